What follows belongs to an exercise in optimizing a design on an open flow for small area, a short achievable clock period and few clock cycles per item; a production flow would make more cautious choices.
Where RTL was checked, it was by simulation tests only, not by an equivalence proof against the original.
Runs are listed by start time; runs that overlapped did not see each other's results, and the first one shown may already differ from the original design.
Some runs may be left out. An edit can pass the tests and still lose a function that they never use.
No functional check of the RTL was part of runs 2 to 4, 6 to 9, 11, 14 and 20.
Power figures rest on the tool's default switching activity, not on a simulated workload.

**design/flow/constraint.sdc**
```tcl
create_clock -name core_clock -period 5.0 [get_ports {clk}]
set_input_delay 1.0000 -clock core_clock [delete_from_list [all_inputs] [get_ports {clk}]]
set_output_delay 1.0000 -clock core_clock [all_outputs]
set_load 0.01 [all_outputs]
```
**design/flow/run.sh**
```bash
#!/bin/bash
# synth_recipe.tcl (not shown) runs the flow's synth.tcl, then flattens the netlist and writes it again
# the make line also repeats each setting of config.mk as NAME=value (left out here)
make -C /OpenROAD-flow-scripts/flow DESIGN_CONFIG=/design/flow/config.mk WORK_HOME=/design/flow/orfs CLKGATE_MAP_FILE= SYNTH_SCRIPT=/design/flow/synth_recipe.tcl finish
```
**design/flow/config.mk**
```make
export PLATFORM = sky130hd
export DESIGN_NAME = qoi_compressor
export DESIGN_NICKNAME = qoi_compressor
export VERILOG_FILES = /design/flow/design.v
export SDC_FILE = /design/flow/constraint.sdc
export NUM_CORES = 4
export LEC_CHECK = 0
export CAP_MARGIN = 20
export CORE_MARGIN = 2
export CORE_UTILIZATION = 40
export SLEW_MARGIN = 20
```
**design/flow/design.v**
```verilog
module qoi_compressor (
    input  wire        rstn,
    input  wire        clk,
    output wire        ctrl_ready,
    input  wire        ctrl_start,
    input  wire [15:0] ctrl_width,
    input  wire [15:0] ctrl_height,
    output wire        i_tready,
    input  wire        i_tvalid,
    input  wire        i_tlast,
    input  wire [ 7:0] i_R, i_G, i_B,
    input  wire        o_tready,
    output reg         o_tvalid,
    output reg         o_tlast,
    output reg  [ 3:0] o_tkeep,
    output reg  [31:0] o_tdata       
);
localparam [2:0] S_INIT  = 3'd0,
                 S_HDR   = 3'd1,
                 S_WAIT  = 3'd2,
                 S_WORK  = 3'd3,
                 S_FLUSH = 3'd4;
reg  [ 2:0] state;
reg  [ 6:0] cnt;
reg  [ 8:0] pipe_shift;
reg  [15:0] width, xpos, ypos;
reg         width_e1, xpos_e1;
wire   pipe_ready =  ~o_tvalid | o_tready;
wire   pipe_flow  = ((state == S_WORK && i_tvalid) || state==S_FLUSH) & pipe_ready;
reg    pipe_flow_r1, pipe_flow_r2;
always @ (posedge clk) {pipe_flow_r1, pipe_flow_r2} <= {pipe_flow, pipe_flow_r1};
assign ctrl_ready =  (state == S_WAIT);
assign i_tready   =  (state == S_WORK) & pipe_ready;
always @ (posedge clk or negedge rstn)
    if (~rstn) begin
        state <= S_INIT;
        cnt   <= 7'd0;
        pipe_shift <= 9'h0;
    end else begin
        case (state)
            S_INIT :     
                if (cnt < 7'd72) begin
                    cnt <= cnt + 7'd1;
                end else begin
                    cnt <= 7'd0;
                    state <= S_WAIT;
                end
            S_WAIT :
                state  <= ctrl_start ? S_HDR : S_WAIT;
            S_HDR  :
                if (pipe_ready) begin
                    if (cnt < 7'd2) begin
                        cnt <= cnt + 7'd1;
                    end else begin
                        cnt <= 7'd0;
                        state <= S_WORK;
                    end
                end
            S_WORK :
                if (pipe_ready & i_tvalid) begin
                    state <= ((xpos==16'd1 && ypos==16'd1) || i_tlast) ? S_FLUSH : S_WORK;
                    pipe_shift <= {1'b1, pipe_shift[8:1]};
                end
            default   : begin
                state <= (pipe_shift == 9'h0) ? S_INIT : S_FLUSH;
                if (pipe_ready)
                    pipe_shift <= {1'b0, pipe_shift[8:1]};
            end
        endcase
    end
always @ (posedge clk)
    case (state)
        S_WAIT : begin
            width   <= (ctrl_width == 16'd0) ? 16'd1 : ctrl_width;
            xpos    <= (ctrl_width == 16'd0) ? 16'd1 : ctrl_width;
            width_e1<= (ctrl_width <= 16'd1);
            xpos_e1 <= (ctrl_width <= 16'd1);
            ypos    <= (ctrl_height== 16'd0) ? 16'd1 : ctrl_height;
        end
        S_WORK :
            if (pipe_ready & i_tvalid) begin
                if (xpos_e1) begin
                    xpos    <= width;
                    xpos_e1 <= width_e1;
                    ypos    <= ypos - 16'd1;
                end else begin
                    xpos    <= xpos - 16'd1;
                    xpos_e1 <=(xpos ==16'd2);
                end
            end
    endcase
wire    a_e, b_e, c_e, d_e, e_e, f_e, g_e, h_e, j_e;                  
assign {a_e, b_e, c_e, d_e, e_e, f_e, g_e, h_e, j_e} = pipe_shift;    
reg  [23:0] a_BGR, b_BGR, c_BGR, d_BGR, e_BGR, f_BGR;
reg         d_same_as_previous;
reg  [ 5:0] e_run   , f_run_m1;
reg         e_run_nz, f_run_nz;
reg  [ 7:0] d_dB, d_dG, d_dR;
reg  [ 7:0] e_xB, e_xG, e_xR;
reg         e_diff;
reg  [ 5:0] e_diff_d;
reg         f_diff;
reg  [ 5:0] f_diff_d;
reg         f_luma;
reg  [13:0] f_luma_d;
reg  [ 5:0] a_hash_5G, a_hash_7B, b_hash_5G7B, b_hash_3R;
reg  [ 5:0] c_hash, d_hash, e_hash, f_hash;
reg  [24:0] HASH_TAB [63:0];     
reg  [24:0] rd1, rd2, rd4;
wire [24:0] rd3, rd5;
always @ (posedge clk)  HASH_TAB[c_hash] <= {c_e, c_BGR};  
always @ (posedge clk)  rd1 <= HASH_TAB[c_hash];           
always @ (posedge clk)  if (pipe_flow_r2) rd2 <= rd1;
assign                                    rd3  = pipe_flow_r2 ? rd1 : rd2;
always @ (posedge clk)  if (pipe_flow_r1) rd4 <= rd3;
assign                                    rd5  = pipe_flow_r1 ? rd3 : rd4;
reg         e_hash_BGR_e;
reg  [23:0] e_hash_BGR;
reg         f_hash_match;
reg  [ 1:0] g_type;       
reg  [31:0] g_bytes;
reg  [ 1:0] g_rem_cnt;    
reg  [23:0] g_rem_bytes;
wire [ 2:0] g_merge_cnt   = (g_type<2'd3) ?  ({1'b0,g_type}+{1'b0,g_rem_cnt}) : {1'b1,g_rem_cnt} ;
wire [55:0] g_merge_bytes = (g_rem_cnt==2'd0) ? {24'h0, g_bytes                   } :
                            (g_rem_cnt==2'd1) ? {16'h0, g_bytes, g_rem_bytes[ 7:0]} :
                            (g_rem_cnt==2'd2) ? { 8'h0, g_bytes, g_rem_bytes[15:0]} :
                                                {       g_bytes, g_rem_bytes      } ;
reg         h_tvalid;
reg         h_tlast;
reg  [ 3:0] h_tkeep;
reg  [31:0] h_tdata;
always @ (posedge clk)
    if (pipe_flow) begin
        {a_BGR, b_BGR, c_BGR, d_BGR, e_BGR, f_BGR} <= {i_B,i_G,i_R, a_BGR, b_BGR, c_BGR, d_BGR, e_BGR};
        d_same_as_previous <= c_e && d_e && (c_BGR == d_BGR);
        e_run    <= (d_same_as_previous && (e_run < 6'd62)) ? (e_run + 6'd1) : 6'd0;
        e_run_nz <= (d_same_as_previous && (e_run < 6'd62));
        f_run_m1 <= e_run - 6'd1;
        f_run_nz <= e_run_nz;
        d_dB <= c_BGR[23:16] - d_BGR[23:16] + 8'd2;
        d_dG <= c_BGR[15: 8] - d_BGR[15: 8] + 8'd2;
        d_dR <= c_BGR[ 7: 0] - d_BGR[ 7: 0] + 8'd2;
        e_xB <= d_dB - d_dG + 8'd8;
        e_xG <= d_dG        + 8'd30;
        e_xR <= d_dR - d_dG + 8'd8;
        e_diff   <= (d_dR<8'd4  && d_dG<8'd4  && d_dB<8'd4 ) && e_e;
        e_diff_d <= {d_dR[1:0],    d_dG[1:0],    d_dB[1:0]};
        f_diff   <= e_diff;
        f_diff_d <= e_diff_d;
        f_luma   <= (e_xR<8'd16 && e_xB<8'd16 && e_xG<8'd64) && f_e;
        f_luma_d <= {e_xR[3:0],    e_xB[3:0],    e_xG[5:0]};
        a_hash_5G  <= i_G[5:0] + {i_G[3:0],2'b0};
        a_hash_7B  <= i_B[5:0] + {i_B[4:0],1'b0} + {i_B[3:0],2'b0};
        b_hash_5G7B <= a_hash_5G + a_hash_7B;
        b_hash_3R   <= a_BGR[5:0] + {a_BGR[4:0],1'b0} + 6'd53;
        c_hash <= b_hash_3R + b_hash_5G7B;
        d_hash <= c_hash;
        e_hash <= d_hash;
        f_hash <= e_hash;
        {e_hash_BGR_e, e_hash_BGR} <= rd5;
        f_hash_match <= (e_hash_BGR_e && (e_hash_BGR == e_BGR));
        if (~f_e) begin
            g_type  <= 2'd0;
            g_bytes <= 0;
        end else if (f_run_nz) begin
            g_type  <= e_run_nz ? 2'd0 : 2'd1;             
            g_bytes <= {24'h0, 2'b11, f_run_m1};
        end else if (f_hash_match) begin                   
            g_type  <= 2'd1;
            g_bytes <= {24'h0, 2'b00, f_hash};
        end else if (f_diff) begin                         
            g_type  <= 2'd1;
            g_bytes <= {24'h0, 2'b01, f_diff_d};
        end else if (f_luma) begin                         
            g_type  <= 2'd2;
            g_bytes <= {16'h0, f_luma_d[13:6], 2'b10, f_luma_d[5:0]};
        end else begin                                     
            g_type  <= 2'd3;
            g_bytes <= {f_BGR, 8'hFE};
        end
        if (g_e) begin
            if (g_merge_cnt[2]) begin
                g_rem_cnt   <= g_merge_cnt[1:0];
                g_rem_bytes <= g_merge_bytes[55:32];
                h_tvalid <= 1'b1;
                h_tlast  <= (~f_e) && (g_merge_cnt[1:0]==2'd0);
                h_tkeep  <= 4'b1111;
                h_tdata  <= g_merge_bytes[31:0];
            end else begin
                g_rem_cnt   <= g_merge_cnt[1:0];
                g_rem_bytes <= g_merge_bytes[23:0];
                h_tvalid <= 1'b0;
            end
        end else if (h_e) begin        
            h_tvalid <= (g_rem_cnt > 2'd0) ? 1'b1 : 1'b0;
            h_tlast  <= (g_rem_cnt > 2'd0) ? 1'b1 : 1'b0;
            h_tkeep  <= (g_rem_cnt== 2'd3) ? 4'b0111 : (g_rem_cnt==2'd2) ? 4'b0011 : 4'b0001 ;
            h_tdata  <= {8'h0, g_rem_bytes};
        end else begin
            h_tvalid <= 1'b0;
            h_tlast  <= 1'b0;
        end
    end else if (state == S_INIT) begin
        c_hash <= c_hash + 6'd1;
        g_rem_cnt   <= 2'd2;        
        g_rem_bytes <= 24'h00_03;   
        h_tvalid <= 1'b0;
    end
always @ (posedge clk or negedge rstn)
    if (~rstn) begin
        {o_tvalid, o_tlast, o_tkeep, o_tdata} <= 38'h0;
    end else begin
        if (state==S_HDR && pipe_ready) begin
            o_tvalid <= 1'b1;
            o_tlast  <= 1'b0;
            o_tkeep  <= 4'b1111;
            o_tdata  <= (cnt==7'd0) ? 32'h66_69_6f_71                :   
                        (cnt==7'd1) ? {xpos[7:0], xpos[15:8], 16'd0} :   
                                      {ypos[7:0], ypos[15:8], 16'd0} ;   
        end else if (pipe_flow) begin
            o_tvalid <= h_tvalid;
            o_tlast  <= h_tlast;
            o_tkeep  <= h_tkeep;
            o_tdata  <= h_tdata;
        end else if (o_tready) begin
            o_tvalid <= 1'b0;
            o_tlast  <= 1'b0;
        end
    end
endmodule
```
==> results of run 1 <==
power by group:
group          leakage (uW)  switching, uW  internal, uW
registers            0.0199           1280         23300
logic               0.00948          13100          6220
clock network       0.00351           7090          9340
total                0.0329          21400         38800
routing by layer:
layer	track usage [%]	share of wire, %	vias up
met5	0	0.032	-
met4	10.8	5.4	12
met3	5.02	9.8	603
met2	36.8	46	2743
met1	30.9	38	25300
li1	-	-	20600
logic make-up after synthesis:
kind of cell | Yosys count | share of synthesized area [%]
adders and majority gates | 117 | 1.82
and+or+nand+nor | 672 | 3.61
DFF | 2186 | 74.9
xor gates and xnor gates | 122 | 1.24
AOI/OAI and AO/OA | 970 | 7.69
muxes | 559 | 8.63
buffers and inverters | 408 | 2.15
area by class of cell:
| class | instances | share of cell area [%] |
|---|---|---|
| multi-input cells | 2440 | 20.4 |
| flip-flops and latches | 2186 | 65.4 |
| clock buffers | 272 | 5.92 |
| inverters | 110 | 0.429 |
| repair buffers | 330 | 2.96 |
| clock inverters | 132 | 1.35 |
| well taps | 2838 | 3.59 |
| diodes | 9 | 0.0228 |
stage by stage:
step                      util, %  total power (uW)
after detailed placement     42.7             43800
after CTS                    46.1             60100
after global placement       42.7             43600
after global routing         46.1             62000
final                        46.1             60200
after floorplan                 -             35200
registers in the layout, summed over array words and instances (netlist names), 9 cells and up:
signal,count
rd1,25
d_BGR,24
ypos,16
f_BGR,24
rd4,25
g_rem_bytes,24
c_BGR,24
pipe_shift,9
xpos,16
h_tdata,32
e_BGR,24
rd2,25
f_luma_d,13
HASH_TAB,1600
b_BGR,24
a_BGR,21
width,16
o_tdata,32
g_bytes,32
e_hash_BGR,24
cell usage in the layout, fill, tap and decap left out, types with 30 or more instances in the layout:
master	synthesis	layout
mux4_2	129	129
xor2_1	46	46
clkbuf_16	0	219
a22oi_1	131	131
inv_1	108	106
dfrtp_1	57	56
o22ai_1	73	73
nand2_1	216	215
nand3_1	47	46
a21oi_1	193	192
clkinv_1	1	51
xnor2_1	76	76
ha_1	103	103
clkdlybuf4s50_1	0	100
mux2_2	190	190
buf_4	38	213
a221oi_1	172	172
clkbuf_1	143	36
dfxtp_1	77	77
nor2_2	1	64
clkinv_2	0	35
edfxtp_1	2052	2052
mux2i_1	240	240
o21ai_0	190	189
nor2_1	212	146
nor3_1	31	30
path summary, 6_finish.rpt:
path | startpoint | to | slack (ns) | depth (start not counted)
hold reg to reg | b_BGR[4] | c_BGR[4] | 0.40 | 0
max in group asynchronous | rstn | pipe_shift[6] | 4.16 | 2
min in group core_clock | b_BGR[4] | c_BGR[4] | 0.40 | 0
hold / removal | rstn | o_tdata[12] | 0.31 | 2
setup reg to reg | c_hash[0] | rd1[6] | 0.56 | 8
setup / recovery | c_hash[0] | rd1[6] | 0.56 | 8
worst max-delay path, cell delays in order (launching register included):
cell	delay (ns)
edfxtp_1	0.86
buf_4	0.30
nand2b_1	0.58
buf_4	0.26
o22ai_1	0.08
a221oi_1	0.24
a21oi_1	0.28
a2111oi_0	0.92
nand4_1	0.56
==> results_dict.tcl, run 1 <==
set metrics [dict create \
    cap_violations 0 \
    clkLatencyLatePin_ns 0.88 \
    fin_hold_ws_ns 0.315 \
    drive_gt1_share_pct 17.7 \
    ys_seq_area_share_pct 74.9 \
    hold_class "input port to asynchronous set/reset pin" \
    rsz0062_at_grt "false" \
    synth_top_area_share_pct 71.4 \
    drc 0 \
    peakVddDrop_mv 0.386 \
    cts_tree "built" \
    fin_area_mm2 0.0988 \
    numCtsBuffers 215 \
    post-route-min-period_ns 4.44 \
    slew_headroom_pct 17.9 \
    postLayoutSetupSlackWorst_ns 0.557 \
    yosys.area.top_type "edfxtp_1" \
    die_x_um 468 \
    async_reset_ff_share_pct 2.61 \
    cts_buffer_depth 3 \
    detail-route-antenna-nets 0 \
    ys_top_cells_by_count "edfxtp_1 (2,052), mux2i_1 (240), nand2_1 (216)" \
    grt_max_degree 125 \
    cts_resized 0 \
    cts-root-buf "clkbuf_16" \
    end_kind "flop" \
    path_max_fanout 11 \
    antenna_found_initial 24 \
    status "finished clean" \
    finalSetupViolCount 0 \
    grt_pass1_wl_mm 363 \
    drt_iter0_drc 7016 \
    synth_flop_cell "edfxtp_1" \
    yosysWarnings 1 \
    fillers 18400 \
    cp-start-kind "flop" \
    io-pin-count 102 \
    synthTopCellsByArea "edfxtp_1 (71%), mux4_2 (3.4%), mux2i_1 (2.8%)" \
    post_drt_wl_per_cell_um 31.3 \
    synth.most_common_cell "edfxtp_1" \
    cts_sinks 2186 \
    syn_area_per_cell_um2 17.1 \
    multi_input_area_mm2 0.0201 \
    clkTransAtPathRegs_ns 0.07 \
    fin_skew_ns 0.0844 \
    fin_cells 8317 \
    synth_edf_count 2052 \
    rows 170 \
    dp.cells 7903 \
    clock.fmax_mhz 225 \
    coreArea_mm2 0.214 \
    hold_viol_final 0 \
    ys_types 77 \
    place_ws_ns 1.02 \
    track_usage_pct 23.3 \
    cp.required_ns 5.54 \
    dp_hpwl_mm 160 \
    cts_setup_buffers 0 \
    routabilityCongestion 0.929 \
    power.density_mw_per_mm2 610 \
    vias 49200 \
    area_delta_synth_final_pct 14.5 \
    io_buffers 101 \
    p_leak_uw 0.0329 \
    initial_core_util_pct 40.2 \
    synth_area_mm2 0.0863 \
    totalWireLength_mm 260 \
    fin_setup_tns_ns 0 \
    worstMarginPinSlew_ns 1.22 \
    overflow 0 \
    firstDrtPassIters 6 \
    synth_cells 5034 \
    dieArea_mm2 0.219 \
    first_global_vias 47400 \
    path_class "flop to flop" \
    maxSlewViolCount 0 \
    fin_nets 5462 \
    viasPerCell 5.92 \
    htree_levels 4 \
    crit_arrival_ns 4.98 \
    dpl-instance-area_mm2 0.0916 \
    synth_nets 5213 \
    min_period_over_period_pct 88.9 \
    cts_hold_buf 0 \
    synth.ff_latch_count 2186 \
    regArea_mm2 0.0646 \
    die_h_um 468 \
]
Testbench counts, summed over its fixed seeds: cycles 56,851, pixels 48,510.
==> run 2, diff against run 1 <==
==> design/flow/design.v (replaced) <==
module qoi_compressor (
    input  wire        rstn,
    input  wire        clk,
    output reg         ctrl_ready,
    input  wire        ctrl_start,
    input  wire [15:0] ctrl_width,
    input  wire [15:0] ctrl_height,
    output reg         i_tready,
    input  wire        i_tvalid,
    input  wire        i_tlast,
    input  wire [ 7:0] i_R, i_G, i_B,
    input  wire        o_tready,
    output reg         o_tvalid,
    output reg         o_tlast,
    output reg  [ 3:0] o_tkeep,
    output reg  [31:0] o_tdata
);
localparam [1:0] K_PIX = 2'd0, K_H0 = 2'd1, K_H1 = 2'd2, K_H2 = 2'd3;
localparam [2:0] S_IDLE = 3'd0, S_H0 = 3'd1, S_H1 = 3'd2, S_H2 = 3'd3, S_PIX = 3'd4;
reg  [ 2:0] state;
reg  [15:0] img_w, img_h;
reg         first_pend;           
reg         I_v, I_first, I_last;
reg  [ 1:0] I_k;
reg  [23:0] I_px;                 
reg         A_v, A_first, A_last, A_same;
reg  [ 1:0] A_k;
reg  [23:0] A_px;
reg  [ 5:0] A_h;
reg  [ 7:0] A_dR, A_dG, A_dB;
reg         S_v;                  
wire        out_ok = ~S_v;
wire A_hold = A_v & (A_k == K_PIX) & ~A_last;
wire A_lpix = A_v & (A_k == K_PIX) & A_last;    
wire adv    = out_ok & (I_v | ~A_hold);
wire I_cons = adv & ~A_lpix;
wire I_free = ~I_v | (out_ok & ~A_lpix);         
wire take = i_tvalid & i_tready;
wire inj  = (state == S_H0 || state == S_H1 || state == S_H2) & I_free;
reg  [2:0] state_n;
always @* begin
    state_n = state;
    case (state)
        S_IDLE: if (ctrl_start & ctrl_ready) state_n = S_H0;
        S_H0:   if (I_free) state_n = S_H1;
        S_H1:   if (I_free) state_n = S_H2;
        S_H2:   if (I_free) state_n = S_PIX;
        default: if (take & i_tlast) state_n = S_IDLE;
    endcase
end
wire I_v_n = take | inj | (I_v & ~I_cons);
wire        W_v;
wire        W_last;
wire [ 3:0] W_keep;
wire [31:0] W_data;
wire push  = adv & W_v;
wire o_cons = o_tvalid & o_tready;
wire S_v_n = S_v ? ~o_tready : (o_tvalid & ~o_tready & push);
always @(posedge clk or negedge rstn)
    if (~rstn) begin
        state      <= S_IDLE;
        ctrl_ready <= 1'b0;
        i_tready   <= 1'b0;
        I_v        <= 1'b0;
        S_v        <= 1'b0;
    end else begin
        state      <= state_n;
        ctrl_ready <= (state_n == S_IDLE);
        i_tready   <= (state_n == S_PIX) & (~I_v_n | ~S_v_n);
        I_v        <= I_v_n;
        S_v        <= S_v_n;
    end
always @(posedge clk) begin
    if (ctrl_start && ctrl_ready) begin
        img_w <= ctrl_width;
        img_w[0] <= ctrl_width[0] | (ctrl_width == 16'd0);
        img_h <= ctrl_height;
        img_h[0] <= ctrl_height[0] | (ctrl_height == 16'd0);
    end
    if (inj) first_pend <= 1'b1;
    else if (take) first_pend <= 1'b0;
end
always @(posedge clk)
    if (take) begin
        I_k     <= K_PIX;
        I_first <= first_pend;
        I_last  <= i_tlast;
        I_px    <= {i_R, i_G, i_B};
    end else if (inj) begin
        I_first <= 1'b0;
        I_last  <= 1'b0;
        case (state)
            S_H0:    begin I_k <= K_H0; I_px <= 24'h6F_69_66; end         
            S_H1:    begin I_k <= K_H1; I_px <= {8'h00, img_w[15:8], img_w[7:0]}; end
            default: begin I_k <= K_H2; I_px <= {8'h00, img_h[15:8], img_h[7:0]}; end
        endcase
    end
wire [7:0] iR = I_px[23:16], iG = I_px[15:8], iB = I_px[7:0];
wire [5:0] hash = {iR[5:0], 1'b0} + iR[5:0]
                + {iG[3:0], 2'b0} + iG[5:0]
                + {iB[2:0], 3'b0} - iB[5:0] + 6'd53;
always @(posedge clk or negedge rstn)
    if (~rstn) A_v <= 1'b0;
    else if (adv) A_v <= I_v & ~A_lpix;
always @(posedge clk)
    if (adv) begin
        A_k     <= I_k;
        A_first <= I_first;
        A_last  <= I_last;
        A_px    <= I_px;
        A_h     <= hash;
        A_same  <= (I_px == A_px);
        A_dR    <= iR - A_px[23:16];
        A_dG    <= iG - A_px[15: 8];
        A_dB    <= iB - A_px[ 7: 0];
    end
reg  [17:0] tab_d [0:63];
reg  [63:0] tab_v;
wire        A_pix = A_v & (A_k == K_PIX);
wire        A_clr = A_v & (A_k == K_H0);
wire [17:0] A_key = {A_px[23:22], A_px[15:0]};
genvar gi;
generate
    for (gi = 0; gi < 64; gi = gi + 1) begin : g_tab
        always @(posedge clk) begin
            if (adv & A_pix & (A_h == gi)) tab_d[gi] <= A_key;
            if (adv & A_clr) tab_v[gi] <= 1'b0;
            else if (adv & A_pix & (A_h == gi)) tab_v[gi] <= 1'b1;
        end
    end
endgenerate
wire [18:0] l1 [0:15];
wire [18:0] l2 [0:3];
generate
    for (gi = 0; gi < 16; gi = gi + 1) begin : g_l1
        wire [18:0] e0 = {tab_v[4*gi+0], tab_d[4*gi+0]};
        wire [18:0] e1 = {tab_v[4*gi+1], tab_d[4*gi+1]};
        wire [18:0] e2 = {tab_v[4*gi+2], tab_d[4*gi+2]};
        wire [18:0] e3 = {tab_v[4*gi+3], tab_d[4*gi+3]};
        assign l1[gi] = A_h[1] ? (A_h[0] ? e3 : e2) : (A_h[0] ? e1 : e0);
    end
    for (gi = 0; gi < 4; gi = gi + 1) begin : g_l2
        assign l2[gi] = A_h[3] ? (A_h[2] ? l1[4*gi+3] : l1[4*gi+2]) : (A_h[2] ? l1[4*gi+1] : l1[4*gi+0]);
    end
endgenerate
wire [18:0] rd = A_h[5] ? (A_h[4] ? l2[3] : l2[2]) : (A_h[4] ? l2[1] : l2[0]);
reg         B_v, B_first, B_last, B_run;
reg  [ 1:0] B_k;
reg  [23:0] B_px;
reg  [ 5:0] B_h, B_q;             
reg  [18:0] B_rd;
reg         B_diff, B_luma;
reg  [ 5:0] B_dcode;
reg  [13:0] B_lcode;
wire A_run = A_pix & A_same & ~A_first & ~(B_run & (B_q == 6'd61));
wire [7:0] dR2 = A_dR + 8'd2, dG2 = A_dG + 8'd2, dB2 = A_dB + 8'd2;
wire [7:0] lG  = A_dG + 8'd32;
wire [7:0] lR  = A_dR - A_dG + 8'd8;
wire [7:0] lB  = A_dB - A_dG + 8'd8;
always @(posedge clk or negedge rstn)
    if (~rstn) B_v <= 1'b0;
    else if (adv) B_v <= A_v;
always @(posedge clk)
    if (adv) begin
        B_k     <= A_k;
        B_first <= A_first;
        B_last  <= A_last;
        B_px    <= A_px;
        B_h     <= A_h;
        B_rd    <= rd;
        B_run   <= A_run;
        B_q     <= B_run ? B_q + 6'd1 : 6'd0;
        B_diff  <= (dR2[7:2] == 6'd0) & (dG2[7:2] == 6'd0) & (dB2[7:2] == 6'd0);
        B_dcode <= {dR2[1:0], dG2[1:0], dB2[1:0]};
        B_luma  <= (lG[7:6] == 2'd0) & (lR[7:4] == 4'd0) & (lB[7:4] == 4'd0);
        B_lcode <= {lR[3:0], lB[3:0], lG[5:0]};
    end
reg         C_v, C_last, C_h2;
reg  [ 2:0] C_n;
reg  [31:0] C_bytes;
wire B_pix   = B_v & (B_k == K_PIX);
wire B_match = B_rd[18] & (B_rd[17:0] == {B_px[23:22], B_px[15:0]});
always @(posedge clk or negedge rstn)
    if (~rstn) C_v <= 1'b0;
    else if (adv) C_v <= B_v;
always @(posedge clk)
    if (adv) begin
        C_last <= B_pix & B_last;
        C_h2   <= B_v & (B_k == K_H2);
        if (~B_v) begin
            C_n     <= 3'd0;
            C_bytes <= 32'hx;
        end else if (B_pix & B_run) begin
            C_n     <= (A_run & ~B_last) ? 3'd0 : 3'd1;
            C_bytes <= {24'hx, 2'b11, B_q};
        end else if (B_pix & ~B_first & B_match) begin
            C_n     <= 3'd1;
            C_bytes <= {24'hx, 2'b00, B_h};
        end else if (B_pix & ~B_first & B_diff) begin
            C_n     <= 3'd1;
            C_bytes <= {24'hx, 2'b01, B_dcode};
        end else if (B_pix & ~B_first & B_luma) begin
            C_n     <= 3'd2;
            C_bytes <= {16'hx, B_lcode[13:6], 2'b10, B_lcode[5:0]};
        end else begin
            C_n     <= 3'd4;
            C_bytes <= {B_px[7:0], B_px[15:8], B_px[23:16],
                        (B_k == K_PIX) ? 8'hFE : (B_k == K_H0) ? 8'h71 : 8'h00};
        end
    end
reg  [ 1:0] P_cnt;
reg  [23:0] P_rem;
reg         P_flush;
wire [ 3:0] tot = {2'b0, P_cnt} + {1'b0, C_n};
reg  [55:0] merged;
always @*
    case (P_cnt)
        2'd0: merged = {24'hx, C_bytes};
        2'd1: merged = {16'hx, C_bytes, P_rem[7:0]};
        2'd2: merged = { 8'hx, C_bytes, P_rem[15:0]};
        default: merged = {C_bytes, P_rem};
    endcase
wire cv = C_v;
assign W_v    = P_flush | (cv & (tot[2] | C_last));
assign W_last = P_flush | (C_last & ~tot[3] & ~(tot[2] & |tot[1:0]));
wire [2:0] kcnt = P_flush ? {1'b0, P_cnt} : (C_last & ~tot[2]) ? tot[2:0] : 3'd4;
assign W_keep = (kcnt == 3'd1) ? 4'b0001 : (kcnt == 3'd2) ? 4'b0011 : (kcnt == 3'd3) ? 4'b0111 : 4'b1111;
assign W_data = P_flush ? {8'hx, P_rem} : merged[31:0];
always @(posedge clk or negedge rstn)
    if (~rstn) begin
        P_cnt   <= 2'd0;
        P_flush <= 1'b0;
    end else if (adv) begin
        if (P_flush) begin
            P_cnt   <= 2'd0;
            P_flush <= 1'b0;
        end else if (cv & C_h2) begin
            P_cnt   <= 2'd2;
        end else if (cv & C_last) begin
            P_cnt   <= (tot > 4'd4) ? tot[1:0] : 2'd0;
            P_flush <= (tot > 4'd4);
        end else if (cv) begin
            P_cnt   <= tot[1:0];
        end
    end
always @(posedge clk)
    if (adv & ~P_flush & cv) begin
        if (C_h2)        P_rem <= 24'h00_03;         
        else if (tot[2]) P_rem <= merged[55:32];
        else             P_rem <= merged[23:0];
    end
reg        S_last;
reg [ 3:0] S_keep;
reg [31:0] S_data;
always @(posedge clk or negedge rstn)
    if (~rstn) o_tvalid <= 1'b0;
    else if (~o_tvalid | o_tready) o_tvalid <= S_v | push;
always @(posedge clk) begin
    if (~o_tvalid | o_tready) begin
        if (S_v) begin
            o_tlast <= S_last; o_tkeep <= S_keep; o_tdata <= S_data;
        end else begin
            o_tlast <= W_last; o_tkeep <= W_keep; o_tdata <= W_data;
        end
    end
    if (~S_v) begin
        S_last <= W_last; S_keep <= W_keep; S_data <= W_data;
    end
end
endmodule
==> results_dict.tcl, run 2 <==
set metrics [dict create \
    peakVddDrop_mv 0.578 \
    cts_hold_buf 0 \
    fin_cells 5698 \
    regArea_mm2 0.0459 \
    firstDrtPassIters 5 \
    clock.fmax_mhz 272 \
    drc 0 \
    cts_buffer_depth 3 \
    path_class "flop to flop" \
    cp_slowest_cell "fa_1" \
    post_drt_wl_per_cell_um 26.8 \
    cp-start-kind "flop" \
    io_buffers 101 \
    vias 31800 \
    worstMarginPinSlew_ns 1.09 \
    status "finished clean" \
    synth.ff_latch_count 1566 \
    cp.required_ns 5.53 \
    first_global_vias 32000 \
    cap_violations 0 \
    synth.most_common_cell "edfxtp_1" \
    fillers 13000 \
    dp.cells 5397 \
    dp_hpwl_mm 90.9 \
    fin_setup_tns_ns 0 \
    slew_headroom_pct 27.1 \
    die_x_um 397 \
    cp_num_buf_inv 2 \
    fin_nets 3658 \
    syn_area_per_cell_um2 18.8 \
    post-route-min-period_ns 3.67 \
    cts_setup_buffers 0 \
    overflow 0 \
    synth_cells 3295 \
    grt_max_degree 75 \
    antenna_found_initial 1 \
    ys_seq_area_share_pct 74.2 \
    crit_chain "fa_1 -> inv_1 -> fa_1 -> fa_1 -> fa_1 -> inv_1 -> ha_1 -> xnor2_1 -> xnor2_1 -> xnor2_1 -> xnor2_1" \
    drive_gt1_share_pct 21.4 \
    top_register "tab_d" \
    hold_class "flop to flop" \
    multi_input_area_mm2 0.0151 \
    dieArea_mm2 0.158 \
    yosysWarnings 2 \
    synth_area_mm2 0.0618 \
    synth_edf_count 1448 \
    yosys.area.top_type "edfxtp_1" \
    clkTransAtPathRegs_ns 0.06 \
    hold_viol_final 0 \
    detail-route-antenna-nets 0 \
    coreArea_mm2 0.154 \
    cts_resized 0 \
    totalWireLength_mm 153 \
    numCtsBuffers 161 \
    cts_tree "built" \
    routabilityCongestion 0.833 \
    ys_types 66 \
    power.density_mw_per_mm2 667 \
    htree_levels 4 \
    crit_family "adder cells" \
    fin_skew_ns 0.0217 \
    synth_flop_cell "edfxtp_1" \
    grt_pass1_wl_mm 222 \
    viasPerCell 5.58 \
    crit_arrival_ns 4.20 \
    synthTopCellsByArea "edfxtp_1 (70%), mux4_2 (11%), dfxtp_1 (3.4%)" \
    path_max_fanout 4 \
    max_stage_delay_ns 0.59 \
    synth_nets 3437 \
    cts_sinks 1566 \
    io-pin-count 102 \
    die_h_um 397 \
    track_usage_pct 19.3 \
    p_leak_uw 0.0234 \
    initial_core_util_pct 40.2 \
    ys_top_cells_by_count "edfxtp_1 (1,448), mux4_2 (304), nor2_1 (190)" \
    area_delta_synth_final_pct 15.2 \
    async_reset_ff_share_pct 0.894 \
    finalSetupViolCount 0 \
    maxSlewViolCount 0 \
    end_kind "flop" \
    layout_common_cells "edfxtp_1 (1,448), mux4_2 (304), clkbuf_16 (164), nor2_1 (124), buf_4 (117)" \
    min_period_over_period_pct 73.5 \
    largest_register_ffs 1152 \
    cts-root-buf "clkbuf_16" \
    fin_hold_ws_ns 0.435 \
    clkLatencyLatePin_ns 0.78 \
    worstSetupStartpoint "I_px[10]" \
    hold_start "I_k[1]" \
    drt_iter0_drc 3245 \
    rsz0062_at_grt "false" \
    fin_total_pwr_uw 47600 \
    reg.largest.list "tab_d (1152), tab_v (64)" \
    synth_top_area_share_pct 70.3 \
    rows 144 \
    mostFrequentLayoutCell "edfxtp_1" \
    r2r_start "I_px[10]" \
]
## run 2: area by class of cell
class                      count  area share (%)
sequential                  1566            64.4
multi-input combinational   1465            21.2
clock buffer                 211            6.13
tap                         2044            3.59
timing repair buffer         230            2.98
clock inverter                88            1.15
inverter                      92           0.486
antenna                        2         0.00702
## run 2: report_power, final
part / switching [uW] / total [uW] / internal, uW
clock: 4970 / 11800 / 6840
combinational: 10000 / 16200 / 6180
sequential: 1190 / 19500 / 18300
## run 2: logic make-up (layout without fill, tap and decap cells)
| group | Yosys count | after routing | synth area share (%) |
|---|---|---|---|
| XOR/XNOR | 62 | 62 | 0.878 |
| multiplexers | 371 | 371 | 12.2 |
| adder cells (fa/ha/maj) | 80 | 80 | 1.85 |
| other | 0 | 2 | 0 |
| flip-flops | 1566 | 1566 | 74.2 |
| AND/OR/NAND/NOR | 448 | 448 | 3.30 |
| buffers and inverters | 264 | 621 | 1.73 |
| AO/OA/AOI/OAI | 504 | 504 | 5.79 |
## run 2: worst register-to-register path, cell delays in order, from the launching register on
cell and delay [ns]:
edfxtp_1 0.49, fa_1 0.59, inv_1 0.06, fa_1 0.55
fa_1 0.44, fa_1 0.49, inv_1 0.04, ha_1 0.18
xnor2_1 0.19, xnor2_1 0.16, xnor2_1 0.15, xnor2_1 0.09
## run 2: path summary, 6_finish.rpt
path | end | slack [ns] | cells after the start
min reg2reg | A_k[1] | 0.43 | 0
min | A_k[1] | 0.43 | 0
min in group asynchronous | i_tready | 0.75 | 1
max in group asynchronous | S_v | 3.60 | 1
max | A_h[5] | 1.33 | 11
max reg2reg | A_h[5] | 1.33 | 11
## run 2: per-layer routing
metal  up-vias  GRT usage (%)  routed length (um)
met1     16800           26.5               64200
met5         -              0                   0
met4         0           5.30                3200
met3       178           3.01                9780
met2      1088           31.9               75400
li1      13800              -                   -
## run 2: through the flow
step,setup WS (ns),instance area (um2),utilization [%]
2_1_floorplan,-0.108,61900,-
3_3_place_gp,1.31,66000,42.9
3_5_place_dp,1.33,66000,42.9
4_1_cts,1.32,71200,46.3
5_1_grt,1.12,71300,46.3
6_report,1.33,71300,46.3
==> run 3, diff against run 2 <==
--- a/design/flow/config.mk
+++ b/design/flow/config.mk
@@ -7,5 +7,7 @@
 export LEC_CHECK = 0
+export ABC_CLOCK_PERIOD_IN_PS = 2000
 export CAP_MARGIN = 20
 export CORE_MARGIN = 2
-export CORE_UTILIZATION = 40
+export CORE_UTILIZATION = 55
+export SETUP_SLACK_MARGIN = 3.0
 export SLEW_MARGIN = 20
==> results_dict.tcl, run 3 <==
set metrics [dict create \
    status "finished clean" \
    synth.ff_latch_count 1566 \
    top_register "tab_d" \
    drive_gt1_share_pct 43.1 \
    cap_violations 0 \
    maxSlewViolCount 0 \
    max_stage_delay_ns 0.58 \
    mostFrequentLayoutCell "edfxtp_1" \
    clkTransAtPathRegs_ns 0.06 \
    drt_iter0_drc 5339 \
    ys_types 66 \
    vias 38700 \
    cp_num_buf_inv 2 \
    rows 123 \
    post_drt_wl_per_cell_um 37.0 \
    ys_top_cells_by_count "edfxtp_1 (1,448), mux4_2 (304), nor2_1 (190)" \
    dieArea_mm2 0.115 \
    numCtsBuffers 162 \
    path_max_fanout 2 \
    synthTopCellsByArea "edfxtp_1 (70%), mux4_2 (11%), dfxtp_1 (3.4%)" \
    drc 0 \
    firstDrtPassIters 5 \
    cts_sinks 1566 \
    path_class "flop to flop" \
    grt_max_degree 75 \
    crit_arrival_ns 4.05 \
    clkLatencyLatePin_ns 0.79 \
    cp-start-kind "flop" \
    io-pin-count 102 \
    routabilityCongestion 0.840 \
    synth_edf_count 1448 \
    fin_hold_ws_ns 0.437 \
    reg.largest.list "tab_d (1152), tab_v (64)" \
    cts_tree "built" \
    post-route-min-period_ns 3.52 \
    ys_seq_area_share_pct 74.2 \
    track_usage_pct 34.5 \
    totalWireLength_mm 215 \
    multi_input_area_mm2 0.0184 \
    clock.fmax_mhz 284 \
    min_period_over_period_pct 70.3 \
    cp.required_ns 5.54 \
    hold_viol_final 0 \
    cpMostUsedCell "fa_1" \
    power.density_mw_per_mm2 674 \
    crit_chain "fa_1 -> inv_2 -> fa_1 -> fa_1 -> fa_1 -> inv_2 -> ha_4 -> xnor2_2 -> xnor2_1 -> xnor2_1 -> xnor2_1" \
    detail-route-antenna-nets 0 \
    initial_core_util_pct 55.2 \
    async_reset_ff_share_pct 0.894 \
    die_x_um 339 \
    synth_top_area_share_pct 70.3 \
    yosys.area.top_type "edfxtp_1" \
    overflow 0 \
    synth_cells 3295 \
    fin_setup_tns_ns 0 \
    dp_hpwl_mm 93.2 \
    cts-root-buf "clkbuf_16" \
    fillers 6070 \
    antenna_found_initial 7 \
    dp.cells 4817 \
    hold_class "flop to flop" \
    fin_skew_ns 0.0379 \
    peakVddDrop_mv 0.605 \
    synth_nets 3437 \
    finalSetupViolCount 0 \
    layout_common_cells "edfxtp_1 (1,448), mux4_2 (304), buf_4 (208), clkbuf_16 (204), buf_12 (201)" \
    cp_slowest_cell "fa_1" \
    coreArea_mm2 0.112 \
    largest_register_ffs 1152 \
    regArea_mm2 0.0459 \
    postLayoutSetupSlackWorst_ns 1.48 \
    synth_flop_cell "edfxtp_1" \
    fin_nets 4306 \
    synth.most_common_cell "edfxtp_1" \
    crit_family "adder cells" \
    rsz0062_at_grt "true" \
    syn_area_per_cell_um2 18.8 \
    worstMarginPinSlew_ns 1.21 \
    fin_total_pwr_uw 57500 \
    end_kind "flop" \
    htree_levels 4 \
    place_ws_ns 1.39 \
    synth_area_mm2 0.0618 \
    area_delta_synth_final_pct 37.8 \
    viasPerCell 6.67 \
    yosysWarnings 2 \
    fin_cells 5806 \
    cts_buffer_depth 3 \
    cts_hold_buf 0 \
    slew_headroom_pct 19.5 \
    io_buffers 101 \
    first_global_vias 37100 \
    die_h_um 339 \
    p_leak_uw 0.0294 \
    grt_pass1_wl_mm 279 \
]
run 3: cell types whose count changed in the layout (fill, tap and decap cells not counted), moves of 61 or more:
cell     before  now
buf_12       11  201
buf_4       117  208
nor2_4        8  100
buf_16        0  122
a22oi_1      85   24
a22oi_2       0   61
buf_6         1  158
run 3: cells by family after synthesis:
logic type | count (synthesis) | synth area share, %
multiplexers | 371 | 12.2
buffers and inverters | 264 | 1.73
adder cells (fa/ha/maj) | 80 | 1.85
AO/OA/AOI/OAI | 504 | 5.79
flip-flops | 1566 | 74.2
XOR/XNOR | 62 | 0.878
AND/OR/NAND/NOR | 448 | 3.30
run 3: area by class of cell:
type                       instances  share of cell area [%]
clock buffer                     202                    5.21
antenna                            3                 0.00881
clock inverter                   101                   0.963
inverter                          92                   0.430
sequential                      1566                    53.9
tap                             1500                    2.20
multi-input combinational       1479                    21.6
timing repair buffer             863                    15.7
run 3: worst register-to-register path, delay by kind of cell (launching register included):
family                   cells  cell delay, ns
buffers and inverters        2            0.10
XOR/XNOR                     4            0.55
flip-flops                   1            0.43
adder cells (fa/ha/maj)      5            2.21
run 3: metrics by stage:
stage               instance area, um2  util (%)
floorplan                        62400         -
global placement                 65500      58.4
detailed placement               65500      58.4
CTS                              81800      73.0
global route                     85200      76.1
finish                           85200      76.1
run 3: layer usage:
layer | global-route usage, % | wire length [um] | vias to the layer above
met5 | 0 | 22 | -
met4 | 16.9 | 13700 | 4
met3 | 5.90 | 23800 | 625
met2 | 56.1 | 104000 | 2864
met1 | 45.7 | 73100 | 20000
li1 | - | - | 15300
run 3: what timing repair did:
action                                  in CTS  in global routing
endpoints found under the setup margin    1650               1536
pin swaps                                  188                177
buffers inserted                           367                131
resized for setup                          905                289
gates cloned                               142                 43
run 3: final timing paths:
kind | start | endpoint | slack (ns) | cells after the start
hold / removal | S_keep[0] | S_keep[0] | 0.44 | 1
setup reg to reg | I_px[12] | A_h[5] | 1.48 | 11
setup / recovery | I_px[12] | A_h[5] | 1.48 | 11
hold reg to reg | S_keep[0] | S_keep[0] | 0.44 | 1
max in group asynchronous | rstn | B_v | 3.65 | 1
min in group asynchronous | rstn | P_flush | 0.73 | 1
run 3: power breakdown:
part	internal, uW	leakage [uW]	switching, uW
registers	18300	0.0144	1260
logic	11200	0.0124	14700
clock network	6880	0.00260	5220
==> run 4, diff against run 3 <==
--- a/design/flow/config.mk
+++ b/design/flow/config.mk
@@ -7,7 +7,7 @@
 export LEC_CHECK = 0
-export ABC_CLOCK_PERIOD_IN_PS = 2000
+export ABC_CLOCK_PERIOD_IN_PS = 2500
 export CAP_MARGIN = 20
 export CORE_MARGIN = 2
-export CORE_UTILIZATION = 55
-export SETUP_SLACK_MARGIN = 3.0
+export CORE_UTILIZATION = 40
+export SETUP_SLACK_MARGIN = 2.5
 export SLEW_MARGIN = 20
==> results_dict.tcl, run 4 <==
set metrics [dict create \
    mostFrequentLayoutCell "edfxtp_1" \
    cts_hold_buf 0 \
    regArea_mm2 0.0459 \
    netSwitchingFraction_pct 34.8 \
    first_global_vias 32400 \
    synth_flop_cell "edfxtp_1" \
    drt_iter0_drc 3562 \
    peakVddDrop_mv 0.522 \
    synth_cells 3295 \
    clkLatencyLatePin_ns 0.79 \
    synth.most_common_cell "edfxtp_1" \
    power.density_mw_per_mm2 687 \
    hold_start "S_keep[0]" \
    cts_sinks 1566 \
    internal-power_uw 33500 \
    cts_tree "built" \
    r2r_cells 11 \
    grt_pass1_wl_mm 226 \
    crit_arrival_ns 4.09 \
    track_usage_pct 19.7 \
    fin_setup_tns_ns 0 \
    cts-root-buf "clkbuf_16" \
    pwr-share-seq_pct 37.8 \
    cap_violations 0 \
    synthTopCellsByArea "edfxtp_1 (70%), mux4_2 (11%), dfxtp_1 (3.4%)" \
    vias 32500 \
    path_max_fanout 2 \
    die_x_um 397 \
    reg.largest.list "tab_d (1152), tab_v (64)" \
    viasPerCell 5.58 \
    antenna_found_initial 4 \
    clkTransAtPathRegs_ns 0.06 \
    switchingPower_uw 17900 \
    dp_hpwl_mm 88.5 \
    multi_input_area_mm2 0.0166 \
    hold_viol_final 0 \
    slew_headroom_pct 19.5 \
    clock.fmax_mhz 282 \
    fin_area_mm2 0.0749 \
    top_register "tab_d" \
    async_reset_ff_share_pct 0.894 \
    worstMarginPinSlew_ns 1.21 \
    fillers 12600 \
    die_h_um 397 \
    initial_core_util_pct 40.2 \
    area_delta_synth_final_pct 21.2 \
    synth_top_area_share_pct 70.3 \
    synth_edf_count 1448 \
    end_kind "flop" \
    synth_area_mm2 0.0618 \
    routabilityCongestion 0.825 \
    yosys.area.top_type "edfxtp_1" \
    reg2reg_slack_ns 1.45 \
    ys_top_cells_by_count "edfxtp_1 (1,448), mux4_2 (304), nor2_1 (190)" \
    io_buffers 101 \
    totalWireLength_mm 157 \
    firstDrtPassIters 5 \
    post-route-min-period_ns 3.55 \
    ys_types 66 \
    coreArea_mm2 0.154 \
    finalSetupViolCount 0 \
    timing.rr.end "A_h[5]" \
    min_period_over_period_pct 71.0 \
    status "finished clean" \
    drc 0 \
    comb_power_share_pct 39.3 \
    syn_area_per_cell_um2 18.8 \
    htree_levels 4 \
    ys_seq_area_share_pct 74.2 \
    rsz0062_at_grt "true" \
    fin_nets 3795 \
    largest_register_ffs 1152 \
    hold_depth 1 \
    numCtsBuffers 158 \
    p_leak_uw 0.0248 \
    drive_gt1_share_pct 30.4 \
    maxSlewViolCount 0 \
    post_drt_wl_per_cell_um 26.9 \
    detail-route-antenna-nets 0 \
    cts_buffer_depth 3 \
    cp-start-kind "flop" \
    hold_end "S_keep[0]" \
    dieArea_mm2 0.158 \
    grt_max_degree 86 \
    final_util_pct 48.7 \
    path_class "flop to flop" \
    cp.required_ns 5.54 \
    yosysWarnings 2 \
    rows 144 \
    synth_nets 3437 \
    overflow 0 \
    dpl-instance-area_mm2 0.0660 \
    clkPwrFrac_pct 22.9 \
    fin_skew_ns 0.0290 \
    hold_class "flop to flop" \
    io-pin-count 102 \
    r2r_start "I_px[12]" \
    synth.ff_latch_count 1566 \
    layout_common_cells "edfxtp_1 (1,448), mux4_2 (304), clkbuf_16 (167), buf_4 (121), dfxtp_1 (104)" \
]
[run 4: cell counts after synthesis]
Identical to the previous run, type by type.
[run 4: layout make-up]
cell class / instances / area share, %
tap: 2044 / 3.41
antenna: 2 / 0.00668
clock inverter: 84 / 1.15
timing repair buffer: 365 / 5.82
clock buffer: 204 / 5.71
multi-input combinational: 1470 / 22.1
sequential: 1566 / 61.3
inverter: 92 / 0.478
[run 4: worst max path at each step]
stage | start | end | cells after the start
finish | I_px[12] | A_h[5] | 11
global route | I_px[19] | A_h[5] | 13
CTS | I_px[12] | A_h[5] | 11
detailed placement | I_px[19] | A_h[5] | 13
global placement | I_px[10] | A_h[5] | 11
floorplan | S_v | P_rem[0] | 4
[run 4: logic make-up (layout without fill, tap and decap cells)]
| kind of cell | after synthesis | count (layout) | synth area share [%] |
|---|---|---|---|
| compound gates | 504 | 504 | 5.79 |
| xor+xnor | 62 | 62 | 0.878 |
| fa+ha+maj | 80 | 80 | 1.85 |
| buf+inv | 264 | 745 | 1.73 |
| flops | 1566 | 1566 | 74.2 |
| mux | 371 | 371 | 12.2 |
| other cells | 0 | 2 | 0 |
| simple gates | 448 | 453 | 3.30 |
[run 4: worst max-delay path, cell delays in order, from the launching register on]
cell      delay, ns
edfxtp_1       0.42
fa_1           0.57
inv_1          0.06
fa_1           0.46
fa_1           0.49
fa_1           0.51
inv_2          0.05
ha_4           0.16
xnor2_1        0.18
xnor2_1        0.16
xnor2_1        0.16
xnor2_1        0.09
[run 4: power by group through the flow]
stage	logic [uW]	registers, uW	clock network, uW
global route	21600	19600	12500
CTS	19200	19500	12000
global placement	16100	19800	0
finish	20200	19500	11800
detailed placement	16300	19800	0
floorplan	9830	20100	0
[run 4: layer usage]
metal | GRT usage (%) | share of wire [%]
met5 | 0 | 0.0083
met4 | 5.66 | 2.4
met3 | 3.27 | 6.2
met2 | 31.9 | 49
met1 | 27.6 | 42
[run 4: what timing repair did]
item                       in CTS  in global routing
cloned                         25                  5
pin swaps                      78                 58
setup endpoints to repair    1470               1013
gates resized for setup       395                108
setup buffers                  75                 39
[run 4: through the flow]
stage / setup WS, ns / hold slack, ns / instances / power (uW)
3_5_place_dp: 1.43 / 0.421 / 5393 / 36000
2_1_floorplan: -0.108 / 0.400 / 3295 / 29900
6_report: 1.45 / 0.431 / 5827 / 51400
5_1_grt: 1.38 / 0.474 / 5827 / 53700
4_1_cts: 1.47 / 0.435 / 5781 / 50700
3_3_place_gp: 1.41 / 0.417 / 5392 / 35900
==> run 5, diff against run 4 <==
--- a/design/flow/design.v
+++ b/design/flow/design.v
@@ -25,3 +25,3 @@
 reg  [23:0] I_px;                 
-reg         A_v, A_first, A_last, A_same;
+reg         A_v, A_first, A_last;
 reg  [ 1:0] A_k;
@@ -82,2 +82,14 @@
 end
+reg  [5:0] I_hs, I_hc;
+wire [5:0] o1 = i_R[5:0], o2 = {i_R[4:0], 1'b0}, o3 = i_G[5:0];
+wire [5:0] o4 = {i_G[3:0], 2'b0}, o5 = {i_B[2:0], 3'b0}, o6 = ~i_B[5:0];
+wire [5:0] s1 = o1 ^ o2 ^ o3, c1 = {(o1[4:0] & o2[4:0]) | (o1[4:0] & o3[4:0]) | (o2[4:0] & o3[4:0]), 1'b0};
+wire [5:0] s2 = o4 ^ o5 ^ o6, c2 = {(o4[4:0] & o5[4:0]) | (o4[4:0] & o6[4:0]) | (o5[4:0] & o6[4:0]), 1'b0};
+wire [5:0] s3 = s1 ^ c1 ^ s2, c3 = {(s1[4:0] & c1[4:0]) | (s1[4:0] & s2[4:0]) | (c1[4:0] & s2[4:0]), 1'b0};
+wire [5:0] s4 = s3 ^ c3 ^ c2, c4 = {(s3[4:0] & c3[4:0]) | (s3[4:0] & c2[4:0]) | (c3[4:0] & c2[4:0]), 1'b0};
+always @(posedge clk)
+    if (take) begin
+        I_hs <= s4;
+        I_hc <= c4;
+    end
 always @(posedge clk)
@@ -98,5 +110,3 @@
 wire [7:0] iR = I_px[23:16], iG = I_px[15:8], iB = I_px[7:0];
-wire [5:0] hash = {iR[5:0], 1'b0} + iR[5:0]
-                + {iG[3:0], 2'b0} + iG[5:0]
-                + {iB[2:0], 3'b0} - iB[5:0] + 6'd53;
+wire [5:0] hash = I_hs + I_hc + 6'd54;
 always @(posedge clk or negedge rstn)
@@ -111,3 +121,2 @@
         A_h     <= hash;
-        A_same  <= (I_px == A_px);
         A_dR    <= iR - A_px[23:16];
@@ -116,2 +125,3 @@
     end
+wire A_same = ~|{A_dR, A_dG, A_dB};
 reg  [17:0] tab_d [0:63];
--- a/design/flow/config.mk
+++ b/design/flow/config.mk
@@ -7,3 +7,2 @@
 export LEC_CHECK = 0
-export ABC_CLOCK_PERIOD_IN_PS = 2500
 export CAP_MARGIN = 20
@@ -11,3 +10,2 @@
 export CORE_UTILIZATION = 40
-export SETUP_SLACK_MARGIN = 2.5
 export SLEW_MARGIN = 20
==> results_dict.tcl, run 5 <==
set metrics [dict create \
    status "finished clean" \
    synth_cells 3320 \
    first_global_vias 32200 \
    top_register "tab_d" \
    synth.ff_latch_count 1575 \
    cts_resized 0 \
    end_kind "flop" \
    hold_viol_final 0 \
    maxSlewViolCount 0 \
    overflow 0 \
    cts_buffer_depth 3 \
    grt_max_degree 184 \
    power.density_mw_per_mm2 622 \
    yosysWarnings 2 \
    synth_top_family_by_area "multiplexers" \
    clkTransAtPathRegs_ns 0.06 \
    fin_nets 3679 \
    cts_tree "built" \
    numCtsBuffers 162 \
    synth_area_mm2 0.0622 \
    reg.largest.list "tab_d (1152), tab_v (64)" \
    drive_gt1_share_pct 20.8 \
    detail-route-antenna-nets 0 \
    mostFrequentLayoutCell "edfxtp_1" \
    viasPerCell 5.54 \
    clkLatencyLatePin_ns 0.77 \
    synth.most_common_cell "edfxtp_1" \
    rows 144 \
    slew_headroom_pct 28.0 \
    cts_setup_buffers 0 \
    synth_nets 3467 \
    fin_area_mm2 0.0714 \
    peakVddDrop_mv 0.465 \
    dp_hpwl_mm 88.7 \
    hold_class "flop to flop" \
    finalSetupViolCount 0 \
    dpl-instance-area_mm2 0.0664 \
    synth-compound-area-share_pct 5.75 \
    antenna_found_initial 3 \
    initial_core_util_pct 40.3 \
    cp.required_ns 5.46 \
    yosys.area.top_type "edfxtp_1" \
    ys_types 67 \
    area_delta_synth_final_pct 14.8 \
    drt_iter0_drc 3338 \
    crit_arrival_ns 4.09 \
    met1Wirelength_mm 64.9 \
    htree_levels 4 \
    largest_register_ffs 1152 \
    io_buffers 101 \
    vias 31600 \
    routed.top_layer "met4" \
    rsz0062_at_grt "false" \
    post_drt_wl_per_cell_um 26.4 \
    path_class "flop to flop" \
    cts-root-buf "clkbuf_16" \
    fin_total_pwr_uw 44400 \
    ys_top_cells_by_count "edfxtp_1 (1,457), mux4_2 (304), nor2_1 (180)" \
    synth-adder-area-share_pct 1.94 \
    track_usage_pct 19.2 \
    grt_pass1_wl_mm 222 \
    clock.fmax_mhz 275 \
    cts_sinks 1575 \
    cap_violations 0 \
    p_leak_uw 0.0235 \
    dieArea_mm2 0.159 \
    die_h_um 398 \
    fin_skew_ns 0.0238 \
    worstMarginPinSlew_ns 1.08 \
    syn_area_per_cell_um2 18.7 \
    drc 0 \
    io-pin-count 102 \
    synth_edf_count 1457 \
    fillers 13100 \
    post-route-min-period_ns 3.63 \
    totalWireLength_mm 151 \
    synthTopCellsByArea "edfxtp_1 (70%), mux4_2 (11%), dfxtp_1 (3.3%)" \
    layout_common_cells "edfxtp_1 (1,457), mux4_2 (304), clkbuf_16 (166), nor2_1 (114), buf_4 (112)" \
    die_x_um 398 \
    synth_flop_cell "edfxtp_1" \
    cts_hold_buf 0 \
    wl_met3_mm 8.21 \
    cp-start-kind "flop" \
    coreArea_mm2 0.154 \
    synthSimpleGateAreaFrac_pct 3.31 \
    wl_met2_mm 73.9 \
    synth_xor_xnor_area_share_pct 0.958 \
    ys_seq_area_share_pct 74.3 \
    routabilityCongestion 0.828 \
    firstDrtPassIters 5 \
    path_max_fanout 72 \
    synth_top_area_share_pct 70.3 \
    async_reset_ff_share_pct 0.889 \
    muxShareOfSynthArea_pct 12.1 \
    min_period_over_period_pct 72.6 \
]
## run 5: cell count changes in the layout (fill, tap and decap cells not counted), sizes merged, moves of 11 or more
cell,delta
buf,-136
a21oi,+13
clkbuf,+21
clkdlybuf4s50,+40
nor2,-14
clkinv,-12
dlygate4sd2,-23
inv,+11
nand3,+14
## run 5: metal layers
metal / up-vias / GRT usage [%]
met5: - / 0
met4: 0 / 5.41
met3: 211 / 2.93
met2: 977 / 31.4
met1: 16600 / 26.6
li1: 13800 / -
## run 5: critical path: stages, from the launching register on
cell	delay, ns
edfxtp_1	0.90
buf_12	0.53
mux4_2	0.62
a22oi_1	0.42
a21oi_1	0.18
nor2_1	0.32
o221ai_1	0.20
## run 5: final cells by class
type,count,area [um2],area share (%)
clock inverters,61,574,0.804
diodes,2,5.00,0.00701
clock buffers,234,4470,6.26
flip-flops and latches,1575,46200,64.7
repair buffers,221,2010,2.82
multi-input cells,1468,15200,21.3
well taps,2044,2560,3.58
inverters,104,390,0.547
## run 5: path summary, 6_finish.rpt
check	start	to	slack (ns)	depth (start not counted)
hold / removal	I_first	A_first	0.43	0
hold reg to reg	I_first	A_first	0.43	0
max in group asynchronous	rstn	S_v	3.72	1
setup / recovery	A_h[0]	B_rd[2]	1.37	6
setup reg to reg	A_h[0]	B_rd[2]	1.37	6
min in group asynchronous	rstn	P_cnt[1]	0.71	1
## run 5: where the power goes
| part | switching (uW) | internal (uW) | total (uW) |
|---|---|---|---|
| registers | 1260 | 18300 | 19600 |
| logic | 8430 | 4820 | 13200 |
| clock network | 4930 | 6630 | 11600 |
| total | 14600 | 29800 | 44400 |
## run 5: cells by family (layout without fill, tap and decap cells)
kind of cell,after synthesis,count (layout)
AOI/OAI and AO/OA,509,509
DFF,1575,1575
xor gates and xnor gates,68,68
other,0,2
adders and majority gates,85,85
muxes,366,366
and+or+nand+nor,440,440
buffers and inverters,277,620
## run 5: metrics by stage
stage	setup TNS (ns)	util, %	instances	hold WS [ns]	worst slack (ns)
2_1_floorplan	-0.283	-	3320	0.400	-0.283
3_3_place_gp	0	43.0	5412	0.408	1.34
3_5_place_dp	0	43.0	5412	0.419	1.30
4_1_cts	0	46.3	5707	0.433	1.26
5_1_grt	0	46.3	5707	0.450	1.16
6_report	0	46.3	5709	0.429	1.37
Testbench counts for the RTL of run 5, summed over its fixed seeds: cycles 48,935, pixels 48,510.
==> run 6, diff against run 5 <==
--- a/design/flow/design.v
+++ b/design/flow/design.v
@@ -28,3 +28,3 @@
 reg  [23:0] A_px;
-reg  [ 5:0] A_h;
+reg  [ 3:0] A_h0, A_h1, A_h2;        
 reg  [ 7:0] A_dR, A_dG, A_dB;
@@ -90,3 +90,3 @@
 always @(posedge clk)
-    if (take) begin
+    if (i_tready) begin
         I_hs <= s4;
@@ -95,3 +95,3 @@
 always @(posedge clk)
-    if (take) begin
+    if (i_tready) begin
         I_k     <= K_PIX;
@@ -120,3 +120,5 @@
         A_px    <= I_px;
-        A_h     <= hash;
+        A_h0    <= 4'b1 << hash[1:0];
+        A_h1    <= 4'b1 << hash[3:2];
+        A_h2    <= 4'b1 << hash[5:4];
         A_dR    <= iR - A_px[23:16];
@@ -135,5 +137,5 @@
         always @(posedge clk) begin
-            if (adv & A_pix & (A_h == gi)) tab_d[gi] <= A_key;
+            if (adv & A_pix & A_sel[gi]) tab_d[gi] <= A_key;
             if (adv & A_clr) tab_v[gi] <= 1'b0;
-            else if (adv & A_pix & (A_h == gi)) tab_v[gi] <= 1'b1;
+            else if (adv & A_pix & A_sel[gi]) tab_v[gi] <= 1'b1;
         end
@@ -141,17 +143,15 @@
 endgenerate
-wire [18:0] l1 [0:15];
-wire [18:0] l2 [0:3];
+wire [63:0] A_sel;
+reg  [18:0] rd;
+integer ri;
 generate
-    for (gi = 0; gi < 16; gi = gi + 1) begin : g_l1
-        wire [18:0] e0 = {tab_v[4*gi+0], tab_d[4*gi+0]};
-        wire [18:0] e1 = {tab_v[4*gi+1], tab_d[4*gi+1]};
-        wire [18:0] e2 = {tab_v[4*gi+2], tab_d[4*gi+2]};
-        wire [18:0] e3 = {tab_v[4*gi+3], tab_d[4*gi+3]};
-        assign l1[gi] = A_h[1] ? (A_h[0] ? e3 : e2) : (A_h[0] ? e1 : e0);
-    end
-    for (gi = 0; gi < 4; gi = gi + 1) begin : g_l2
-        assign l2[gi] = A_h[3] ? (A_h[2] ? l1[4*gi+3] : l1[4*gi+2]) : (A_h[2] ? l1[4*gi+1] : l1[4*gi+0]);
+    for (gi = 0; gi < 64; gi = gi + 1) begin : g_sel
+        assign A_sel[gi] = A_h2[gi / 16] & A_h1[(gi / 4) % 4] & A_h0[gi % 4];
     end
 endgenerate
-wire [18:0] rd = A_h[5] ? (A_h[4] ? l2[3] : l2[2]) : (A_h[4] ? l2[1] : l2[0]);
+always @* begin
+    rd = 19'd0;
+    for (ri = 0; ri < 64; ri = ri + 1)
+        rd = rd | ({19{A_sel[ri]}} & {tab_v[ri], tab_d[ri]});
+end
 reg         B_v, B_first, B_last, B_run;
@@ -178,3 +178,5 @@
         B_px    <= A_px;
-        B_h     <= A_h;
+        B_h     <= {A_h2[3] | A_h2[2], A_h2[3] | A_h2[1],
+                    A_h1[3] | A_h1[2], A_h1[3] | A_h1[1],
+                    A_h0[3] | A_h0[2], A_h0[3] | A_h0[1]};
         B_rd    <= rd;
--- a/design/flow/config.mk
+++ b/design/flow/config.mk
@@ -10,2 +10,3 @@
 export CORE_UTILIZATION = 40
+export SETUP_SLACK_MARGIN = 2.5
 export SLEW_MARGIN = 20
==> results_dict.tcl, run 6 <==
set metrics [dict create \
    status "finished clean" \
    synth-compound-area-share_pct 12.2 \
    regArea_mm2 0.0464 \
    post_drt_wl_per_cell_um 41.3 \
    antenna_found_initial 23 \
    cts_buffer_depth 3 \
    synthSimpleGateAreaFrac_pct 6.04 \
    viasPerCell 6.81 \
    mostFrequentLayoutCell "edfxtp_1" \
    fin_setup_tns_ns 0 \
    first_global_vias 40400 \
    synth-adder-area-share_pct 1.96 \
    peakVddDrop_mv 0.481 \
    io-pin-count 102 \
    die_x_um 396 \
    hold_start "I_first" \
    worstSetupStartpoint "A_h1[2]" \
    switchingPower_uw 19100 \
    internal-power_uw 31400 \
    clkTransAtPathRegs_ns 0.07 \
    dpl-instance-area_mm2 0.0655 \
    ys_types 69 \
    cts-root-buf "clkbuf_16" \
    pwr-share-seq_pct 39.9 \
    fillers 12400 \
    drive_gt1_share_pct 25.1 \
    layout_common_cells "edfxtp_1 (1,463), buf_4 (275), a22oi_1 (263), nand2_1 (184), clkbuf_16 (161)" \
    muxShareOfSynthArea_pct 0.996 \
    synth_top_area_share_pct 71.5 \
    synth_edf_count 1463 \
    io_buffers 101 \
    htree_levels 4 \
    cts_tree "built" \
    dp_hpwl_mm 154 \
    crit_chain "buf_4 -> buf_4 -> buf_4 -> and3_2 -> a22oi_1 -> o21ai_0 -> nor4_2 -> nand4_1 -> or3_1" \
    fin_area_mm2 0.0764 \
    slew_headroom_pct 5.74 \
    die_h_um 396 \
    synth.most_common_cell "edfxtp_1" \
    netSwitchingFraction_pct 37.8 \
    synth.ff_latch_count 1581 \
    vias 44400 \
    fin_nets 4504 \
    busiest_layer "met2" \
    async_reset_ff_share_pct 0.886 \
    grtUsageMet2_pct 45.7 \
    cp.required_ns 5.57 \
    path_max_fanout 12 \
    min_period_over_period_pct 63.8 \
    routabilityCongestion 1.01 \
    numCtsBuffers 155 \
    yosysWarnings 2 \
    synth_top_family_by_area "compound AO/OA/AOI/OAI gates" \
    cp_slowest_cell "nor4_2" \
    top_register "tab_d" \
    synth_cells 3896 \
    largest_register_ffs 1152 \
    maxSlewViolCount 0 \
    path_class "flop to flop" \
    reg.largest.list "tab_d (1152), tab_v (64)" \
    synth_nets 4043 \
    dieArea_mm2 0.157 \
    max_stage_delay_ns 0.47 \
    firstDrtPassIters 10 \
    end_kind "flop" \
    use_met1_pct 40.3 \
    cpMostUsedCell "buf_4" \
    hold_class "flop to flop" \
    synth_xor_xnor_area_share_pct 1.01 \
    fin_total_pwr_uw 50400 \
    totalWireLength_mm 269 \
    yosys.area.top_type "edfxtp_1" \
    use_met3_pct 17.6 \
    finalSetupViolCount 0 \
    synthTopCellsByArea "edfxtp_1 (72%), a22oi_1 (4.2%), dfxtp_1 (3.4%)" \
    rows 143 \
    fin_skew_ns 0.0471 \
    clkPwrFrac_pct 23.2 \
    grt_pass1_wl_mm 353 \
    synth_area_mm2 0.0614 \
    comb_power_share_pct 36.8 \
    clkLatencyLatePin_ns 0.84 \
    synth_flop_cell "edfxtp_1" \
    fin_hold_ws_ns 0.417 \
    ys_top_cells_by_count "edfxtp_1 (1,463), a22oi_1 (344), nand2_1 (224)" \
    clock.fmax_mhz 314 \
    drt_iter0_drc 10000 \
    ys_seq_area_share_pct 75.5 \
    syn_area_per_cell_um2 15.8 \
    coreArea_mm2 0.152 \
    grt_max_degree 109 \
    multi_input_area_mm2 0.0163 \
    cts_sinks 1581 \
    rsz0062_at_grt "true" \
    track_usage_pct 33.4 \
    power.density_mw_per_mm2 660 \
    overflow 0 \
    post-route-min-period_ns 3.19 \
    r2r_start "A_h1[2]" \
    cap_violations 0 \
    initial_core_util_pct 40.3 \
    cp-start-kind "flop" \
    crit_arrival_ns 3.76 \
    detail-route-antenna-nets 0 \
    drc 0 \
    hold_viol_final 0 \
    p_leak_uw 0.0261 \
    worstMarginPinSlew_ns 1.41 \
    area_delta_synth_final_pct 24.5 \
]
run 6: final timing paths:
| check | end | slack [ns] | cells after the start |
|---|---|---|---|
| setup reg to reg | B_rd[10] | 1.81 | 9 |
| max in group asynchronous | A_v | 3.78 | 1 |
| hold reg to reg | A_first | 0.42 | 0 |
| min in group asynchronous | o_tvalid | 0.65 | 1 |
| hold / removal | A_first | 0.42 | 0 |
| setup / recovery | B_rd[10] | 1.81 | 9 |
run 6: final cells by class:
| cell class | instances | share of cell area (%) |
|---|---|---|
| sequential | 1581 | 60.7 |
| tap | 2030 | 3.32 |
| timing repair inverter | 1 | 0.0262 |
| clock buffer | 208 | 5.54 |
| antenna | 10 | 0.0327 |
| multi-input combinational | 1991 | 21.3 |
| timing repair buffer | 532 | 7.59 |
| inverter | 95 | 0.509 |
| clock inverter | 76 | 0.980 |
run 6: logic make-up (layout without fill, tap and decap cells):
family	after synthesis	count (layout)
xor+xnor	71	71
mux	58	58
fa+ha+maj	85	85
flops	1581	1581
simple gates	734	742
buf+inv	332	912
other cells	0	10
compound gates	1035	1035
run 6: power groups by stage:
stage	clock network, uW	registers, uW	logic [uW]
floorplan	0	20500	7010
global placement	0	20500	13800
detailed placement	0	20500	13900
CTS	11700	20100	16700
global route	12200	20300	18800
finish	11700	20100	18600
run 6: stage by stage:
stage / std cells / util (%) / worst slack [ns]
2_1_floorplan: 3896 / - / 2.27
3_3_place_gp: 5955 / 43.0 / 0.976
3_5_place_dp: 5957 / 43.0 / 1.14
4_1_cts: 6412 / 49.0 / 2.04
5_1_grt: 6518 / 50.2 / 1.89
6_report: 6524 / 50.2 / 1.81
run 6: repair_timing:
item                                    4_1_cts  5_1_grt
setup buffers                               146       97
cloned                                       25        5
hold buffers                                  0        0
gates resized for setup                     633      172
pin swaps                                   128      108
endpoints found under the setup margin     1380      959
run 6: critical path: cells and delay by family, from the launching register on:
family	cells	cell delay [ns]
buffers and inverters	3	0.51
flip-flops	1	0.40
AO/OA/AOI/OAI	2	0.42
AND/OR/NAND/NOR	4	1.61
run 6: per-layer routing:
metal  part of all wire (%)  wire length [um]
met5                   0.21               570
met2                     40            108000
met4                    9.2             24800
met1                     33             88600
met3                     18             47600
==> run 7, diff against run 6 <==
--- a/design/flow/design.v
+++ b/design/flow/design.v
@@ -28,3 +28,4 @@
 reg  [23:0] A_px;
-reg  [ 3:0] A_h0, A_h1, A_h2;        
+reg  [ 5:0] A_h;
+reg  [63:0] A_sel;                  
 reg  [ 7:0] A_dR, A_dG, A_dB;
@@ -120,5 +121,4 @@
         A_px    <= I_px;
-        A_h0    <= 4'b1 << hash[1:0];
-        A_h1    <= 4'b1 << hash[3:2];
-        A_h2    <= 4'b1 << hash[5:4];
+        A_h     <= hash;
+        A_sel   <= 64'd1 << hash;
         A_dR    <= iR - A_px[23:16];
@@ -143,10 +143,4 @@
 endgenerate
-wire [63:0] A_sel;
 reg  [18:0] rd;
 integer ri;
-generate
-    for (gi = 0; gi < 64; gi = gi + 1) begin : g_sel
-        assign A_sel[gi] = A_h2[gi / 16] & A_h1[(gi / 4) % 4] & A_h0[gi % 4];
-    end
-endgenerate
 always @* begin
@@ -165,6 +159,5 @@
 wire A_run = A_pix & A_same & ~A_first & ~(B_run & (B_q == 6'd61));
-wire [7:0] dR2 = A_dR + 8'd2, dG2 = A_dG + 8'd2, dB2 = A_dB + 8'd2;
-wire [7:0] lG  = A_dG + 8'd32;
-wire [7:0] lR  = A_dR - A_dG + 8'd8;
-wire [7:0] lB  = A_dB - A_dG + 8'd8;
+wire [7:0] xR = A_dR - A_dG, xB = A_dB - A_dG;
+wire diff_ok = (&A_dR[7:1] | ~|A_dR[7:1]) & (&A_dG[7:1] | ~|A_dG[7:1]) & (&A_dB[7:1] | ~|A_dB[7:1]);
+wire luma_ok = (&A_dG[7:5] | ~|A_dG[7:5]) & (&xR[7:3] | ~|xR[7:3]) & (&xB[7:3] | ~|xB[7:3]);
 always @(posedge clk or negedge rstn)
@@ -178,5 +171,3 @@
         B_px    <= A_px;
-        B_h     <= {A_h2[3] | A_h2[2], A_h2[3] | A_h2[1],
-                    A_h1[3] | A_h1[2], A_h1[3] | A_h1[1],
-                    A_h0[3] | A_h0[2], A_h0[3] | A_h0[1]};
+        B_h     <= A_h;
         B_rd    <= rd;
@@ -184,6 +175,6 @@
         B_q     <= B_run ? B_q + 6'd1 : 6'd0;
-        B_diff  <= (dR2[7:2] == 6'd0) & (dG2[7:2] == 6'd0) & (dB2[7:2] == 6'd0);
-        B_dcode <= {dR2[1:0], dG2[1:0], dB2[1:0]};
-        B_luma  <= (lG[7:6] == 2'd0) & (lR[7:4] == 4'd0) & (lB[7:4] == 4'd0);
-        B_lcode <= {lR[3:0], lB[3:0], lG[5:0]};
+        B_diff  <= diff_ok;
+        B_dcode <= {~A_dR[1], A_dR[0], ~A_dG[1], A_dG[0], ~A_dB[1], A_dB[0]};    
+        B_luma  <= luma_ok;
+        B_lcode <= {~xR[3], xR[2:0], ~xB[3], xB[2:0], ~A_dG[5], A_dG[4:0]};       
     end
==> results_dict.tcl, run 7 <==
set metrics [dict create \
    synth_top_area_share_pct 73.8 \
    fin_hold_ws_ns 0.417 \
    p_leak_uw 0.0263 \
    hold_class "flop to flop" \
    io_buffers 101 \
    top_register "tab_d" \
    dieArea_mm2 0.158 \
    rows 144 \
    cp_num_buf_inv 0 \
    antenna_found_initial 18 \
    peakVddDrop_mv 0.479 \
    cts_tree "built" \
    end_kind "flop" \
    cp-start-kind "flop" \
    max_stage_delay_ns 0.49 \
    coreArea_mm2 0.154 \
    drc 0 \
    reg.largest.list "tab_d (1152), A_sel (64), tab_v (64)" \
    initial_core_util_pct 40.2 \
    cts_sinks 1639 \
    rsz0062_at_grt "true" \
    fin_skew_ns 0.0377 \
    slew_headroom_pct 22.7 \
    cp_slowest_cell "a222oi_1" \
    crit_cells 7 \
    synth_nets 3827 \
    synth_edf_count 1521 \
    first_global_vias 38200 \
    routabilityCongestion 0.986 \
    ys_types 67 \
    post-route-min-period_ns 2.81 \
    cts-root-buf "clkbuf_16" \
    finalSetupViolCount 0 \
    clkLatencyLatePin_ns 0.83 \
    synth.most_common_cell "edfxtp_1" \
    final_util_pct 49.5 \
    area_delta_synth_final_pct 23.1 \
    crit_arrival_ns 3.35 \
    layout_common_cells "edfxtp_1 (1,521), a22o_1 (296), buf_4 (276), nor2_1 (266), clkbuf_16 (167)" \
    synth_area_mm2 0.0619 \
    status "finished clean" \
    io-pin-count 102 \
    track_usage_pct 30.3 \
    die_h_um 397 \
    crit_family "compound AO/OA/AOI/OAI gates" \
    maxSlewViolCount 0 \
    cts_buffer_depth 3 \
    crit_chain "ha_2 -> fa_2 -> nand2b_4 -> a211oi_4 -> a311oi_2 -> or4_1 -> a222oi_1" \
    fin_nets 4306 \
    drive_gt1_share_pct 23.4 \
    htree_levels 4 \
    mostFrequentLayoutCell "edfxtp_1" \
    firstDrtPassIters 10 \
    grt_max_degree 91 \
    path_class "flop to flop" \
    synth_cells 3696 \
    path_max_fanout 3 \
    vias 41500 \
    hold_depth 0 \
    totalWireLength_mm 245 \
    yosysWarnings 2 \
    synthTopCellsByArea "edfxtp_1 (74%), a221oi_1 (4.5%), a22o_1 (4.4%)" \
    fin_setup_tns_ns 0 \
    place_ws_ns 1.32 \
    synth_flop_cell "edfxtp_1" \
    clkTransAtPathRegs_ns 0.06 \
    r2r_cells 7 \
    overflow 0 \
    numCtsBuffers 162 \
    viasPerCell 6.53 \
    ys_seq_area_share_pct 77.7 \
    hold_viol_final 0 \
    synth.ff_latch_count 1639 \
    grt_pass1_wl_mm 324 \
    worstMarginPinSlew_ns 1.16 \
    detail-route-antenna-nets 0 \
    clock.fmax_mhz 355 \
    syn_area_per_cell_um2 16.7 \
    ys_top_cells_by_count "edfxtp_1 (1,521), a221oi_1 (316), a22o_1 (314)" \
    yosys.area.top_type "edfxtp_1" \
    power.density_mw_per_mm2 677 \
    cap_violations 0 \
    drt_iter0_drc 8283 \
    post_drt_wl_per_cell_um 38.6 \
    dp_hpwl_mm 148 \
    async_reset_ff_share_pct 0.854 \
    largest_register_ffs 1152 \
    die_x_um 397 \
    cp.required_ns 5.54 \
    min_period_over_period_pct 56.3 \
    reg2reg_slack_ns 2.19 \
    postLayoutSetupSlackWorst_ns 2.19 \
    cts_hold_buf 0 \
]
## run 7: cell count changes after synthesis, moves of 31 or more
cell and change:
and2_1 +76, buf_2 -43, o21ai_0 -69, clkbuf_1 +31, nand2_1 -124, o22ai_1 -79, and3_1 -139, a22o_1 +248
nor2_1 +161, o21a_1 -63, a22oi_1 -330, a221oi_1 +185, edfxtp_1 +58
## run 7: power by group
group / leakage (uW) / switching, uW / internal [uW]
Clock: 0.00253 / 5320 / 6780
Combinational: 0.00853 / 12200 / 5630
Sequential: 0.0153 / 1630 / 20000
Total: 0.0263 / 19200 / 32400
## run 7: worst register-to-register path, delay by kind of cell (launching register included)
family / cells / cell delay [ns]
AO/OA/AOI/OAI: 3 / 0.89
adder cells (fa/ha/maj): 2 / 0.59
flip-flops: 1 / 0.44
AND/OR/NAND/NOR: 2 / 0.64
## run 7: what timing repair did
action | CTS | global route
gates resized for setup | 437 | 219
pin swaps | 67 | 72
setup buffers | 156 | 74
endpoints found under the setup margin | 1513 | 655
cloned | 8 | 3
## run 7: metal layers
metal / vias up / routed length [um] / track usage [%]
li1: 15900 / - / -
met1: 20500 / 82500 / 38.2
met2: 4086 / 101000 / 42.7
met3: 1021 / 38900 / 11.7
met4: 18 / 22100 / 21.6
met5: - / 204 / 0.121
## run 7: metrics by stage
step                cell area, um2  cells  total power [uW]
finish                       76200   6357             51600
global route                 76200   6351             52500
CTS                          74400   6273             49700
detailed placement           66200   5814             36200
global placement             66100   5809             36000
floorplan                    62000   3696             28700
## run 7: layout make-up
cell class	count	area (um2)
diodes	7	17.5
clock buffers	211	4390
clock inverters	84	767
fillers	12600	77700
inverters	92	364
multi-input cells	1769	14900
flip-flops and latches	1639	48100
well taps	2044	2560
repair buffers	510	5070
repair inverters	1	8.76
## run 7: logic make-up (layout without fill, tap and decap cells)
group,count (synthesis),in the layout,share of synthesized area (%)
AND/OR/NAND/NOR,694,699,5.55
adder cells (fa/ha/maj),69,69,1.63
other,0,7,0
multiplexers,74,74,1.23
XOR/XNOR,67,67,0.948
flip-flops,1639,1639,77.7
AO/OA/AOI/OAI,860,860,11.1
buffers and inverters,293,898,1.79
## run 7: final timing paths
check | start | to
min reg2reg | A_h[1] | B_h[1]
min in group asynchronous | rstn | state[0]
max | A_dG[0] | B_luma
max reg2reg | A_dG[0] | B_luma
min | A_h[1] | B_h[1]
max in group asynchronous | rstn | P_cnt[1]
==> run 8, diff against run 7 <==
--- a/design/flow/config.mk
+++ b/design/flow/config.mk
@@ -7,2 +7,3 @@
 export LEC_CHECK = 0
+export ABC_CLOCK_PERIOD_IN_PS = 2500
 export CAP_MARGIN = 20
==> results_dict.tcl, run 8 <==
set metrics [dict create \
    htree_levels 4 \
    clock.fmax_mhz 355 \
    reg.largest.list "tab_d (1152), A_sel (64), tab_v (64)" \
    track_usage_pct 30.3 \
    crit_arrival_ns 3.35 \
    dieArea_mm2 0.158 \
    largest_register_ffs 1152 \
    fin_nets 4306 \
    r2r_start "A_dG[0]" \
    fin_hold_ws_ns 0.417 \
    yosysWarnings 2 \
    fin_setup_tns_ns 0 \
    synthTopCellsByArea "edfxtp_1 (74%), a221oi_1 (4.5%), a22o_1 (4.4%)" \
    layout_common_cells "edfxtp_1 (1,521), a22o_1 (296), buf_4 (276), nor2_1 (266), clkbuf_16 (167)" \
    synth_area_mm2 0.0619 \
    io-pin-count 102 \
    finalSetupViolCount 0 \
    path_max_fanout 3 \
    cts_tree "built" \
    crit_end "B_luma" \
    use_met3_pct 11.7 \
    grt_max_degree 91 \
    rsz0062_at_grt "true" \
    first_global_vias 38200 \
    grtUsageMet2_pct 42.7 \
    end_kind "flop" \
    viasPerCell 6.53 \
    mostFrequentLayoutCell "edfxtp_1" \
    min_period_over_period_pct 56.3 \
    vias 41500 \
    die_h_um 397 \
    overflow 0 \
    worstMarginPinSlew_ns 1.16 \
    top_register "tab_d" \
    max_stage_delay_ns 0.49 \
    p_leak_uw 0.0263 \
    cts_sinks 1639 \
    rows 144 \
    crit_chain "ha_2 -> fa_2 -> nand2b_4 -> a211oi_4 -> a311oi_2 -> or4_1 -> a222oi_1" \
    drive_gt1_share_pct 23.4 \
    slew_headroom_pct 22.7 \
    busiest_layer "met2" \
    use_met1_pct 38.2 \
    async_reset_ff_share_pct 0.854 \
    post_drt_wl_per_cell_um 38.6 \
    area_delta_synth_final_pct 23.1 \
    coreArea_mm2 0.154 \
    antenna_found_initial 18 \
    synth_nets 3827 \
    synth.most_common_cell "edfxtp_1" \
    r2r_cells 7 \
    post-route-min-period_ns 2.81 \
    syn_area_per_cell_um2 16.7 \
    dp_hpwl_mm 148 \
    detail-route-antenna-nets 0 \
    drc 0 \
    ys_top_cells_by_count "edfxtp_1 (1,521), a221oi_1 (316), a22o_1 (314)" \
    ys_types 67 \
    worstSetupStartpoint "A_dG[0]" \
    ys_seq_area_share_pct 77.7 \
    synth.ff_latch_count 1639 \
    postLayoutSetupSlackWorst_ns 2.19 \
    initial_core_util_pct 40.2 \
    place_ws_ns 1.32 \
    drt_iter0_drc 8283 \
    timing.rr.end "B_luma" \
    final_util_pct 49.5 \
    fin_skew_ns 0.0377 \
    routabilityCongestion 0.986 \
    hold_viol_final 0 \
    io_buffers 101 \
    cap_violations 0 \
    grt_pass1_wl_mm 324 \
    numCtsBuffers 162 \
    clkLatencyLatePin_ns 0.83 \
    yosys.area.top_type "edfxtp_1" \
    clkTransAtPathRegs_ns 0.06 \
    peakVddDrop_mv 0.479 \
    cp.required_ns 5.54 \
    synth_edf_count 1521 \
    power.density_mw_per_mm2 677 \
    cp_slowest_cell "a222oi_1" \
    totalWireLength_mm 245 \
    synth_cells 3696 \
    firstDrtPassIters 10 \
    synth_top_area_share_pct 73.8 \
    synth_flop_cell "edfxtp_1" \
    cts_buffer_depth 3 \
    hold_class "flop to flop" \
    cts-root-buf "clkbuf_16" \
    maxSlewViolCount 0 \
    cp-start-kind "flop" \
    die_x_um 397 \
    path_class "flop to flop" \
    status "finished clean" \
    reg2reg_slack_ns 2.19 \
]
==> run 8: kinds of logic after synthesis <==
group | count (synthesis) | share of synthesized area, %
fa+ha+maj | 69 | 1.63
simple gates | 694 | 5.55
xor+xnor | 67 | 0.948
buf+inv | 293 | 1.79
compound gates | 860 | 11.1
flops | 1639 | 77.7
mux | 74 | 1.23
==> run 8: per-layer routing <==
metal,routed length [um],vias up
li1,-,15900
met1,82500,20500
met2,101000,4086
met3,38900,1021
met4,22100,18
met5,204,-
==> run 8: critical path: cells and delay by family (launching register included) <==
family,cells,cell delay (ns)
AO/OA/AOI/OAI,3,0.89
AND/OR/NAND/NOR,2,0.64
adder cells (fa/ha/maj),2,0.59
flip-flops,1,0.44
==> run 8: how the worst min path moves through the flow <==
stage,startpoint,endpoint,slack [ns],depth (start not counted)
final,A_h[1],B_h[1],0.42,0
after global routing,A_h[1],B_h[1],0.42,0
after CTS,A_h[3],B_h[3],0.42,0
after detailed placement,A_h[5],B_h[5],0.41,0
after global placement,A_h[0],B_h[0],0.41,0
after floorplan,I_first,A_first,0.40,0
==> run 8: metrics by stage <==
step | cell area, um2 | instances | total power (uW)
after floorplan | 62000 | 3696 | 28700
after global placement | 66100 | 5809 | 36000
after detailed placement | 66200 | 5814 | 36200
after CTS | 74400 | 6273 | 49700
after global routing | 76200 | 6351 | 52500
final | 76200 | 6357 | 51600
==> run 8: area by class of cell <==
class	instances	area [um2]
diodes	7	17.5
clock buffers	211	4390
clock inverters	84	767
fillers	12600	77700
inverters	92	364
multi-input cells	1769	14900
flip-flops and latches	1639	48100
well taps	2044	2560
repair buffers	510	5070
repair inverters	1	8.76
==> run 8: repair_timing <==
item	in CTS	in global routing
pin swaps	67	72
gates cloned	8	3
hold buffers	0	0
endpoints found under the setup margin	1513	655
resized for setup	437	219
buffers inserted	156	74
==> run 8: power breakdown <==
part           leakage, uW  total, uW  internal (uW)  switching (uW)
Sequential          0.0153      21600          20000            1630
Clock              0.00253      12100           6780            5320
Combinational      0.00853      17900           5630           12200
Total               0.0263      51600          32400           19200
==> run 9, diff against run 8 <==
--- a/design/flow/design.v
+++ b/design/flow/design.v
@@ -143,8 +143,11 @@
 endgenerate
-reg  [18:0] rd;
+reg  [18:0] rd0, rd1;
 integer ri;
 always @* begin
-    rd = 19'd0;
-    for (ri = 0; ri < 64; ri = ri + 1)
-        rd = rd | ({19{A_sel[ri]}} & {tab_v[ri], tab_d[ri]});
+    rd0 = 19'd0;
+    rd1 = 19'd0;
+    for (ri = 0; ri < 32; ri = ri + 1) begin
+        rd0 = rd0 | ({19{A_sel[ri]}}      & {tab_v[ri],      tab_d[ri]});
+        rd1 = rd1 | ({19{A_sel[ri + 32]}} & {tab_v[ri + 32], tab_d[ri + 32]});
+    end
 end
@@ -154,3 +157,3 @@
 reg  [ 5:0] B_h, B_q;             
-reg  [18:0] B_rd;
+reg  [18:0] B_rd0, B_rd1;
 reg         B_diff, B_luma;
@@ -172,3 +175,4 @@
         B_h     <= A_h;
-        B_rd    <= rd;
+        B_rd0   <= rd0;
+        B_rd1   <= rd1;
         B_run   <= A_run;
@@ -184,2 +188,3 @@
 wire B_pix   = B_v & (B_k == K_PIX);
+wire [18:0] B_rd = B_h[5] ? B_rd1 : B_rd0;
 wire B_match = B_rd[18] & (B_rd[17:0] == {B_px[23:22], B_px[15:0]});
--- a/design/flow/config.mk
+++ b/design/flow/config.mk
@@ -7,3 +7,2 @@
 export LEC_CHECK = 0
-export ABC_CLOCK_PERIOD_IN_PS = 2500
 export CAP_MARGIN = 20
==> results_dict.tcl, run 9 <==
set metrics [dict create \
    post_drt_wl_per_cell_um 31.0 \
    fin_area_mm2 0.0741 \
    async_reset_ff_share_pct 0.844 \
    rsz0062_at_grt "true" \
    hold_start "A_h[4]" \
    synth_top_area_share_pct 73.7 \
    crit_family "simple AND/OR/NAND/NOR gates" \
    fillers 13200 \
    hold_depth 0 \
    firstDrtPassIters 6 \
    drt_iter0_drc 5694 \
    reg.largest.list "tab_d (1152), A_sel (64), tab_v (64)" \
    cp_num_buf_inv 0 \
    synth_cells 3855 \
    fin_nets 4299 \
    area_delta_synth_final_pct 18.2 \
    min_period_over_period_pct 52.5 \
    dp.cells 5950 \
    max_stage_delay_ns 0.54 \
    worstMarginPinSlew_ns 1.15 \
    path_class "flop to flop" \
    post-route-min-period_ns 2.63 \
    p_leak_uw 0.0251 \
    vias 38100 \
    r2r_cells 8 \
    finalSetupViolCount 0 \
    hold_class "flop to flop" \
    grt_pass1_wl_mm 271 \
    numCtsBuffers 166 \
    mostFrequentLayoutCell "edfxtp_1" \
    peakVddDrop_mv 0.448 \
    layout_common_cells "edfxtp_1 (1,540), a22oi_1 (469), nor2_1 (283), clkbuf_16 (181), buf_4 (176)" \
    clock.fmax_mhz 381 \
    synth_area_mm2 0.0627 \
    drive_gt1_share_pct 15.8 \
    r2r_start "A_dG[0]" \
    path_max_fanout 3 \
    dp_hpwl_mm 114 \
    syn_area_per_cell_um2 16.3 \
    yosys.area.top_type "edfxtp_1" \
    fin_skew_ns 0.0495 \
    first_global_vias 36300 \
    synth_nets 3986 \
    cts_buffer_depth 3 \
    crit_cells 8 \
    end_kind "flop" \
    top_register "tab_d" \
    cp-start-kind "flop" \
    cap_violations 0 \
    ys_types 73 \
    yosysWarnings 2 \
    io-pin-count 102 \
    cts_hold_buf 0 \
    clkLatencyLatePin_ns 0.80 \
    grt_max_degree 93 \
    dpl-instance-area_mm2 0.0667 \
    cts_sinks 1658 \
    routabilityCongestion 0.867 \
    rows 145 \
    crit_chain "ha_4 -> fa_2 -> nand2b_4 -> a21oi_4 -> nand3_2 -> o311a_1 -> or4_4 -> a222oi_1" \
    coreArea_mm2 0.156 \
    cts_tree "built" \
    final_util_pct 47.5 \
    cp.required_ns 5.60 \
    synth_edf_count 1540 \
    viasPerCell 5.98 \
    status "finished clean" \
    power.density_mw_per_mm2 662 \
    largest_register_ffs 1152 \
    initial_core_util_pct 40.2 \
    worstSetupStartpoint "A_dG[0]" \
    die_h_um 400 \
    cp_slowest_cell "or4_4" \
    antenna_found_initial 6 \
    detail-route-antenna-nets 0 \
    crit_arrival_ns 3.23 \
    fin_cells 6367 \
    cts-root-buf "clkbuf_16" \
    maxSlewViolCount 0 \
    synth.most_common_cell "edfxtp_1" \
    synthTopCellsByArea "edfxtp_1 (74%), a22oi_1 (5.6%), dfxtp_1 (3.3%)" \
    ys_top_cells_by_count "edfxtp_1 (1,540), a22oi_1 (470), nor2_1 (290)" \
    ys_seq_area_share_pct 77.6 \
    totalWireLength_mm 197 \
    io_buffers 101 \
    overflow 0 \
    hold_viol_final 0 \
    drc 0 \
    dieArea_mm2 0.160 \
    clkTransAtPathRegs_ns 0.06 \
    slew_headroom_pct 23.5 \
    htree_levels 4 \
    track_usage_pct 23.9 \
    die_x_um 400 \
    synth.ff_latch_count 1658 \
    synth_flop_cell "edfxtp_1" \
]
[run 9: cells by family after synthesis]
group	Yosys count	share of synthesized area [%]
AO/OA/AOI/OAI	860	10.1
AND/OR/NAND/NOR	829	6.61
buffers and inverters	293	1.82
adder cells (fa/ha/maj)	69	1.60
multiplexers	81	1.34
flip-flops	1658	77.6
XOR/XNOR	65	0.907
[run 9: stage by stage]
step	power, uW	setup TNS, ns	setup WS (ns)	hold slack [ns]
3_3_place_gp	34900	0	1.28	0.404
5_1_grt	50900	0	2.30	0.419
4_1_cts	48300	0	2.42	0.419
2_1_floorplan	29200	-156.61	-0.761	0.400
6_report	49100	0	2.37	0.414
3_5_place_dp	35300	0	1.29	0.409
[run 9: power by group]
group | internal, uW | switching, uW
clock | 6920 | 5390
combinational | 4830 | 10300
sequential | 20200 | 1410
total | 32000 | 17100
[run 9: path summary, 6_finish.rpt]
| path | endpoint | slack [ns] |
|---|---|---|
| setup / recovery | B_luma | 2.37 |
| min in group asynchronous | B_v | 0.70 |
| hold reg to reg | B_h[4] | 0.41 |
| setup reg to reg | B_luma | 2.37 |
| hold / removal | B_h[4] | 0.41 |
| max in group asynchronous | P_cnt[0] | 3.66 |
[run 9: worst register-to-register path, cell delays in order (launching register included)]
cell and delay [ns]:
edfxtp_1 0.51, ha_4 0.22, fa_2 0.37, nand2b_4 0.16, a21oi_4 0.15, nand3_2 0.09
o311a_1 0.15, or4_4 0.54, a222oi_1 0.24
[run 9: timing repair]
action,in CTS,in global routing
setup buffers,64,18
resized for setup,234,113
endpoints found under the hold margin,0,0
pin swaps,14,17
setup endpoints to repair,1515,513
gates cloned,5,20
[run 9: area by class of cell]
cell class              instances  area (um2)  area share (%)
clock buffers                 247        4680            6.32
repair buffers                344        3560            4.81
inverters                      87         333           0.449
flip-flops and latches       1658       48700            65.7
well taps                    2058        2570            3.47
diodes                          2        5.00         0.00675
multi-input cells            1911       13600            18.3
clock inverters                60         698           0.942
[run 9: routing by layer]
metal	part of all wire, %	vias to the layer above	global-route usage (%)
li1	-	16000	-
met1	40	19400	33.2
met2	46	2322	37.2
met3	11	316	5.64
met4	3.0	4	7.37
met5	0.014	-	0
==> run 10, diff against run 9 <==
==> design/flow/design.v: back to that of run 5 <==
--- a/design/flow/config.mk
+++ b/design/flow/config.mk
@@ -10,3 +10,5 @@
 export CORE_UTILIZATION = 40
-export SETUP_SLACK_MARGIN = 2.5
+export CTS_BUF_LIST = sky130_fd_sc_hd__clkbuf_4 sky130_fd_sc_hd__clkbuf_8
+export CTS_CLUSTER_SIZE = 25
+export SETUP_SLACK_MARGIN = 2.3
 export SLEW_MARGIN = 20
==> results_dict.tcl, run 10 <==
set metrics [dict create \
    area_delta_synth_final_pct 19.5 \
    totalWireLength_mm 163 \
    initial_core_util_pct 40.3 \
    post-route-min-period_ns 2.76 \
    cap_violations 0 \
    fin_hold_ws_ns 0.419 \
    ys_seq_area_share_pct 74.3 \
    rsz0062_at_grt "true" \
    hold_class "flop to flop" \
    antenna_found_initial 4 \
    layout_common_cells "edfxtp_1 (1,457), mux4_2 (304), clkbuf_8 (303), buf_4 (105), dfxtp_1 (104)" \
    min_period_over_period_pct 55.1 \
    power.density_mw_per_mm2 616 \
    fin_skew_ns 0.0649 \
    reg.largest.list "tab_d (1152), tab_v (64)" \
    synth_xor_xnor_area_share_pct 0.958 \
    first_global_vias 34300 \
    drive_gt1_share_pct 30.0 \
    path_max_fanout 17 \
    synth_top_family_by_area "multiplexers" \
    wl_met2_mm 78.3 \
    fin_total_pwr_uw 45800 \
    muxShareOfSynthArea_pct 12.1 \
    dieArea_mm2 0.159 \
    io-pin-count 102 \
    met1Wirelength_mm 67.7 \
    track_usage_pct 20.6 \
    rows 144 \
    synth.ff_latch_count 1575 \
    synth_area_mm2 0.0622 \
    ys_types 67 \
    fin_nets 3907 \
    synth_top_area_share_pct 70.3 \
    detail-route-antenna-nets 0 \
    drt_iter0_drc 3885 \
    clock.fmax_mhz 363 \
    syn_area_per_cell_um2 18.7 \
    async_reset_ff_share_pct 0.889 \
    postLayoutSetupSlackWorst_ns 2.24 \
    clkTransAtPathRegs_ns 0.06 \
    worstMarginPinSlew_ns 1.11 \
    end_kind "flop" \
    largest_register_ffs 1152 \
    overflow 0 \
    final_util_pct 48.2 \
    die_h_um 398 \
    io_buffers 101 \
    dp.cells 5409 \
    synth_edf_count 1457 \
    peakVddDrop_mv 0.473 \
    post_drt_wl_per_cell_um 27.3 \
    slew_headroom_pct 26.1 \
    firstDrtPassIters 7 \
    r2r_start "A_k[1]" \
    cp-start-kind "flop" \
    cts_sinks 1575 \
    maxSlewViolCount 0 \
    synth_flop_cell "edfxtp_1" \
    vias 33800 \
    coreArea_mm2 0.154 \
    routabilityCongestion 0.816 \
    cts-root-buf "clkbuf_8" \
    synth_nets 3467 \
    viasPerCell 5.63 \
    grt_pass1_wl_mm 237 \
    mostFrequentLayoutCell "edfxtp_1" \
    wl_met3_mm 12.9 \
    place_ws_ns 1.38 \
    die_x_um 398 \
    cts_hold_buf 0 \
    hold_viol_final 0 \
    clkLatencyLatePin_ns 1.00 \
    crit_arrival_ns 3.41 \
    p_leak_uw 0.0249 \
    synthTopCellsByArea "edfxtp_1 (70%), mux4_2 (11%), dfxtp_1 (3.3%)" \
    hold_start "I_first" \
    fin_cells 5994 \
    worstSetupStartpoint "A_k[1]" \
    dp_hpwl_mm 89.7 \
    path_class "flop to flop" \
    synth.most_common_cell "edfxtp_1" \
    status "finished clean" \
    top_register "tab_d" \
    cp.required_ns 5.65 \
    cts_buffer_depth 4 \
    yosysWarnings 2 \
    routed.top_layer "met5" \
    numCtsBuffers 278 \
    synthSimpleGateAreaFrac_pct 3.31 \
    cts_tree "built" \
    yosys.area.top_type "edfxtp_1" \
    htree_levels 5 \
    synth-compound-area-share_pct 5.75 \
    synth-adder-area-share_pct 1.94 \
    synth_cells 3320 \
    ys_top_cells_by_count "edfxtp_1 (1,457), mux4_2 (304), nor2_1 (180)" \
    drc 0 \
    finalSetupViolCount 0 \
    grt_max_degree 93 \
]
-- run 10: repair_timing --
item	4_1_cts	5_1_grt
setup endpoints to repair	1301	541
setup buffers	83	12
gates cloned	11	8
gates resized for setup	214	92
pin swaps	42	26
-- run 10: metal layers --
metal,vias up,global-route usage (%)
met5,-,0
li1,14400,-
met3,256,4.68
met4,4,6.76
met2,1474,32.6
met1,17700,28.2
-- run 10: logic make-up after synthesis --
kind of cell	after synthesis
AO/OA/AOI/OAI	509
XOR/XNOR	68
adder cells (fa/ha/maj)	85
buffers and inverters	277
flip-flops	1575
multiplexers	366
AND/OR/NAND/NOR	440
-- run 10: worst paths after layout --
kind                                     end  slack (ns)  depth (start not counted)
worst max-delay path            tab_d[50][6]        2.24                          7
worst min-delay path                 A_first        0.42                          0
worst max register to register  tab_d[50][6]        2.24                          7
worst min register to register       A_first        0.42                          0
max in group asynchronous                S_v        3.88                          1
min in group asynchronous           i_tready        0.51                          1
-- run 10: worst max-delay path: stages, from the launching register on --
cell      delay [ns]
edfxtp_1        0.40
or3b_4          0.45
or3_4           0.48
nor3b_4         0.35
buf_6           0.17
nand2_8         0.08
nor2_4          0.22
buf_12          0.21
-- run 10: power by group --
| group | switching, uW | internal (uW) |
|---|---|---|
| registers | 1250 | 18300 |
| logic | 9080 | 5690 |
| clock network | 5100 | 6330 |
| total | 15400 | 30400 |
-- run 10: cell type report --
type | count | area [um2]
Inverter | 104 | 390
Timing Repair Buffer | 331 | 4120
Tap cell | 2044 | 2560
Fill cell | 12800 | 79900
Clock inverter | 84 | 494
Multi-Input combinational cell | 1470 | 15800
Clock buffer | 382 | 4760
Sequential cell | 1575 | 46200
Antenna cell | 4 | 10.0
-- run 10: metrics by stage --
stage / instance area (um2) / TNS (ns)
finish: 74300 / 0
global route: 74300 / 0
CTS: 73600 / 0
detailed placement: 66500 / 0
global placement: 66500 / 0
floorplan: 62400 / -0.282
Testbench counts for the RTL of run 10, summed over its fixed seeds: cycles 48,935, pixels 48,510.
==> run 11, diff against run 10 <==
--- a/design/flow/design.v
+++ b/design/flow/design.v
@@ -18,5 +18,4 @@
 localparam [1:0] K_PIX = 2'd0, K_H0 = 2'd1, K_H1 = 2'd2, K_H2 = 2'd3;
-localparam [2:0] S_IDLE = 3'd0, S_H0 = 3'd1, S_H1 = 3'd2, S_H2 = 3'd3, S_PIX = 3'd4;
-reg  [ 2:0] state;
-reg  [15:0] img_w, img_h;
+localparam [1:0] S_IDLE = 2'd0, S_H1 = 2'd1, S_H2 = 2'd2, S_PIX = 2'd3;
+reg  [ 1:0] state;
 reg         first_pend;           
@@ -29,2 +28,3 @@
 reg  [ 5:0] A_h;
+reg  [63:0] A_sel;                  
 reg  [ 7:0] A_dR, A_dG, A_dB;
@@ -32,4 +32,5 @@
 wire        out_ok = ~S_v;
-wire A_hold = A_v & (A_k == K_PIX) & ~A_last;
-wire A_lpix = A_v & (A_k == K_PIX) & A_last;    
+reg  A_pix;                      
+wire A_hold = A_pix & ~A_last;
+wire A_lpix = A_pix & A_last;    
 wire adv    = out_ok & (I_v | ~A_hold);
@@ -38,4 +39,7 @@
 wire take = i_tvalid & i_tready;
-wire inj  = (state == S_H0 || state == S_H1 || state == S_H2) & I_free;
-reg  [2:0] state_n;
+wire inj  = (state == S_H1 || state == S_H2) & I_free;
+wire hs   = ctrl_start & ctrl_ready;   
+wire [15:0] ww = {ctrl_width[15:1],  ctrl_width[0]  | (ctrl_width  == 16'd0)};
+wire [15:0] hh = {ctrl_height[15:1], ctrl_height[0] | (ctrl_height == 16'd0)};
+reg  [1:0] state_n;
 always @* begin
@@ -43,4 +47,3 @@
     case (state)
-        S_IDLE: if (ctrl_start & ctrl_ready) state_n = S_H0;
-        S_H0:   if (I_free) state_n = S_H1;
+        S_IDLE: if (hs) state_n = S_H1;
         S_H1:   if (I_free) state_n = S_H2;
@@ -50,3 +53,4 @@
 end
-wire I_v_n = take | inj | (I_v & ~I_cons);
+wire I_v_n = take | inj | hs | (I_v & ~I_cons);
+wire A_lpix_n = adv ? (I_v & ~A_lpix & (I_k == K_PIX) & I_last) : A_lpix;
 wire        W_v;
@@ -67,3 +71,3 @@
         state      <= state_n;
-        ctrl_ready <= (state_n == S_IDLE);
+        ctrl_ready <= (state_n == S_IDLE) & (~I_v_n | (~S_v_n & ~A_lpix_n));
         i_tready   <= (state_n == S_PIX) & (~I_v_n | ~S_v_n);
@@ -73,8 +77,2 @@
 always @(posedge clk) begin
-    if (ctrl_start && ctrl_ready) begin
-        img_w <= ctrl_width;
-        img_w[0] <= ctrl_width[0] | (ctrl_width == 16'd0);
-        img_h <= ctrl_height;
-        img_h[0] <= ctrl_height[0] | (ctrl_height == 16'd0);
-    end
     if (inj) first_pend <= 1'b1;
@@ -90,8 +88,9 @@
 always @(posedge clk)
-    if (take) begin
+    if (i_tready) begin
         I_hs <= s4;
         I_hc <= c4;
-    end
-always @(posedge clk)
-    if (take) begin
+    end else if (hs)
+        I_hs <= hh[13:8];
+always @(posedge clk)
+    if (i_tready) begin
         I_k     <= K_PIX;
@@ -100,10 +99,13 @@
         I_px    <= {i_R, i_G, i_B};
+    end else if (hs) begin
+        I_k     <= K_H0;
+        I_px    <= {hh[7:0], ww};
+        I_first <= hh[14];
+        I_last  <= hh[15];
     end else if (inj) begin
-        I_first <= 1'b0;
-        I_last  <= 1'b0;
-        case (state)
-            S_H0:    begin I_k <= K_H0; I_px <= 24'h6F_69_66; end         
-            S_H1:    begin I_k <= K_H1; I_px <= {8'h00, img_w[15:8], img_w[7:0]}; end
-            default: begin I_k <= K_H2; I_px <= {8'h00, img_h[15:8], img_h[7:0]}; end
-        endcase
+        if (state == S_H1) I_k <= K_H1;
+        else begin
+            I_k  <= K_H2;
+            I_px <= {8'hxx, I_last, I_first, I_hs, I_px[23:16]};
+        end
     end
@@ -112,4 +114,9 @@
 always @(posedge clk or negedge rstn)
-    if (~rstn) A_v <= 1'b0;
-    else if (adv) A_v <= I_v & ~A_lpix;
+    if (~rstn) begin
+        A_v   <= 1'b0;
+        A_pix <= 1'b0;
+    end else if (adv) begin
+        A_v   <= I_v & ~A_lpix;
+        A_pix <= I_v & ~A_lpix & (I_k == K_PIX);
+    end
 always @(posedge clk)
@@ -121,2 +128,3 @@
         A_h     <= hash;
+        A_sel   <= 64'd1 << hash;
         A_dR    <= iR - A_px[23:16];
@@ -128,3 +136,2 @@
 reg  [63:0] tab_v;
-wire        A_pix = A_v & (A_k == K_PIX);
 wire        A_clr = A_v & (A_k == K_H0);
@@ -135,5 +142,5 @@
         always @(posedge clk) begin
-            if (adv & A_pix & (A_h == gi)) tab_d[gi] <= A_key;
+            if (adv & A_pix & A_sel[gi]) tab_d[gi] <= A_key;
             if (adv & A_clr) tab_v[gi] <= 1'b0;
-            else if (adv & A_pix & (A_h == gi)) tab_v[gi] <= 1'b1;
+            else if (adv & A_pix & A_sel[gi]) tab_v[gi] <= 1'b1;
         end
@@ -141,17 +148,9 @@
 endgenerate
-wire [18:0] l1 [0:15];
-wire [18:0] l2 [0:3];
-generate
-    for (gi = 0; gi < 16; gi = gi + 1) begin : g_l1
-        wire [18:0] e0 = {tab_v[4*gi+0], tab_d[4*gi+0]};
-        wire [18:0] e1 = {tab_v[4*gi+1], tab_d[4*gi+1]};
-        wire [18:0] e2 = {tab_v[4*gi+2], tab_d[4*gi+2]};
-        wire [18:0] e3 = {tab_v[4*gi+3], tab_d[4*gi+3]};
-        assign l1[gi] = A_h[1] ? (A_h[0] ? e3 : e2) : (A_h[0] ? e1 : e0);
-    end
-    for (gi = 0; gi < 4; gi = gi + 1) begin : g_l2
-        assign l2[gi] = A_h[3] ? (A_h[2] ? l1[4*gi+3] : l1[4*gi+2]) : (A_h[2] ? l1[4*gi+1] : l1[4*gi+0]);
-    end
-endgenerate
-wire [18:0] rd = A_h[5] ? (A_h[4] ? l2[3] : l2[2]) : (A_h[4] ? l2[1] : l2[0]);
+reg  [18:0] rd;
+integer ri;
+always @* begin
+    rd = 19'd0;
+    for (ri = 0; ri < 64; ri = ri + 1)
+        rd = rd | ({19{A_sel[ri]}} & {tab_v[ri], tab_d[ri]});
+end
 reg         B_v, B_first, B_last, B_run;
@@ -165,6 +164,22 @@
 wire A_run = A_pix & A_same & ~A_first & ~(B_run & (B_q == 6'd61));
-wire [7:0] dR2 = A_dR + 8'd2, dG2 = A_dG + 8'd2, dB2 = A_dB + 8'd2;
-wire [7:0] lG  = A_dG + 8'd32;
-wire [7:0] lR  = A_dR - A_dG + 8'd8;
-wire [7:0] lB  = A_dB - A_dG + 8'd8;
+function eq5;    
+    input [4:0] a, b, k;
+    reg   [4:0] c;
+    begin
+        c = {(a[3:0] & b[3:0]) | ((a[3:0] | b[3:0]) & ~k[3:0]), 1'b0};
+        eq5 = ((a ^ b ^ k) == c);
+    end
+endfunction
+function small8;    
+    input [7:0] a, g;
+    reg   [3:0] lo;
+    begin
+        lo = {1'b0, a[2:0]} + {1'b0, ~g[2:0]} + 4'd1;
+        small8 = lo[3] ? (eq5(a[7:3], ~g[7:3], 5'd31) | eq5(a[7:3], ~g[7:3], 5'd30))
+                       : (eq5(a[7:3], ~g[7:3], 5'd0)  | eq5(a[7:3], ~g[7:3], 5'd31));
+    end
+endfunction
+wire [3:0] xR = A_dR[3:0] - A_dG[3:0], xB = A_dB[3:0] - A_dG[3:0];
+wire diff_ok = (&A_dR[7:1] | ~|A_dR[7:1]) & (&A_dG[7:1] | ~|A_dG[7:1]) & (&A_dB[7:1] | ~|A_dB[7:1]);
+wire luma_ok = (&A_dG[7:5] | ~|A_dG[7:5]) & small8(A_dR, A_dG) & small8(A_dB, A_dG);
 always @(posedge clk or negedge rstn)
@@ -182,6 +197,6 @@
         B_q     <= B_run ? B_q + 6'd1 : 6'd0;
-        B_diff  <= (dR2[7:2] == 6'd0) & (dG2[7:2] == 6'd0) & (dB2[7:2] == 6'd0);
-        B_dcode <= {dR2[1:0], dG2[1:0], dB2[1:0]};
-        B_luma  <= (lG[7:6] == 2'd0) & (lR[7:4] == 4'd0) & (lB[7:4] == 4'd0);
-        B_lcode <= {lR[3:0], lB[3:0], lG[5:0]};
+        B_diff  <= diff_ok;
+        B_dcode <= {~A_dR[1], A_dR[0], ~A_dG[1], A_dG[0], ~A_dB[1], A_dB[0]};    
+        B_luma  <= luma_ok;
+        B_lcode <= {~xR[3], xR[2:0], ~xB[3], xB[2:0], ~A_dG[5], A_dG[4:0]};       
     end
@@ -216,4 +231,5 @@
             C_n     <= 3'd4;
-            C_bytes <= {B_px[7:0], B_px[15:8], B_px[23:16],
-                        (B_k == K_PIX) ? 8'hFE : (B_k == K_H0) ? 8'h71 : 8'h00};
+            C_bytes <= (B_k == K_H0)  ? 32'h66_69_6F_71 :                           
+                       (B_k == K_PIX) ? {B_px[7:0], B_px[15:8], B_px[23:16], 8'hFE} :
+                                        {B_px[7:0], B_px[15:8], 16'h0};              
         end
--- a/design/flow/config.mk
+++ b/design/flow/config.mk
@@ -7,2 +7,3 @@
 export LEC_CHECK = 0
+export ABC_CLOCK_PERIOD_IN_PS = 2500
 export CAP_MARGIN = 20
@@ -10,5 +11,3 @@
 export CORE_UTILIZATION = 40
-export CTS_BUF_LIST = sky130_fd_sc_hd__clkbuf_4 sky130_fd_sc_hd__clkbuf_8
-export CTS_CLUSTER_SIZE = 25
-export SETUP_SLACK_MARGIN = 2.3
+export SETUP_SLACK_MARGIN = 2.5
 export SLEW_MARGIN = 20
==> results_dict.tcl, run 11 <==
set metrics [dict create \
    cts_tree "built" \
    grt_pass1_wl_mm 308 \
    yosys.area.top_type "edfxtp_1" \
    routabilityCongestion 0.935 \
    drt_iter0_drc 7210 \
    peakVddDrop_mv 0.489 \
    htree_levels 4 \
    cp.required_ns 5.50 \
    synth-adder-area-share_pct 1.88 \
    dp.cells 5741 \
    synthTopCellsByArea "edfxtp_1 (73%), a221oi_1 (4.4%), a22o_1 (4.3%)" \
    r2r_cells 4 \
    syn_area_per_cell_um2 16.8 \
    synth_cells 3656 \
    end_kind "flop" \
    clkPwrFrac_pct 23.1 \
    p_leak_uw 0.0255 \
    cts_sinks 1607 \
    crit_family "simple AND/OR/NAND/NOR gates" \
    cts_buffer_depth 3 \
    synth_edf_count 1489 \
    hold_class "flop to flop" \
    track_usage_pct 28.7 \
    dieArea_mm2 0.157 \
    synth_top_family_by_area "compound AO/OA/AOI/OAI gates" \
    synth_xor_xnor_area_share_pct 1.05 \
    clkLatencyLatePin_ns 0.83 \
    internal-power_uw 32500 \
    post-route-min-period_ns 2.79 \
    hold_viol_final 0 \
    die_h_um 396 \
    fin_skew_ns 0.0578 \
    fin_nets 4200 \
    drive_gt1_share_pct 22.2 \
    worstMarginPinSlew_ns 1.13 \
    coreArea_mm2 0.152 \
    grt_max_degree 81 \
    cap_violations 0 \
    power.density_mw_per_mm2 696 \
    path_max_fanout 20 \
    crit_chain "buf_4 -> a221oi_2 -> nand4_1 -> or4_4" \
    rsz0062_at_grt "true" \
    pwr-share-seq_pct 42.2 \
    firstDrtPassIters 6 \
    synth_area_mm2 0.0615 \
    hold_start "A_h[3]" \
    io-pin-count 102 \
    worstSetupStartpoint "A_sel[14]" \
    fin_setup_tns_ns 0 \
    clock.fmax_mhz 359 \
    overflow 0 \
    synth.most_common_cell "edfxtp_1" \
    synth-compound-area-share_pct 12.0 \
    synth_nets 3799 \
    ys_top_cells_by_count "edfxtp_1 (1,489), a221oi_1 (312), a22o_1 (304)" \
    rows 143 \
    comb_power_share_pct 34.7 \
    clkTransAtPathRegs_ns 0.06 \
    viasPerCell 6.43 \
    totalWireLength_mm 230 \
    cp_slowest_cell "or4_4" \
    netSwitchingFraction_pct 37.3 \
    fillers 12700 \
    layout_common_cells "edfxtp_1 (1,489), a22o_1 (297), buf_4 (236), a221oi_1 (181), clkbuf_16 (161)" \
    numCtsBuffers 159 \
    mostFrequentLayoutCell "edfxtp_1" \
    switchingPower_uw 19300 \
    crit_cells 4 \
    reg.largest.list "tab_d (1152), A_sel (64), tab_v (64)" \
    largest_register_ffs 1152 \
    hold_depth 0 \
    min_period_over_period_pct 55.7 \
    first_global_vias 37000 \
    r2r_start "A_sel[14]" \
    synth_flop_cell "edfxtp_1" \
    io_buffers 101 \
    cts-root-buf "clkbuf_16" \
    async_reset_ff_share_pct 0.871 \
    crit_arrival_ns 3.29 \
    cp_num_buf_inv 1 \
    reg2reg_slack_ns 2.21 \
    die_x_um 396 \
    drc 0 \
    antenna_found_initial 9 \
    max_stage_delay_ns 0.78 \
    timing.rr.end "B_rd[14]" \
    finalSetupViolCount 0 \
    path_class "flop to flop" \
    ys_types 76 \
    post_drt_wl_per_cell_um 37.0 \
    top_register "tab_d" \
    area_delta_synth_final_pct 21.0 \
    slew_headroom_pct 24.6 \
    dp_hpwl_mm 137 \
    crit_end "B_rd[14]" \
    yosysWarnings 2 \
    status "finished clean" \
    detail-route-antenna-nets 0 \
    cp-start-kind "flop" \
    maxSlewViolCount 0 \
    synth_top_area_share_pct 72.7 \
    synth.ff_latch_count 1607 \
    muxShareOfSynthArea_pct 1.38 \
    fin_cells 6226 \
    synthSimpleGateAreaFrac_pct 5.00 \
    vias 40000 \
    initial_core_util_pct 40.4 \
    ys_seq_area_share_pct 76.7 \
]
-- run 11: area by class of cell --
class	count	area, um2	share of cell area, %
flip-flops and latches	1607	47200	63.3
multi-input cells	1737	14700	19.7
repair buffers	449	4470	6.00
clock buffers	213	4300	5.78
well taps	2030	2540	3.41
clock inverters	84	872	1.17
inverters	101	412	0.553
repair inverters	2	23.8	0.0319
diodes	3	7.51	0.0101
-- run 11: repair_timing --
action                                 in CTS  in global routing
resized for setup                         356                122
setup endpoints to repair                1626                364
pin swaps                                  58                 55
cloned                                      4                  4
setup buffers                             142                 35
endpoints found under the hold margin       0                  0
hold buffers                                0                  0
-- run 11: power groups by stage --
stage	clock [uW]	combinational (uW)	sequential (uW)
after detailed placement	0	14700	22600
final	12000	18000	21900
after global routing	12500	18500	22100
after global placement	0	14500	22500
after CTS	12000	16700	21800
after floorplan	0	7640	22100
-- run 11: how the worst min path moves through the flow --
stage                     endpoint  slack [ns]
final                       B_h[3]        0.42
after global routing        B_h[2]        0.43
after CTS                   B_h[3]        0.42
after detailed placement    B_h[3]        0.41
after global placement      B_h[2]        0.41
after floorplan             B_h[0]        0.40
-- run 11: metrics by stage --
step	power, uW	utilization (%)	area (um2)	hold slack [ns]	worst slack, ns
detailed placement	37300	43.1	65600	0.410	1.29
CTS	50500	48.2	73400	0.424	2.36
finish	51800	48.9	74400	0.420	2.21
floorplan	29700	-	61600	0.400	2.02
global placement	37000	43.0	65500	0.407	1.30
global route	53100	48.9	74400	0.434	2.28
-- run 11: worst reg2reg max path, cell delays in order, from the launching register on --
cell and delay, ns:
edfxtp_1 0.37, buf_4 0.31, a221oi_2 0.36, nand4_1 0.65, or4_4 0.79
-- run 11: logic make-up after synthesis --
family / Yosys count
adder cells (fa/ha/maj): 81
AO/OA/AOI/OAI: 894
buffers and inverters: 314
AND/OR/NAND/NOR: 605
flip-flops: 1607
XOR/XNOR: 74
multiplexers: 81
-- run 11: routing by layer --
| metal | track usage, % | part of all wire (%) | vias up |
|---|---|---|---|
| li1 | - | - | 15700 |
| met1 | 37.5 | 36 | 20300 |
| met2 | 42.4 | 43 | 3389 |
| met3 | 9.80 | 15 | 631 |
| met4 | 14.6 | 5.6 | 16 |
| met5 | 0.647 | 0.18 | - |
==> run 12, diff against run 11 <==
--- a/design/flow/design.v
+++ b/design/flow/design.v
@@ -148,8 +148,11 @@
 endgenerate
-reg  [18:0] rd;
+reg  [18:0] rd0, rd1;
 integer ri;
 always @* begin
-    rd = 19'd0;
-    for (ri = 0; ri < 64; ri = ri + 1)
-        rd = rd | ({19{A_sel[ri]}} & {tab_v[ri], tab_d[ri]});
+    rd0 = 19'd0;
+    rd1 = 19'd0;
+    for (ri = 0; ri < 32; ri = ri + 1) begin
+        rd0 = rd0 | ({19{A_sel[ri]}}      & {tab_v[ri],      tab_d[ri]});
+        rd1 = rd1 | ({19{A_sel[ri + 32]}} & {tab_v[ri + 32], tab_d[ri + 32]});
+    end
 end
@@ -159,3 +162,3 @@
 reg  [ 5:0] B_h, B_q;             
-reg  [18:0] B_rd;
+reg  [18:0] B_rd0, B_rd1;
 reg         B_diff, B_luma;
@@ -194,3 +197,4 @@
         B_h     <= A_h;
-        B_rd    <= rd;
+        B_rd0   <= rd0;
+        B_rd1   <= rd1;
         B_run   <= A_run;
@@ -206,2 +210,3 @@
 wire B_pix   = B_v & (B_k == K_PIX);
+wire [18:0] B_rd = B_h[5] ? B_rd1 : B_rd0;
 wire B_match = B_rd[18] & (B_rd[17:0] == {B_px[23:22], B_px[15:0]});
--- a/design/flow/config.mk
+++ b/design/flow/config.mk
@@ -7,3 +7,2 @@
 export LEC_CHECK = 0
-export ABC_CLOCK_PERIOD_IN_PS = 2500
 export CAP_MARGIN = 20
@@ -11,2 +10,4 @@
 export CORE_UTILIZATION = 40
+export CTS_CLUSTER_DIAMETER = 60
+export CTS_CLUSTER_SIZE = 24
 export SETUP_SLACK_MARGIN = 2.5
==> results_dict.tcl, run 12 <==
set metrics [dict create \
    area_delta_synth_final_pct 15.3 \
    initial_core_util_pct 40.2 \
    die_h_um 398 \
    multi_input_area_mm2 0.0137 \
    totalWireLength_mm 192 \
    min_period_over_period_pct 50.3 \
    io-pin-count 102 \
    clkTransAtPathRegs_ns 0.09 \
    place_ws_ns 1.31 \
    drive_gt1_share_pct 14.4 \
    cap_violations 0 \
    routabilityCongestion 0.855 \
    cts_sinks 1626 \
    status "finished clean" \
    grt_pass1_wl_mm 268 \
    rows 144 \
    synth_flop_cell "edfxtp_1" \
    regArea_mm2 0.0477 \
    synth_top_area_share_pct 73.0 \
    crit_arrival_ns 2.92 \
    worstSetupStartpoint "I_v" \
    detail-route-antenna-nets 0 \
    hold_class "flop to flop" \
    cp.required_ns 5.41 \
    cts_buffer_depth 3 \
    fin_nets 4234 \
    dieArea_mm2 0.158 \
    hold_viol_final 0 \
    fin_cells 6231 \
    numCtsBuffers 108 \
    grt_max_degree 100 \
    drc 0 \
    postLayoutSetupSlackWorst_ns 2.48 \
    clock.fmax_mhz 398 \
    path_max_fanout 55 \
    synth.ff_latch_count 1626 \
    cts-root-buf "clkbuf_16" \
    fillers 13300 \
    synth.most_common_cell "edfxtp_1" \
    peakVddDrop_mv 0.452 \
    die_x_um 398 \
    synth_edf_count 1508 \
    drt_iter0_drc 5540 \
    p_leak_uw 0.0240 \
    end_kind "flop" \
    overflow 0 \
    hold_end "B_h[3]" \
    ys_top_cells_by_count "edfxtp_1 (1,508), a22oi_1 (457), nor2_1 (307)" \
    rsz0062_at_grt "true" \
    worstMarginPinSlew_ns 1.05 \
    syn_area_per_cell_um2 16.0 \
    viasPerCell 6.03 \
    ys_types 68 \
    track_usage_pct 23.8 \
    synthTopCellsByArea "edfxtp_1 (73%), a22oi_1 (5.5%), dfxtp_1 (3.4%)" \
    finalSetupViolCount 0 \
    synth_cells 3863 \
    post_drt_wl_per_cell_um 30.9 \
    maxSlewViolCount 0 \
    reg.largest.list "tab_d (1152), A_sel (64), tab_v (64)" \
    mostFrequentLayoutCell "edfxtp_1" \
    cts_tree "built" \
    synth_area_mm2 0.0620 \
    dp.cells 5928 \
    dpl-instance-area_mm2 0.0659 \
    hold_depth 0 \
    vias 37600 \
    timing.rr.end "tab_d[60][15]" \
    post-route-min-period_ns 2.52 \
    async_reset_ff_share_pct 0.861 \
    synth_nets 4006 \
    yosys.area.top_type "edfxtp_1" \
    largest_register_ffs 1152 \
    cp-start-kind "flop" \
    firstDrtPassIters 11 \
    coreArea_mm2 0.154 \
    top_register "tab_d" \
    first_global_vias 35400 \
    io_buffers 101 \
    fin_total_pwr_uw 47500 \
    yosysWarnings 2 \
    slew_headroom_pct 30.1 \
    antenna_found_initial 8 \
    fin_area_mm2 0.0715 \
    ys_seq_area_share_pct 77.0 \
    fin_setup_tns_ns 0 \
    fin_skew_ns 0.0695 \
    layout_common_cells "edfxtp_1 (1,508), a22oi_1 (457), nor2_1 (303), buf_4 (175), nand2_1 (118)" \
    reg2reg_slack_ns 2.48 \
    path_class "flop to flop" \
    power.density_mw_per_mm2 664 \
    r2r_cells 5 \
    clkLatencyLatePin_ns 0.78 \
    hold_start "A_h[3]" \
    r2r_start "I_v" \
    dp_hpwl_mm 111 \
    htree_levels 3 \
]
-- run 12: report_power, final --
group          switching [uW]  internal (uW)  total [uW]
Sequential               1500          20500       22000
Combinational           10900           4640       15500
Clock                    5220           4800       10000
Total                   17600          29900       47500
-- run 12: layer usage --
metal	wire [um]	global-route usage (%)	vias up
met2	89100	37.6	2252
met1	77400	33.9	19300
li1	-	-	15700
met5	80	0	-
met4	5060	6.30	6
met3	20800	4.43	297
-- run 12: final cells by class --
type                       count  share of cell area (%)
sequential                  1626                    66.7
timing repair inverter         1                  0.0157
clock buffer                 116                    3.94
clock inverter                89                    1.59
tap                         2044                    3.58
timing repair buffer         327                    4.39
inverter                     102                   0.576
antenna                        1                 0.00350
multi-input combinational   1925                    19.2
-- run 12: worst max path at each step --
stage	end	slack, ns	cells past startpoint
6_report	tab_d[60][15]	2.48	5
5_1_grt	tab_d[60][15]	2.40	5
4_1_cts	i_tready	2.28	2
3_5_place_dp	I_hs[4]	1.31	7
3_3_place_gp	I_hs[4]	1.34	7
2_1_floorplan	I_hs[4]	2.02	4
-- run 12: critical path, cell delays in order, from the launching register on --
cell,delay (ns)
dfrtp_1,0.45
nor3b_1,0.08
or2_2,0.44
bufinv_16,0.38
and3_4,0.36
buf_4,0.34
-- run 12: timing repair --
item,CTS,global route
hold buffers,0,0
pin swaps,10,15
cloned,4,3
buffers inserted,37,53
setup endpoints to repair,1356,450
gates resized for setup,178,87
-- run 12: kinds of logic (layout without fill, tap and decap cells) --
| group | count (synthesis) | in the layout | share of synthesized area [%] |
|---|---|---|---|
| AOI/OAI and AO/OA | 833 | 833 | 9.92 |
| xor gates and xnor gates | 74 | 74 | 1.05 |
| adders and majority gates | 81 | 81 | 1.86 |
| buffers and inverters | 313 | 635 | 1.93 |
| DFF | 1626 | 1626 | 77.0 |
| muxes | 100 | 100 | 1.68 |
| other | 0 | 1 | 0 |
| and+or+nand+nor | 836 | 837 | 6.60 |
-- run 12: through the flow --
| stage | hold slack [ns] | utilization [%] |
|---|---|---|
| final | 0.426 | 46.4 |
| after global routing | 0.437 | 46.4 |
| after CTS | 0.426 | 45.8 |
| after detailed placement | 0.405 | 42.8 |
| after global placement | 0.405 | 42.8 |
| after floorplan | 0.400 | - |
Testbench counts for the RTL of run 12, summed over its fixed seeds: cycles 48,927, pixels 48,510.
==> run 13, diff against run 12 <==
--- a/design/flow/config.mk
+++ b/design/flow/config.mk
@@ -10,4 +10,4 @@
 export CORE_UTILIZATION = 40
-export CTS_CLUSTER_DIAMETER = 60
-export CTS_CLUSTER_SIZE = 24
+export CTS_CLUSTER_DIAMETER = 50
+export CTS_CLUSTER_SIZE = 30
 export SETUP_SLACK_MARGIN = 2.5
==> results_dict.tcl, run 13 <==
set metrics [dict create \
    status "finished clean" \
    grtUsageMet2_pct 37.9 \
    dieArea_mm2 0.158 \
    firstDrtPassIters 6 \
    layout_common_cells "edfxtp_1 (1,508), a22oi_1 (457), nor2_1 (304), buf_4 (165), clkbuf_16 (141)" \
    final_util_pct 46.9 \
    busiest_layer "met2" \
    peakVddDrop_mv 0.476 \
    fin_area_mm2 0.0722 \
    cp.required_ns 4.00 \
    synth_edf_count 1508 \
    drive_gt1_share_pct 14.9 \
    top_register "tab_d" \
    cap_violations 0 \
    internal-power_uw 31100 \
    hold_start "A_h[5]" \
    reg2reg_slack_ns 2.48 \
    mostFrequentLayoutCell "edfxtp_1" \
    clock.fmax_mhz 396 \
    maxSlewViolCount 0 \
    cp_slowest_cell "dfrtp_2" \
    synth.most_common_cell "edfxtp_1" \
    r2r_cells 5 \
    drt_iter0_drc 5551 \
    switchingPower_uw 17900 \
    netSwitchingFraction_pct 36.5 \
    cts-root-buf "clkbuf_16" \
    path_class "flop to output pin" \
    cp-start-kind "flop" \
    coreArea_mm2 0.154 \
    io-pin-count 102 \
    r2r_start "A_pix" \
    rows 144 \
    ys_types 68 \
    reg.largest.list "tab_d (1152), A_sel (64), tab_v (64)" \
    crit_chain "buf_12 -> clkbuf_2" \
    vias 37700 \
    htree_levels 4 \
    clkPwrFrac_pct 24.1 \
    crit_family "flip-flops" \
    slew_headroom_pct 27.8 \
    grt_pass1_wl_mm 270 \
    async_reset_ff_share_pct 0.861 \
    routabilityCongestion 0.855 \
    synthTopCellsByArea "edfxtp_1 (73%), a22oi_1 (5.5%), dfxtp_1 (3.4%)" \
    hold_viol_final 0 \
    clkLatencyLatePin_ns 0.83 \
    worstMarginPinSlew_ns 1.08 \
    timing.rr.end "tab_d[18][2]" \
    dpl-instance-area_mm2 0.0659 \
    use_met3_pct 5.17 \
    io_buffers 101 \
    overflow 0 \
    cts_buffer_depth 3 \
    synth_top_area_share_pct 73.0 \
    finalSetupViolCount 0 \
    first_global_vias 35800 \
    hold_end "B_h[5]" \
    post_drt_wl_per_cell_um 30.8 \
    totalWireLength_mm 193 \
    detail-route-antenna-nets 0 \
    drc 0 \
    hold_class "flop to flop" \
    cp_num_buf_inv 2 \
    cts_sinks 1626 \
    syn_area_per_cell_um2 16.0 \
    end_kind "output pin" \
    synth_flop_cell "edfxtp_1" \
    grt_max_degree 100 \
    cts_tree "built" \
    antenna_found_initial 9 \
    p_leak_uw 0.0243 \
    yosys.area.top_type "edfxtp_1" \
    ys_top_cells_by_count "edfxtp_1 (1,508), a22oi_1 (457), nor2_1 (307)" \
    path_max_fanout 9 \
    fin_setup_tns_ns 0 \
    post-route-min-period_ns 2.53 \
    fin_nets 4244 \
    numCtsBuffers 140 \
    largest_register_ffs 1152 \
    initial_core_util_pct 40.2 \
    synth_cells 3863 \
    power.density_mw_per_mm2 679 \
    die_x_um 398 \
    min_period_over_period_pct 50.5 \
    synth_nets 4006 \
    max_stage_delay_ns 0.45 \
    track_usage_pct 24.0 \
    comb_power_share_pct 31.1 \
    crit_arrival_ns 1.53 \
    area_delta_synth_final_pct 16.5 \
    cts_hold_buf 0 \
    synth.ff_latch_count 1626 \
    hold_depth 0 \
    fin_skew_ns 0.0454 \
    rsz0062_at_grt "true" \
    dp_hpwl_mm 111 \
    synth_area_mm2 0.0620 \
    die_h_um 398 \
    pwr-share-seq_pct 44.8 \
    clkTransAtPathRegs_ns 0.08 \
    use_met1_pct 33.5 \
    yosysWarnings 2 \
    viasPerCell 6.01 \
    ys_seq_area_share_pct 77.0 \
]
## run 13: cells by family after synthesis
group | Yosys count | synth area share (%)
and+or+nand+nor | 836 | 6.60
AOI/OAI and AO/OA | 833 | 9.92
adders and majority gates | 81 | 1.86
xor gates and xnor gates | 74 | 1.05
muxes | 100 | 1.68
DFF | 1626 | 77.0
buffers and inverters | 313 | 1.93
## run 13: layer usage
metal / vias to the layer above / wire, um / part of all wire, %
met5: - / 61 / 0.032
met4: 6 / 5930 / 3.1
met3: 299 / 20500 / 11
met2: 2155 / 89100 / 46
met1: 19400 / 77300 / 40
li1: 15800 / - / -
## run 13: power groups by stage
stage          registers [uW]  clock network, uW  logic (uW)
4_1_cts                 22000              11900       14900
6_report                22000              11800       15200
3_5_place_dp            22500                  0       14000
3_3_place_gp            22400                  0       13800
5_1_grt                 22300              12400       16200
2_1_floorplan           22400                  0        7410
## run 13: worst max-delay path by stage
stage | startpoint | end | slack, ns | cells after the start
4_1_cts | i_tready | i_tready | 2.25 | 2
2_1_floorplan | i_R[3] | I_hs[4] | 2.02 | 4
5_1_grt | I_hs[3] | A_sel[25] | 2.41 | 9
3_5_place_dp | i_B[1] | I_hs[4] | 1.31 | 7
6_report | i_tready | i_tready | 2.47 | 2
3_3_place_gp | i_B[1] | I_hs[4] | 1.34 | 7
## run 13: metrics by stage
stage / worst slack, ns / total power [uW] / hold WS, ns / cells
6_report: 2.47 / 49000 / 0.421 / 6267
5_1_grt: 2.41 / 50900 / 0.437 / 6265
4_1_cts: 2.25 / 48800 / 0.424 / 6239
3_5_place_dp: 1.31 / 36500 / 0.405 / 5928
3_3_place_gp: 1.34 / 36200 / 0.405 / 5928
2_1_floorplan: 2.02 / 29800 / 0.400 / 3863
## run 13: cell type report
class / count / area, um2
multi-input combinational: 1924 / 13600
fill: 13300 / 81800
timing repair buffer: 306 / 2820
clock inverter: 108 / 1430
sequential: 1626 / 47700
timing repair inverter: 1 / 16.3
tap: 2044 / 2560
antenna: 2 / 5.00
inverter: 102 / 412
clock buffer: 154 / 3600
## run 13: timing repair
item                                    4_1_cts  5_1_grt
endpoints found under the setup margin     1322      305
pin swaps                                    15       12
resized for setup                           223       58
buffers inserted                             45       26
cloned                                        4        0
hold endpoints to repair                      0        0
==> run 14, diff against run 13 <==
--- a/design/flow/design.v
+++ b/design/flow/design.v
@@ -30,4 +30,3 @@
 reg  [ 7:0] A_dR, A_dG, A_dB;
-reg         S_v;                  
-wire        out_ok = ~S_v;
+wire        out_ok = ~o_tvalid | o_tready;    
 reg  A_pix;                      
@@ -54,3 +53,2 @@
 wire I_v_n = take | inj | hs | (I_v & ~I_cons);
-wire A_lpix_n = adv ? (I_v & ~A_lpix & (I_k == K_PIX) & I_last) : A_lpix;
 wire        W_v;
@@ -60,4 +58,6 @@
 wire push  = adv & W_v;
-wire o_cons = o_tvalid & o_tready;
-wire S_v_n = S_v ? ~o_tready : (o_tvalid & ~o_tready & push);
+always @* begin
+    ctrl_ready = (state == S_IDLE) & I_free;
+    i_tready   = (state == S_PIX) & I_free;
+end
 always @(posedge clk or negedge rstn)
@@ -65,12 +65,6 @@
         state      <= S_IDLE;
-        ctrl_ready <= 1'b0;
-        i_tready   <= 1'b0;
         I_v        <= 1'b0;
-        S_v        <= 1'b0;
     end else begin
         state      <= state_n;
-        ctrl_ready <= (state_n == S_IDLE) & (~I_v_n | (~S_v_n & ~A_lpix_n));
-        i_tready   <= (state_n == S_PIX) & (~I_v_n | ~S_v_n);
         I_v        <= I_v_n;
-        S_v        <= S_v_n;
     end
@@ -282,20 +276,9 @@
     end
-reg        S_last;
-reg [ 3:0] S_keep;
-reg [31:0] S_data;
 always @(posedge clk or negedge rstn)
     if (~rstn) o_tvalid <= 1'b0;
-    else if (~o_tvalid | o_tready) o_tvalid <= S_v | push;
-always @(posedge clk) begin
-    if (~o_tvalid | o_tready) begin
-        if (S_v) begin
-            o_tlast <= S_last; o_tkeep <= S_keep; o_tdata <= S_data;
-        end else begin
-            o_tlast <= W_last; o_tkeep <= W_keep; o_tdata <= W_data;
-        end
-    end
-    if (~S_v) begin
-        S_last <= W_last; S_keep <= W_keep; S_data <= W_data;
-    end
-end
+    else if (out_ok) o_tvalid <= push;
+always @(posedge clk)
+    if (push) begin
+        o_tlast <= W_last; o_tkeep <= W_keep; o_tdata <= W_data;
+    end
 endmodule
--- a/design/flow/config.mk
+++ b/design/flow/config.mk
@@ -10,4 +10,2 @@
 export CORE_UTILIZATION = 40
-export CTS_CLUSTER_DIAMETER = 50
-export CTS_CLUSTER_SIZE = 30
 export SETUP_SLACK_MARGIN = 2.5
==> results_dict.tcl, run 14 <==
set metrics [dict create \
    cts_hold_buf 0 \
    cts_tree "built" \
    maxSlewViolCount 0 \
    post_drt_wl_per_cell_um 31.6 \
    synth_nets 3907 \
    clock.fmax_mhz 345 \
    clkTransAtPathRegs_ns 0.06 \
    yosys.area.top_type "edfxtp_1" \
    io_buffers 100 \
    pwr-share-seq_pct 41.8 \
    synth_flop_cell "edfxtp_1" \
    internal-power_uw 33300 \
    synth.ff_latch_count 1585 \
    layout_common_cells "edfxtp_1 (1,507), a22oi_1 (457), nor2_1 (244), buf_4 (239), clkbuf_16 (163)" \
    first_global_vias 36200 \
    htree_levels 4 \
    totalWireLength_mm 198 \
    post-route-min-period_ns 2.90 \
    initial_core_util_pct 40.2 \
    final_util_pct 47.4 \
    hold_class "flop to flop" \
    comb_power_share_pct 35.6 \
    fin_setup_tns_ns 0 \
    rsz0062_at_grt "true" \
    overflow 0 \
    fin_nets 4240 \
    cp-start-kind "flop" \
    synth_top_area_share_pct 74.4 \
    rows 143 \
    synth_cells 3763 \
    cp.required_ns 4.00 \
    syn_area_per_cell_um2 16.2 \
    clkLatencyLatePin_ns 0.80 \
    synth.most_common_cell "edfxtp_1" \
    firstDrtPassIters 6 \
    ys_types 67 \
    path_max_fanout 3 \
    antenna_found_initial 14 \
    vias 38200 \
    synth_area_mm2 0.0608 \
    fin_skew_ns 0.0333 \
    fillers 12900 \
    dp_hpwl_mm 117 \
    drive_gt1_share_pct 15.5 \
    grt_pass1_wl_mm 277 \
    cts-root-buf "clkbuf_16" \
    clkPwrFrac_pct 22.6 \
    power.density_mw_per_mm2 748 \
    numCtsBuffers 161 \
    io-pin-count 102 \
    netSwitchingFraction_pct 37.9 \
    die_x_um 394 \
    track_usage_pct 25.0 \
    reg.largest.list "tab_d (1152), A_sel (64), tab_v (64)" \
    path_class "flop to output pin" \
    p_leak_uw 0.0243 \
    detail-route-antenna-nets 0 \
    mostFrequentLayoutCell "edfxtp_1" \
    cts_buffer_depth 3 \
    switchingPower_uw 20300 \
    worstMarginPinSlew_ns 1.10 \
    multi_input_area_mm2 0.0132 \
    grt_max_degree 112 \
    top_register "tab_d" \
    ys_top_cells_by_count "edfxtp_1 (1,507), a22oi_1 (457), nor2_1 (247)" \
    ys_seq_area_share_pct 77.1 \
    crit_arrival_ns 1.90 \
    reg2reg_slack_ns 2.46 \
    coreArea_mm2 0.151 \
    cts_sinks 1585 \
    status "finished clean" \
    synth_edf_count 1507 \
    drc 0 \
    slew_headroom_pct 27.0 \
    drt_iter0_drc 6205 \
    largest_register_ffs 1152 \
    synthTopCellsByArea "edfxtp_1 (74%), a22oi_1 (5.6%), dfxtp_1 (2.2%)" \
    peakVddDrop_mv 0.527 \
    hold_viol_final 0 \
    cap_violations 0 \
    routabilityCongestion 0.875 \
    finalSetupViolCount 0 \
    yosysWarnings 2 \
    async_reset_ff_share_pct 0.694 \
    die_h_um 394 \
    dieArea_mm2 0.155 \
    viasPerCell 6.10 \
    area_delta_synth_final_pct 17.9 \
    regArea_mm2 0.0469 \
    end_kind "output pin" \
    min_period_over_period_pct 58.0 \
]
run 14: changes by cell type in the layout (fill, tap and decap cells not counted), moves of 16 or more:
cell           previous run  this run
and3_2                    3        23
inv_8                    18         2
and3_1                   17        33
nor2_1                  304       244
clkbuf_16               141       163
clkbuf_1                 11        44
clkinv_1                  5        22
and3_4                   49        12
buf_4                   165       239
dfxtp_1                 104        67
dlygate4sd2_1             9        39
run 14: power groups by stage:
stage	registers, uW	logic (uW)	clock network (uW)
final	22400	19100	12100
after global routing	22700	20000	12700
after global placement	23300	16300	0
after detailed placement	23400	16500	0
after floorplan	22500	8920	0
after CTS	22400	18400	12200
run 14: path summary, 6_finish.rpt:
check                      startpoint  cells after the start        to
max                          o_tvalid                      6  i_tready
min reg2reg                    A_h[4]                      0    B_h[4]
max in group asynchronous        rstn                      1  state[0]
min in group asynchronous        rstn                      1  o_tvalid
max reg2reg                 A_sel[39]                      4  B_rd1[6]
min                            A_h[4]                      0    B_h[4]
run 14: timing repair:
item / CTS / global route
buffers inserted: 96 / 15
pin swaps: 10 / 11
resized for setup: 147 / 62
gates cloned: 6 / 1
setup endpoints to repair: 959 / 278
endpoints found under the hold margin: 0 / 0
run 14: logic make-up (layout without fill, tap and decap cells):
logic type | Yosys count | after routing | share of synthesized area (%)
buf+inv | 312 | 777 | 1.99
fa+ha+maj | 82 | 82 | 1.92
mux | 79 | 79 | 1.35
simple gates | 806 | 806 | 6.57
other cells | 1 | 3 | 0.00617
compound gates | 823 | 826 | 10.0
flops | 1585 | 1585 | 77.1
xor+xnor | 75 | 75 | 1.08
run 14: routing by layer:
metal  part of all wire, %  track usage, %
met4                   3.9            9.29
met2                    45            38.5
met5                 0.036               0
met3                    11            5.90
met1                    39            34.5
run 14: through the flow:
| stage | hold slack (ns) | setup WS, ns | power (uW) | std cells | area [um2] |
|---|---|---|---|---|---|
| after detailed placement | 0.408 | 1.22 | 39800 | 5845 | 64900 |
| after floorplan | 0.400 | 2.17 | 31400 | 3763 | 61000 |
| after CTS | 0.419 | 2.06 | 52900 | 6245 | 71300 |
| after global placement | 0.407 | 1.14 | 39600 | 5845 | 64900 |
| after global routing | 0.425 | 2.05 | 55400 | 6261 | 71700 |
| final | 0.423 | 2.10 | 53600 | 6263 | 71700 |
run 14: critical path: stages (launching register included):
cell and delay [ns]:
dfrtp_1 0.39, nand2b_4 0.09, a21bo_4 0.26, buf_6 0.15
nand2_8 0.07, inv_4 0.03, buf_6 0.11
run 14: final cells by class:
type                       count  share of cell area, %
antenna                        2                0.00698
clock buffer                 219                   6.15
clock inverter                79                   1.21
inverter                     104                  0.571
multi-input combinational   1869                   18.5
sequential                  1585                   65.4
tap                         2030                   3.54
timing repair buffer         372                   4.61
timing repair inverter         3                 0.0576
==> run 15, diff against run 14 <==
--- a/design/flow/design.v
+++ b/design/flow/design.v
@@ -30,3 +30,4 @@
 reg  [ 7:0] A_dR, A_dG, A_dB;
-wire        out_ok = ~o_tvalid | o_tready;    
+reg         S_v;                  
+wire        out_ok = ~S_v;
 reg  A_pix;                      
@@ -53,2 +54,3 @@
 wire I_v_n = take | inj | hs | (I_v & ~I_cons);
+wire A_lpix_n = adv ? (I_v & ~A_lpix & (I_k == K_PIX) & I_last) : A_lpix;
 wire        W_v;
@@ -58,6 +60,4 @@
 wire push  = adv & W_v;
-always @* begin
-    ctrl_ready = (state == S_IDLE) & I_free;
-    i_tready   = (state == S_PIX) & I_free;
-end
+wire o_cons = o_tvalid & o_tready;
+wire S_v_n = S_v ? ~o_tready : (o_tvalid & ~o_tready & push);
 always @(posedge clk or negedge rstn)
@@ -65,6 +65,12 @@
         state      <= S_IDLE;
+        ctrl_ready <= 1'b0;
+        i_tready   <= 1'b0;
         I_v        <= 1'b0;
+        S_v        <= 1'b0;
     end else begin
         state      <= state_n;
+        ctrl_ready <= (state_n == S_IDLE) & (~I_v_n | (~S_v_n & ~A_lpix_n));
+        i_tready   <= (state_n == S_PIX) & (~I_v_n | ~S_v_n);
         I_v        <= I_v_n;
+        S_v        <= S_v_n;
     end
@@ -276,9 +282,20 @@
     end
+reg        S_last;
+reg [ 3:0] S_keep;
+reg [31:0] S_data;
 always @(posedge clk or negedge rstn)
     if (~rstn) o_tvalid <= 1'b0;
-    else if (out_ok) o_tvalid <= push;
-always @(posedge clk)
-    if (push) begin
-        o_tlast <= W_last; o_tkeep <= W_keep; o_tdata <= W_data;
-    end
+    else if (~o_tvalid | o_tready) o_tvalid <= S_v | push;
+always @(posedge clk) begin
+    if (~o_tvalid | o_tready) begin
+        if (S_v) begin
+            o_tlast <= S_last; o_tkeep <= S_keep; o_tdata <= S_data;
+        end else begin
+            o_tlast <= W_last; o_tkeep <= W_keep; o_tdata <= W_data;
+        end
+    end
+    if (~S_v) begin
+        S_last <= W_last; S_keep <= W_keep; S_data <= W_data;
+    end
+end
 endmodule
--- a/design/flow/config.mk
+++ b/design/flow/config.mk
@@ -7,2 +7,3 @@
 export LEC_CHECK = 0
+export ABC_CLOCK_PERIOD_IN_PS = 2500
 export CAP_MARGIN = 20
==> results_dict.tcl, run 15 <==
set metrics [dict create \
    status "finished clean" \
    io_buffers 101 \
    dp_hpwl_mm 111 \
    end_kind "output pin" \
    area_delta_synth_final_pct 16.7 \
    clock.fmax_mhz 394 \
    grt_pass1_wl_mm 272 \
    reg2reg_slack_ns 2.50 \
    path_class "flop to output pin" \
    viasPerCell 6.01 \
    reg.largest.list "tab_d (1152), A_sel (64), tab_v (64)" \
    ys_seq_area_share_pct 77.0 \
    io-pin-count 102 \
    fin_total_pwr_uw 49700 \
    worstSetupStartpoint "i_tready" \
    synth.most_common_cell "edfxtp_1" \
    slew_headroom_pct 31.6 \
    crit_arrival_ns 1.54 \
    cts_sinks 1626 \
    cts-root-buf "clkbuf_16" \
    totalWireLength_mm 194 \
    hold_class "flop to flop" \
    synth_area_mm2 0.0620 \
    finalSetupViolCount 0 \
    async_reset_ff_share_pct 0.861 \
    rows 144 \
    htree_levels 4 \
    cp.required_ns 4.00 \
    track_usage_pct 24.2 \
    detail-route-antenna-nets 0 \
    dieArea_mm2 0.158 \
    r2r_start "A_sel[21]" \
    cts_tree "built" \
    syn_area_per_cell_um2 16.0 \
    switchingPower_uw 17700 \
    hold_depth 0 \
    fin_skew_ns 0.0592 \
    r2r_cells 5 \
    hold_end "B_h[3]" \
    fin_nets 4256 \
    ys_top_cells_by_count "edfxtp_1 (1,508), a22oi_1 (457), nor2_1 (307)" \
    grt_max_degree 100 \
    top_register "tab_d" \
    synth.ff_latch_count 1626 \
    post_drt_wl_per_cell_um 30.8 \
    rsz0062_at_grt "true" \
    cts_buffer_depth 3 \
    routabilityCongestion 0.855 \
    regArea_mm2 0.0477 \
    synth_nets 4006 \
    peakVddDrop_mv 0.520 \
    clkPwrFrac_pct 24.9 \
    drive_gt1_share_pct 14.2 \
    antenna_found_initial 9 \
    synth_edf_count 1508 \
    min_period_over_period_pct 50.7 \
    postLayoutSetupSlackWorst_ns 2.46 \
    clkTransAtPathRegs_ns 0.06 \
    fin_setup_tns_ns 0 \
    pwr-share-seq_pct 44.3 \
    vias 37900 \
    path_max_fanout 9 \
    multi_input_area_mm2 0.0137 \
    cp-start-kind "flop" \
    firstDrtPassIters 6 \
    overflow 0 \
    drt_iter0_drc 5582 \
    yosysWarnings 2 \
    drc 0 \
    numCtsBuffers 167 \
    hold_viol_final 0 \
    die_h_um 398 \
    synthTopCellsByArea "edfxtp_1 (73%), a22oi_1 (5.5%), dfxtp_1 (3.4%)" \
    internal-power_uw 32000 \
    cts_hold_buf 0 \
    fillers 13200 \
    clkLatencyLatePin_ns 0.81 \
    netSwitchingFraction_pct 35.7 \
    post-route-min-period_ns 2.54 \
    synth_top_area_share_pct 73.0 \
    initial_core_util_pct 40.2 \
    first_global_vias 36100 \
    layout_common_cells "edfxtp_1 (1,508), a22oi_1 (457), nor2_1 (303), clkbuf_16 (169), buf_4 (167)" \
    synth_flop_cell "edfxtp_1" \
    p_leak_uw 0.0245 \
    die_x_um 398 \
    mostFrequentLayoutCell "edfxtp_1" \
    coreArea_mm2 0.154 \
    comb_power_share_pct 30.9 \
    place_ws_ns 1.31 \
    power.density_mw_per_mm2 687 \
    cap_violations 0 \
    synth_cells 3863 \
    worstMarginPinSlew_ns 1.03 \
    largest_register_ffs 1152 \
    maxSlewViolCount 0 \
    timing.rr.end "B_rd0[2]" \
    fin_hold_ws_ns 0.406 \
    hold_start "A_h[3]" \
    ys_types 68 \
    yosys.area.top_type "edfxtp_1" \
]
## run 15: cell types whose count changed after synthesis, sizes merged, moves of 11 or more
cell,before,now
a21oi,39,51
buf,39,25
clkbuf,169,186
dfxtp,67,104
mux2i,55,68
nand2,138,124
nor2,247,307
o21ai,98,87
## run 15: final cells by class
class | count | share of cell area (%)
Sequential cell | 1626 | 65.9
Clock buffer | 235 | 6.28
Timing Repair inverter | 2 | 0.0311
Multi-Input combinational cell | 1924 | 18.9
Timing Repair Buffer | 290 | 3.50
Clock inverter | 74 | 1.23
Inverter | 102 | 0.569
Tap cell | 2044 | 3.53
Antenna cell | 3 | 0.0104
## run 15: how the worst max path moves through the flow
| stage | endpoint | cells past startpoint | slack, ns |
|---|---|---|---|
| after detailed placement | I_hs[4] | 7 | 1.31 |
| after global routing | ctrl_ready | 9 | 2.42 |
| after floorplan | I_hs[4] | 4 | 2.02 |
| after global placement | I_hs[4] | 7 | 1.34 |
| after CTS | i_tready | 2 | 2.23 |
| final | i_tready | 2 | 2.46 |
## run 15: cells by family after synthesis
group           count (synthesis)  synth area share [%]
flops                        1626                  77.0
simple gates                  836                  6.60
compound gates                833                  9.92
buf+inv                       313                  1.93
mux                           100                  1.68
fa+ha+maj                      81                  1.86
xor+xnor                       74                  1.05
## run 15: through the flow
step,utilization [%],std cells,cell area [um2]
floorplan,-,3863,62100
global placement,42.8,5928,65900
detailed placement,42.8,5928,65900
CTS,46.8,6284,72100
global route,47.0,6297,72400
finish,47.0,6300,72400
## run 15: timing repair
item,4_1_cts,5_1_grt
cloned,6,0
endpoints found under the setup margin,1332,486
pin swaps,16,12
buffers inserted,41,13
gates resized for setup,203,56
## run 15: power by group through the flow
stage / clock (uW) / combinational [uW] / sequential (uW)
3_3_place_gp: 0 / 13800 / 22400
6_report: 12400 / 15300 / 22000
3_5_place_dp: 0 / 14000 / 22500
4_1_cts: 12500 / 14900 / 22000
5_1_grt: 13000 / 16300 / 22300
2_1_floorplan: 0 / 7410 / 22400
## run 15: routing by layer
| metal | routed length (um) | vias to the layer above | global-route usage, % | share of wire, % |
|---|---|---|---|---|
| li1 | - | 15800 | - | - |
| met1 | 78400 | 19500 | 33.8 | 40 |
| met2 | 89600 | 2191 | 37.9 | 46 |
| met3 | 20100 | 346 | 5.38 | 10 |
| met4 | 5860 | 8 | 7.25 | 3.0 |
| met5 | 48 | - | 0 | 0.025 |
## run 15: worst max-delay path, stage by stage (launching register included)
cell	delay [ns]
dfrtp_2	0.45
buf_12	0.16
clkbuf_2	0.12
Testbench counts for the RTL of run 15, summed over its fixed seeds: cycles 48,927, pixels 48,510.
==> run 16, diff against run 15 <==
--- a/design/flow/config.mk
+++ b/design/flow/config.mk
@@ -7,3 +7,2 @@
 export LEC_CHECK = 0
-export ABC_CLOCK_PERIOD_IN_PS = 2500
 export CAP_MARGIN = 20
@@ -11,3 +10,3 @@
 export CORE_UTILIZATION = 40
-export SETUP_SLACK_MARGIN = 2.5
+export SETUP_SLACK_MARGIN = 2.6
 export SLEW_MARGIN = 20
==> results_dict.tcl, run 16 <==
set metrics [dict create \
    maxSlewViolCount 0 \
    hold_depth 0 \
    fin_setup_tns_ns 0 \
    coreArea_mm2 0.154 \
    p_leak_uw 0.0249 \
    post-route-min-period_ns 2.50 \
    overflow 0 \
    viasPerCell 6.03 \
    cts_sinks 1626 \
    dieArea_mm2 0.158 \
    fin_skew_ns 0.0566 \
    vias 38300 \
    synth_flop_cell "edfxtp_1" \
    timing.rr.end "B_rd1[10]" \
    async_reset_ff_share_pct 0.861 \
    die_h_um 398 \
    slew_headroom_pct 36.7 \
    crit_chain "buf_6" \
    path_max_fanout 2 \
    synth.ff_latch_count 1626 \
    syn_area_per_cell_um2 16.0 \
    numCtsBuffers 166 \
    crit_end "i_tready" \
    min_period_over_period_pct 50.0 \
    track_usage_pct 24.6 \
    end_kind "output pin" \
    synth_edf_count 1508 \
    area_delta_synth_final_pct 17.7 \
    place_ws_ns 1.32 \
    cp_num_buf_inv 1 \
    cp-start-kind "flop" \
    cp_slowest_cell "dfrtp_4" \
    routabilityCongestion 0.880 \
    dp_hpwl_mm 113 \
    cts_tree "built" \
    first_global_vias 36300 \
    status "finished clean" \
    fin_nets 4310 \
    clkLatencyLatePin_ns 0.82 \
    largest_register_ffs 1152 \
    synth.most_common_cell "edfxtp_1" \
    drt_iter0_drc 5994 \
    reg2reg_slack_ns 2.59 \
    postLayoutSetupSlackWorst_ns 2.50 \
    io-pin-count 102 \
    synth_nets 4006 \
    clkTransAtPathRegs_ns 0.06 \
    grt_pass1_wl_mm 276 \
    ys_top_cells_by_count "edfxtp_1 (1,508), a22oi_1 (457), nor2_1 (307)" \
    cts_hold_buf 0 \
    mostFrequentLayoutCell "edfxtp_1" \
    die_x_um 398 \
    firstDrtPassIters 8 \
    r2r_cells 5 \
    detail-route-antenna-nets 0 \
    power.density_mw_per_mm2 688 \
    worstSetupStartpoint "i_tready" \
    ys_types 68 \
    io_buffers 101 \
    rows 144 \
    synthTopCellsByArea "edfxtp_1 (73%), a22oi_1 (5.5%), dfxtp_1 (3.4%)" \
    synth_cells 3863 \
    cts-root-buf "clkbuf_16" \
    drive_gt1_share_pct 17.3 \
    peakVddDrop_mv 0.393 \
    grt_max_degree 77 \
    finalSetupViolCount 0 \
    crit_cells 1 \
    max_stage_delay_ns 0.55 \
    synth_top_area_share_pct 73.0 \
    hold_viol_final 0 \
    crit_arrival_ns 1.50 \
    htree_levels 4 \
    worstMarginPinSlew_ns 0.950 \
    rsz0062_at_grt "true" \
    cp.required_ns 4.00 \
    layout_common_cells "edfxtp_1 (1,508), a22oi_1 (457), nor2_1 (295), buf_4 (197), clkbuf_16 (169)" \
    yosysWarnings 2 \
    top_register "tab_d" \
    synth_area_mm2 0.0620 \
    post_drt_wl_per_cell_um 31.2 \
    cts_buffer_depth 3 \
    r2r_start "A_sel[47]" \
    clock.fmax_mhz 400 \
    hold_class "flop to flop" \
    initial_core_util_pct 40.2 \
    antenna_found_initial 16 \
    path_class "flop to output pin" \
    ys_seq_area_share_pct 77.0 \
    crit_family "flip-flops" \
    reg.largest.list "tab_d (1152), A_sel (64), tab_v (64)" \
    cap_violations 0 \
    yosys.area.top_type "edfxtp_1" \
    drc 0 \
    totalWireLength_mm 198 \
]
==> run 16: cell counts after synthesis <==
Identical to the previous run, type by type.
==> run 16: worst min-delay path by stage <==
stage                     endpoint  slack [ns]   start
after detailed placement    B_h[4]        0.40  A_h[4]
after global routing        B_h[1]        0.42  A_h[1]
after CTS                   B_h[4]        0.42  A_h[4]
final                       B_h[4]        0.42  A_h[4]
after global placement      B_h[1]        0.40  A_h[1]
after floorplan             B_h[0]        0.40  A_h[0]
==> run 16: per-stage QoR <==
step | cell area (um2) | power, uW | hold slack, ns | cells | utilization [%]
2_1_floorplan | 62100 | 29800 | 0.400 | 3863 | -
3_3_place_gp | 66000 | 36200 | 0.405 | 5943 | 42.8
3_5_place_dp | 66000 | 36500 | 0.405 | 5944 | 42.9
4_1_cts | 72300 | 49400 | 0.418 | 6333 | 46.9
5_1_grt | 72900 | 52000 | 0.425 | 6353 | 47.4
6_report | 72900 | 50200 | 0.417 | 6355 | 47.4
==> run 16: cells by family (layout without fill, tap and decap cells) <==
group	Yosys count	after routing	share of synthesized area (%)
flops	1626	1626	77.0
simple gates	836	838	6.60
compound gates	833	833	9.92
buf+inv	313	755	1.93
mux	100	100	1.68
fa+ha+maj	81	81	1.86
xor+xnor	74	74	1.05
other cells	0	4	0
==> run 16: routing by layer <==
layer	track usage [%]	up-vias	part of all wire, %
met5	0	-	0.078
met4	8.23	14	3.3
met3	5.81	347	11
met2	38.6	2374	46
met1	33.7	19700	39
li1	-	15900	-
==> run 16: final cells by class <==
cell class                      instances  area [um2]
Sequential cell                      1626       47700
Antenna cell                            4        10.0
Tap cell                             2044        2560
Clock inverter                         83         837
Multi-Input combinational cell       1926       13900
Inverter                              102         402
Timing Repair inverter                  2        36.3
Timing Repair Buffer                  343        3020
Clock buffer                          225        4460
Fill cell                           13100       81100
==> run 16: report_power, final <==
part           switching (uW)  internal [uW]  total [uW]
Combinational           11200           4860       16100
Clock                    5360           6740       12100
Sequential               1510          20500       22000
==> run 16: timing repair <==
action                                  4_1_cts  5_1_grt
pin swaps                                    20       35
setup buffers                                76       14
endpoints found under the setup margin     1434      506
gates resized for setup                     313      115
cloned                                        5        4
==> run 17, diff against run 16 <==
--- a/design/flow/config.mk
+++ b/design/flow/config.mk
@@ -10,3 +10,3 @@
 export CORE_UTILIZATION = 40
-export SETUP_SLACK_MARGIN = 2.6
+export SETUP_SLACK_MARGIN = 2.8
 export SLEW_MARGIN = 20
==> results_dict.tcl, run 17 <==
set metrics [dict create \
    status "finished clean" \
    cap_violations 0 \
    clkTransAtPathRegs_ns 0.06 \
    die_x_um 398 \
    rsz0062_at_grt "true" \
    p_leak_uw 0.0261 \
    layout_common_cells "edfxtp_1 (1,508), a22oi_1 (449), nor2_1 (237), buf_4 (180), clkbuf_16 (174)" \
    first_global_vias 37400 \
    yosysWarnings 2 \
    synthTopCellsByArea "edfxtp_1 (73%), a22oi_1 (5.5%), dfxtp_1 (3.4%)" \
    drc 0 \
    overflow 0 \
    io-pin-count 102 \
    cts_tree "built" \
    synth_cells 3863 \
    fin_nets 4445 \
    dieArea_mm2 0.158 \
    r2r_cells 10 \
    fin_setup_tns_ns 0 \
    end_kind "output pin" \
    synth-compound-area-share_pct 9.92 \
    rows 144 \
    cts_hold_buf 0 \
    mostFrequentLayoutCell "edfxtp_1" \
    synth_area_mm2 0.0620 \
    grt_max_degree 86 \
    firstDrtPassIters 18 \
    routabilityCongestion 0.865 \
    hold_viol_final 0 \
    crit_end "i_tready" \
    synth_xor_xnor_area_share_pct 1.05 \
    hold_class "flop to flop" \
    drt_iter0_drc 5692 \
    drive_gt1_share_pct 24.7 \
    cp.required_ns 4.00 \
    slew_headroom_pct 23.0 \
    min_period_over_period_pct 49.9 \
    ys_seq_area_share_pct 77.0 \
    path_class "flop to output pin" \
    cp-start-kind "flop" \
    yosys.area.top_type "edfxtp_1" \
    crit_chain "buf_6" \
    muxShareOfSynthArea_pct 1.68 \
    max_stage_delay_ns 0.50 \
    largest_register_ffs 1152 \
    reg.largest.list "tab_d (1152), A_sel (64), tab_v (64)" \
    synth_flop_cell "edfxtp_1" \
    crit_arrival_ns 1.49 \
    top_register "tab_d" \
    synth_top_family_by_area "compound AO/OA/AOI/OAI gates" \
    fin_area_mm2 0.0768 \
    r2r_start "B_h[5]" \
    numCtsBuffers 165 \
    timing.rr.end "C_bytes[7]" \
    die_h_um 398 \
    crit_cells 1 \
    ys_top_cells_by_count "edfxtp_1 (1,508), a22oi_1 (457), nor2_1 (307)" \
    fin_skew_ns 0.0599 \
    synth_top_area_share_pct 73.0 \
    peakVddDrop_mv 0.492 \
    htree_levels 4 \
    worstMarginPinSlew_ns 1.15 \
    area_delta_synth_final_pct 23.9 \
    synth-adder-area-share_pct 1.86 \
    cts_buffer_depth 3 \
    reg2reg_slack_ns 2.52 \
    initial_core_util_pct 40.2 \
    syn_area_per_cell_um2 16.0 \
    ys_types 68 \
    vias 39700 \
    crit_family "flip-flops" \
    power.density_mw_per_mm2 702 \
    clock.fmax_mhz 401 \
    worstSetupStartpoint "i_tready" \
    cts_sinks 1626 \
    cts-root-buf "clkbuf_16" \
    synth.most_common_cell "edfxtp_1" \
    clkLatencyLatePin_ns 0.82 \
    async_reset_ff_share_pct 0.861 \
    detail-route-antenna-nets 0 \
    synth.ff_latch_count 1626 \
    cp_slowest_cell "dfrtp_2" \
    antenna_found_initial 9 \
    synth_nets 4006 \
    post-route-min-period_ns 2.49 \
    viasPerCell 6.12 \
    grt_pass1_wl_mm 284 \
    totalWireLength_mm 208 \
    synth_edf_count 1508 \
    finalSetupViolCount 0 \
    post_drt_wl_per_cell_um 32.1 \
    maxSlewViolCount 0 \
    path_max_fanout 4 \
    cp_num_buf_inv 1 \
    fillers 12500 \
    dpl-instance-area_mm2 0.0660 \
    dp_hpwl_mm 110 \
    synthSimpleGateAreaFrac_pct 6.60 \
    coreArea_mm2 0.154 \
    io_buffers 101 \
    track_usage_pct 25.4 \
]
run 17: cell types whose count changed in the layout (fill, tap and decap cells not counted), sizes merged, moves of 2 or more:
cell,before,now
diode,4,6
clkdlybuf4s15,2,0
buf,284,393
nand2b,10,13
bufinv,8,10
and3,69,92
clkinv,68,66
clkbuf,231,228
run 17: logic make-up (layout without fill, tap and decap cells):
family,after synthesis,in the layout
xor+xnor,74,74
compound gates,833,834
flops,1626,1626
mux,100,100
other cells,0,6
fa+ha+maj,81,81
simple gates,836,866
buf+inv,313,857
run 17: power by group:
group / internal, uW / total (uW) / switching [uW] / leakage (uW)
clock: 6950 / 12400 / 5410 / 0.00263
combinational: 6590 / 19500 / 12900 / 0.00825
sequential: 20500 / 22100 / 1610 / 0.0152
total: 34000 / 53900 / 19900 / 0.0261
run 17: worst min path at each step:
| stage | from | endpoint | depth (start not counted) |
|---|---|---|---|
| floorplan | A_h[0] | B_h[0] | 0 |
| global placement | A_h[5] | B_h[5] | 0 |
| detailed placement | A_h[5] | B_h[5] | 0 |
| CTS | A_h[5] | B_h[5] | 0 |
| global route | A_h[2] | B_h[2] | 0 |
| finish | A_h[5] | B_h[5] | 0 |
run 17: timing repair:
item                                   4_1_cts  5_1_grt
resized for setup                          633      320
pin swaps                                  120      129
gates cloned                                32       14
buffers inserted                           119       86
setup endpoints to repair                 1750      761
endpoints found under the hold margin        0        0
run 17: area by class of cell:
class                   count  area [um2]  area share (%)
clock buffers             223        4520            5.88
well taps                2044        2560            3.33
clock inverters            80         938            1.22
repair inverters            4        92.6           0.120
inverters                 102         427           0.555
multi-input cells        1955       15800            20.6
diodes                      6        15.0          0.0195
flip-flops and latches   1626       47700            62.1
repair buffers            448        4770            6.20
run 17: metrics by stage:
stage          utilization (%)  worst slack (ns)  std cells  hold WS (ns)  total power [uW]
2_1_floorplan                -              2.02       3863         0.400             30000
3_3_place_gp              42.8              1.33       5928         0.403             36200
3_5_place_dp              42.8              1.29       5928         0.406             36500
4_1_cts                   48.3              2.47       6382         0.419             51600
5_1_grt                   49.9              2.43       6483         0.436             55700
6_report                  49.9              2.51       6488         0.418             53900
run 17: layer usage:
layer	GRT usage, %	vias to the layer above	share of wire, %
li1	-	16300	-
met1	34.3	20300	38
met2	40.1	2634	46
met3	6.03	458	12
met4	9.35	2	4.3
met5	0	-	0.0082
==> run 18, diff against run 17 <==
--- a/design/flow/design.v
+++ b/design/flow/design.v
@@ -71,4 +71,4 @@
         state      <= state_n;
-        ctrl_ready <= (state_n == S_IDLE) & (~I_v_n | (~S_v_n & ~A_lpix_n));
-        i_tready   <= (state_n == S_PIX) & (~I_v_n | ~S_v_n);
+        ctrl_ready <= ctrl_ready_n;
+        i_tready   <= i_tready_n;
         I_v        <= I_v_n;
@@ -76,2 +76,9 @@
     end
+wire ctrl_ready_n = (state_n == S_IDLE) & (~I_v_n | (~S_v_n & ~A_lpix_n));
+wire i_tready_n   = (state_n == S_PIX) & (~I_v_n | ~S_v_n);
+reg  I_ldp, I_ldh;
+always @(posedge clk) begin
+    I_ldp <= i_tready_n;
+    I_ldh <= ctrl_ready_n;
+end
 always @(posedge clk) begin
@@ -88,9 +95,11 @@
 always @(posedge clk)
-    if (i_tready) begin
+    if (I_ldp) begin
         I_hs <= s4;
         I_hc <= c4;
-    end else if (hs)
-        I_hs <= hh[13:8];
+    end
+reg  [7:0] I_hh;
+always @(posedge clk)
+    if (I_ldh) I_hh <= hh[15:8];
 always @(posedge clk)
-    if (i_tready) begin
+    if (I_ldp) begin
         I_k     <= K_PIX;
@@ -99,7 +108,5 @@
         I_px    <= {i_R, i_G, i_B};
-    end else if (hs) begin
+    end else if (I_ldh) begin
         I_k     <= K_H0;
         I_px    <= {hh[7:0], ww};
-        I_first <= hh[14];
-        I_last  <= hh[15];
     end else if (inj) begin
@@ -108,3 +115,3 @@
             I_k  <= K_H2;
-            I_px <= {8'hxx, I_last, I_first, I_hs, I_px[23:16]};
+            I_px <= {8'hxx, I_hh, I_px[23:16]};
         end
@@ -210,4 +217,5 @@
 wire B_pix   = B_v & (B_k == K_PIX);
-wire [18:0] B_rd = B_h[5] ? B_rd1 : B_rd0;
-wire B_match = B_rd[18] & (B_rd[17:0] == {B_px[23:22], B_px[15:0]});
+wire B_m0 = B_rd0[18] & (B_rd0[17:0] == {B_px[23:22], B_px[15:0]});
+wire B_m1 = B_rd1[18] & (B_rd1[17:0] == {B_px[23:22], B_px[15:0]});
+wire B_match = B_h[5] ? B_m1 : B_m0;
 always @(posedge clk or negedge rstn)
--- a/design/flow/config.mk
+++ b/design/flow/config.mk
@@ -10,3 +10,3 @@
 export CORE_UTILIZATION = 40
-export SETUP_SLACK_MARGIN = 2.8
+export SETUP_SLACK_MARGIN = 2.6
 export SLEW_MARGIN = 20
==> results_dict.tcl, run 18 <==
set metrics [dict create \
    status "finished clean" \
    grt_pass1_wl_mm 270 \
    io_buffers 101 \
    finalSetupViolCount 0 \
    async_reset_ff_share_pct 0.856 \
    routabilityCongestion 0.860 \
    grt_max_degree 78 \
    firstDrtPassIters 6 \
    mostFrequentLayoutCell "edfxtp_1" \
    clkPwrFrac_pct 24.3 \
    synth_nets 3978 \
    final_util_pct 47.0 \
    synth_top_area_share_pct 73.3 \
    hold_viol_final 0 \
    p_leak_uw 0.0245 \
    track_usage_pct 24.1 \
    clock.fmax_mhz 406 \
    antenna_found_initial 7 \
    cap_violations 0 \
    cp_num_buf_inv 1 \
    synth_edf_count 1516 \
    hold_start "I_first" \
    overflow 0 \
    r2r_start "A_sel[21]" \
    top_register "tab_d" \
    min_period_over_period_pct 49.2 \
    fin_setup_tns_ns 0 \
    synthTopCellsByArea "edfxtp_1 (73%), a22oi_1 (5.5%), dfxtp_1 (3.4%)" \
    drive_gt1_share_pct 15.3 \
    peakVddDrop_mv 0.441 \
    hold_class "flop to flop" \
    cts-root-buf "clkbuf_16" \
    io-pin-count 102 \
    cp-start-kind "flop" \
    max_stage_delay_ns 0.67 \
    reg2reg_slack_ns 2.54 \
    path_class "flop to flop" \
    crit_arrival_ns 2.95 \
    coreArea_mm2 0.154 \
    hold_end "A_first" \
    dpl-instance-area_mm2 0.0660 \
    numCtsBuffers 166 \
    rows 144 \
    rsz0062_at_grt "true" \
    post-route-min-period_ns 2.46 \
    synth.ff_latch_count 1636 \
    comb_power_share_pct 31.4 \
    fin_cells 6278 \
    clkLatencyLatePin_ns 0.81 \
    totalWireLength_mm 193 \
    r2r_cells 5 \
    drc 0 \
    crit_family "simple AND/OR/NAND/NOR gates" \
    yosysWarnings 2 \
    synth_area_mm2 0.0621 \
    detail-route-antenna-nets 0 \
    path_max_fanout 20 \
    synth-adder-area-share_pct 1.86 \
    die_x_um 398 \
    initial_core_util_pct 40.3 \
    cp_slowest_cell "or4_1" \
    netSwitchingFraction_pct 35.7 \
    cp.required_ns 5.48 \
    largest_register_ffs 1152 \
    fin_area_mm2 0.0724 \
    cts_hold_buf 0 \
    crit_chain "buf_4 -> a22o_1 -> a221oi_2 -> nand3_2 -> or4_1" \
    fin_hold_ws_ns 0.418 \
    power.density_mw_per_mm2 700 \
    dieArea_mm2 0.158 \
    internal-power_uw 32600 \
    cts_sinks 1636 \
    cts_tree "built" \
    hold_depth 0 \
    first_global_vias 36000 \
    clkTransAtPathRegs_ns 0.06 \
    viasPerCell 5.96 \
    ys_top_cells_by_count "edfxtp_1 (1,516), a22oi_1 (456), nor2_1 (297)" \
    synth.most_common_cell "edfxtp_1" \
    die_h_um 398 \
    area_delta_synth_final_pct 16.7 \
    yosys.area.top_type "edfxtp_1" \
    ys_types 68 \
    synth_xor_xnor_area_share_pct 1.33 \
    timing.rr.end "B_rd0[0]" \
    layout_common_cells "edfxtp_1 (1,516), a22oi_1 (456), nor2_1 (293), clkbuf_16 (167), buf_4 (167)" \
    worstMarginPinSlew_ns 0.990 \
    fin_skew_ns 0.0385 \
    worstSetupStartpoint "A_sel[21]" \
    fin_nets 4248 \
    pwr-share-seq_pct 44.3 \
    ys_seq_area_share_pct 77.3 \
    switchingPower_uw 18100 \
    muxShareOfSynthArea_pct 1.27 \
    syn_area_per_cell_um2 16.2 \
    synth_cells 3835 \
    htree_levels 4 \
    synth-compound-area-share_pct 9.96 \
    dp_hpwl_mm 110 \
    synthSimpleGateAreaFrac_pct 6.40 \
    synth_flop_cell "edfxtp_1" \
    maxSlewViolCount 0 \
    post_drt_wl_per_cell_um 30.8 \
    synth_top_family_by_area "compound AO/OA/AOI/OAI gates" \
    dp.cells 5903 \
    slew_headroom_pct 34.0 \
    reg.largest.list "tab_d (1152), A_sel (64), tab_v (64)" \
    cts_buffer_depth 3 \
    drt_iter0_drc 5587 \
    end_kind "flop" \
    vias 37400 \
]
run 18: cell count changes after synthesis, sizes merged, moves of 12 or more:
cell | previous run | this run
clkbuf | 186 | 168
mux2i | 68 | 52
a21oi | 51 | 65
buf | 25 | 37
nand3 | 115 | 103
nor3 | 22 | 10
xnor2 | 51 | 63
run 18: stage by stage:
stage	setup WS (ns)	power [uW]
6_report	2.54	50700
5_1_grt	2.52	52600
4_1_cts	2.30	50100
3_5_place_dp	1.58	37400
3_3_place_gp	1.56	37100
2_1_floorplan	2.25	30400
run 18: worst max-delay path by stage:
stage                      end  slack, ns  depth (start not counted)
floorplan              I_hs[4]       2.25                          4
global placement       I_hs[4]       1.56                          6
detailed placement     I_hs[4]       1.58                          6
CTS                 ctrl_ready       2.30                          1
global route        ctrl_ready       2.52                          1
finish                B_rd0[0]       2.54                          5
run 18: logic make-up after synthesis:
group | Yosys count
buffers and inverters | 302
and+or+nand+nor | 805
xor gates and xnor gates | 94
AOI/OAI and AO/OA | 841
adders and majority gates | 81
DFF | 1636
muxes | 76
run 18: cell type report:
cell class | count | area [um2]
fill | 13100 | 81600
clock buffer | 209 | 4350
inverter | 97 | 378
antenna | 2 | 5.00
multi-input combinational | 1901 | 13500
timing repair buffer | 303 | 2640
clock inverter | 86 | 970
sequential | 1636 | 48000
tap | 2044 | 2560
run 18: power groups by stage:
stage	Combinational [uW]	Sequential, uW	Clock [uW]
floorplan	7560	22900	0
global placement	14100	22900	0
detailed placement	14400	23000	0
CTS	15200	22500	12400
global route	16900	22800	13000
finish	15900	22500	12300
run 18: per-layer routing:
metal  part of all wire [%]  up-vias  global-route usage, %  routed length (um)
li1                       -    15800                      -                   -
met1                     39    19000                   33.0               75700
met2                     46     2312                   37.7               89700
met3                     12      339                   6.17               22200
met4                    2.9        4                   7.41                5580
met5                  0.012        -                      0                  23
run 18: worst reg2reg max path, stage by stage (launching register included):
cell,delay (ns)
edfxtp_1,0.38
buf_4,0.27
a22o_1,0.32
a221oi_2,0.26
nand3_2,0.23
or4_1,0.68
run 18: timing repair:
item,CTS,global route
pin swaps,10,18
endpoints found under the setup margin,1218,420
resized for setup,251,75
gates cloned,3,3
buffers inserted,51,21
Testbench counts for the RTL of run 18, summed over its fixed seeds: cycles 48,927, pixels 48,510.
==> run 19, diff against run 18 <==
--- a/design/flow/design.v
+++ b/design/flow/design.v
@@ -71,4 +71,4 @@
         state      <= state_n;
-        ctrl_ready <= ctrl_ready_n;
-        i_tready   <= i_tready_n;
+        ctrl_ready <= (state_n == S_IDLE) & (~I_v_n | (~S_v_n & ~A_lpix_n));
+        i_tready   <= (state_n == S_PIX) & (~I_v_n | ~S_v_n);
         I_v        <= I_v_n;
@@ -76,9 +76,2 @@
     end
-wire ctrl_ready_n = (state_n == S_IDLE) & (~I_v_n | (~S_v_n & ~A_lpix_n));
-wire i_tready_n   = (state_n == S_PIX) & (~I_v_n | ~S_v_n);
-reg  I_ldp, I_ldh;
-always @(posedge clk) begin
-    I_ldp <= i_tready_n;
-    I_ldh <= ctrl_ready_n;
-end
 always @(posedge clk) begin
@@ -95,11 +88,9 @@
 always @(posedge clk)
-    if (I_ldp) begin
+    if (i_tready) begin
         I_hs <= s4;
         I_hc <= c4;
-    end
-reg  [7:0] I_hh;
-always @(posedge clk)
-    if (I_ldh) I_hh <= hh[15:8];
+    end else if (hs)
+        I_hs <= hh[13:8];
 always @(posedge clk)
-    if (I_ldp) begin
+    if (i_tready) begin
         I_k     <= K_PIX;
@@ -108,5 +99,7 @@
         I_px    <= {i_R, i_G, i_B};
-    end else if (I_ldh) begin
+    end else if (hs) begin
         I_k     <= K_H0;
         I_px    <= {hh[7:0], ww};
+        I_first <= hh[14];
+        I_last  <= hh[15];
     end else if (inj) begin
@@ -115,3 +108,3 @@
             I_k  <= K_H2;
-            I_px <= {8'hxx, I_hh, I_px[23:16]};
+            I_px <= {8'hxx, I_last, I_first, I_hs, I_px[23:16]};
         end
@@ -217,5 +210,4 @@
 wire B_pix   = B_v & (B_k == K_PIX);
-wire B_m0 = B_rd0[18] & (B_rd0[17:0] == {B_px[23:22], B_px[15:0]});
-wire B_m1 = B_rd1[18] & (B_rd1[17:0] == {B_px[23:22], B_px[15:0]});
-wire B_match = B_h[5] ? B_m1 : B_m0;
+wire [18:0] B_rd = B_h[5] ? B_rd1 : B_rd0;
+wire B_match = B_rd[18] & (B_rd[17:0] == {B_px[23:22], B_px[15:0]});
 always @(posedge clk or negedge rstn)
--- a/design/flow/config.mk
+++ b/design/flow/config.mk
@@ -9,3 +9,3 @@
 export CORE_MARGIN = 2
-export CORE_UTILIZATION = 40
+export CORE_UTILIZATION = 50
 export SETUP_SLACK_MARGIN = 2.6
==> results_dict.tcl, run 19 <==
set metrics [dict create \
    synth_flop_cell "edfxtp_1" \
    ys_types 68 \
    max_stage_delay_ns 0.42 \
    firstDrtPassIters 6 \
    io-pin-count 102 \
    cts-root-buf "clkbuf_16" \
    io_buffers 101 \
    largest_register_ffs 1152 \
    p_leak_uw 0.0250 \
    die_h_um 356 \
    crit_family "flip-flops" \
    final_util_pct 58.9 \
    viasPerCell 6.44 \
    cts_tree "built" \
    hold_end "B_h[5]" \
    cap_violations 0 \
    finalSetupViolCount 0 \
    slew_headroom_pct 32.6 \
    area_delta_synth_final_pct 17.1 \
    yosysWarnings 2 \
    die_x_um 356 \
    ys_top_cells_by_count "edfxtp_1 (1,508), a22oi_1 (457), nor2_1 (307)" \
    path_class "flop to output pin" \
    drc 0 \
    overflow 0 \
    synth.ff_latch_count 1626 \
    initial_core_util_pct 50.3 \
    post-route-min-period_ns 2.47 \
    track_usage_pct 30.8 \
    yosys.area.top_type "edfxtp_1" \
    fin_nets 4341 \
    fillers 9456 \
    first_global_vias 36500 \
    dpl-instance-area_mm2 0.0656 \
    synth_edf_count 1508 \
    drive_gt1_share_pct 16.9 \
    hold_start "A_h[5]" \
    hold_depth 0 \
    fin_skew_ns 0.0411 \
    coreArea_mm2 0.123 \
    clkLatencyLatePin_ns 0.82 \
    power.density_mw_per_mm2 692 \
    hold_viol_final 0 \
    top_register "tab_d" \
    grt_max_degree 77 \
    syn_area_per_cell_um2 16.0 \
    synth_area_mm2 0.0620 \
    clock.fmax_mhz 404 \
    timing.rr.end "B_rd1[2]" \
    drt_iter0_drc 6019 \
    ys_seq_area_share_pct 77.0 \
    post_drt_wl_per_cell_um 32.8 \
    totalWireLength_mm 196 \
    peakVddDrop_mv 0.459 \
    hold_class "flop to flop" \
    cp_num_buf_inv 2 \
    path_max_fanout 2 \
    dp_hpwl_mm 113 \
    crit_arrival_ns 1.47 \
    cts_buffer_depth 3 \
    synth.most_common_cell "edfxtp_1" \
    worstSetupStartpoint "i_tready" \
    cp-start-kind "flop" \
    clkTransAtPathRegs_ns 0.06 \
    synth_cells 3863 \
    status "finished clean" \
    cp_slowest_cell "dfrtp_2" \
    reg2reg_slack_ns 2.56 \
    synth_top_area_share_pct 73.0 \
    layout_common_cells "edfxtp_1 (1,508), a22oi_1 (456), nor2_1 (303), buf_4 (220), clkbuf_16 (167)" \
    fin_area_mm2 0.0726 \
    htree_levels 4 \
    routabilityCongestion 0.889 \
    fin_total_pwr_uw 50200 \
    synth_nets 4006 \
    synthTopCellsByArea "edfxtp_1 (73%), a22oi_1 (5.5%), dfxtp_1 (3.4%)" \
    mostFrequentLayoutCell "edfxtp_1" \
    reg.largest.list "tab_d (1152), A_sel (64), tab_v (64)" \
    fin_setup_tns_ns 0 \
    r2r_start "A_sel[45]" \
    cts_hold_buf 0 \
    grt_pass1_wl_mm 275 \
    dieArea_mm2 0.127 \
    worstMarginPinSlew_ns 1.01 \
    rsz0062_at_grt "true" \
    cts_sinks 1626 \
    r2r_cells 4 \
    vias 38400 \
    async_reset_ff_share_pct 0.861 \
    numCtsBuffers 164 \
    crit_chain "buf_12 -> buf_6" \
    min_period_over_period_pct 49.5 \
    end_kind "output pin" \
    maxSlewViolCount 0 \
    detail-route-antenna-nets 0 \
    fin_hold_ws_ns 0.424 \
    cp.required_ns 4.00 \
    rows 129 \
    antenna_found_initial 14 \
]
## run 19: metal layers
| metal | GRT usage, % | wire (um) |
|---|---|---|
| met5 | 0 | 43 |
| met1 | 44.4 | 76600 |
| met3 | 6.42 | 23100 |
| met4 | 10.7 | 6870 |
| met2 | 46.7 | 89000 |
## run 19: cell type report
cell class / count / area, um2 / area share [%]
sequential: 1626 / 47700 / 65.7
antenna: 1 / 2.50 / 0.00345
tap: 1637 / 2050 / 2.82
timing repair buffer: 377 / 3390 / 4.67
clock inverter: 75 / 803 / 1.11
timing repair inverter: 1 / 16.3 / 0.0224
clock buffer: 225 / 4470 / 6.15
inverter: 102 / 402 / 0.553
multi-input combinational: 1926 / 13700 / 18.9
## run 19: power breakdown
part | internal [uW] | switching (uW) | total [uW] | leakage, uW
sequential | 20500 | 1530 | 22000 | 0.0152
combinational | 4960 | 11200 | 16100 | 0.00729
clock | 6860 | 5230 | 12100 | 0.00255
total | 32300 | 17900 | 50200 | 0.0250
## run 19: repair_timing
action | CTS | global route
pin swaps | 18 | 27
endpoints found under the setup margin | 1229 | 607
resized for setup | 310 | 110
gates cloned | 5 | 3
buffers inserted | 81 | 24
## run 19: per-stage QoR
stage,std cells,setup WS (ns)
6_report,5970,2.53
4_1_cts,5942,2.50
5_1_grt,5969,2.48
2_1_floorplan,3863,2.02
3_5_place_dp,5556,1.29
3_3_place_gp,5555,1.25
## run 19: worst max-delay path by stage
stage	cells after the start	endpoint
after global placement	7	I_hs[4]
final	2	i_tready
after detailed placement	7	I_hs[4]
after CTS	2	i_tready
after global routing	2	i_tready
after floorplan	4	I_hs[4]
## run 19: logic make-up (layout without fill, tap and decap cells)
logic type / after synthesis / count (layout) / share of synthesized area, %
and+or+nand+nor: 836 / 838 / 6.60
adders and majority gates: 81 / 81 / 1.86
buffers and inverters: 313 / 780 / 1.93
muxes: 100 / 100 / 1.68
xor gates and xnor gates: 74 / 74 / 1.05
AOI/OAI and AO/OA: 833 / 833 / 9.92
other: 0 / 1 / 0
DFF: 1626 / 1626 / 77.0
Testbench counts for the RTL of run 19, summed over its fixed seeds: cycles 48,927, pixels 48,510.
==> run 20, diff against run 19 <==
--- a/design/flow/design.v
+++ b/design/flow/design.v
@@ -71,4 +71,4 @@
         state      <= state_n;
-        ctrl_ready <= (state_n == S_IDLE) & (~I_v_n | (~S_v_n & ~A_lpix_n));
-        i_tready   <= (state_n == S_PIX) & (~I_v_n | ~S_v_n);
+        ctrl_ready <= ctrl_ready_n;
+        i_tready   <= i_tready_n;
         I_v        <= I_v_n;
@@ -76,2 +76,9 @@
     end
+wire ctrl_ready_n = (state_n == S_IDLE) & (~I_v_n | (~S_v_n & ~A_lpix_n));
+wire i_tready_n   = (state_n == S_PIX) & (~I_v_n | ~S_v_n);
+reg  I_ldp, I_ldh;
+always @(posedge clk) begin
+    I_ldp <= i_tready_n;
+    I_ldh <= ctrl_ready_n;
+end
 always @(posedge clk) begin
@@ -88,9 +95,11 @@
 always @(posedge clk)
-    if (i_tready) begin
+    if (I_ldp) begin
         I_hs <= s4;
         I_hc <= c4;
-    end else if (hs)
-        I_hs <= hh[13:8];
+    end
+reg  [7:0] I_hh;
+always @(posedge clk)
+    if (I_ldh) I_hh <= hh[15:8];
 always @(posedge clk)
-    if (i_tready) begin
+    if (I_ldp) begin
         I_k     <= K_PIX;
@@ -99,7 +108,5 @@
         I_px    <= {i_R, i_G, i_B};
-    end else if (hs) begin
+    end else if (I_ldh) begin
         I_k     <= K_H0;
         I_px    <= {hh[7:0], ww};
-        I_first <= hh[14];
-        I_last  <= hh[15];
     end else if (inj) begin
@@ -108,3 +115,3 @@
             I_k  <= K_H2;
-            I_px <= {8'hxx, I_last, I_first, I_hs, I_px[23:16]};
+            I_px <= {8'hxx, I_hh, I_px[23:16]};
         end
@@ -148,3 +155,3 @@
 endgenerate
-reg  [18:0] rd0, rd1;
+reg  [18:0] rd0, rd1, rd2, rd3;
 integer ri;
@@ -153,5 +160,9 @@
     rd1 = 19'd0;
-    for (ri = 0; ri < 32; ri = ri + 1) begin
+    rd2 = 19'd0;
+    rd3 = 19'd0;
+    for (ri = 0; ri < 16; ri = ri + 1) begin
         rd0 = rd0 | ({19{A_sel[ri]}}      & {tab_v[ri],      tab_d[ri]});
-        rd1 = rd1 | ({19{A_sel[ri + 32]}} & {tab_v[ri + 32], tab_d[ri + 32]});
+        rd1 = rd1 | ({19{A_sel[ri + 16]}} & {tab_v[ri + 16], tab_d[ri + 16]});
+        rd2 = rd2 | ({19{A_sel[ri + 32]}} & {tab_v[ri + 32], tab_d[ri + 32]});
+        rd3 = rd3 | ({19{A_sel[ri + 48]}} & {tab_v[ri + 48], tab_d[ri + 48]});
     end
@@ -162,3 +173,3 @@
 reg  [ 5:0] B_h, B_q;             
-reg  [18:0] B_rd0, B_rd1;
+reg  [18:0] B_rd0, B_rd1, B_rd2, B_rd3;
 reg         B_diff, B_luma;
@@ -199,2 +210,4 @@
         B_rd1   <= rd1;
+        B_rd2   <= rd2;
+        B_rd3   <= rd3;
         B_run   <= A_run;
@@ -210,4 +223,7 @@
 wire B_pix   = B_v & (B_k == K_PIX);
-wire [18:0] B_rd = B_h[5] ? B_rd1 : B_rd0;
-wire B_match = B_rd[18] & (B_rd[17:0] == {B_px[23:22], B_px[15:0]});
+wire B_m0 = B_rd0[18] & (B_rd0[17:0] == {B_px[23:22], B_px[15:0]});
+wire B_m1 = B_rd1[18] & (B_rd1[17:0] == {B_px[23:22], B_px[15:0]});
+wire B_m2 = B_rd2[18] & (B_rd2[17:0] == {B_px[23:22], B_px[15:0]});
+wire B_m3 = B_rd3[18] & (B_rd3[17:0] == {B_px[23:22], B_px[15:0]});
+wire B_match = B_h[5] ? (B_h[4] ? B_m3 : B_m2) : (B_h[4] ? B_m1 : B_m0);
 always @(posedge clk or negedge rstn)
--- a/design/flow/config.mk
+++ b/design/flow/config.mk
@@ -9,3 +9,3 @@
 export CORE_MARGIN = 2
-export CORE_UTILIZATION = 50
+export CORE_UTILIZATION = 40
 export SETUP_SLACK_MARGIN = 2.6
==> results_dict.tcl, run 20 <==
set metrics [dict create \
    finalSetupViolCount 0 \
    path_class "flop to flop" \
    io-pin-count 102 \
    post_drt_wl_per_cell_um 28.3 \
    area_delta_synth_final_pct 17.9 \
    grt_pass1_wl_mm 257 \
    synth_area_mm2 0.0637 \
    synth.ff_latch_count 1674 \
    synth_flop_cell "edfxtp_1" \
    htree_levels 4 \
    hold_viol_final 0 \
    drive_gt1_share_pct 17.4 \
    vias 37300 \
    fin_skew_ns 0.0321 \
    crit_end "C_bytes[27]" \
    firstDrtPassIters 5 \
    p_leak_uw 0.0257 \
    status "finished clean" \
    clkTransAtPathRegs_ns 0.06 \
    viasPerCell 5.87 \
    drc 0 \
    rows 146 \
    end_kind "flop" \
    maxSlewViolCount 0 \
    mostFrequentLayoutCell "edfxtp_1" \
    slew_headroom_pct 26.2 \
    crit_arrival_ns 3.16 \
    top_register "tab_d" \
    overflow 0 \
    synthTopCellsByArea "edfxtp_1 (73%), a221oi_1 (4.3%), a22o_1 (4.3%)" \
    largest_register_ffs 1152 \
    yosys.area.top_type "edfxtp_1" \
    first_global_vias 36100 \
    r2r_cells 8 \
    cts_hold_buf 0 \
    power.density_mw_per_mm2 687 \
    final_util_pct 47.5 \
    yosysWarnings 2 \
    cts_tree "built" \
    peakVddDrop_mv 0.441 \
    async_reset_ff_share_pct 0.836 \
    dp_hpwl_mm 102 \
    initial_core_util_pct 40.2 \
    postLayoutSetupSlackWorst_ns 2.35 \
    routabilityCongestion 0.831 \
    cts_buffer_depth 3 \
    antenna_found_initial 10 \
    io_buffers 101 \
    fin_setup_tns_ns 0 \
    worstSetupStartpoint "B_px[7]" \
    rsz0062_at_grt "true" \
    ys_top_cells_by_count "edfxtp_1 (1,554), a221oi_1 (314), a22o_1 (313)" \
    ys_seq_area_share_pct 77.1 \
    synth_top_area_share_pct 73.2 \
    min_period_over_period_pct 52.9 \
    reg.largest.list "tab_d (1152), A_sel (64), tab_v (64)" \
    syn_area_per_cell_um2 16.6 \
    fin_nets 4287 \
    drt_iter0_drc 4687 \
    coreArea_mm2 0.158 \
    hold_class "flop to flop" \
    ys_types 65 \
    die_h_um 403 \
    clock.fmax_mhz 378 \
    die_x_um 403 \
    synth_nets 3977 \
    layout_common_cells "edfxtp_1 (1,554), a22o_1 (313), a221oi_1 (310), nor2_1 (274), buf_4 (177)" \
    numCtsBuffers 167 \
    synth_edf_count 1554 \
    cp-start-kind "flop" \
    synth_cells 3834 \
    cts-root-buf "clkbuf_16" \
    r2r_start "B_px[7]" \
    reg2reg_slack_ns 2.35 \
    dieArea_mm2 0.163 \
    cp.required_ns 5.52 \
    timing.rr.end "C_bytes[27]" \
    post-route-min-period_ns 2.65 \
    clkLatencyLatePin_ns 0.80 \
    totalWireLength_mm 180 \
    synth.most_common_cell "edfxtp_1" \
    path_max_fanout 7 \
    place_ws_ns 1.49 \
    worstMarginPinSlew_ns 1.11 \
    detail-route-antenna-nets 0 \
    grt_max_degree 79 \
    cap_violations 0 \
    track_usage_pct 21.7 \
    cts_sinks 1674 \
]
[run 20: changes by cell type after synthesis, sizes merged, moves of 38 or more]
cell    delta
xor2      +62
a22o     +236
a221oi   +230
nand3     -82
a22oi    -456
or4       -38
edfxtp    +46
[run 20: routing by layer]
metal,vias to the layer above,wire length [um],track usage (%)
met5,-,36,0
met4,6,5090,7.03
met3,296,15900,4.24
met2,1876,84500,34.4
met1,19100,74300,30.3
li1,16000,-,-
[run 20: through the flow]
step / power (uW) / area [um2] / std cells / hold slack (ns)
final: 51600 / 75200 / 6353 / 0.420
after global routing: 53700 / 75200 / 6351 / 0.428
after floorplan: 31100 / 63900 / 3834 / 0.400
after detailed placement: 37400 / 67500 / 5909 / 0.405
after CTS: 51100 / 74500 / 6316 / 0.419
after global placement: 37100 / 67400 / 5907 / 0.402
[run 20: worst min-delay path by stage]
stage,from,end,cells after the start
2_1_floorplan,I_first,A_first,0
3_5_place_dp,A_h[4],B_h[4],0
5_1_grt,A_h[4],B_h[4],0
3_3_place_gp,A_h[2],B_h[2],0
6_report,A_h[4],B_h[4],0
4_1_cts,A_h[4],B_h[4],0
[run 20: critical path, stage by stage (launching register included)]
cell	delay, ns
edfxtp_1	0.40
buf_4	0.19
xor2_1	0.16
nor4_1	0.28
nand4_1	0.35
o221ai_4	0.36
o211ai_4	0.26
nand3_4	0.26
nor4_2	0.09
[run 20: area by class of cell]
type	count	area, um2
repair inverters	6	83.8
fillers	13200	83200
flip-flops and latches	1674	49100
repair buffers	356	3380
clock inverters	75	746
clock buffers	228	4670
well taps	2072	2590
diodes	3	7.51
inverters	104	424
multi-input cells	1835	14100
[run 20: cell families (layout without fill, tap and decap cells)]
logic type / count (synthesis) / count (layout) / synth area share (%)
AND/OR/NAND/NOR: 704 / 708 / 5.31
AO/OA/AOI/OAI: 835 / 836 / 10.5
multiplexers: 78 / 78 / 1.27
XOR/XNOR: 132 / 132 / 1.81
flip-flops: 1674 / 1674 / 77.1
other: 0 / 3 / 0
buffers and inverters: 330 / 769 / 2.13
adder cells (fa/ha/maj): 81 / 81 / 1.81
[run 20: power breakdown]
part	internal (uW)	leakage (uW)	switching [uW]
clock network	7210	0.00264	5290
logic	5320	0.00740	10800
registers	21200	0.0157	1740
[run 20: repair_timing]
item                       4_1_cts  5_1_grt
setup buffers                   91       31
gates resized for setup        380       98
cloned                          13        3
setup endpoints to repair     1598      502
pin swaps                       58       29
==> run 21, diff against run 20 <==
--- a/design/flow/design.v
+++ b/design/flow/design.v
@@ -155,3 +155,3 @@
 endgenerate
-reg  [18:0] rd0, rd1, rd2, rd3;
+reg  [18:0] rd0, rd1;
 integer ri;
@@ -160,9 +160,5 @@
     rd1 = 19'd0;
-    rd2 = 19'd0;
-    rd3 = 19'd0;
-    for (ri = 0; ri < 16; ri = ri + 1) begin
+    for (ri = 0; ri < 32; ri = ri + 1) begin
         rd0 = rd0 | ({19{A_sel[ri]}}      & {tab_v[ri],      tab_d[ri]});
-        rd1 = rd1 | ({19{A_sel[ri + 16]}} & {tab_v[ri + 16], tab_d[ri + 16]});
-        rd2 = rd2 | ({19{A_sel[ri + 32]}} & {tab_v[ri + 32], tab_d[ri + 32]});
-        rd3 = rd3 | ({19{A_sel[ri + 48]}} & {tab_v[ri + 48], tab_d[ri + 48]});
+        rd1 = rd1 | ({19{A_sel[ri + 32]}} & {tab_v[ri + 32], tab_d[ri + 32]});
     end
@@ -173,3 +169,3 @@
 reg  [ 5:0] B_h, B_q;             
-reg  [18:0] B_rd0, B_rd1, B_rd2, B_rd3;
+reg  [18:0] B_rd0, B_rd1;
 reg         B_diff, B_luma;
@@ -210,4 +206,2 @@
         B_rd1   <= rd1;
-        B_rd2   <= rd2;
-        B_rd3   <= rd3;
         B_run   <= A_run;
@@ -225,5 +219,3 @@
 wire B_m1 = B_rd1[18] & (B_rd1[17:0] == {B_px[23:22], B_px[15:0]});
-wire B_m2 = B_rd2[18] & (B_rd2[17:0] == {B_px[23:22], B_px[15:0]});
-wire B_m3 = B_rd3[18] & (B_rd3[17:0] == {B_px[23:22], B_px[15:0]});
-wire B_match = B_h[5] ? (B_h[4] ? B_m3 : B_m2) : (B_h[4] ? B_m1 : B_m0);
+wire B_match = B_h[5] ? B_m1 : B_m0;
 always @(posedge clk or negedge rstn)
--- a/design/flow/config.mk
+++ b/design/flow/config.mk
@@ -10,3 +10,3 @@
 export CORE_UTILIZATION = 40
-export SETUP_SLACK_MARGIN = 2.6
+export SETUP_SLACK_MARGIN = 2.7
 export SLEW_MARGIN = 20
==> results_dict.tcl, run 21 <==
set metrics [dict create \
    dp.cells 5901 \
    fin_area_mm2 0.0734 \
    end_kind "output pin" \
    first_global_vias 36100 \
    die_x_um 398 \
    synthTopCellsByArea "edfxtp_1 (73%), a22oi_1 (5.5%), dfxtp_1 (3.4%)" \
    fin_skew_ns 0.0491 \
    drt_iter0_drc 5988 \
    dp_hpwl_mm 110 \
    viasPerCell 6.02 \
    path_class "flop to output pin" \
    dpl-instance-area_mm2 0.0660 \
    rsz0062_at_grt "true" \
    path_max_fanout 1 \
    final_util_pct 47.6 \
    drive_gt1_share_pct 17.7 \
    yosys.area.top_type "edfxtp_1" \
    synth.most_common_cell "edfxtp_1" \
    grt_max_degree 80 \
    dieArea_mm2 0.158 \
    crit_arrival_ns 1.37 \
    synth_nets 3978 \
    status "finished clean" \
    post_drt_wl_per_cell_um 31.3 \
    routabilityCongestion 0.839 \
    clock.fmax_mhz 421 \
    cts_buffer_depth 3 \
    p_leak_uw 0.0248 \
    rows 144 \
    coreArea_mm2 0.154 \
    reg2reg_slack_ns 2.65 \
    top_register "tab_d" \
    fin_cells 6308 \
    reg.largest.list "tab_d (1152), A_sel (64), tab_v (64)" \
    synth_top_area_share_pct 73.3 \
    clkTransAtPathRegs_ns 0.06 \
    cts_sinks 1636 \
    crit_chain "buf_2" \
    power.density_mw_per_mm2 703 \
    io-pin-count 102 \
    finalSetupViolCount 0 \
    vias 38000 \
    crit_family "flip-flops" \
    synth_flop_cell "edfxtp_1" \
    track_usage_pct 24.4 \
    worstMarginPinSlew_ns 0.974 \
    area_delta_synth_final_pct 18.2 \
    drc 0 \
    firstDrtPassIters 6 \
    die_h_um 398 \
    ys_seq_area_share_pct 77.3 \
    io_buffers 101 \
    detail-route-antenna-nets 0 \
    htree_levels 4 \
    numCtsBuffers 166 \
    ys_types 68 \
    maxSlewViolCount 0 \
    antenna_found_initial 7 \
    cp_num_buf_inv 1 \
    largest_register_ffs 1152 \
    max_stage_delay_ns 0.42 \
    fin_nets 4260 \
    ys_top_cells_by_count "edfxtp_1 (1,516), a22oi_1 (456), nor2_1 (297)" \
    cts_tree "built" \
    overflow 0 \
    totalWireLength_mm 198 \
    cts-root-buf "clkbuf_16" \
    post-route-min-period_ns 2.37 \
    cap_violations 0 \
    synth.ff_latch_count 1636 \
    synth_edf_count 1516 \
    synth_area_mm2 0.0621 \
    slew_headroom_pct 35.1 \
    async_reset_ff_share_pct 0.856 \
    clkLatencyLatePin_ns 0.82 \
    yosysWarnings 2 \
    min_period_over_period_pct 47.5 \
    cp-start-kind "flop" \
    grt_pass1_wl_mm 273 \
    cp_slowest_cell "edfxtp_1" \
    synth_cells 3835 \
    hold_class "flop to flop" \
    mostFrequentLayoutCell "edfxtp_1" \
    cp.required_ns 4.00 \
    syn_area_per_cell_um2 16.2 \
    peakVddDrop_mv 0.562 \
    fin_setup_tns_ns 0 \
    layout_common_cells "edfxtp_1 (1,516), a22oi_1 (455), nor2_1 (285), clkbuf_16 (172), buf_4 (150)" \
    hold_viol_final 0 \
    initial_core_util_pct 40.3 \
]
==> run 21: cell types whose count changed in the layout (fill, tap and decap cells not counted), sizes merged, moves of 37 or more <==
cell,delta
nand3,+68
buf,-42
a22oi,+455
edfxtp,-38
a221oi,-230
or4,+37
a22o,-230
xor2,-54
==> run 21: worst paths after layout <==
path | start | to | cells past startpoint
setup / recovery | o_tdata[4] | o_tdata[4] | 1
hold reg to reg | A_h[5] | B_h[5] | 0
min in group asynchronous | rstn | state[1] | 1
setup reg to reg | A_sel[2] | B_rd0[15] | 4
max in group asynchronous | rstn | P_cnt[0] | 1
hold / removal | A_h[5] | B_h[5] | 0
==> run 21: repair_timing <==
action	CTS	global route
pin swaps	22	45
setup endpoints to repair	1610	538
buffers inserted	59	24
cloned	3	6
hold buffers	0	0
resized for setup	337	139
==> run 21: cells by family (layout without fill, tap and decap cells) <==
family	Yosys count	count (layout)	share of synthesized area [%]
adder cells (fa/ha/maj)	81	81	1.86
flip-flops	1636	1636	77.3
other	0	7	0
buffers and inverters	302	719	1.86
multiplexers	76	76	1.27
XOR/XNOR	94	94	1.33
AO/OA/AOI/OAI	841	842	9.96
AND/OR/NAND/NOR	805	809	6.40
==> run 21: per-layer routing <==
layer / vias to the layer above / share of wire, % / track usage [%]
met1: 19500 / 39 / 33.3
li1: 15800 / - / -
met5: - / 0 / 0.0605
met4: 0 / 3.1 / 7.33
met2: 2343 / 46 / 38.3
met3: 347 / 11 / 6.28
==> run 21: through the flow <==
stage          total power [uW]  hold WS, ns  setup WS (ns)
2_1_floorplan             30400        0.400           2.25
3_3_place_gp              37100        0.405           1.58
3_5_place_dp              37400        0.405           1.58
4_1_cts                   50700        0.424           2.35
5_1_grt                   53400        0.430           2.58
6_report                  51600        0.422           2.63
==> run 21: final cells by class <==
| cell class | count | area, um2 |
|---|---|---|
| fill | 13000 | 80700 |
| sequential | 1636 | 48000 |
| multi-input combinational | 1902 | 14000 |
| clock buffer | 201 | 4460 |
| timing repair buffer | 314 | 2920 |
| tap | 2044 | 2560 |
| clock inverter | 107 | 1020 |
| inverter | 97 | 380 |
| antenna | 7 | 17.5 |
==> run 21: power by group <==
part / internal (uW) / total (uW) / switching (uW) / leakage [uW]
combinational: 4990 / 16600 / 11600 / 0.00692
sequential: 20800 / 22500 / 1660 / 0.0153
clock: 7160 / 12500 / 5350 / 0.00268
total: 33000 / 51600 / 18600 / 0.0248
Testbench counts for the RTL of run 21, summed over its fixed seeds: cycles 48,927, pixels 48,510.
==> run 22, diff against run 21 <==
--- a/design/flow/config.mk
+++ b/design/flow/config.mk
@@ -10,3 +10,3 @@
 export CORE_UTILIZATION = 40
-export SETUP_SLACK_MARGIN = 2.7
+export SETUP_SLACK_MARGIN = 2.8
 export SLEW_MARGIN = 20
==> results_dict.tcl, run 22 <==
set metrics [dict create \
    slew_headroom_pct 32.4 \
    crit_arrival_ns 3.09 \
    cts_sinks 1636 \
    async_reset_ff_share_pct 0.856 \
    maxSlewViolCount 0 \
    drc 0 \
    ys_types 68 \
    yosysWarnings 2 \
    cp.required_ns 5.66 \
    power.density_mw_per_mm2 707 \
    post-route-min-period_ns 2.43 \
    fin_skew_ns 0.0379 \
    cap_violations 0 \
    fin_setup_tns_ns 0 \
    cts_hold_buf 0 \
    syn_area_per_cell_um2 16.2 \
    synth_top_area_share_pct 73.3 \
    fillers 12600 \
    first_global_vias 36600 \
    reg.largest.list "tab_d (1152), A_sel (64), tab_v (64)" \
    clkTransAtPathRegs_ns 0.06 \
    hold_end "B_h[5]" \
    path_max_fanout 4 \
    dp_hpwl_mm 113 \
    hold_viol_final 0 \
    fin_total_pwr_uw 54300 \
    cp_slowest_cell "fa_2" \
    die_h_um 398 \
    synth_nets 3978 \
    crit_chain "inv_2 -> ha_4 -> inv_2 -> ha_4 -> fa_2 -> buf_4 -> buf_6 -> nor2_4 -> buf_6 -> nand2_4 -> nor2_2" \
    rows 144 \
    p_leak_uw 0.0263 \
    cp-start-kind "flop" \
    path_class "flop to flop" \
    ys_seq_area_share_pct 77.3 \
    cp_num_buf_inv 5 \
    largest_register_ffs 1152 \
    io-pin-count 102 \
    timing.rr.end "A_sel[35]" \
    layout_common_cells "edfxtp_1 (1,516), a22oi_1 (421), nor2_1 (230), buf_4 (192), clkbuf_16 (184)" \
    dp.cells 5912 \
    viasPerCell 6.10 \
    numCtsBuffers 168 \
    hold_class "flop to flop" \
    end_kind "flop" \
    synth_flop_cell "edfxtp_1" \
    yosys.area.top_type "edfxtp_1" \
    coreArea_mm2 0.154 \
    r2r_start "I_hs[2]" \
    totalWireLength_mm 208 \
    initial_core_util_pct 40.3 \
    peakVddDrop_mv 0.562 \
    synth_cells 3835 \
    die_x_um 398 \
    synthTopCellsByArea "edfxtp_1 (73%), a22oi_1 (5.5%), dfxtp_1 (3.4%)" \
    max_stage_delay_ns 0.56 \
    fin_hold_ws_ns 0.421 \
    dpl-instance-area_mm2 0.0661 \
    hold_depth 0 \
    cts_buffer_depth 3 \
    dieArea_mm2 0.158 \
    io_buffers 101 \
    routabilityCongestion 0.868 \
    synth_edf_count 1516 \
    top_register "tab_d" \
    cts_tree "built" \
    reg2reg_slack_ns 2.57 \
    track_usage_pct 25.1 \
    worstMarginPinSlew_ns 1.01 \
    overflow 0 \
    clkLatencyLatePin_ns 0.82 \
    clock.fmax_mhz 411 \
    ys_top_cells_by_count "edfxtp_1 (1,516), a22oi_1 (456), nor2_1 (297)" \
    finalSetupViolCount 0 \
    htree_levels 4 \
    synth_area_mm2 0.0621 \
    crit_family "adder cells" \
    vias 39400 \
    firstDrtPassIters 6 \
    fin_cells 6462 \
    grt_max_degree 81 \
    drt_iter0_drc 6207 \
    cts-root-buf "clkbuf_16" \
    synth.most_common_cell "edfxtp_1" \
    status "finished clean" \
    antenna_found_initial 8 \
    fin_nets 4415 \
    drive_gt1_share_pct 24.4 \
    min_period_over_period_pct 48.6 \
    rsz0062_at_grt "true" \
    fin_area_mm2 0.0768 \
    area_delta_synth_final_pct 23.7 \
    mostFrequentLayoutCell "edfxtp_1" \
    synth.ff_latch_count 1636 \
    grt_pass1_wl_mm 279 \
    hold_start "A_h[5]" \
    r2r_cells 11 \
    detail-route-antenna-nets 0 \
    post_drt_wl_per_cell_um 32.2 \
]
## run 22: area by class of cell
class / count / area (um2) / area share [%]
clock buffer: 242 / 4750 / 6.18
antenna: 4 / 10.0 / 0.0130
inverter: 97 / 385 / 0.502
tap: 2044 / 2560 / 3.33
sequential: 1636 / 48000 / 62.5
timing repair buffer: 464 / 5010 / 6.52
clock inverter: 70 / 769 / 1.00
multi-input combinational: 1905 / 15300 / 19.9
## run 22: cell families (layout without fill, tap and decap cells)
family | count (synthesis) | after routing | share of synthesized area, %
buf+inv | 302 | 873 | 1.86
xor+xnor | 94 | 94 | 1.33
flops | 1636 | 1636 | 77.3
fa+ha+maj | 81 | 81 | 1.86
compound gates | 841 | 842 | 9.96
simple gates | 805 | 812 | 6.40
other cells | 0 | 4 | 0
mux | 76 | 76 | 1.27
## run 22: metrics by stage
stage	util, %	setup WS (ns)
after floorplan	-	2.25
after global placement	42.9	1.57
after detailed placement	42.9	1.58
after CTS	48.2	2.56
after global routing	49.8	2.51
final	49.8	2.57
## run 22: how the worst max path moves through the flow
stage / start / endpoint / cells past startpoint
global placement: i_B[1] / I_hs[4] / 6
global route: I_hs[2] / A_sel[2] / 11
CTS: ctrl_ready / ctrl_ready / 1
finish: I_hs[2] / A_sel[35] / 11
detailed placement: i_B[1] / I_hs[4] / 6
floorplan: i_B[4] / I_hs[4] / 4
## run 22: what timing repair did
action / CTS / global route
endpoints found under the setup margin: 1338 / 694
pin swaps: 91 / 162
cloned: 16 / 12
setup buffers: 120 / 86
resized for setup: 567 / 328
## run 22: where the power goes
group / switching (uW) / leakage, uW / total [uW] / internal, uW
Clock: 5320 / 0.00269 / 12500 / 7210
Combinational: 12800 / 0.00835 / 19200 / 6390
Sequential: 1760 / 0.0153 / 22600 / 20800
Total: 19900 / 0.0263 / 54300 / 34400
## run 22: layer usage
layer	routed length (um)	vias up	part of all wire [%]	GRT usage (%)
met5	31	-	0.015	0
met4	8390	6	4.0	8.36
met3	25700	443	12	6.66
met2	95200	2625	46	39.3
met1	78600	20200	38	34.0
li1	-	16200	-	-
## run 22: worst reg2reg max path: cells and delay by family (launching register included)
kind / cells / cell delay, ns
buf+inv: 5 / 0.53
simple gates: 3 / 0.46
flops: 1 / 0.34
fa+ha+maj: 3 / 0.96
==> run 23, diff against run 22 <==
--- a/design/flow/config.mk
+++ b/design/flow/config.mk
@@ -10,3 +10,4 @@
 export CORE_UTILIZATION = 40
-export SETUP_SLACK_MARGIN = 2.8
+export PLACE_DENSITY = 0.72
+export SETUP_SLACK_MARGIN = 2.7
 export SLEW_MARGIN = 20
==> results_dict.tcl, run 23 <==
set metrics [dict create \
    io-pin-count 102 \
    path_max_fanout 6 \
    largest_register_ffs 1152 \
    synth_top_area_share_pct 73.3 \
    finalSetupViolCount 0 \
    path_class "flop to flop" \
    cp_slowest_cell "fa_2" \
    synthSimpleGateAreaFrac_pct 6.40 \
    crit_family "adder cells" \
    clock.fmax_mhz 419 \
    cts_tree "built" \
    synth_edf_count 1516 \
    slew_headroom_pct 30.4 \
    firstDrtPassIters 6 \
    antenna_found_initial 12 \
    synth_top_family_by_area "compound AO/OA/AOI/OAI gates" \
    totalWireLength_mm 191 \
    syn_area_per_cell_um2 16.2 \
    vias 39000 \
    cp_num_buf_inv 2 \
    area_delta_synth_final_pct 17.7 \
    synth.ff_latch_count 1636 \
    rsz0062_at_grt "true" \
    drc 0 \
    clkTransAtPathRegs_ns 0.06 \
    fin_skew_ns 0.0413 \
    dieArea_mm2 0.158 \
    hold_class "flop to flop" \
    ys_seq_area_share_pct 77.3 \
    synth_cells 3835 \
    die_x_um 398 \
    synth_xor_xnor_area_share_pct 1.33 \
    track_usage_pct 23.3 \
    rows 144 \
    fillers 12600 \
    crit_chain "inv_2 -> ha_4 -> inv_2 -> ha_4 -> fa_2 -> nor2b_4 -> nand3_4 -> nor2_2" \
    viasPerCell 6.18 \
    hold_viol_final 0 \
    fin_setup_tns_ns 0 \
    maxSlewViolCount 0 \
    synth_area_mm2 0.0621 \
    mostFrequentLayoutCell "edfxtp_1" \
    synth.most_common_cell "edfxtp_1" \
    numCtsBuffers 159 \
    drt_iter0_drc 7965 \
    first_global_vias 36800 \
    async_reset_ff_share_pct 0.856 \
    synthTopCellsByArea "edfxtp_1 (73%), a22oi_1 (5.5%), dfxtp_1 (3.4%)" \
    yosysWarnings 2 \
    reg.largest.list "tab_d (1152), A_sel (64), tab_v (64)" \
    dp.cells 5918 \
    routabilityCongestion 0.905 \
    coreArea_mm2 0.154 \
    detail-route-antenna-nets 0 \
    cap_violations 0 \
    synth_flop_cell "edfxtp_1" \
    dp_hpwl_mm 107 \
    power.density_mw_per_mm2 700 \
    worstMarginPinSlew_ns 1.04 \
    overflow 0 \
    layout_common_cells "edfxtp_1 (1,516), a22oi_1 (456), nor2_1 (279), buf_4 (166), clkbuf_16 (165)" \
    cp-start-kind "flop" \
    htree_levels 4 \
    io_buffers 101 \
    max_stage_delay_ns 0.73 \
    crit_arrival_ns 3.04 \
    min_period_over_period_pct 47.7 \
    post_drt_wl_per_cell_um 30.3 \
    end_kind "flop" \
    drive_gt1_share_pct 17.0 \
    top_register "tab_d" \
    ys_top_cells_by_count "edfxtp_1 (1,516), a22oi_1 (456), nor2_1 (297)" \
    clkLatencyLatePin_ns 0.82 \
    p_leak_uw 0.0248 \
    cts-root-buf "clkbuf_16" \
    cp.required_ns 5.66 \
    grt_pass1_wl_mm 263 \
    grt_max_degree 147 \
    initial_core_util_pct 40.3 \
    fin_cells 6310 \
    fin_nets 4274 \
    peakVddDrop_mv 0.604 \
    synth-adder-area-share_pct 1.86 \
    cts_buffer_depth 3 \
    status "finished clean" \
    die_h_um 398 \
    yosys.area.top_type "edfxtp_1" \
    cts_sinks 1636 \
    ys_types 68 \
    synth-compound-area-share_pct 9.96 \
    muxShareOfSynthArea_pct 1.27 \
    post-route-min-period_ns 2.39 \
    synth_nets 3978 \
]
-- run 23: cell counts after synthesis --
Identical to the previous run, type by type.
-- run 23: layout make-up --
cell class                 count  area [um2]  share of cell area, %
antenna                        8        20.0                 0.0274
clock buffer                 210        4290                   5.88
clock inverter                78         810                   1.11
inverter                      97         378                  0.517
multi-input combinational   1905       13900                   19.0
sequential                  1636       48000                   65.7
tap                         2044        2560                   3.50
timing repair buffer         332        3120                   4.27
-- run 23: power breakdown --
part           leakage (uW)  switching, uW  total (uW)  internal (uW)
clock network       0.00245           5240       11800           6580
registers            0.0153           1650       22500          20800
logic               0.00707          11700       16800           5120
total                0.0248          18600       51100          32500
-- run 23: kinds of logic after synthesis --
| group | count (synthesis) |
|---|---|
| simple gates | 805 |
| xor+xnor | 94 |
| buf+inv | 302 |
| compound gates | 841 |
| mux | 76 |
| flops | 1636 |
| fa+ha+maj | 81 |
-- run 23: path summary, 6_finish.rpt --
check                      startpoint   endpoint  slack [ns]  cells after the start
max reg2reg                   I_hs[2]  A_sel[63]        2.61                      8
max in group asynchronous        rstn      A_pix        3.85                      1
min                            A_h[0]     B_h[0]        0.42                      0
min reg2reg                    A_h[0]     B_h[0]        0.42                      0
max                           I_hs[2]  A_sel[63]        2.61                      8
min in group asynchronous        rstn   P_cnt[1]        0.63                      1
-- run 23: worst register-to-register path: stages (launching register included) --
cell      delay, ns
edfxtp_1       0.35
inv_2          0.05
ha_4           0.25
inv_2          0.04
ha_4           0.16
fa_2           0.73
nor2b_4        0.31
nand3_4        0.19
nor2_2         0.17
-- run 23: per-stage QoR --
step / util, % / setup slack (ns) / power, uW / hold slack [ns] / area [um2]
4_1_cts: 46.8 / 2.58 / 49700 / 0.407 / 72100
3_5_place_dp: 42.9 / 1.54 / 37100 / 0.406 / 66100
2_1_floorplan: - / 2.25 / 30400 / 0.400 / 62200
3_3_place_gp: 42.9 / 1.54 / 36700 / 0.401 / 66100
5_1_grt: 47.4 / 2.54 / 52700 / 0.425 / 73000
6_report: 47.4 / 2.61 / 51100 / 0.421 / 73000
-- run 23: what timing repair did --
action / 4_1_cts / 5_1_grt
gates resized for setup: 307 / 139
hold buffers: 0 / 0
endpoints found under the setup margin: 1659 / 385
buffers inserted: 57 / 23
pin swaps: 15 / 48
cloned: 5 / 10
-- run 23: per-layer routing --
layer | track usage, % | vias to the layer above | part of all wire, % | routed length [um]
li1 | - | 15800 | - | -
met3 | 7.44 | 549 | 15 | 29400
met1 | 30.1 | 19200 | 34 | 65800
met5 | 0.333 | - | 0.012 | 23
met2 | 35.9 | 3423 | 46 | 87200
met4 | 10.2 | 4 | 4.7 | 8940
==> run 24, diff against run 23 <==
--- a/design/flow/config.mk
+++ b/design/flow/config.mk
@@ -10,3 +10,4 @@
 export CORE_UTILIZATION = 40
-export PLACE_DENSITY = 0.72
+export CTS_CLUSTER_DIAMETER = 70
+export CTS_CLUSTER_SIZE = 20
 export SETUP_SLACK_MARGIN = 2.7
==> results_dict.tcl, run 24 <==
set metrics [dict create \
    status "finished clean" \
    place_ws_ns 1.58 \
    dieArea_mm2 0.158 \
    path_class "flop to flop" \
    dpl-instance-area_mm2 0.0660 \
    viasPerCell 6.05 \
    reg2reg_slack_ns 2.63 \
    htree_levels 3 \
    grt_pass1_wl_mm 271 \
    mostFrequentLayoutCell "edfxtp_1" \
    synth.ff_latch_count 1636 \
    clock.fmax_mhz 423 \
    track_usage_pct 24.1 \
    totalWireLength_mm 195 \
    netSwitchingFraction_pct 37.5 \
    routabilityCongestion 0.839 \
    vias 37500 \
    hold_class "flop to flop" \
    io-pin-count 102 \
    cts_sinks 1636 \
    clkTransAtPathRegs_ns 0.08 \
    firstDrtPassIters 6 \
    fin_nets 4212 \
    pwr-share-seq_pct 46.9 \
    rsz0062_at_grt "true" \
    initial_core_util_pct 40.3 \
    largest_register_ffs 1152 \
    cts_buffer_depth 3 \
    drive_gt1_share_pct 16.7 \
    synth_nets 3978 \
    ys_seq_area_share_pct 77.3 \
    finalSetupViolCount 0 \
    numCtsBuffers 99 \
    layout_common_cells "edfxtp_1 (1,516), a22oi_1 (455), nor2_1 (264), buf_4 (161), nand2_1 (113)" \
    post_drt_wl_per_cell_um 31.6 \
    die_h_um 398 \
    cp.required_ns 5.47 \
    coreArea_mm2 0.154 \
    crit_arrival_ns 2.84 \
    io_buffers 101 \
    grtUsageMet2_pct 37.6 \
    ys_top_cells_by_count "edfxtp_1 (1,516), a22oi_1 (456), nor2_1 (297)" \
    area_delta_synth_final_pct 14.9 \
    fin_skew_ns 0.0470 \
    internal-power_uw 30000 \
    syn_area_per_cell_um2 16.2 \
    cap_violations 0 \
    end_kind "flop" \
    synth_area_mm2 0.0621 \
    reg.largest.list "tab_d (1152), A_sel (64), tab_v (64)" \
    synth_top_area_share_pct 73.3 \
    rows 144 \
    overflow 0 \
    cp-start-kind "flop" \
    yosys.area.top_type "edfxtp_1" \
    drc 0 \
    detail-route-antenna-nets 0 \
    top_register "tab_d" \
    first_global_vias 35400 \
    post-route-min-period_ns 2.37 \
    fin_setup_tns_ns 0 \
    peakVddDrop_mv 0.413 \
    min_period_over_period_pct 47.3 \
    power.density_mw_per_mm2 672 \
    use_met1_pct 33.2 \
    synth_cells 3835 \
    hold_start "A_h[2]" \
    yosysWarnings 2 \
    grt_max_degree 80 \
    p_leak_uw 0.0237 \
    path_max_fanout 5 \
    clkLatencyLatePin_ns 0.76 \
    maxSlewViolCount 0 \
    busiest_layer "met2" \
    async_reset_ff_share_pct 0.856 \
    synth_edf_count 1516 \
    die_x_um 398 \
    slew_headroom_pct 32.9 \
    clkPwrFrac_pct 18.0 \
    antenna_found_initial 7 \
    postLayoutSetupSlackWorst_ns 2.63 \
    cts-root-buf "clkbuf_16" \
    hold_viol_final 0 \
    switchingPower_uw 18000 \
    fin_area_mm2 0.0714 \
    comb_power_share_pct 35.1 \
    worstSetupStartpoint "A_sel[37]" \
    synth.most_common_cell "edfxtp_1" \
    drt_iter0_drc 5839 \
    dp_hpwl_mm 110 \
    r2r_start "A_sel[37]" \
    cts_tree "built" \
    synth_flop_cell "edfxtp_1" \
    use_met3_pct 5.95 \
    cts_hold_buf 0 \
    worstMarginPinSlew_ns 1.01 \
    synthTopCellsByArea "edfxtp_1 (73%), a22oi_1 (5.5%), dfxtp_1 (3.4%)" \
    ys_types 68 \
]
## run 24: cell counts after synthesis
Identical to the previous run, type by type.
## run 24: final timing paths
| path | end | cells past startpoint |
|---|---|---|
| setup / recovery | B_rd1[1] | 5 |
| hold / removal | B_h[2] | 0 |
| setup reg to reg | B_rd1[1] | 5 |
| max in group asynchronous | P_cnt[0] | 1 |
| min in group asynchronous | S_v | 1 |
| hold reg to reg | B_h[2] | 0 |
## run 24: cell type report
| type | count | area, um2 |
|---|---|---|
| Fill cell | 13100 | 82700 |
| Sequential cell | 1636 | 48000 |
| Multi-Input combinational cell | 1902 | 14200 |
| Timing Repair Buffer | 333 | 3110 |
| Clock buffer | 141 | 2710 |
| Tap cell | 2044 | 2560 |
| Clock inverter | 33 | 389 |
| Inverter | 97 | 378 |
| Antenna cell | 4 | 10.0 |
## run 24: critical path: stages (launching register included)
cell and delay [ns]:
edfxtp_1 0.51, buf_6 0.21, buf_4 0.18, a22oi_1 0.23, nand4_1 0.34, or4_4 0.61
## run 24: timing repair
item                                    4_1_cts  5_1_grt
resized for setup                           352      187
pin swaps                                    22       64
buffers inserted                             61       41
endpoints found under the setup margin     1614      487
endpoints found under the hold margin         0        0
cloned                                        3        6
## run 24: power by group through the flow
stage / clock network, uW / logic, uW / registers (uW)
finish: 8630 / 16800 / 22500
floorplan: 0 / 7580 / 22900
global route: 9180 / 17800 / 22800
detailed placement: 0 / 14400 / 23000
CTS: 8720 / 15600 / 22500
global placement: 0 / 14200 / 22900
## run 24: stage by stage
step | power [uW] | instances | hold WS (ns) | util (%)
floorplan | 30400 | 3835 | 0.400 | -
global route | 49800 | 6186 | 0.438 | 46.3
global placement | 37100 | 5900 | 0.405 | 42.8
CTS | 46800 | 6139 | 0.424 | 45.5
detailed placement | 37400 | 5901 | 0.405 | 42.9
finish | 48000 | 6190 | 0.426 | 46.3
## run 24: kinds of logic (layout without fill, tap and decap cells)
family / after synthesis / in the layout / share of synthesized area (%)
xor+xnor: 94 / 94 / 1.33
other cells: 0 / 4 / 0
compound gates: 841 / 841 / 9.96
flops: 1636 / 1636 / 77.3
mux: 76 / 76 / 1.27
fa+ha+maj: 81 / 81 / 1.86
simple gates: 805 / 810 / 6.40
buf+inv: 302 / 604 / 1.86
## run 24: routing by layer
layer	vias to the layer above	wire length (um)
li1	15600	-
met1	19200	76800
met2	2276	90300
met3	325	22500
met4	0	5790
met5	-	0
==> run 25, diff against run 24 <==
--- a/design/flow/config.mk
+++ b/design/flow/config.mk
@@ -10,4 +10,4 @@
 export CORE_UTILIZATION = 40
-export CTS_CLUSTER_DIAMETER = 70
-export CTS_CLUSTER_SIZE = 20
+export CTS_CLUSTER_DIAMETER = 75
+export CTS_CLUSTER_SIZE = 26
 export SETUP_SLACK_MARGIN = 2.7
==> results_dict.tcl, run 25 <==
set metrics [dict create \
    fin_nets 4210 \
    synth.most_common_cell "edfxtp_1" \
    fin_skew_ns 0.0616 \
    rsz0062_at_grt "true" \
    cts_buffer_depth 3 \
    syn_area_per_cell_um2 16.2 \
    clock.fmax_mhz 425 \
    crit_arrival_ns 2.85 \
    cts_sinks 1636 \
    largest_register_ffs 1152 \
    fin_hold_ws_ns 0.428 \
    reg2reg_slack_ns 2.65 \
    rows 144 \
    synth_flop_cell "edfxtp_1" \
    mostFrequentLayoutCell "edfxtp_1" \
    synthSimpleGateAreaFrac_pct 6.40 \
    first_global_vias 35400 \
    synth_top_area_share_pct 73.3 \
    min_period_over_period_pct 47.0 \
    grt_max_degree 80 \
    io_buffers 101 \
    cp_num_buf_inv 1 \
    overflow 0 \
    timing.rr.end "B_rd1[18]" \
    drc 0 \
    r2r_start "A_sel[61]" \
    crit_family "simple AND/OR/NAND/NOR gates" \
    post-route-min-period_ns 2.35 \
    synth_nets 3978 \
    area_delta_synth_final_pct 15.0 \
    status "finished clean" \
    fin_cells 6186 \
    worstMarginPinSlew_ns 0.991 \
    synth_cells 3835 \
    routabilityCongestion 0.839 \
    dp.cells 5901 \
    fin_total_pwr_uw 48100 \
    async_reset_ff_share_pct 0.856 \
    numCtsBuffers 91 \
    top_register "tab_d" \
    totalWireLength_mm 195 \
    yosysWarnings 2 \
    r2r_cells 4 \
    cap_violations 0 \
    drive_gt1_share_pct 16.7 \
    detail-route-antenna-nets 0 \
    hold_class "flop to flop" \
    antenna_found_initial 6 \
    dieArea_mm2 0.158 \
    cts-root-buf "clkbuf_16" \
    path_max_fanout 11 \
    synthTopCellsByArea "edfxtp_1 (73%), a22oi_1 (5.5%), dfxtp_1 (3.4%)" \
    yosys.area.top_type "edfxtp_1" \
    drt_iter0_drc 6306 \
    firstDrtPassIters 6 \
    synth_edf_count 1516 \
    reg.largest.list "tab_d (1152), A_sel (64), tab_v (64)" \
    hold_depth 0 \
    end_kind "flop" \
    layout_common_cells "edfxtp_1 (1,516), a22oi_1 (455), nor2_1 (280), buf_4 (164), nand2_1 (114)" \
    clkLatencyLatePin_ns 0.77 \
    vias 37300 \
    muxShareOfSynthArea_pct 1.27 \
    path_class "flop to flop" \
    hold_start "A_h[2]" \
    peakVddDrop_mv 0.448 \
    io-pin-count 102 \
    slew_headroom_pct 33.9 \
    synth_xor_xnor_area_share_pct 1.33 \
    htree_levels 3 \
    synth_top_family_by_area "compound AO/OA/AOI/OAI gates" \
    ys_types 68 \
    power.density_mw_per_mm2 673 \
    grt_pass1_wl_mm 271 \
    hold_viol_final 0 \
    cts_tree "built" \
    initial_core_util_pct 40.3 \
    die_h_um 398 \
    p_leak_uw 0.0239 \
    synth.ff_latch_count 1636 \
    synth-adder-area-share_pct 1.86 \
    ys_seq_area_share_pct 77.3 \
    coreArea_mm2 0.154 \
    cp.required_ns 5.50 \
    cts_hold_buf 0 \
    crit_chain "buf_6 -> a22oi_1 -> nand4_1 -> or4_4" \
    dp_hpwl_mm 110 \
    cp-start-kind "flop" \
    synth_area_mm2 0.0621 \
    fillers 13100 \
    hold_end "B_h[2]" \
    fin_setup_tns_ns 0 \
    max_stage_delay_ns 0.75 \
    synth-compound-area-share_pct 9.96 \
    maxSlewViolCount 0 \
    clkTransAtPathRegs_ns 0.10 \
    cp_slowest_cell "edfxtp_1" \
    post_drt_wl_per_cell_um 31.6 \
    track_usage_pct 24.1 \
    viasPerCell 6.04 \
    finalSetupViolCount 0 \
    die_x_um 398 \
    ys_top_cells_by_count "edfxtp_1 (1,516), a22oi_1 (456), nor2_1 (297)" \
]
run 25: cell counts after synthesis:
No cell type changed its count.
run 25: what timing repair did:
action	4_1_cts	5_1_grt
cloned	6	6
setup endpoints to repair	1633	472
pin swaps	22	65
resized for setup	357	142
setup buffers	64	41
run 25: metal layers:
metal	global-route usage, %	vias up	part of all wire, %
li1	-	15600	-
met1	33.4	19100	39
met2	38.0	2267	46
met3	5.55	299	12
met4	6.91	4	3.0
met5	0.605	-	0.069
run 25: worst max-delay path by stage:
| stage | startpoint | end | slack [ns] | cells past startpoint |
|---|---|---|---|---|
| 5_1_grt | P_cnt[0] | o_tkeep[2] | 2.58 | 8 |
| 4_1_cts | o_tdata[10] | o_tdata[10] | 2.61 | 1 |
| 6_report | A_sel[61] | B_rd1[18] | 2.65 | 4 |
| 3_3_place_gp | i_R[1] | I_hs[3] | 1.58 | 6 |
| 3_5_place_dp | i_R[1] | I_hs[3] | 1.58 | 6 |
| 2_1_floorplan | i_B[4] | I_hs[4] | 2.25 | 4 |
run 25: cells by family (layout without fill, tap and decap cells):
logic type	Yosys count	count (layout)
flops	1636	1636
compound gates	841	842
simple gates	805	812
buf+inv	302	600
xor+xnor	94	94
fa+ha+maj	81	81
mux	76	76
other cells	0	1
run 25: cell type report:
cell class / instances / area (um2) / share of cell area, %
flip-flops and latches: 1636 / 48000 / 67.2
multi-input cells: 1905 / 14000 / 19.7
repair buffers: 336 / 3180 / 4.45
well taps: 2044 / 2560 / 3.58
clock buffers: 105 / 2380 / 3.33
clock inverters: 62 / 856 / 1.20
inverters: 97 / 380 / 0.533
diodes: 1 / 2.50 / 0.00351
run 25: per-stage QoR:
step	utilization, %	setup WS [ns]	cell area [um2]
floorplan	-	2.25	62200
global placement	42.8	1.58	66000
detailed placement	42.9	1.58	66000
CTS	45.7	2.61	70400
global route	46.3	2.58	71400
finish	46.3	2.65	71400
run 25: report_power, final:
group	internal (uW)	switching, uW
registers	20800	1670
logic	5110	11600
clock network	3990	4900
==> run 26, diff against run 25 <==
--- a/design/flow/config.mk
+++ b/design/flow/config.mk
@@ -10,4 +10,4 @@
 export CORE_UTILIZATION = 40
-export CTS_CLUSTER_DIAMETER = 75
-export CTS_CLUSTER_SIZE = 26
+export CTS_CLUSTER_DIAMETER = 70
+export CTS_CLUSTER_SIZE = 16
 export SETUP_SLACK_MARGIN = 2.7
==> results_dict.tcl, run 26 <==
set metrics [dict create \
    status "finished clean" \
    io_buffers 101 \
    ys_top_cells_by_count "edfxtp_1 (1,516), a22oi_1 (456), nor2_1 (297)" \
    numCtsBuffers 116 \
    initial_core_util_pct 40.3 \
    grt_pass1_wl_mm 272 \
    netSwitchingFraction_pct 37.1 \
    clkTransAtPathRegs_ns 0.07 \
    clkPwrFrac_pct 19.1 \
    yosys.area.top_type "edfxtp_1" \
    busiest_layer "met2" \
    comb_power_share_pct 34.4 \
    synth_top_family_by_area "compound AO/OA/AOI/OAI gates" \
    cp.required_ns 5.50 \
    top_register "tab_d" \
    use_met1_pct 33.1 \
    ys_types 68 \
    first_global_vias 35800 \
    syn_area_per_cell_um2 16.2 \
    synthSimpleGateAreaFrac_pct 6.40 \
    synth_area_mm2 0.0621 \
    final_util_pct 46.4 \
    fillers 13100 \
    grtUsageMet2_pct 38.0 \
    maxSlewViolCount 0 \
    synth.ff_latch_count 1636 \
    r2r_start "A_sel[49]" \
    post-route-min-period_ns 2.35 \
    vias 37600 \
    fin_area_mm2 0.0714 \
    die_x_um 398 \
    async_reset_ff_share_pct 0.856 \
    area_delta_synth_final_pct 15.1 \
    use_met3_pct 6.25 \
    slew_headroom_pct 32.3 \
    io-pin-count 102 \
    synth.most_common_cell "edfxtp_1" \
    cp_slowest_cell "or4_4" \
    synth_top_area_share_pct 73.3 \
    fin_skew_ns 0.0421 \
    yosysWarnings 2 \
    internal-power_uw 30400 \
    synth_nets 3978 \
    power.density_mw_per_mm2 676 \
    totalWireLength_mm 195 \
    dieArea_mm2 0.158 \
    viasPerCell 6.05 \
    worstMarginPinSlew_ns 1.02 \
    synth-adder-area-share_pct 1.86 \
    firstDrtPassIters 6 \
    cts_tree "built" \
    pwr-share-seq_pct 46.5 \
    grt_max_degree 80 \
    largest_register_ffs 1152 \
    antenna_found_initial 5 \
    cts_sinks 1636 \
    layout_common_cells "edfxtp_1 (1,516), a22oi_1 (454), nor2_1 (281), buf_4 (154), clkbuf_16 (120)" \
    track_usage_pct 24.2 \
    cts-root-buf "clkbuf_16" \
    path_class "flop to flop" \
    path_max_fanout 10 \
    coreArea_mm2 0.154 \
    fin_hold_ws_ns 0.421 \
    synthTopCellsByArea "edfxtp_1 (73%), a22oi_1 (5.5%), dfxtp_1 (3.4%)" \
    muxShareOfSynthArea_pct 1.27 \
    crit_arrival_ns 2.86 \
    fin_total_pwr_uw 48300 \
    p_leak_uw 0.0238 \
    dpl-instance-area_mm2 0.0660 \
    cts_buffer_depth 3 \
    peakVddDrop_mv 0.488 \
    crit_chain "buf_4 -> a22oi_1 -> nand4_1 -> or4_4" \
    min_period_over_period_pct 47.1 \
    hold_start "A_h[2]" \
    finalSetupViolCount 0 \
    max_stage_delay_ns 0.73 \
    synth_cells 3835 \
    die_h_um 398 \
    clkLatencyLatePin_ns 0.78 \
    post_drt_wl_per_cell_um 31.5 \
    worstSetupStartpoint "A_sel[49]" \
    rows 144 \
    hold_viol_final 0 \
    hold_class "flop to flop" \
    cap_violations 0 \
    fin_setup_tns_ns 0 \
    htree_levels 3 \
    end_kind "flop" \
    fin_nets 4218 \
    clock.fmax_mhz 425 \
    overflow 0 \
    cp-start-kind "flop" \
    synth_flop_cell "edfxtp_1" \
    synth-compound-area-share_pct 9.96 \
    detail-route-antenna-nets 0 \
    synth_xor_xnor_area_share_pct 1.33 \
    switchingPower_uw 17900 \
    synth_edf_count 1516 \
    drt_iter0_drc 5733 \
    mostFrequentLayoutCell "edfxtp_1" \
    drc 0 \
    reg.largest.list "tab_d (1152), A_sel (64), tab_v (64)" \
    drive_gt1_share_pct 15.7 \
    dp_hpwl_mm 110 \
    ys_seq_area_share_pct 77.3 \
    rsz0062_at_grt "true" \
    routabilityCongestion 0.839 \
]
-- run 26: cell counts after synthesis --
No cell type changed its count.
-- run 26: final timing paths --
kind / end / slack, ns / cells after the start
setup reg to reg: B_rd1[8] / 2.65 / 4
setup / recovery: B_rd1[8] / 2.65 / 4
hold reg to reg: B_h[2] / 0.42 / 0
max in group asynchronous: P_cnt[0] / 3.93 / 1
hold / removal: B_h[2] / 0.42 / 0
min in group asynchronous: i_tready / 0.61 / 1
-- run 26: cell families (layout without fill, tap and decap cells) --
kind of cell             Yosys count  count (layout)
buffers and inverters            302             618
XOR/XNOR                          94              94
flip-flops                      1636            1636
adder cells (fa/ha/maj)           81              81
other                              0               5
multiplexers                      76              76
AND/OR/NAND/NOR                  805             811
AO/OA/AOI/OAI                    841             842
-- run 26: repair_timing --
item	4_1_cts	5_1_grt
hold buffers	0	0
setup buffers	67	23
gates resized for setup	347	151
endpoints found under the setup margin	1630	456
pin swaps	22	58
gates cloned	6	4
-- run 26: metrics by stage --
stage,worst slack (ns),instances
floorplan,2.25,3835
global placement,1.58,5900
detailed placement,1.58,5901
CTS,2.60,6175
global route,2.62,6202
finish,2.65,6207
-- run 26: power groups by stage --
stage                     logic, uW  clock network (uW)  registers [uW]
after CTS                     15700                9270           22500
final                         16600                9200           22500
after global routing          17600                9760           22700
after detailed placement      14400                   0           23000
after global placement        14200                   0           22900
after floorplan                7580                   0           22900
-- run 26: layout make-up --
type                            count  area (um2)  area share, %
Antenna cell                        5        12.5         0.0175
Tap cell                         2044        2560           3.58
Sequential cell                  1636       48000           67.2
Clock buffer                      186        3240           4.53
Timing Repair Buffer              320        2980           4.17
Clock inverter                     15         213          0.298
Inverter                           97         378          0.529
Multi-Input combinational cell   1904       14100           19.7
-- run 26: worst max-delay path, delay by kind of cell (launching register included) --
| family | cells | cell delay (ns) |
|---|---|---|
| buffers and inverters | 1 | 0.26 |
| and+or+nand+nor | 2 | 1.14 |
| DFF | 1 | 0.50 |
| AOI/OAI and AO/OA | 1 | 0.19 |
-- run 26: layer usage --
metal,routed length (um),up-vias
met5,158,-
met3,22200,338
met2,90400,2304
met1,76600,19300
met4,5890,6
li1,-,15700
==> run 27, diff against run 26 <==
--- a/design/flow/config.mk
+++ b/design/flow/config.mk
@@ -7,2 +7,3 @@
 export LEC_CHECK = 0
+export ABC_AREA = 1
 export CAP_MARGIN = 20
==> results_dict.tcl, run 27 <==
set metrics [dict create \
    r2r_cells 12 \
    drc 0 \
    reg.largest.list "tab_d (1152), A_sel (64), tab_v (64)" \
    mostFrequentLayoutCell "edfxtp_1" \
    ys_types 57 \
    pwr-share-seq_pct 45.8 \
    hold_viol_final 0 \
    synth_flop_cell "edfxtp_1" \
    synth_area_mm2 0.0638 \
    drive_gt1_share_pct 14.5 \
    die_h_um 403 \
    cp.required_ns 5.50 \
    cts-root-buf "clkbuf_16" \
    syn_area_per_cell_um2 13.3 \
    clkLatencyLatePin_ns 0.78 \
    post_drt_wl_per_cell_um 24.0 \
    fin_setup_tns_ns 0 \
    netSwitchingFraction_pct 37.2 \
    synthTopCellsByArea "edfxtp_1 (71%), nand2_1 (7.1%), dfxtp_1 (3.3%)" \
    track_usage_pct 21.2 \
    maxSlewViolCount 0 \
    dp_hpwl_mm 105 \
    antenna_found_initial 5 \
    dpl-instance-area_mm2 0.0677 \
    cts_tree "built" \
    fin_nets 5297 \
    post-route-min-period_ns 2.36 \
    fin_area_mm2 0.0748 \
    muxShareOfSynthArea_pct 0 \
    hold_start "I_first" \
    clkTransAtPathRegs_ns 0.08 \
    worstMarginPinSlew_ns 1.13 \
    synth_xor_xnor_area_share_pct 0.767 \
    yosysWarnings 2 \
    area_delta_synth_final_pct 17.2 \
    io-pin-count 102 \
    clkPwrFrac_pct 19.8 \
    vias 39700 \
    peakVddDrop_mv 0.390 \
    synth.most_common_cell "edfxtp_1" \
    end_kind "flop" \
    fin_hold_ws_ns 0.430 \
    postLayoutSetupSlackWorst_ns 2.64 \
    switchingPower_uw 17300 \
    layout_common_cells "edfxtp_1 (1,516), nand2_1 (1,195), inv_1 (305), nand3_1 (191), a21oi_1 (185)" \
    synth-adder-area-share_pct 1.81 \
    routabilityCongestion 0.874 \
    cts_sinks 1636 \
    synth_edf_count 1516 \
    comb_power_share_pct 34.4 \
    overflow 0 \
    synth-compound-area-share_pct 6.35 \
    rsz0062_at_grt "true" \
    largest_register_ffs 1152 \
    internal-power_uw 29300 \
    async_reset_ff_share_pct 0.856 \
    htree_levels 3 \
    synth_cells 4809 \
    path_class "flop to flop" \
    slew_headroom_pct 24.3 \
    fin_skew_ns 0.0419 \
    hold_class "flop to flop" \
    min_period_over_period_pct 47.2 \
    synthSimpleGateAreaFrac_pct 12.5 \
    clock.fmax_mhz 424 \
    first_global_vias 37900 \
    grt_pass1_wl_mm 255 \
    io_buffers 101 \
    die_x_um 403 \
    hold_depth 0 \
    rows 146 \
    ys_seq_area_share_pct 75.3 \
    synth_top_area_share_pct 71.4 \
    synth.ff_latch_count 1636 \
    cp-start-kind "flop" \
    path_max_fanout 3 \
    reg2reg_slack_ns 2.64 \
    yosys.area.top_type "edfxtp_1" \
    place_ws_ns 1.50 \
    totalWireLength_mm 176 \
    cts_buffer_depth 3 \
    firstDrtPassIters 6 \
    synth_top_family_by_area "simple AND/OR/NAND/NOR gates" \
    grt_max_degree 81 \
    synth_nets 4952 \
    viasPerCell 5.41 \
    detail-route-antenna-nets 0 \
    status "finished clean" \
    ys_top_cells_by_count "edfxtp_1 (1,516), nand2_1 (1,206), inv_1 (351)" \
    p_leak_uw 0.0261 \
    timing.rr.end "o_tkeep[1]" \
    fin_total_pwr_uw 46600 \
    r2r_start "C_n[0]" \
    hold_end "A_first" \
    drt_iter0_drc 4834 \
    coreArea_mm2 0.158 \
    power.density_mw_per_mm2 623 \
    dieArea_mm2 0.163 \
    cap_violations 0 \
    initial_core_util_pct 40.3 \
    finalSetupViolCount 0 \
    top_register "tab_d" \
    numCtsBuffers 117 \
    crit_arrival_ns 2.86 \
]
## run 27: cell families (layout without fill, tap and decap cells)
| family | count (synthesis) | count (layout) |
|---|---|---|
| AOI/OAI and AO/OA | 590 | 590 |
| xor gates and xnor gates | 55 | 55 |
| adders and majority gates | 81 | 81 |
| buffers and inverters | 553 | 1000 |
| DFF | 1636 | 1636 |
| other | 0 | 2 |
| and+or+nand+nor | 1894 | 1895 |
## run 27: metal layers
metal / share of wire, % / wire (um) / vias to the layer above / global-route usage [%]
li1: - / - / 18000 / -
met1: 42 / 74200 / 19900 / 29.8
met2: 47 / 83300 / 1555 / 34.2
met3: 8.2 / 14400 / 206 / 3.24
met4: 2.4 / 4270 / 0 / 5.69
met5: 0 / 0 / - / 0
## run 27: layout make-up
class                   instances  area (um2)
fillers                     13600       83600
inverters                     360        1550
clock buffers                 204        3290
flip-flops and latches       1636       48000
multi-input cells            2621       14800
repair inverters                6        40.0
clock inverters                18         248
well taps                    2072        2590
diodes                          2        5.00
repair buffers                412        4270
## run 27: what timing repair did
action,in CTS,in global routing
buffers inserted,143,42
hold endpoints to repair,0,0
gates cloned,9,9
resized for setup,395,167
endpoints found under the setup margin,1549,666
pin swaps,37,56
hold buffers,0,0
## run 27: worst max path at each step
stage / slack (ns) / from / endpoint
floorplan: 2.23 / i_G[2] / I_hs[4]
global placement: 1.52 / i_G[2] / I_hs[4]
detailed placement: 1.50 / i_G[2] / I_hs[4]
CTS: 2.63 / I_hc[2] / A_sel[51]
global route: 2.55 / A_sel[1] / B_rd0[9]
finish: 2.64 / C_n[0] / o_tkeep[1]
## run 27: power by group through the flow
stage | clock, uW | sequential (uW) | combinational [uW]
finish | 9230 | 21300 | 16000
global route | 9870 | 21600 | 17200
CTS | 9370 | 21300 | 15000
detailed placement | 0 | 21900 | 13400
global placement | 0 | 21900 | 13200
floorplan | 0 | 21700 | 7210
## run 27: worst max-delay path, cell delays in order, from the launching register on
cell and delay, ns:
edfxtp_1 0.40, ha_2 0.23, fa_2 0.36, or2_4 0.24
nand2_4 0.08, buf_12 0.10, clkinvlp_4 0.09, nor2_2 0.13
nand3_1 0.10, o21ai_2 0.12, nand2_1 0.09, nand2_2 0.10
nand2_1 0.08
## run 27: through the flow
stage | std cells | utilization, %
final | 7331 | 47.2
after global routing | 7329 | 47.2
after CTS | 7278 | 46.5
after detailed placement | 6904 | 42.7
after global placement | 6903 | 42.7
after floorplan | 4809 | -
==> run 28, diff against run 27 <==
--- a/design/flow/config.mk
+++ b/design/flow/config.mk
@@ -7,6 +7,5 @@
 export LEC_CHECK = 0
-export ABC_AREA = 1
 export CAP_MARGIN = 20
 export CORE_MARGIN = 2
-export CORE_UTILIZATION = 40
+export CORE_UTILIZATION = 45
 export CTS_CLUSTER_DIAMETER = 70
==> results_dict.tcl, run 28 <==
set metrics [dict create \
    vias 38200 \
    totalWireLength_mm 200 \
    viasPerCell 6.34 \
    synth-adder-area-share_pct 1.86 \
    synth_top_family_by_area "compound AO/OA/AOI/OAI gates" \
    place_ws_ns 1.59 \
    crit_family "flip-flops" \
    overflow 0 \
    synth_area_mm2 0.0621 \
    postLayoutSetupSlackWorst_ns 2.58 \
    area_delta_synth_final_pct 16.6 \
    min_period_over_period_pct 48.3 \
    die_x_um 375 \
    routabilityCongestion 0.879 \
    ys_types 68 \
    reg.largest.list "tab_d (1152), A_sel (64), tab_v (64)" \
    coreArea_mm2 0.137 \
    synth_cells 3835 \
    finalSetupViolCount 0 \
    firstDrtPassIters 6 \
    io-pin-count 102 \
    post-route-min-period_ns 2.42 \
    first_global_vias 36100 \
    worstMarginPinSlew_ns 1.04 \
    cap_violations 0 \
    clock.fmax_mhz 414 \
    ys_seq_area_share_pct 77.3 \
    cp.required_ns 4.00 \
    synth_xor_xnor_area_share_pct 1.33 \
    post_drt_wl_per_cell_um 33.2 \
    fin_setup_tns_ns 0 \
    cp_slowest_cell "edfxtp_1" \
    detail-route-antenna-nets 0 \
    clkTransAtPathRegs_ns 0.07 \
    cp-start-kind "flop" \
    drt_iter0_drc 6226 \
    dp_hpwl_mm 116 \
    synthTopCellsByArea "edfxtp_1 (73%), a22oi_1 (5.5%), dfxtp_1 (3.4%)" \
    synth_nets 3978 \
    rows 136 \
    drive_gt1_share_pct 18.8 \
    crit_arrival_ns 1.42 \
    die_h_um 375 \
    cts_hold_buf 0 \
    grt_pass1_wl_mm 278 \
    cts_buffer_depth 3 \
    grt_max_degree 81 \
    path_max_fanout 1 \
    peakVddDrop_mv 0.463 \
    fin_nets 4278 \
    synth.ff_latch_count 1636 \
    synthSimpleGateAreaFrac_pct 6.40 \
    io_buffers 101 \
    htree_levels 3 \
    p_leak_uw 0.0245 \
    synth_top_area_share_pct 73.3 \
    cts-root-buf "clkbuf_16" \
    rsz0062_at_grt "true" \
    maxSlewViolCount 0 \
    fillers 11100 \
    drc 0 \
    slew_headroom_pct 31.0 \
    cts_sinks 1636 \
    status "finished clean" \
    max_stage_delay_ns 0.47 \
    crit_chain "buf_6" \
    fin_cells 6030 \
    cts_tree "built" \
    cp_num_buf_inv 1 \
    clkLatencyLatePin_ns 0.81 \
    dieArea_mm2 0.141 \
    antenna_found_initial 9 \
    hold_class "flop to flop" \
    ys_top_cells_by_count "edfxtp_1 (1,516), a22oi_1 (456), nor2_1 (297)" \
    largest_register_ffs 1152 \
    dp.cells 5674 \
    async_reset_ff_share_pct 0.856 \
    synth_edf_count 1516 \
    numCtsBuffers 119 \
    yosys.area.top_type "edfxtp_1" \
    hold_viol_final 0 \
    synth_flop_cell "edfxtp_1" \
    track_usage_pct 27.9 \
    mostFrequentLayoutCell "edfxtp_1" \
    initial_core_util_pct 45.3 \
    syn_area_per_cell_um2 16.2 \
    synth-compound-area-share_pct 9.96 \
    yosysWarnings 2 \
    layout_common_cells "edfxtp_1 (1,516), a22oi_1 (444), nor2_1 (265), buf_4 (186), clkbuf_16 (122)" \
    muxShareOfSynthArea_pct 1.27 \
    synth.most_common_cell "edfxtp_1" \
    top_register "tab_d" \
    fin_skew_ns 0.0711 \
    path_class "flop to output pin" \
    end_kind "output pin" \
    power.density_mw_per_mm2 685 \
]
-- run 28: final timing paths --
kind | start | to | slack, ns | depth (start not counted)
worst max register to register | A_sel[23] | B_rd0[10] | 2.59 | 6
max in group asynchronous | rstn | P_cnt[0] | 3.86 | 1
worst max-delay path | o_tdata[23] | o_tdata[23] | 2.58 | 1
worst min-delay path | A_h[3] | B_h[3] | 0.42 | 0
min in group asynchronous | rstn | P_flush | 0.63 | 1
worst min register to register | A_h[3] | B_h[3] | 0.42 | 0
-- run 28: logic make-up (layout without fill, tap and decap cells) --
kind of cell             Yosys count  after routing
AO/OA/AOI/OAI                    841            842
flip-flops                      1636           1636
multiplexers                      76             76
AND/OR/NAND/NOR                  805            811
adder cells (fa/ha/maj)           81             81
buffers and inverters            302            693
other                              0              3
XOR/XNOR                          94             94
-- run 28: routing by layer --
metal	track usage [%]	vias up	part of all wire, %
met5	0	-	0.015
met4	9.37	6	3.6
met3	5.70	370	12
met2	43.5	2576	46
met1	39.3	19500	39
li1	-	15800	-
-- run 28: repair_timing --
item                                    in CTS  in global routing
endpoints found under the hold margin        0                  0
endpoints found under the setup margin    1177                750
cloned                                      13                  4
pin swaps                                   46                 70
setup buffers                               90                 27
gates resized for setup                    422                203
-- run 28: power breakdown --
group | leakage (uW) | internal, uW | switching [uW]
Clock | 0.00172 | 4590 | 4790
Combinational | 0.00755 | 5420 | 12200
Sequential | 0.0153 | 20800 | 1740
Total | 0.0245 | 30800 | 18800
-- run 28: area by class of cell --
| type | count | area, um2 | share of cell area (%) |
|---|---|---|---|
| flip-flops and latches | 1636 | 48000 | 66.3 |
| multi-input cells | 1904 | 14600 | 20.1 |
| repair buffers | 377 | 3580 | 4.95 |
| clock buffers | 196 | 3320 | 4.58 |
| well taps | 1794 | 2240 | 3.10 |
| inverters | 97 | 380 | 0.525 |
| clock inverters | 23 | 275 | 0.380 |
| diodes | 3 | 7.51 | 0.0104 |
-- run 28: through the flow --
stage	utilization (%)	total power (uW)	hold slack (ns)	instance area, um2
after floorplan	-	30400	0.400	62200
after global placement	48.0	37400	0.403	65800
after detailed placement	48.0	37700	0.405	65800
after CTS	52.0	48500	0.421	71300
after global routing	52.8	51300	0.429	72400
final	52.8	49600	0.420	72400
==> run 29, diff against run 28 <==
--- a/design/flow/config.mk
+++ b/design/flow/config.mk
@@ -9,3 +9,3 @@
 export CORE_MARGIN = 2
-export CORE_UTILIZATION = 45
+export CORE_UTILIZATION = 35
 export CTS_CLUSTER_DIAMETER = 70
==> results_dict.tcl, run 29 <==
set metrics [dict create \
    cts_tree "built" \
    r2r_start "A_sel[35]" \
    dieArea_mm2 0.181 \
    numCtsBuffers 117 \
    drt_iter0_drc 5741 \
    largest_register_ffs 1152 \
    io_buffers 101 \
    cp-start-kind "flop" \
    clkTransAtPathRegs_ns 0.07 \
    dp_hpwl_mm 115 \
    syn_area_per_cell_um2 16.2 \
    viasPerCell 5.78 \
    min_period_over_period_pct 50.6 \
    drive_gt1_share_pct 17.5 \
    hold_start "A_h[4]" \
    grt_max_degree 67 \
    die_h_um 425 \
    drc 0 \
    grt_pass1_wl_mm 276 \
    synth_edf_count 1516 \
    crit_family "flip-flops" \
    end_kind "output pin" \
    fin_skew_ns 0.0698 \
    finalSetupViolCount 0 \
    power.density_mw_per_mm2 676 \
    cts-root-buf "clkbuf_16" \
    cp_num_buf_inv 1 \
    worstMarginPinSlew_ns 1.02 \
    die_x_um 425 \
    cts_hold_buf 0 \
    fin_hold_ws_ns 0.420 \
    cp_slowest_cell "edfxtp_1" \
    synthTopCellsByArea "edfxtp_1 (73%), a22oi_1 (5.5%), dfxtp_1 (3.4%)" \
    reg.largest.list "tab_d (1152), A_sel (64), tab_v (64)" \
    first_global_vias 36000 \
    detail-route-antenna-nets 0 \
    antenna_found_initial 9 \
    synth_area_mm2 0.0621 \
    synth.ff_latch_count 1636 \
    firstDrtPassIters 5 \
    ys_seq_area_share_pct 77.3 \
    synth_flop_cell "edfxtp_1" \
    yosysWarnings 2 \
    initial_core_util_pct 35.2 \
    dpl-instance-area_mm2 0.0665 \
    timing.rr.end "B_rd1[1]" \
    p_leak_uw 0.0243 \
    status "finished clean" \
    maxSlewViolCount 0 \
    coreArea_mm2 0.176 \
    fin_area_mm2 0.0727 \
    fin_total_pwr_uw 49200 \
    io-pin-count 102 \
    clock.fmax_mhz 395 \
    path_class "flop to output pin" \
    cts_buffer_depth 3 \
    htree_levels 3 \
    ys_types 68 \
    layout_common_cells "edfxtp_1 (1,516), a22oi_1 (454), nor2_1 (282), buf_4 (194), clkbuf_16 (118)" \
    reg2reg_slack_ns 2.58 \
    post-route-min-period_ns 2.53 \
    hold_viol_final 0 \
    postLayoutSetupSlackWorst_ns 2.47 \
    area_delta_synth_final_pct 17.1 \
    rsz0062_at_grt "true" \
    cts_sinks 1636 \
    cp.required_ns 4.00 \
    clkLatencyLatePin_ns 0.81 \
    routabilityCongestion 0.881 \
    rows 154 \
    synth_nets 3978 \
    vias 38000 \
    crit_arrival_ns 1.53 \
    fin_setup_tns_ns 0 \
    post_drt_wl_per_cell_um 30.4 \
    hold_end "B_h[4]" \
    r2r_cells 5 \
    hold_class "flop to flop" \
    place_ws_ns 1.54 \
    cap_violations 0 \
    hold_depth 0 \
    overflow 0 \
    mostFrequentLayoutCell "edfxtp_1" \
    peakVddDrop_mv 0.464 \
    max_stage_delay_ns 0.55 \
    slew_headroom_pct 32.2 \
    synth_top_area_share_pct 73.3 \
    synth_cells 3835 \
    async_reset_ff_share_pct 0.856 \
    track_usage_pct 21.4 \
    fin_nets 4282 \
    synth.most_common_cell "edfxtp_1" \
    crit_chain "buf_2" \
    path_max_fanout 1 \
    totalWireLength_mm 200 \
    yosys.area.top_type "edfxtp_1" \
    ys_top_cells_by_count "edfxtp_1 (1,516), a22oi_1 (456), nor2_1 (297)" \
    top_register "tab_d" \
    fillers 15800 \
]
## run 29: changes by cell type in the layout (fill, tap and decap cells not counted), sizes merged
cell	change
clkdlybuf4s15	+2
clkbuf	-7
and3	+1
bufinv	+2
dlygate4sd2	+1
clkinv	-3
inv	-5
clkinvlp	+2
or2	+1
buf	+4
diode	-1
## run 29: layer usage
metal	up-vias	global-route usage, %	wire length, um
li1	15800	-	-
met1	19300	29.1	77400
met2	2421	33.7	91900
met3	398	4.78	22800
met4	8	7.53	7510
met5	-	0	90
## run 29: power by group
| group | switching, uW | internal [uW] | total [uW] |
|---|---|---|---|
| Clock | 4830 | 4610 | 9440 |
| Sequential | 1680 | 20800 | 22500 |
| Combinational | 11800 | 5440 | 17200 |
| Total | 18300 | 30900 | 49200 |
## run 29: logic make-up (layout without fill, tap and decap cells)
| group | after synthesis | in the layout | synth area share, % |
|---|---|---|---|
| flops | 1636 | 1636 | 77.3 |
| other cells | 0 | 2 | 0 |
| buf+inv | 302 | 689 | 1.86 |
| mux | 76 | 76 | 1.27 |
| fa+ha+maj | 81 | 81 | 1.86 |
| simple gates | 805 | 813 | 6.40 |
| compound gates | 841 | 842 | 9.96 |
| xor+xnor | 94 | 94 | 1.33 |
## run 29: worst max path at each step
stage	from	to	slack (ns)	cells past startpoint
CTS	o_tdata[20]	o_tdata[20]	2.39	1
floorplan	i_B[4]	I_hs[4]	2.25	4
global route	o_tdata[20]	o_tdata[20]	2.46	1
finish	o_tdata[20]	o_tdata[20]	2.47	1
detailed placement	i_B[1]	I_hs[4]	1.54	6
global placement	i_B[1]	I_hs[5]	1.50	9
## run 29: area by class of cell
class | count | area, um2 | area share (%)
clock buffers | 192 | 3250 | 4.47
clock inverters | 19 | 340 | 0.468
well taps | 2340 | 2930 | 4.03
repair buffers | 381 | 3620 | 4.98
inverters | 97 | 378 | 0.520
flip-flops and latches | 1636 | 48000 | 66.0
diodes | 2 | 5.00 | 0.00688
multi-input cells | 1906 | 14200 | 19.5
## run 29: repair_timing
action                                 in CTS  in global routing
endpoints found under the hold margin       0                  0
setup endpoints to repair                1718                757
buffers inserted                           94                 34
resized for setup                         393                168
gates cloned                               10                  4
pin swaps                                  29                 67
## run 29: stage by stage
| stage | util (%) | cells |
|---|---|---|
| 6_report | 41.3 | 6573 |
| 5_1_grt | 41.3 | 6572 |
| 4_1_cts | 40.7 | 6533 |
| 3_5_place_dp | 37.8 | 6218 |
| 3_3_place_gp | 37.7 | 6218 |
| 2_1_floorplan | - | 3835 |
==> run 30, diff against run 29 <==
--- a/design/flow/config.mk
+++ b/design/flow/config.mk
@@ -9,3 +9,4 @@
 export CORE_MARGIN = 2
-export CORE_UTILIZATION = 35
+export CORE_UTILIZATION = 40
+export CTS_BUF_LIST = sky130_fd_sc_hd__clkbuf_8
 export CTS_CLUSTER_DIAMETER = 70
==> results_dict.tcl, run 30 <==
set metrics [dict create \
    slew_headroom_pct 32.0 \
    layout_common_cells "edfxtp_1 (1,516), a22oi_1 (454), nor2_1 (272), buf_4 (160), inv_1 (155)" \
    viasPerCell 6.04 \
    clkLatencyLatePin_ns 0.89 \
    cp.required_ns 4.00 \
    hold_class "flop to flop" \
    hold_start "A_h[2]" \
    yosysWarnings 2 \
    cts_tree "built" \
    post-route-min-period_ns 2.47 \
    cp_slowest_cell "edfxtp_1" \
    vias 37600 \
    fin_hold_ws_ns 0.428 \
    synth_top_area_share_pct 73.3 \
    crit_chain "buf_2" \
    r2r_cells 6 \
    fin_nets 4233 \
    muxShareOfSynthArea_pct 1.27 \
    synth_top_family_by_area "compound AO/OA/AOI/OAI gates" \
    r2r_start "A_sel[31]" \
    reg.largest.list "tab_d (1152), A_sel (64), tab_v (64)" \
    first_global_vias 35700 \
    routabilityCongestion 0.839 \
    synth-adder-area-share_pct 1.86 \
    area_delta_synth_final_pct 13.4 \
    min_period_over_period_pct 49.5 \
    cts-root-buf "clkbuf_8" \
    max_stage_delay_ns 0.43 \
    async_reset_ff_share_pct 0.856 \
    end_kind "output pin" \
    numCtsBuffers 116 \
    drc 0 \
    synth_cells 3835 \
    rows 144 \
    ys_types 68 \
    coreArea_mm2 0.154 \
    synth_nets 3978 \
    fin_setup_tns_ns 0 \
    reg2reg_slack_ns 2.62 \
    rsz0062_at_grt "true" \
    synth.most_common_cell "edfxtp_1" \
    path_max_fanout 1 \
    io_buffers 101 \
    worstMarginPinSlew_ns 1.02 \
    fillers 13200 \
    path_class "flop to output pin" \
    peakVddDrop_mv 0.415 \
    antenna_found_initial 14 \
    initial_core_util_pct 40.3 \
    synthTopCellsByArea "edfxtp_1 (73%), a22oi_1 (5.5%), dfxtp_1 (3.4%)" \
    cts_sinks 1636 \
    finalSetupViolCount 0 \
    maxSlewViolCount 0 \
    synth_edf_count 1516 \
    firstDrtPassIters 8 \
    synth-compound-area-share_pct 9.96 \
    grt_max_degree 80 \
    synth_flop_cell "edfxtp_1" \
    crit_arrival_ns 1.47 \
    fin_skew_ns 0.0544 \
    cap_violations 0 \
    syn_area_per_cell_um2 16.2 \
    clkTransAtPathRegs_ns 0.10 \
    io-pin-count 102 \
    overflow 0 \
    synth_area_mm2 0.0621 \
    hold_end "B_h[2]" \
    place_ws_ns 1.58 \
    synth_xor_xnor_area_share_pct 1.33 \
    status "finished clean" \
    top_register "tab_d" \
    timing.rr.end "B_rd0[11]" \
    synthSimpleGateAreaFrac_pct 6.40 \
    grt_pass1_wl_mm 271 \
    p_leak_uw 0.0236 \
    cp_num_buf_inv 1 \
    drive_gt1_share_pct 16.2 \
    totalWireLength_mm 195 \
    die_h_um 398 \
    post_drt_wl_per_cell_um 31.4 \
    drt_iter0_drc 5772 \
    hold_depth 0 \
    ys_top_cells_by_count "edfxtp_1 (1,516), a22oi_1 (456), nor2_1 (297)" \
    track_usage_pct 24.1 \
    ys_seq_area_share_pct 77.3 \
    clock.fmax_mhz 404 \
    detail-route-antenna-nets 0 \
    dieArea_mm2 0.158 \
    crit_family "flip-flops" \
    mostFrequentLayoutCell "edfxtp_1" \
    die_x_um 398 \
    htree_levels 3 \
    yosys.area.top_type "edfxtp_1" \
    largest_register_ffs 1152 \
    postLayoutSetupSlackWorst_ns 2.53 \
    power.density_mw_per_mm2 654 \
    hold_viol_final 0 \
    synth.ff_latch_count 1636 \
    cts_buffer_depth 3 \
    cp-start-kind "flop" \
    dp_hpwl_mm 110 \
]
[run 30: cell counts after synthesis]
Identical to the previous run, type by type.
[run 30: timing repair]
item / 4_1_cts / 5_1_grt
setup endpoints to repair: 1622 / 517
resized for setup: 343 / 162
hold buffers: 0 / 0
setup buffers: 66 / 38
pin swaps: 22 / 73
gates cloned: 6 / 5
[run 30: power by group]
part	leakage [uW]	switching (uW)	internal, uW
clock network	0.00130	4360	2350
registers	0.0153	1670	20800
logic	0.00708	11600	5200
[run 30: layout make-up]
type	count	area (um2)	area share, %
Tap cell	2044	2560	3.63
Timing Repair Buffer	335	3200	4.54
Antenna cell	6	15.0	0.0213
Clock inverter	82	445	0.633
Multi-Input combinational cell	1904	14100	20.1
Inverter	97	380	0.540
Sequential cell	1636	48000	68.2
Clock buffer	119	1640	2.33
[run 30: cells by family (layout without fill, tap and decap cells)]
kind of cell    count (synthesis)  count (layout)
simple gates                  805             811
mux                            76              76
buf+inv                       302             633
compound gates                841             842
other cells                     0               6
flops                        1636            1636
fa+ha+maj                      81              81
xor+xnor                       94              94
[run 30: worst max path at each step]
stage	from	slack [ns]	end	cells past startpoint
after floorplan	i_B[4]	2.25	I_hs[4]	4
after global placement	i_R[1]	1.58	I_hs[3]	6
after detailed placement	i_R[1]	1.58	I_hs[3]	6
after CTS	o_tdata[18]	2.33	o_tdata[18]	1
after global routing	o_tdata[17]	2.45	o_tdata[17]	1
final	o_tdata[4]	2.53	o_tdata[4]	1
[run 30: metal layers]
layer | up-vias | part of all wire (%) | global-route usage (%)
met1 | 19200 | 39 | 33.0
met2 | 2383 | 46 | 37.5
met3 | 370 | 12 | 6.21
li1 | 15600 | - | -
met5 | - | 0.028 | 0.0605
met4 | 4 | 3.6 | 7.77
[run 30: metrics by stage]
step | power [uW] | cells | util [%] | instance area [um2]
2_1_floorplan | 30400 | 3835 | - | 62200
3_5_place_dp | 37400 | 5901 | 42.9 | 66000
6_report | 46000 | 6223 | 45.7 | 70400
4_1_cts | 44900 | 6174 | 44.9 | 69200
5_1_grt | 47800 | 6219 | 45.7 | 70400
3_3_place_gp | 37100 | 5900 | 42.8 | 66000
==> run 31, diff against run 30 <==
--- a/design/flow/config.mk
+++ b/design/flow/config.mk
@@ -10,3 +10,3 @@
 export CORE_UTILIZATION = 40
-export CTS_BUF_LIST = sky130_fd_sc_hd__clkbuf_8
+export CTS_BUF_LIST = sky130_fd_sc_hd__clkbuf_8 sky130_fd_sc_hd__clkbuf_16
 export CTS_CLUSTER_DIAMETER = 70
==> results_dict.tcl, run 31 <==
set metrics [dict create \
    status "finished clean" \
    detail-route-antenna-nets 0 \
    layout_common_cells "edfxtp_1 (1,516), a22oi_1 (454), nor2_1 (281), inv_1 (154), buf_4 (153)" \
    totalWireLength_mm 196 \
    fin_skew_ns 0.0419 \
    cp_num_buf_inv 1 \
    grt_max_degree 80 \
    ys_top_cells_by_count "edfxtp_1 (1,516), a22oi_1 (456), nor2_1 (297)" \
    post-route-min-period_ns 2.36 \
    clkTransAtPathRegs_ns 0.08 \
    synthTopCellsByArea "edfxtp_1 (73%), a22oi_1 (5.5%), dfxtp_1 (3.4%)" \
    die_x_um 398 \
    yosys.area.top_type "edfxtp_1" \
    cp_slowest_cell "or4_4" \
    die_h_um 398 \
    cp.required_ns 5.50 \
    async_reset_ff_share_pct 0.856 \
    fin_cells 6204 \
    max_stage_delay_ns 0.73 \
    fin_nets 4218 \
    worstMarginPinSlew_ns 1.00 \
    antenna_found_initial 7 \
    internal-power_uw 30200 \
    comb_power_share_pct 34.5 \
    drt_iter0_drc 5709 \
    cts-root-buf "clkbuf_16" \
    grt_pass1_wl_mm 272 \
    rsz0062_at_grt "true" \
    dieArea_mm2 0.158 \
    firstDrtPassIters 6 \
    io_buffers 101 \
    min_period_over_period_pct 47.2 \
    viasPerCell 6.03 \
    path_max_fanout 10 \
    end_kind "flop" \
    pwr-share-seq_pct 46.6 \
    first_global_vias 35800 \
    htree_levels 3 \
    yosysWarnings 2 \
    initial_core_util_pct 40.3 \
    clkPwrFrac_pct 18.8 \
    clock.fmax_mhz 424 \
    netSwitchingFraction_pct 37.2 \
    synth.ff_latch_count 1636 \
    area_delta_synth_final_pct 15.1 \
    drive_gt1_share_pct 15.7 \
    crit_family "simple AND/OR/NAND/NOR gates" \
    top_register "tab_d" \
    cts_sinks 1636 \
    rows 144 \
    clkLatencyLatePin_ns 0.78 \
    synth_cells 3835 \
    synth.most_common_cell "edfxtp_1" \
    fin_total_pwr_uw 48200 \
    synth_top_area_share_pct 73.3 \
    reg.largest.list "tab_d (1152), A_sel (64), tab_v (64)" \
    crit_chain "buf_4 -> a22oi_1 -> nand4_1 -> or4_4" \
    path_class "flop to flop" \
    numCtsBuffers 116 \
    postLayoutSetupSlackWorst_ns 2.64 \
    synth_nets 3978 \
    dp.cells 5901 \
    synth_edf_count 1516 \
    cp-start-kind "flop" \
    maxSlewViolCount 0 \
    synth_flop_cell "edfxtp_1" \
    track_usage_pct 24.2 \
    hold_class "flop to flop" \
    peakVddDrop_mv 0.485 \
    p_leak_uw 0.0241 \
    power.density_mw_per_mm2 674 \
    switchingPower_uw 17900 \
    mostFrequentLayoutCell "edfxtp_1" \
    synth_area_mm2 0.0621 \
    drc 0 \
    ys_types 68 \
    cts_tree "built" \
    dp_hpwl_mm 110 \
    routabilityCongestion 0.839 \
    hold_viol_final 0 \
    place_ws_ns 1.58 \
    slew_headroom_pct 33.3 \
    io-pin-count 102 \
    vias 37400 \
    finalSetupViolCount 0 \
    overflow 0 \
    crit_arrival_ns 2.86 \
    coreArea_mm2 0.154 \
    fin_setup_tns_ns 0 \
    cts_buffer_depth 3 \
    ys_seq_area_share_pct 77.3 \
    largest_register_ffs 1152 \
    syn_area_per_cell_um2 16.2 \
    post_drt_wl_per_cell_um 31.5 \
    cap_violations 0 \
]
-- run 31: final timing paths --
check,from,to,slack (ns),cells past startpoint
setup / recovery,A_sel[49],B_rd1[8],2.64,4
hold / removal,A_h[2],B_h[2],0.42,0
setup reg to reg,A_sel[49],B_rd1[8],2.64,4
hold reg to reg,A_h[2],B_h[2],0.42,0
max in group asynchronous,rstn,P_cnt[0],3.93,1
min in group asynchronous,rstn,i_tready,0.61,1
-- run 31: per-stage QoR --
step	util, %	hold WS [ns]	area [um2]
detailed placement	42.9	0.405	66000
finish	46.4	0.421	71500
floorplan	-	0.400	62200
global placement	42.8	0.405	66000
CTS	45.8	0.421	70600
global route	46.4	0.434	71500
-- run 31: logic make-up (layout without fill, tap and decap cells) --
logic type                 Yosys count  in the layout  share of synthesized area [%]
other                                0              2                              0
DFF                               1636           1636                           77.3
AOI/OAI and AO/OA                  841            842                           9.96
xor gates and xnor gates            94             94                           1.33
muxes                               76             76                           1.27
adders and majority gates           81             81                           1.86
buffers and inverters              302            618                           1.86
and+or+nand+nor                    805            811                           6.40
-- run 31: final cells by class --
cell class | count | area, um2
Clock buffer | 120 | 2990
Multi-Input combinational cell | 1904 | 14100
Timing Repair Buffer | 320 | 2980
Tap cell | 2044 | 2560
Antenna cell | 2 | 5.00
Fill cell | 13100 | 82600
Inverter | 97 | 378
Clock inverter | 81 | 460
Sequential cell | 1636 | 48000
-- run 31: layer usage --
layer  vias up  GRT usage (%)  wire length (um)
met2      2204           37.9             90200
met1     19200           33.2             76900
met5         -          0.393               104
met4         6           7.16              5930
li1      15700              -                 -
met3       339           6.22             22400
-- run 31: power groups by stage --
stage	Sequential (uW)	Combinational (uW)	Clock, uW
after CTS	22500	15700	9150
after global routing	22700	17600	9630
after global placement	22900	14200	0
final	22500	16600	9080
after floorplan	22900	7580	0
after detailed placement	23000	14400	0
-- run 31: repair_timing --
item / CTS / global route
pin swaps: 22 / 59
gates cloned: 6 / 4
gates resized for setup: 347 / 157
hold buffers: 0 / 0
setup buffers: 67 / 23
endpoints found under the setup margin: 1630 / 456
==> run 32, diff against run 31 <==
--- a/design/flow/config.mk
+++ b/design/flow/config.mk
@@ -10,3 +10,2 @@
 export CORE_UTILIZATION = 40
-export CTS_BUF_LIST = sky130_fd_sc_hd__clkbuf_8 sky130_fd_sc_hd__clkbuf_16
 export CTS_CLUSTER_DIAMETER = 70
@@ -15 +14,2 @@
 export SLEW_MARGIN = 20
+export TNS_END_PERCENT = 10
==> results_dict.tcl, run 32 <==
set metrics [dict create \
    drive_gt1_share_pct 13.3 \
    synth-adder-area-share_pct 1.86 \
    hold_depth 0 \
    post-route-min-period_ns 2.59 \
    firstDrtPassIters 6 \
    pwr-share-seq_pct 46.9 \
    viasPerCell 6.09 \
    dp_hpwl_mm 112 \
    mostFrequentLayoutCell "edfxtp_1" \
    synth_top_family_by_area "compound AO/OA/AOI/OAI gates" \
    fin_skew_ns 0.0736 \
    finalSetupViolCount 0 \
    dieArea_mm2 0.158 \
    async_reset_ff_share_pct 0.856 \
    synth-compound-area-share_pct 9.96 \
    die_h_um 398 \
    ys_top_cells_by_count "edfxtp_1 (1,516), a22oi_1 (456), nor2_1 (297)" \
    comb_power_share_pct 34.0 \
    dpl-instance-area_mm2 0.0660 \
    crit_family "simple AND/OR/NAND/NOR gates" \
    drc 0 \
    htree_levels 3 \
    internal-power_uw 30100 \
    maxSlewViolCount 0 \
    clkPwrFrac_pct 19.0 \
    rows 144 \
    synthTopCellsByArea "edfxtp_1 (73%), a22oi_1 (5.5%), dfxtp_1 (3.4%)" \
    worstMarginPinSlew_ns 1.03 \
    fillers 13300 \
    synthSimpleGateAreaFrac_pct 6.40 \
    grt_max_degree 81 \
    muxShareOfSynthArea_pct 1.27 \
    synth_nets 3978 \
    syn_area_per_cell_um2 16.2 \
    clock.fmax_mhz 386 \
    die_x_um 398 \
    reg.largest.list "tab_d (1152), A_sel (64), tab_v (64)" \
    layout_common_cells "edfxtp_1 (1,516), a22oi_1 (452), nor2_1 (291), buf_4 (196), clkbuf_16 (125)" \
    area_delta_synth_final_pct 14.7 \
    synth.most_common_cell "edfxtp_1" \
    yosysWarnings 2 \
    hold_start "A_h[5]" \
    hold_class "flop to flop" \
    antenna_found_initial 9 \
    cts_buffer_depth 3 \
    drt_iter0_drc 6486 \
    cts_tree "built" \
    synth_edf_count 1516 \
    cp_slowest_cell "or4_1" \
    cp-start-kind "flop" \
    timing.rr.end "B_rd0[14]" \
    clkTransAtPathRegs_ns 0.08 \
    path_class "flop to flop" \
    synth.ff_latch_count 1636 \
    cts_sinks 1636 \
    cts_hold_buf 0 \
    vias 37900 \
    multi_input_area_mm2 0.0135 \
    totalWireLength_mm 199 \
    initial_core_util_pct 40.3 \
    hold_viol_final 0 \
    status "finished clean" \
    min_period_over_period_pct 51.8 \
    busiest_layer "met2" \
    cp_num_buf_inv 1 \
    path_max_fanout 5 \
    cap_violations 0 \
    r2r_cells 5 \
    grt_pass1_wl_mm 270 \
    largest_register_ffs 1152 \
    overflow 0 \
    peakVddDrop_mv 0.364 \
    hold_end "B_h[5]" \
    crit_arrival_ns 3.06 \
    routabilityCongestion 0.852 \
    fin_nets 4243 \
    fin_setup_tns_ns 0 \
    grtUsageMet2_pct 37.6 \
    track_usage_pct 24.1 \
    synth_top_area_share_pct 73.3 \
    worstSetupStartpoint "A_sel[0]" \
    cp.required_ns 5.48 \
    first_global_vias 35500 \
    ys_seq_area_share_pct 77.3 \
    synth_area_mm2 0.0621 \
    p_leak_uw 0.0240 \
    yosys.area.top_type "edfxtp_1" \
    top_register "tab_d" \
    use_met1_pct 33.6 \
    cts-root-buf "clkbuf_16" \
    coreArea_mm2 0.154 \
    clkLatencyLatePin_ns 0.80 \
    power.density_mw_per_mm2 674 \
    fin_area_mm2 0.0712 \
    synth_cells 3835 \
    post_drt_wl_per_cell_um 32.0 \
    slew_headroom_pct 31.1 \
    r2r_start "A_sel[0]" \
    end_kind "flop" \
    use_met3_pct 5.44 \
    synth_flop_cell "edfxtp_1" \
    numCtsBuffers 116 \
    crit_chain "buf_4 -> a22o_1 -> a221oi_1 -> nand3_1 -> or4_1" \
    io_buffers 101 \
    detail-route-antenna-nets 0 \
    io-pin-count 102 \
    synth_xor_xnor_area_share_pct 1.33 \
    ys_types 68 \
    switchingPower_uw 17900 \
    reg2reg_slack_ns 2.41 \
    netSwitchingFraction_pct 37.3 \
    rsz0062_at_grt "true" \
    regArea_mm2 0.0480 \
    max_stage_delay_ns 0.65 \
]
[run 32: cells by family (layout without fill, tap and decap cells)]
logic type,Yosys count,after routing
flip-flops,1636,1636
AO/OA/AOI/OAI,841,842
AND/OR/NAND/NOR,805,809
buffers and inverters,302,642
XOR/XNOR,94,94
adder cells (fa/ha/maj),81,81
multiplexers,76,76
other,0,4
[run 32: worst max-delay path by stage]
stage	end	slack, ns	cells past startpoint
floorplan	I_hs[3]	2.22	5
global placement	I_hs[4]	1.59	6
detailed placement	I_hs[4]	1.58	6
CTS	o_tdata[16]	2.39	1
global route	i_tready	2.49	1
finish	B_rd0[14]	2.41	5
[run 32: cell type report]
cell class	instances	share of cell area [%]
tap	2044	3.59
timing repair buffer	347	4.58
antenna	4	0.0141
inverter	97	0.512
multi-input combinational	1902	19.0
clock buffer	180	4.47
clock inverter	18	0.341
sequential	1636	67.5
[run 32: per-layer routing]
layer	up-vias	routed length (um)
li1	15700	-
met1	19400	78000
met2	2507	90500
met4	0	7060
met3	349	23600
met5	-	0
[run 32: per-stage QoR]
stage | setup WS (ns) | power (uW) | instances | hold WS (ns) | utilization, %
6_report | 2.41 | 48000 | 6228 | 0.420 | 46.2
5_1_grt | 2.49 | 49700 | 6226 | 0.425 | 46.2
3_5_place_dp | 1.58 | 37400 | 5912 | 0.405 | 42.9
2_1_floorplan | 2.22 | 30400 | 3835 | 0.400 | -
4_1_cts | 2.39 | 46800 | 6158 | 0.421 | 45.4
3_3_place_gp | 1.59 | 37000 | 5911 | 0.405 | 42.8
[run 32: timing repair]
item,in CTS,in global routing
setup endpoints to repair,1643,1147
gates resized for setup,117,157
pin swaps,7,35
cloned,3,13
buffers inserted,45,52
[run 32: power groups by stage]
stage	Combinational, uW	Sequential, uW	Clock, uW
5_1_grt	17200	22800	9670
2_1_floorplan	7500	22900	0
3_3_place_gp	14000	23000	0
6_report	16300	22500	9130
4_1_cts	15000	22600	9200
3_5_place_dp	14300	23100	0
==> run 33, diff against run 32 <==
--- a/design/flow/config.mk
+++ b/design/flow/config.mk
@@ -14,2 +14,2 @@
 export SLEW_MARGIN = 20
-export TNS_END_PERCENT = 10
+export TNS_END_PERCENT = 30
==> results_dict.tcl, run 33 <==
set metrics [dict create \
    mostFrequentLayoutCell "edfxtp_1" \
    grt_max_degree 81 \
    clkLatencyLatePin_ns 0.80 \
    maxSlewViolCount 0 \
    drt_iter0_drc 5940 \
    area_delta_synth_final_pct 15.7 \
    antenna_found_initial 10 \
    power.density_mw_per_mm2 675 \
    overflow 0 \
    end_kind "flop" \
    fin_setup_tns_ns 0 \
    synth_flop_cell "edfxtp_1" \
    yosys.area.top_type "edfxtp_1" \
    cap_violations 0 \
    rows 144 \
    clkTransAtPathRegs_ns 0.07 \
    post-route-min-period_ns 2.49 \
    use_met3_pct 5.23 \
    busiest_layer "met2" \
    io_buffers 101 \
    cts_sinks 1636 \
    use_met1_pct 33.9 \
    ys_top_cells_by_count "edfxtp_1 (1,516), a22oi_1 (456), nor2_1 (297)" \
    fin_skew_ns 0.0775 \
    slew_headroom_pct 35.8 \
    synth.most_common_cell "edfxtp_1" \
    synth_edf_count 1516 \
    min_period_over_period_pct 49.8 \
    synth_nets 3978 \
    regArea_mm2 0.0480 \
    viasPerCell 6.07 \
    firstDrtPassIters 6 \
    finalSetupViolCount 0 \
    reg2reg_slack_ns 2.51 \
    synth_area_mm2 0.0621 \
    p_leak_uw 0.0242 \
    timing.rr.end "tab_d[12][13]" \
    die_h_um 398 \
    hold_depth 0 \
    async_reset_ff_share_pct 0.856 \
    drive_gt1_share_pct 15.8 \
    die_x_um 398 \
    yosysWarnings 2 \
    rsz0062_at_grt "true" \
    place_ws_ns 1.58 \
    path_class "flop to flop" \
    grt_pass1_wl_mm 271 \
    hold_end "B_h[5]" \
    cp-start-kind "flop" \
    clock.fmax_mhz 401 \
    largest_register_ffs 1152 \
    r2r_cells 4 \
    detail-route-antenna-nets 0 \
    post_drt_wl_per_cell_um 32.0 \
    layout_common_cells "edfxtp_1 (1,516), a22oi_1 (451), nor2_1 (289), buf_4 (194), clkbuf_16 (126)" \
    hold_start "A_h[5]" \
    totalWireLength_mm 200 \
    top_register "tab_d" \
    initial_core_util_pct 40.3 \
    syn_area_per_cell_um2 16.2 \
    dieArea_mm2 0.158 \
    ys_seq_area_share_pct 77.3 \
    hold_class "flop to flop" \
    peakVddDrop_mv 0.381 \
    synth_top_area_share_pct 73.3 \
    r2r_start "A_pix" \
    multi_input_area_mm2 0.0139 \
    routabilityCongestion 0.852 \
    cts_buffer_depth 3 \
    drc 0 \
    numCtsBuffers 116 \
    synth.ff_latch_count 1636 \
    vias 38000 \
    coreArea_mm2 0.154 \
    crit_arrival_ns 2.93 \
    cts_hold_buf 0 \
    status "finished clean" \
    postLayoutSetupSlackWorst_ns 2.51 \
    path_max_fanout 16 \
    first_global_vias 35600 \
    io-pin-count 102 \
    cts-root-buf "clkbuf_16" \
    track_usage_pct 24.1 \
    cts_tree "built" \
    synthTopCellsByArea "edfxtp_1 (73%), a22oi_1 (5.5%), dfxtp_1 (3.4%)" \
    reg.largest.list "tab_d (1152), A_sel (64), tab_v (64)" \
    htree_levels 3 \
    ys_types 68 \
    fillers 13200 \
    fin_nets 4273 \
    dp_hpwl_mm 112 \
    worstMarginPinSlew_ns 0.963 \
    cp.required_ns 5.44 \
    hold_viol_final 0 \
    synth_cells 3835 \
    grtUsageMet2_pct 37.6 \
]
[run 33: cell counts after synthesis]
No cell type changed its count.
[run 33: stage by stage]
step | util [%] | cells | instance area, um2 | hold slack, ns | power (uW)
2_1_floorplan | - | 3835 | 62100 | 0.400 | 30400
3_3_place_gp | 42.8 | 5911 | 66000 | 0.405 | 37000
3_5_place_dp | 42.9 | 5912 | 66000 | 0.405 | 37400
4_1_cts | 45.6 | 6164 | 70200 | 0.421 | 46900
5_1_grt | 46.6 | 6254 | 71800 | 0.425 | 50200
6_report | 46.6 | 6255 | 71800 | 0.422 | 48500
[run 33: how the worst max path moves through the flow]
stage	startpoint	endpoint	slack, ns
floorplan	i_B[0]	I_hs[3]	2.22
global placement	i_B[1]	I_hs[4]	1.59
detailed placement	i_B[1]	I_hs[4]	1.58
CTS	A_sel[63]	B_rd1[14]	2.39
global route	S_v	I_px[7]	2.48
finish	A_pix	tab_d[12][13]	2.51
[run 33: where the power goes]
group	leakage [uW]	switching (uW)	total (uW)	internal, uW
clock	0.00163	4710	9130	4410
combinational	0.00736	11700	16900	5190
sequential	0.0153	1700	22500	20800
total	0.0242	18100	48500	30400
[run 33: cell families (layout without fill, tap and decap cells)]
logic type	count (synthesis)	in the layout	synth area share [%]
DFF	1636	1636	77.3
AOI/OAI and AO/OA	841	842	9.96
and+or+nand+nor	805	813	6.40
buffers and inverters	302	668	1.86
xor gates and xnor gates	94	94	1.33
adders and majority gates	81	81	1.86
muxes	76	76	1.27
other	0	1	0
[run 33: repair_timing]
item | CTS | global route
gates resized for setup | 169 | 280
pin swaps | 9 | 51
setup endpoints to repair | 1643 | 1365
gates cloned | 5 | 15
buffers inserted | 49 | 74
[run 33: per-layer routing]
metal | wire [um] | up-vias
met5 | 0 | -
met4 | 6590 | 0
met3 | 24500 | 355
met2 | 91700 | 2446
met1 | 77500 | 19400
li1 | - | 15800
[run 33: area by class of cell]
type                            count  area share [%]
Clock inverter                     18           0.338
Tap cell                         2044            3.56
Multi-Input combinational cell   1906            19.3
Sequential cell                  1636            66.9
Timing Repair Buffer              373            4.96
Inverter                           97           0.507
Clock buffer                      180            4.44
Antenna cell                        1         0.00349
[run 33: worst max-delay path, cell delays in order, from the launching register on]
cell and delay (ns):
dfrtp_2 0.41, nor3b_4 0.20, nor2_2 0.74, and3_1 0.38
buf_4 0.42
==> run 34, diff against run 33 <==
--- a/design/flow/design.v
+++ b/design/flow/design.v
@@ -60,3 +60,2 @@
 wire push  = adv & W_v;
-wire o_cons = o_tvalid & o_tready;
 wire S_v_n = S_v ? ~o_tready : (o_tvalid & ~o_tready & push);
@@ -115,3 +114,3 @@
             I_k  <= K_H2;
-            I_px <= {8'hxx, I_hh, I_px[23:16]};
+            I_px <= {8'h00, I_hh, I_px[23:16]};
         end
@@ -229,15 +228,15 @@
             C_n     <= 3'd0;
-            C_bytes <= 32'hx;
+            C_bytes <= 32'h0;
         end else if (B_pix & B_run) begin
             C_n     <= (A_run & ~B_last) ? 3'd0 : 3'd1;
-            C_bytes <= {24'hx, 2'b11, B_q};
+            C_bytes <= {24'h0, 2'b11, B_q};
         end else if (B_pix & ~B_first & B_match) begin
             C_n     <= 3'd1;
-            C_bytes <= {24'hx, 2'b00, B_h};
+            C_bytes <= {24'h0, 2'b00, B_h};
         end else if (B_pix & ~B_first & B_diff) begin
             C_n     <= 3'd1;
-            C_bytes <= {24'hx, 2'b01, B_dcode};
+            C_bytes <= {24'h0, 2'b01, B_dcode};
         end else if (B_pix & ~B_first & B_luma) begin
             C_n     <= 3'd2;
-            C_bytes <= {16'hx, B_lcode[13:6], 2'b10, B_lcode[5:0]};
+            C_bytes <= {16'h0, B_lcode[13:6], 2'b10, B_lcode[5:0]};
         end else begin
@@ -256,5 +255,5 @@
     case (P_cnt)
-        2'd0: merged = {24'hx, C_bytes};
-        2'd1: merged = {16'hx, C_bytes, P_rem[7:0]};
-        2'd2: merged = { 8'hx, C_bytes, P_rem[15:0]};
+        2'd0: merged = {24'h0, C_bytes};
+        2'd1: merged = {16'h0, C_bytes, P_rem[7:0]};
+        2'd2: merged = { 8'h0, C_bytes, P_rem[15:0]};
         default: merged = {C_bytes, P_rem};
@@ -266,3 +265,3 @@
 assign W_keep = (kcnt == 3'd1) ? 4'b0001 : (kcnt == 3'd2) ? 4'b0011 : (kcnt == 3'd3) ? 4'b0111 : 4'b1111;
-assign W_data = P_flush ? {8'hx, P_rem} : merged[31:0];
+assign W_data = P_flush ? {8'h0, P_rem} : merged[31:0];
 always @(posedge clk or negedge rstn)
--- a/design/flow/config.mk
+++ b/design/flow/config.mk
@@ -14,2 +14 @@
 export SLEW_MARGIN = 20
-export TNS_END_PERCENT = 30
==> results_dict.tcl, run 34 <==
set metrics [dict create \
    grt_max_degree 69 \
    final_util_pct 46.9 \
    power.density_mw_per_mm2 714 \
    dp_hpwl_mm 111 \
    cts_buffer_depth 3 \
    rsz0062_at_grt "true" \
    initial_core_util_pct 40.3 \
    area_delta_synth_final_pct 16.3 \
    peakVddDrop_mv 0.372 \
    max_stage_delay_ns 0.43 \
    pwr-share-seq_pct 43.7 \
    crit_arrival_ns 1.36 \
    cp-start-kind "flop" \
    rows 144 \
    io_buffers 101 \
    end_kind "output pin" \
    clkTransAtPathRegs_ns 0.07 \
    cp_num_buf_inv 1 \
    path_max_fanout 1 \
    detail-route-antenna-nets 0 \
    synth_cells 3851 \
    viasPerCell 6.06 \
    synth.most_common_cell "edfxtp_1" \
    dieArea_mm2 0.159 \
    clock.fmax_mhz 423 \
    path_class "flop to output pin" \
    fin_total_pwr_uw 51600 \
    cap_violations 0 \
    maxSlewViolCount 0 \
    mostFrequentLayoutCell "edfxtp_1" \
    synth_area_mm2 0.0622 \
    htree_levels 3 \
    numCtsBuffers 117 \
    vias 38000 \
    worstMarginPinSlew_ns 1.01 \
    async_reset_ff_share_pct 0.856 \
    cp_slowest_cell "edfxtp_1" \
    syn_area_per_cell_um2 16.1 \
    slew_headroom_pct 32.5 \
    netSwitchingFraction_pct 39.0 \
    hold_class "flop to flop" \
    cts_sinks 1636 \
    cts_hold_buf 0 \
    crit_chain "buf_6" \
    cts-root-buf "clkbuf_16" \
    crit_family "flip-flops" \
    dp.cells 5925 \
    clkPwrFrac_pct 17.7 \
    drc 0 \
    fin_area_mm2 0.0723 \
    overflow 0 \
    synth_top_area_share_pct 73.2 \
    synth_edf_count 1516 \
    antenna_found_initial 5 \
    firstDrtPassIters 6 \
    track_usage_pct 24.3 \
    clkLatencyLatePin_ns 0.78 \
    synthTopCellsByArea "edfxtp_1 (73%), a22oi_1 (5.5%), dfxtp_1 (3.4%)" \
    switchingPower_uw 20100 \
    internal-power_uw 31500 \
    drive_gt1_share_pct 17.5 \
    reg.largest.list "tab_d (1152), A_sel (64), tab_v (64)" \
    coreArea_mm2 0.154 \
    min_period_over_period_pct 47.2 \
    synth_nets 3994 \
    top_register "tab_d" \
    grt_pass1_wl_mm 274 \
    fin_skew_ns 0.0696 \
    dpl-instance-area_mm2 0.0662 \
    yosysWarnings 2 \
    drt_iter0_drc 5329 \
    synth_flop_cell "edfxtp_1" \
    fin_cells 6273 \
    cts_tree "built" \
    post_drt_wl_per_cell_um 31.4 \
    die_h_um 398 \
    yosys.area.top_type "edfxtp_1" \
    post-route-min-period_ns 2.36 \
    layout_common_cells "edfxtp_1 (1,516), a22oi_1 (453), nor2_1 (283), buf_4 (203), clkbuf_16 (119)" \
    totalWireLength_mm 197 \
    cp.required_ns 4.00 \
    fin_setup_tns_ns 0 \
    comb_power_share_pct 38.6 \
    ys_seq_area_share_pct 77.2 \
    hold_viol_final 0 \
    finalSetupViolCount 0 \
    io-pin-count 102 \
    die_x_um 398 \
    status "finished clean" \
    ys_types 72 \
    fin_nets 4290 \
    largest_register_ffs 1152 \
    p_leak_uw 0.0243 \
    synth.ff_latch_count 1636 \
    first_global_vias 36100 \
    ys_top_cells_by_count "edfxtp_1 (1,516), a22oi_1 (456), nor2_1 (300)" \
    routabilityCongestion 0.872 \
]
==> run 34: changes by cell type in the layout (fill, tap and decap cells not counted), moves of 9 or more <==
cell and delta:
clkbuf_2 -27, buf_6 -12, a21oi_1 -13, xnor2_1 -26, xor2_1 +10, xnor2_2 +12
o21ai_0 -9, buf_4 +9, buf_12 +12, buf_2 +28, dlymetal6s2s_1 -11
==> run 34: power by group through the flow <==
stage | clock network [uW] | logic, uW | registers [uW]
finish | 9140 | 19900 | 22600
detailed placement | 0 | 16700 | 23300
global route | 9690 | 20900 | 22800
CTS | 9220 | 18600 | 22500
global placement | 0 | 16400 | 23200
floorplan | 0 | 8760 | 22900
==> run 34: final cells by class <==
cell class / instances / area [um2]
Antenna cell: 1 / 2.50
Clock buffer: 179 / 3190
Clock inverter: 21 / 243
Fill cell: 13200 / 81900
Inverter: 101 / 392
Multi-Input combinational cell: 1918 / 14400
Sequential cell: 1636 / 48000
Tap cell: 2044 / 2560
Timing Repair Buffer: 373 / 3520
==> run 34: kinds of logic after synthesis <==
logic type | share of synthesized area [%]
AOI/OAI and AO/OA | 9.96
xor gates and xnor gates | 1.32
adders and majority gates | 1.86
buffers and inverters | 1.85
DFF | 77.2
muxes | 1.27
and+or+nand+nor | 6.54
==> run 34: worst paths after layout <==
check / slack [ns] / depth (start not counted) / to / startpoint
max: 2.64 / 1 / o_tdata[18] / o_tdata[18]
min: 0.42 / 0 / B_h[0] / A_h[0]
max reg2reg: 2.64 / 8 / A_sel[8] / I_hs[1]
min reg2reg: 0.42 / 0 / B_h[0] / A_h[0]
max in group asynchronous: 3.79 / 1 / S_v / rstn
min in group asynchronous: 0.68 / 1 / P_cnt[0] / rstn
==> run 34: timing repair <==
| action | in CTS | in global routing |
|---|---|---|
| endpoints found under the hold margin | 0 | 0 |
| setup buffers | 91 | 49 |
| gates resized for setup | 367 | 170 |
| pin swaps | 25 | 57 |
| endpoints found under the setup margin | 1772 | 279 |
| gates cloned | 6 | 1 |
==> run 34: routing by layer <==
metal | share of wire, % | wire [um] | up-vias | GRT usage (%)
li1 | - | - | 15800 | -
met4 | 3.5 | 6900 | 0 | 7.70
met5 | 0 | 0 | - | 0
met3 | 11 | 22300 | 348 | 5.64
met1 | 39 | 77200 | 19600 | 33.6
met2 | 46 | 90700 | 2300 | 38.2
==> run 34: stage by stage <==
| stage | hold WS (ns) | worst slack [ns] |
|---|---|---|
| 4_1_cts | 0.421 | 2.56 |
| 5_1_grt | 0.432 | 2.58 |
| 2_1_floorplan | 0.400 | 2.25 |
| 3_5_place_dp | 0.405 | 1.53 |
| 3_3_place_gp | 0.404 | 1.57 |
| 6_report | 0.424 | 2.64 |
Testbench counts for the RTL of run 34, summed over its fixed seeds: cycles 48,927, pixels 48,510.
==> run 35, diff against run 34 <==
--- a/design/flow/design.v
+++ b/design/flow/design.v
@@ -60,2 +60,3 @@
 wire push  = adv & W_v;
+wire o_cons = o_tvalid & o_tready;
 wire S_v_n = S_v ? ~o_tready : (o_tvalid & ~o_tready & push);
@@ -114,3 +115,3 @@
             I_k  <= K_H2;
-            I_px <= {8'h00, I_hh, I_px[23:16]};
+            I_px <= {8'hxx, I_hh, I_px[23:16]};
         end
@@ -228,15 +229,15 @@
             C_n     <= 3'd0;
-            C_bytes <= 32'h0;
+            C_bytes <= 32'hx;
         end else if (B_pix & B_run) begin
             C_n     <= (A_run & ~B_last) ? 3'd0 : 3'd1;
-            C_bytes <= {24'h0, 2'b11, B_q};
+            C_bytes <= {24'hx, 2'b11, B_q};
         end else if (B_pix & ~B_first & B_match) begin
             C_n     <= 3'd1;
-            C_bytes <= {24'h0, 2'b00, B_h};
+            C_bytes <= {24'hx, 2'b00, B_h};
         end else if (B_pix & ~B_first & B_diff) begin
             C_n     <= 3'd1;
-            C_bytes <= {24'h0, 2'b01, B_dcode};
+            C_bytes <= {24'hx, 2'b01, B_dcode};
         end else if (B_pix & ~B_first & B_luma) begin
             C_n     <= 3'd2;
-            C_bytes <= {16'h0, B_lcode[13:6], 2'b10, B_lcode[5:0]};
+            C_bytes <= {16'hx, B_lcode[13:6], 2'b10, B_lcode[5:0]};
         end else begin
@@ -255,5 +256,5 @@
     case (P_cnt)
-        2'd0: merged = {24'h0, C_bytes};
-        2'd1: merged = {16'h0, C_bytes, P_rem[7:0]};
-        2'd2: merged = { 8'h0, C_bytes, P_rem[15:0]};
+        2'd0: merged = {24'hx, C_bytes};
+        2'd1: merged = {16'hx, C_bytes, P_rem[7:0]};
+        2'd2: merged = { 8'hx, C_bytes, P_rem[15:0]};
         default: merged = {C_bytes, P_rem};
@@ -265,3 +266,3 @@
 assign W_keep = (kcnt == 3'd1) ? 4'b0001 : (kcnt == 3'd2) ? 4'b0011 : (kcnt == 3'd3) ? 4'b0111 : 4'b1111;
-assign W_data = P_flush ? {8'h0, P_rem} : merged[31:0];
+assign W_data = P_flush ? {8'hx, P_rem} : merged[31:0];
 always @(posedge clk or negedge rstn)
--- a/design/flow/config.mk
+++ b/design/flow/config.mk
@@ -7,3 +7,3 @@
 export LEC_CHECK = 0
-export CAP_MARGIN = 20
+export CAP_MARGIN = 5
 export CORE_MARGIN = 2
@@ -13,2 +13,2 @@
 export SETUP_SLACK_MARGIN = 2.7
-export SLEW_MARGIN = 20
+export SLEW_MARGIN = 5
==> results_dict.tcl, run 35 <==
set metrics [dict create \
    status "finished clean" \
    post_drt_wl_per_cell_um 31.8 \
    fin_cells 6210 \
    dp_hpwl_mm 110 \
    maxSlewViolCount 0 \
    path_max_fanout 4 \
    peakVddDrop_mv 0.491 \
    largest_register_ffs 1152 \
    grt_pass1_wl_mm 272 \
    firstDrtPassIters 8 \
    syn_area_per_cell_um2 16.2 \
    detail-route-antenna-nets 0 \
    viasPerCell 6.06 \
    synth_edf_count 1516 \
    cp-start-kind "flop" \
    yosys.area.top_type "edfxtp_1" \
    p_leak_uw 0.0240 \
    post-route-min-period_ns 2.44 \
    fin_skew_ns 0.0539 \
    postLayoutSetupSlackWorst_ns 2.56 \
    power.density_mw_per_mm2 680 \
    cap_violations 0 \
    overflow 0 \
    hold_viol_final 0 \
    die_h_um 398 \
    reg2reg_slack_ns 2.56 \
    synth_flop_cell "edfxtp_1" \
    cts_sinks 1636 \
    worstMarginPinSlew_ns 1.20 \
    coreArea_mm2 0.154 \
    finalSetupViolCount 0 \
    dp.cells 5900 \
    dieArea_mm2 0.158 \
    reg.largest.list "tab_d (1152), A_sel (64), tab_v (64)" \
    antenna_found_initial 11 \
    totalWireLength_mm 197 \
    routabilityCongestion 0.839 \
    hold_class "flop to flop" \
    synth_area_mm2 0.0621 \
    timing.rr.end "A_sel[10]" \
    clkTransAtPathRegs_ns 0.08 \
    synth.most_common_cell "edfxtp_1" \
    r2r_start "I_hs[2]" \
    layout_common_cells "edfxtp_1 (1,516), a22oi_1 (455), nor2_1 (257), buf_4 (164), clkbuf_16 (121)" \
    crit_end "A_sel[10]" \
    cts_buffer_depth 3 \
    track_usage_pct 24.2 \
    cts-root-buf "clkbuf_16" \
    min_period_over_period_pct 48.9 \
    synth_cells 3835 \
    cp.required_ns 5.62 \
    regArea_mm2 0.0480 \
    clkLatencyLatePin_ns 0.79 \
    fin_hold_ws_ns 0.427 \
    cts_tree "built" \
    end_kind "flop" \
    ys_seq_area_share_pct 77.3 \
    numCtsBuffers 116 \
    top_register "tab_d" \
    drc 0 \
    area_delta_synth_final_pct 15.6 \
    ys_top_cells_by_count "edfxtp_1 (1,516), a22oi_1 (456), nor2_1 (297)" \
    async_reset_ff_share_pct 0.856 \
    path_class "flop to flop" \
    initial_core_util_pct 40.3 \
    fillers 13200 \
    final_util_pct 46.6 \
    first_global_vias 35700 \
    worstSetupStartpoint "I_hs[2]" \
    rows 144 \
    mostFrequentLayoutCell "edfxtp_1" \
    fin_nets 4236 \
    clock.fmax_mhz 409 \
    synth_top_area_share_pct 73.3 \
    io-pin-count 102 \
    drive_gt1_share_pct 16.9 \
    place_ws_ns 1.58 \
    multi_input_area_mm2 0.0143 \
    ys_types 68 \
    die_x_um 398 \
    yosysWarnings 2 \
    grt_max_degree 80 \
    rsz0062_at_grt "true" \
    synthTopCellsByArea "edfxtp_1 (73%), a22oi_1 (5.5%), dfxtp_1 (3.4%)" \
    synth.ff_latch_count 1636 \
    synth_nets 3978 \
    crit_arrival_ns 3.06 \
    fin_setup_tns_ns 0 \
    drt_iter0_drc 5853 \
    slew_headroom_pct 19.8 \
    io_buffers 101 \
    htree_levels 3 \
    r2r_cells 11 \
    vias 37600 \
]
## run 35: cell count changes in the layout (fill, tap and decap cells not counted), sizes merged, moves of 6 or more
cell | before | now
buf | 309 | 272
o21a | 9 | 1
a21oi | 55 | 65
xor2 | 42 | 31
nor3b | 2 | 11
o21ai | 78 | 87
and2 | 12 | 6
nor4 | 23 | 13
clkinv | 14 | 8
xnor2 | 52 | 63
o22ai | 9 | 3
## run 35: area by class of cell
type / instances / share of cell area (%)
diodes: 2 / 0.00698
clock buffers: 172 / 4.40
clock inverters: 17 / 0.317
inverters: 97 / 0.527
multi-input cells: 1906 / 19.9
flip-flops and latches: 1636 / 66.9
well taps: 2044 / 3.56
repair buffers: 336 / 4.38
## run 35: stage by stage
step	power (uW)	cell area, um2
6_report	48800	71800
5_1_grt	50600	71700
4_1_cts	47300	70500
3_5_place_dp	37400	66000
3_3_place_gp	37100	66000
2_1_floorplan	30400	62200
## run 35: how the worst min path moves through the flow
stage             from      end  slack (ns)  depth (start not counted)
2_1_floorplan  I_first  A_first        0.40                          0
3_3_place_gp    A_h[0]   B_h[0]        0.41                          0
3_5_place_dp    A_h[0]   B_h[0]        0.41                          0
4_1_cts         A_h[2]   B_h[2]        0.42                          0
5_1_grt         A_h[0]   B_h[0]        0.43                          0
6_report        A_h[0]   B_h[0]        0.43                          0
## run 35: logic make-up after synthesis
logic type                 count (synthesis)  synth area share [%]
buffers and inverters                    302                  1.86
muxes                                     76                  1.27
adders and majority gates                 81                  1.86
xor gates and xnor gates                  94                  1.33
DFF                                     1636                  77.3
and+or+nand+nor                          805                  6.40
AOI/OAI and AO/OA                        841                  9.96
## run 35: per-layer routing
| layer | vias up | share of wire, % | track usage [%] |
|---|---|---|---|
| met1 | 19300 | 39 | 33.4 |
| li1 | 15700 | - | - |
| met3 | 358 | 12 | 5.58 |
| met5 | - | 0.018 | 0.333 |
| met4 | 6 | 3.3 | 7.60 |
| met2 | 2346 | 46 | 38.0 |
## run 35: where the power goes
| group | internal (uW) | switching [uW] |
|---|---|---|
| clock network | 4440 | 4700 |
| registers | 20800 | 1690 |
| logic | 5260 | 11900 |
## run 35: what timing repair did
action | in CTS | in global routing
endpoints found under the setup margin | 1612 | 726
setup buffers | 69 | 37
hold buffers | 0 | 0
gates cloned | 5 | 8
resized for setup | 361 | 197
pin swaps | 34 | 64
## run 35: worst max-delay path, cell delays in order (launching register included)
cell	delay, ns
edfxtp_1	0.33
inv_1	0.04
ha_1	0.26
inv_1	0.04
ha_2	0.18
fa_2	0.62
buf_6	0.12
buf_6	0.09
nor2b_4	0.22
buf_6	0.13
nand2_4	0.08
nor2_1	0.16
Testbench counts for the RTL of run 35, summed over its fixed seeds: cycles 48,927, pixels 48,510.

==> what the ideal ports hide <==
The results above use ideal ports. As a check the final layouts listed here were re-extracted and re-timed, cells and wires unchanged.
Step 1 sets driving cells, clkbuf_16 on the clock port and buf_2 on the other inputs (assumed; they add their load-dependent delay and slew).
Step 2 also shifts input and output timing later by t, the mid clock arrival at the registers, as if the neighbouring blocks saw the same clock.
a / b / c = no drivers / after step 1 / after step 2; a / b = the first two.
run | t (ns) | slack for setup (ns) | cell pins on the clock port's net
run 1 | 0.923 | 0.557 / 0.557 / 0.557 | 1
run 2 | 0.853 | 1.327 / 1.327 / 1.327 | 1
run 3 | 0.859 | 1.485 / 1.485 / 1.485 | 1
run 4 | 0.859 | 1.448 / 1.448 / 1.448 | 1
run 5 | 0.847 | 1.369 / 1.369 / 1.369 | 1
run 6 | 0.901 | 1.810 / 1.810 / 1.664 | 1
run 7 | 0.893 | 2.187 / 2.187 / 1.693 | 1
run 8 | 0.893 | 2.187 / 2.187 / 1.693 | 1
run 9 | 0.858 | 2.373 / 2.373 / 1.721 | 1
run 10 | 1.050 | 2.243 / 2.243 / 1.623 | 1
run 11 | 0.884 | 2.213 / 2.213 / 1.724 | 1
run 12 | 0.828 | 2.485 / 2.429 / 1.741 | 1
run 13 | 0.886 | 2.474 / 2.392 / 1.694 | 1
run 14 | 0.862 | 2.102 / 2.021 / 1.718 | 1
run 15 | 0.863 | 2.464 / 2.381 / 1.731 | 1
run 16 | 0.873 | 2.501 / 2.419 / 1.791 | 1
run 17 | 0.875 | 2.505 / 2.431 / 1.784 | 1
run 18 | 0.867 | 2.538 / 2.509 / 1.839 | 1
run 19 | 0.877 | 2.526 / 2.449 / 1.775 | 1
run 20 | 0.869 | 2.353 / 2.353 / 1.759 | 1
run 21 | 0.883 | 2.626 / 2.538 / 1.881 | 1
run 22 | 0.882 | 2.569 / 2.547 / 2.006 | 1
run 23 | 0.879 | 2.615 / 2.551 / 1.898 | 1
run 24 | 0.824 | 2.634 / 2.585 / 1.923 | 1
run 25 | 0.827 | 2.648 / 2.564 / 1.937 | 1
run 26 | 0.845 | 2.647 / 2.574 / 1.919 | 1
run 27 | 0.830 | 2.642 / 2.618 / 1.933 | 1
run 28 | 0.851 | 2.584 / 2.506 / 1.942 | 1
run 29 | 0.854 | 2.468 / 2.387 / 1.899 | 1
run 30 | 0.942 | 2.527 / 2.453 / 1.805 | 1
run 31 | 0.843 | 2.641 / 2.578 / 1.918 | 1
run 32 | 0.843 | 2.412 / 2.412 / 1.933 | 1
run 33 | 0.844 | 2.509 / 2.509 / 1.941 | 1
run 34 | 0.829 | 2.638 / 2.554 / 1.941 | 1
run 35 | 0.851 | 2.557 / 2.557 / 1.927 | 1
After both steps setup and hold are still met in every run listed. For run 13, which loses most, drivers alone change the setup slack by -0.082 ns; drivers and shift together by -0.780 ns.
